Source: an optimization exercise on an open RTL-to-GDS flow (aim: small area, a short achievable clock period and few clock cycles per item). Production flows keep margins and buffers that such runs may drop. Where RTL was checked, it was by simulation tests only, not by an equivalence proof against the original. Order is by start time. A run may have started before the one above it ended, and the first run may already hold edits. Some runs may be left out. An edit can pass the tests and still lose a function that they never use. Only the layout flow was run in runs 1, 3, 4, 6 to 10, 17 to 19, 21, 26 to 30, 33 to 37, 40, 42, 43, 45 and 47; the RTL was not checked for function there.

<file path="config.mk">
export PLATFORM = sky130hd
export DESIGN_NAME = sigmoid_unit
export DESIGN_NICKNAME = sigmoid_unit
export VERILOG_FILES = /design/flow/design.v
export SDC_FILE = /design/flow/constraint.sdc
export NUM_CORES = 4
export LEC_CHECK = 0
export CAP_MARGIN = 20
export CORE_MARGIN = 2
export CORE_UTILIZATION = 40
export SLEW_MARGIN = 20
</file>
<file path="constraint.sdc">
create_clock -name core_clock -period 62.0 [get_ports {clk}]
set_input_delay 12.4000 -clock core_clock [delete_from_list [all_inputs] [get_ports {clk}]]
set_output_delay 12.4000 -clock core_clock [all_outputs]
set_load 0.01 [all_outputs]
</file>
<file path="design.v">
module sigmoid_unit (
    input  wire               clk,
    input  wire               rst,
    input  wire               in_valid,
    input  wire signed [15:0] net_in,
    output wire               out_valid,
    output wire signed [31:0] f_net,
    output wire signed [31:0] x,
    output wire signed [31:0] y,
    output wire signed [31:0] z
);
reg [15:0] net_q;
reg        v0;
always @(posedge clk) begin
    net_q <= net_in;
    v0    <= in_valid & ~rst;
end
wire        s0 = net_q[15];
wire [15:0] d0 = (net_q ^ {16{s0}}) + {15'd0, s0} + 16'd1000;
wire [10:0] tk9 = 11'd1953;
wire        ge9 = ~|d0[15:11] & (tk9 >= d0[10:0]);
wire [10:0] df9 = tk9 - d0[10:0];
wire [10:0] tr9 = ge9 ? df9[10:0] : tk9[10:0];
wire [11:0] tk8 = {tr9, 1'b0};
wire        ge8 = ~|d0[15:12] & (tk8 >= d0[11:0]);
wire [11:0] df8 = tk8 - d0[11:0];
wire [11:0] tr8 = ge8 ? df8[11:0] : tk8[11:0];
wire [12:0] tk7 = {tr8, 1'b0};
wire        ge7 = ~|d0[15:13] & (tk7 >= d0[12:0]);
wire [12:0] df7 = tk7 - d0[12:0];
wire [12:0] tr7 = ge7 ? df7[12:0] : tk7[12:0];
wire [13:0] tk6 = {tr7, 1'b0};
wire        ge6 = ~|d0[15:14] & (tk6 >= d0[13:0]);
wire [13:0] df6 = tk6 - d0[13:0];
wire [13:0] tr6 = ge6 ? df6[13:0] : tk6[13:0];
reg [15:0] d1;
reg        s1;
reg        v1;
reg [13:0] t1;
reg        q9_1;
reg        q8_1;
reg        q7_1;
reg        q6_1;
always @(posedge clk) begin
    d1 <= d0;
    s1 <= s0;
    v1 <= v0 & ~rst;
    t1 <= tr6;
    q9_1 <= ge9;
    q8_1 <= ge8;
    q7_1 <= ge7;
    q6_1 <= ge6;
end
wire [14:0] tk5 = {t1, 1'b1};
wire        ge5 = ~|d1[15:15] & (tk5 >= d1[14:0]);
wire [14:0] df5 = tk5 - d1[14:0];
wire [14:0] tr5 = ge5 ? df5[14:0] : tk5[14:0];
wire [15:0] tk4 = {tr5, 1'b1};
wire        ge4 = ({1'd0, tk4} >= {1'b0, d1});
wire [16:0] df4 = {1'd0, tk4} - {1'b0, d1};
wire [15:0] tr4 = ge4 ? df4[15:0] : tk4[15:0];
wire [16:0] tk3 = {tr4, 1'b1};
wire        ge3 = (tk3 >= {1'b0, d1});
wire [16:0] df3 = tk3 - {1'b0, d1};
wire [15:0] tr3 = ge3 ? df3[15:0] : tk3[15:0];
wire [16:0] tk2 = {tr3, 1'b1};
wire        ge2 = (tk2 >= {1'b0, d1});
wire [16:0] df2 = tk2 - {1'b0, d1};
wire [15:0] tr2 = ge2 ? df2[15:0] : tk2[15:0];
reg [15:0] d2;
reg        s2;
reg        v2;
reg [15:0] t2;
reg        q9_2;
reg        q8_2;
reg        q7_2;
reg        q6_2;
reg        q5_2;
reg        q4_2;
reg        q3_2;
reg        q2_2;
always @(posedge clk) begin
    d2 <= d1;
    s2 <= s1;
    v2 <= v1 & ~rst;
    t2 <= tr2;
    q9_2 <= q9_1;
    q8_2 <= q8_1;
    q7_2 <= q7_1;
    q6_2 <= q6_1;
    q5_2 <= ge5;
    q4_2 <= ge4;
    q3_2 <= ge3;
    q2_2 <= ge2;
end
wire [16:0] tk1 = {t2, 1'b1};
wire        ge1 = (tk1 >= {1'b0, d2});
wire [16:0] df1 = tk1 - {1'b0, d2};
wire [15:0] tr1 = ge1 ? df1[15:0] : tk1[15:0];
wire [16:0] tk0 = {tr1, 1'b1};
wire        ge0 = (tk0 >= {1'b0, d2});
wire [16:0] df0 = tk0 - {1'b0, d2};
wire [9:0]  q  = {q9_2, q8_2, q7_2, q6_2, q5_2, q4_2, q3_2, q2_2, ge1, ge0};
wire [10:0] zz = s2 ? {1'b0, q} + 11'd1 : 11'd1999 - {1'b0, q};
wire [10:0] yy = s2 ? {1'b0, q} - 11'd999 : 11'd999 - {1'b0, q};
wire [21:0] p125 = {d2, 7'd0} - {d2, 2'd0} + d2 - 22'd125000;
wire [21:0] xx = s2 ? 22'd0 - p125 : p125;
reg        vo;
reg        xs;
reg [21:0] xr;
reg [10:0] yr;
reg [10:1] zr;
always @(posedge clk) begin
    vo <= v2 & ~rst;
    xs <= s2;
    xr <= xx;
    yr <= yy;
    zr <= zz[10:1];
end
assign out_valid = vo;
assign x     = {{7{xs}}, xr, 3'b000};
assign y     = {{21{yr[10]}}, yr};
assign z     = {21'd0, zr, yr[0]};
assign f_net = {22'd0, zr};
endmodule
</file>
<file path="run.sh">
#!/bin/bash
# synth_recipe.tcl (not shown) runs the flow's synth.tcl, then flattens the netlist and writes it again
# the make line also repeats each setting of config.mk as NAME=value (left out here)
make -C /OpenROAD-flow-scripts/flow DESIGN_CONFIG=/design/flow/config.mk WORK_HOME=/design/flow/orfs CLKGATE_MAP_FILE= SYNTH_SCRIPT=/design/flow/synth_recipe.tcl finish
</file>
==> impl_metrics.env, run 1 <==
export IMPL_outcome="timing/DRC/antenna clean"
export IMPL_post_route_cell_area_mm2=0.0151
export IMPL_post_drt_wl_per_cell_um=14.7
export IMPL_syn_area_mm2=0.0135
export IMPL_core_mm2=0.0334
export IMPL_place_hpwl_mm=26.4
export IMPL_grt_first_pass_wirelength_mm=53.5
export IMPL_reg2reg_from="d1[1]"
export IMPL_finalSetupViolCount=0
export IMPL_via_per_inst=5.25
export IMPL_n_antenna_cell=0
export IMPL_cap_violations=0
export IMPL_die_w_um=188
export IMPL_clockBufferDepth=2
export IMPL_arrival_ps=1760
export IMPL_ctsHtreeMaxLevel=4
export IMPL_place_gp_congestion=0.863
export IMPL_syn2layout_area_growth_pct=11.5
export IMPL_tightest_slew_ps=917
export IMPL_cts_root_buffer="clkbuf_16"
export IMPL_via_count=11600
export IMPL_port_buffer_count=101
export IMPL_ys_ff_latch=138
export IMPL_required_ps=49600
export IMPL_slew_headroom_pct=38.7
export IMPL_num_io_pins=148
export IMPL_ys_flop_type="dfxtp_1"
export IMPL_hp_class="flop to flop"
export IMPL_dpl_instance_area_mm2=0.0145
export IMPL_route_detailed_drc=0
export IMPL_route_final_wire_length_mm=32.5
export IMPL_worstPathCellList="clkdlybuf4s50_1"
export IMPL_min_from="s1"
export IMPL_max_freq_mhz=70.6
export IMPL_grt_use_total_pct=18.4
export IMPL_synth_warnings=1
export IMPL_crit_fanout=22
export IMPL_initial_core_util_pct=40.4
export IMPL_maxSlewViolCount=0
export IMPL_cts_repair_resize_count=0
export IMPL_numCtsBuffers=17
export IMPL_num_rows=67
export IMPL_finalNetCount=1958
export IMPL_synthCells=1707
export IMPL_fin_worst_skew_ps=13.8
export IMPL_antenna_found_initial=0
export IMPL_fillerInstances=3294
export IMPL_critical_path_slowest_cell="dfxtp_1"
export IMPL_grt_pass1_vias=10900
export IMPL_async_reset_ff_share_pct=0
export IMPL_synth_edf_count=0
export IMPL_antenna_left=0
export IMPL_cp_start_kind="flop"
export IMPL_synthTopCellsByArea="dfxtp_1 (20%), ha_1 (16%), xnor2_1 (6.0%)"
export IMPL_critPathBufInv=1
export IMPL_cts_setup_buffers=0
export IMPL_cp_end_kind="output pin"
export IMPL_ys_seq_area_share_pct=20.4
export IMPL_hold_buffers=0
export IMPL_synth_top_area_cell="dfxtp_1"
export IMPL_synth_top_area_share_pct=20.4
export IMPL_clk_pin_slew_ps=60
export IMPL_firstDrtPassIters=5
export IMPL_post_route_period_util_pct=22.8
export IMPL_critical_path_top_delay_family="flip-flops"
export IMPL_dieArea_mm2=0.0353
export IMPL_dieHeight_um=188
export IMPL_cp_startpoint="yr[10]"
export IMPL_grt_max_degree=51
export IMPL_ys_types=91
export IMPL_worstSetupPathType="flop to output pin"
export IMPL_layout_drive_gt1_share_pct=6.19
export IMPL_period_minus_slack_ps=14160
export IMPL_cts_sinks=138
export IMPL_tns_ps=0
export IMPL_grt_overflow=0
export IMPL_rsz0062_at_grt="false"
export IMPL_final_hold_viol_count=0
export IMPL_fin_util_pct=45.1
export IMPL_avgSynthCellArea_um2=7.92
export IMPL_cts_tree="done"
export IMPL_place_worst_setup_slack_ps=48250
export IMPL_timing_final_ws_setup_ps=47840
export IMPL_max_stage_delay_ps=680
export IMPL_dr_first_iter_drc_count=622
export IMPL_clock_latency_ps=430
stage by stage:
stage          std cells  hold WS, ps
2_1_floorplan       1752          310
3_3_place_gp        2177          313
3_5_place_dp        2177          314
4_1_cts             2209          329
5_1_grt             2209          332
6_report            2209          326
layout by cell type, fill, tap and decap left out, types with 19 or more instances in the layout:
| cell type | n |
|---|---|
| a21o_1 | 25 |
| a21oi_1 | 101 |
| clkdlybuf4s50_1 | 101 |
| conb_1 | 46 |
| dfxtp_1 | 138 |
| ha_1 | 176 |
| inv_1 | 162 |
| mux2_2 | 37 |
| nand2_1 | 140 |
| nand2b_1 | 19 |
| nand3_1 | 26 |
| nand4_1 | 22 |
| nor2_1 | 124 |
| nor2b_1 | 25 |
| nor3_1 | 33 |
| o21a_1 | 20 |
| o21ai_0 | 116 |
| o31ai_1 | 24 |
| xnor2_1 | 92 |
| xor2_1 | 36 |
cell type report:
type	count	area [um^2]	share of cell area, %
sequential	138	2760	18.3
clock buffer	18	439	2.91
clock inverter	14	159	1.05
multi-input combinational	1317	9460	62.8
timing repair buffer	108	1060	7.06
tap	448	561	3.72
inverter	166	623	4.13
cells in the mapped netlist, drive strengths merged, types with 8 or more instances:
cell type	count
a21boi	17
and3	13
nand2b	19
o21a	20
a21oi	102
a211oi	11
fa	15
ha	176
nor4	10
nor2b	25
or3	10
nor2	124
a21o	25
mux2	41
buf	103
xnor2	92
nand3	27
nand2	141
o31ai	26
nor3	33
clkbuf	28
o21ai	125
mux2i	12
nand4	22
a31oi	12
or2	10
dfxtp	138
xor2	36
o21bai	8
inv	164
and2	12
routing by layer:
metal | GRT usage, % | up-vias | wire length, um
met4 | 4.45 | 0 | 469
met1 | 24.1 | 5379 | 15400
met2 | 31.9 | 250 | 15200
met3 | 2.55 | 33 | 1420
li1 | - | 5940 | -
met5 | 0 | - | 0
kinds of logic after synthesis:
| group | count (synthesis) | share of synthesized area, % |
|---|---|---|
| AOI/OAI and AO/OA | 417 | 19.9 |
| xor gates and xnor gates | 129 | 8.46 |
| adders and majority gates | 193 | 18.7 |
| buffers and inverters | 297 | 10.8 |
| DFF | 138 | 20.4 |
| muxes | 53 | 4.33 |
| other | 1 | 0.0277 |
| and+or+nand+nor | 479 | 17.4 |
path summary, 6_finish.rpt:
| kind | to | slack, ps | depth (start not counted) |
|---|---|---|---|
| setup / recovery | y[24] | 47840 | 1 |
| hold / removal | s2 | 330 | 0 |
| setup reg to reg | t2[13] | 48340 | 56 |
| hold reg to reg | s2 | 330 | 0 |
sequential cells by signal, indices dropped and copies added, names as in the netlist, 9 cells and up:
name / cells
yr: 9
xr: 22
zr: 10
net_q: 16
d2: 16
t1: 14
d1: 16
t2: 16
Power of run 1 is not shown: default switching activity piles up to over one toggle a cycle in this logic, so the estimate is an artifact.
==> run 2, diff against run 1 <==
--- a/design.v
+++ b/design.v
@@ -100,26 +100,43 @@
 wire [16:0] tk0 = {tr1, 1'b1};
 wire        ge0 = (tk0 >= {1'b0, d2});
 wire [16:0] df0 = tk0 - {1'b0, d2};
-wire [9:0]  q  = {q9_2, q8_2, q7_2, q6_2, q5_2, q4_2, q3_2, q2_2, ge1, ge0};
-wire [10:0] zz = s2 ? {1'b0, q} + 11'd1 : 11'd1999 - {1'b0, q};
-wire [10:0] yy = s2 ? {1'b0, q} - 11'd999 : 11'd999 - {1'b0, q};
-wire [21:0] p125 = {d2, 7'd0} - {d2, 2'd0} + d2 - 22'd125000;
-wire [21:0] xx = s2 ? 22'd0 - p125 : p125;
+wire [8:0]  qh = {q9_2, q8_2, q7_2, q6_2, q5_2, q4_2, q3_2, q2_2, ge1};
+wire        q0 = ge0;
+wire [8:0]  v   = 9'd499 - qh;
+wire [9:0]  nv  = 10'd0 - {1'b0, v};
+wire [9:0]  zp  = 10'd999 - {1'b0, qh};
+wire [9:0]  qh1 = {1'b0, qh} + 10'd1;
+wire [9:0]  yv  = s2 ? (q0 ? {nv[8:0], 1'b0} : {~v, 1'b1}) : {v, ~q0};
+wire [9:0]  zv  = s2 ? (q0 ? qh1 : {1'b0, qh}) : zp;
+wire        yneg0 = s2 & (d2 >= 16'd1002);
+wire        yneg1 = s2 & (d2 != 16'd1001);
+wire        yneg2 = s2 & ((|d2[15:10]) | (d2[9:0] >= 10'd1002));
+wire        yneg3 = s2 & (d2[15:1] != 15'd500);
+wire [15:0] nn   = s2 ? 16'd1000 - d2 : d2 - 16'd1000;
+wire [21:0] n22  = {{6{s2}}, nn};
+wire [21:0] xx   = {n22[14:0], 7'd0} - {n22[19:0], 2'd0} + n22;
 reg        vo;
-reg        xs;
+reg [2:0] xs;
+reg [3:0] ys;
 reg [21:0] xr;
-reg [10:0] yr;
-reg [10:1] zr;
+reg [9:0]  yr;
+reg [9:0]  zr;
 always @(posedge clk) begin
     vo <= v2 & ~rst;
-    xs <= s2;
+    xs[0] <= s2;
+    xs[1] <= s2 & (d2 != 16'd1000);
+    xs[2] <= nn[15];
+    ys[0] <= yneg0;
+    ys[1] <= yneg1;
+    ys[2] <= yneg2;
+    ys[3] <= yneg3;
     xr <= xx;
-    yr <= yy;
-    zr <= zz[10:1];
+    yr <= yv;
+    zr <= zv;
 end
 assign out_valid = vo;
-assign x     = {{7{xs}}, xr, 3'b000};
-assign y     = {{21{yr[10]}}, yr};
+assign x     = {xs[0], xs[0], xs[0], xs[1], xs[1], xs[2], xs[2], xr, 3'b000};
+assign y     = {ys[0], ys[0], ys[0], ys[0], ys[0], ys[0], ys[1], ys[1], ys[1], ys[1], ys[1], ys[2], ys[2], ys[2], ys[2], ys[2], ys[2], ys[3], ys[3], ys[3], ys[3], ys[3], yr};
 assign z     = {21'd0, zr, yr[0]};
 assign f_net = {22'd0, zr};
 endmodule
==> flow/run.sh (new file) <==
#!/bin/bash
set -euo pipefail
export BUFFER_PORTS_ARGS="-buffer_cell sky130_fd_sc_hd__buf_2"
bash standard.sh > standard.log 2>&1
==> standard.sh (new file) <==
#!/bin/bash
# synth_recipe.tcl (not shown) runs the flow's synth.tcl, then flattens the netlist and writes it again
# the make line also repeats each setting of config.mk as NAME=value (left out here)
make -C /OpenROAD-flow-scripts/flow DESIGN_CONFIG=/design/flow/config.mk WORK_HOME=/design/flow/orfs CLKGATE_MAP_FILE= SYNTH_SCRIPT=/design/flow/synth_recipe.tcl "${@:-finish}"
--- a/config.mk
+++ b/config.mk
@@ -5,6 +5,7 @@
 export SDC_FILE = /design/flow/constraint.sdc
 export NUM_CORES = 4
 export LEC_CHECK = 0
+export ABC_AREA = 1
 export CAP_MARGIN = 20
 export CORE_MARGIN = 2
 export CORE_UTILIZATION = 40
removed: run.sh
==> impl_metrics.env, run 2 <==
export IMPL_worstPathCellList="buf_2"
export IMPL_crit_fanout=6
export IMPL_route_detailed_drc=0
export IMPL_cts_sinks=143
export IMPL_cp_start_kind="flop"
export IMPL_post_place_cells=2305
export IMPL_finalNetCount=2077
export IMPL_dieArea_mm2=0.0342
export IMPL_multi_input_area_mm2=0.00870
export IMPL_place_gp_congestion=0.892
export IMPL_ys_types=61
export IMPL_route_final_wire_length_mm=30.2
export IMPL_syn2layout_area_growth_pct=7.90
export IMPL_dr_first_iter_drc_count=730
export IMPL_core_mm2=0.0324
export IMPL_numCtsBuffers=17
export IMPL_final_hold_viol_count=0
export IMPL_place_hpwl_mm=25.4
export IMPL_max_freq_mhz=74.9
export IMPL_clk_pin_slew_ps=60
export IMPL_maxSlewViolCount=0
export IMPL_fin_cells=2337
export IMPL_place_worst_setup_slack_ps=49070
export IMPL_ys_flop_type="dfxtp_1"
export IMPL_grt_first_pass_wirelength_mm=50.0
export IMPL_ys_ff_latch=143
export IMPL_post_drt_wl_per_cell_um=12.9
export IMPL_fin_worst_skew_ps=7.23
export IMPL_grt_max_degree=36
export IMPL_synth_top_area_cell="dfxtp_1"
export IMPL_cap_violations=0
export IMPL_final_common_cell="nand2_1"
export IMPL_slew_headroom_pct=45.1
export IMPL_hp_class="flop to flop"
export IMPL_num_rows=66
export IMPL_synthCells=1825
export IMPL_fillerInstances=3361
export IMPL_seqCellArea_mm2=0.00286
export IMPL_cp_end_kind="output pin"
export IMPL_grt_pass1_vias=10500
export IMPL_reg2regPathDepth=68
export IMPL_critPathBufInv=1
export IMPL_rsz0062_at_grt="false"
export IMPL_synthTopCellsByArea="dfxtp_1 (22%), ha_1 (15%), nand2_1 (11%)"
export IMPL_outcome="timing/DRC/antenna clean"
export IMPL_holdPathStages=0
export IMPL_required_ps=49600
export IMPL_initial_core_util_pct=40.5
export IMPL_cts_repair_resize_count=0
export IMPL_period_minus_slack_ps=13360
export IMPL_via_per_inst=4.86
export IMPL_antenna_found_initial=0
export IMPL_cts_tree="done"
export IMPL_critical_path_slowest_cell="dfxtp_1"
export IMPL_synthTopCellsByCount="nand2_1 (384), inv_1 (237), ha_1 (160)"
export IMPL_tns_ps=0
export IMPL_layout_common_cells="nand2_1 (384), inv_1 (237), ha_1 (160), dfxtp_1 (143), o21ai_0 (133)"
export IMPL_cts_setup_buffers=0
export IMPL_tightest_slew_ps=823
export IMPL_synth_edf_count=0
export IMPL_die_w_um=185
export IMPL_ys_seq_area_share_pct=21.9
export IMPL_grt_use_total_pct=18.1
export IMPL_worstSetupPathType="flop to output pin"
export IMPL_clock_latency_ps=430
export IMPL_async_reset_ff_share_pct=0
export IMPL_critical_path_top_delay_family="flip-flops"
export IMPL_synth_warnings=1
export IMPL_arrival_ps=960
export IMPL_largest_reg_flops=22
export IMPL_via_count=11400
export IMPL_synth_most_common_cell="nand2_1"
export IMPL_port_buffer_count=101
export IMPL_avgSynthCellArea_um2=7.18
export IMPL_grt_overflow=0
export IMPL_n_antenna_cell=0
export IMPL_layout_drive_gt1_share_pct=11.6
export IMPL_hold_buffers=0
export IMPL_synth_top_area_share_pct=21.9
export IMPL_ctsHtreeMaxLevel=4
export IMPL_timing_final_ws_setup_ps=48640
export IMPL_syn_area_mm2=0.0131
export IMPL_top_register="xr"
export IMPL_num_io_pins=148
export IMPL_path_depth=1
export IMPL_firstDrtPassIters=5
export IMPL_antenna_left=0
export IMPL_cts_root_buffer="clkbuf_16"
export IMPL_post_route_period_util_pct=21.5
export IMPL_finalSetupViolCount=0
export IMPL_dieHeight_um=185
export IMPL_clockBufferDepth=2
export IMPL_max_stage_delay_ps=380
run 2: worst paths after layout:
| check | start | end | slack, ps |
|---|---|---|---|
| max | ys[2] | y[17] | 48640 |
| min reg2reg | s1 | s2 | 330 |
| min | s1 | s2 | 330 |
| max reg2reg | d1[1] | t2[1] | 49360 |
run 2: area by class of cell:
cell class,instances,area share (%)
clock buffers,21,3.19
clock inverters,11,0.823
inverters,246,6.57
multi-input cells,1371,61.6
flip-flops and latches,143,20.3
well taps,442,3.91
repair buffers,103,3.68
run 2: per-layer routing:
layer	up-vias	wire (um)	track usage, %	part of all wire, %
li1	5926	-	-	-
met3	38	1250	2.40	4.1
met2	243	14100	31.1	47
met1	5159	14200	23.1	47
met5	-	0	0	0
met4	0	741	6.48	2.5
run 2: logic make-up (layout without fill, tap and decap cells):
family | count (synthesis) | in the layout | share of synthesized area, %
fa+ha+maj | 176 | 176 | 17.7
flops | 143 | 143 | 21.9
compound gates | 315 | 315 | 13.3
other cells | 1 | 46 | 0.0286
buf+inv | 356 | 381 | 13.0
xor+xnor | 146 | 146 | 9.82
simple gates | 688 | 688 | 24.2
run 2: metrics by stage:
step                      hold WS (ps)  area, um^2  util [%]
after floorplan                    310       13300         -
after global placement             314       13600      41.9
after detailed placement           314       13600      41.9
after CTS                          327       14100      43.7
after global routing               333       14100      43.7
final                              326       14100      43.7
Testbench counts for the RTL of run 2, summed over its fixed seeds: cycles 16,032, items 16,000.
Power of run 2 is left out for the same reason.
## Run 3: large edit since run 2, in outline
design.v: 142 -> 996 lines; modules unchanged: 0
  sigmoid_unit: edited, 142 -> 593 lines, not shown
  pfx_row_h3_11_11: new, 45 lines, not shown
  pfx_row_h3_12_12: new, 51 lines, not shown
  pfx_row_h3_13_13: new, 53 lines, not shown
  pfx_row_h3_14_14: new, 57 lines, not shown
  pfx_row_h3_15_15: new, 61 lines, not shown
  pfx_row_bk_16_16: new, 67 lines, not shown
  pfx_row_bk_17_16: new, 69 lines, not shown
==> impl_metrics.env, run 3 <==
export IMPL_cts_tree="done"
export IMPL_antenna_left=0
export IMPL_top_register="xr"
export IMPL_worstSetupPathType="flop to output pin"
export IMPL_synthTopCellsByArea="dfxtp_1 (18%), ha_1 (16%), fa_1 (14%)"
export IMPL_cp_end_kind="output pin"
export IMPL_num_rows=61
export IMPL_port_buffer_count=101
export IMPL_avgSynthCellArea_um2=7.69
export IMPL_dieArea_mm2=0.0292
export IMPL_synthTopCellsByCount="nand2_1 (357), inv_1 (184), ha_1 (140)"
export IMPL_firstDrtPassIters=4
export IMPL_clock_latency_ps=360
export IMPL_via_per_inst=4.63
export IMPL_dpl_instance_area_mm2=0.0116
export IMPL_syn2layout_area_growth_pct=6.66
export IMPL_synth_edf_count=0
export IMPL_hold_buffers=0
export IMPL_fillerInstances=2830
export IMPL_antenna_found_initial=0
export IMPL_max_stage_delay_ps=370
export IMPL_layout_drive_gt1_share_pct=11.2
export IMPL_cp_startpoint="ys[0]"
export IMPL_ys_flop_type="dfxtp_1"
export IMPL_ys_seq_area_share_pct=18.5
export IMPL_tns_ps=0
export IMPL_cp_start_kind="flop"
export IMPL_reg2reg_slack_ps=49820
export IMPL_synth_top_area_share_pct=18.5
export IMPL_ctsHtreeMaxLevel=3
export IMPL_syn_area_mm2=0.0112
export IMPL_path_depth=1
export IMPL_critical_path_slowest_cell="dfxtp_1"
export IMPL_synth_warnings=1
export IMPL_clockBufferDepth=2
export IMPL_outcome="timing/DRC/antenna clean"
export IMPL_cts_sinks=103
export IMPL_clk_pin_slew_ps=80
export IMPL_reg_top3="xr: 22 flops, d1: 16 flops, net_q: 16 flops"
export IMPL_ys_ff_latch=103
export IMPL_dieHeight_um=171
export IMPL_route_final_wire_length_mm=22.2
export IMPL_ys_types=49
export IMPL_post_route_cell_area_mm2=0.0119
export IMPL_grt_first_pass_wirelength_mm=37.7
export IMPL_route_detailed_drc=0
export IMPL_place_hpwl_mm=18.7
export IMPL_via_count=8715
export IMPL_hp_class="flop to flop"
export IMPL_reg2regPathDepth=58
export IMPL_slew_headroom_pct=48.1
export IMPL_rsz0062_at_grt="false"
export IMPL_crit_fanout=6
export IMPL_final_hold_viol_count=0
export IMPL_tightest_slew_ps=773
export IMPL_post_route_period_util_pct=21.4
export IMPL_num_io_pins=148
export IMPL_cts_root_buffer="clkbuf_16"
export IMPL_cts_repair_resize_count=0
export IMPL_timing_critical_path_to="y[30]"
export IMPL_numCtsBuffers=9
export IMPL_finalSetupViolCount=0
export IMPL_post_drt_wl_per_cell_um=11.8
export IMPL_place_gp_congestion=0.862
export IMPL_maxSlewViolCount=0
export IMPL_required_ps=49600
export IMPL_reg2reg_from="d1[2]"
export IMPL_synthCells=1450
export IMPL_grt_max_degree=47
export IMPL_grt_overflow=0
export IMPL_async_reset_ff_share_pct=0
export IMPL_worstPathCellList="buf_2"
export IMPL_layout_common_cells="nand2_1 (357), inv_1 (184), ha_1 (140), dfxtp_1 (102), buf_2 (101)"
export IMPL_die_w_um=171
export IMPL_largest_reg_flops=22
export IMPL_n_antenna_cell=0
export IMPL_cts_setup_buffers=0
export IMPL_critical_path_top_delay_family="flip-flops"
export IMPL_synth_top_area_cell="dfxtp_1"
export IMPL_timing_rr_end="zr[3]"
export IMPL_critPathBufInv=1
export IMPL_cap_violations=0
export IMPL_max_freq_mhz=75.3
export IMPL_initial_core_util_pct=40.4
export IMPL_final_common_cell="nand2_1"
export IMPL_grt_use_total_pct=16.0
export IMPL_arrival_ps=880
export IMPL_synth_most_common_cell="nand2_1"
export IMPL_core_mm2=0.0276
export IMPL_fin_worst_skew_ps=14.0
export IMPL_dr_first_iter_drc_count=291
export IMPL_period_minus_slack_ps=13280
export IMPL_grt_pass1_vias=8292
export IMPL_finalNetCount=1739
run 3: changes by cell type after synthesis, moves of 16 or more:
cell | before | now
fa_1 | 16 | 80
a21oi_1 | 115 | 51
ha_1 | 160 | 140
o21ai_0 | 133 | 71
nand2_4 | 19 | 1
inv_1 | 237 | 184
o21ai_1 | 3 | 25
nand2_2 | 29 | 10
nor2_1 | 92 | 44
o21bai_1 | 18 | 2
xor2_1 | 103 | 50
nand3_1 | 94 | 70
dfxtp_1 | 143 | 103
nand2_1 | 384 | 357
run 3: kinds of logic after synthesis:
| kind of cell | after synthesis | share of synthesized area [%] |
|---|---|---|
| and+or+nand+nor | 536 | 21.0 |
| buffers and inverters | 305 | 13.4 |
| adders and majority gates | 220 | 30.1 |
| AOI/OAI and AO/OA | 189 | 9.35 |
| DFF | 103 | 18.5 |
| xor gates and xnor gates | 96 | 7.67 |
| other | 1 | 0.0336 |
run 3: stage by stage:
stage | utilization (%) | hold WS, ps | setup WS, ps | instances
CTS | 43.0 | 407 | 48710 | 1883
floorplan | - | 367 | 49030 | 1495
global placement | 41.9 | 392 | 49100 | 1867
global route | 43.1 | 444 | 48310 | 1883
finish | 43.1 | 405 | 48720 | 1883
detailed placement | 41.9 | 396 | 49090 | 1867
run 3: final cells by class:
cell class                      count  area [um^2]  area share [%]
Clock buffer                       11          253            2.12
Sequential cell                   103         2060            17.3
Tap cell                          378          473            3.97
Multi-Input combinational cell   1087         7780            65.4
Timing Repair Buffer              106          543            4.56
Clock inverter                      5         63.8           0.536
Inverter                          193          724            6.09
run 3: worst min-delay path by stage:
stage	cells past startpoint	slack, ps	end	from
finish	2	410	v1	v0
global route	2	440	v1	v0
CTS	2	410	v1	v0
detailed placement	2	400	v1	v0
global placement	2	390	v1	v0
floorplan	0	370	s1	net_q[15]
run 3: layer usage:
metal | part of all wire (%) | up-vias | global-route usage, %
met4 | 2.0 | 0 | 5.05
met5 | 0 | - | 0
met3 | 2.7 | 20 | 1.71
met1 | 47 | 3926 | 19.4
li1 | - | 4619 | -
met2 | 48 | 150 | 29.5
Power of run 3 is left out for the same reason.
## Run 4: large edit since run 3, in outline
design.v: 996 -> 864 lines; modules unchanged: 7
  sigmoid_unit: edited, 593 -> 461 lines, not shown
==> impl_metrics.env, run 4 <==
export IMPL_final_hold_viol_count=0
export IMPL_cp_end_kind="output pin"
export IMPL_ys_seq_area_share_pct=18.4
export IMPL_syn_area_mm2=0.0112
export IMPL_avgSynthCellArea_um2=7.75
export IMPL_num_rows=61
export IMPL_synthTopCellsByArea="dfxtp_1 (18%), ha_1 (16%), fa_1 (14%)"
export IMPL_tns_ps=0
export IMPL_max_stage_delay_ps=380
export IMPL_clk_pin_slew_ps=80
export IMPL_synth_warnings=1
export IMPL_grt_max_degree=38
export IMPL_cts_tree="done"
export IMPL_worstPathCellList="buf_2"
export IMPL_dr_first_iter_drc_count=349
export IMPL_grt_overflow=0
export IMPL_ys_types=53
export IMPL_finalNetCount=1737
export IMPL_rsz0062_at_grt="false"
export IMPL_cts_setup_buffers=0
export IMPL_synth_most_common_cell="nand2_1"
export IMPL_cts_sinks=103
export IMPL_via_per_inst=4.73
export IMPL_post_route_cell_area_mm2=0.0119
export IMPL_ys_flop_type="dfxtp_1"
export IMPL_initial_core_util_pct=40.5
export IMPL_place_gp_congestion=0.832
export IMPL_outcome="timing/DRC/antenna clean"
export IMPL_ctsHtreeMaxLevel=3
export IMPL_synth_edf_count=0
export IMPL_synth_top_area_cell="dfxtp_1"
export IMPL_antenna_left=0
export IMPL_numCtsBuffers=9
export IMPL_grt_use_total_pct=16.7
export IMPL_hold_buffers=0
export IMPL_critical_path_slowest_cell="dfxtp_1"
export IMPL_route_detailed_drc=0
export IMPL_place_hpwl_mm=19.9
export IMPL_slew_headroom_pct=35.0
export IMPL_critPathBufInv=1
export IMPL_route_final_wire_length_mm=23.6
export IMPL_cp_start_kind="flop"
export IMPL_port_buffer_count=101
export IMPL_syn2layout_area_growth_pct=6.09
export IMPL_synthTopCellsByCount="nand2_1 (351), inv_1 (188), ha_1 (141)"
export IMPL_hp_class="flop to flop"
export IMPL_tightest_slew_ps=976
export IMPL_maxSlewViolCount=0
export IMPL_cap_violations=0
export IMPL_top_register="xr"
export IMPL_max_freq_mhz=75.2
export IMPL_dieArea_mm2=0.0294
export IMPL_critical_path_top_delay_family="flip-flops"
export IMPL_grt_first_pass_wirelength_mm=39.8
export IMPL_final_common_cell="nand2_1"
export IMPL_grt_pass1_vias=8406
export IMPL_cts_repair_resize_count=0
export IMPL_ys_ff_latch=103
export IMPL_multi_input_area_mm2=0.00781
export IMPL_cts_root_buffer="clkbuf_16"
export IMPL_grtUsageMet2_pct=29.6
export IMPL_post_route_period_util_pct=21.5
export IMPL_gr_usage_met3_pct=2.25
export IMPL_reg_top3="xr: 22 flops, d1: 16 flops, net_q: 16 flops"
export IMPL_fin_cells=1880
export IMPL_grt_use_met1_pct=21.5
export IMPL_dieHeight_um=172
export IMPL_antenna_found_initial=0
export IMPL_layout_common_cells="nand2_1 (351), inv_1 (188), ha_1 (141), dfxtp_1 (102), buf_2 (101)"
export IMPL_fillerInstances=2910
export IMPL_fin_worst_skew_ps=13.9
export IMPL_crit_fanout=6
export IMPL_layout_drive_gt1_share_pct=11.7
export IMPL_n_antenna_cell=0
export IMPL_worstSetupPathType="flop to output pin"
export IMPL_async_reset_ff_share_pct=0
export IMPL_clock_latency_ps=360
export IMPL_finalSetupViolCount=0
export IMPL_arrival_ps=900
export IMPL_required_ps=49600
export IMPL_post_drt_wl_per_cell_um=12.6
export IMPL_num_io_pins=148
export IMPL_dpl_instance_area_mm2=0.0116
export IMPL_clockBufferDepth=2
export IMPL_largest_reg_flops=22
export IMPL_seqCellArea_mm2=0.00206
export IMPL_busiest_layer="met2"
export IMPL_synthCells=1448
export IMPL_post_place_cells=1864
export IMPL_firstDrtPassIters=5
export IMPL_die_w_um=172
export IMPL_via_count=8888
export IMPL_core_mm2=0.0277
export IMPL_period_minus_slack_ps=13300
export IMPL_synth_top_area_share_pct=18.4
run 4: metal layers:
metal | wire (um) | part of all wire (%) | vias to the layer above
met5 | 0 | 0 | -
met1 | 11000 | 46 | 4113
met3 | 749 | 3.2 | 17
met4 | 366 | 1.5 | 0
li1 | - | - | 4601
met2 | 11600 | 49 | 157
run 4: through the flow:
step	utilization [%]	hold WS, ps	setup WS [ps]
floorplan	-	367	49030
finish	43.0	411	48700
global placement	41.9	390	49100
global route	43.0	442	47960
detailed placement	41.9	399	49070
CTS	43.0	413	48670
run 4: worst paths after layout:
check / from / end / slack [ps] / cells after the start
hold / removal: v0 / v1 / 410 / 2
setup / recovery: ys[0] / y[26] / 48700 / 1
hold reg to reg: v0 / v1 / 410 / 2
setup reg to reg: net_q[15] / t1[12] / 49280 / 66
run 4: area by class of cell:
cell class	count	area share [%]
multi-input combinational	1084	65.6
sequential	103	17.3
inverter	196	6.22
timing repair buffer	103	4.37
tap	378	3.97
clock buffer	10	2.01
clock inverter	6	0.525
run 4: kinds of logic after synthesis:
kind of cell             share of synthesized area, %
flip-flops                                       18.4
adder cells (fa/ha/maj)                          30.0
AO/OA/AOI/OAI                                    10.1
AND/OR/NAND/NOR                                  20.3
other                                          0.0334
buffers and inverters                            13.6
XOR/XNOR                                         7.55
multiplexers                                   0.0892
Power of run 4 is left out for the same reason.
--- run 5: outline of the changes from run 4 ---
design.v: 864 -> 996 lines; modules unchanged: 7
  sigmoid_unit: edited, 461 -> 593 lines, not shown
--- a/config.mk
+++ b/config.mk
@@ -9,4 +9,6 @@
 export CAP_MARGIN = 20
 export CORE_MARGIN = 2
 export CORE_UTILIZATION = 40
+export CTS_CLUSTER_DIAMETER = 500
+export CTS_CLUSTER_SIZE = 100
 export SLEW_MARGIN = 20
==> impl_metrics.env, run 5 <==
export IMPL_timing_final_ws_setup_ps=48720
export IMPL_hp_class="flop to flop"
export IMPL_grt_overflow=0
export IMPL_place_gp_congestion=0.862
export IMPL_finalNetCount=1739
export IMPL_synthTopCellsByArea="dfxtp_1 (18%), ha_1 (16%), fa_1 (14%)"
export IMPL_critical_path_top_delay_family="flip-flops"
export IMPL_num_io_pins=148
export IMPL_place_worst_setup_slack_ps=49090
export IMPL_fin_cells=1883
export IMPL_finalSetupViolCount=0
export IMPL_cts_root_buffer="clkbuf_16"
export IMPL_rsz0062_at_grt="false"
export IMPL_critical_path_slowest_cell="dfxtp_1"
export IMPL_syn2layout_area_growth_pct=6.66
export IMPL_clk_pin_slew_ps=80
export IMPL_numCtsBuffers=9
export IMPL_initial_core_util_pct=40.4
export IMPL_reg_top3="xr: 22 flops, d1: 16 flops, net_q: 16 flops"
export IMPL_ys_seq_area_share_pct=18.5
export IMPL_cp_end_kind="output pin"
export IMPL_grt_use_met1_pct=19.4
export IMPL_tightest_slew_ps=773
export IMPL_grt_first_pass_wirelength_mm=37.7
export IMPL_clock_latency_ps=360
export IMPL_final_common_cell="nand2_1"
export IMPL_largest_reg_flops=22
export IMPL_cap_violations=0
export IMPL_cp_startpoint="ys[0]"
export IMPL_synth_warnings=1
export IMPL_ys_ff_latch=103
export IMPL_async_reset_ff_share_pct=0
export IMPL_period_minus_slack_ps=13280
export IMPL_hold_buffers=0
export IMPL_post_route_cell_area_mm2=0.0119
export IMPL_worstPathCellList="buf_2"
export IMPL_gr_usage_met3_pct=1.71
export IMPL_syn_area_mm2=0.0112
export IMPL_final_hold_viol_count=0
export IMPL_slew_headroom_pct=48.1
export IMPL_clockBufferDepth=2
export IMPL_layout_drive_gt1_share_pct=11.2
export IMPL_cts_tree="done"
export IMPL_ys_flop_type="dfxtp_1"
export IMPL_grtUsageMet2_pct=29.5
export IMPL_synth_most_common_cell="nand2_1"
export IMPL_synth_top_area_cell="dfxtp_1"
export IMPL_via_count=8715
export IMPL_max_freq_mhz=75.3
export IMPL_port_buffer_count=101
export IMPL_n_antenna_cell=0
export IMPL_fillerInstances=2830
export IMPL_dieArea_mm2=0.0292
export IMPL_min_from="v0"
export IMPL_post_route_period_util_pct=21.4
export IMPL_dieHeight_um=171
export IMPL_grt_use_total_pct=16.0
export IMPL_antenna_found_initial=0
export IMPL_ctsHtreeMaxLevel=3
export IMPL_antenna_left=0
export IMPL_cts_setup_buffers=0
export IMPL_cts_repair_resize_count=0
export IMPL_core_mm2=0.0276
export IMPL_busiest_layer="met2"
export IMPL_maxSlewViolCount=0
export IMPL_num_rows=61
export IMPL_die_w_um=171
export IMPL_synth_edf_count=0
export IMPL_avgSynthCellArea_um2=7.69
export IMPL_place_hpwl_mm=18.7
export IMPL_worstSetupPathType="flop to output pin"
export IMPL_arrival_ps=880
export IMPL_cts_sinks=103
export IMPL_ys_types=49
export IMPL_top_register="xr"
export IMPL_dr_first_iter_drc_count=291
export IMPL_crit_fanout=6
export IMPL_route_detailed_drc=0
export IMPL_reg2reg_from="d1[2]"
export IMPL_synth_top_area_share_pct=18.5
export IMPL_cp_start_kind="flop"
export IMPL_max_stage_delay_ps=370
export IMPL_seqCellArea_mm2=0.00206
export IMPL_route_final_wire_length_mm=22.2
export IMPL_grt_max_degree=47
export IMPL_fin_worst_skew_ps=14.0
export IMPL_outcome="timing/DRC/antenna clean"
export IMPL_synthCells=1450
export IMPL_post_place_cells=1867
export IMPL_multi_input_area_mm2=0.00778
export IMPL_via_per_inst=4.63
export IMPL_firstDrtPassIters=4
export IMPL_synthTopCellsByCount="nand2_1 (357), inv_1 (184), ha_1 (140)"
export IMPL_post_drt_wl_per_cell_um=11.8
export IMPL_required_ps=49600
export IMPL_layout_common_cells="nand2_1 (357), inv_1 (184), ha_1 (140), dfxtp_1 (102), buf_2 (101)"
export IMPL_grt_pass1_vias=8292
export IMPL_critPathBufInv=1
export IMPL_dpl_instance_area_mm2=0.0116
export IMPL_tns_ps=0
## run 5: changes by cell type in the layout (fill, tap and decap cells not counted), moves of 5 or more
cell,before,now
nor2_1,49,44
nand3_1,63,70
o21ai_2,13,0
a21oi_1,46,51
o21ai_1,20,25
xnor2_1,32,44
nand2_1,351,357
xor2_1,61,49
## run 5: final timing paths
check | end | slack, ps | depth (start not counted)
setup / recovery | y[30] | 48720 | 1
hold reg to reg | v1 | 410 | 2
hold / removal | v1 | 410 | 2
setup reg to reg | zr[3] | 49820 | 58
## run 5: cells by family (layout without fill, tap and decap cells)
group | Yosys count | in the layout | synth area share (%)
simple gates | 536 | 536 | 21.0
xor+xnor | 96 | 96 | 7.67
fa+ha+maj | 220 | 220 | 30.1
compound gates | 189 | 189 | 9.35
other cells | 1 | 46 | 0.0336
flops | 103 | 103 | 18.5
buf+inv | 305 | 315 | 13.4
## run 5: metal layers
metal  up-vias  share of wire (%)
met5         -                  0
met4         0                2.0
met3        20                2.7
met2       150                 48
met1      3926                 47
li1       4619                  -
## run 5: cell type report
cell class	count	area share [%]
flip-flops and latches	103	17.3
clock inverters	5	0.536
clock buffers	11	2.12
well taps	378	3.97
inverters	193	6.09
repair buffers	106	4.56
multi-input cells	1087	65.4
## run 5: metrics by stage
step	utilization, %	hold slack [ps]
final	43.1	405
after global routing	43.1	444
after CTS	43.0	407
after detailed placement	41.9	396
after global placement	41.9	392
after floorplan	-	367
Testbench counts for the RTL of run 5, summed over its fixed seeds: cycles 16,024, items 16,000.
Power of run 5 is left out for the same reason.
--- run 6: outline of the changes from run 5 ---
design.v: 996 -> 1021 lines; modules unchanged: 0
  sigmoid_unit: edited, 593 -> 594 lines, not shown
  pfxn_row_h3_11_11: new, 51 lines, not shown
  pfxn_row_h3_12_12: new, 53 lines, not shown
  pfxn_row_h3_13_13: new, 57 lines, not shown
  pfxn_row_h3_14_14: new, 61 lines, not shown
  pfxn_row_h3_15_15: new, 63 lines, not shown
  pfxn_row_bk_16_16: new, 69 lines, not shown
  pfxn_row_bk_17_16: new, 73 lines, not shown
  removed: pfx_row_h3_11_11, pfx_row_h3_12_12, pfx_row_h3_13_13, pfx_row_h3_14_14, pfx_row_h3_15_15, pfx_row_bk_16_16, pfx_row_bk_17_16
==> flow/run.sh (replaced) <==
#!/bin/bash
set -euo pipefail
export BUFFER_PORTS_ARGS="-buffer_cell sky130_fd_sc_hd__buf_1"
bash standard.sh > standard.log 2>&1
--- a/config.mk
+++ b/config.mk
@@ -9,6 +9,4 @@
 export CAP_MARGIN = 20
 export CORE_MARGIN = 2
 export CORE_UTILIZATION = 40
-export CTS_CLUSTER_DIAMETER = 500
-export CTS_CLUSTER_SIZE = 100
 export SLEW_MARGIN = 20
==> impl_metrics.env, run 6 <==
export IMPL_outcome="timing/DRC/antenna clean"
export IMPL_route_detailed_drc=0
export IMPL_clock_latency_ps=350
export IMPL_critPathBufInv=14
export IMPL_max_freq_mhz=60.7
export IMPL_dieArea_mm2=0.0291
export IMPL_ys_types=53
export IMPL_worstSetupPathType="flop to flop"
export IMPL_final_hold_viol_count=0
export IMPL_place_gp_congestion=0.863
export IMPL_syn_area_mm2=0.0111
export IMPL_fin_worst_skew_ps=6.95
export IMPL_grt_max_degree=43
export IMPL_ys_flop_type="dfxtp_1"
export IMPL_n_antenna_cell=0
export IMPL_critical_path_top_delay_family="compound AO/OA/AOI/OAI gates"
export IMPL_synth_top_area_cell="dfxtp_1"
export IMPL_synthTopCellsByCount="nand2_1 (320), inv_1 (198), ha_1 (146)"
export IMPL_max_stage_delay_ps=690
export IMPL_synthCells=1445
export IMPL_clockBufferDepth=2
export IMPL_grt_pass1_vias=8503
export IMPL_initial_core_util_pct=40.9
export IMPL_numCtsBuffers=9
export IMPL_dieHeight_um=170
export IMPL_tns_ps=0
export IMPL_reg_top3="xr: 22 flops, d1: 16 flops, net_q: 16 flops"
export IMPL_final_common_cell="nand2_1"
export IMPL_crit_fanout=25
export IMPL_tightest_slew_ps=1060
export IMPL_rsz0062_at_grt="false"
export IMPL_top_register="xr"
export IMPL_hold_buffers=0
export IMPL_hp_class="flop to flop"
export IMPL_grt_overflow=0
export IMPL_finalNetCount=1732
export IMPL_cts_sinks=103
export IMPL_cts_repair_resize_count=0
export IMPL_die_w_um=170
export IMPL_core_mm2=0.0271
export IMPL_num_rows=60
export IMPL_synth_edf_count=0
export IMPL_clk_pin_slew_ps=70
export IMPL_num_io_pins=148
export IMPL_syn2layout_area_growth_pct=4.94
export IMPL_cap_violations=0
export IMPL_synth_warnings=1
export IMPL_via_per_inst=4.65
export IMPL_required_ps=62240
export IMPL_largest_reg_flops=22
export IMPL_ys_seq_area_share_pct=18.6
export IMPL_antenna_left=0
export IMPL_cts_setup_buffers=0
export IMPL_via_count=8698
export IMPL_grt_first_pass_wirelength_mm=38.4
export IMPL_slew_headroom_pct=29.5
export IMPL_synthTopCellsByArea="dfxtp_1 (19%), ha_1 (16%), fa_1 (13%)"
export IMPL_port_buffer_count=101
export IMPL_synth_most_common_cell="nand2_1"
export IMPL_finalSetupViolCount=0
export IMPL_ctsHtreeMaxLevel=3
export IMPL_place_hpwl_mm=18.9
export IMPL_layout_drive_gt1_share_pct=4.73
export IMPL_firstDrtPassIters=4
export IMPL_cp_common_cell="nand2_1"
export IMPL_critical_path_slowest_cell="fa_1"
export IMPL_period_minus_slack_ps=16470
export IMPL_cp_end_kind="flop"
export IMPL_async_reset_ff_share_pct=0
export IMPL_synth_top_area_share_pct=18.6
export IMPL_cts_root_buffer="clkbuf_16"
export IMPL_ys_ff_latch=103
export IMPL_route_final_wire_length_mm=22.2
export IMPL_arrival_ps=16710
export IMPL_post_drt_wl_per_cell_um=11.9
export IMPL_dr_first_iter_drc_count=305
export IMPL_cts_tree="done"
export IMPL_maxSlewViolCount=0
export IMPL_layout_common_cells="nand2_1 (320), inv_1 (198), ha_1 (146), o21ai_0 (104), dfxtp_1 (102)"
export IMPL_avgSynthCellArea_um2=7.67
export IMPL_grt_use_total_pct=16.1
export IMPL_post_route_period_util_pct=26.6
export IMPL_cp_start_kind="flop"
export IMPL_antenna_found_initial=0
export IMPL_holdWs_ps=406
## run 6: cell types whose count changed after synthesis, moves of 8 or more
cell | before | now
o21ai_1 | 25 | 1
nand2_1 | 357 | 320
o21ai_0 | 71 | 104
a21o_1 | 15 | 7
inv_1 | 184 | 198
nand2_2 | 10 | 22
nor2_1 | 44 | 64
fa_1 | 80 | 72
nand4_1 | 17 | 8
## run 6: path summary, 6_finish.rpt
kind,endpoint,slack (ps),startpoint,cells after the start
max,yr[7],45530,d1[1],89
min,v1,410,v0,2
max reg2reg,yr[7],45530,d1[1],89
min reg2reg,v1,410,v0,2
## run 6: kinds of logic after synthesis
| group | synth area share (%) |
|---|---|
| other cells | 0.0338 |
| simple gates | 20.3 |
| xor+xnor | 7.67 |
| flops | 18.6 |
| fa+ha+maj | 29.5 |
| compound gates | 10.1 |
| buf+inv | 13.8 |
## run 6: worst reg2reg max path: cells and delay by family (launching register included)
kind                       cells  cell delay (ps)
and+or+nand+nor               39             4520
AOI/OAI and AO/OA             29             5740
xor gates and xnor gates       1              160
adders and majority gates      6             2340
DFF                            1              530
buffers and inverters         14             3070
## run 6: metrics by stage
stage	cells	util, %	instance area [um^2]	setup slack (ps)
floorplan	1490	-	11300	49030
global placement	1856	41.9	11400	45750
detailed placement	1856	41.9	11400	45350
global route	1872	42.9	11600	43040
CTS	1872	42.9	11600	45260
finish	1872	42.9	11600	45530
## run 6: area by class of cell
type	count	area (um^2)
clock buffers	11	233
fillers	2774	15500
inverters	206	776
flip-flops and latches	103	2060
repair buffers	103	394
clock inverters	5	42.5
multi-input cells	1072	7660
well taps	372	465
## run 6: layer usage
metal | GRT usage (%) | wire length, um
met5 | 0 | 0
met1 | 19.2 | 10100
met4 | 4.94 | 497
met3 | 2.04 | 583
met2 | 30.0 | 11100
Power of run 6 is left out for the same reason.
==> run 7: too many edits to list; what changed since run 6 <==
design.v: 1021 -> 984 lines; modules unchanged: 0
  sigmoid_unit: edited, 594 -> 593 lines, not shown
  pfx_row_h4_11_11: new, 45 lines, not shown
  pfx_row_h4_12_12: new, 49 lines, not shown
  pfx_row_h4_13_13: new, 51 lines, not shown
  pfx_row_h4_14_14: new, 55 lines, not shown
  pfx_row_h4_15_15: new, 59 lines, not shown
  pfx_row_h4_16_16: new, 65 lines, not shown
  pfx_row_h4_17_16: new, 67 lines, not shown
  removed: pfxn_row_h3_11_11, pfxn_row_h3_12_12, pfxn_row_h3_13_13, pfxn_row_h3_14_14, pfxn_row_h3_15_15, pfxn_row_bk_16_16, pfxn_row_bk_17_16
==> impl_metrics.env, run 7 <==
export IMPL_maxSlewViolCount=0
export IMPL_clk_pin_slew_ps=80
export IMPL_grt_use_total_pct=15.9
export IMPL_ctsHtreeMaxLevel=3
export IMPL_cts_repair_resize_count=0
export IMPL_antenna_left=0
export IMPL_place_gp_congestion=0.827
export IMPL_antenna_found_initial=0
export IMPL_synth_edf_count=0
export IMPL_async_reset_ff_share_pct=0
export IMPL_cp_end_kind="flop"
export IMPL_fillerInstances=2719
export IMPL_cap_violations=0
export IMPL_dieArea_mm2=0.0284
export IMPL_synthTopCellsByArea="dfxtp_1 (19%), ha_1 (15%), fa_1 (14%)"
export IMPL_port_buffer_count=101
export IMPL_grt_first_pass_wirelength_mm=37.0
export IMPL_num_rows=60
export IMPL_reg_top3="xr: 22 flops, d1: 16 flops, net_q: 16 flops"
export IMPL_grt_max_degree=47
export IMPL_clockBufferDepth=2
export IMPL_max_freq_mhz=67.7
export IMPL_syn2layout_area_growth_pct=5.39
export IMPL_avgSynthCellArea_um2=7.91
export IMPL_synth_top_area_share_pct=19.1
export IMPL_arrival_ps=15020
export IMPL_cp_common_cell="inv_1"
export IMPL_reg2reg_from="net_q[15]"
export IMPL_initial_core_util_pct=40.5
export IMPL_ys_flop_type="dfxtp_1"
export IMPL_worstSetupPathType="flop to flop"
export IMPL_finalNetCount=1640
export IMPL_route_final_wire_length_mm=21.5
export IMPL_post_route_cell_area_mm2=0.0114
export IMPL_n_antenna_cell=0
export IMPL_final_common_cell="nand2_1"
export IMPL_period_minus_slack_ps=14770
export IMPL_synth_top_area_cell="dfxtp_1"
export IMPL_fin_worst_skew_ps=16.1
export IMPL_top_register="xr"
export IMPL_synth_most_common_cell="nand2_1"
export IMPL_post_route_period_util_pct=23.8
export IMPL_ys_types=54
export IMPL_grt_overflow=0
export IMPL_min_from="v1"
export IMPL_finalSetupViolCount=0
export IMPL_tns_ps=0
export IMPL_ys_ff_latch=103
export IMPL_layout_common_cells="nand2_1 (280), inv_1 (181), ha_1 (128), dfxtp_1 (101), buf_1 (101)"
export IMPL_place_hpwl_mm=17.9
export IMPL_crit_fanout=25
export IMPL_critical_path_slowest_cell="dfxtp_2"
export IMPL_cts_root_buffer="clkbuf_16"
export IMPL_cp_startpoint="net_q[15]"
export IMPL_die_w_um=168
export IMPL_numCtsBuffers=9
export IMPL_core_mm2=0.0267
export IMPL_via_count=8264
export IMPL_synthTopCellsByCount="nand2_1 (280), inv_1 (181), ha_1 (128)"
export IMPL_dpl_instance_area_mm2=0.0111
export IMPL_rsz0062_at_grt="false"
export IMPL_clock_latency_ps=370
export IMPL_largest_reg_flops=22
export IMPL_tightest_slew_ps=1080
export IMPL_dieHeight_um=168
export IMPL_required_ps=62250
export IMPL_syn_area_mm2=0.0108
export IMPL_post_drt_wl_per_cell_um=12.2
export IMPL_synthCells=1369
export IMPL_outcome="timing/DRC/antenna clean"
export IMPL_grt_pass1_vias=7775
export IMPL_max_stage_delay_ps=710
export IMPL_hp_class="flop to flop"
export IMPL_dr_first_iter_drc_count=278
export IMPL_route_detailed_drc=0
export IMPL_cts_setup_buffers=0
export IMPL_fin_util_pct=42.7
export IMPL_slew_headroom_pct=27.6
export IMPL_cts_sinks=103
export IMPL_ys_seq_area_share_pct=19.1
export IMPL_firstDrtPassIters=4
export IMPL_synth_warnings=1
export IMPL_hold_buffers=0
export IMPL_cts_tree="done"
export IMPL_via_per_inst=4.68
export IMPL_final_hold_viol_count=0
export IMPL_layout_drive_gt1_share_pct=6.46
export IMPL_cp_start_kind="flop"
export IMPL_num_io_pins=148
[run 7: final timing paths]
kind / end / slack, ps / depth (start not counted)
worst max-delay path: t1[4] / 47230 / 94
worst min-delay path: vo / 410 / 2
worst max register to register: t1[4] / 47230 / 94
worst min register to register: vo / 410 / 2
[run 7: worst max-delay path: cells and delay by family, from the launching register on]
family / cells / cell delay [ps]
adder cells (fa/ha/maj): 16 / 4870
AND/OR/NAND/NOR: 32 / 3070
buffers and inverters: 24 / 2790
AO/OA/AOI/OAI: 21 / 2660
flip-flops: 1 / 710
XOR/XNOR: 1 / 490
[run 7: logic make-up (layout without fill, tap and decap cells)]
| logic type | Yosys count | in the layout | synth area share [%] |
|---|---|---|---|
| buffers and inverters | 301 | 312 | 13.7 |
| adder cells (fa/ha/maj) | 201 | 201 | 28.3 |
| other | 1 | 46 | 0.0346 |
| XOR/XNOR | 116 | 116 | 9.77 |
| multiplexers | 6 | 6 | 0.555 |
| AND/OR/NAND/NOR | 466 | 466 | 19.1 |
| AO/OA/AOI/OAI | 175 | 175 | 9.53 |
| flip-flops | 103 | 103 | 19.1 |
[run 7: through the flow]
stage          std cells  hold WS [ps]  setup WS, ps
2_1_floorplan       1414           367         48870
3_3_place_gp        1750           390         47140
3_5_place_dp        1750           399         46720
4_1_cts             1766           411         46690
5_1_grt             1766           417         45510
6_report            1766           407         47230
[run 7: layout make-up]
cell class	instances	area (um^2)	share of cell area (%)
multi-input combinational	1010	7450	65.3
tap	341	427	3.74
clock buffer	9	225	1.97
inverter	189	712	6.24
timing repair buffer	107	424	3.72
sequential	103	2060	18.1
clock inverter	7	103	0.900
[run 7: per-layer routing]
metal  vias up  GRT usage (%)  routed length [um]
met5         -              0                   0
met4         0           4.01                 257
met3        21           2.17                 614
met2       148           27.7               10100
met1      3766           20.9               10500
li1       4329              -                   -
Power of run 7 is left out for the same reason.
==> run 8: too many edits to list; what changed since run 7 <==
design.v: 984 -> 1059 lines; modules unchanged: 3
  sigmoid_unit: edited, 593 -> 593 lines, not shown
  pfx_row_h3_11_11: new, 45 lines, not shown
  pfx_row_h3_12_12: new, 51 lines, not shown
  pfx_row_h3_13_13: new, 53 lines, not shown
  pfx_row_bk_16_16: new, 67 lines, not shown
  pfx_row_bk_17_16: new, 69 lines, not shown
  removed: pfx_row_h4_11_11, pfx_row_h4_12_12, pfx_row_h4_13_13, pfx_row_h4_16_16
==> impl_metrics.env, run 8 <==
export IMPL_cap_violations=0
export IMPL_dr_first_iter_drc_count=318
export IMPL_fillerInstances=2899
export IMPL_ys_types=50
export IMPL_arrival_ps=15050
export IMPL_num_rows=61
export IMPL_via_count=8933
export IMPL_crit_fanout=23
export IMPL_seqCellArea_mm2=0.00206
export IMPL_clockBufferDepth=2
export IMPL_largest_reg_flops=22
export IMPL_fin_worst_skew_ps=11.7
export IMPL_via_per_inst=4.66
export IMPL_cp_start_kind="flop"
export IMPL_antenna_found_initial=0
export IMPL_n_antenna_cell=0
export IMPL_port_buffer_count=101
export IMPL_cts_root_buffer="clkbuf_16"
export IMPL_reg2reg_from="net_q[15]"
export IMPL_outcome="timing/DRC/antenna clean"
export IMPL_numCtsBuffers=9
export IMPL_path_depth=74
export IMPL_route_final_wire_length_mm=24.0
export IMPL_worstSetupPathType="flop to flop"
export IMPL_grt_max_degree=42
export IMPL_num_io_pins=148
export IMPL_synthCells=1490
export IMPL_die_w_um=172
export IMPL_grt_use_met1_pct=20.2
export IMPL_synth_edf_count=0
export IMPL_period_minus_slack_ps=14810
export IMPL_cp_startpoint="net_q[15]"
export IMPL_finalSetupViolCount=0
export IMPL_clk_pin_slew_ps=80
export IMPL_firstDrtPassIters=5
export IMPL_layout_common_cells="nand2_1 (353), inv_1 (208), ha_1 (135), dfxtp_1 (102), buf_1 (101)"
export IMPL_tightest_slew_ps=883
export IMPL_cp_end_kind="flop"
export IMPL_grt_overflow=0
export IMPL_critical_path_slowest_cell="dfxtp_1"
export IMPL_maxSlewViolCount=0
export IMPL_post_route_period_util_pct=23.9
export IMPL_layout_drive_gt1_share_pct=4.67
export IMPL_reg_top3="xr: 22 flops, d1: 16 flops, net_q: 16 flops"
export IMPL_multi_input_area_mm2=0.00779
export IMPL_grt_pass1_vias=8669
export IMPL_top_register="xr"
export IMPL_synthTopCellsByArea="dfxtp_1 (18%), ha_1 (15%), fa_1 (14%)"
export IMPL_place_hpwl_mm=20.2
export IMPL_synth_most_common_cell="nand2_1"
export IMPL_async_reset_ff_share_pct=0
export IMPL_initial_core_util_pct=40.6
export IMPL_grt_use_total_pct=17.1
export IMPL_dpl_instance_area_mm2=0.0115
export IMPL_dieHeight_um=172
export IMPL_gr_usage_met3_pct=2.43
export IMPL_antenna_left=0
export IMPL_synth_top_area_share_pct=18.3
export IMPL_critPathBufInv=13
export IMPL_cp_common_cell="nand2_1"
export IMPL_hold_buffers=0
export IMPL_required_ps=62240
export IMPL_post_route_cell_area_mm2=0.0119
export IMPL_core_mm2=0.0278
export IMPL_final_hold_viol_count=0
export IMPL_reg2reg_slack_ps=47190
export IMPL_max_freq_mhz=67.5
export IMPL_ctsHtreeMaxLevel=3
export IMPL_synth_top_area_cell="dfxtp_1"
export IMPL_final_common_cell="nand2_1"
export IMPL_synth_warnings=1
export IMPL_slew_headroom_pct=41.0
export IMPL_busiest_layer="met2"
export IMPL_place_gp_congestion=0.849
export IMPL_critical_path_top_delay_family="simple AND/OR/NAND/NOR gates"
export IMPL_dieArea_mm2=0.0295
export IMPL_timing_rr_end="t1[13]"
export IMPL_route_detailed_drc=0
export IMPL_syn_area_mm2=0.0113
export IMPL_holdWs_ps=409
export IMPL_synthTopCellsByCount="nand2_1 (353), inv_1 (208), ha_1 (135)"
export IMPL_hp_class="flop to flop"
export IMPL_cts_repair_resize_count=0
export IMPL_finalNetCount=1768
export IMPL_ys_ff_latch=103
export IMPL_timing_critical_path_to="t1[13]"
export IMPL_ys_seq_area_share_pct=18.3
export IMPL_cts_tree="done"
export IMPL_cts_sinks=103
export IMPL_clock_latency_ps=360
export IMPL_max_stage_delay_ps=880
export IMPL_grtUsageMet2_pct=31.6
export IMPL_avgSynthCellArea_um2=7.57
export IMPL_post_drt_wl_per_cell_um=12.5
export IMPL_rsz0062_at_grt="false"
export IMPL_ys_flop_type="dfxtp_1"
export IMPL_cts_setup_buffers=0
export IMPL_grt_first_pass_wirelength_mm=40.7
export IMPL_reg2regPathDepth=74
export IMPL_syn2layout_area_growth_pct=5.28
export IMPL_tns_ps=0
-- run 8: logic make-up (layout without fill, tap and decap cells) --
logic type               count (synthesis)  in the layout  share of synthesized area, %
other                                    1             46                        0.0333
AO/OA/AOI/OAI                          178            178                          8.89
AND/OR/NAND/NOR                        564            564                          21.9
adder cells (fa/ha/maj)                213            213                          28.8
XOR/XNOR                                99             99                          7.76
multiplexers                             2              2                         0.178
flip-flops                             103            103                          18.3
buffers and inverters                  330            336                          14.1
-- run 8: worst min-delay path by stage --
stage,startpoint,to,depth (start not counted)
3_5_place_dp,v1,vo,2
2_1_floorplan,v0,v1,2
3_3_place_gp,v0,v1,2
5_1_grt,v0,v1,2
6_report,v0,v1,2
4_1_cts,v0,v1,2
-- run 8: tightest hold or removal path, delay by kind of cell (launching register included) --
family	cells	cell delay, ps
AND/OR/NAND/NOR	1	30
flip-flops	1	300
buffers and inverters	1	40
-- run 8: final cells by class --
| cell class | count | share of cell area [%] |
|---|---|---|
| Clock buffer | 11 | 2.05 |
| Timing Repair Buffer | 104 | 3.38 |
| Inverter | 216 | 6.83 |
| Sequential cell | 103 | 17.4 |
| Tap cell | 378 | 3.98 |
| Multi-Input combinational cell | 1102 | 65.6 |
| Clock inverter | 5 | 0.738 |
-- run 8: metal layers --
metal,up-vias,wire length [um]
li1,4690,-
met1,4084,10800
met2,132,12200
met3,27,580
met4,0,514
met5,-,0
-- run 8: metrics by stage --
| step | setup WS, ps | util, % | std cells |
|---|---|---|---|
| after floorplan | 49030 | - | 1535 |
| after global placement | 47180 | 41.5 | 1903 |
| after detailed placement | 47080 | 41.5 | 1903 |
| after CTS | 47040 | 42.7 | 1919 |
| after global routing | 45770 | 42.7 | 1919 |
| final | 47190 | 42.7 | 1919 |
Power of run 8 is left out for the same reason.
## Run 9: large edit since run 8, in outline
design.v: 1059 -> 992 lines; modules unchanged: 5
  sigmoid_unit: edited, 593 -> 591 lines, not shown
  pfx_row_h3_14_14: new, 57 lines, not shown
  pfx_row_bk_15_15: new, 59 lines, not shown
  removed: pfx_row_h4_14_14, pfx_row_h4_15_15, pfx_row_h4_17_16
==> impl_metrics.env, run 9 <==
export IMPL_core_mm2=0.0271
export IMPL_min_to="v1"
export IMPL_grt_pass1_vias=8460
export IMPL_cp_start_kind="flop"
export IMPL_place_gp_congestion=0.865
export IMPL_largest_reg_flops=22
export IMPL_cap_violations=0
export IMPL_post_drt_wl_per_cell_um=12.0
export IMPL_final_common_cell="nand2_1"
export IMPL_slew_headroom_pct=48.9
export IMPL_clk_pin_slew_ps=70
export IMPL_initial_core_util_pct=40.9
export IMPL_maxSlewViolCount=0
export IMPL_synth_top_area_share_pct=18.2
export IMPL_post_route_period_util_pct=23.6
export IMPL_fin_worst_skew_ps=12.5
export IMPL_syn_area_mm2=0.0111
export IMPL_num_io_pins=148
export IMPL_dieHeight_um=171
export IMPL_synth_edf_count=0
export IMPL_layout_drive_gt1_share_pct=5.54
export IMPL_antenna_left=0
export IMPL_hold_buffers=0
export IMPL_ctsHtreeMaxLevel=3
export IMPL_reg2regPathDepth=69
export IMPL_n_antenna_cell=0
export IMPL_dieArea_mm2=0.0291
export IMPL_ys_ff_latch=101
export IMPL_tns_ps=0
export IMPL_cts_setup_buffers=0
export IMPL_num_rows=60
export IMPL_grt_first_pass_wirelength_mm=38.8
export IMPL_reg_top3="xr: 22 flops, d1: 16 flops, net_q: 16 flops"
export IMPL_holdPathStages=2
export IMPL_via_count=8616
export IMPL_rsz0062_at_grt="false"
export IMPL_clockBufferDepth=2
export IMPL_dr_first_iter_drc_count=329
export IMPL_top_register="xr"
export IMPL_max_stage_delay_ps=720
export IMPL_antenna_found_initial=0
export IMPL_via_per_inst=4.65
export IMPL_hp_class="flop to flop"
export IMPL_fillerInstances=2737
export IMPL_period_minus_slack_ps=14610
export IMPL_cp_end_kind="flop"
export IMPL_grt_overflow=0
export IMPL_synthTopCellsByCount="nand2_1 (339), inv_1 (164), ha_1 (139)"
export IMPL_cts_root_buffer="clkbuf_16"
export IMPL_place_hpwl_mm=18.9
export IMPL_grt_max_degree=48
export IMPL_crit_fanout=31
export IMPL_synth_warnings=1
export IMPL_cts_sinks=101
export IMPL_tightest_slew_ps=766
export IMPL_ys_types=44
export IMPL_route_final_wire_length_mm=22.2
export IMPL_layout_common_cells="nand2_1 (339), inv_1 (164), ha_1 (139), buf_1 (101), dfxtp_1 (100)"
export IMPL_finalSetupViolCount=0
export IMPL_syn2layout_area_growth_pct=5.02
export IMPL_reg2reg_slack_ps=47390
export IMPL_ys_seq_area_share_pct=18.2
export IMPL_outcome="timing/DRC/antenna clean"
export IMPL_reg2reg_from="d1[2]"
export IMPL_cts_tree="done"
export IMPL_avgSynthCellArea_um2=7.79
export IMPL_cts_repair_resize_count=0
export IMPL_synthCells=1425
export IMPL_ys_flop_type="dfxtp_1"
export IMPL_synth_most_common_cell="nand2_1"
export IMPL_cp_common_cell="nand2_1"
export IMPL_timing_rr_end="zr[2]"
export IMPL_critical_path_slowest_cell="dfxtp_1"
export IMPL_firstDrtPassIters=4
export IMPL_arrival_ps=14910
export IMPL_port_buffer_count=101
export IMPL_final_hold_viol_count=0
export IMPL_min_from="v0"
export IMPL_die_w_um=171
export IMPL_route_detailed_drc=0
export IMPL_synth_top_area_cell="dfxtp_1"
export IMPL_grt_use_total_pct=16.2
export IMPL_max_freq_mhz=68.5
export IMPL_numCtsBuffers=9
export IMPL_finalNetCount=1716
export IMPL_required_ps=62300
export IMPL_multi_input_area_mm2=0.00781
export IMPL_async_reset_ff_share_pct=0
export IMPL_seqCellArea_mm2=0.00202
export IMPL_clock_latency_ps=360
export IMPL_synthTopCellsByArea="dfxtp_1 (18%), ha_1 (16%), fa_1 (15%)"
export IMPL_worstSetupPathType="flop to flop"
[run 9: changes by cell type after synthesis, moves of 7 or more]
cell     previous run  this run
xnor2_1            34        52
inv_1             208       164
o21ai_0            94        59
xor2_1             64        43
nand3_1            63        78
nor3_1             11         2
nand4_1            26        16
nand2_1           353       339
o21ai_2             1         8
o21ai_1             4        17
[run 9: cell type report]
class / instances / area share [%]
repair buffers: 106 / 3.58
flip-flops and latches: 101 / 17.4
inverters: 178 / 5.75
well taps: 372 / 3.99
multi-input cells: 1079 / 67.0
clock inverters: 6 / 0.344
clock buffers: 10 / 1.96
[run 9: worst max-delay path: cells and delay by family (launching register included)]
kind,cells,cell delay [ps]
AOI/OAI and AO/OA,15,3670
adders and majority gates,7,2360
buffers and inverters,6,2200
DFF,1,720
and+or+nand+nor,41,5530
[run 9: per-stage QoR]
step	hold WS (ps)	std cells	utilization, %	instance area, um^2	setup slack (ps)
detailed placement	400	1836	42.0	11400	47200
floorplan	367	1470	-	11300	49030
global route	429	1852	43.0	11700	45240
CTS	411	1852	43.0	11700	47190
global placement	394	1836	42.0	11400	47660
finish	406	1852	43.0	11700	47390
[run 9: worst max path at each step]
stage | start | endpoint | slack (ps) | cells past startpoint
6_report | d1[2] | zr[2] | 47390 | 69
3_3_place_gp | d1[2] | zr[2] | 47660 | 69
3_5_place_dp | d1[2] | yr[3] | 47200 | 68
2_1_floorplan | ys[2] | y[16] | 49030 | 1
4_1_cts | d1[2] | zr[2] | 47190 | 69
5_1_grt | d1[2] | yr[3] | 45240 | 68
[run 9: logic make-up (layout without fill, tap and decap cells)]
kind of cell	Yosys count	after routing	share of synthesized area, %
AOI/OAI and AO/OA	168	168	8.72
xor gates and xnor gates	101	101	8.38
adders and majority gates	222	222	30.6
buffers and inverters	290	300	12.9
DFF	101	101	18.2
muxes	1	1	0.0902
other	1	46	0.0338
and+or+nand+nor	541	541	21.0
[run 9: routing by layer]
layer  GRT usage (%)  up-vias  routed length (um)
met2            30.1      122               11000
met1            20.3     3960               10400
li1                -     4521                   -
met5               0        -                   0
met3            1.85       13                 489
met4            3.12        0                 260
Power of run 9 is left out for the same reason.
--- run 10: outline of the changes from run 9 ---
design.v: 992 -> 986 lines; modules unchanged: 5
  sigmoid_unit: edited, 591 -> 593 lines, not shown
  pfx_row_rc_11_11: new, 35 lines, not shown
  pfx_row_h3_15_15: new, 61 lines, not shown
  removed: pfx_row_h3_11_11, pfx_row_bk_15_15
==> impl_metrics.env, run 10 <==
export IMPL_synth_most_common_cell="nand2_1"
export IMPL_layout_common_cells="nand2_1 (356), inv_1 (189), ha_1 (144), dfxtp_1 (102), buf_1 (101)"
export IMPL_num_rows=61
export IMPL_cap_violations=0
export IMPL_fillerInstances=2833
export IMPL_dieArea_mm2=0.0294
export IMPL_post_route_period_util_pct=21.5
export IMPL_via_count=8857
export IMPL_core_mm2=0.0277
export IMPL_ys_seq_area_share_pct=18.4
export IMPL_critPathBufInv=1
export IMPL_ys_flop_type="dfxtp_1"
export IMPL_port_buffer_count=101
export IMPL_cts_repair_resize_count=0
export IMPL_worstPathCellList="buf_1"
export IMPL_synth_xor_area_share_pct=6.32
export IMPL_reg2reg_from="net_q[15]"
export IMPL_route_detailed_drc=0
export IMPL_path_depth=1
export IMPL_critical_path_slowest_cell="dfxtp_1"
export IMPL_dieHeight_um=171
export IMPL_synthTopCellsByCount="nand2_1 (356), inv_1 (189), ha_1 (144)"
export IMPL_cts_root_buffer="clkbuf_16"
export IMPL_outcome="timing/DRC/antenna clean"
export IMPL_multi_input_area_mm2=0.00780
export IMPL_grt_use_total_pct=17.2
export IMPL_synth_warnings=1
export IMPL_place_hpwl_mm=19.7
export IMPL_synth_top_family_by_area="adder cells"
export IMPL_final_hold_viol_count=0
export IMPL_route_final_wire_length_mm=23.4
export IMPL_clockBufferDepth=2
export IMPL_cts_setup_buffers=0
export IMPL_synth_top_area_share_pct=18.4
export IMPL_antenna_found_initial=0
export IMPL_synth_edf_count=0
export IMPL_tightest_slew_ps=774
export IMPL_cp_start_kind="flop"
export IMPL_num_io_pins=148
export IMPL_numCtsBuffers=9
export IMPL_grt_first_pass_wirelength_mm=40.9
export IMPL_grt_pass1_vias=8969
export IMPL_place_worst_setup_slack_ps=48760
export IMPL_post_drt_wl_per_cell_um=12.3
export IMPL_rsz0062_at_grt="false"
export IMPL_reg2reg_slack_ps=48830
export IMPL_reg_top3="xr: 22 flops, d1: 16 flops, net_q: 16 flops"
export IMPL_largest_reg_flops=22
export IMPL_ys_types=49
export IMPL_arrival_ps=940
export IMPL_antenna_left=0
export IMPL_finalSetupViolCount=0
export IMPL_hp_class="flop to flop"
export IMPL_timing_critical_path_to="y[19]"
export IMPL_maxSlewViolCount=0
export IMPL_timing_rr_end="t1[10]"
export IMPL_clock_latency_ps=370
export IMPL_layout_drive_gt1_share_pct=5.07
export IMPL_synth_adder_area_share_pct=30.3
export IMPL_yosys_area_share_simple_pct=21.3
export IMPL_finalNetCount=1758
export IMPL_syn2layout_area_growth_pct=5.08
export IMPL_cts_sinks=103
export IMPL_dr_first_iter_drc_count=308
export IMPL_cts_tree="done"
export IMPL_tns_ps=0
export IMPL_crit_fanout=6
export IMPL_avgSynthCellArea_um2=7.64
export IMPL_clk_pin_slew_ps=70
export IMPL_critical_path_top_delay_family="flip-flops"
export IMPL_worstSetupPathType="flop to output pin"
export IMPL_firstDrtPassIters=5
export IMPL_syn_area_mm2=0.0112
export IMPL_synth_compound_area_share_pct=9.95
export IMPL_grt_max_degree=51
export IMPL_top_register="xr"
export IMPL_hold_buffers=0
export IMPL_initial_core_util_pct=40.5
export IMPL_cp_end_kind="output pin"
export IMPL_reg2regPathDepth=69
export IMPL_seqCellArea_mm2=0.00206
export IMPL_n_antenna_cell=0
export IMPL_max_freq_mhz=75.0
export IMPL_ys_ff_latch=103
export IMPL_async_reset_ff_share_pct=0
export IMPL_period_minus_slack_ps=13340
export IMPL_synthMuxAreaShare_pct=0.0892
export IMPL_synthTopCellsByArea="dfxtp_1 (18%), ha_1 (16%), fa_1 (14%)"
export IMPL_grt_overflow=0
export IMPL_slew_headroom_pct=48.1
export IMPL_via_per_inst=4.67
export IMPL_ctsHtreeMaxLevel=3
export IMPL_synthCells=1468
export IMPL_final_common_cell="nand2_1"
export IMPL_die_w_um=171
export IMPL_max_stage_delay_ps=400
export IMPL_place_gp_congestion=0.840
export IMPL_synth_top_area_cell="dfxtp_1"
export IMPL_fin_worst_skew_ps=9.25
export IMPL_timing_final_ws_setup_ps=48660
export IMPL_required_ps=49600
export IMPL_cp_startpoint="ys[2]"
==> run 10: cell count changes in the layout (fill, tap and decap cells not counted), sizes merged, moves of 6 or more <==
cell and change:
a21oi +6, inv +20, nand2 +23, nor2 -10, o21ai +25, xnor2 -23
==> run 10: cell families (layout without fill, tap and decap cells) <==
kind of cell,Yosys count,in the layout
mux,1,1
xor+xnor,81,81
simple gates,551,551
fa+ha+maj,224,224
buf+inv,311,318
other cells,1,46
flops,103,103
compound gates,196,196
==> run 10: worst min-delay path by stage <==
| stage | startpoint | to | depth (start not counted) |
|---|---|---|---|
| after global placement | v0 | v1 | 2 |
| after detailed placement | v1 | vo | 2 |
| after CTS | v1 | vo | 2 |
| after floorplan | net_q[15] | s1 | 0 |
| final | v1 | vo | 2 |
| after global routing | v1 | vo | 2 |
==> run 10: through the flow <==
stage	hold slack [ps]	instances	cell area, um^2	utilization [%]
after floorplan	367	1513	11400	-
after global placement	391	1882	11500	41.4
after detailed placement	399	1882	11500	41.4
after CTS	412	1898	11800	42.6
after global routing	424	1898	11800	42.6
final	408	1898	11800	42.6
==> run 10: layer usage <==
layer,GRT usage (%),vias to the layer above,wire length (um)
met5,0,-,0
li1,-,4667,-
met1,20.3,4012,10500
met4,6.19,0,549
met3,2.65,35,733
met2,31.4,143,11600
==> run 10: layout make-up <==
type | count | area share, %
clock buffer | 11 | 1.97
clock inverter | 5 | 0.700
inverter | 199 | 6.36
multi-input combinational | 1099 | 66.1
sequential | 103 | 17.5
tap | 378 | 4.01
timing repair buffer | 103 | 3.34
Power of run 10 is left out for the same reason.
==> run 11, diff against run 10 <==
--- a/design.v
+++ b/design.v
@@ -20,7 +20,7 @@
 wire [10:0] tk9 = 11'd1953;
 wire [10:0] df9;
 wire        ge9;
-pfx_row_rc_11_11 row9 (.t(tk9), .d(d0[10:0]), .hz(~|d0[15:11]), .ge(ge9), .r(df9));
+pfx_row_h3_11_11 row9 (.t(tk9), .d(d0[10:0]), .hz(~|d0[15:11]), .ge(ge9), .r(df9));
 wire [10:0] tr9 = df9;
 wire [11:0] tk8 = {tr9, 1'b0};
 wire [11:0] df8;
@@ -591,7 +591,7 @@
 assign z     = {21'd0, zr, yr[0]};
 assign f_net = {22'd0, zr};
 endmodule
-module pfx_row_rc_11_11 (
+module pfx_row_h3_11_11 (
     input  wire [10:0] t,
     input  wire [10:0] d,
     input  wire        hz,
@@ -603,26 +603,36 @@
 wire [10:0] g = ~t & dd;      
 wire g0_1 = g[1] | (p[1] & g[0]);
 wire p0_1 = p[1] & p[0];
+wire g0_4 = g[4] | (p[4] & g[3]);
+wire p0_4 = p[4] & p[3];
+wire g0_7 = g[7] | (p[7] & g[6]);
+wire p0_7 = p[7] & p[6];
+wire g0_10 = g[10] | (p[10] & g[9]);
+wire p0_10 = p[10] & p[9];
 wire g1_2 = g[2] | (p[2] & g0_1);
 wire p1_2 = p[2] & p0_1;
-wire g2_3 = g[3] | (p[3] & g1_2);
-wire p2_3 = p[3] & p1_2;
-wire g3_4 = g[4] | (p[4] & g2_3);
-wire p3_4 = p[4] & p2_3;
-wire g4_5 = g[5] | (p[5] & g3_4);
-wire p4_5 = p[5] & p3_4;
-wire g5_6 = g[6] | (p[6] & g4_5);
-wire p5_6 = p[6] & p4_5;
-wire g6_7 = g[7] | (p[7] & g5_6);
-wire p6_7 = p[7] & p5_6;
-wire g7_8 = g[8] | (p[8] & g6_7);
-wire p7_8 = p[8] & p6_7;
-wire g8_9 = g[9] | (p[9] & g7_8);
-wire p8_9 = p[9] & p7_8;
-wire g9_10 = g[10] | (p[10] & g8_9);
-wire p9_10 = p[10] & p8_9;
-wire [10:0] bi = {g8_9, g7_8, g6_7, g5_6, g4_5, g3_4, g2_3, g1_2, g0_1, g[0], 1'b0};
-assign ge = hz & ~g9_10;
+wire g1_5 = g[5] | (p[5] & g0_4);
+wire p1_5 = p[5] & p0_4;
+wire g1_8 = g[8] | (p[8] & g0_7);
+wire p1_8 = p[8] & p0_7;
+wire g2_5 = g1_5 | (p1_5 & g1_2);
+wire p2_5 = p1_5 & p1_2;
+wire g3_8 = g1_8 | (p1_8 & g2_5);
+wire p3_8 = p1_8 & p2_5;
+wire g4_3 = g[3] | (p[3] & g1_2);
+wire p4_3 = p[3] & p1_2;
+wire g4_4 = g0_4 | (p0_4 & g1_2);
+wire p4_4 = p0_4 & p1_2;
+wire g4_6 = g[6] | (p[6] & g2_5);
+wire p4_6 = p[6] & p2_5;
+wire g4_7 = g0_7 | (p0_7 & g2_5);
+wire p4_7 = p0_7 & p2_5;
+wire g4_9 = g[9] | (p[9] & g3_8);
+wire p4_9 = p[9] & p3_8;
+wire g4_10 = g0_10 | (p0_10 & g3_8);
+wire p4_10 = p0_10 & p3_8;
+wire [10:0] bi = {g4_9, g3_8, g4_7, g4_6, g2_5, g4_4, g4_3, g1_2, g0_1, g[0], 1'b0};
+assign ge = hz & ~g4_10;
 wire [10:0] df = t ^ dd ^ bi;
 assign r  = ge ? df[10:0] : t[10:0];
 endmodule
==> impl_metrics.env, run 11 <==
export IMPL_post_place_cells=1866
export IMPL_synthTopCellsByCount="nand2_1 (357), inv_1 (184), ha_1 (140)"
export IMPL_critical_path_slowest_cell="dfxtp_1"
export IMPL_n_antenna_cell=0
export IMPL_grt_use_met1_pct=20.2
export IMPL_firstDrtPassIters=5
export IMPL_min_from="v1"
export IMPL_arrival_ps=900
export IMPL_clock_latency_ps=350
export IMPL_syn_area_mm2=0.0112
export IMPL_avgSynthCellArea_um2=7.69
export IMPL_route_final_wire_length_mm=22.3
export IMPL_required_ps=49600
export IMPL_cp_start_kind="flop"
export IMPL_fin_cells=1882
export IMPL_synth_warnings=1
export IMPL_fin_worst_skew_ps=11.6
export IMPL_tns_ps=0
export IMPL_path_depth=1
export IMPL_finalNetCount=1738
export IMPL_ys_types=49
export IMPL_syn2layout_area_growth_pct=5.24
export IMPL_grt_overflow=0
export IMPL_cts_repair_resize_count=0
export IMPL_hold_buffers=0
export IMPL_cts_sinks=103
export IMPL_cts_setup_buffers=0
export IMPL_place_gp_congestion=0.878
export IMPL_antenna_left=0
export IMPL_layout_drive_gt1_share_pct=4.26
export IMPL_post_drt_wl_per_cell_um=11.8
export IMPL_synth_top_area_cell="dfxtp_1"
export IMPL_worstPathCellList="buf_1"
export IMPL_reg2reg_from="d1[3]"
export IMPL_dr_first_iter_drc_count=295
export IMPL_place_worst_setup_slack_ps=49060
export IMPL_slew_headroom_pct=45.0
export IMPL_rsz0062_at_grt="false"
export IMPL_synthCells=1450
export IMPL_grt_first_pass_wirelength_mm=38.6
export IMPL_grtUsageMet2_pct=29.8
export IMPL_ys_flop_type="dfxtp_1"
export IMPL_final_hold_viol_count=0
export IMPL_place_hpwl_mm=18.9
export IMPL_ctsHtreeMaxLevel=3
export IMPL_reg2regPathDepth=57
export IMPL_period_minus_slack_ps=13300
export IMPL_async_reset_ff_share_pct=0
export IMPL_top_register="xr"
export IMPL_cts_root_buffer="clkbuf_16"
export IMPL_numCtsBuffers=9
export IMPL_gr_usage_met3_pct=1.57
export IMPL_via_per_inst=4.67
export IMPL_critical_path_top_delay_family="flip-flops"
export IMPL_cts_tree="done"
export IMPL_synth_most_common_cell="nand2_1"
export IMPL_finalSetupViolCount=0
export IMPL_timing_critical_path_to="y[29]"
export IMPL_maxSlewViolCount=0
export IMPL_crit_fanout=6
export IMPL_synth_edf_count=0
export IMPL_dieArea_mm2=0.0292
export IMPL_route_detailed_drc=0
export IMPL_timing_final_ws_setup_ps=48700
export IMPL_num_io_pins=148
export IMPL_port_buffer_count=101
export IMPL_timing_rr_end="zr[3]"
export IMPL_holdWs_ps=407
export IMPL_post_route_period_util_pct=21.5
export IMPL_outcome="timing/DRC/antenna clean"
export IMPL_synth_top_area_share_pct=18.5
export IMPL_synthTopCellsByArea="dfxtp_1 (18%), ha_1 (16%), fa_1 (14%)"
export IMPL_via_count=8784
export IMPL_die_w_um=171
export IMPL_max_stage_delay_ps=390
export IMPL_cap_violations=0
export IMPL_num_rows=61
export IMPL_final_common_cell="nand2_1"
export IMPL_reg2reg_slack_ps=49420
export IMPL_cp_startpoint="ys[0]"
export IMPL_grt_use_total_pct=16.2
export IMPL_core_mm2=0.0276
export IMPL_ys_ff_latch=103
export IMPL_max_freq_mhz=75.2
export IMPL_layout_common_cells="nand2_1 (357), inv_1 (184), ha_1 (140), dfxtp_1 (102), buf_1 (101)"
export IMPL_critPathBufInv=1
export IMPL_worstSetupPathType="flop to output pin"
export IMPL_hp_class="flop to flop"
export IMPL_tightest_slew_ps=819
export IMPL_initial_core_util_pct=40.4
export IMPL_reg_top3="xr: 22 flops, d1: 16 flops, net_q: 16 flops"
export IMPL_busiest_layer="met2"
export IMPL_clockBufferDepth=2
export IMPL_ys_seq_area_share_pct=18.5
export IMPL_dieHeight_um=171
export IMPL_cp_end_kind="output pin"
export IMPL_grt_max_degree=47
export IMPL_clk_pin_slew_ps=80
export IMPL_largest_reg_flops=22
export IMPL_antenna_found_initial=0
export IMPL_grt_pass1_vias=8404
## run 11: cell count changes after synthesis, moves of 4 or more
cell / delta
o21a_1: +5
o21ai_2: -12
nand3_1: -6
ha_1: -4
nor2_1: -12
xnor2_1: +12
inv_1: -5
## run 11: worst min path at each step
stage / cells after the start / slack, ps / end
after floorplan: 0 / 370 / s1
after global placement: 2 / 390 / v1
after detailed placement: 2 / 400 / v1
after CTS: 2 / 410 / v1
after global routing: 2 / 430 / v1
final: 2 / 410 / vo
## run 11: through the flow
step | instance area (um^2) | utilization [%]
detailed placement | 11400 | 41.4
CTS | 11700 | 42.5
finish | 11700 | 42.5
floorplan | 11300 | -
global placement | 11400 | 41.4
global route | 11700 | 42.5
## run 11: cells by family after synthesis
family | count (synthesis) | synth area share [%]
adders and majority gates | 220 | 30.1
buffers and inverters | 305 | 13.4
DFF | 103 | 18.5
AOI/OAI and AO/OA | 189 | 9.35
xor gates and xnor gates | 96 | 7.67
and+or+nand+nor | 536 | 21.0
other | 1 | 0.0336
## run 11: area by class of cell
type	instances	area, um^2
Clock buffer	12	236
Clock inverter	4	55.1
Fill cell	2867	15900
Inverter	193	724
Multi-Input combinational cell	1087	7780
Sequential cell	103	2060
Tap cell	378	473
Timing Repair Buffer	105	409
## run 11: metal layers
metal / wire length (um) / vias to the layer above
met1: 10300 / 4001
met5: 0 / -
met3: 599 / 19
met4: 376 / 0
li1: - / 4613
met2: 11000 / 151
Testbench counts for the RTL of run 11, summed over its fixed seeds: cycles 16,024, items 16,000.
Power of run 11 is left out for the same reason.
==> run 12, diff against run 11 <==
==> flow/run.sh (replaced) <==
#!/bin/bash
set -euo pipefail
export BUFFER_PORTS_ARGS="-buffer_cell sky130_fd_sc_hd__buf_1"
# one tie cell drives all constant outputs
export SKIP_REPAIR_TIE_FANOUT=1
bash standard.sh > standard.log 2>&1
==> impl_metrics.env, run 12 <==
export IMPL_cp_start_kind="flop"
export IMPL_cts_setup_buffers=0
export IMPL_synthTopCellsByArea="dfxtp_1 (18%), ha_1 (16%), fa_1 (14%)"
export IMPL_n_antenna_cell=0
export IMPL_firstDrtPassIters=5
export IMPL_max_freq_mhz=75.2
export IMPL_grt_pass1_vias=8489
export IMPL_route_detailed_drc=0
export IMPL_cts_sinks=103
export IMPL_final_common_cell="nand2_1"
export IMPL_avgSynthCellArea_um2=7.69
export IMPL_top_register="xr"
export IMPL_hold_buffers=0
export IMPL_die_w_um=171
export IMPL_fin_worst_skew_ps=17.7
export IMPL_grt_max_degree=47
export IMPL_syn_area_mm2=0.0112
export IMPL_worstPathCellList="buf_1"
export IMPL_cts_repair_resize_count=0
export IMPL_synthTopCellsByCount="nand2_1 (357), inv_1 (184), ha_1 (140)"
export IMPL_seqCellArea_mm2=0.00206
export IMPL_route_final_wire_length_mm=21.8
export IMPL_grt_use_total_pct=16.0
export IMPL_synth_edf_count=0
export IMPL_core_mm2=0.0276
export IMPL_antenna_left=0
export IMPL_antenna_found_initial=0
export IMPL_final_hold_viol_count=0
export IMPL_cts_root_buffer="clkbuf_16"
export IMPL_synth_top_area_share_pct=18.5
export IMPL_reg_top3="xr: 22 flops, d1: 16 flops, net_q: 16 flops"
export IMPL_clock_latency_ps=360
export IMPL_outcome="timing/DRC/antenna clean"
export IMPL_synth_top_area_cell="dfxtp_1"
export IMPL_via_count=8616
export IMPL_ys_types=49
export IMPL_reg2reg_from="net_q[15]"
export IMPL_rsz0062_at_grt="false"
export IMPL_min_from="v0"
export IMPL_multi_input_area_mm2=0.00761
export IMPL_port_buffer_count=101
export IMPL_post_route_period_util_pct=21.5
export IMPL_fillerInstances=2847
export IMPL_arrival_ps=900
export IMPL_grt_overflow=0
export IMPL_ys_seq_area_share_pct=18.5
export IMPL_async_reset_ff_share_pct=0
export IMPL_place_gp_congestion=0.863
export IMPL_worstSetupPathType="flop to output pin"
export IMPL_maxSlewViolCount=0
export IMPL_clk_pin_slew_ps=70
export IMPL_dr_first_iter_drc_count=328
export IMPL_num_io_pins=148
export IMPL_tightest_slew_ps=1010
export IMPL_max_stage_delay_ps=390
export IMPL_cp_startpoint="ys[2]"
export IMPL_layout_common_cells="nand2_1 (357), inv_1 (184), ha_1 (140), dfxtp_1 (102), buf_1 (101)"
export IMPL_slew_headroom_pct=32.7
export IMPL_reg2reg_slack_ps=49580
export IMPL_layout_drive_gt1_share_pct=4.46
export IMPL_fin_util_pct=41.9
export IMPL_ctsHtreeMaxLevel=3
export IMPL_num_rows=61
export IMPL_initial_core_util_pct=40.4
export IMPL_largest_reg_flops=22
export IMPL_hp_class="flop to flop"
export IMPL_synth_most_common_cell="nand2_1"
export IMPL_dieArea_mm2=0.0292
export IMPL_via_per_inst=4.69
export IMPL_critPathBufInv=1
export IMPL_post_drt_wl_per_cell_um=11.8
export IMPL_numCtsBuffers=9
export IMPL_place_hpwl_mm=18.5
export IMPL_finalSetupViolCount=0
export IMPL_required_ps=49600
export IMPL_critical_path_top_delay_family="flip-flops"
export IMPL_dieHeight_um=171
export IMPL_cp_end_kind="output pin"
export IMPL_cap_violations=0
export IMPL_period_minus_slack_ps=13300
export IMPL_syn2layout_area_growth_pct=3.81
export IMPL_synthCells=1450
export IMPL_finalNetCount=1693
export IMPL_tns_ps=0
export IMPL_grt_first_pass_wirelength_mm=38.0
export IMPL_crit_fanout=6
export IMPL_critical_path_slowest_cell="dfxtp_1"
export IMPL_ys_flop_type="dfxtp_1"
export IMPL_ys_ff_latch=103
export IMPL_cts_tree="done"
export IMPL_clockBufferDepth=2
export IMPL_synth_warnings=1
-- run 12: through the flow --
stage,cell area (um^2),setup slack (ps),std cells,hold WS [ps]
CTS,11600,48670,1837,406
global route,11600,48110,1837,430
floorplan,11200,49030,1450,367
global placement,11300,49060,1821,390
detailed placement,11300,48960,1821,395
finish,11600,48700,1837,403
-- run 12: worst register-to-register path, delay by kind of cell, from the launching register on --
kind,cells,cell delay (ps)
flops,1,980
simple gates,30,3840
buf+inv,12,1520
compound gates,16,2230
fa+ha+maj,9,2980
xor+xnor,2,720
-- run 12: layout make-up --
cell class                      count  area share [%]
Timing Repair Buffer              105            3.53
Clock inverter                      4           0.475
Clock buffer                       12            2.13
Inverter                          193            6.26
Multi-Input combinational cell   1042            65.7
Tap cell                          378            4.08
Sequential cell                   103            17.8
-- run 12: per-layer routing --
metal / up-vias / track usage, % / wire (um)
met5: - / 0 / 0
met4: 0 / 4.75 / 416
met3: 21 / 2.27 / 707
met2: 144 / 29.8 / 10700
met1: 3888 / 18.9 / 9980
li1: 4563 / - / -
-- run 12: cells by family after synthesis --
logic type      Yosys count  share of synthesized area [%]
fa+ha+maj               220                           30.1
flops                   103                           18.5
compound gates          189                           9.35
buf+inv                 305                           13.4
other cells               1                         0.0336
simple gates            536                           21.0
xor+xnor                 96                           7.67
-- run 12: final timing paths --
| path | endpoint | depth (start not counted) |
|---|---|---|
| min | v1 | 2 |
| max reg2reg | t1[13] | 69 |
| min reg2reg | v1 | 2 |
| max | y[15] | 1 |
Power of run 12 is left out for the same reason.
==> run 13, diff against run 12 <==
==> flow/run.sh (replaced) <==
#!/bin/bash
set -euo pipefail
export BUFFER_PORTS_ARGS="-buffer_cell sky130_fd_sc_hd__buf_1"

bash standard.sh > standard.log 2>&1
--- a/config.mk
+++ b/config.mk
@@ -9,4 +9,5 @@
 export CAP_MARGIN = 20
 export CORE_MARGIN = 2
 export CORE_UTILIZATION = 40
+export CTS_BUF_LIST = sky130_fd_sc_hd__clkbuf_4 sky130_fd_sc_hd__clkbuf_8
 export SLEW_MARGIN = 20
==> impl_metrics.env, run 13 <==
export IMPL_post_drt_wl_per_cell_um=11.8
export IMPL_fillerInstances=2888
export IMPL_synth_warnings=1
export IMPL_layout_common_cells="nand2_1 (357), inv_1 (184), ha_1 (140), dfxtp_1 (102), buf_1 (101)"
export IMPL_critPathBufInv=1
export IMPL_cap_violations=0
export IMPL_syn_area_mm2=0.0112
export IMPL_route_final_wire_length_mm=22.3
export IMPL_fin_worst_skew_ps=19.7
export IMPL_dr_first_iter_drc_count=310
export IMPL_cts_tree="done"
export IMPL_synth_compound_area_share_pct=9.35
export IMPL_min_to="vo"
export IMPL_highest_layer="met4"
export IMPL_synthCells=1450
export IMPL_clock_latency_ps=390
export IMPL_synth_most_common_cell="nand2_1"
export IMPL_tns_ps=0
export IMPL_antenna_found_initial=0
export IMPL_cts_root_buffer="clkbuf_8"
export IMPL_slew_headroom_pct=43.3
export IMPL_firstDrtPassIters=4
export IMPL_met3WireLength_um=752
export IMPL_cts_repair_resize_count=0
export IMPL_post_route_period_util_pct=21.5
export IMPL_final_hold_viol_count=0
export IMPL_die_w_um=171
export IMPL_synth_top_area_share_pct=18.5
export IMPL_hp_class="flop to flop"
export IMPL_reg2reg_from="d1[2]"
export IMPL_syn2layout_area_growth_pct=4.43
export IMPL_synth_top_family_by_area="adder cells"
export IMPL_num_rows=61
export IMPL_synthMuxAreaShare_pct=0
export IMPL_layout_drive_gt1_share_pct=4.45
export IMPL_route_met2_wl_mm=10.9
export IMPL_ys_ff_latch=103
export IMPL_synth_adder_area_share_pct=30.1
export IMPL_place_worst_setup_slack_ps=49060
export IMPL_reg_top3="xr: 22 flops, d1: 16 flops, net_q: 16 flops"
export IMPL_cp_end_kind="output pin"
export IMPL_grt_first_pass_wirelength_mm=38.6
export IMPL_maxSlewViolCount=0
export IMPL_synth_edf_count=0
export IMPL_synthTopCellsByCount="nand2_1 (357), inv_1 (184), ha_1 (140)"
export IMPL_hold_buffers=0
export IMPL_synthTopCellsByArea="dfxtp_1 (18%), ha_1 (16%), fa_1 (14%)"
export IMPL_place_gp_congestion=0.878
export IMPL_synth_top_area_cell="dfxtp_1"
export IMPL_ys_flop_type="dfxtp_1"
export IMPL_dieArea_mm2=0.0292
export IMPL_holdPathStages=2
export IMPL_clockBufferDepth=2
export IMPL_final_common_cell="nand2_1"
export IMPL_critical_path_slowest_cell="dfxtp_1"
export IMPL_initial_core_util_pct=40.4
export IMPL_max_freq_mhz=75.0
export IMPL_reg2reg_slack_ps=49430
export IMPL_required_ps=49600
export IMPL_place_hpwl_mm=18.9
export IMPL_synth_xor_area_share_pct=7.67
export IMPL_core_mm2=0.0276
export IMPL_grt_overflow=0
export IMPL_reg2regPathDepth=57
export IMPL_clk_pin_slew_ps=110
export IMPL_min_from="v1"
export IMPL_tightest_slew_ps=845
export IMPL_largest_reg_flops=22
export IMPL_n_antenna_cell=0
export IMPL_worstPathCellList="buf_1"
export IMPL_dieHeight_um=171
export IMPL_cts_sinks=103
export IMPL_crit_fanout=6
export IMPL_arrival_ps=940
export IMPL_timing_final_ws_setup_ps=48660
export IMPL_numCtsBuffers=9
export IMPL_ys_seq_area_share_pct=18.5
export IMPL_max_stage_delay_ps=400
export IMPL_route_detailed_drc=0
export IMPL_worstSetupPathType="flop to output pin"
export IMPL_avgSynthCellArea_um2=7.69
export IMPL_timing_rr_end="zr[3]"
export IMPL_grt_max_degree=47
export IMPL_finalNetCount=1738
export IMPL_async_reset_ff_share_pct=0
export IMPL_via_per_inst=4.64
export IMPL_cp_start_kind="flop"
export IMPL_finalSetupViolCount=0
export IMPL_ctsHtreeMaxLevel=3
export IMPL_via_count=8741
export IMPL_cts_setup_buffers=0
export IMPL_grt_pass1_vias=8416
export IMPL_port_buffer_count=101
export IMPL_critical_path_top_delay_family="flip-flops"
export IMPL_period_minus_slack_ps=13340
export IMPL_num_io_pins=148
export IMPL_yosys_area_share_simple_pct=21.0
export IMPL_ys_types=49
export IMPL_grt_use_total_pct=16.2
export IMPL_wl_met1_mm=10.2
export IMPL_outcome="timing/DRC/antenna clean"
export IMPL_antenna_left=0
export IMPL_top_register="xr"
export IMPL_rsz0062_at_grt="false"
-- run 13: layout make-up --
cell class	instances	area (um^2)	area share [%]
inverter	193	724	6.22
clock inverter	4	55.1	0.473
multi-input combinational	1087	7780	66.8
sequential	103	2060	17.7
timing repair buffer	105	409	3.51
clock buffer	12	146	1.26
tap	378	473	4.06
-- run 13: kinds of logic after synthesis --
family | count (synthesis)
buf+inv | 305
fa+ha+maj | 220
other cells | 1
flops | 103
xor+xnor | 96
compound gates | 189
simple gates | 536
-- run 13: worst register-to-register path: cells and delay by family, from the launching register on --
kind	cells	cell delay [ps]
simple gates	27	4500
compound gates	16	3100
buf+inv	9	2550
fa+ha+maj	5	1570
flops	1	700
-- run 13: how the worst max path moves through the flow --
stage / end / slack [ps] / from / depth (start not counted)
floorplan: y[16] / 49030 / ys[2] / 1
global placement: y[28] / 49070 / ys[0] / 1
detailed placement: y[29] / 49060 / ys[0] / 1
CTS: y[29] / 48630 / ys[0] / 1
global route: zr[3] / 47790 / d1[2] / 58
finish: y[29] / 48660 / ys[0] / 1
-- run 13: routing by layer --
metal | track usage, % | vias up
li1 | - | 4607
met1 | 20.2 | 3977
met2 | 29.8 | 132
met3 | 1.57 | 25
met4 | 4.57 | 0
met5 | 0 | -
-- run 13: metrics by stage --
stage / hold slack, ps / cells / util (%) / area [um^2]
5_1_grt: 435 / 1882 / 42.2 / 11600
3_3_place_gp: 392 / 1866 / 41.4 / 11400
4_1_cts: 419 / 1882 / 42.1 / 11600
3_5_place_dp: 401 / 1866 / 41.4 / 11400
6_report: 412 / 1882 / 42.2 / 11600
2_1_floorplan: 367 / 1495 / - / 11300
Power of run 13 is left out for the same reason.
==> run 14, diff against run 13 <==
==> flow/run.sh (replaced) <==
#!/bin/bash
set -euo pipefail
export BUFFER_PORTS_ARGS="-buffer_cell sky130_fd_sc_hd__buf_1"
# one tie cell drives all constant outputs
export SKIP_REPAIR_TIE_FANOUT=1
bash standard.sh > standard.log 2>&1
--- a/config.mk
+++ b/config.mk
@@ -8,6 +8,6 @@
 export ABC_AREA = 1
 export CAP_MARGIN = 20
 export CORE_MARGIN = 2
-export CORE_UTILIZATION = 40
+export CORE_UTILIZATION = 60
 export CTS_BUF_LIST = sky130_fd_sc_hd__clkbuf_4 sky130_fd_sc_hd__clkbuf_8
 export SLEW_MARGIN = 20
==> impl_metrics.env, run 14 <==
export IMPL_outcome="timing/DRC/antenna clean"
export IMPL_post_place_cells=1674
export IMPL_reg_top3="xr: 22 flops, d1: 16 flops, net_q: 16 flops"
export IMPL_period_minus_slack_ps=13380
export IMPL_cts_root_buffer="clkbuf_8"
export IMPL_hold_buffers=0
export IMPL_place_gp_congestion=0.863
export IMPL_final_hold_viol_count=0
export IMPL_route_final_wire_length_mm=23.3
export IMPL_die_w_um=140
export IMPL_cts_tree="done"
export IMPL_avgSynthCellArea_um2=7.69
export IMPL_tightest_slew_ps=1100
export IMPL_max_stage_delay_ps=410
export IMPL_initial_core_util_pct=61.7
export IMPL_n_antenna_cell=0
export IMPL_antenna_found_initial=0
export IMPL_cts_setup_buffers=0
export IMPL_synth_most_common_cell="nand2_1"
export IMPL_timing_final_ws_setup_ps=48620
export IMPL_synthTopCellsByArea="dfxtp_1 (18%), ha_1 (16%), fa_1 (14%)"
export IMPL_cap_violations=0
export IMPL_grt_max_degree=47
export IMPL_ys_types=49
export IMPL_ctsHtreeMaxLevel=3
export IMPL_multi_input_area_mm2=0.00760
export IMPL_critical_path_slowest_cell="dfxtp_1"
export IMPL_place_worst_setup_slack_ps=49060
export IMPL_synth_top_area_cell="dfxtp_1"
export IMPL_seqCellArea_mm2=0.00206
export IMPL_final_common_cell="nand2_1"
export IMPL_fin_worst_skew_ps=20.6
export IMPL_critPathBufInv=1
export IMPL_dieArea_mm2=0.0197
export IMPL_post_drt_wl_per_cell_um=13.8
export IMPL_layout_common_cells="nand2_1 (357), inv_1 (184), ha_1 (140), dfxtp_1 (102), buf_1 (101)"
export IMPL_cp_start_kind="flop"
export IMPL_top_register="xr"
export IMPL_numCtsBuffers=9
export IMPL_clk_pin_slew_ps=130
export IMPL_cts_repair_resize_count=0
export IMPL_place_hpwl_mm=19.3
export IMPL_slew_headroom_pct=26.6
export IMPL_largest_reg_flops=22
export IMPL_finalSetupViolCount=0
export IMPL_ys_flop_type="dfxtp_1"
export IMPL_via_per_inst=5.20
export IMPL_worstPathCellList="buf_1"
export IMPL_met3WireLength_mm=1.07
export IMPL_core_mm2=0.0181
export IMPL_crit_fanout=6
export IMPL_tns_ps=0
export IMPL_route_detailed_drc=0
export IMPL_required_ps=49600
export IMPL_grt_first_pass_wirelength_mm=39.8
export IMPL_clockBufferDepth=2
export IMPL_maxSlewViolCount=0
export IMPL_synth_warnings=1
export IMPL_synth_top_area_share_pct=18.5
export IMPL_syn2layout_area_growth_pct=1.46
export IMPL_route_met2_wl_mm=10.8
export IMPL_cts_sinks=103
export IMPL_grt_pass1_vias=8330
export IMPL_antenna_left=0
export IMPL_layout_drive_gt1_share_pct=4.65
export IMPL_wl_met1_mm=10.9
export IMPL_grt_use_total_pct=25.1
export IMPL_fin_cells=1690
export IMPL_via_count=8785
export IMPL_critical_path_top_delay_family="flip-flops"
export IMPL_synthTopCellsByCount="nand2_1 (357), inv_1 (184), ha_1 (140)"
export IMPL_rsz0062_at_grt="false"
export IMPL_dieHeight_um=140
export IMPL_fillerInstances=1743
export IMPL_cp_end_kind="output pin"
export IMPL_finalNetCount=1695
export IMPL_arrival_ps=980
export IMPL_async_reset_ff_share_pct=0
export IMPL_syn_area_mm2=0.0112
export IMPL_hp_class="flop to flop"
export IMPL_synth_edf_count=0
export IMPL_ys_seq_area_share_pct=18.5
export IMPL_port_buffer_count=101
export IMPL_synthCells=1450
export IMPL_ys_ff_latch=103
export IMPL_firstDrtPassIters=5
export IMPL_highest_layer="met4"
export IMPL_fin_util_pct=62.6
export IMPL_dr_first_iter_drc_count=333
export IMPL_worstSetupPathType="flop to output pin"
export IMPL_grt_overflow=0
export IMPL_clock_latency_ps=410
export IMPL_num_rows=49
export IMPL_max_freq_mhz=74.7
export IMPL_num_io_pins=148
export IMPL_post_route_period_util_pct=21.6
-- run 14: area by class of cell --
type                            count  share of cell area, %
Multi-Input combinational cell   1042                   67.2
Sequential cell                   103                   18.2
Inverter                          193                   6.40
Timing Repair Buffer              107                   3.75
Tap cell                          229                   2.53
Clock buffer                        9                   1.09
Clock inverter                      7                  0.829
-- run 14: final timing paths --
| check | startpoint | end | slack [ps] | cells past startpoint |
|---|---|---|---|---|
| max | ys[0] | y[30] | 48620 | 1 |
| min | v1 | vo | 420 | 2 |
| max reg2reg | net_q[15] | t1[10] | 49570 | 68 |
| min reg2reg | v1 | vo | 420 | 2 |
-- run 14: worst min-delay path, stage by stage (launching register included) --
cell and delay (ps):
dfxtp_1 320, inv_1 40, nor2_1 30
-- run 14: kinds of logic after synthesis --
group,share of synthesized area [%]
adder cells (fa/ha/maj),30.1
AO/OA/AOI/OAI,9.35
buffers and inverters,13.4
flip-flops,18.5
XOR/XNOR,7.67
AND/OR/NAND/NOR,21.0
other,0.0336
-- run 14: through the flow --
stage          hold slack [ps]  cell area, um^2
3_3_place_gp               395            11100
2_1_floorplan              367            11200
4_1_cts                    420            11300
5_1_grt                    435            11300
6_report                   416            11300
3_5_place_dp               399            11100
-- run 14: per-layer routing --
metal / global-route usage (%) / up-vias
li1: - / 4570
met1: 33.1 / 3989
met2: 42.4 / 195
met3: 4.48 / 31
met4: 7.23 / 0
met5: 0 / -
Power of run 14 is left out for the same reason.
==> run 15, diff against run 14 <==
==> flow/run.sh (replaced) <==
#!/bin/bash
set -euo pipefail
export BUFFER_PORTS_ARGS="-buffer_cell sky130_fd_sc_hd__buf_1"
export SKIP_REPAIR_TIE_FANOUT=1
export SETUP_SLACK_MARGIN=48.9
bash standard.sh > standard.log 2>&1
--- a/config.mk
+++ b/config.mk
@@ -8,6 +8,6 @@
 export ABC_AREA = 1
 export CAP_MARGIN = 20
 export CORE_MARGIN = 2
-export CORE_UTILIZATION = 60
+export CORE_UTILIZATION = 40
 export CTS_BUF_LIST = sky130_fd_sc_hd__clkbuf_4 sky130_fd_sc_hd__clkbuf_8
 export SLEW_MARGIN = 20
==> impl_metrics.env, run 15 <==
export IMPL_cts_sinks=103
export IMPL_ys_flop_type="dfxtp_1"
export IMPL_max_stage_delay_ps=380
export IMPL_layout_drive_gt1_share_pct=12.3
export IMPL_route_detailed_drc=0
export IMPL_arrival_ps=880
export IMPL_clockBufferDepth=2
export IMPL_cts_tree="done"
export IMPL_num_rows=61
export IMPL_fin_worst_skew_ps=26.4
export IMPL_min_to="v1"
export IMPL_n_antenna_cell=0
export IMPL_initial_core_util_pct=40.4
export IMPL_port_buffer_count=101
export IMPL_avgSynthCellArea_um2=7.69
export IMPL_grt_first_pass_wirelength_mm=38.4
export IMPL_synth_top_area_cell="dfxtp_1"
export IMPL_async_reset_ff_share_pct=0
export IMPL_grt_overflow=0
export IMPL_timing_rr_end="t1[13]"
export IMPL_reg2reg_slack_ps=50310
export IMPL_place_hpwl_mm=18.5
export IMPL_synthCells=1450
export IMPL_slew_headroom_pct=42.1
export IMPL_required_ps=49600
export IMPL_outcome="timing/DRC/antenna clean"
export IMPL_rsz0062_at_grt="true"
export IMPL_critPathBufInv=1
export IMPL_holdPathStages=2
export IMPL_largest_reg_flops=22
export IMPL_tns_ps=0
export IMPL_reg2reg_from="net_q[15]"
export IMPL_ctsHtreeMaxLevel=3
export IMPL_via_count=8694
export IMPL_seqCellArea_mm2=0.00211
export IMPL_tightest_slew_ps=862
export IMPL_ys_types=49
export IMPL_grt_pass1_vias=8584
export IMPL_finalSetupViolCount=0
export IMPL_crit_fanout=6
export IMPL_cts_setup_buffers=0
export IMPL_period_minus_slack_ps=13280
export IMPL_synth_warnings=1
export IMPL_post_drt_wl_per_cell_um=12.2
export IMPL_ys_ff_latch=103
export IMPL_cap_violations=0
export IMPL_synthTopCellsByArea="dfxtp_1 (18%), ha_1 (16%), fa_1 (14%)"
export IMPL_top_register="xr"
export IMPL_cp_start_kind="flop"
export IMPL_syn_area_mm2=0.0112
export IMPL_antenna_left=0
export IMPL_clk_pin_slew_ps=110
export IMPL_ys_seq_area_share_pct=18.5
export IMPL_synth_edf_count=0
export IMPL_cp_end_kind="output pin"
export IMPL_cts_root_buffer="clkbuf_8"
export IMPL_hp_class="flop to flop"
export IMPL_grt_use_total_pct=16.2
export IMPL_maxSlewViolCount=0
export IMPL_multi_input_area_mm2=0.00763
export IMPL_synth_most_common_cell="nand2_1"
export IMPL_layout_common_cells="nand2_1 (356), inv_1 (182), ha_1 (140), fa_1 (80), dfxtp_1 (78)"
export IMPL_num_io_pins=148
export IMPL_antenna_found_initial=0
export IMPL_critical_path_slowest_cell="dfxtp_4"
export IMPL_route_final_wire_length_mm=22.4
export IMPL_syn2layout_area_growth_pct=7.00
export IMPL_numCtsBuffers=9
export IMPL_dr_first_iter_drc_count=330
export IMPL_clock_latency_ps=400
export IMPL_worstPathCellList="buf_2"
export IMPL_core_mm2=0.0276
export IMPL_max_freq_mhz=75.3
export IMPL_via_per_inst=4.73
export IMPL_firstDrtPassIters=4
export IMPL_finalNetCount=1694
export IMPL_post_route_period_util_pct=21.4
export IMPL_critical_path_top_delay_family="flip-flops"
export IMPL_worstSetupPathType="flop to output pin"
export IMPL_place_gp_congestion=0.863
export IMPL_dieArea_mm2=0.0292
export IMPL_final_common_cell="nand2_1"
export IMPL_reg2regPathDepth=69
export IMPL_synthTopCellsByCount="nand2_1 (357), inv_1 (184), ha_1 (140)"
export IMPL_die_w_um=171
export IMPL_reg_top3="xr: 22 flops, d1: 16 flops, net_q: 16 flops"
export IMPL_fillerInstances=2777
export IMPL_final_hold_viol_count=0
export IMPL_synth_top_area_share_pct=18.5
export IMPL_dieHeight_um=171
export IMPL_grt_max_degree=47
export IMPL_min_from="v0"
run 15: cell counts after synthesis:
No cell type changed its count.
run 15: final cells by class:
type | count | share of cell area (%)
Clock inverter | 4 | 0.461
Timing Repair inverter | 1 | 0.0629
Sequential cell | 103 | 17.7
Multi-Input combinational cell | 1042 | 63.9
Clock buffer | 12 | 1.28
Timing Repair Buffer | 105 | 6.50
Inverter | 193 | 6.16
Tap cell | 378 | 3.96
run 15: how the worst max path moves through the flow:
stage               startpoint  endpoint  depth (start not counted)
floorplan                ys[2]     y[16]                          1
global placement         ys[2]     y[15]                          1
detailed placement   net_q[15]    t1[13]                         69
CTS                      ys[2]     y[15]                          1
global route             ys[2]     y[16]                          1
finish                   ys[2]     y[18]                          1
run 15: what timing repair did:
item,CTS,global route
gates resized for setup,123,39
gates cloned,0,1
hold buffers,0,0
endpoints found under the setup margin,83,117
run 15: per-stage QoR:
step | setup slack, ps | hold WS, ps | area, um^2 | std cells | util [%]
floorplan | 49030 | 367 | 11200 | 1450 | -
global placement | 49060 | 390 | 11300 | 1821 | 40.8
detailed placement | 48960 | 395 | 11300 | 1821 | 40.8
CTS | 48710 | 412 | 11700 | 1837 | 42.5
global route | 48670 | 435 | 11900 | 1838 | 43.2
finish | 48720 | 407 | 11900 | 1838 | 43.2
run 15: cells by family after synthesis:
| family | after synthesis | share of synthesized area, % |
|---|---|---|
| XOR/XNOR | 96 | 7.67 |
| AND/OR/NAND/NOR | 536 | 21.0 |
| buffers and inverters | 305 | 13.4 |
| adder cells (fa/ha/maj) | 220 | 30.1 |
| flip-flops | 103 | 18.5 |
| other | 1 | 0.0336 |
| AO/OA/AOI/OAI | 189 | 9.35 |
run 15: routing by layer:
layer  wire (um)  GRT usage, %
met5           0             0
met4         432          4.50
met3         755          2.38
met2       11200          30.4
met1       10000          19.0
Power of run 15 is left out for the same reason.
==> run 16, diff against run 15 <==
==> flow/run.sh (replaced) <==
#!/bin/bash
set -euo pipefail
export BUFFER_PORTS_ARGS="-buffer_cell sky130_fd_sc_hd__buf_1"
export SKIP_REPAIR_TIE_FANOUT=1
export SETUP_SLACK_MARGIN=49.3
bash standard.sh > standard.log 2>&1
==> impl_metrics.env, run 16 <==
export IMPL_hold_buffers=0
export IMPL_worstSetupPathType="flop to output pin"
export IMPL_reg_top3="xr: 22 flops, d1: 16 flops, net_q: 16 flops"
export IMPL_period_minus_slack_ps=13320
export IMPL_route_final_wire_length_mm=23.0
export IMPL_cp_end_kind="output pin"
export IMPL_final_common_cell="nand2_1"
export IMPL_yosys_area_share_simple_pct=21.0
export IMPL_via_per_inst=4.73
export IMPL_synth_adder_area_share_pct=30.1
export IMPL_cts_sinks=103
export IMPL_required_ps=49600
export IMPL_ys_seq_area_share_pct=18.5
export IMPL_ys_ff_latch=103
export IMPL_cts_root_buffer="clkbuf_8"
export IMPL_post_route_period_util_pct=21.5
export IMPL_arrival_ps=920
export IMPL_via_count=8717
export IMPL_firstDrtPassIters=5
export IMPL_place_gp_congestion=0.832
export IMPL_min_from="v1"
export IMPL_ys_types=49
export IMPL_cts_tree="done"
export IMPL_grt_use_total_pct=16.7
export IMPL_layout_common_cells="nand2_1 (355), inv_1 (182), ha_1 (140), fa_1 (80), o21ai_0 (71)"
export IMPL_critPathBufInv=1
export IMPL_num_io_pins=148
export IMPL_synth_top_area_share_pct=18.5
export IMPL_synthTopCellsByArea="dfxtp_1 (18%), ha_1 (16%), fa_1 (14%)"
export IMPL_final_hold_viol_count=0
export IMPL_max_stage_delay_ps=370
export IMPL_clockBufferDepth=2
export IMPL_outcome="timing/DRC/antenna clean"
export IMPL_syn_area_mm2=0.0112
export IMPL_antenna_left=0
export IMPL_worstPathCellList="buf_4"
export IMPL_synth_top_family_by_area="adder cells"
export IMPL_grt_overflow=0
export IMPL_max_freq_mhz=75.1
export IMPL_ctsHtreeMaxLevel=3
export IMPL_fin_cells=1842
export IMPL_critical_path_slowest_cell="dfxtp_4"
export IMPL_layout_drive_gt1_share_pct=14.4
export IMPL_synth_top_area_cell="dfxtp_1"
export IMPL_reg2regPathDepth=55
export IMPL_post_place_cells=1820
export IMPL_reg2reg_from="d1[9]"
export IMPL_timing_critical_path_to="y[10]"
export IMPL_tns_ps=0
export IMPL_fin_worst_skew_ps=23.2
export IMPL_synth_most_common_cell="nand2_1"
export IMPL_cap_violations=0
export IMPL_grt_first_pass_wirelength_mm=39.4
export IMPL_timing_rr_end="zr[3]"
export IMPL_place_hpwl_mm=18.8
export IMPL_rsz0062_at_grt="true"
export IMPL_synth_edf_count=0
export IMPL_hp_class="flop to flop"
export IMPL_dieArea_mm2=0.0292
export IMPL_post_drt_wl_per_cell_um=12.5
export IMPL_cp_start_kind="flop"
export IMPL_antenna_found_initial=0
export IMPL_top_register="xr"
export IMPL_synthCells=1450
export IMPL_path_depth=1
export IMPL_num_rows=61
export IMPL_clock_latency_ps=410
export IMPL_holdWs_ps=405
export IMPL_slew_headroom_pct=45.2
export IMPL_clk_pin_slew_ps=110
export IMPL_reg2reg_slack_ps=50570
export IMPL_die_w_um=171
export IMPL_cp_startpoint="ys[3]"
export IMPL_dr_first_iter_drc_count=403
export IMPL_maxSlewViolCount=0
export IMPL_initial_core_util_pct=40.4
export IMPL_critical_path_top_delay_family="flip-flops"
export IMPL_core_mm2=0.0276
export IMPL_numCtsBuffers=9
export IMPL_async_reset_ff_share_pct=0
export IMPL_dieHeight_um=171
export IMPL_synthTopCellsByCount="nand2_1 (357), inv_1 (184), ha_1 (140)"
export IMPL_ys_flop_type="dfxtp_1"
export IMPL_synth_compound_area_share_pct=9.35
export IMPL_largest_reg_flops=22
export IMPL_route_detailed_drc=0
export IMPL_port_buffer_count=101
export IMPL_tightest_slew_ps=817
export IMPL_synth_warnings=1
export IMPL_finalSetupViolCount=0
export IMPL_n_antenna_cell=0
export IMPL_avgSynthCellArea_um2=7.69
export IMPL_synthMuxAreaShare_pct=0
export IMPL_finalNetCount=1698
export IMPL_syn2layout_area_growth_pct=8.98
export IMPL_synth_xor_area_share_pct=7.67
export IMPL_grt_max_degree=47
export IMPL_grt_pass1_vias=8434
export IMPL_crit_fanout=5
==> run 16: cell counts after synthesis <==
Identical to the previous run, type by type.
==> run 16: cell families (layout without fill, tap and decap cells) <==
logic type	Yosys count	count (layout)
buffers and inverters	305	319
AND/OR/NAND/NOR	536	536
adder cells (fa/ha/maj)	220	220
flip-flops	103	103
AO/OA/AOI/OAI	189	189
other	1	1
XOR/XNOR	96	96
==> run 16: layout make-up <==
cell class                 instances  area [um^2]
fill                            2771        15500
clock buffer                       9          124
timing repair inverter             2         12.5
clock inverter                     7         83.8
inverter                         193          736
sequential                       103         2150
tap                              378          473
timing repair buffer             108          947
multi-input combinational       1042         7640
==> run 16: worst min path at each step <==
stage / depth (start not counted) / slack [ps] / end
6_report: 2 / 410 / vo
5_1_grt: 2 / 420 / vo
4_1_cts: 2 / 410 / vo
3_5_place_dp: 2 / 390 / vo
3_3_place_gp: 2 / 390 / vo
2_1_floorplan: 0 / 370 / s1
==> run 16: repair_timing <==
| item | CTS | global route |
|---|---|---|
| setup buffers | 0 | 4 |
| gates resized for setup | 144 | 18 |
| endpoints found under the setup margin | 99 | 117 |
| gates cloned | 0 | 2 |
| pin swaps | 0 | 2 |
| endpoints found under the hold margin | 0 | 0 |
==> run 16: worst register-to-register path, delay by kind of cell (launching register included) <==
kind	cells	cell delay (ps)
AO/OA/AOI/OAI	20	4110
adder cells (fa/ha/maj)	5	1510
buffers and inverters	9	1630
flip-flops	1	710
AND/OR/NAND/NOR	21	3360
==> run 16: per-stage QoR <==
step / util (%) / area [um^2] / worst slack [ps]
final: 44.0 / 12200 / 48680
after global routing: 44.0 / 12200 / 48620
after CTS: 43.6 / 12000 / 48670
after global placement: 41.1 / 11300 / 49110
after detailed placement: 41.1 / 11300 / 49030
after floorplan: - / 11300 / 49120
==> run 16: layer usage <==
| layer | global-route usage (%) | up-vias | share of wire (%) |
|---|---|---|---|
| li1 | - | 4587 | - |
| met1 | 21.3 | 3973 | 47 |
| met2 | 29.8 | 138 | 48 |
| met3 | 2.22 | 19 | 3.2 |
| met4 | 4.27 | 0 | 1.7 |
| met5 | 0 | - | 0 |
Power of run 16 is left out for the same reason.
--- run 17: outline of the changes from run 16 ---
design.v: 996 -> 1097 lines; modules unchanged: 7
  sigmoid_unit: edited, 593 -> 694 lines, not shown
==> flow/run.sh (replaced) <==
#!/bin/bash
set -euo pipefail
export BUFFER_PORTS_ARGS="-buffer_cell sky130_fd_sc_hd__buf_1"
# one tie cell drives all constant outputs
export SKIP_REPAIR_TIE_FANOUT=1
bash standard.sh > standard.log 2>&1
==> impl_metrics.env, run 17 <==
export IMPL_outcome="timing/DRC/antenna clean"
export IMPL_critPathBufInv=1
export IMPL_ys_ff_latch=103
export IMPL_hp_class="flop to flop"
export IMPL_post_drt_wl_per_cell_um=11.9
export IMPL_synth_edf_count=0
export IMPL_cts_setup_buffers=0
export IMPL_maxSlewViolCount=0
export IMPL_reg2reg_slack_ps=49740
export IMPL_top_register="xr"
export IMPL_holdWs_ps=414
export IMPL_path_depth=1
export IMPL_num_rows=61
export IMPL_reg_top3="xr: 22 flops, d1: 16 flops, net_q: 16 flops"
export IMPL_critical_path_top_delay_family="flip-flops"
export IMPL_period_minus_slack_ps=13380
export IMPL_numCtsBuffers=9
export IMPL_cap_violations=0
export IMPL_synth_warnings=1
export IMPL_synthCells=1488
export IMPL_antenna_left=0
export IMPL_timing_final_ws_setup_ps=48630
export IMPL_synthTopCellsByArea="dfxtp_1 (18%), ha_1 (16%), fa_1 (14%)"
export IMPL_timing_critical_path_to="y[16]"
export IMPL_max_freq_mhz=74.8
export IMPL_largest_reg_flops=22
export IMPL_final_common_cell="nand2_1"
export IMPL_multi_input_area_mm2=0.00775
export IMPL_post_route_period_util_pct=21.6
export IMPL_async_reset_ff_share_pct=0
export IMPL_dr_first_iter_drc_count=315
export IMPL_antenna_found_initial=0
export IMPL_synthTopCellsByCount="nand2_1 (363), inv_1 (193), ha_1 (141)"
export IMPL_clockBufferDepth=2
export IMPL_firstDrtPassIters=4
export IMPL_grt_first_pass_wirelength_mm=39.8
export IMPL_ys_flop_type="dfxtp_1"
export IMPL_finalSetupViolCount=0
export IMPL_ys_types=55
export IMPL_grt_overflow=0
export IMPL_crit_fanout=6
export IMPL_route_final_wire_length_mm=22.3
export IMPL_ctsHtreeMaxLevel=3
export IMPL_place_hpwl_mm=18.8
export IMPL_reg2reg_from="net_q[15]"
export IMPL_via_count=8872
export IMPL_fin_worst_skew_ps=18.7
export IMPL_num_io_pins=148
export IMPL_synth_top_area_share_pct=18.1
export IMPL_synth_top_area_cell="dfxtp_1"
export IMPL_timing_rr_end="t1[13]"
export IMPL_route_detailed_drc=0
export IMPL_reg2regPathDepth=67
export IMPL_cts_tree="done"
export IMPL_layout_common_cells="nand2_1 (363), inv_1 (193), ha_1 (141), dfxtp_1 (102), buf_1 (101)"
export IMPL_seqCellArea_mm2=0.00206
export IMPL_n_antenna_cell=0
export IMPL_max_stage_delay_ps=410
export IMPL_synth_most_common_cell="nand2_1"
export IMPL_clk_pin_slew_ps=120
export IMPL_initial_core_util_pct=40.8
export IMPL_via_per_inst=4.73
export IMPL_core_mm2=0.0279
export IMPL_dpl_instance_area_mm2=0.0115
export IMPL_worstSetupPathType="flop to output pin"
export IMPL_dieHeight_um=173
export IMPL_worstPathCellList="buf_1"
export IMPL_place_worst_setup_slack_ps=49040
export IMPL_post_route_cell_area_mm2=0.0117
export IMPL_cp_end_kind="output pin"
export IMPL_tns_ps=0
export IMPL_tightest_slew_ps=881
export IMPL_syn2layout_area_growth_pct=2.59
export IMPL_ys_seq_area_share_pct=18.1
export IMPL_syn_area_mm2=0.0114
export IMPL_port_buffer_count=101
export IMPL_grt_pass1_vias=8822
export IMPL_rsz0062_at_grt="false"
export IMPL_place_gp_congestion=0.846
export IMPL_layout_drive_gt1_share_pct=4.95
export IMPL_holdPathStages=2
export IMPL_cp_startpoint="ys[2]"
export IMPL_cp_start_kind="flop"
export IMPL_required_ps=49600
export IMPL_fillerInstances=2914
export IMPL_cts_root_buffer="clkbuf_8"
export IMPL_die_w_um=173
export IMPL_critical_path_slowest_cell="dfxtp_1"
export IMPL_avgSynthCellArea_um2=7.64
export IMPL_grt_max_degree=51
export IMPL_slew_headroom_pct=41.2
export IMPL_clock_latency_ps=400
export IMPL_cts_repair_resize_count=0
export IMPL_grt_use_total_pct=15.8
export IMPL_finalNetCount=1732
export IMPL_hold_buffers=0
export IMPL_dieArea_mm2=0.0298
export IMPL_final_hold_viol_count=0
export IMPL_cts_sinks=103
export IMPL_arrival_ps=970
[run 17: worst min path at each step]
stage | slack [ps] | to | start
6_report | 410 | v1 | v0
2_1_floorplan | 370 | s1 | net_q[15]
4_1_cts | 420 | v1 | v0
3_5_place_dp | 400 | vo | v1
3_3_place_gp | 390 | v1 | v0
5_1_grt | 440 | v1 | v0
[run 17: stage by stage]
step | utilization (%) | instances
after floorplan | - | 1488
after global placement | 41.1 | 1859
after detailed placement | 41.1 | 1859
after CTS | 41.9 | 1874
after global routing | 41.9 | 1874
final | 41.9 | 1874
[run 17: layer usage]
layer	track usage, %	up-vias	wire, um
met5	0	-	0
met4	2.17	0	117
met3	2.09	11	624
met2	30.2	121	11200
met1	19.1	4058	10300
li1	-	4682	-
[run 17: final cells by class]
class,count,share of cell area (%)
multi-input combinational,1070,66.5
sequential,103,17.7
inverter,204,6.63
tap,378,4.06
timing repair buffer,104,3.44
clock buffer,11,1.24
clock inverter,4,0.461
[run 17: kinds of logic after synthesis]
| kind of cell | after synthesis | synth area share, % |
|---|---|---|
| simple gates | 567 | 21.9 |
| buf+inv | 315 | 13.7 |
| fa+ha+maj | 221 | 29.6 |
| compound gates | 191 | 9.66 |
| flops | 103 | 18.1 |
| xor+xnor | 89 | 6.93 |
| other cells | 1 | 0.0330 |
| mux | 1 | 0.0881 |
Power of run 17 is left out for the same reason.
--- run 18: outline of the changes from run 17 ---
design.v: 1097 -> 1000 lines; modules unchanged: 7
  sigmoid_unit: edited, 694 -> 597 lines, not shown
==> impl_metrics.env, run 18 <==
export IMPL_outcome="timing/DRC/antenna clean"
export IMPL_synth_top_area_share_pct=18.5
export IMPL_die_w_um=172
export IMPL_finalSetupViolCount=0
export IMPL_post_place_cells=1850
export IMPL_cap_violations=0
export IMPL_arrival_ps=930
export IMPL_synthCells=1477
export IMPL_num_rows=61
export IMPL_post_route_cell_area_mm2=0.0117
export IMPL_top_register="xr"
export IMPL_post_route_period_util_pct=21.5
export IMPL_place_gp_congestion=0.807
export IMPL_synthTopCellsByArea="dfxtp_1 (19%), ha_1 (15%), fa_1 (14%)"
export IMPL_period_minus_slack_ps=13330
export IMPL_rsz0062_at_grt="false"
export IMPL_fin_worst_skew_ps=17.8
export IMPL_ys_types=48
export IMPL_synth_adder_area_share_pct=29.6
export IMPL_initial_core_util_pct=40.7
export IMPL_synth_xor_area_share_pct=7.34
export IMPL_tightest_slew_ps=913
export IMPL_dr_first_iter_drc_count=394
export IMPL_place_worst_setup_slack_ps=49080
export IMPL_hp_class="flop to flop"
export IMPL_port_buffer_count=101
export IMPL_synth_top_area_cell="dfxtp_1"
export IMPL_synth_compound_area_share_pct=9.88
export IMPL_reg_top3="xr: 22 flops, d1: 16 flops, net_q: 16 flops"
export IMPL_layout_common_cells="nand2_1 (366), inv_1 (185), ha_1 (140), dfxtp_1 (104), buf_1 (101)"
export IMPL_synth_top_family_by_area="adder cells"
export IMPL_hold_buffers=0
export IMPL_maxSlewViolCount=0
export IMPL_antenna_found_initial=0
export IMPL_ctsHtreeMaxLevel=3
export IMPL_cts_sinks=105
export IMPL_required_ps=49600
export IMPL_critPathBufInv=1
export IMPL_yosys_area_share_simple_pct=21.6
export IMPL_post_drt_wl_per_cell_um=12.3
export IMPL_async_reset_ff_share_pct=0
export IMPL_synth_edf_count=0
export IMPL_ys_ff_latch=105
export IMPL_grt_max_degree=52
export IMPL_cts_repair_resize_count=0
export IMPL_cts_setup_buffers=0
export IMPL_ys_seq_area_share_pct=18.5
export IMPL_final_common_cell="nand2_1"
export IMPL_route_final_wire_length_mm=22.9
export IMPL_worstSetupPathType="flop to output pin"
export IMPL_via_count=8816
export IMPL_final_hold_viol_count=0
export IMPL_dpl_instance_area_mm2=0.0115
export IMPL_route_detailed_drc=0
export IMPL_timing_final_ws_setup_ps=48670
export IMPL_clockBufferDepth=2
export IMPL_grt_overflow=0
export IMPL_crit_fanout=4
export IMPL_grt_use_total_pct=16.6
export IMPL_largest_reg_flops=22
export IMPL_place_hpwl_mm=19.1
export IMPL_synth_most_common_cell="nand2_1"
export IMPL_clk_pin_slew_ps=100
export IMPL_antenna_left=0
export IMPL_critical_path_slowest_cell="dfxtp_1"
export IMPL_num_io_pins=148
export IMPL_cp_end_kind="output pin"
export IMPL_cts_root_buffer="clkbuf_8"
export IMPL_finalNetCount=1722
export IMPL_dieHeight_um=172
export IMPL_firstDrtPassIters=4
export IMPL_max_stage_delay_ps=370
export IMPL_via_per_inst=4.73
export IMPL_syn2layout_area_growth_pct=2.90
export IMPL_fin_cells=1865
export IMPL_max_freq_mhz=75.0
export IMPL_grt_first_pass_wirelength_mm=40.0
export IMPL_synthTopCellsByCount="nand2_1 (366), inv_1 (185), ha_1 (140)"
export IMPL_worstPathCellList="buf_1"
export IMPL_clock_latency_ps=390
export IMPL_slew_headroom_pct=38.5
export IMPL_n_antenna_cell=0
export IMPL_synthMuxAreaShare_pct=0.0883
export IMPL_synth_warnings=1
export IMPL_syn_area_mm2=0.0113
export IMPL_ys_flop_type="dfxtp_1"
export IMPL_tns_ps=0
export IMPL_dieArea_mm2=0.0297
export IMPL_cp_start_kind="flop"
export IMPL_avgSynthCellArea_um2=7.67
export IMPL_cts_tree="done"
export IMPL_numCtsBuffers=9
export IMPL_layout_drive_gt1_share_pct=4.51
export IMPL_core_mm2=0.0279
export IMPL_critical_path_top_delay_family="flip-flops"
export IMPL_grt_pass1_vias=8652
-- run 18: cell count changes in the layout (fill, tap and decap cells not counted), moves of 3 or more --
| cell | change |
|---|---|
| nand3_2 | +3 |
| nand2_1 | +3 |
| a21oi_1 | +3 |
| o21ai_1 | +7 |
| nor2_1 | -13 |
| xnor2_1 | +8 |
| inv_4 | -3 |
| inv_1 | -8 |
| a31oi_1 | +3 |
| o21ai_2 | -4 |
-- run 18: worst reg2reg max path, delay by kind of cell (launching register included) --
kind	cells	cell delay (ps)
adders and majority gates	9	2650
xor gates and xnor gates	2	760
AOI/OAI and AO/OA	16	2920
buffers and inverters	11	1900
DFF	1	330
and+or+nand+nor	31	3830
-- run 18: metal layers --
metal  vias up  GRT usage, %  share of wire, %
met5         -             0                 0
li1       4674             -                 -
met2       113          30.0                48
met1      3996          20.3                46
met3        33          2.20               2.5
met4         0          5.30               2.7
-- run 18: cell families after synthesis --
| family | after synthesis |
|---|---|
| simple gates | 555 |
| buf+inv | 301 |
| fa+ha+maj | 220 |
| compound gates | 199 |
| flops | 105 |
| xor+xnor | 95 |
| other cells | 1 |
| mux | 1 |
-- run 18: area by class of cell --
type	instances	area [um^2]
tap	378	473
inverter	192	721
clock inverter	4	51.3
fill	2863	16200
sequential	105	2100
clock buffer	11	145
timing repair buffer	104	402
multi-input combinational	1071	7770
-- run 18: metrics by stage --
stage | hold WS (ps) | util (%)
after floorplan | 388 | -
after global placement | 393 | 41.2
after detailed placement | 401 | 41.2
after CTS | 415 | 41.9
after global routing | 446 | 41.9
final | 414 | 41.9
-- run 18: final timing paths --
| path | start | end | slack, ps | depth (start not counted) |
|---|---|---|---|---|
| min | v0 | v1 | 410 | 2 |
| max | ys[0] | y[28] | 48670 | 1 |
| max reg2reg | net_q[15] | t1[13] | 49410 | 69 |
| min reg2reg | v0 | v1 | 410 | 2 |
Power of run 18 is left out for the same reason.
==> run 19: too many edits to list; what changed since run 18 <==
design.v: 1000 -> 990 lines; modules unchanged: 5
  sigmoid_unit: edited, 597 -> 593 lines, not shown
  pfx_row_h3_16_16: new, 63 lines, not shown
  pfx_row_h3_17_16: new, 67 lines, not shown
  removed: pfx_row_bk_16_16, pfx_row_bk_17_16
==> impl_metrics.env, run 19 <==
export IMPL_tightest_slew_ps=1040
export IMPL_yosys_area_share_simple_pct=19.1
export IMPL_synthTopCellsByArea="dfxtp_1 (19%), ha_1 (16%), fa_1 (14%)"
export IMPL_final_common_cell="nand2_1"
export IMPL_fillerInstances=2729
export IMPL_synthTopCellsByCount="nand2_1 (308), inv_1 (184), ha_1 (135)"
export IMPL_finalNetCount=1626
export IMPL_antenna_found_initial=0
export IMPL_grt_first_pass_wirelength_mm=36.7
export IMPL_cap_violations=0
export IMPL_max_stage_delay_ps=1020
export IMPL_die_w_um=169
export IMPL_initial_core_util_pct=40.5
export IMPL_cp_common_cell="nor2_1"
export IMPL_ctsHtreeMaxLevel=3
export IMPL_synth_xor_area_share_pct=9.29
export IMPL_cts_root_buffer="clkbuf_8"
export IMPL_multi_input_area_mm2=0.00730
export IMPL_route_detailed_drc=0
export IMPL_cp_end_kind="flop"
export IMPL_synthCells=1393
export IMPL_core_mm2=0.0268
export IMPL_layout_drive_gt1_share_pct=4.78
export IMPL_critical_path_top_delay_family="simple AND/OR/NAND/NOR gates"
export IMPL_num_rows=60
export IMPL_fin_worst_skew_ps=14.2
export IMPL_seqCellArea_mm2=0.00206
export IMPL_cts_tree="done"
export IMPL_maxSlewViolCount=0
export IMPL_clk_pin_slew_ps=100
export IMPL_arrival_ps=15550
export IMPL_synthMuxAreaShare_pct=0.462
export IMPL_hp_class="flop to flop"
export IMPL_place_worst_setup_slack_ps=46590
export IMPL_outcome="timing/DRC/antenna clean"
export IMPL_worstSetupPathType="flop to flop"
export IMPL_synth_adder_area_share_pct=29.2
export IMPL_via_per_inst=4.72
export IMPL_reg_top3="xr: 22 flops, d1: 16 flops, net_q: 16 flops"
export IMPL_route_final_wire_length_mm=20.9
export IMPL_synth_warnings=1
export IMPL_via_count=8224
export IMPL_synth_compound_area_share_pct=9.21
export IMPL_top_register="xr"
export IMPL_synth_top_family_by_area="adder cells"
export IMPL_critical_path_slowest_cell="dfxtp_1"
export IMPL_synth_top_area_share_pct=19.0
export IMPL_post_route_period_util_pct=24.6
export IMPL_dieArea_mm2=0.0284
export IMPL_ys_ff_latch=103
export IMPL_crit_fanout=27
export IMPL_max_freq_mhz=65.6
export IMPL_async_reset_ff_share_pct=0
export IMPL_grt_pass1_vias=8061
export IMPL_place_hpwl_mm=17.7
export IMPL_post_drt_wl_per_cell_um=12.0
export IMPL_antenna_left=0
export IMPL_cts_repair_resize_count=0
export IMPL_clockBufferDepth=2
export IMPL_numCtsBuffers=9
export IMPL_synth_edf_count=0
export IMPL_fin_util_pct=41.5
export IMPL_n_antenna_cell=0
export IMPL_tns_ps=0
export IMPL_rsz0062_at_grt="false"
export IMPL_slew_headroom_pct=30.4
export IMPL_timing_final_ws_setup_ps=46770
export IMPL_largest_reg_flops=22
export IMPL_cts_sinks=103
export IMPL_avgSynthCellArea_um2=7.78
export IMPL_ys_types=51
export IMPL_required_ps=62320
export IMPL_layout_common_cells="nand2_1 (308), inv_1 (184), ha_1 (135), dfxtp_1 (102), buf_1 (101)"
export IMPL_firstDrtPassIters=4
export IMPL_synth_top_area_cell="dfxtp_1"
export IMPL_ys_seq_area_share_pct=19.0
export IMPL_place_gp_congestion=0.808
export IMPL_grt_max_degree=47
export IMPL_syn_area_mm2=0.0108
export IMPL_port_buffer_count=101
export IMPL_dr_first_iter_drc_count=304
export IMPL_final_hold_viol_count=0
export IMPL_synth_most_common_cell="nand2_1"
export IMPL_finalSetupViolCount=0
export IMPL_ys_flop_type="dfxtp_1"
export IMPL_period_minus_slack_ps=15230
export IMPL_hold_buffers=0
export IMPL_grt_overflow=0
export IMPL_critPathBufInv=11
export IMPL_syn2layout_area_growth_pct=2.59
export IMPL_cp_start_kind="flop"
export IMPL_num_io_pins=148
export IMPL_dieHeight_um=169
export IMPL_clock_latency_ps=390
export IMPL_holdWs_ps=409
export IMPL_grt_use_total_pct=15.6
export IMPL_cts_setup_buffers=0
==> run 19: cell count changes after synthesis, sizes merged, moves of 9 or more <==
| cell | delta |
|---|---|
| a21oi | -13 |
| a21o | -9 |
| xor2 | +12 |
| nand2 | -68 |
| nor2 | +41 |
| nand3 | -36 |
==> run 19: worst paths after layout <==
path              from  endpoint  slack [ps]  cells past startpoint
max          net_q[15]     t1[2]       46770                     79
min reg2reg         v0        v1         410                      2
min                 v0        v1         410                      2
max reg2reg  net_q[15]     t1[2]       46770                     79
==> run 19: layer usage <==
metal / track usage, % / wire [um]
met5: 0 / 0
met4: 3.86 / 271
met3: 2.41 / 640
met2: 28.5 / 10000
met1: 19.3 / 9940
==> run 19: area by class of cell <==
type / count / area share [%]
clock inverter: 6 / 0.630
tap: 341 / 3.84
sequential: 103 / 18.5
inverter: 192 / 6.50
clock buffer: 10 / 1.18
multi-input combinational: 987 / 65.6
timing repair buffer: 105 / 3.68
==> run 19: cell families (layout without fill, tap and decap cells) <==
| group | after synthesis | count (layout) |
|---|---|---|
| buf+inv | 303 | 313 |
| fa+ha+maj | 209 | 209 |
| xor+xnor | 109 | 109 |
| flops | 103 | 103 |
| mux | 5 | 5 |
| simple gates | 490 | 490 |
| compound gates | 173 | 173 |
| other cells | 1 | 1 |
==> run 19: stage by stage <==
stage | instance area, um^2 | cells
CTS | 11100 | 1744
detailed placement | 10900 | 1728
finish | 11100 | 1744
global route | 11100 | 1744
global placement | 10900 | 1728
floorplan | 10800 | 1393
==> run 19: worst reg2reg max path: cells and delay by family (launching register included) <==
family | cells | cell delay (ps)
flip-flops | 1 | 1020
AND/OR/NAND/NOR | 36 | 4180
adder cells (fa/ha/maj) | 8 | 2690
buffers and inverters | 11 | 1950
XOR/XNOR | 1 | 690
AO/OA/AOI/OAI | 21 | 3980
multiplexers | 2 | 610
Power of run 19 is left out for the same reason.
==> run 20, diff against run 19 <==
==> design.v: back to that of run 5 <==
==> impl_metrics.env, run 20 <==
export IMPL_outcome="timing/DRC/antenna clean"
export IMPL_grt_use_total_pct=16.0
export IMPL_min_to="v1"
export IMPL_top_register="xr"
export IMPL_synth_edf_count=0
export IMPL_via_per_inst=4.69
export IMPL_cts_repair_resize_count=0
export IMPL_timing_rr_end="t1[13]"
export IMPL_finalSetupViolCount=0
export IMPL_grt_max_degree=47
export IMPL_tightest_slew_ps=1010
export IMPL_synth_top_area_cell="dfxtp_1"
export IMPL_cts_setup_buffers=0
export IMPL_avgSynthCellArea_um2=7.69
export IMPL_holdPathStages=2
export IMPL_syn2layout_area_growth_pct=2.97
export IMPL_layout_drive_gt1_share_pct=4.59
export IMPL_n_antenna_cell=0
export IMPL_final_hold_viol_count=0
export IMPL_place_worst_setup_slack_ps=48960
export IMPL_ys_flop_type="dfxtp_1"
export IMPL_core_mm2=0.0276
export IMPL_hp_class="flop to flop"
export IMPL_dieArea_mm2=0.0292
export IMPL_num_io_pins=148
export IMPL_min_from="v0"
export IMPL_reg2reg_from="net_q[15]"
export IMPL_critPathBufInv=1
export IMPL_clockBufferDepth=2
export IMPL_rsz0062_at_grt="false"
export IMPL_period_minus_slack_ps=13340
export IMPL_cap_violations=0
export IMPL_initial_core_util_pct=40.4
export IMPL_fin_worst_skew_ps=25.6
export IMPL_dieHeight_um=171
export IMPL_layout_common_cells="nand2_1 (357), inv_1 (184), ha_1 (140), dfxtp_1 (102), buf_1 (101)"
export IMPL_cp_start_kind="flop"
export IMPL_synthTopCellsByArea="dfxtp_1 (18%), ha_1 (16%), fa_1 (14%)"
export IMPL_numCtsBuffers=9
export IMPL_num_rows=61
export IMPL_critical_path_top_delay_family="flip-flops"
export IMPL_timing_final_ws_setup_ps=48660
export IMPL_port_buffer_count=101
export IMPL_cts_sinks=103
export IMPL_cp_startpoint="ys[2]"
export IMPL_final_common_cell="nand2_1"
export IMPL_post_route_period_util_pct=21.5
export IMPL_grt_overflow=0
export IMPL_route_detailed_drc=0
export IMPL_place_hpwl_mm=18.5
export IMPL_clock_latency_ps=400
export IMPL_worstPathCellList="buf_1"
export IMPL_route_final_wire_length_mm=21.8
export IMPL_hold_buffers=0
export IMPL_cp_end_kind="output pin"
export IMPL_synth_top_area_share_pct=18.5
export IMPL_place_gp_congestion=0.863
export IMPL_holdWs_ps=407
export IMPL_post_place_cells=1821
export IMPL_ys_ff_latch=103
export IMPL_reg2regPathDepth=69
export IMPL_largest_reg_flops=22
export IMPL_ys_types=49
export IMPL_reg_top3="xr: 22 flops, d1: 16 flops, net_q: 16 flops"
export IMPL_synth_most_common_cell="nand2_1"
export IMPL_reg2reg_slack_ps=49550
export IMPL_firstDrtPassIters=4
export IMPL_antenna_left=0
export IMPL_arrival_ps=940
export IMPL_synth_warnings=1
export IMPL_max_stage_delay_ps=400
export IMPL_post_drt_wl_per_cell_um=11.9
export IMPL_via_count=8616
export IMPL_grt_first_pass_wirelength_mm=38.0
export IMPL_worstSetupPathType="flop to output pin"
export IMPL_tns_ps=0
export IMPL_ys_seq_area_share_pct=18.5
export IMPL_crit_fanout=6
export IMPL_maxSlewViolCount=0
export IMPL_dr_first_iter_drc_count=306
export IMPL_max_freq_mhz=75.0
export IMPL_synthTopCellsByCount="nand2_1 (357), inv_1 (184), ha_1 (140)"
export IMPL_grt_pass1_vias=8480
export IMPL_required_ps=49600
export IMPL_async_reset_ff_share_pct=0
export IMPL_syn_area_mm2=0.0112
export IMPL_cts_tree="done"
export IMPL_finalNetCount=1693
export IMPL_die_w_um=171
export IMPL_slew_headroom_pct=32.7
export IMPL_synthCells=1450
export IMPL_clk_pin_slew_ps=110
export IMPL_ctsHtreeMaxLevel=3
export IMPL_cts_root_buffer="clkbuf_8"
export IMPL_critical_path_slowest_cell="dfxtp_1"
export IMPL_antenna_found_initial=0
export IMPL_fin_cells=1837
-- run 20: changes by cell type in the layout (fill, tap and decap cells not counted), moves of 8 or more --
cell,before,now
o21ai_0,58,71
o21ai_2,8,0
nand3_1,49,70
xor2_1,61,49
o21ai_1,33,25
a21oi_1,39,51
nor2_1,84,44
nand2_1,308,357
-- run 20: how the worst max path moves through the flow --
| stage | endpoint | slack (ps) | cells past startpoint |
|---|---|---|---|
| CTS | y[15] | 48630 | 1 |
| floorplan | y[16] | 49030 | 1 |
| finish | y[15] | 48660 | 1 |
| global placement | y[15] | 49060 | 1 |
| global route | t1[4] | 48110 | 70 |
| detailed placement | t1[13] | 48960 | 69 |
-- run 20: cell type report --
cell class | instances | area (um^2)
repair buffers | 105 | 409
fillers | 2844 | 16100
well taps | 378 | 473
clock inverters | 4 | 55.1
flip-flops and latches | 103 | 2060
multi-input cells | 1042 | 7610
inverters | 193 | 724
clock buffers | 12 | 153
-- run 20: routing by layer --
layer  part of all wire (%)  global-route usage, %  up-vias  wire length (um)
met3                    3.2                   2.38       25               691
met1                     46                   19.0     3888              9970
met2                     49                   29.8      141             10700
met5                      0                      0        -                 0
li1                       -                      -     4562                 -
met4                    2.0                   4.50        0               432
-- run 20: cells by family (layout without fill, tap and decap cells) --
group | after synthesis | after routing | synth area share [%]
compound gates | 189 | 189 | 9.35
xor+xnor | 96 | 96 | 7.67
fa+ha+maj | 220 | 220 | 30.1
buf+inv | 305 | 314 | 13.4
flops | 103 | 103 | 18.5
other cells | 1 | 1 | 0.0336
simple gates | 536 | 536 | 21.0
-- run 20: stage by stage --
stage               area [um^2]  util, %
finish                    11500     41.6
global route              11500     41.6
CTS                       11500     41.5
detailed placement        11300     40.8
global placement          11300     40.8
floorplan                 11200        -
Testbench counts for the RTL of run 20, summed over its fixed seeds: cycles 16,024, items 16,000.
Power of run 20 is left out for the same reason.
==> run 21, diff against run 20 <==
--- a/design.v
+++ b/design.v
@@ -85,7 +85,7 @@
 wire [16:0] tk0 = {tr1, 1'b1};
 wire [15:0] df0;
 wire        ge0;
-pfx_row_bk_17_16 row0 (.t(tk0), .d(d1[15:0]), .hz(1'b1), .ge(ge0), .r(df0));
+pfx_row_h3_17_16 row0 (.t(tk0), .d(d1[15:0]), .hz(1'b1), .ge(ge0), .r(df0));
 wire [8:0]  qh = {q9_1, q8_1, q7_1, q6_1, q5_1, ge4, ge3, ge2, ge1};
 wire        q0 = ge0;
 wire [8:0] v;
@@ -994,3 +994,70 @@
 wire [16:0] df = t ^ dd ^ bi;
 assign r  = ge ? df[15:0] : t[15:0];
 endmodule
+module pfx_row_h3_17_16 (
+    input  wire [16:0] t,
+    input  wire [15:0] d,
+    input  wire        hz,
+    output wire        ge,
+    output wire [15:0] r
+);
+wire [16:0] dd = {1'd0, d};
+wire [16:0] p = ~(t ^ dd);    
+wire [16:0] g = ~t & dd;      
+wire g0_1 = g[1] | (p[1] & g[0]);
+wire p0_1 = p[1] & p[0];
+wire g0_4 = g[4] | (p[4] & g[3]);
+wire p0_4 = p[4] & p[3];
+wire g0_7 = g[7] | (p[7] & g[6]);
+wire p0_7 = p[7] & p[6];
+wire g0_10 = g[10] | (p[10] & g[9]);
+wire p0_10 = p[10] & p[9];
+wire g0_13 = g[13] | (p[13] & g[12]);
+wire p0_13 = p[13] & p[12];
+wire g0_16 = g[16] | (p[16] & g[15]);
+wire p0_16 = p[16] & p[15];
+wire g1_2 = g[2] | (p[2] & g0_1);
+wire p1_2 = p[2] & p0_1;
+wire g1_5 = g[5] | (p[5] & g0_4);
+wire p1_5 = p[5] & p0_4;
+wire g1_8 = g[8] | (p[8] & g0_7);
+wire p1_8 = p[8] & p0_7;
+wire g1_11 = g[11] | (p[11] & g0_10);
+wire p1_11 = p[11] & p0_10;
+wire g1_14 = g[14] | (p[14] & g0_13);
+wire p1_14 = p[14] & p0_13;
+wire g2_5 = g1_5 | (p1_5 & g1_2);
+wire p2_5 = p1_5 & p1_2;
+wire g2_11 = g1_11 | (p1_11 & g1_8);
+wire p2_11 = p1_11 & p1_8;
+wire g3_8 = g1_8 | (p1_8 & g2_5);
+wire p3_8 = p1_8 & p2_5;
+wire g3_11 = g2_11 | (p2_11 & g2_5);
+wire p3_11 = p2_11 & p2_5;
+wire g4_14 = g1_14 | (p1_14 & g3_11);
+wire p4_14 = p1_14 & p3_11;
+wire g5_3 = g[3] | (p[3] & g1_2);
+wire p5_3 = p[3] & p1_2;
+wire g5_4 = g0_4 | (p0_4 & g1_2);
+wire p5_4 = p0_4 & p1_2;
+wire g5_6 = g[6] | (p[6] & g2_5);
+wire p5_6 = p[6] & p2_5;
+wire g5_7 = g0_7 | (p0_7 & g2_5);
+wire p5_7 = p0_7 & p2_5;
+wire g5_9 = g[9] | (p[9] & g3_8);
+wire p5_9 = p[9] & p3_8;
+wire g5_10 = g0_10 | (p0_10 & g3_8);
+wire p5_10 = p0_10 & p3_8;
+wire g5_12 = g[12] | (p[12] & g3_11);
+wire p5_12 = p[12] & p3_11;
+wire g5_13 = g0_13 | (p0_13 & g3_11);
+wire p5_13 = p0_13 & p3_11;
+wire g5_15 = g[15] | (p[15] & g4_14);
+wire p5_15 = p[15] & p4_14;
+wire g5_16 = g0_16 | (p0_16 & g4_14);
+wire p5_16 = p0_16 & p4_14;
+wire [16:0] bi = {g5_15, g4_14, g5_13, g5_12, g3_11, g5_10, g5_9, g3_8, g5_7, g5_6, g2_5, g5_4, g5_3, g1_2, g0_1, g[0], 1'b0};
+assign ge = hz & ~g5_16;
+wire [16:0] df = t ^ dd ^ bi;
+assign r  = ge ? df[15:0] : t[15:0];
+endmodule
==> impl_metrics.env, run 21 <==
export IMPL_cts_sinks=103
export IMPL_seqCellArea_mm2=0.00206
export IMPL_num_io_pins=148
export IMPL_antenna_left=0
export IMPL_place_gp_congestion=0.873
export IMPL_reg2regPathDepth=59
export IMPL_critical_path_slowest_cell="dfxtp_1"
export IMPL_finalSetupViolCount=0
export IMPL_cts_root_buffer="clkbuf_8"
export IMPL_route_final_wire_length_mm=24.5
export IMPL_synth_warnings=1
export IMPL_post_route_period_util_pct=21.6
export IMPL_largest_reg_flops=22
export IMPL_dieHeight_um=173
export IMPL_period_minus_slack_ps=13370
export IMPL_via_per_inst=4.77
export IMPL_top_register="xr"
export IMPL_ctsHtreeMaxLevel=3
export IMPL_synthTopCellsByArea="dfxtp_1 (18%), ha_1 (15%), fa_1 (14%)"
export IMPL_final_hold_viol_count=0
export IMPL_max_freq_mhz=74.8
export IMPL_ys_ff_latch=103
export IMPL_clk_pin_slew_ps=120
export IMPL_syn_area_mm2=0.0114
export IMPL_holdPathStages=2
export IMPL_num_rows=61
export IMPL_cap_violations=0
export IMPL_dr_first_iter_drc_count=513
export IMPL_synthCells=1520
export IMPL_cts_setup_buffers=0
export IMPL_cp_end_kind="output pin"
export IMPL_ys_seq_area_share_pct=18.1
export IMPL_grt_use_total_pct=17.1
export IMPL_async_reset_ff_share_pct=0
export IMPL_slew_headroom_pct=40.8
export IMPL_dieArea_mm2=0.0298
export IMPL_worstPathCellList="buf_1"
export IMPL_ys_flop_type="dfxtp_1"
export IMPL_fillerInstances=2910
export IMPL_place_worst_setup_slack_ps=49050
export IMPL_timing_final_ws_setup_ps=48630
export IMPL_ys_types=47
export IMPL_synth_most_common_cell="nand2_1"
export IMPL_grt_overflow=0
export IMPL_synthTopCellsByCount="nand2_1 (363), inv_1 (219), ha_1 (140)"
export IMPL_final_common_cell="nand2_1"
export IMPL_outcome="timing/DRC/antenna clean"
export IMPL_initial_core_util_pct=40.8
export IMPL_timing_rr_end="zr[2]"
export IMPL_clockBufferDepth=2
export IMPL_place_hpwl_mm=20.5
export IMPL_syn2layout_area_growth_pct=2.57
export IMPL_layout_drive_gt1_share_pct=4.25
export IMPL_post_place_cells=1891
export IMPL_critical_path_top_delay_family="flip-flops"
export IMPL_cts_tree="done"
export IMPL_synth_top_area_share_pct=18.1
export IMPL_crit_fanout=6
export IMPL_n_antenna_cell=0
export IMPL_multi_input_area_mm2=0.00770
export IMPL_required_ps=49600
export IMPL_maxSlewViolCount=0
export IMPL_reg2reg_slack_ps=49420
export IMPL_grt_pass1_vias=8703
export IMPL_finalNetCount=1763
export IMPL_firstDrtPassIters=5
export IMPL_cp_start_kind="flop"
export IMPL_tns_ps=0
export IMPL_max_stage_delay_ps=410
export IMPL_reg_top3="xr: 22 flops, d1: 16 flops, net_q: 16 flops"
export IMPL_fin_cells=1906
export IMPL_antenna_found_initial=0
export IMPL_numCtsBuffers=9
export IMPL_grt_max_degree=47
export IMPL_grt_first_pass_wirelength_mm=42.1
export IMPL_die_w_um=173
export IMPL_synth_edf_count=0
export IMPL_fin_worst_skew_ps=18.1
export IMPL_core_mm2=0.0279
export IMPL_min_to="vo"
export IMPL_hold_buffers=0
export IMPL_reg2reg_from="d1[9]"
export IMPL_rsz0062_at_grt="false"
export IMPL_synth_top_area_cell="dfxtp_1"
export IMPL_holdWs_ps=393
export IMPL_layout_common_cells="nand2_1 (363), inv_1 (219), ha_1 (140), dfxtp_1 (102), buf_1 (101)"
export IMPL_hp_class="flop to flop"
export IMPL_avgSynthCellArea_um2=7.50
export IMPL_critPathBufInv=1
export IMPL_port_buffer_count=101
export IMPL_post_drt_wl_per_cell_um=12.8
export IMPL_clock_latency_ps=400
export IMPL_via_count=9091
export IMPL_cts_repair_resize_count=0
export IMPL_arrival_ps=970
export IMPL_tightest_slew_ps=882
export IMPL_worstSetupPathType="flop to output pin"
export IMPL_min_from="v1"
export IMPL_route_detailed_drc=0
run 21: changes by cell type after synthesis, sizes merged, moves of 3 or more:
| cell | delta |
|---|---|
| xnor2 | -4 |
| a21oi | -6 |
| inv | +32 |
| nor3 | +3 |
| or2 | +4 |
| nand4 | -5 |
| nor2 | +16 |
| o21a | -3 |
| o21ai | +6 |
| nand2 | +11 |
| nand3 | +12 |
run 21: how the worst max path moves through the flow:
| stage | start | end | depth (start not counted) | slack (ps) |
|---|---|---|---|---|
| 5_1_grt | net_q[15] | t1[5] | 71 | 47980 |
| 2_1_floorplan | ys[2] | y[16] | 1 | 49030 |
| 4_1_cts | ys[0] | y[28] | 1 | 48590 |
| 6_report | ys[0] | y[28] | 1 | 48630 |
| 3_3_place_gp | ys[0] | y[26] | 1 | 49060 |
| 3_5_place_dp | ys[0] | y[28] | 1 | 49050 |
run 21: routing by layer:
| layer | global-route usage, % | up-vias | share of wire, % |
|---|---|---|---|
| met5 | 0 | - | 0 |
| met4 | 4.91 | 0 | 2.1 |
| met3 | 1.98 | 25 | 3.5 |
| met2 | 30.6 | 166 | 48 |
| met1 | 21.7 | 4140 | 47 |
| li1 | - | 4760 | - |
run 21: cell type report:
type	instances	area share, %
inverters	226	7.28
well taps	378	4.05
clock inverters	6	0.471
flip-flops and latches	103	17.7
clock buffers	9	1.06
multi-input cells	1078	65.9
repair buffers	106	3.57
run 21: tightest hold or removal path: cells and delay by family (launching register included):
kind,cells,cell delay (ps)
simple gates,1,30
buf+inv,1,40
flops,1,310
run 21: cells by family after synthesis:
kind of cell,share of synthesized area [%]
DFF,18.1
adders and majority gates,29.4
buffers and inverters,14.3
other,0.0329
xor gates and xnor gates,7.06
AOI/OAI and AO/OA,9.30
and+or+nand+nor,21.8
run 21: stage by stage:
stage               instance area (um^2)  utilization (%)
floorplan                          11400                -
CTS                                11700             41.8
finish                             11700             41.8
global placement                   11500             41.2
global route                       11700             41.8
detailed placement                 11500             41.2
Power of run 21 is left out for the same reason.
==> run 22, diff against run 21 <==
==> design.v: back to that of run 5 <==
--- a/config.mk
+++ b/config.mk
@@ -9,5 +9,5 @@
 export CAP_MARGIN = 20
 export CORE_MARGIN = 2
 export CORE_UTILIZATION = 40
-export CTS_BUF_LIST = sky130_fd_sc_hd__clkbuf_4 sky130_fd_sc_hd__clkbuf_8
+export CTS_BUF_LIST = sky130_fd_sc_hd__clkbuf_2 sky130_fd_sc_hd__clkbuf_4 sky130_fd_sc_hd__clkbuf_8
 export SLEW_MARGIN = 20
==> impl_metrics.env, run 22 <==
export IMPL_synth_most_common_cell="nand2_1"
export IMPL_synth_warnings=1
export IMPL_synth_xor_area_share_pct=7.67
export IMPL_die_w_um=171
export IMPL_critical_path_top_delay_family="flip-flops"
export IMPL_slew_headroom_pct=32.7
export IMPL_grt_pass1_vias=8480
export IMPL_reg2regPathDepth=69
export IMPL_reg2reg_slack_ps=49550
export IMPL_synthTopCellsByCount="nand2_1 (357), inv_1 (184), ha_1 (140)"
export IMPL_num_io_pins=148
export IMPL_cts_setup_buffers=0
export IMPL_hp_class="flop to flop"
export IMPL_maxSlewViolCount=0
export IMPL_tightest_slew_ps=1010
export IMPL_ctsHtreeMaxLevel=3
export IMPL_timing_rr_end="t1[13]"
export IMPL_grt_first_pass_wirelength_mm=38.0
export IMPL_tns_ps=0
export IMPL_dieArea_mm2=0.0292
export IMPL_worstSetupPathType="flop to output pin"
export IMPL_synth_compound_area_share_pct=9.35
export IMPL_via_count=8616
export IMPL_period_minus_slack_ps=13340
export IMPL_syn2layout_area_growth_pct=2.97
export IMPL_cts_repair_resize_count=0
export IMPL_ys_types=49
export IMPL_crit_fanout=6
export IMPL_reg_top3="xr: 22 flops, d1: 16 flops, net_q: 16 flops"
export IMPL_avgSynthCellArea_um2=7.69
export IMPL_via_per_inst=4.69
export IMPL_synthTopCellsByArea="dfxtp_1 (18%), ha_1 (16%), fa_1 (14%)"
export IMPL_critical_path_slowest_cell="dfxtp_1"
export IMPL_route_detailed_drc=0
export IMPL_grt_overflow=0
export IMPL_syn_area_mm2=0.0112
export IMPL_synth_top_area_share_pct=18.5
export IMPL_fin_worst_skew_ps=25.6
export IMPL_clock_latency_ps=400
export IMPL_layout_common_cells="nand2_1 (357), inv_1 (184), ha_1 (140), dfxtp_1 (102), buf_1 (101)"
export IMPL_cts_sinks=103
export IMPL_synth_top_family_by_area="adder cells"
export IMPL_cap_violations=0
export IMPL_port_buffer_count=101
export IMPL_post_route_period_util_pct=21.5
export IMPL_top_register="xr"
export IMPL_min_to="v1"
export IMPL_ys_seq_area_share_pct=18.5
export IMPL_dr_first_iter_drc_count=306
export IMPL_cp_end_kind="output pin"
export IMPL_final_hold_viol_count=0
export IMPL_ys_flop_type="dfxtp_1"
export IMPL_holdPathStages=2
export IMPL_cp_start_kind="flop"
export IMPL_post_place_cells=1821
export IMPL_antenna_left=0
export IMPL_dieHeight_um=171
export IMPL_synthMuxAreaShare_pct=0
export IMPL_place_gp_congestion=0.863
export IMPL_reg2reg_from="net_q[15]"
export IMPL_grt_use_total_pct=16.0
export IMPL_synth_adder_area_share_pct=30.1
export IMPL_synthCells=1450
export IMPL_required_ps=49600
export IMPL_core_mm2=0.0276
export IMPL_place_hpwl_mm=18.5
export IMPL_cts_tree="done"
export IMPL_fillerInstances=2844
export IMPL_max_stage_delay_ps=400
export IMPL_fin_cells=1837
export IMPL_rsz0062_at_grt="false"
export IMPL_numCtsBuffers=9
export IMPL_final_common_cell="nand2_1"
export IMPL_outcome="timing/DRC/antenna clean"
export IMPL_max_freq_mhz=75.0
export IMPL_async_reset_ff_share_pct=0
export IMPL_arrival_ps=940
export IMPL_ys_ff_latch=103
export IMPL_clk_pin_slew_ps=110
export IMPL_finalSetupViolCount=0
export IMPL_layout_drive_gt1_share_pct=4.59
export IMPL_clockBufferDepth=2
export IMPL_num_rows=61
export IMPL_fin_util_pct=41.6
export IMPL_finalNetCount=1693
export IMPL_synth_edf_count=0
export IMPL_cts_root_buffer="clkbuf_8"
export IMPL_initial_core_util_pct=40.4
export IMPL_firstDrtPassIters=4
export IMPL_critPathBufInv=1
export IMPL_yosys_area_share_simple_pct=21.0
export IMPL_worstPathCellList="buf_1"
export IMPL_synth_top_area_cell="dfxtp_1"
export IMPL_route_final_wire_length_mm=21.8
export IMPL_grt_max_degree=47
export IMPL_largest_reg_flops=22
export IMPL_n_antenna_cell=0
export IMPL_hold_buffers=0
export IMPL_antenna_found_initial=0
export IMPL_post_drt_wl_per_cell_um=11.9
export IMPL_min_from="v0"
run 22: worst min-delay path, cell delays in order (launching register included):
cell and delay, ps:
dfxtp_1 310, inv_1 40, nor2_1 30
run 22: layer usage:
| metal | global-route usage [%] | up-vias | routed length (um) |
|---|---|---|---|
| met5 | 0 | - | 0 |
| met4 | 4.50 | 0 | 432 |
| met3 | 2.38 | 25 | 691 |
| met2 | 29.8 | 141 | 10700 |
| met1 | 19.0 | 3888 | 9970 |
| li1 | - | 4562 | - |
run 22: logic make-up (layout without fill, tap and decap cells):
kind of cell / count (synthesis) / count (layout)
flops: 103 / 103
xor+xnor: 96 / 96
simple gates: 536 / 536
buf+inv: 305 / 314
fa+ha+maj: 220 / 220
other cells: 1 / 1
compound gates: 189 / 189
run 22: final cells by class:
type | instances | area [um^2] | share of cell area (%)
timing repair buffer | 105 | 409 | 3.56
inverter | 193 | 724 | 6.31
clock inverter | 4 | 55.1 | 0.479
clock buffer | 12 | 153 | 1.33
sequential | 103 | 2060 | 18.0
multi-input combinational | 1042 | 7610 | 66.2
tap | 378 | 473 | 4.12
run 22: metrics by stage:
stage | instance area, um^2 | hold slack, ps | worst slack, ps
after floorplan | 11200 | 367 | 49030
after global placement | 11300 | 390 | 49060
after detailed placement | 11300 | 395 | 48960
after CTS | 11500 | 412 | 48630
after global routing | 11500 | 435 | 48110
final | 11500 | 407 | 48660
run 22: worst max path at each step:
stage	from	to	slack, ps	cells after the start
final	ys[2]	y[15]	48660	1
after floorplan	ys[2]	y[16]	49030	1
after CTS	ys[2]	y[15]	48630	1
after global routing	net_q[15]	t1[4]	48110	70
after global placement	ys[2]	y[15]	49060	1
after detailed placement	net_q[15]	t1[13]	48960	69
Testbench counts for the RTL of run 22, summed over its fixed seeds: cycles 16,024, items 16,000.
Power of run 22 is left out for the same reason.
==> run 23, diff against run 22 <==
--- a/config.mk
+++ b/config.mk
@@ -9,5 +9,5 @@
 export CAP_MARGIN = 20
 export CORE_MARGIN = 2
 export CORE_UTILIZATION = 40
-export CTS_BUF_LIST = sky130_fd_sc_hd__clkbuf_2 sky130_fd_sc_hd__clkbuf_4 sky130_fd_sc_hd__clkbuf_8
+export CTS_BUF_LIST = sky130_fd_sc_hd__clkbuf_8
 export SLEW_MARGIN = 20
==> impl_metrics.env, run 23 <==
export IMPL_dieHeight_um=171
export IMPL_initial_core_util_pct=40.4
export IMPL_dr_first_iter_drc_count=338
export IMPL_cts_setup_buffers=0
export IMPL_tns_ps=0
export IMPL_finalNetCount=1693
export IMPL_worstPathCellList="buf_1"
export IMPL_num_rows=61
export IMPL_synthTopCellsByCount="nand2_1 (357), inv_1 (184), ha_1 (140)"
export IMPL_post_route_period_util_pct=21.5
export IMPL_place_hpwl_mm=18.5
export IMPL_post_drt_wl_per_cell_um=11.9
export IMPL_route_detailed_drc=0
export IMPL_cts_root_buffer="clkbuf_8"
export IMPL_grt_first_pass_wirelength_mm=38.0
export IMPL_synthCells=1450
export IMPL_synth_most_common_cell="nand2_1"
export IMPL_grt_overflow=0
export IMPL_final_hold_viol_count=0
export IMPL_ys_types=49
export IMPL_reg2regPathDepth=69
export IMPL_synthTopCellsByArea="dfxtp_1 (18%), ha_1 (16%), fa_1 (14%)"
export IMPL_synth_warnings=1
export IMPL_grt_pass1_vias=8480
export IMPL_max_stage_delay_ps=400
export IMPL_maxSlewViolCount=0
export IMPL_holdPathStages=2
export IMPL_tightest_slew_ps=1010
export IMPL_reg2reg_from="net_q[15]"
export IMPL_async_reset_ff_share_pct=0
export IMPL_synth_adder_area_share_pct=30.1
export IMPL_critical_path_top_delay_family="flip-flops"
export IMPL_route_final_wire_length_mm=21.8
export IMPL_synth_edf_count=0
export IMPL_outcome="timing/DRC/antenna clean"
export IMPL_clk_pin_slew_ps=110
export IMPL_largest_reg_flops=22
export IMPL_clock_latency_ps=400
export IMPL_arrival_ps=940
export IMPL_reg2reg_slack_ps=49530
export IMPL_port_buffer_count=101
export IMPL_ys_seq_area_share_pct=18.5
export IMPL_finalSetupViolCount=0
export IMPL_rsz0062_at_grt="false"
export IMPL_firstDrtPassIters=4
export IMPL_synth_xor_area_share_pct=7.67
export IMPL_ys_ff_latch=103
export IMPL_numCtsBuffers=9
export IMPL_cap_violations=0
export IMPL_max_freq_mhz=75.0
export IMPL_timing_rr_end="t1[13]"
export IMPL_required_ps=49600
export IMPL_hold_buffers=0
export IMPL_ys_flop_type="dfxtp_1"
export IMPL_worstSetupPathType="flop to output pin"
export IMPL_cts_sinks=103
export IMPL_place_gp_congestion=0.863
export IMPL_grt_max_degree=47
export IMPL_yosys_area_share_simple_pct=21.0
export IMPL_cp_start_kind="flop"
export IMPL_layout_common_cells="nand2_1 (357), inv_1 (186), ha_1 (140), dfxtp_1 (102), buf_1 (101)"
export IMPL_clockBufferDepth=2
export IMPL_avgSynthCellArea_um2=7.69
export IMPL_fin_worst_skew_ps=24.2
export IMPL_hp_class="flop to flop"
export IMPL_cts_repair_resize_count=0
export IMPL_critPathBufInv=1
export IMPL_die_w_um=171
export IMPL_synthMuxAreaShare_pct=0
export IMPL_via_per_inst=4.69
export IMPL_cp_end_kind="output pin"
export IMPL_antenna_found_initial=0
export IMPL_grt_use_total_pct=16.0
export IMPL_syn2layout_area_growth_pct=2.91
export IMPL_antenna_left=0
export IMPL_ctsHtreeMaxLevel=3
export IMPL_dieArea_mm2=0.0292
export IMPL_top_register="xr"
export IMPL_synth_compound_area_share_pct=9.35
export IMPL_synth_top_area_cell="dfxtp_1"
export IMPL_reg_top3="xr: 22 flops, d1: 16 flops, net_q: 16 flops"
export IMPL_num_io_pins=148
export IMPL_path_depth=1
export IMPL_slew_headroom_pct=32.8
export IMPL_period_minus_slack_ps=13340
export IMPL_critical_path_slowest_cell="dfxtp_1"
export IMPL_min_from="v0"
export IMPL_min_to="v1"
export IMPL_synth_top_area_share_pct=18.5
export IMPL_synth_top_family_by_area="adder cells"
export IMPL_n_antenna_cell=0
export IMPL_cts_tree="done"
export IMPL_crit_fanout=6
export IMPL_via_count=8610
export IMPL_final_common_cell="nand2_1"
export IMPL_layout_drive_gt1_share_pct=4.46
export IMPL_syn_area_mm2=0.0112
export IMPL_core_mm2=0.0276
run 23: layer usage:
layer	vias to the layer above	track usage (%)	part of all wire, %
li1	4565	-	-
met1	3882	19.0	46
met2	138	29.7	49
met3	25	2.38	3.3
met4	0	4.50	2.0
met5	-	0	0
run 23: through the flow:
stage                     std cells  worst slack, ps  cell area [um^2]  util (%)  hold slack, ps
after floorplan                1450            49030             11200         -             367
after global placement         1821            49060             11300      40.8             390
after detailed placement       1821            48960             11300      40.8             395
after CTS                      1837            48630             11500      41.5             412
after global routing           1837            48110             11500      41.5             435
final                          1837            48660             11500      41.5             407
run 23: cells by family (layout without fill, tap and decap cells):
family / Yosys count / after routing
compound gates: 189 / 189
other cells: 1 / 1
fa+ha+maj: 220 / 220
buf+inv: 305 / 314
xor+xnor: 96 / 96
simple gates: 536 / 536
flops: 103 / 103
run 23: how the worst max path moves through the flow:
stage                     startpoint  endpoint  slack, ps
after floorplan                ys[2]     y[16]      49030
after global placement         ys[2]     y[15]      49060
after detailed placement   net_q[15]    t1[13]      48960
after CTS                      ys[2]     y[15]      48630
after global routing       net_q[15]     t1[4]      48110
final                          ys[2]     y[15]      48660
run 23: area by class of cell:
type                       instances  area [um^2]
clock inverter                     6         62.6
clock buffer                      10          138
sequential                       103         2060
timing repair buffer             105          409
fill                            2848        16100
multi-input combinational       1042         7610
inverter                         193          724
tap                              378          473
run 23: worst register-to-register path: cells and delay by family, from the launching register on:
family | cells | cell delay (ps)
flip-flops | 1 | 990
AO/OA/AOI/OAI | 16 | 2250
adder cells (fa/ha/maj) | 9 | 2980
buffers and inverters | 12 | 1550
XOR/XNOR | 2 | 710
AND/OR/NAND/NOR | 30 | 3860
Power of run 23 is left out for the same reason.
==> run 24, diff against run 23 <==
==> flow/run.sh (replaced) <==
#!/bin/bash
set -euo pipefail
export BUFFER_PORTS_ARGS="-buffer_cell sky130_fd_sc_hd__buf_1"
# one tie cell drives all constant outputs
export SKIP_REPAIR_TIE_FANOUT=1
# stronger flip-flops where one drives several output buffers
export POST_GLOBAL_PLACE_TCL=$PWD/flow/upsize_out_ff.tcl UPSIZE_FF4_MIN=4 UPSIZE_FF2_MIN=99
bash standard.sh > standard.log 2>&1
==> flow/upsize_out_ff.tcl (new file) <==
# Give the flip-flops that drive several output-port buffers (the copies of
# the sign bits, and the z bits that also drive f_net) a stronger drive.
set block [ord::get_db_block]
set n_up 0
foreach inst [$block getInsts] {
  if {[[$inst getMaster] getName] ne "sky130_fd_sc_hd__dfxtp_1"} { continue }
  set q [$inst findITerm Q]
  set net [$q getNet]
  if {$net eq "NULL"} { continue }
  set nout 0
  foreach it [$net getITerms] {
    if {[string match "output*" [[$it getInst] getName]]} { incr nout }
  }
  if {$nout >= $::env(UPSIZE_FF4_MIN)} {
    replace_cell [$inst getName] sky130_fd_sc_hd__dfxtp_4
    incr n_up
  } elseif {$nout >= $::env(UPSIZE_FF2_MIN)} {
    replace_cell [$inst getName] sky130_fd_sc_hd__dfxtp_2
    incr n_up
  }
}
puts "upsize_out_ff: resized $n_up flip-flops"
--- a/config.mk
+++ b/config.mk
@@ -9,5 +9,5 @@
 export CAP_MARGIN = 20
 export CORE_MARGIN = 2
 export CORE_UTILIZATION = 40
-export CTS_BUF_LIST = sky130_fd_sc_hd__clkbuf_8
+export CTS_BUF_LIST = sky130_fd_sc_hd__clkbuf_4 sky130_fd_sc_hd__clkbuf_8
 export SLEW_MARGIN = 20
==> impl_metrics.env, run 24 <==
export IMPL_synthTopCellsByArea="dfxtp_1 (18%), ha_1 (16%), fa_1 (14%)"
export IMPL_dpl_instance_area_mm2=0.0113
export IMPL_max_stage_delay_ps=370
export IMPL_cp_start_kind="flop"
export IMPL_slew_headroom_pct=33.7
export IMPL_required_ps=49600
export IMPL_worstSetupPathType="flop to output pin"
export IMPL_synth_most_common_cell="nand2_1"
export IMPL_ctsHtreeMaxLevel=3
export IMPL_clk_pin_slew_ps=110
export IMPL_crit_fanout=6
export IMPL_syn_area_mm2=0.0112
export IMPL_antenna_found_initial=0
export IMPL_cts_root_buffer="clkbuf_8"
export IMPL_grt_first_pass_wirelength_mm=38.3
export IMPL_post_drt_wl_per_cell_um=11.9
export IMPL_outcome="timing/DRC/antenna clean"
export IMPL_num_rows=61
export IMPL_cts_setup_buffers=0
export IMPL_port_buffer_count=101
export IMPL_top_register="xr"
export IMPL_n_antenna_cell=0
export IMPL_via_per_inst=4.69
export IMPL_initial_core_util_pct=40.4
export IMPL_fin_worst_skew_ps=22.8
export IMPL_layout_common_cells="nand2_1 (357), inv_1 (184), ha_1 (140), buf_1 (101), dfxtp_1 (98)"
export IMPL_synth_warnings=1
export IMPL_place_worst_setup_slack_ps=48950
export IMPL_antenna_left=0
export IMPL_route_detailed_drc=0
export IMPL_hold_buffers=0
export IMPL_grt_pass1_vias=8500
export IMPL_cp_end_kind="output pin"
export IMPL_clockBufferDepth=2
export IMPL_arrival_ps=910
export IMPL_critPathBufInv=1
export IMPL_synth_edf_count=0
export IMPL_dr_first_iter_drc_count=262
export IMPL_post_route_period_util_pct=21.5
export IMPL_critical_path_top_delay_family="flip-flops"
export IMPL_synthTopCellsByCount="nand2_1 (357), inv_1 (184), ha_1 (140)"
export IMPL_cts_tree="done"
export IMPL_synthCells=1450
export IMPL_final_common_cell="nand2_1"
export IMPL_syn2layout_area_growth_pct=3.44
export IMPL_finalSetupViolCount=0
export IMPL_route_final_wire_length_mm=21.8
export IMPL_synth_top_area_cell="dfxtp_1"
export IMPL_reg2reg_slack_ps=49500
export IMPL_async_reset_ff_share_pct=0
export IMPL_period_minus_slack_ps=13310
export IMPL_firstDrtPassIters=4
export IMPL_ys_types=49
export IMPL_dieHeight_um=171
export IMPL_layout_drive_gt1_share_pct=4.87
export IMPL_core_mm2=0.0276
export IMPL_worstPathCellList="buf_1"
export IMPL_ys_ff_latch=103
export IMPL_grt_use_total_pct=16.1
export IMPL_rsz0062_at_grt="false"
export IMPL_clock_latency_ps=400
export IMPL_grt_overflow=0
export IMPL_cap_violations=0
export IMPL_grt_max_degree=47
export IMPL_post_route_cell_area_mm2=0.0115
export IMPL_ys_flop_type="dfxtp_1"
export IMPL_die_w_um=171
export IMPL_ys_seq_area_share_pct=18.5
export IMPL_fin_util_pct=41.8
export IMPL_place_hpwl_mm=18.5
export IMPL_finalNetCount=1693
export IMPL_dieArea_mm2=0.0292
export IMPL_final_hold_viol_count=0
export IMPL_hp_class="flop to flop"
export IMPL_timing_final_ws_setup_ps=48690
export IMPL_numCtsBuffers=9
export IMPL_via_count=8607
export IMPL_reg_top3="xr: 22 flops, d1: 16 flops, net_q: 16 flops"
export IMPL_tightest_slew_ps=994
export IMPL_cts_repair_resize_count=0
export IMPL_tns_ps=0
export IMPL_largest_reg_flops=22
export IMPL_avgSynthCellArea_um2=7.69
export IMPL_synth_top_area_share_pct=18.5
export IMPL_num_io_pins=148
export IMPL_critical_path_slowest_cell="dfxtp_4"
export IMPL_max_freq_mhz=75.1
export IMPL_maxSlewViolCount=0
export IMPL_cts_sinks=103
==> run 24: cells by family (layout without fill, tap and decap cells) <==
group | after synthesis | in the layout | synth area share, %
simple gates | 536 | 536 | 21.0
buf+inv | 305 | 314 | 13.4
fa+ha+maj | 220 | 220 | 30.1
compound gates | 189 | 189 | 9.35
flops | 103 | 103 | 18.5
xor+xnor | 96 | 96 | 7.67
other cells | 1 | 1 | 0.0336
==> run 24: area by class of cell <==
class	count	area [um^2]
clock buffers	11	139
clock inverters	5	106
fillers	2832	16100
inverters	193	724
multi-input cells	1042	7610
flip-flops and latches	103	2080
well taps	378	473
repair buffers	105	409
==> run 24: final timing paths <==
path             start  endpoint  cells after the start
max reg2reg  net_q[15]    t1[13]                     69
min                 v0        v1                      2
min reg2reg         v0        v1                      2
max              ys[2]     y[15]                      1
==> run 24: stage by stage <==
stage	hold WS [ps]	std cells
finish	407	1837
detailed placement	395	1821
floorplan	367	1450
CTS	411	1837
global placement	390	1821
global route	435	1837
==> run 24: routing by layer <==
metal | share of wire (%) | GRT usage (%) | routed length [um]
met2 | 49 | 30.0 | 10700
met1 | 46 | 19.2 | 9970
met4 | 1.9 | 4.31 | 409
met3 | 3.6 | 2.38 | 778
met5 | 0 | 0 | 0
Power of run 24 is left out for the same reason.
==> run 25, diff against run 24 <==
==> flow/run.sh (replaced) <==
#!/bin/bash
set -euo pipefail
export BUFFER_PORTS_ARGS="-buffer_cell sky130_fd_sc_hd__buf_1"
# one tie cell drives all constant outputs
export SKIP_REPAIR_TIE_FANOUT=1
# stronger flip-flops where one drives several output buffers
export POST_GLOBAL_PLACE_TCL=$PWD/flow/upsize_out_ff.tcl UPSIZE_FF4_MIN=4 UPSIZE_FF2_MIN=2
bash standard.sh > standard.log 2>&1
==> impl_metrics.env, run 25 <==
export IMPL_dieHeight_um=171
export IMPL_fin_worst_skew_ps=23.5
export IMPL_rsz0062_at_grt="false"
export IMPL_max_freq_mhz=75.2
export IMPL_layout_drive_gt1_share_pct=5.83
export IMPL_dr_first_iter_drc_count=323
export IMPL_port_buffer_count=101
export IMPL_synth_top_area_cell="dfxtp_1"
export IMPL_fin_cells=1837
export IMPL_layout_common_cells="nand2_1 (357), inv_1 (184), ha_1 (140), buf_1 (101), dfxtp_1 (84)"
export IMPL_async_reset_ff_share_pct=0
export IMPL_antenna_left=0
export IMPL_largest_reg_flops=22
export IMPL_grt_use_met1_pct=19.5
export IMPL_tightest_slew_ps=1010
export IMPL_grt_use_total_pct=16.2
export IMPL_ys_types=49
export IMPL_route_detailed_drc=0
export IMPL_clock_latency_ps=400
export IMPL_synth_edf_count=0
export IMPL_num_rows=61
export IMPL_cts_repair_resize_count=0
export IMPL_hp_class="flop to flop"
export IMPL_critical_path_top_delay_family="flip-flops"
export IMPL_tns_ps=0
export IMPL_finalSetupViolCount=0
export IMPL_finalNetCount=1693
export IMPL_top_register="xr"
export IMPL_grt_overflow=0
export IMPL_period_minus_slack_ps=13300
export IMPL_ctsHtreeMaxLevel=3
export IMPL_busiest_layer="met2"
export IMPL_outcome="timing/DRC/antenna clean"
export IMPL_cp_start_kind="flop"
export IMPL_num_io_pins=148
export IMPL_critical_path_slowest_cell="dfxtp_4"
export IMPL_route_final_wire_length_mm=21.8
export IMPL_ys_ff_latch=103
export IMPL_grtUsageMet2_pct=29.5
export IMPL_crit_fanout=6
export IMPL_post_route_period_util_pct=21.5
export IMPL_final_hold_viol_count=0
export IMPL_gr_usage_met3_pct=1.73
export IMPL_via_per_inst=4.72
export IMPL_avgSynthCellArea_um2=7.69
export IMPL_post_place_cells=1821
export IMPL_ys_flop_type="dfxtp_1"
export IMPL_synthCells=1450
export IMPL_grt_max_degree=47
export IMPL_cts_tree="done"
export IMPL_synth_warnings=1
export IMPL_initial_core_util_pct=40.4
export IMPL_place_hpwl_mm=18.5
export IMPL_cts_root_buffer="clkbuf_8"
export IMPL_synth_top_area_share_pct=18.5
export IMPL_synthTopCellsByArea="dfxtp_1 (18%), ha_1 (16%), fa_1 (14%)"
export IMPL_cts_setup_buffers=0
export IMPL_firstDrtPassIters=4
export IMPL_maxSlewViolCount=0
export IMPL_syn2layout_area_growth_pct=3.11
export IMPL_clk_pin_slew_ps=120
export IMPL_syn_area_mm2=0.0112
export IMPL_numCtsBuffers=9
export IMPL_die_w_um=171
export IMPL_cts_sinks=103
export IMPL_synth_most_common_cell="nand2_1"
export IMPL_grt_first_pass_wirelength_mm=38.5
export IMPL_cap_violations=0
export IMPL_dieArea_mm2=0.0292
export IMPL_antenna_found_initial=0
export IMPL_reg_top3="xr: 22 flops, d1: 16 flops, net_q: 16 flops"
export IMPL_max_stage_delay_ps=370
export IMPL_via_count=8665
export IMPL_post_drt_wl_per_cell_um=11.9
export IMPL_core_mm2=0.0276
export IMPL_n_antenna_cell=0
export IMPL_critPathBufInv=1
export IMPL_grt_pass1_vias=8540
export IMPL_final_common_cell="nand2_1"
export IMPL_slew_headroom_pct=32.7
export IMPL_arrival_ps=900
export IMPL_clockBufferDepth=2
export IMPL_ys_seq_area_share_pct=18.5
export IMPL_worstSetupPathType="flop to output pin"
export IMPL_synthTopCellsByCount="nand2_1 (357), inv_1 (184), ha_1 (140)"
export IMPL_hold_buffers=0
export IMPL_cp_end_kind="output pin"
export IMPL_required_ps=49600
export IMPL_worstPathCellList="buf_1"
==> run 25: kinds of logic (layout without fill, tap and decap cells) <==
family	Yosys count	in the layout	share of synthesized area, %
adders and majority gates	220	220	30.1
other	1	1	0.0336
buffers and inverters	305	314	13.4
AOI/OAI and AO/OA	189	189	9.35
and+or+nand+nor	536	536	21.0
xor gates and xnor gates	96	96	7.67
DFF	103	103	18.5
==> run 25: path summary, 6_finish.rpt <==
path	startpoint	to	slack [ps]	cells after the start
setup / recovery	ys[2]	y[16]	48700	1
hold reg to reg	v0	v1	410	2
setup reg to reg	net_q[15]	t1[13]	49550	69
hold / removal	v0	v1	410	2
==> run 25: per-layer routing <==
metal,part of all wire (%),wire (um)
met2,48,10600
met5,0,0
met4,2.4,529
met3,3.0,645
met1,46,10100
==> run 25: cell type report <==
class	count	area (um^2)
fillers	2844	16100
multi-input cells	1042	7610
flip-flops and latches	103	2100
inverters	193	724
well taps	378	473
repair buffers	105	409
clock buffers	10	138
clock inverters	6	52.6
==> run 25: stage by stage <==
stage	setup slack (ps)	utilization [%]	hold WS, ps	instance area [um^2]
3_5_place_dp	48940	40.9	395	11300
2_1_floorplan	49030	-	367	11200
5_1_grt	48130	41.6	434	11500
3_3_place_gp	49060	40.8	390	11300
4_1_cts	48670	41.6	413	11500
6_report	48700	41.6	410	11500
Power of run 25 is left out for the same reason.
==> run 26, diff against run 25 <==
--- a/design.v
+++ b/design.v
@@ -43,7 +43,7 @@
 pfx_row_h3_15_15 row5 (.t(tk5), .d(d0[14:0]), .hz(~|d0[15:15]), .ge(ge5), .r(df5));
 wire [14:0] tr5 = df5;
 reg [15:0] d1;
-reg        s1;
+reg [15:0] n1;
 reg        v1;
 reg [14:0] t1;
 reg        q9_1;
@@ -53,7 +53,7 @@
 reg        q5_1;
 always @(posedge clk) begin
     d1 <= d0;
-    s1 <= s0;
+    n1 <= net_q;
     v1 <= v0 & ~rst;
     t1 <= tr5;
     q9_1 <= ge9;
@@ -310,80 +310,14 @@
 assign qh1[7] = qh1_p[8] ^ qh1_g2_7;
 assign qh1[8] = qh1_p[9] ^ qh1_g3_8;
 assign qh1[9] = qh1_p[10] ^ qh1_g3_9;
-wire [9:0]  yv  = s1 ? (q0 ? {nv[8:0], 1'b0} : {~v, 1'b1}) : {v, ~q0};
-wire [9:0]  zv  = s1 ? (q0 ? qh1 : {1'b0, qh}) : zp;
-wire        yneg0 = s1 & (d1 >= 16'd1002);
-wire        yneg1 = s1 & (d1 != 16'd1001);
-wire        yneg2 = s1 & ((|d1[15:10]) | (d1[9:0] >= 10'd1002));
-wire        yneg3 = s1 & (d1[15:1] != 15'd500);
-wire [15:0] nn;
-wire [16:0] nn_p, nn_g;
-assign nn_g[0] = 1'b0; assign nn_p[0] = 1'b0;
-assign nn_p[1] = (d1[0] ^ s1) ^ (s1); assign nn_g[1] = (d1[0] ^ s1) & (s1);
-assign nn_p[2] = (d1[1] ^ s1) ^ (1'b0); assign nn_g[2] = (d1[1] ^ s1) & (1'b0);
-assign nn_p[3] = (d1[2] ^ s1) ^ (1'b0); assign nn_g[3] = (d1[2] ^ s1) & (1'b0);
-assign nn_p[4] = (d1[3] ^ s1) ^ (1'b1); assign nn_g[4] = (d1[3] ^ s1) & (1'b1);
-assign nn_p[5] = (d1[4] ^ s1) ^ (~s1); assign nn_g[5] = (d1[4] ^ s1) & (~s1);
-assign nn_p[6] = (d1[5] ^ s1) ^ (s1); assign nn_g[6] = (d1[5] ^ s1) & (s1);
-assign nn_p[7] = (d1[6] ^ s1) ^ (s1); assign nn_g[7] = (d1[6] ^ s1) & (s1);
-assign nn_p[8] = (d1[7] ^ s1) ^ (s1); assign nn_g[8] = (d1[7] ^ s1) & (s1);
-assign nn_p[9] = (d1[8] ^ s1) ^ (s1); assign nn_g[9] = (d1[8] ^ s1) & (s1);
-assign nn_p[10] = (d1[9] ^ s1) ^ (s1); assign nn_g[10] = (d1[9] ^ s1) & (s1);
-assign nn_p[11] = (d1[10] ^ s1) ^ (~s1); assign nn_g[11] = (d1[10] ^ s1) & (~s1);
-assign nn_p[12] = (d1[11] ^ s1) ^ (~s1); assign nn_g[12] = (d1[11] ^ s1) & (~s1);
-assign nn_p[13] = (d1[12] ^ s1) ^ (~s1); assign nn_g[13] = (d1[12] ^ s1) & (~s1);
-assign nn_p[14] = (d1[13] ^ s1) ^ (~s1); assign nn_g[14] = (d1[13] ^ s1) & (~s1);
-assign nn_p[15] = (d1[14] ^ s1) ^ (~s1); assign nn_g[15] = (d1[14] ^ s1) & (~s1);
-assign nn_p[16] = (d1[15] ^ s1) ^ (~s1); assign nn_g[16] = (d1[15] ^ s1) & (~s1);
-wire nn_g0_1 = nn_g[1] | (nn_p[1] & nn_g[0]);
-wire nn_p0_1 = nn_p[1] & nn_p[0];
-wire nn_g1_2 = nn_g[2] | (nn_p[2] & nn_g0_1);
-wire nn_p1_2 = nn_p[2] & nn_p0_1;
-wire nn_g2_3 = nn_g[3] | (nn_p[3] & nn_g1_2);
-wire nn_p2_3 = nn_p[3] & nn_p1_2;
-wire nn_g3_4 = nn_g[4] | (nn_p[4] & nn_g2_3);
-wire nn_p3_4 = nn_p[4] & nn_p2_3;
-wire nn_g4_5 = nn_g[5] | (nn_p[5] & nn_g3_4);
-wire nn_p4_5 = nn_p[5] & nn_p3_4;
-wire nn_g5_6 = nn_g[6] | (nn_p[6] & nn_g4_5);
-wire nn_p5_6 = nn_p[6] & nn_p4_5;
-wire nn_g6_7 = nn_g[7] | (nn_p[7] & nn_g5_6);
-wire nn_p6_7 = nn_p[7] & nn_p5_6;
-wire nn_g7_8 = nn_g[8] | (nn_p[8] & nn_g6_7);
-wire nn_p7_8 = nn_p[8] & nn_p6_7;
-wire nn_g8_9 = nn_g[9] | (nn_p[9] & nn_g7_8);
-wire nn_p8_9 = nn_p[9] & nn_p7_8;
-wire nn_g9_10 = nn_g[10] | (nn_p[10] & nn_g8_9);
-wire nn_p9_10 = nn_p[10] & nn_p8_9;
-wire nn_g10_11 = nn_g[11] | (nn_p[11] & nn_g9_10);
-wire nn_p10_11 = nn_p[11] & nn_p9_10;
-wire nn_g11_12 = nn_g[12] | (nn_p[12] & nn_g10_11);
-wire nn_p11_12 = nn_p[12] & nn_p10_11;
-wire nn_g12_13 = nn_g[13] | (nn_p[13] & nn_g11_12);
-wire nn_p12_13 = nn_p[13] & nn_p11_12;
-wire nn_g13_14 = nn_g[14] | (nn_p[14] & nn_g12_13);
-wire nn_p13_14 = nn_p[14] & nn_p12_13;
-wire nn_g14_15 = nn_g[15] | (nn_p[15] & nn_g13_14);
-wire nn_p14_15 = nn_p[15] & nn_p13_14;
-wire nn_g15_16 = nn_g[16] | (nn_p[16] & nn_g14_15);
-wire nn_p15_16 = nn_p[16] & nn_p14_15;
-assign nn[0] = nn_p[1] ^ nn_g[0];
-assign nn[1] = nn_p[2] ^ nn_g0_1;
-assign nn[2] = nn_p[3] ^ nn_g1_2;
-assign nn[3] = nn_p[4] ^ nn_g2_3;
-assign nn[4] = nn_p[5] ^ nn_g3_4;
-assign nn[5] = nn_p[6] ^ nn_g4_5;
-assign nn[6] = nn_p[7] ^ nn_g5_6;
-assign nn[7] = nn_p[8] ^ nn_g6_7;
-assign nn[8] = nn_p[9] ^ nn_g7_8;
-assign nn[9] = nn_p[10] ^ nn_g8_9;
-assign nn[10] = nn_p[11] ^ nn_g9_10;
-assign nn[11] = nn_p[12] ^ nn_g10_11;
-assign nn[12] = nn_p[13] ^ nn_g11_12;
-assign nn[13] = nn_p[14] ^ nn_g12_13;
-assign nn[14] = nn_p[15] ^ nn_g13_14;
-assign nn[15] = nn_p[16] ^ nn_g14_15;
-wire [21:0] n22  = {{6{s1}}, nn};
+wire [9:0]  yv  = n1[15] ? (q0 ? {nv[8:0], 1'b0} : {~v, 1'b1}) : {v, ~q0};
+wire [9:0]  zv  = n1[15] ? (q0 ? qh1 : {1'b0, qh}) : zp;
+wire        yneg0 = n1[15] & (d1 >= 16'd1002);
+wire        yneg1 = n1[15] & (~&n1[14:0]);
+wire        yneg2 = n1[15] & (d1 != 16'd1001);
+wire        yneg3 = n1[15] & (n1[14:0] != 15'h7FFF);
+wire [15:0] nn   = n1;
+wire [21:0] n22  = {{6{n1[15]}}, nn};
 wire [21:0] x1;
 wire [22:0] x1_p, x1_g;
 assign x1_g[0] = 1'b0; assign x1_p[0] = 1'b0;
@@ -574,9 +508,9 @@
 reg [9:0]  zr;
 always @(posedge clk) begin
     vo <= v1 & ~rst;
-    xs[0] <= s1;
-    xs[1] <= s1 & (d1 != 16'd1000);
-    xs[2] <= nn[15];
+    xs[0] <= n1[15];
+    xs[1] <= n1[15] & (d1 != 16'd1000);
+    xs[2] <= n1[15] & (d1 > 16'd1000);
     ys[0] <= yneg0;
     ys[1] <= yneg1;
     ys[2] <= yneg2;
==> impl_metrics.env, run 26 <==
export IMPL_layout_common_cells="nand2_1 (350), inv_1 (186), ha_1 (136), buf_1 (101), dfxtp_1 (100)"
export IMPL_port_buffer_count=101
export IMPL_grt_pass1_vias=8717
export IMPL_multi_input_area_mm2=0.00753
export IMPL_initial_core_util_pct=40.8
export IMPL_ys_flop_type="dfxtp_1"
export IMPL_cts_setup_buffers=0
export IMPL_critical_path_top_delay_family="flip-flops"
export IMPL_final_common_cell="nand2_1"
export IMPL_clock_latency_ps=440
export IMPL_post_drt_wl_per_cell_um=13.3
export IMPL_reg2reg_from="net_q[15]"
export IMPL_outcome="timing/DRC/antenna clean"
export IMPL_hold_buffers=0
export IMPL_rsz0062_at_grt="false"
export IMPL_tns_ps=0
export IMPL_synth_top_area_share_pct=20.6
export IMPL_reg2reg_slack_ps=49160
export IMPL_ys_seq_area_share_pct=20.6
export IMPL_fin_worst_skew_ps=16.7
export IMPL_timing_rr_end="t1[11]"
export IMPL_arrival_ps=990
export IMPL_core_mm2=0.0279
export IMPL_grt_overflow=0
export IMPL_min_from="net_q[12]"
export IMPL_max_stage_delay_ps=390
export IMPL_seqCellArea_mm2=0.00237
export IMPL_grt_use_total_pct=17.2
export IMPL_synth_warnings=1
export IMPL_max_freq_mhz=74.7
export IMPL_worstPathCellList="buf_1"
export IMPL_n_antenna_cell=0
export IMPL_ctsHtreeMaxLevel=4
export IMPL_via_per_inst=4.78
export IMPL_worstSetupPathType="flop to output pin"
export IMPL_antenna_left=0
export IMPL_dieHeight_um=173
export IMPL_met3WireLength_um=703
export IMPL_grt_max_degree=47
export IMPL_num_rows=61
export IMPL_ys_ff_latch=117
export IMPL_maxSlewViolCount=0
export IMPL_largest_reg_flops=22
export IMPL_finalNetCount=1708
export IMPL_post_route_period_util_pct=21.6
export IMPL_top_register="xr"
export IMPL_reg2regPathDepth=62
export IMPL_min_to="n1[12]"
export IMPL_holdPathStages=0
export IMPL_firstDrtPassIters=7
export IMPL_dr_first_iter_drc_count=365
export IMPL_cts_repair_resize_count=0
export IMPL_synth_top_area_cell="dfxtp_1"
export IMPL_route_met2_wl_mm=11.8
export IMPL_clockBufferDepth=2
export IMPL_route_detailed_drc=0
export IMPL_final_hold_viol_count=0
export IMPL_highest_layer="met4"
export IMPL_synthTopCellsByCount="nand2_1 (350), inv_1 (186), ha_1 (136)"
export IMPL_cts_tree="done"
export IMPL_die_w_um=173
export IMPL_synth_edf_count=0
export IMPL_antenna_found_initial=1
export IMPL_required_ps=49600
export IMPL_via_count=8909
export IMPL_cap_violations=0
export IMPL_place_hpwl_mm=20.5
export IMPL_wl_met1_mm=12.0
export IMPL_synthTopCellsByArea="dfxtp_1 (21%), ha_1 (15%), fa_1 (14%)"
export IMPL_route_final_wire_length_mm=24.8
export IMPL_ys_types=56
export IMPL_cp_start_kind="flop"
export IMPL_synth_most_common_cell="nand2_1"
export IMPL_synthCells=1460
export IMPL_async_reset_ff_share_pct=0
export IMPL_cp_startpoint="ys[3]"
export IMPL_clk_pin_slew_ps=80
export IMPL_dieArea_mm2=0.0298
export IMPL_cp_end_kind="output pin"
export IMPL_hp_class="flop to flop"
export IMPL_cts_root_buffer="clkbuf_8"
export IMPL_syn_area_mm2=0.0114
export IMPL_fillerInstances=2884
export IMPL_critPathBufInv=1
export IMPL_cts_sinks=117
export IMPL_finalSetupViolCount=0
export IMPL_syn2layout_area_growth_pct=4.60
export IMPL_num_io_pins=148
export IMPL_crit_fanout=10
export IMPL_layout_drive_gt1_share_pct=7.74
export IMPL_numCtsBuffers=17
export IMPL_slew_headroom_pct=27.1
export IMPL_grt_first_pass_wirelength_mm=42.4
export IMPL_avgSynthCellArea_um2=7.80
export IMPL_critical_path_slowest_cell="dfxtp_4"
export IMPL_tightest_slew_ps=1090
export IMPL_period_minus_slack_ps=13390
==> run 26: final cells by class <==
type                       instances  share of cell area [%]
multi-input combinational       1037                    63.2
inverter                         196                    6.22
clock buffer                      17                    1.96
clock inverter                    15                    1.34
timing repair buffer             104                    3.37
tap                              378                    3.97
sequential                       117                    19.9
==> run 26: cell families (layout without fill, tap and decap cells) <==
family | count (synthesis) | after routing | synth area share [%]
flops | 117 | 117 | 20.6
simple gates | 546 | 546 | 21.2
other cells | 1 | 1 | 0.0329
fa+ha+maj | 216 | 216 | 29.0
mux | 1 | 1 | 0.0879
xor+xnor | 78 | 78 | 6.13
compound gates | 195 | 195 | 9.72
buf+inv | 306 | 332 | 13.3
==> run 26: how the worst max path moves through the flow <==
stage / to / slack [ps] / cells past startpoint
global placement: y[23] / 48990 / 1
CTS: y[21] / 48570 / 1
detailed placement: y[21] / 49070 / 1
floorplan: y[11] / 48940 / 1
global route: t1[3] / 47900 / 62
finish: y[24] / 48610 / 1
==> run 26: layer usage <==
metal	GRT usage, %	vias up
met5	0	-
met4	4.38	0
met3	2.42	18
met2	29.8	114
met1	22.6	4152
li1	-	4625
==> run 26: through the flow <==
stage	hold slack [ps]	util [%]	std cells	worst slack, ps	instance area (um^2)
after floorplan	329	-	1460	48940	11400
final	364	42.6	1864	48610	11900
after global routing	376	42.6	1864	47900	11900
after global placement	360	41.1	1832	48990	11500
after CTS	363	42.6	1864	48570	11900
after detailed placement	362	41.2	1832	49070	11500
Power of run 26 is left out for the same reason.
==> run 27: too many edits to list; what changed since run 26 <==
design.v: 930 -> 942 lines; modules unchanged: 7
  sigmoid_unit: edited, 527 -> 539 lines, not shown
==> impl_metrics.env, run 27 <==
export IMPL_outcome="timing/DRC/antenna clean"
export IMPL_num_rows=62
export IMPL_syn_area_mm2=0.0116
export IMPL_final_common_cell="nand2_1"
export IMPL_finalNetCount=1728
export IMPL_ys_flop_type="dfxtp_1"
export IMPL_cp_end_kind="output pin"
export IMPL_numCtsBuffers=9
export IMPL_crit_fanout=2
export IMPL_ys_seq_area_share_pct=17.8
export IMPL_slew_headroom_pct=40.6
export IMPL_timing_rr_end="t1[1]"
export IMPL_finalSetupViolCount=0
export IMPL_tns_ps=0
export IMPL_synth_top_area_cell="dfxtp_1"
export IMPL_required_ps=49600
export IMPL_reg2reg_slack_ps=49560
export IMPL_grt_max_degree=57
export IMPL_core_mm2=0.0286
export IMPL_ys_types=51
export IMPL_layout_common_cells="nand2_1 (333), inv_1 (188), ha_1 (152), buf_1 (101), dfxtp_1 (84)"
export IMPL_grt_use_total_pct=16.9
export IMPL_clock_latency_ps=400
export IMPL_ys_ff_latch=103
export IMPL_synthMuxAreaShare_pct=0
export IMPL_avgSynthCellArea_um2=7.88
export IMPL_critPathBufInv=1
export IMPL_clk_pin_slew_ps=100
export IMPL_cp_start_kind="flop"
export IMPL_n_antenna_cell=0
export IMPL_synthCells=1474
export IMPL_synth_edf_count=0
export IMPL_dr_first_iter_drc_count=291
export IMPL_clockBufferDepth=2
export IMPL_seqCellArea_mm2=0.00210
export IMPL_reg2regPathDepth=75
export IMPL_num_io_pins=148
export IMPL_yosys_area_share_simple_pct=21.2
export IMPL_worstPathCellList="buf_1"
export IMPL_maxSlewViolCount=0
export IMPL_layout_drive_gt1_share_pct=10.3
export IMPL_grt_pass1_vias=9028
export IMPL_max_stage_delay_ps=350
export IMPL_critical_path_slowest_cell="dfxtp_2"
export IMPL_reg_top3="xr: 22 flops, d1: 16 flops, net_q: 16 flops"
export IMPL_holdPathStages=2
export IMPL_critical_path_top_delay_family="flip-flops"
export IMPL_via_count=8859
export IMPL_place_hpwl_mm=20.3
export IMPL_synthTopCellsByArea="dfxtp_1 (18%), ha_1 (16%), fa_1 (14%)"
export IMPL_min_from="v0"
export IMPL_port_buffer_count=101
export IMPL_fillerInstances=2924
export IMPL_cts_repair_resize_count=0
export IMPL_post_route_period_util_pct=21.5
export IMPL_largest_reg_flops=22
export IMPL_route_final_wire_length_mm=24.1
export IMPL_die_w_um=174
export IMPL_final_hold_viol_count=0
export IMPL_async_reset_ff_share_pct=0
export IMPL_ctsHtreeMaxLevel=3
export IMPL_worstSetupPathType="flop to output pin"
export IMPL_rsz0062_at_grt="false"
export IMPL_synth_warnings=1
export IMPL_initial_core_util_pct=40.6
export IMPL_fin_worst_skew_ps=15.0
export IMPL_route_detailed_drc=0
export IMPL_multi_input_area_mm2=0.00797
export IMPL_hold_buffers=0
export IMPL_synth_top_area_share_pct=17.8
export IMPL_grt_first_pass_wirelength_mm=42.1
export IMPL_tightest_slew_ps=888
export IMPL_dieArea_mm2=0.0304
export IMPL_grt_overflow=0
export IMPL_firstDrtPassIters=4
export IMPL_arrival_ps=920
export IMPL_syn2layout_area_growth_pct=2.78
export IMPL_period_minus_slack_ps=13320
export IMPL_antenna_found_initial=0
export IMPL_cts_sinks=103
export IMPL_cts_root_buffer="clkbuf_8"
export IMPL_cts_setup_buffers=0
export IMPL_synth_top_family_by_area="adder cells"
export IMPL_synthTopCellsByCount="nand2_1 (333), inv_1 (188), ha_1 (152)"
export IMPL_hp_class="flop to flop"
export IMPL_cap_violations=0
export IMPL_min_to="v1"
export IMPL_synth_xor_area_share_pct=7.07
export IMPL_post_drt_wl_per_cell_um=12.9
export IMPL_via_per_inst=4.75
export IMPL_reg2reg_from="net_q[15]"
export IMPL_synth_adder_area_share_pct=30.2
export IMPL_cts_tree="done"
export IMPL_antenna_left=0
export IMPL_dieHeight_um=174
export IMPL_max_freq_mhz=75.1
export IMPL_synth_compound_area_share_pct=10.1
export IMPL_top_register="xr"
export IMPL_synth_most_common_cell="nand2_1"
==> run 27: cell type report <==
cell class	instances	area share [%]
clock buffers	10	1.10
flip-flops and latches	103	17.6
multi-input cells	1050	66.7
repair buffers	104	3.37
inverters	209	6.61
well taps	384	4.03
clock inverters	6	0.587
==> run 27: metal layers <==
metal / wire (um) / track usage, %
met1: 10800 / 20.1
met2: 12200 / 31.4
met3: 679 / 2.36
met4: 452 / 4.45
met5: 0 / 0
==> run 27: cell families after synthesis <==
kind of cell | Yosys count
AND/OR/NAND/NOR | 537
buffers and inverters | 321
adder cells (fa/ha/maj) | 232
AO/OA/AOI/OAI | 190
flip-flops | 103
XOR/XNOR | 90
other | 1
==> run 27: how the worst max path moves through the flow <==
| stage | start | end | cells past startpoint |
|---|---|---|---|
| floorplan | ys[2] | y[16] | 1 |
| global route | net_q[15] | t1[7] | 75 |
| finish | yr[0] | z[0] | 1 |
| detailed placement | yr[0] | z[0] | 1 |
| global placement | ys[2] | y[15] | 1 |
| CTS | yr[0] | z[0] | 1 |
==> run 27: per-stage QoR <==
stage	hold slack [ps]	util [%]	area [um^2]	cells	setup WS, ps
after global placement	392	40.9	11700	1850	49060
after global routing	428	41.7	11900	1866	48110
after detailed placement	398	41.0	11700	1850	49090
final	411	41.7	11900	1866	48680
after CTS	414	41.7	11900	1866	48630
after floorplan	388	-	11600	1474	49030
Power of run 27 is left out for the same reason.
--- run 28: outline of the changes from run 27 ---
design.v: 942 -> 1083 lines; modules unchanged: 7
  sigmoid_unit: edited, 539 -> 680 lines, not shown
==> impl_metrics.env, run 28 <==
export IMPL_outcome="timing/DRC/antenna clean"
export IMPL_cap_violations=0
export IMPL_clock_latency_ps=400
export IMPL_grt_max_degree=48
export IMPL_syn2layout_area_growth_pct=2.88
export IMPL_arrival_ps=960
export IMPL_slew_headroom_pct=37.6
export IMPL_layout_common_cells="nand2_1 (322), inv_1 (190), ha_1 (146), buf_1 (101), dfxtp_1 (84)"
export IMPL_cts_repair_resize_count=0
export IMPL_async_reset_ff_share_pct=0
export IMPL_clockBufferDepth=2
export IMPL_via_count=8527
export IMPL_finalNetCount=1678
export IMPL_top_register="xr"
export IMPL_final_common_cell="nand2_1"
export IMPL_synth_top_area_cell="dfxtp_1"
export IMPL_tns_ps=0
export IMPL_cts_tree="done"
export IMPL_place_hpwl_mm=19.8
export IMPL_grt_pass1_vias=8562
export IMPL_gr_usage_met3_pct=1.96
export IMPL_ys_ff_latch=103
export IMPL_grt_use_met1_pct=20.5
export IMPL_num_io_pins=148
export IMPL_dieHeight_um=171
export IMPL_ys_types=52
export IMPL_port_buffer_count=101
export IMPL_grt_overflow=0
export IMPL_critical_path_top_delay_family="flip-flops"
export IMPL_cts_setup_buffers=0
export IMPL_critical_path_slowest_cell="dfxtp_2"
export IMPL_post_drt_wl_per_cell_um=12.9
export IMPL_dr_first_iter_drc_count=266
export IMPL_fillerInstances=2868
export IMPL_route_final_wire_length_mm=23.5
export IMPL_ys_seq_area_share_pct=18.4
export IMPL_cp_end_kind="output pin"
export IMPL_clk_pin_slew_ps=120
export IMPL_reg_top3="xr: 22 flops, d1: 16 flops, net_q: 16 flops"
export IMPL_finalSetupViolCount=0
export IMPL_ys_flop_type="dfxtp_1"
export IMPL_busiest_layer="met2"
export IMPL_antenna_left=0
export IMPL_worstPathCellList="buf_1"
export IMPL_worstSetupPathType="flop to output pin"
export IMPL_tightest_slew_ps=933
export IMPL_die_w_um=171
export IMPL_layout_drive_gt1_share_pct=7.02
export IMPL_num_rows=61
export IMPL_synthTopCellsByCount="nand2_1 (322), inv_1 (190), ha_1 (146)"
export IMPL_crit_fanout=3
export IMPL_cp_start_kind="flop"
export IMPL_synth_warnings=1
export IMPL_synthCells=1430
export IMPL_max_stage_delay_ps=400
export IMPL_synth_most_common_cell="nand2_1"
export IMPL_initial_core_util_pct=40.5
export IMPL_max_freq_mhz=74.9
export IMPL_fin_worst_skew_ps=23.6
export IMPL_core_mm2=0.0277
export IMPL_ctsHtreeMaxLevel=3
export IMPL_antenna_found_initial=0
export IMPL_firstDrtPassIters=5
export IMPL_route_detailed_drc=0
export IMPL_n_antenna_cell=0
export IMPL_rsz0062_at_grt="false"
export IMPL_critPathBufInv=1
export IMPL_grt_use_total_pct=17.1
export IMPL_required_ps=49600
export IMPL_cts_root_buffer="clkbuf_8"
export IMPL_synthTopCellsByArea="dfxtp_1 (18%), ha_1 (16%), fa_1 (14%)"
export IMPL_hold_buffers=0
export IMPL_reg2reg_slack_ps=49490
export IMPL_synth_edf_count=0
export IMPL_cts_sinks=103
export IMPL_period_minus_slack_ps=13350
export IMPL_avgSynthCellArea_um2=7.84
export IMPL_grtUsageMet2_pct=31.6
export IMPL_largest_reg_flops=22
export IMPL_numCtsBuffers=9
export IMPL_maxSlewViolCount=0
export IMPL_fin_util_pct=41.6
export IMPL_post_route_period_util_pct=21.5
export IMPL_grt_first_pass_wirelength_mm=40.1
export IMPL_final_hold_viol_count=0
export IMPL_dieArea_mm2=0.0294
export IMPL_syn_area_mm2=0.0112
export IMPL_hp_class="flop to flop"
export IMPL_via_per_inst=4.70
export IMPL_synth_top_area_share_pct=18.4
run 28: cell count changes in the layout (fill, tap and decap cells not counted), sizes merged, moves of 6 or more:
cell	previous run	this run
nand2	369	334
o21ai	96	108
xnor2	33	41
a31oi	12	6
ha	152	146
run 28: tightest hold or removal path, cell delays in order, from the launching register on:
cell and delay (ps):
dfxtp_1 310, inv_1 40, nor2_1 30
run 28: cells by family after synthesis:
group / synth area share [%]
buf+inv: 13.8
other cells: 0.0335
xor+xnor: 7.86
flops: 18.4
simple gates: 19.5
compound gates: 9.73
mux: 0.179
fa+ha+maj: 30.6
run 28: metrics by stage:
stage | worst slack, ps | hold WS, ps | area, um^2 | cells
floorplan | 49030 | 367 | 11200 | 1430
global placement | 49010 | 390 | 11300 | 1800
detailed placement | 49070 | 397 | 11300 | 1800
CTS | 48600 | 417 | 11500 | 1816
global route | 48060 | 430 | 11500 | 1816
finish | 48650 | 412 | 11500 | 1816
run 28: path summary, 6_finish.rpt:
| check | from | endpoint | cells after the start |
|---|---|---|---|
| worst max-delay path | zr[1] | f_net[1] | 1 |
| worst min-delay path | v1 | vo | 2 |
| worst max register to register | net_q[15] | t1[12] | 69 |
| worst min register to register | v1 | vo | 2 |
run 28: routing by layer:
| layer | up-vias | share of wire (%) | routed length [um] |
|---|---|---|---|
| met2 | 126 | 50 | 11600 |
| met5 | - | 0 | 0 |
| met1 | 3882 | 45 | 10600 |
| met4 | 0 | 2.6 | 599 |
| li1 | 4491 | - | - |
| met3 | 28 | 2.7 | 632 |
run 28: cell type report:
cell class / instances / area (um^2) / share of cell area (%)
multi-input cells: 1013 / 7600 / 65.9
flip-flops and latches: 103 / 2100 / 18.2
inverters: 201 / 762 / 6.61
well taps: 378 / 473 / 4.10
repair buffers: 105 / 409 / 3.55
clock buffers: 10 / 131 / 1.14
clock inverters: 6 / 57.6 / 0.499
Power of run 28 is left out for the same reason.
## Run 29: large edit since run 28, in outline
design.v: 1083 -> 845 lines; modules unchanged: 0
  sigmoid_unit: edited, 680 -> 375 lines, shown in part
  pfx_row_h3_r11_11_11: new, 45 lines, not shown
  pfx_row_h3_r12_12_12: new, 51 lines, not shown
  pfx_row_h3_r13_13_13: new, 53 lines, not shown
  pfx_row_h3_r14_14_14: new, 57 lines, not shown
  pfx_row_h3_r15_15_15: new, 61 lines, not shown
  pfx_row_bk_r15_16_16: new, 67 lines, not shown
  pfx_row_bk_r16_16_16: new, 67 lines, not shown
  pfx_row_bk_r16_17_16: new, 69 lines, not shown
  removed: pfx_row_h3_11_11, pfx_row_h3_12_12, pfx_row_h3_13_13, pfx_row_h3_14_14, pfx_row_h3_15_15, pfx_row_bk_16_16, pfx_row_bk_17_16
==> module sigmoid_unit as of run 29, first 17 of 375 lines <==
module sigmoid_unit (
    input  wire               clk,
    input  wire               rst,
    input  wire               in_valid,
    input  wire signed [15:0] net_in,
    output wire               out_valid,
    output wire signed [31:0] f_net,
    output wire signed [31:0] x,
    output wire signed [31:0] y,
    output wire signed [31:0] z
);
reg [15:0] net_q;
reg        v0;
always @(posedge clk) begin
    net_q <= net_in;
    v0    <= in_valid & ~rst;
end
==> impl_metrics.env, run 29 <==
export IMPL_port_buffer_count=101
export IMPL_synth_xor_area_share_pct=7.96
export IMPL_n_antenna_cell=0
export IMPL_async_reset_ff_share_pct=0
export IMPL_reg_top3="xr: 22 flops, d1: 16 flops, net_q: 16 flops"
export IMPL_dr_first_iter_drc_count=346
export IMPL_place_hpwl_mm=19.1
export IMPL_synth_most_common_cell="nand2_1"
export IMPL_ctsHtreeMaxLevel=3
export IMPL_worstPathCellList="buf_1"
export IMPL_synth_adder_area_share_pct=29.0
export IMPL_dieHeight_um=171
export IMPL_largest_reg_flops=22
export IMPL_yosys_area_share_simple_pct=20.4
export IMPL_grt_first_pass_wirelength_mm=39.0
export IMPL_syn_area_mm2=0.0112
export IMPL_antenna_found_initial=0
export IMPL_rsz0062_at_grt="false"
export IMPL_synth_top_area_share_pct=18.5
export IMPL_ys_types=53
export IMPL_synthTopCellsByArea="dfxtp_1 (18%), ha_1 (15%), fa_1 (14%)"
export IMPL_core_mm2=0.0276
export IMPL_clk_pin_slew_ps=120
export IMPL_num_io_pins=148
export IMPL_route_detailed_drc=0
export IMPL_grt_pass1_vias=8534
export IMPL_synthTopCellsByCount="nand2_1 (349), inv_1 (179), ha_1 (135)"
export IMPL_numCtsBuffers=9
export IMPL_synth_compound_area_share_pct=10.9
export IMPL_final_common_cell="nand2_1"
export IMPL_post_route_period_util_pct=21.5
export IMPL_worstSetupPathType="flop to output pin"
export IMPL_slew_headroom_pct=37.4
export IMPL_maxSlewViolCount=0
export IMPL_num_rows=61
export IMPL_synth_warnings=1
export IMPL_tightest_slew_ps=938
export IMPL_die_w_um=171
export IMPL_arrival_ps=930
export IMPL_finalNetCount=1701
export IMPL_top_register="xr"
export IMPL_initial_core_util_pct=40.4
export IMPL_cap_violations=0
export IMPL_max_freq_mhz=75.0
export IMPL_dieArea_mm2=0.0292
export IMPL_tns_ps=0
export IMPL_cp_end_kind="output pin"
export IMPL_fillerInstances=2902
export IMPL_ys_flop_type="dfxtp_1"
export IMPL_synthMuxAreaShare_pct=0.0897
export IMPL_grt_overflow=0
export IMPL_cts_setup_buffers=0
export IMPL_post_drt_wl_per_cell_um=12.3
export IMPL_grt_use_total_pct=16.4
export IMPL_syn2layout_area_growth_pct=3.37
export IMPL_via_per_inst=4.77
export IMPL_route_final_wire_length_mm=22.8
export IMPL_required_ps=49600
export IMPL_period_minus_slack_ps=13330
export IMPL_layout_common_cells="nand2_1 (349), inv_1 (179), ha_1 (135), buf_1 (101), dfxtp_1 (84)"
export IMPL_avgSynthCellArea_um2=7.64
export IMPL_synth_top_family_by_area="adder cells"
export IMPL_cp_start_kind="flop"
export IMPL_clockBufferDepth=2
export IMPL_cts_tree="done"
export IMPL_hp_class="flop to flop"
export IMPL_critical_path_slowest_cell="dfxtp_4"
export IMPL_critical_path_top_delay_family="flip-flops"
export IMPL_ys_ff_latch=103
export IMPL_firstDrtPassIters=5
export IMPL_synth_top_area_cell="dfxtp_1"
export IMPL_cts_sinks=103
export IMPL_crit_fanout=6
export IMPL_finalSetupViolCount=0
export IMPL_antenna_left=0
export IMPL_cts_repair_resize_count=0
export IMPL_final_hold_viol_count=0
export IMPL_hold_buffers=0
export IMPL_synthCells=1460
export IMPL_synth_edf_count=0
export IMPL_via_count=8832
export IMPL_fin_worst_skew_ps=24.3
export IMPL_cts_root_buffer="clkbuf_8"
export IMPL_grt_max_degree=47
export IMPL_max_stage_delay_ps=380
export IMPL_ys_seq_area_share_pct=18.5
export IMPL_critPathBufInv=1
export IMPL_layout_drive_gt1_share_pct=7.39
export IMPL_clock_latency_ps=400
export IMPL_outcome="timing/DRC/antenna clean"
[run 29: tightest hold or removal path, cell delays in order, from the launching register on]
cell     delay, ps
dfxtp_1        320
inv_1           40
nor2_1          30
[run 29: cell families after synthesis]
group | after synthesis
other cells | 1
flops | 103
fa+ha+maj | 212
simple gates | 527
mux | 1
xor+xnor | 99
compound gates | 214
buf+inv | 303
[run 29: through the flow]
stage	hold WS [ps]	utilization, %	area [um^2]	instances	worst slack, ps
after global routing	435	41.7	11500	1853	48280
final	410	41.7	11500	1853	48670
after CTS	413	41.7	11500	1853	48640
after floorplan	388	-	11200	1460	49030
after detailed placement	395	41.1	11300	1837	49100
after global placement	391	40.9	11300	1837	49070
[run 29: final cells by class]
class	count	area (um^2)	share of cell area, %
Clock buffer	10	131	1.14
Clock inverter	6	53.8	0.467
Multi-Input combinational cell	1054	7620	66.1
Tap cell	378	473	4.10
Timing Repair Buffer	107	424	3.68
Inverter	195	732	6.35
Sequential cell	103	2100	18.2
[run 29: layer usage]
| metal | wire (um) | track usage (%) |
|---|---|---|
| met5 | 0 | 0 |
| met4 | 473 | 4.31 |
| met3 | 690 | 2.31 |
| met2 | 11400 | 31.0 |
| met1 | 10200 | 19.2 |
[run 29: worst paths after layout]
check	start	end	slack [ps]	cells past startpoint
setup / recovery	ys[0]	y[28]	48670	1
hold / removal	v0	v1	410	2
setup reg to reg	net_q[15]	t1[13]	49560	73
hold reg to reg	v0	v1	410	2
Power of run 29 is left out for the same reason.
## Run 30: large edit since run 29, in outline
design.v: 845 -> 1126 lines; modules unchanged: 0
  sigmoid_unit: edited, 375 -> 595 lines, not shown
  pfx_row_h2_r11_11_11: new, 45 lines, not shown
  pfx_row_h2_r12_12_12: new, 51 lines, not shown
  pfx_row_h2_r13_13_13: new, 53 lines, not shown
  pfx_row_h2_r14_14_14: new, 59 lines, not shown
  pfx_row_h2_r15_15_15: new, 61 lines, not shown
  pfx_row_h2_r15_16_16: new, 69 lines, not shown
  pfx_row_h3_r15_16_16: new, 63 lines, not shown
  pfx_row_h3_r16_16_16: new, 63 lines, not shown
  pfx_row_h3_r16_17_16: new, 67 lines, not shown
  removed: pfx_row_h3_r11_11_11, pfx_row_h3_r12_12_12, pfx_row_h3_r13_13_13, pfx_row_h3_r14_14_14, pfx_row_h3_r15_15_15, pfx_row_bk_r15_16_16, pfx_row_bk_r16_16_16, pfx_row_bk_r16_17_16
==> impl_metrics.env, run 30 <==
export IMPL_reg_top3="xr: 22 flops, d1: 16 flops, net_q: 16 flops"
export IMPL_ys_seq_area_share_pct=18.2
export IMPL_syn_area_mm2=0.0114
export IMPL_cts_sinks=104
export IMPL_min_to="v1"
export IMPL_grt_use_total_pct=17.0
export IMPL_fin_worst_skew_ps=14.5
export IMPL_post_route_cell_area_mm2=0.0118
export IMPL_cap_violations=0
export IMPL_min_from="v0"
export IMPL_tns_ps=0
export IMPL_post_route_period_util_pct=25.7
export IMPL_num_rows=61
export IMPL_synthTopCellsByCount="nand2_1 (377), inv_1 (201), ha_1 (139)"
export IMPL_crit_fanout=25
export IMPL_tightest_slew_ps=974
export IMPL_syn2layout_area_growth_pct=3.15
export IMPL_dpl_instance_area_mm2=0.0116
export IMPL_clk_pin_slew_ps=100
export IMPL_numCtsBuffers=9
export IMPL_slew_headroom_pct=34.8
export IMPL_required_ps=62300
export IMPL_post_drt_wl_per_cell_um=12.9
export IMPL_ys_ff_latch=104
export IMPL_place_hpwl_mm=20.4
export IMPL_route_detailed_drc=0
export IMPL_dr_first_iter_drc_count=374
export IMPL_rsz0062_at_grt="false"
export IMPL_num_io_pins=148
export IMPL_finalSetupViolCount=0
export IMPL_final_hold_viol_count=0
export IMPL_arrival_ps=16260
export IMPL_synth_top_area_cell="dfxtp_1"
export IMPL_reg2regPathDepth=83
export IMPL_synthTopCellsByArea="dfxtp_1 (18%), ha_1 (15%), fa_1 (14%)"
export IMPL_cts_tree="done"
export IMPL_cp_start_kind="flop"
export IMPL_worstSetupPathType="flop to flop"
export IMPL_synth_most_common_cell="nand2_1"
export IMPL_synth_top_area_share_pct=18.2
export IMPL_cts_root_buffer="clkbuf_8"
export IMPL_hp_class="flop to flop"
export IMPL_holdPathStages=2
export IMPL_final_common_cell="nand2_1"
export IMPL_synthCells=1507
export IMPL_grt_pass1_vias=8684
export IMPL_port_buffer_count=101
export IMPL_antenna_left=0
export IMPL_antenna_found_initial=0
export IMPL_async_reset_ff_share_pct=0
export IMPL_timing_rr_end="t1[13]"
export IMPL_grt_overflow=0
export IMPL_place_worst_setup_slack_ps=46050
export IMPL_timing_final_ws_setup_ps=46040
export IMPL_ctsHtreeMaxLevel=3
export IMPL_reg2reg_from="net_q[15]"
export IMPL_largest_reg_flops=22
export IMPL_period_minus_slack_ps=15960
export IMPL_dieHeight_um=173
export IMPL_outcome="timing/DRC/antenna clean"
export IMPL_dieArea_mm2=0.0299
export IMPL_maxSlewViolCount=0
export IMPL_via_count=8978
export IMPL_core_mm2=0.0279
export IMPL_synth_edf_count=0
export IMPL_clockBufferDepth=2
export IMPL_reg2reg_slack_ps=46040
export IMPL_n_antenna_cell=0
export IMPL_avgSynthCellArea_um2=7.58
export IMPL_firstDrtPassIters=5
export IMPL_ys_flop_type="dfxtp_1"
export IMPL_top_register="xr"
export IMPL_hold_buffers=0
export IMPL_via_per_inst=4.74
export IMPL_max_freq_mhz=62.7
export IMPL_route_final_wire_length_mm=24.5
export IMPL_cts_repair_resize_count=0
export IMPL_grt_max_degree=47
export IMPL_cp_common_cell="nand2_1"
export IMPL_ys_types=52
export IMPL_fillerInstances=2885
export IMPL_cp_end_kind="flop"
export IMPL_layout_common_cells="nand2_1 (377), inv_1 (201), ha_1 (139), buf_1 (101), dfxtp_1 (86)"
export IMPL_grt_first_pass_wirelength_mm=41.8
export IMPL_max_stage_delay_ps=970
export IMPL_critical_path_slowest_cell="dfxtp_1"
export IMPL_initial_core_util_pct=40.9
export IMPL_cts_setup_buffers=0
export IMPL_finalNetCount=1748
export IMPL_layout_drive_gt1_share_pct=8.24
export IMPL_die_w_um=173
export IMPL_synth_warnings=1
export IMPL_clock_latency_ps=400
## run 30: cell types whose count changed after synthesis, sizes merged, moves of 7 or more
cell	delta
o21ai	-9
nor3	-7
or2	+9
and2	+7
xor2	-11
nand3	+29
a21oi	-10
inv	+18
nand2	+27
## run 30: final cells by class
type / count / area (um^2) / share of cell area (%)
tap: 378 / 473 / 4.01
timing repair buffer: 106 / 417 / 3.53
multi-input combinational: 1081 / 7780 / 66.0
inverter: 210 / 793 / 6.73
clock buffer: 12 / 159 / 1.35
clock inverter: 4 / 51.3 / 0.435
sequential: 104 / 2110 / 17.9
## run 30: critical path, delay by kind of cell (launching register included)
kind            cells  cell delay [ps]
simple gates       41             5010
buf+inv            10             1740
compound gates     20             4840
xor+xnor            2              650
fa+ha+maj          10             2600
flops               1              970
## run 30: metal layers
layer | part of all wire [%] | routed length [um] | vias up | global-route usage (%)
met2 | 49 | 12100 | 153 | 30.8
met1 | 46 | 11300 | 4115 | 21.2
li1 | - | - | 4694 | -
met3 | 2.9 | 716 | 16 | 2.09
met5 | 0 | 0 | - | 0
met4 | 1.6 | 380 | 0 | 4.41
## run 30: worst max-delay path by stage
| stage | startpoint | endpoint | slack, ps | cells after the start |
|---|---|---|---|---|
| global route | net_q[15] | t1[13] | 44210 | 83 |
| CTS | net_q[15] | t1[13] | 45980 | 83 |
| finish | net_q[15] | t1[13] | 46040 | 83 |
| floorplan | net_q[15] | t1[13] | 48290 | 89 |
| detailed placement | net_q[15] | t1[13] | 46050 | 83 |
| global placement | net_q[15] | t1[13] | 46590 | 83 |
## run 30: cells by family after synthesis
logic type                 synth area share (%)
and+or+nand+nor                            23.2
buffers and inverters                      13.7
adders and majority gates                  28.9
AOI/OAI and AO/OA                          9.11
DFF                                        18.2
xor gates and xnor gates                   6.73
muxes                                     0.175
other                                    0.0328
## run 30: stage by stage
stage / instances / hold slack, ps / utilization, %
6_report: 1895 / 407 / 42.2
3_5_place_dp: 1879 / 396 / 41.4
5_1_grt: 1895 / 445 / 42.2
3_3_place_gp: 1879 / 390 / 41.3
4_1_cts: 1895 / 410 / 42.2
2_1_floorplan: 1507 / 388 / -
Power of run 30 is left out for the same reason.
## Run 31: large edit since run 30, in outline
design.v: 1126 -> 1063 lines; modules unchanged: 0
  sigmoid_unit: edited, 595 -> 593 lines, not shown
  pfx_row_h3_r11_11_11: new, 45 lines, not shown
  pfx_row_h3_r12_12_12: new, 51 lines, not shown
  pfx_row_h3_r13_13_13: new, 53 lines, not shown
  pfx_row_h3_r14_14_14: new, 57 lines, not shown
  pfx_row_h3_r15_15_15: new, 61 lines, not shown
  pfx_row_bk_r15_16_16: new, 67 lines, not shown
  pfx_row_bk_r16_16_16: new, 67 lines, not shown
  pfx_row_bk_r16_17_16: new, 69 lines, not shown
  removed: pfx_row_h2_r11_11_11, pfx_row_h2_r12_12_12, pfx_row_h2_r13_13_13, pfx_row_h2_r14_14_14, pfx_row_h2_r15_15_15, pfx_row_h2_r15_16_16, pfx_row_h3_r15_16_16, pfx_row_h3_r16_16_16, pfx_row_h3_r16_17_16
==> impl_metrics.env, run 31 <==
export IMPL_outcome="timing/DRC/antenna clean"
export IMPL_die_w_um=171
export IMPL_clk_pin_slew_ps=110
export IMPL_grt_pass1_vias=8606
export IMPL_post_place_cells=1815
export IMPL_dieHeight_um=171
export IMPL_synthTopCellsByCount="nand2_1 (330), inv_1 (188), ha_1 (140)"
export IMPL_cts_repair_resize_count=0
export IMPL_wl_met1_mm=9.95
export IMPL_numCtsBuffers=9
export IMPL_via_per_inst=4.74
export IMPL_critPathBufInv=1
export IMPL_synth_warnings=1
export IMPL_layout_drive_gt1_share_pct=6.79
export IMPL_synth_most_common_cell="nand2_1"
export IMPL_worstPathCellList="buf_1"
export IMPL_cts_sinks=103
export IMPL_cp_end_kind="output pin"
export IMPL_hp_class="flop to flop"
export IMPL_ys_seq_area_share_pct=18.6
export IMPL_clockBufferDepth=2
export IMPL_place_worst_setup_slack_ps=49100
export IMPL_async_reset_ff_share_pct=0
export IMPL_n_antenna_cell=0
export IMPL_layout_common_cells="nand2_1 (330), inv_1 (188), ha_1 (140), buf_1 (101), dfxtp_1 (85)"
export IMPL_rsz0062_at_grt="false"
export IMPL_final_common_cell="nand2_1"
export IMPL_post_drt_wl_per_cell_um=12.3
export IMPL_final_hold_viol_count=0
export IMPL_core_mm2=0.0271
export IMPL_via_count=8670
export IMPL_reg2reg_from="net_q[15]"
export IMPL_fin_worst_skew_ps=25.1
export IMPL_firstDrtPassIters=4
export IMPL_ys_types=51
export IMPL_finalNetCount=1690
export IMPL_top_register="xr"
export IMPL_cap_violations=0
export IMPL_min_from="v1"
export IMPL_post_route_cell_area_mm2=0.0114
export IMPL_route_final_wire_length_mm=22.6
export IMPL_grt_overflow=0
export IMPL_critical_path_top_delay_family="flip-flops"
export IMPL_critical_path_slowest_cell="dfxtp_4"
export IMPL_place_hpwl_mm=19.2
export IMPL_dr_first_iter_drc_count=380
export IMPL_avgSynthCellArea_um2=7.69
export IMPL_arrival_ps=930
export IMPL_synth_top_area_share_pct=18.6
export IMPL_synth_edf_count=0
export IMPL_crit_fanout=6
export IMPL_initial_core_util_pct=40.9
export IMPL_worstSetupPathType="flop to output pin"
export IMPL_antenna_found_initial=0
export IMPL_dieArea_mm2=0.0291
export IMPL_reg_top3="xr: 22 flops, d1: 16 flops, net_q: 16 flops"
export IMPL_grt_first_pass_wirelength_mm=39.8
export IMPL_maxSlewViolCount=0
export IMPL_highest_layer="met4"
export IMPL_synthTopCellsByArea="dfxtp_1 (19%), ha_1 (16%), fa_1 (14%)"
export IMPL_num_rows=60
export IMPL_tightest_slew_ps=848
export IMPL_port_buffer_count=101
export IMPL_route_met2_wl_mm=11.8
export IMPL_reg2reg_slack_ps=49700
export IMPL_post_route_period_util_pct=21.5
export IMPL_route_detailed_drc=0
export IMPL_ys_ff_latch=103
export IMPL_period_minus_slack_ps=13330
export IMPL_syn2layout_area_growth_pct=3.20
export IMPL_tns_ps=0
export IMPL_ctsHtreeMaxLevel=3
export IMPL_synthCells=1443
export IMPL_synth_top_area_cell="dfxtp_1"
export IMPL_cp_start_kind="flop"
export IMPL_met3WireLength_um=567
export IMPL_timing_final_ws_setup_ps=48670
export IMPL_antenna_left=0
export IMPL_syn_area_mm2=0.0111
export IMPL_num_io_pins=148
export IMPL_hold_buffers=0
export IMPL_cts_setup_buffers=0
export IMPL_cp_startpoint="ys[2]"
export IMPL_grt_use_total_pct=16.9
export IMPL_max_freq_mhz=75.0
export IMPL_clock_latency_ps=400
export IMPL_finalSetupViolCount=0
export IMPL_required_ps=49600
export IMPL_ys_flop_type="dfxtp_1"
export IMPL_slew_headroom_pct=43.3
export IMPL_largest_reg_flops=22
export IMPL_cts_tree="done"
export IMPL_dpl_instance_area_mm2=0.0113
export IMPL_fin_cells=1831
export IMPL_max_stage_delay_ps=380
export IMPL_cts_root_buffer="clkbuf_8"
export IMPL_grt_max_degree=47
## run 31: cell types whose count changed in the layout (fill, tap and decap cells not counted), sizes merged, moves of 9 or more
cell and delta:
nor3 +9, o21ai +13, or2 -10, inv -10
nand2 -52, nor2 +9, nand3 -38
## run 31: layout make-up
type	instances	area [um^2]
fillers	2778	15700
multi-input cells	1032	7520
flip-flops and latches	103	2090
inverters	202	761
well taps	372	465
repair buffers	106	417
clock buffers	10	131
clock inverters	6	53.8
## run 31: metal layers
layer	vias up	track usage, %
met5	-	0
met4	0	3.98
met3	20	1.99
met2	120	32.8
met1	3972	19.5
li1	4558	-
## run 31: worst min-delay path: stages (launching register included)
cell and delay, ps:
dfxtp_1 310, inv_1 40, nor2_1 30
## run 31: final timing paths
| path | end | cells after the start |
|---|---|---|
| worst max register to register | t1[13] | 65 |
| worst max-delay path | y[15] | 1 |
| worst min register to register | vo | 2 |
| worst min-delay path | vo | 2 |
## run 31: logic make-up after synthesis
group / Yosys count / share of synthesized area (%)
compound gates: 221 / 11.3
mux: 1 / 0.0902
flops: 103 / 18.6
fa+ha+maj: 217 / 29.7
xor+xnor: 92 / 7.26
other cells: 1 / 0.0338
simple gates: 500 / 19.4
buf+inv: 308 / 13.6
## run 31: per-stage QoR
stage | utilization, % | hold slack (ps)
after floorplan | - | 388
after global placement | 41.4 | 392
after detailed placement | 41.6 | 400
after CTS | 42.2 | 418
after global routing | 42.2 | 429
final | 42.2 | 412
Testbench counts for the RTL of run 31, summed over its fixed seeds: cycles 16,024, items 16,000.
Power of run 31 is left out for the same reason.
## Run 32: large edit since run 31, in outline
design.v: 1063 -> 1063 lines; modules unchanged: 0
  sigmoid_unit: edited, 593 -> 593 lines, not shown
  pfxi_row_h3_r11_11_11: new, 45 lines, not shown
  pfxi_row_h3_r12_12_12: new, 51 lines, not shown
  pfxi_row_h3_r13_13_13: new, 53 lines, not shown
  pfxi_row_h3_r14_14_14: new, 57 lines, not shown
  pfxi_row_h3_r15_15_15: new, 61 lines, not shown
  pfxi_row_bk_r15_16_16: new, 67 lines, not shown
  pfxi_row_bk_r16_16_16: new, 67 lines, not shown
  pfxi_row_bk_r16_17_16: new, 69 lines, not shown
  removed: pfx_row_h3_r11_11_11, pfx_row_h3_r12_12_12, pfx_row_h3_r13_13_13, pfx_row_h3_r14_14_14, pfx_row_h3_r15_15_15, pfx_row_bk_r15_16_16, pfx_row_bk_r16_16_16, pfx_row_bk_r16_17_16
--- a/config.mk
+++ b/config.mk
@@ -9,5 +9,4 @@
 export CAP_MARGIN = 20
 export CORE_MARGIN = 2
 export CORE_UTILIZATION = 40
-export CTS_BUF_LIST = sky130_fd_sc_hd__clkbuf_4 sky130_fd_sc_hd__clkbuf_8
 export SLEW_MARGIN = 20
==> impl_metrics.env, run 32 <==
export IMPL_ys_flop_type="dfxtp_1"
export IMPL_async_reset_ff_share_pct=0
export IMPL_cts_root_buffer="clkbuf_16"
export IMPL_ctsHtreeMaxLevel=3
export IMPL_post_route_period_util_pct=21.4
export IMPL_max_stage_delay_ps=370
export IMPL_synth_top_area_share_pct=18.8
export IMPL_tightest_slew_ps=1060
export IMPL_cap_violations=0
export IMPL_final_common_cell="nand2_1"
export IMPL_numCtsBuffers=9
export IMPL_antenna_left=0
export IMPL_synth_top_area_cell="dfxtp_1"
export IMPL_holdPathStages=2
export IMPL_grt_first_pass_wirelength_mm=38.5
export IMPL_holdWs_ps=406
export IMPL_core_mm2=0.0269
export IMPL_hold_buffers=0
export IMPL_layout_common_cells="nand2_1 (284), inv_1 (167), ha_1 (138), o21ai_0 (104), buf_1 (101)"
export IMPL_clockBufferDepth=2
export IMPL_via_count=8247
export IMPL_tns_ps=0
export IMPL_cts_sinks=103
export IMPL_critical_path_top_delay_family="flip-flops"
export IMPL_final_hold_viol_count=0
export IMPL_synth_edf_count=0
export IMPL_top_register="xr"
export IMPL_syn_area_mm2=0.0109
export IMPL_place_hpwl_mm=18.6
export IMPL_cts_repair_resize_count=0
export IMPL_hp_class="flop to flop"
export IMPL_dieHeight_um=169
export IMPL_fin_worst_skew_ps=16.0
export IMPL_worstPathCellList="buf_1"
export IMPL_arrival_ps=880
export IMPL_num_io_pins=148
export IMPL_synth_warnings=1
export IMPL_worstSetupPathType="flop to output pin"
export IMPL_ys_seq_area_share_pct=18.8
export IMPL_avgSynthCellArea_um2=8.06
export IMPL_num_rows=60
export IMPL_outcome="timing/DRC/antenna clean"
export IMPL_cp_startpoint="ys[0]"
export IMPL_reg2reg_from="net_q[15]"
export IMPL_min_from="v0"
export IMPL_required_ps=49600
export IMPL_ys_types=55
export IMPL_maxSlewViolCount=0
export IMPL_reg_top3="xr: 22 flops, d1: 16 flops, net_q: 16 flops"
export IMPL_finalNetCount=1606
export IMPL_grt_use_total_pct=16.5
export IMPL_antenna_found_initial=0
export IMPL_cts_setup_buffers=0
export IMPL_max_freq_mhz=75.3
export IMPL_reg2reg_slack_ps=49200
export IMPL_post_drt_wl_per_cell_um=13.0
export IMPL_cp_end_kind="output pin"
export IMPL_timing_rr_end="t1[13]"
export IMPL_layout_drive_gt1_share_pct=7.78
export IMPL_crit_fanout=6
export IMPL_finalSetupViolCount=0
export IMPL_grt_max_degree=47
export IMPL_fillerInstances=2751
export IMPL_synthTopCellsByArea="dfxtp_1 (19%), ha_1 (16%), fa_1 (14%)"
export IMPL_route_final_wire_length_mm=22.3
export IMPL_firstDrtPassIters=6
export IMPL_critPathBufInv=1
export IMPL_rsz0062_at_grt="false"
export IMPL_syn2layout_area_growth_pct=4.08
export IMPL_via_per_inst=4.80
export IMPL_synth_most_common_cell="nand2_1"
export IMPL_route_detailed_drc=0
export IMPL_n_antenna_cell=0
export IMPL_synthTopCellsByCount="nand2_1 (284), inv_1 (167), ha_1 (138)"
export IMPL_slew_headroom_pct=28.8
export IMPL_cp_start_kind="flop"
export IMPL_synthCells=1357
export IMPL_port_buffer_count=101
export IMPL_grt_overflow=0
export IMPL_min_to="v1"
export IMPL_critical_path_slowest_cell="dfxtp_4"
export IMPL_dr_first_iter_drc_count=289
export IMPL_reg2regPathDepth=68
export IMPL_ys_ff_latch=103
export IMPL_initial_core_util_pct=40.7
export IMPL_largest_reg_flops=22
export IMPL_die_w_um=169
export IMPL_period_minus_slack_ps=13280
export IMPL_clock_latency_ps=360
export IMPL_dieArea_mm2=0.0287
export IMPL_clk_pin_slew_ps=90
export IMPL_cts_tree="done"
export IMPL_grt_pass1_vias=8193
-- run 32: changes by cell type after synthesis, sizes merged, moves of 4 or more --
cell   delta
nand2    -41
o21a      -4
buf       -5
xor2      -8
inv      -28
a21o      -4
a31oi     -4
xnor2    +11
nor2     -15
-- run 32: worst max-delay path by stage --
| stage | slack (ps) | to | cells after the start |
|---|---|---|---|
| 2_1_floorplan | 49030 | y[16] | 1 |
| 3_3_place_gp | 49070 | y[27] | 1 |
| 3_5_place_dp | 49040 | zr[6] | 57 |
| 4_1_cts | 48700 | y[28] | 1 |
| 5_1_grt | 47520 | yr[4] | 55 |
| 6_report | 48720 | y[28] | 1 |
-- run 32: area by class of cell --
type                            count  area [um^2]  area share [%]
Inverter                          174          659            5.79
Clock buffer                        9          225            1.98
Tap cell                          341          427            3.75
Timing Repair Buffer              107          424            3.72
Multi-Input combinational cell    976         7480            65.7
Clock inverter                      7         72.6           0.637
Sequential cell                   103         2090            18.4
-- run 32: logic make-up (layout without fill, tap and decap cells) --
kind of cell	Yosys count	in the layout	share of synthesized area, %
fa+ha+maj	216	216	30.1
other cells	1	1	0.0343
buf+inv	278	297	12.7
simple gates	453	453	18.9
xor+xnor	95	95	8.57
flops	103	103	18.8
compound gates	211	211	10.9
-- run 32: routing by layer --
| metal | wire length, um | track usage (%) | share of wire (%) | up-vias |
|---|---|---|---|---|
| met2 | 11200 | 30.7 | 50 | 114 |
| met1 | 10200 | 20.1 | 46 | 3780 |
| met5 | 0 | 0 | 0 | - |
| li1 | - | - | - | 4329 |
| met3 | 517 | 2.08 | 2.3 | 24 |
| met4 | 354 | 4.31 | 1.6 | 0 |
-- run 32: through the flow --
stage	cells	util, %	setup WS (ps)	area [um^2]
after floorplan	1357	-	49030	10900
after global placement	1701	41.1	49070	11100
after detailed placement	1701	41.3	49040	11100
after CTS	1717	42.4	48700	11400
after global routing	1717	42.4	47520	11400
final	1717	42.4	48720	11400
Testbench counts for the RTL of run 32, summed over its fixed seeds: cycles 16,024, items 16,000.
Power of run 32 is left out for the same reason.
==> run 33: too many edits to list; what changed since run 32 <==
design.v: 1063 -> 850 lines; modules unchanged: 8
  sigmoid_unit: edited, 593 -> 380 lines, not shown
==> impl_metrics.env, run 33 <==
export IMPL_hp_class="flop to flop"
export IMPL_outcome="timing/DRC/antenna clean"
export IMPL_maxSlewViolCount=0
export IMPL_required_ps=49600
export IMPL_antenna_found_initial=0
export IMPL_reg_top3="xr: 22 flops, d1: 16 flops, net_q: 16 flops"
export IMPL_post_place_cells=1727
export IMPL_cts_setup_buffers=0
export IMPL_dieArea_mm2=0.0285
export IMPL_grt_first_pass_wirelength_mm=39.7
export IMPL_rsz0062_at_grt="false"
export IMPL_cp_start_kind="flop"
export IMPL_synth_warnings=1
export IMPL_period_minus_slack_ps=13290
export IMPL_crit_fanout=6
export IMPL_firstDrtPassIters=5
export IMPL_cp_end_kind="output pin"
export IMPL_hold_buffers=0
export IMPL_top_register="xr"
export IMPL_place_hpwl_mm=19.2
export IMPL_post_drt_wl_per_cell_um=13.0
export IMPL_layout_drive_gt1_share_pct=6.78
export IMPL_synthTopCellsByCount="nand2_1 (305), inv_1 (170), ha_1 (135)"
export IMPL_dieHeight_um=169
export IMPL_cts_root_buffer="clkbuf_16"
export IMPL_via_count=8461
export IMPL_ys_flop_type="dfxtp_1"
export IMPL_cts_tree="done"
export IMPL_critPathBufInv=1
export IMPL_cts_repair_resize_count=0
export IMPL_ys_ff_latch=103
export IMPL_ys_types=54
export IMPL_layout_common_cells="nand2_1 (305), inv_1 (170), ha_1 (135), o21ai_0 (109), buf_1 (101)"
export IMPL_core_mm2=0.0268
export IMPL_dr_first_iter_drc_count=403
export IMPL_worstPathCellList="buf_1"
export IMPL_grt_use_total_pct=17.1
export IMPL_syn2layout_area_growth_pct=4.08
export IMPL_arrival_ps=890
export IMPL_cap_violations=0
export IMPL_slew_headroom_pct=40.1
export IMPL_num_io_pins=148
export IMPL_synth_top_area_cell="dfxtp_1"
export IMPL_worstSetupPathType="flop to output pin"
export IMPL_initial_core_util_pct=40.6
export IMPL_route_final_wire_length_mm=22.6
export IMPL_synthTopCellsByArea="dfxtp_1 (19%), ha_1 (16%), fa_1 (14%)"
export IMPL_final_hold_viol_count=0
export IMPL_cts_sinks=103
export IMPL_max_freq_mhz=75.2
export IMPL_route_detailed_drc=0
export IMPL_avgSynthCellArea_um2=7.85
export IMPL_post_route_period_util_pct=21.4
export IMPL_ys_seq_area_share_pct=19.0
export IMPL_die_w_um=169
export IMPL_num_rows=60
export IMPL_n_antenna_cell=0
export IMPL_synthCells=1384
export IMPL_fin_worst_skew_ps=14.8
export IMPL_synth_top_area_share_pct=19.0
export IMPL_critical_path_slowest_cell="dfxtp_4"
export IMPL_synth_most_common_cell="nand2_1"
export IMPL_grt_overflow=0
export IMPL_clockBufferDepth=2
export IMPL_largest_reg_flops=22
export IMPL_finalSetupViolCount=0
export IMPL_holdWs_ps=399
export IMPL_antenna_left=0
export IMPL_numCtsBuffers=9
export IMPL_clk_pin_slew_ps=80
export IMPL_via_per_inst=4.85
export IMPL_tightest_slew_ps=895
export IMPL_max_stage_delay_ps=370
export IMPL_critical_path_top_delay_family="flip-flops"
export IMPL_synth_edf_count=0
export IMPL_syn_area_mm2=0.0109
export IMPL_finalNetCount=1629
export IMPL_async_reset_ff_share_pct=0
export IMPL_final_common_cell="nand2_1"
export IMPL_grt_pass1_vias=8555
export IMPL_fin_cells=1743
export IMPL_tns_ps=0
export IMPL_clock_latency_ps=360
export IMPL_port_buffer_count=101
export IMPL_fillerInstances=2762
export IMPL_grt_max_degree=47
export IMPL_ctsHtreeMaxLevel=3
[run 33: area by class of cell]
cell class	instances	area, um^2	share of cell area [%]
Multi-Input combinational cell	1002	7410	65.5
Timing Repair Buffer	104	402	3.55
Sequential cell	103	2090	18.5
Tap cell	341	427	3.77
Clock inverter	5	65.1	0.575
Inverter	177	669	5.92
Clock buffer	11	243	2.15
[run 33: per-layer routing]
metal	share of wire, %	global-route usage, %	up-vias
li1	-	-	4394
met1	43	19.3	3887
met2	51	32.7	142
met3	2.6	2.03	38
met4	3.3	6.60	0
met5	0	0	-
[run 33: worst paths after layout]
| path | to | start | slack [ps] | cells after the start |
|---|---|---|---|---|
| min | vo | v1 | 400 | 2 |
| max reg2reg | yr[7] | d1[9] | 48930 | 57 |
| max | y[27] | ys[0] | 48710 | 1 |
| min reg2reg | vo | v1 | 400 | 2 |
[run 33: kinds of logic (layout without fill, tap and decap cells)]
| kind of cell | count (synthesis) | count (layout) | synth area share, % |
|---|---|---|---|
| other cells | 1 | 1 | 0.0345 |
| compound gates | 210 | 210 | 10.9 |
| buf+inv | 279 | 297 | 12.8 |
| fa+ha+maj | 213 | 213 | 29.9 |
| flops | 103 | 103 | 19.0 |
| mux | 1 | 1 | 0.0921 |
| simple gates | 487 | 487 | 19.8 |
| xor+xnor | 90 | 90 | 7.46 |
[run 33: metrics by stage]
step,instance area (um^2),util [%],setup WS [ps]
final,11300,42.2,48710
after CTS,11300,42.2,48690
after global routing,11300,42.2,47320
after detailed placement,11000,41.1,48920
after global placement,11000,40.9,49030
after floorplan,10900,-,49030
Power of run 33 is left out for the same reason.
==> run 34: too many edits to list; what changed since run 33 <==
design.v: 850 -> 844 lines; modules unchanged: 6
  sigmoid_unit: edited, 380 -> 380 lines, not shown
  pfxi_row_h3_r16_16_16: new, 63 lines, not shown
  pfxi_row_h3_r16_17_16: new, 67 lines, not shown
  removed: pfxi_row_bk_r16_16_16, pfxi_row_bk_r16_17_16
==> impl_metrics.env, run 34 <==
export IMPL_critical_path_slowest_cell="clkinv_1"
export IMPL_via_count=8591
export IMPL_outcome="timing/DRC/antenna clean"
export IMPL_fin_worst_skew_ps=13.4
export IMPL_layout_drive_gt1_share_pct=6.61
export IMPL_hold_buffers=0
export IMPL_cts_setup_buffers=0
export IMPL_max_freq_mhz=62.9
export IMPL_via_per_inst=4.83
export IMPL_tightest_slew_ps=883
export IMPL_cp_end_kind="flop"
export IMPL_place_worst_setup_slack_ps=46130
export IMPL_place_hpwl_mm=19.8
export IMPL_syn_area_mm2=0.0110
export IMPL_synth_top_area_share_pct=18.7
export IMPL_synthTopCellsByCount="nand2_1 (330), inv_1 (188), ha_1 (133)"
export IMPL_fillerInstances=2747
export IMPL_avgSynthCellArea_um2=7.72
export IMPL_fin_util_pct=42.2
export IMPL_synth_most_common_cell="nand2_1"
export IMPL_syn2layout_area_growth_pct=3.59
export IMPL_dr_first_iter_drc_count=439
export IMPL_rsz0062_at_grt="false"
export IMPL_synthCells=1427
export IMPL_arrival_ps=16170
export IMPL_period_minus_slack_ps=15910
export IMPL_synth_top_area_cell="dfxtp_1"
export IMPL_ys_flop_type="dfxtp_1"
export IMPL_firstDrtPassIters=4
export IMPL_route_detailed_drc=0
export IMPL_worstSetupPathType="flop to flop"
export IMPL_cap_violations=0
export IMPL_grt_max_degree=47
export IMPL_grt_overflow=0
export IMPL_dieHeight_um=170
export IMPL_grt_pass1_vias=8380
export IMPL_post_drt_wl_per_cell_um=13.5
export IMPL_dieArea_mm2=0.0289
export IMPL_numCtsBuffers=9
export IMPL_initial_core_util_pct=40.8
export IMPL_route_final_wire_length_mm=24.0
export IMPL_top_register="xr"
export IMPL_cts_root_buffer="clkbuf_16"
export IMPL_cts_tree="done"
export IMPL_grt_first_pass_wirelength_mm=41.0
export IMPL_die_w_um=170
export IMPL_largest_reg_flops=22
export IMPL_max_stage_delay_ps=680
export IMPL_async_reset_ff_share_pct=0
export IMPL_cp_start_kind="flop"
export IMPL_port_buffer_count=101
export IMPL_antenna_found_initial=0
export IMPL_ctsHtreeMaxLevel=3
export IMPL_critical_path_top_delay_family="compound AO/OA/AOI/OAI gates"
export IMPL_cts_sinks=103
export IMPL_antenna_left=0
export IMPL_maxSlewViolCount=0
export IMPL_synth_edf_count=0
export IMPL_finalNetCount=1662
export IMPL_timing_final_ws_setup_ps=46090
export IMPL_cts_repair_resize_count=0
export IMPL_finalSetupViolCount=0
export IMPL_hp_class="flop to flop"
export IMPL_ys_seq_area_share_pct=18.7
export IMPL_num_io_pins=148
export IMPL_dpl_instance_area_mm2=0.0111
export IMPL_required_ps=62260
export IMPL_slew_headroom_pct=41.0
export IMPL_final_hold_viol_count=0
export IMPL_reg_top3="xr: 22 flops, d1: 16 flops, net_q: 16 flops"
export IMPL_post_route_cell_area_mm2=0.0114
export IMPL_tns_ps=0
export IMPL_clk_pin_slew_ps=80
export IMPL_final_common_cell="nand2_1"
export IMPL_post_route_period_util_pct=25.7
export IMPL_layout_common_cells="nand2_1 (330), inv_1 (188), ha_1 (133), buf_1 (101), o21ai_0 (99)"
export IMPL_clock_latency_ps=360
export IMPL_grt_use_total_pct=17.6
export IMPL_synth_warnings=1
export IMPL_synthTopCellsByArea="dfxtp_1 (19%), ha_1 (15%), fa_1 (14%)"
export IMPL_ys_ff_latch=103
export IMPL_crit_fanout=26
export IMPL_critPathBufInv=10
export IMPL_cp_common_cell="nand2_1"
export IMPL_n_antenna_cell=0
export IMPL_ys_types=52
export IMPL_clockBufferDepth=2
export IMPL_num_rows=60
export IMPL_core_mm2=0.0270
==> run 34: layer usage <==
layer	global-route usage [%]	part of all wire (%)	vias up
li1	-	-	4488
met1	23.1	48	3897
met2	30.1	45	178
met3	2.65	4.3	28
met4	5.28	2.5	0
met5	0	0	-
==> run 34: final timing paths <==
| kind | start | cells after the start | end | slack [ps] |
|---|---|---|---|---|
| max | d1[3] | 74 | yr[2] | 46090 |
| min | v1 | 2 | vo | 410 |
| max reg2reg | d1[3] | 74 | yr[2] | 46090 |
| min reg2reg | v1 | 2 | vo | 410 |
==> run 34: cells by family (layout without fill, tap and decap cells) <==
group | Yosys count | in the layout | share of synthesized area, %
flip-flops | 103 | 103 | 18.7
AO/OA/AOI/OAI | 190 | 190 | 9.75
buffers and inverters | 304 | 315 | 13.5
XOR/XNOR | 98 | 98 | 8.13
AND/OR/NAND/NOR | 520 | 520 | 20.7
multiplexers | 1 | 1 | 0.0909
other | 1 | 1 | 0.0340
adder cells (fa/ha/maj) | 210 | 210 | 29.1
==> run 34: tightest hold or removal path, cell delays in order, from the launching register on <==
cell and delay [ps]:
dfxtp_1 300, inv_1 40, nor2_1 30
==> run 34: per-stage QoR <==
stage                     hold WS (ps)  cells
final                              406   1779
after global routing               441   1779
after CTS                          409   1779
after detailed placement           395   1763
after global placement             391   1763
after floorplan                    367   1427
==> run 34: area by class of cell <==
class                   count  area, um^2  share of cell area (%)
repair buffers            104         402                    3.52
inverters                 195         737                    6.46
multi-input cells        1020        7470                    65.4
well taps                 341         427                    3.74
clock inverters             6        47.5                   0.417
flip-flops and latches    103        2090                    18.4
clock buffers              10         239                    2.09
Power of run 34 is left out for the same reason.
==> run 35: too many edits to list; what changed since run 34 <==
design.v: 844 -> 1061 lines; modules unchanged: 1
  sigmoid_unit: edited, 380 -> 593 lines, not shown
  pfxi_row_bk_r11_11_11: new, 45 lines, not shown
  pfxi_row_bk_r12_12_12: new, 51 lines, not shown
  pfxi_row_bk_r13_13_13: new, 53 lines, not shown
  pfxi_row_bk_r14_14_14: new, 57 lines, not shown
  pfxi_row_bk_r15_15_15: new, 59 lines, not shown
  pfxi_row_bk_r16_16_16: new, 67 lines, not shown
  pfxi_row_bk_r16_17_16: new, 69 lines, not shown
  removed: pfxi_row_h3_r11_11_11, pfxi_row_h3_r12_12_12, pfxi_row_h3_r13_13_13, pfxi_row_h3_r14_14_14, pfxi_row_h3_r15_15_15, pfxi_row_h3_r16_16_16, pfxi_row_h3_r16_17_16
==> impl_metrics.env, run 35 <==
export IMPL_outcome="timing/DRC/antenna clean"
export IMPL_grt_first_pass_wirelength_mm=43.4
export IMPL_min_from="v1"
export IMPL_min_to="vo"
export IMPL_ys_types=59
export IMPL_firstDrtPassIters=4
export IMPL_place_hpwl_mm=21.2
export IMPL_dieArea_mm2=0.0299
export IMPL_worstPathCellList="buf_1"
export IMPL_avgSynthCellArea_um2=7.92
export IMPL_synth_top_area_share_pct=18.0
export IMPL_grt_pass1_vias=8887
export IMPL_rsz0062_at_grt="false"
export IMPL_grt_use_total_pct=17.7
export IMPL_tns_ps=0
export IMPL_n_antenna_cell=0
export IMPL_max_stage_delay_ps=370
export IMPL_clock_latency_ps=370
export IMPL_clk_pin_slew_ps=80
export IMPL_critPathBufInv=1
export IMPL_largest_reg_flops=22
export IMPL_finalNetCount=1697
export IMPL_fin_worst_skew_ps=19.6
export IMPL_post_route_period_util_pct=21.4
export IMPL_antenna_left=0
export IMPL_cp_end_kind="output pin"
export IMPL_antenna_found_initial=0
export IMPL_reg2regPathDepth=61
export IMPL_syn_area_mm2=0.0114
export IMPL_reg_top3="xr: 22 flops, d1: 16 flops, net_q: 16 flops"
export IMPL_synthTopCellsByArea="dfxtp_1 (18%), ha_1 (16%), fa_1 (14%)"
export IMPL_reg2reg_slack_ps=49140
export IMPL_via_count=8911
export IMPL_cts_repair_resize_count=0
export IMPL_crit_fanout=6
export IMPL_cts_setup_buffers=0
export IMPL_synth_edf_count=0
export IMPL_hold_buffers=0
export IMPL_max_freq_mhz=75.2
export IMPL_dr_first_iter_drc_count=413
export IMPL_ys_ff_latch=103
export IMPL_synth_most_common_cell="nand2_1"
export IMPL_final_hold_viol_count=0
export IMPL_route_detailed_drc=0
export IMPL_holdPathStages=2
export IMPL_grt_overflow=0
export IMPL_worstSetupPathType="flop to output pin"
export IMPL_initial_core_util_pct=40.9
export IMPL_top_register="xr"
export IMPL_route_final_wire_length_mm=25.1
export IMPL_ys_flop_type="dfxtp_1"
export IMPL_via_per_inst=4.86
export IMPL_critical_path_slowest_cell="dfxtp_4"
export IMPL_die_w_um=173
export IMPL_async_reset_ff_share_pct=0
export IMPL_ys_seq_area_share_pct=18.0
export IMPL_critical_path_top_delay_family="flip-flops"
export IMPL_timing_rr_end="t1[3]"
export IMPL_required_ps=49600
export IMPL_cts_sinks=103
export IMPL_num_rows=61
export IMPL_period_minus_slack_ps=13290
export IMPL_core_mm2=0.0279
export IMPL_cts_tree="done"
export IMPL_numCtsBuffers=9
export IMPL_clockBufferDepth=2
export IMPL_cts_root_buffer="clkbuf_16"
export IMPL_grt_max_degree=47
export IMPL_finalSetupViolCount=0
export IMPL_slew_headroom_pct=47.5
export IMPL_dieHeight_um=173
export IMPL_fillerInstances=2848
export IMPL_synthCells=1443
export IMPL_arrival_ps=890
export IMPL_maxSlewViolCount=0
export IMPL_ctsHtreeMaxLevel=3
export IMPL_fin_util_pct=42.5
export IMPL_post_drt_wl_per_cell_um=13.7
export IMPL_syn2layout_area_growth_pct=3.84
export IMPL_reg2reg_from="net_q[15]"
export IMPL_hp_class="flop to flop"
export IMPL_port_buffer_count=101
export IMPL_synth_warnings=1
export IMPL_final_common_cell="nand2_1"
export IMPL_synthTopCellsByCount="nand2_1 (334), inv_1 (153), ha_1 (144)"
export IMPL_layout_drive_gt1_share_pct=10.0
export IMPL_tightest_slew_ps=785
export IMPL_num_io_pins=148
export IMPL_cap_violations=0
export IMPL_cp_start_kind="flop"
export IMPL_layout_common_cells="nand2_1 (334), inv_1 (153), ha_1 (144), buf_1 (101), dfxtp_1 (84)"
export IMPL_synth_top_area_cell="dfxtp_1"
run 35: cell count changes after synthesis, moves of 14 or more:
cell	change
a21oi_1	+14
clkbuf_1	-14
inv_1	-35
o21ai_0	-37
o21ai_1	+22
o21ai_2	+16
run 35: cell families after synthesis:
| kind of cell | share of synthesized area [%] |
|---|---|
| other | 0.0328 |
| buffers and inverters | 12.8 |
| DFF | 18.0 |
| muxes | 0.197 |
| xor gates and xnor gates | 6.96 |
| adders and majority gates | 30.1 |
| and+or+nand+nor | 20.4 |
| AOI/OAI and AO/OA | 11.5 |
run 35: area by class of cell:
class                   count  area, um^2  share of cell area (%)
inverters                 174         668                    5.63
multi-input cells        1056        7910                    66.7
flip-flops and latches    103        2100                    17.7
well taps                 378         473                    3.99
clock inverters             6        57.6                   0.485
repair buffers            108         432                    3.64
clock buffers              10         229                    1.93
run 35: layer usage:
layer / track usage (%) / wire [um]
met5: 0 / 0
met4: 5.47 / 610
met1: 21.4 / 11000
met2: 32.6 / 12700
met3: 2.09 / 777
run 35: how the worst max path moves through the flow:
stage | end | from | slack [ps] | depth (start not counted)
after global placement | y[20] | ys[2] | 49050 | 1
after CTS | y[16] | ys[2] | 48690 | 1
after detailed placement | y[31] | ys[0] | 49100 | 1
after global routing | t1[4] | net_q[15] | 47630 | 62
after floorplan | y[16] | ys[2] | 49030 | 1
final | y[29] | ys[0] | 48710 | 1
run 35: metrics by stage:
step / instance area [um^2] / instances / hold WS [ps] / worst slack (ps)
finish: 11900 / 1835 / 399 / 48710
global route: 11900 / 1835 / 412 / 47630
floorplan: 11400 / 1443 / 367 / 49030
detailed placement: 11600 / 1819 / 393 / 49100
global placement: 11500 / 1819 / 392 / 49050
CTS: 11900 / 1835 / 400 / 48690
Power of run 35 is left out for the same reason.
==> run 36, diff against run 35 <==
==> design.v: back to that of run 33 <==
--- a/config.mk
+++ b/config.mk
@@ -9,4 +9,5 @@
 export CAP_MARGIN = 20
 export CORE_MARGIN = 2
 export CORE_UTILIZATION = 40
+export CTS_BUF_LIST = sky130_fd_sc_hd__clkbuf_8 sky130_fd_sc_hd__clkbuf_16
 export SLEW_MARGIN = 20
==> impl_metrics.env, run 36 <==
export IMPL_outcome="timing/DRC/antenna clean"
export IMPL_synth_edf_count=0
export IMPL_place_hpwl_mm=19.2
export IMPL_seqCellArea_mm2=0.00209
export IMPL_maxSlewViolCount=0
export IMPL_antenna_found_initial=0
export IMPL_dieArea_mm2=0.0285
export IMPL_synth_most_common_cell="nand2_1"
export IMPL_place_worst_setup_slack_ps=48920
export IMPL_holdPathStages=2
export IMPL_grt_overflow=0
export IMPL_cts_repair_resize_count=0
export IMPL_initial_core_util_pct=40.6
export IMPL_fin_cells=1743
export IMPL_finalNetCount=1629
export IMPL_ctsHtreeMaxLevel=3
export IMPL_finalSetupViolCount=0
export IMPL_worstSetupPathType="flop to output pin"
export IMPL_grt_pass1_vias=8555
export IMPL_cts_root_buffer="clkbuf_16"
export IMPL_synthTopCellsByCount="nand2_1 (305), inv_1 (170), ha_1 (135)"
export IMPL_slew_headroom_pct=40.1
export IMPL_antenna_left=0
export IMPL_post_route_period_util_pct=21.4
export IMPL_syn2layout_area_growth_pct=4.08
export IMPL_synthCells=1384
export IMPL_via_count=8469
export IMPL_rsz0062_at_grt="false"
export IMPL_post_route_cell_area_mm2=0.0113
export IMPL_reg2reg_slack_ps=48930
export IMPL_port_buffer_count=101
export IMPL_multi_input_area_mm2=0.00741
export IMPL_async_reset_ff_share_pct=0
export IMPL_num_rows=60
export IMPL_reg_top3="xr: 22 flops, d1: 16 flops, net_q: 16 flops"
export IMPL_grt_max_degree=47
export IMPL_top_register="xr"
export IMPL_firstDrtPassIters=5
export IMPL_cp_start_kind="flop"
export IMPL_cts_tree="done"
export IMPL_path_depth=1
export IMPL_timing_rr_end="yr[7]"
export IMPL_dieHeight_um=169
export IMPL_period_minus_slack_ps=13290
export IMPL_numCtsBuffers=9
export IMPL_layout_drive_gt1_share_pct=6.78
export IMPL_ys_types=54
export IMPL_dpl_instance_area_mm2=0.0110
export IMPL_tns_ps=0
export IMPL_synth_warnings=1
export IMPL_largest_reg_flops=22
export IMPL_max_freq_mhz=75.2
export IMPL_clk_pin_slew_ps=80
export IMPL_clockBufferDepth=2
export IMPL_ys_ff_latch=103
export IMPL_cts_sinks=103
export IMPL_post_drt_wl_per_cell_um=13.0
export IMPL_timing_final_ws_setup_ps=48710
export IMPL_critPathBufInv=1
export IMPL_arrival_ps=890
export IMPL_tightest_slew_ps=895
export IMPL_route_detailed_drc=0
export IMPL_grt_use_total_pct=17.1
export IMPL_final_common_cell="nand2_1"
export IMPL_ys_seq_area_share_pct=19.0
export IMPL_critical_path_slowest_cell="dfxtp_4"
export IMPL_required_ps=49600
export IMPL_worstPathCellList="buf_1"
export IMPL_ys_flop_type="dfxtp_1"
export IMPL_fin_worst_skew_ps=14.8
export IMPL_synth_top_area_cell="dfxtp_1"
export IMPL_hp_class="flop to flop"
export IMPL_reg2reg_from="d1[9]"
export IMPL_synth_top_area_share_pct=19.0
export IMPL_via_per_inst=4.86
export IMPL_cts_setup_buffers=0
export IMPL_synthTopCellsByArea="dfxtp_1 (19%), ha_1 (16%), fa_1 (14%)"
export IMPL_cp_end_kind="output pin"
export IMPL_max_stage_delay_ps=370
export IMPL_min_from="v1"
export IMPL_cap_violations=0
export IMPL_fillerInstances=2762
export IMPL_critical_path_top_delay_family="flip-flops"
export IMPL_n_antenna_cell=0
export IMPL_syn_area_mm2=0.0109
export IMPL_grt_first_pass_wirelength_mm=39.7
export IMPL_num_io_pins=148
export IMPL_clock_latency_ps=360
export IMPL_core_mm2=0.0268
export IMPL_post_place_cells=1727
export IMPL_avgSynthCellArea_um2=7.85
export IMPL_crit_fanout=6
export IMPL_die_w_um=169
export IMPL_dr_first_iter_drc_count=403
export IMPL_reg2regPathDepth=57
export IMPL_route_final_wire_length_mm=22.6
export IMPL_min_to="vo"
export IMPL_hold_buffers=0
export IMPL_final_hold_viol_count=0
export IMPL_layout_common_cells="nand2_1 (305), inv_1 (171), ha_1 (135), o21ai_0 (109), buf_1 (101)"
-- run 36: worst max-delay path by stage --
stage | from | to | slack (ps)
4_1_cts | ys[0] | y[30] | 48690
3_3_place_gp | ys[0] | y[30] | 49030
3_5_place_dp | d1[9] | yr[8] | 48920
6_report | ys[0] | y[27] | 48710
5_1_grt | d1[9] | yr[7] | 47320
2_1_floorplan | ys[2] | y[16] | 49030
-- run 36: final cells by class --
cell class	count	area share [%]
Multi-Input combinational cell	1002	65.5
Inverter	177	5.92
Sequential cell	103	18.5
Clock buffer	10	2.11
Timing Repair Buffer	104	3.55
Clock inverter	6	0.608
Tap cell	341	3.77
-- run 36: routing by layer --
metal  up-vias  GRT usage, %  wire (um)
li1       4394             -          -
met1      3891          19.3       9680
met2       146          32.7      11600
met3        38          2.03        583
met4         0          6.60        736
met5         -             0          0
-- run 36: worst min-delay path, delay by kind of cell, from the launching register on --
family	cells	cell delay, ps
flops	1	300
buf+inv	1	40
simple gates	1	30
-- run 36: cell families (layout without fill, tap and decap cells) --
logic type,after synthesis,after routing,synth area share (%)
AOI/OAI and AO/OA,210,210,10.9
xor gates and xnor gates,90,90,7.46
adders and majority gates,213,213,29.9
buffers and inverters,279,297,12.8
DFF,103,103,19.0
muxes,1,1,0.0921
other,1,1,0.0345
and+or+nand+nor,487,487,19.8
-- run 36: per-stage QoR --
stage	util, %	hold WS, ps
finish	42.2	399
CTS	42.2	402
global placement	40.9	391
global route	42.2	416
floorplan	-	367
detailed placement	41.1	392
Power of run 36 is left out for the same reason.
--- run 37: outline of the changes from run 36 ---
design.v: 850 -> 1061 lines; modules unchanged: 8
  sigmoid_unit: edited, 380 -> 591 lines, not shown
--- a/config.mk
+++ b/config.mk
@@ -9,5 +9,4 @@
 export CAP_MARGIN = 20
 export CORE_MARGIN = 2
 export CORE_UTILIZATION = 40
-export CTS_BUF_LIST = sky130_fd_sc_hd__clkbuf_8 sky130_fd_sc_hd__clkbuf_16
 export SLEW_MARGIN = 20
==> impl_metrics.env, run 37 <==
export IMPL_hold_buffers=0
export IMPL_core_mm2=0.0279
export IMPL_synthTopCellsByArea="dfxtp_1 (18%), ha_1 (15%), fa_1 (14%)"
export IMPL_path_depth=78
export IMPL_dieArea_mm2=0.0298
export IMPL_grt_pass1_vias=8979
export IMPL_cts_sinks=102
export IMPL_route_detailed_drc=0
export IMPL_synth_most_common_cell="nand2_1"
export IMPL_synth_top_area_cell="dfxtp_1"
export IMPL_initial_core_util_pct=40.8
export IMPL_max_stage_delay_ps=820
export IMPL_antenna_left=0
export IMPL_ys_ff_latch=102
export IMPL_avgSynthCellArea_um2=7.57
export IMPL_synth_warnings=1
export IMPL_async_reset_ff_share_pct=0
export IMPL_final_hold_viol_count=0
export IMPL_outcome="timing/DRC/antenna clean"
export IMPL_period_minus_slack_ps=15540
export IMPL_die_w_um=172
export IMPL_reg_top3="xr: 22 flops, d1: 16 flops, net_q: 16 flops"
export IMPL_reg2reg_from="net_q[15]"
export IMPL_syn2layout_area_growth_pct=3.97
export IMPL_cp_end_kind="flop"
export IMPL_cap_violations=0
export IMPL_ys_types=53
export IMPL_critical_path_top_delay_family="simple AND/OR/NAND/NOR gates"
export IMPL_reg2regPathDepth=78
export IMPL_ys_flop_type="dfxtp_1"
export IMPL_grt_first_pass_wirelength_mm=41.9
export IMPL_seqCellArea_mm2=0.00207
export IMPL_dr_first_iter_drc_count=360
export IMPL_post_route_period_util_pct=25.1
export IMPL_clk_pin_slew_ps=80
export IMPL_post_drt_wl_per_cell_um=13.0
export IMPL_tns_ps=0
export IMPL_min_to="v1"
export IMPL_fin_cells=1887
export IMPL_worstSetupPathType="flop to flop"
export IMPL_arrival_ps=15840
export IMPL_critical_path_slowest_cell="dfxtp_1"
export IMPL_num_io_pins=148
export IMPL_via_per_inst=4.81
export IMPL_cts_setup_buffers=0
export IMPL_synthCells=1500
export IMPL_cp_common_cell="nand2_1"
export IMPL_fin_worst_skew_ps=12.7
export IMPL_slew_headroom_pct=36.2
export IMPL_crit_fanout=22
export IMPL_layout_drive_gt1_share_pct=7.49
export IMPL_antenna_found_initial=0
export IMPL_num_rows=61
export IMPL_grt_max_degree=47
export IMPL_hp_class="flop to flop"
export IMPL_grt_use_total_pct=17.6
export IMPL_firstDrtPassIters=5
export IMPL_grt_overflow=0
export IMPL_tightest_slew_ps=950
export IMPL_syn_area_mm2=0.0114
export IMPL_clock_latency_ps=360
export IMPL_place_hpwl_mm=20.6
export IMPL_timing_rr_end="t1[9]"
export IMPL_maxSlewViolCount=0
export IMPL_synth_edf_count=0
export IMPL_synthTopCellsByCount="nand2_1 (378), inv_1 (172), ha_1 (139)"
export IMPL_layout_common_cells="nand2_1 (378), inv_1 (172), ha_1 (139), buf_1 (101), nand3_1 (88)"
export IMPL_cts_root_buffer="clkbuf_16"
export IMPL_port_buffer_count=101
export IMPL_finalNetCount=1740
export IMPL_finalSetupViolCount=0
export IMPL_multi_input_area_mm2=0.00786
export IMPL_n_antenna_cell=0
export IMPL_max_freq_mhz=64.4
export IMPL_synth_top_area_share_pct=18.0
export IMPL_holdPathStages=2
export IMPL_route_final_wire_length_mm=24.5
export IMPL_fillerInstances=2907
export IMPL_cp_start_kind="flop"
export IMPL_post_place_cells=1871
export IMPL_cts_tree="done"
export IMPL_numCtsBuffers=9
export IMPL_final_common_cell="nand2_1"
export IMPL_largest_reg_flops=22
export IMPL_dieHeight_um=172
export IMPL_reg2reg_slack_ps=46460
export IMPL_ctsHtreeMaxLevel=3
export IMPL_clockBufferDepth=2
export IMPL_cts_repair_resize_count=0
export IMPL_required_ps=62300
export IMPL_rsz0062_at_grt="false"
export IMPL_fin_util_pct=42.4
export IMPL_top_register="xr"
export IMPL_critPathBufInv=11
export IMPL_ys_seq_area_share_pct=18.0
export IMPL_via_count=9083
export IMPL_min_from="v0"
run 37: cell types whose count changed after synthesis, moves of 5 or more:
cell / before / now
a21oi_1: 48 / 40
o21ai_0: 109 / 62
xnor2_1: 43 / 34
and2_1: 2 / 15
or2_2: 1 / 13
inv_2: 1 / 7
nand4_1: 7 / 12
nand2_1: 305 / 378
o21ai_1: 3 / 14
buf_2: 0 / 8
nand3_1: 43 / 88
run 37: per-layer routing:
metal	GRT usage, %	vias up	share of wire, %	wire length [um]
met2	32.6	123	50	12300
met1	20.9	4182	45	11000
met4	5.52	0	2.5	618
met3	2.36	31	2.3	574
met5	0	-	0	0
li1	-	4747	-	-
run 37: layout make-up:
| class | instances | share of cell area (%) |
|---|---|---|
| sequential | 102 | 17.5 |
| clock buffer | 10 | 2.12 |
| timing repair buffer | 104 | 3.40 |
| inverter | 183 | 5.82 |
| clock inverter | 6 | 0.572 |
| tap | 378 | 4.01 |
| multi-input combinational | 1104 | 66.5 |
run 37: kinds of logic (layout without fill, tap and decap cells):
kind of cell	count (synthesis)	count (layout)	synth area share, %
xor+xnor	80	80	6.24
fa+ha+maj	217	217	29.1
flops	102	102	18.0
compound gates	170	170	8.81
buf+inv	294	303	12.8
mux	1	1	0.0881
other cells	1	1	0.0330
simple gates	635	635	24.9
run 37: per-stage QoR:
| stage | cell area, um^2 | hold WS [ps] | setup WS [ps] |
|---|---|---|---|
| detailed placement | 11500 | 396 | 46380 |
| finish | 11800 | 405 | 46460 |
| global placement | 11500 | 390 | 46850 |
| floorplan | 11400 | 388 | 48980 |
| global route | 11800 | 423 | 44550 |
| CTS | 11800 | 409 | 46330 |
run 37: how the worst max path moves through the flow:
stage / endpoint / from / slack [ps]
floorplan: y[25] / ys[0] / 48980
global placement: t1[9] / net_q[15] / 46850
detailed placement: t1[9] / net_q[15] / 46380
CTS: t1[9] / net_q[15] / 46330
global route: t1[9] / net_q[15] / 44550
finish: t1[9] / net_q[15] / 46460
run 37: worst register-to-register path, delay by kind of cell (launching register included):
kind / cells / cell delay, ps
flops: 1 / 820
xor+xnor: 1 / 550
buf+inv: 11 / 2520
compound gates: 12 / 1960
simple gates: 44 / 6120
fa+ha+maj: 10 / 3540
Power of run 37 is left out for the same reason.
==> run 38, diff against run 37 <==
--- a/design.v
+++ b/design.v
@@ -315,6 +315,7 @@
 wire        yneg0 = s1 & (d1 >= 16'd1002);
 wire        yneg1 = s1 & (d1 != 16'd1001);
 wire        yneg2 = s1 & ((|d1[15:10]) | (d1[9:0] >= 10'd1002));
+wire        yneg3 = s1 & (d1[15:1] != 15'd500);
 wire [15:0] nn;
 wire [16:0] nn_p, nn_g;
 assign nn_g[0] = 1'b0; assign nn_p[0] = 1'b0;
@@ -566,8 +567,8 @@
 assign xx[20] = xx_p[21] ^ xx_g19_20;
 assign xx[21] = xx_p[22] ^ xx_g20_21;
 reg        vo;
-reg [2:0] xs;
-reg [2:0] ys;
+reg [1:0] xs;
+reg [3:0] ys;
 reg [21:0] xr;
 reg [9:0]  yr;
 reg [9:0]  zr;
@@ -575,17 +576,17 @@
     vo <= v1 & ~rst;
     xs[0] <= s1;
     xs[1] <= s1 & (d1 != 16'd1000);
-    xs[2] <= nn[15];
     ys[0] <= yneg0;
     ys[1] <= yneg1;
     ys[2] <= yneg2;
+    ys[3] <= yneg3;
     xr <= xx;
     yr <= yv;
     zr <= zv;
 end
 assign out_valid = vo;
-assign x     = {xs[0], xs[0], xs[0], xs[1], xs[1], xs[2], xs[2], xr, 3'b000};
-assign y     = {ys[0], ys[0], ys[0], ys[0], ys[0], ys[0], ys[0], ys[0], ys[1], ys[1], ys[1], ys[1], ys[1], ys[1], ys[1], ys[2], ys[2], ys[2], ys[2], ys[2], ys[2], ys[2], yr};
+assign x     = {xs[0], xs[0], xs[0], xs[0], xs[1], xs[1], xs[1], xr, 3'b000};
+assign y     = {ys[0], ys[0], ys[0], ys[0], ys[0], ys[0], ys[1], ys[1], ys[1], ys[1], ys[1], ys[2], ys[2], ys[2], ys[2], ys[2], ys[2], ys[3], ys[3], ys[3], ys[3], ys[3], yr};
 assign z     = {21'd0, zr, yr[0]};
 assign f_net = {22'd0, zr};
 endmodule
==> impl_metrics.env, run 38 <==
export IMPL_final_hold_viol_count=0
export IMPL_critPathBufInv=1
export IMPL_required_ps=49600
export IMPL_cp_end_kind="output pin"
export IMPL_cts_setup_buffers=0
export IMPL_route_final_wire_length_mm=21.8
export IMPL_max_stage_delay_ps=370
export IMPL_dieHeight_um=169
export IMPL_synthTopCellsByArea="dfxtp_1 (19%), ha_1 (16%), fa_1 (14%)"
export IMPL_slew_headroom_pct=42.6
export IMPL_ys_flop_type="dfxtp_1"
export IMPL_cts_sinks=102
export IMPL_cp_start_kind="flop"
export IMPL_syn_area_mm2=0.0110
export IMPL_final_common_cell="nand2_1"
export IMPL_synth_top_area_share_pct=18.6
export IMPL_finalSetupViolCount=0
export IMPL_async_reset_ff_share_pct=0
export IMPL_ctsHtreeMaxLevel=3
export IMPL_num_rows=60
export IMPL_crit_fanout=6
export IMPL_num_io_pins=148
export IMPL_place_hpwl_mm=18.5
export IMPL_die_w_um=169
export IMPL_port_buffer_count=101
export IMPL_cts_root_buffer="clkbuf_16"
export IMPL_tightest_slew_ps=858
export IMPL_hp_class="flop to flop"
export IMPL_post_drt_wl_per_cell_um=12.4
export IMPL_via_per_inst=4.79
export IMPL_max_freq_mhz=75.3
export IMPL_critical_path_top_delay_family="flip-flops"
export IMPL_largest_reg_flops=22
export IMPL_cap_violations=0
export IMPL_worstPathCellList="buf_1"
export IMPL_reg_top3="xr: 22 flops, d1: 16 flops, net_q: 16 flops"
export IMPL_grt_pass1_vias=8245
export IMPL_clockBufferDepth=2
export IMPL_top_register="xr"
export IMPL_worstSetupPathType="flop to output pin"
export IMPL_layout_common_cells="nand2_1 (302), inv_1 (171), ha_1 (138), o21ai_0 (109), buf_1 (101)"
export IMPL_syn2layout_area_growth_pct=3.87
export IMPL_multi_input_area_mm2=0.00749
export IMPL_via_count=8382
export IMPL_ys_ff_latch=102
export IMPL_fin_worst_skew_ps=16.7
export IMPL_fillerInstances=2748
export IMPL_route_detailed_drc=0
export IMPL_antenna_left=0
export IMPL_critical_path_slowest_cell="dfxtp_4"
export IMPL_initial_core_util_pct=40.6
export IMPL_grt_overflow=0
export IMPL_numCtsBuffers=9
export IMPL_n_antenna_cell=0
export IMPL_ys_types=52
export IMPL_synth_top_area_cell="dfxtp_1"
export IMPL_dieArea_mm2=0.0287
export IMPL_avgSynthCellArea_um2=7.87
export IMPL_layout_drive_gt1_share_pct=6.46
export IMPL_synth_warnings=1
export IMPL_grt_max_degree=47
export IMPL_arrival_ps=880
export IMPL_ys_seq_area_share_pct=18.6
export IMPL_grt_first_pass_wirelength_mm=37.7
export IMPL_firstDrtPassIters=6
export IMPL_synth_most_common_cell="nand2_1"
export IMPL_grt_use_total_pct=16.0
export IMPL_rsz0062_at_grt="false"
export IMPL_post_route_period_util_pct=21.4
export IMPL_cts_tree="done"
export IMPL_hold_buffers=0
export IMPL_core_mm2=0.0270
export IMPL_tns_ps=0
export IMPL_synth_edf_count=0
export IMPL_clock_latency_ps=360
export IMPL_clk_pin_slew_ps=80
export IMPL_maxSlewViolCount=0
export IMPL_cts_repair_resize_count=0
export IMPL_dr_first_iter_drc_count=316
export IMPL_synthCells=1392
export IMPL_outcome="timing/DRC/antenna clean"
export IMPL_synthTopCellsByCount="nand2_1 (302), inv_1 (171), ha_1 (138)"
export IMPL_antenna_found_initial=0
export IMPL_period_minus_slack_ps=13280
export IMPL_seqCellArea_mm2=0.00208
export IMPL_finalNetCount=1639
-- run 38: cell type report --
type | instances | share of cell area, %
Clock buffer | 9 | 1.98
Clock inverter | 7 | 0.506
Inverter | 178 | 5.89
Multi-Input combinational cell | 1005 | 65.8
Sequential cell | 102 | 18.2
Tap cell | 341 | 3.75
Timing Repair Buffer | 108 | 3.79
-- run 38: per-layer routing --
layer	global-route usage, %	share of wire, %
met4	5.65	2.6
met3	1.77	2.4
met2	30.2	51
met5	0	0
met1	18.6	44
-- run 38: path summary, 6_finish.rpt --
| path | depth (start not counted) | from | end | slack (ps) |
|---|---|---|---|---|
| hold / removal | 2 | v0 | v1 | 400 |
| hold reg to reg | 2 | v0 | v1 | 400 |
| setup reg to reg | 69 | net_q[15] | t1[13] | 49340 |
| setup / recovery | 1 | ys[2] | y[18] | 48720 |
-- run 38: through the flow --
step | utilization [%] | area, um^2 | setup slack [ps] | instances | hold WS [ps]
CTS | 42.2 | 11400 | 48700 | 1750 | 405
floorplan | - | 11000 | 49030 | 1392 | 386
global route | 42.2 | 11400 | 47970 | 1750 | 435
detailed placement | 41.2 | 11100 | 49100 | 1734 | 395
finish | 42.2 | 11400 | 48720 | 1750 | 401
global placement | 41.0 | 11100 | 49070 | 1734 | 392
-- run 38: kinds of logic after synthesis --
kind of cell	after synthesis	synth area share [%]
and+or+nand+nor	473	19.0
buffers and inverters	285	13.0
AOI/OAI and AO/OA	219	11.2
other	1	0.0342
DFF	102	18.6
xor gates and xnor gates	96	8.12
adders and majority gates	216	30.0
Testbench counts for the RTL of run 38, summed over its fixed seeds: cycles 16,024, items 16,000.
Power of run 38 is left out for the same reason.
==> run 39, diff against run 38 <==
--- a/config.mk
+++ b/config.mk
@@ -8,5 +8,5 @@
 export ABC_AREA = 1
 export CAP_MARGIN = 20
 export CORE_MARGIN = 2
-export CORE_UTILIZATION = 40
+export CORE_UTILIZATION = 50
 export SLEW_MARGIN = 20
==> impl_metrics.env, run 39 <==
export IMPL_firstDrtPassIters=5
export IMPL_slew_headroom_pct=39.1
export IMPL_via_per_inst=5.01
export IMPL_reg_top3="xr: 22 flops, d1: 16 flops, net_q: 16 flops"
export IMPL_required_ps=49600
export IMPL_cts_sinks=102
export IMPL_max_stage_delay_ps=370
export IMPL_cts_root_buffer="clkbuf_16"
export IMPL_synth_warnings=1
export IMPL_grt_max_degree=47
export IMPL_post_route_period_util_pct=21.4
export IMPL_worstPathCellList="buf_1"
export IMPL_reg2reg_slack_ps=49280
export IMPL_synth_top_area_cell="dfxtp_1"
export IMPL_initial_core_util_pct=50.5
export IMPL_core_mm2=0.0217
export IMPL_ctsHtreeMaxLevel=3
export IMPL_num_rows=54
export IMPL_synthTopCellsByArea="dfxtp_1 (19%), ha_1 (16%), fa_1 (14%)"
export IMPL_layout_drive_gt1_share_pct=6.33
export IMPL_die_w_um=152
export IMPL_cts_setup_buffers=0
export IMPL_syn_area_mm2=0.0110
export IMPL_gr_usage_met3_pct=2.68
export IMPL_min_from="v1"
export IMPL_busiest_layer="met2"
export IMPL_period_minus_slack_ps=13290
export IMPL_post_route_cell_area_mm2=0.0113
export IMPL_critical_path_slowest_cell="dfxtp_4"
export IMPL_worstSetupPathType="flop to output pin"
export IMPL_layout_common_cells="nand2_1 (302), inv_1 (171), ha_1 (138), o21ai_0 (109), buf_1 (101)"
export IMPL_synth_top_area_share_pct=18.6
export IMPL_ys_types=52
export IMPL_holdPathStages=2
export IMPL_synth_edf_count=0
export IMPL_ys_seq_area_share_pct=18.6
export IMPL_min_to="vo"
export IMPL_place_hpwl_mm=18.5
export IMPL_antenna_left=0
export IMPL_n_antenna_cell=0
export IMPL_tightest_slew_ps=911
export IMPL_tns_ps=0
export IMPL_antenna_found_initial=0
export IMPL_ys_flop_type="dfxtp_1"
export IMPL_post_drt_wl_per_cell_um=13.4
export IMPL_cap_violations=0
export IMPL_clock_latency_ps=370
export IMPL_final_hold_viol_count=0
export IMPL_outcome="timing/DRC/antenna clean"
export IMPL_via_count=8453
export IMPL_port_buffer_count=101
export IMPL_finalSetupViolCount=0
export IMPL_hold_buffers=0
export IMPL_cp_start_kind="flop"
export IMPL_dr_first_iter_drc_count=306
export IMPL_maxSlewViolCount=0
export IMPL_grt_use_met1_pct=27.2
export IMPL_fin_worst_skew_ps=10.3
export IMPL_synth_most_common_cell="nand2_1"
export IMPL_grt_overflow=0
export IMPL_holdWs_ps=409
export IMPL_grt_first_pass_wirelength_mm=38.1
export IMPL_cts_repair_resize_count=0
export IMPL_async_reset_ff_share_pct=0
export IMPL_timing_rr_end="zr[8]"
export IMPL_ys_ff_latch=102
export IMPL_route_final_wire_length_mm=22.5
export IMPL_dieHeight_um=152
export IMPL_critical_path_top_delay_family="flip-flops"
export IMPL_synthTopCellsByCount="nand2_1 (302), inv_1 (171), ha_1 (138)"
export IMPL_grtUsageMet2_pct=33.4
export IMPL_reg2regPathDepth=54
export IMPL_clockBufferDepth=2
export IMPL_num_io_pins=148
export IMPL_critPathBufInv=1
export IMPL_hp_class="flop to flop"
export IMPL_reg2reg_from="d1[3]"
export IMPL_cp_end_kind="output pin"
export IMPL_arrival_ps=890
export IMPL_grt_use_total_pct=20.1
export IMPL_dieArea_mm2=0.0231
export IMPL_final_common_cell="nand2_1"
export IMPL_syn2layout_area_growth_pct=3.30
export IMPL_rsz0062_at_grt="false"
export IMPL_fin_cells=1687
export IMPL_dpl_instance_area_mm2=0.0110
export IMPL_crit_fanout=6
export IMPL_cts_tree="done"
export IMPL_numCtsBuffers=9
export IMPL_top_register="xr"
export IMPL_largest_reg_flops=22
export IMPL_avgSynthCellArea_um2=7.87
export IMPL_route_detailed_drc=0
export IMPL_grt_pass1_vias=7844
export IMPL_max_freq_mhz=75.3
export IMPL_clk_pin_slew_ps=80
export IMPL_post_place_cells=1671
export IMPL_finalNetCount=1637
export IMPL_synthCells=1392
-- run 39: kinds of logic after synthesis --
logic type	after synthesis	synth area share (%)
compound gates	219	11.2
other cells	1	0.0342
fa+ha+maj	216	30.0
flops	102	18.6
simple gates	473	19.0
xor+xnor	96	8.12
buf+inv	285	13.0
-- run 39: worst max path at each step --
| stage | cells after the start | startpoint | end | slack [ps] |
|---|---|---|---|---|
| after CTS | 1 | ys[0] | y[29] | 48690 |
| after detailed placement | 1 | ys[0] | y[29] | 49100 |
| final | 1 | ys[0] | y[29] | 48710 |
| after global placement | 1 | ys[0] | y[29] | 49060 |
| after global routing | 54 | d1[3] | zr[8] | 47650 |
| after floorplan | 1 | ys[2] | y[16] | 49030 |
-- run 39: per-layer routing --
metal | part of all wire (%) | routed length, um
met5 | 0 | 0
met4 | 2.3 | 526
met3 | 2.9 | 663
met2 | 46 | 10400
met1 | 48 | 10900
-- run 39: through the flow --
step | util (%) | setup slack [ps]
CTS | 52.2 | 48690
global route | 52.2 | 47650
global placement | 50.6 | 49060
floorplan | - | 49030
detailed placement | 50.7 | 49100
finish | 52.2 | 48710
-- run 39: layout make-up --
class / instances / area, um^2
Timing Repair Buffer: 106 / 417
Fill cell: 2166 / 10400
Multi-Input combinational cell: 1005 / 7490
Sequential cell: 102 / 2080
Inverter: 178 / 671
Clock buffer: 9 / 225
Tap cell: 280 / 350
Clock inverter: 7 / 86.3
Power of run 39 is left out for the same reason.
--- run 40: outline of the changes from run 39 ---
design.v: 1062 -> 852 lines; modules unchanged: 8
  sigmoid_unit: edited, 592 -> 382 lines, shown in part
==> module sigmoid_unit, changes in run 40, first 22 of 264 lines <==
@@ -9,14 +9,17 @@
     output wire signed [31:0] y,
     output wire signed [31:0] z
 );
-reg [15:0] net_q;
+reg [14:0] nx_q;
+reg        s_q;
 reg        v0;
 always @(posedge clk) begin
-    net_q <= net_in;
+    nx_q  <= net_in[14:0] ^ {15{net_in[15]}};
+    s_q   <= net_in[15];
     v0    <= in_valid & ~rst;
 end
-wire        s0 = net_q[15];
-wire [15:0] d0 = ((net_q ^ {16{s0}}) + {15'd0, s0} + 16'd1000);
+wire        s0 = s_q;
+wire [15:0] nx0 = {1'b0, nx_q};
+wire [15:0] d0 = (nx0 + {15'd0, s0} + 16'd1000);
 wire [10:0] tk9 = ~11'd1953;    
 wire [10:0] df9;
 wire        ge9;
--- a/config.mk
+++ b/config.mk
@@ -8,5 +8,5 @@
 export ABC_AREA = 1
 export CAP_MARGIN = 20
 export CORE_MARGIN = 2
-export CORE_UTILIZATION = 50
+export CORE_UTILIZATION = 40
 export SLEW_MARGIN = 20
==> impl_metrics.env, run 40 <==
export IMPL_outcome="timing/DRC/antenna clean"
export IMPL_post_route_period_util_pct=21.4
export IMPL_largest_reg_flops=22
export IMPL_fin_util_pct=42.4
export IMPL_min_from="s_q"
export IMPL_timing_rr_end="zr[2]"
export IMPL_ys_seq_area_share_pct=18.5
export IMPL_route_detailed_drc=0
export IMPL_antenna_left=0
export IMPL_critical_path_slowest_cell="dfxtp_4"
export IMPL_die_w_um=170
export IMPL_max_freq_mhz=75.3
export IMPL_finalSetupViolCount=0
export IMPL_post_drt_wl_per_cell_um=12.5
export IMPL_layout_drive_gt1_share_pct=7.38
export IMPL_maxSlewViolCount=0
export IMPL_via_per_inst=4.79
export IMPL_syn_area_mm2=0.0110
export IMPL_cp_start_kind="flop"
export IMPL_worstPathCellList="buf_1"
export IMPL_reg2reg_from="d1[6]"
export IMPL_clockBufferDepth=2
export IMPL_clk_pin_slew_ps=80
export IMPL_rsz0062_at_grt="false"
export IMPL_synth_adder_area_share_pct=29.6
export IMPL_synth_top_area_cell="dfxtp_1"
export IMPL_required_ps=49600
export IMPL_synthMuxAreaShare_pct=0
export IMPL_fillerInstances=2803
export IMPL_hp_class="flop to flop"
export IMPL_num_io_pins=148
export IMPL_slew_headroom_pct=32.9
export IMPL_grt_first_pass_wirelength_mm=38.5
export IMPL_cts_root_buffer="clkbuf_16"
export IMPL_worstSetupPathType="flop to output pin"
export IMPL_port_buffer_count=101
export IMPL_ys_flop_type="dfxtp_1"
export IMPL_grt_pass1_vias=8327
export IMPL_num_rows=60
export IMPL_cts_setup_buffers=0
export IMPL_reg2reg_slack_ps=49380
export IMPL_synth_xor_area_share_pct=8.44
export IMPL_holdPathStages=0
export IMPL_multi_input_area_mm2=0.00756
export IMPL_dieHeight_um=170
export IMPL_cts_sinks=102
export IMPL_final_common_cell="nand2_1"
export IMPL_critPathBufInv=1
export IMPL_antenna_found_initial=0
export IMPL_via_count=8445
export IMPL_hold_buffers=0
export IMPL_ys_types=54
export IMPL_avgSynthCellArea_um2=7.82
export IMPL_synth_top_area_share_pct=18.5
export IMPL_synth_most_common_cell="nand2_1"
export IMPL_synth_warnings=1
export IMPL_firstDrtPassIters=4
export IMPL_ctsHtreeMaxLevel=3
export IMPL_max_stage_delay_ps=370
export IMPL_synth_top_family_by_area="adder cells"
export IMPL_cp_startpoint="ys[0]"
export IMPL_min_to="s1"
export IMPL_synthCells=1412
export IMPL_grt_max_degree=47
export IMPL_cts_repair_resize_count=0
export IMPL_tns_ps=0
export IMPL_cp_end_kind="output pin"
export IMPL_dieArea_mm2=0.0289
export IMPL_final_hold_viol_count=0
export IMPL_synthTopCellsByCount="nand2_1 (309), inv_1 (174), ha_1 (136)"
export IMPL_reg_top3="xr: 22 flops, d1: 16 flops"
export IMPL_clock_latency_ps=360
export IMPL_cap_violations=0
export IMPL_crit_fanout=6
export IMPL_grt_use_total_pct=16.2
export IMPL_finalNetCount=1651
export IMPL_top_register="xr"
export IMPL_async_reset_ff_share_pct=0
export IMPL_critical_path_top_delay_family="flip-flops"
export IMPL_core_mm2=0.0270
export IMPL_synth_compound_area_share_pct=11.1
export IMPL_synth_edf_count=0
export IMPL_dr_first_iter_drc_count=327
export IMPL_initial_core_util_pct=40.8
export IMPL_arrival_ps=880
export IMPL_cts_tree="done"
export IMPL_layout_common_cells="nand2_1 (309), inv_1 (174), ha_1 (136), buf_1 (101), dfxtp_1 (84)"
export IMPL_route_final_wire_length_mm=22.0
export IMPL_syn2layout_area_growth_pct=3.71
export IMPL_tightest_slew_ps=1010
export IMPL_grt_overflow=0
export IMPL_numCtsBuffers=9
export IMPL_seqCellArea_mm2=0.00208
export IMPL_n_antenna_cell=0
export IMPL_synthTopCellsByArea="dfxtp_1 (18%), ha_1 (15%), fa_1 (14%)"
export IMPL_ys_ff_latch=102
export IMPL_reg2regPathDepth=55
export IMPL_fin_worst_skew_ps=17.3
export IMPL_yosys_area_share_simple_pct=19.4
export IMPL_place_hpwl_mm=18.6
export IMPL_period_minus_slack_ps=13280
## run 40: cell count changes in the layout (fill, tap and decap cells not counted), sizes merged, moves of 5 or more
| cell | before | now |
|---|---|---|
| nand3 | 51 | 58 |
| xnor2 | 50 | 35 |
| nand2 | 320 | 332 |
| nor2 | 68 | 62 |
| inv | 176 | 187 |
| xor2 | 46 | 68 |
| o21ai | 119 | 114 |
| a21oi | 55 | 49 |
## run 40: kinds of logic (layout without fill, tap and decap cells)
family | count (synthesis) | count (layout)
compound gates | 210 | 210
xor+xnor | 104 | 104
fa+ha+maj | 214 | 214
buf+inv | 294 | 305
flops | 102 | 102
other cells | 1 | 1
simple gates | 487 | 487
## run 40: stage by stage
stage / hold slack (ps) / std cells / worst slack (ps) / instance area (um^2)
floorplan: 337 / 1412 / 48640 / 11000
global placement: 338 / 1748 / 48570 / 11100
detailed placement: 339 / 1748 / 48520 / 11200
CTS: 349 / 1764 / 48690 / 11400
global route: 361 / 1764 / 47690 / 11400
finish: 348 / 1764 / 48720 / 11400
## run 40: area by class of cell
type,instances,area share [%]
Timing Repair Buffer,103,3.44
Tap cell,341,3.73
Multi-Input combinational cell,1016,66.1
Clock buffer,10,2.09
Sequential cell,102,18.1
Inverter,186,6.10
Clock inverter,6,0.426
## run 40: worst register-to-register path, delay by kind of cell, from the launching register on
kind                       cells  cell delay (ps)
and+or+nand+nor               24             4140
AOI/OAI and AO/OA             15             3960
buffers and inverters         10             2060
adders and majority gates      5             1440
DFF                            1              720
xor gates and xnor gates       1              200
## run 40: worst max-delay path by stage
stage	end	slack [ps]	depth (start not counted)
floorplan	nx_q[10]	48640	3
global placement	nx_q[5]	48570	2
detailed placement	nx_q[9]	48520	2
CTS	x[28]	48690	1
global route	zr[2]	47690	55
finish	y[29]	48720	1
## run 40: per-layer routing
metal,vias up,global-route usage [%],share of wire [%]
li1,4459,-,-
met1,3861,19.4,45
met2,106,30.5,50
met3,19,1.95,2.7
met4,0,4.24,1.8
met5,-,0,0
Power of run 40 is left out for the same reason.
==> run 41: too many edits to list; what changed since run 40 <==
design.v: 852 -> 1065 lines; modules unchanged: 8
  sigmoid_unit: edited, 382 -> 595 lines, not shown
==> impl_metrics.env, run 41 <==
export IMPL_initial_core_util_pct=40.7
export IMPL_layout_common_cells="nand2_1 (320), inv_1 (164), ha_1 (139), buf_1 (101), dfxtp_1 (85)"
export IMPL_async_reset_ff_share_pct=0
export IMPL_synth_warnings=1
export IMPL_ys_flop_type="dfxtp_1"
export IMPL_cts_setup_buffers=0
export IMPL_ys_types=52
export IMPL_reg_top3="xr: 22 flops, d1: 16 flops"
export IMPL_synth_edf_count=0
export IMPL_holdPathStages=0
export IMPL_cts_root_buffer="clkbuf_16"
export IMPL_worstSetupPathType="flop to output pin"
export IMPL_fillerInstances=2762
export IMPL_slew_headroom_pct=31.1
export IMPL_cap_violations=0
export IMPL_outcome="timing/DRC/antenna clean"
export IMPL_hold_buffers=0
export IMPL_num_rows=60
export IMPL_ys_ff_latch=102
export IMPL_n_antenna_cell=0
export IMPL_tightest_slew_ps=1030
export IMPL_finalNetCount=1646
export IMPL_ys_seq_area_share_pct=18.7
export IMPL_syn2layout_area_growth_pct=3.63
export IMPL_cts_sinks=102
export IMPL_cts_tree="done"
export IMPL_period_minus_slack_ps=13280
export IMPL_dieArea_mm2=0.0287
export IMPL_place_hpwl_mm=18.4
export IMPL_synth_top_area_share_pct=18.7
export IMPL_synthTopCellsByCount="nand2_1 (320), inv_1 (164), ha_1 (139)"
export IMPL_critical_path_slowest_cell="dfxtp_2"
export IMPL_dr_first_iter_drc_count=308
export IMPL_route_detailed_drc=0
export IMPL_antenna_left=0
export IMPL_via_count=8472
export IMPL_top_register="xr"
export IMPL_num_io_pins=148
export IMPL_grt_pass1_vias=8485
export IMPL_synth_top_area_cell="dfxtp_1"
export IMPL_die_w_um=169
export IMPL_cp_start_kind="flop"
export IMPL_synth_most_common_cell="nand2_1"
export IMPL_worstPathCellList="buf_1"
export IMPL_final_common_cell="nand2_1"
export IMPL_clock_latency_ps=360
export IMPL_cts_repair_resize_count=0
export IMPL_maxSlewViolCount=0
export IMPL_path_depth=1
export IMPL_grt_first_pass_wirelength_mm=38.4
export IMPL_tns_ps=0
export IMPL_clk_pin_slew_ps=70
export IMPL_layout_drive_gt1_share_pct=6.57
export IMPL_multi_input_area_mm2=0.00748
export IMPL_post_route_period_util_pct=21.4
export IMPL_post_drt_wl_per_cell_um=12.4
export IMPL_ctsHtreeMaxLevel=3
export IMPL_grt_use_total_pct=16.3
export IMPL_fin_worst_skew_ps=17.5
export IMPL_finalSetupViolCount=0
export IMPL_critPathBufInv=1
export IMPL_via_per_inst=4.82
export IMPL_required_ps=49600
export IMPL_grt_max_degree=47
export IMPL_antenna_found_initial=0
export IMPL_crit_fanout=3
export IMPL_seqCellArea_mm2=0.00208
export IMPL_critical_path_top_delay_family="flip-flops"
export IMPL_route_final_wire_length_mm=21.8
export IMPL_max_freq_mhz=75.3
export IMPL_numCtsBuffers=9
export IMPL_grt_overflow=0
export IMPL_cp_end_kind="output pin"
export IMPL_clockBufferDepth=2
export IMPL_synthCells=1403
export IMPL_rsz0062_at_grt="false"
export IMPL_port_buffer_count=101
export IMPL_max_stage_delay_ps=360
export IMPL_arrival_ps=880
export IMPL_reg2regPathDepth=54
export IMPL_avgSynthCellArea_um2=7.79
export IMPL_dieHeight_um=169
export IMPL_hp_class="flop to flop"
export IMPL_largest_reg_flops=22
export IMPL_syn_area_mm2=0.0109
export IMPL_final_hold_viol_count=0
export IMPL_synthTopCellsByArea="dfxtp_1 (19%), ha_1 (16%), fa_1 (14%)"
export IMPL_core_mm2=0.0269
export IMPL_firstDrtPassIters=4
-- run 41: metrics by stage --
stage / hold WS, ps / std cells / worst slack (ps) / area (um^2) / utilization (%)
after global routing: 380 / 1756 / 47620 / 11300 / 42.1
after floorplan: 337 / 1403 / 48640 / 10900 / -
after CTS: 372 / 1756 / 48690 / 11300 / 42.1
after detailed placement: 354 / 1740 / 48510 / 11000 / 41.1
after global placement: 341 / 1740 / 48540 / 11000 / 40.9
final: 367 / 1756 / 48720 / 11300 / 42.1
-- run 41: final cells by class --
type | count | area share, %
clock buffers | 11 | 2.14
clock inverters | 5 | 0.365
inverters | 172 | 5.70
multi-input cells | 1020 | 66.1
flip-flops and latches | 102 | 18.3
well taps | 341 | 3.77
repair buffers | 105 | 3.61
-- run 41: cell families (layout without fill, tap and decap cells) --
family / Yosys count / in the layout / share of synthesized area (%)
mux: 1 / 1 / 0.0916
fa+ha+maj: 217 / 217 / 30.2
other cells: 1 / 1 / 0.0343
xor+xnor: 94 / 94 / 7.66
compound gates: 211 / 211 / 11.0
simple gates: 496 / 496 / 19.5
flops: 102 / 102 / 18.7
buf+inv: 281 / 293 / 12.8
-- run 41: worst paths after layout --
check        start       end  slack, ps
max          zr[1]  f_net[1]      48720
min            s_q        s1        370
max reg2reg  d1[2]     yr[7]      49250
min reg2reg    s_q        s1        370
-- run 41: layer usage --
layer	vias up	part of all wire (%)	wire length (um)	global-route usage (%)
li1	4445	-	-	-
met1	3901	45	9860	19.0
met2	104	51	11000	30.9
met4	0	1.7	367	4.46
met5	-	0	0	0
met3	22	2.4	520	2.05
Testbench counts for the RTL of run 41, summed over its fixed seeds: cycles 16,024, items 16,000.
Power of run 41 is left out for the same reason.
==> run 42, diff against run 41 <==
--- a/design.v
+++ b/design.v
@@ -23,7 +23,7 @@
 wire [10:0] tk9 = ~11'd1953;    
 wire [10:0] df9;
 wire        ge9;
-pfxi_row_h3_r11_11_11 row9 (.t(tk9), .d(d0[10:0]), .hz(~|d0[15:11]), .ge(ge9), .r(df9));
+pfxi_row_rc_r11_11_11 row9 (.t(tk9), .d(d0[10:0]), .hz(~|d0[15:11]), .ge(ge9), .r(df9));
 wire [10:0] tr9 = df9;
 wire [11:0] tk8 = {tr9, 1'b1};
 wire [11:0] df8;
@@ -593,7 +593,7 @@
 assign z     = {21'd0, zr, yr[0]};
 assign f_net = {22'd0, zr};
 endmodule
-module pfxi_row_h3_r11_11_11 (
+module pfxi_row_rc_r11_11_11 (
     input  wire [10:0] t,
     input  wire [10:0] d,
     input  wire        hz,
@@ -605,36 +605,26 @@
 wire [10:0] g = t & dd;    
 wire g0_1 = g[1] | (p[1] & g[0]);
 wire p0_1 = p[1] & p[0];
-wire g0_4 = g[4] | (p[4] & g[3]);
-wire p0_4 = p[4] & p[3];
-wire g0_7 = g[7] | (p[7] & g[6]);
-wire p0_7 = p[7] & p[6];
-wire g0_10 = g[10] | (p[10] & g[9]);
-wire p0_10 = p[10] & p[9];
 wire g1_2 = g[2] | (p[2] & g0_1);
 wire p1_2 = p[2] & p0_1;
-wire g1_5 = g[5] | (p[5] & g0_4);
-wire p1_5 = p[5] & p0_4;
-wire g1_8 = g[8] | (p[8] & g0_7);
-wire p1_8 = p[8] & p0_7;
-wire g2_5 = g1_5 | (p1_5 & g1_2);
-wire p2_5 = p1_5 & p1_2;
-wire g3_8 = g1_8 | (p1_8 & g2_5);
-wire p3_8 = p1_8 & p2_5;
-wire g4_3 = g[3] | (p[3] & g1_2);
-wire p4_3 = p[3] & p1_2;
-wire g4_4 = g0_4 | (p0_4 & g1_2);
-wire p4_4 = p0_4 & p1_2;
-wire g4_6 = g[6] | (p[6] & g2_5);
-wire p4_6 = p[6] & p2_5;
-wire g4_7 = g0_7 | (p0_7 & g2_5);
-wire p4_7 = p0_7 & p2_5;
-wire g4_9 = g[9] | (p[9] & g3_8);
-wire p4_9 = p[9] & p3_8;
-wire g4_10 = g0_10 | (p0_10 & g3_8);
-wire p4_10 = p0_10 & p3_8;
-wire [10:0] bi = {g4_9, g3_8, g4_7, g4_6, g2_5, g4_4, g4_3, g1_2, g0_1, g[0], 1'b0};
-assign ge = hz & ~g4_10;
+wire g2_3 = g[3] | (p[3] & g1_2);
+wire p2_3 = p[3] & p1_2;
+wire g3_4 = g[4] | (p[4] & g2_3);
+wire p3_4 = p[4] & p2_3;
+wire g4_5 = g[5] | (p[5] & g3_4);
+wire p4_5 = p[5] & p3_4;
+wire g5_6 = g[6] | (p[6] & g4_5);
+wire p5_6 = p[6] & p4_5;
+wire g6_7 = g[7] | (p[7] & g5_6);
+wire p6_7 = p[7] & p5_6;
+wire g7_8 = g[8] | (p[8] & g6_7);
+wire p7_8 = p[8] & p6_7;
+wire g8_9 = g[9] | (p[9] & g7_8);
+wire p8_9 = p[9] & p7_8;
+wire g9_10 = g[10] | (p[10] & g8_9);
+wire p9_10 = p[10] & p8_9;
+wire [10:0] bi = {g8_9, g7_8, g6_7, g5_6, g4_5, g3_4, g2_3, g1_2, g0_1, g[0], 1'b0};
+assign ge = hz & ~g9_10;
 wire [10:0] dn = p ^ bi;    
 assign r  = ge ? dn[10:0] : t[10:0];
 endmodule
==> impl_metrics.env, run 42 <==
export IMPL_cp_start_kind="flop"
export IMPL_cap_violations=0
export IMPL_critPathBufInv=1
export IMPL_synthTopCellsByArea="dfxtp_1 (18%), ha_1 (16%), fa_1 (14%)"
export IMPL_dr_first_iter_drc_count=302
export IMPL_antenna_left=0
export IMPL_cts_tree="done"
export IMPL_holdWs_ps=375
export IMPL_synth_edf_count=0
export IMPL_via_count=8699
export IMPL_ys_flop_type="dfxtp_1"
export IMPL_synth_top_area_share_pct=18.3
export IMPL_grt_use_total_pct=16.5
export IMPL_outcome="timing/DRC/antenna clean"
export IMPL_clock_latency_ps=360
export IMPL_numCtsBuffers=9
export IMPL_dieArea_mm2=0.0293
export IMPL_layout_common_cells="nand2_1 (335), inv_1 (180), ha_1 (146), nand3_1 (101), buf_1 (101)"
export IMPL_port_buffer_count=101
export IMPL_slew_headroom_pct=36.5
export IMPL_fin_worst_skew_ps=10.6
export IMPL_post_route_cell_area_mm2=0.0116
export IMPL_post_drt_wl_per_cell_um=12.3
export IMPL_ys_ff_latch=102
export IMPL_fillerInstances=2839
export IMPL_synth_top_area_cell="dfxtp_1"
export IMPL_critical_path_top_delay_family="flip-flops"
export IMPL_hp_class="flop to flop"
export IMPL_top_register="xr"
export IMPL_async_reset_ff_share_pct=0
export IMPL_multi_input_area_mm2=0.00764
export IMPL_rsz0062_at_grt="false"
export IMPL_place_hpwl_mm=19.2
export IMPL_cts_setup_buffers=0
export IMPL_clockBufferDepth=2
export IMPL_clk_pin_slew_ps=80
export IMPL_cts_sinks=102
export IMPL_crit_fanout=6
export IMPL_required_ps=49600
export IMPL_initial_core_util_pct=40.4
export IMPL_syn_area_mm2=0.0112
export IMPL_grt_overflow=0
export IMPL_avgSynthCellArea_um2=7.71
export IMPL_worstSetupPathType="flop to output pin"
export IMPL_max_freq_mhz=75.3
export IMPL_maxSlewViolCount=0
export IMPL_via_per_inst=4.73
export IMPL_arrival_ps=890
export IMPL_grt_first_pass_wirelength_mm=39.4
export IMPL_dieHeight_um=171
export IMPL_ctsHtreeMaxLevel=3
export IMPL_tightest_slew_ps=952
export IMPL_grt_pass1_vias=8550
export IMPL_final_hold_viol_count=0
export IMPL_tns_ps=0
export IMPL_die_w_um=171
export IMPL_fin_util_pct=42.1
export IMPL_grt_max_degree=47
export IMPL_route_detailed_drc=0
export IMPL_num_rows=61
export IMPL_layout_drive_gt1_share_pct=7.53
export IMPL_num_io_pins=148
export IMPL_synth_most_common_cell="nand2_1"
export IMPL_cts_root_buffer="clkbuf_16"
export IMPL_cts_repair_resize_count=0
export IMPL_finalNetCount=1699
export IMPL_finalSetupViolCount=0
export IMPL_post_route_period_util_pct=21.4
export IMPL_synthTopCellsByCount="nand2_1 (335), inv_1 (180), ha_1 (146)"
export IMPL_period_minus_slack_ps=13290
export IMPL_syn2layout_area_growth_pct=4.19
export IMPL_ys_types=54
export IMPL_hold_buffers=0
export IMPL_synthCells=1449
export IMPL_largest_reg_flops=22
export IMPL_route_final_wire_length_mm=22.7
export IMPL_critical_path_slowest_cell="dfxtp_4"
export IMPL_cp_end_kind="output pin"
export IMPL_ys_seq_area_share_pct=18.3
export IMPL_firstDrtPassIters=5
export IMPL_dpl_instance_area_mm2=0.0113
export IMPL_final_common_cell="nand2_1"
export IMPL_n_antenna_cell=0
export IMPL_antenna_found_initial=0
export IMPL_synth_warnings=1
export IMPL_seqCellArea_mm2=0.00208
export IMPL_worstPathCellList="buf_1"
export IMPL_max_stage_delay_ps=370
export IMPL_reg_top3="xr: 22 flops, d1: 16 flops"
export IMPL_core_mm2=0.0276
## run 42: metrics by stage
step / instances / setup WS, ps
final: 1839 / 48710
after global routing: 1839 / 47450
after CTS: 1839 / 48700
after detailed placement: 1823 / 48530
after global placement: 1823 / 48610
after floorplan: 1449 / 48640
## run 42: layout make-up
class | instances | area share (%)
inverter | 190 | 6.18
timing repair buffer | 106 | 3.58
clock buffer | 10 | 2.05
tap | 378 | 4.06
sequential | 102 | 17.8
clock inverter | 6 | 0.634
multi-input combinational | 1047 | 65.6
## run 42: logic make-up after synthesis
kind of cell               count (synthesis)  share of synthesized area, %
adders and majority gates                224                          30.3
DFF                                      102                          18.3
AOI/OAI and AO/OA                        154                          7.73
and+or+nand+nor                          585                          23.6
other                                      1                        0.0336
xor gates and xnor gates                  83                          6.64
buffers and inverters                    300                          13.3
## run 42: worst paths after layout
path / start / end / slack, ps / depth (start not counted)
worst max register to register: s_q / t1[8] / 49250 / 84
worst min register to register: s_q / s1 / 380 / 0
worst max-delay path: ys[0] / y[28] / 48710 / 1
worst min-delay path: s_q / s1 / 380 / 0
## run 42: per-layer routing
metal,vias to the layer above,GRT usage (%),part of all wire (%)
met1,3955,19.7,45
li1,4574,-,-
met4,0,5.78,2.6
met2,140,30.2,49
met3,30,2.36,3.0
met5,-,0,0
Power of run 42 is left out for the same reason.
--- run 43: outline of the changes from run 42 ---
design.v: 1055 -> 1152 lines; modules unchanged: 7
  sigmoid_unit: edited, 595 -> 682 lines, not shown
  pfxi_row_h3_r11_11_11: new, 45 lines, not shown
  removed: pfxi_row_rc_r11_11_11
==> impl_metrics.env, run 43 <==
export IMPL_post_place_cells=1759
export IMPL_cts_tree="done"
export IMPL_grt_first_pass_wirelength_mm=36.4
export IMPL_clock_latency_ps=360
export IMPL_antenna_found_initial=0
export IMPL_avgSynthCellArea_um2=7.95
export IMPL_place_hpwl_mm=17.9
export IMPL_numCtsBuffers=9
export IMPL_firstDrtPassIters=4
export IMPL_fin_cells=1775
export IMPL_ys_flop_type="dfxtp_1"
export IMPL_route_detailed_drc=0
export IMPL_synth_adder_area_share_pct=30.5
export IMPL_holdWs_ps=385
export IMPL_clockBufferDepth=2
export IMPL_n_antenna_cell=0
export IMPL_synth_warnings=1
export IMPL_synthMuxAreaShare_pct=0.0904
export IMPL_critical_path_slowest_cell="dfxtp_4"
export IMPL_synthTopCellsByCount="nand2_1 (303), inv_1 (167), ha_1 (145)"
export IMPL_tns_ps=0
export IMPL_clk_pin_slew_ps=80
export IMPL_final_common_cell="nand2_1"
export IMPL_tightest_slew_ps=1010
export IMPL_grt_max_degree=47
export IMPL_core_mm2=0.0271
export IMPL_reg_top3="xr: 22 flops, d1: 16 flops"
export IMPL_fillerInstances=2779
export IMPL_ctsHtreeMaxLevel=3
export IMPL_dieHeight_um=170
export IMPL_grt_use_total_pct=15.2
export IMPL_rsz0062_at_grt="false"
export IMPL_synth_most_common_cell="nand2_1"
export IMPL_max_stage_delay_ps=360
export IMPL_critPathBufInv=1
export IMPL_synth_xor_area_share_pct=7.52
export IMPL_crit_fanout=5
export IMPL_post_drt_wl_per_cell_um=11.8
export IMPL_cts_setup_buffers=0
export IMPL_syn2layout_area_growth_pct=3.96
export IMPL_synthTopCellsByArea="dfxtp_1 (18%), ha_1 (16%), fa_1 (14%)"
export IMPL_cap_violations=0
export IMPL_finalSetupViolCount=0
export IMPL_cp_end_kind="output pin"
export IMPL_layout_drive_gt1_share_pct=8.48
export IMPL_cp_start_kind="flop"
export IMPL_required_ps=49600
export IMPL_initial_core_util_pct=40.8
export IMPL_cts_sinks=102
export IMPL_synth_top_area_share_pct=18.4
export IMPL_slew_headroom_pct=32.6
export IMPL_via_per_inst=4.72
export IMPL_maxSlewViolCount=0
export IMPL_antenna_left=0
export IMPL_hold_buffers=0
export IMPL_synth_compound_area_share_pct=11.2
export IMPL_post_route_cell_area_mm2=0.0115
export IMPL_async_reset_ff_share_pct=0
export IMPL_cts_root_buffer="clkbuf_16"
export IMPL_worstSetupPathType="flop to output pin"
export IMPL_ys_seq_area_share_pct=18.4
export IMPL_post_route_period_util_pct=21.4
export IMPL_num_rows=60
export IMPL_largest_reg_flops=22
export IMPL_fin_worst_skew_ps=9.88
export IMPL_max_freq_mhz=75.4
export IMPL_critical_path_top_delay_family="flip-flops"
export IMPL_layout_common_cells="nand2_1 (303), inv_1 (167), ha_1 (145), buf_1 (101), dfxtp_1 (84)"
export IMPL_route_final_wire_length_mm=20.9
export IMPL_top_register="xr"
export IMPL_grt_pass1_vias=8010
export IMPL_ys_ff_latch=102
export IMPL_dieArea_mm2=0.0290
export IMPL_hp_class="flop to flop"
export IMPL_dr_first_iter_drc_count=297
export IMPL_arrival_ps=870
export IMPL_via_count=8379
export IMPL_worstPathCellList="buf_1"
export IMPL_die_w_um=170
export IMPL_dpl_instance_area_mm2=0.0112
export IMPL_yosys_area_share_simple_pct=19.2
export IMPL_synth_edf_count=0
export IMPL_synth_top_family_by_area="adder cells"
export IMPL_syn_area_mm2=0.0111
export IMPL_ys_types=54
export IMPL_port_buffer_count=101
export IMPL_final_hold_viol_count=0
export IMPL_synthCells=1392
export IMPL_grt_overflow=0
export IMPL_synth_top_area_cell="dfxtp_1"
export IMPL_finalNetCount=1640
export IMPL_period_minus_slack_ps=13270
export IMPL_reg2reg_slack_ps=50300
export IMPL_cts_repair_resize_count=0
export IMPL_outcome="timing/DRC/antenna clean"
export IMPL_num_io_pins=148
[run 43: cell types whose count changed in the layout (fill, tap and decap cells not counted), moves of 5 or more]
cell	change
o21ai_1	+5
nor2_1	+16
xnor2_1	+10
o21ai_2	+14
nand3_1	-56
nand2_1	-32
or2_2	-12
a21oi_1	-12
o21ai_0	+18
inv_1	-13
a21o_1	+8
nand2_4	+6
and2_1	-17
nand3_2	-7
[run 43: layout make-up]
type                            count  area [um^2]  area share, %
Sequential cell                   102         2080           18.0
Timing Repair Buffer              105          409           3.56
Clock buffer                       10          239           2.08
Multi-Input combinational cell   1001         7590           65.9
Tap cell                          372          465           4.04
Clock inverter                      6         51.3          0.446
Inverter                          179          677           5.88
[run 43: logic make-up after synthesis]
family | after synthesis
AOI/OAI and AO/OA | 198
xor gates and xnor gates | 95
adders and majority gates | 223
buffers and inverters | 289
DFF | 102
muxes | 1
other | 1
and+or+nand+nor | 483
[run 43: final timing paths]
path	start	endpoint	cells past startpoint
worst max register to register	s_q	t1[13]	69
worst min register to register	s_q	s1	0
worst min-delay path	s_q	s1	0
worst max-delay path	ys[1]	y[22]	1
[run 43: per-layer routing]
layer,GRT usage [%],wire length [um],vias to the layer above
met1,18.5,9590,3835
met5,0,0,-
met3,1.98,682,12
met2,28.8,10500,134
li1,-,-,4398
met4,2.12,124,0
[run 43: stage by stage]
stage | setup WS [ps] | util (%)
global placement | 48590 | 41.3
floorplan | 48640 | -
global route | 48670 | 42.5
CTS | 48710 | 42.5
finish | 48730 | 42.5
detailed placement | 48550 | 41.4
Power of run 43 is left out for the same reason.
--- run 44: outline of the changes from run 43 ---
design.v: 1152 -> 1154 lines; modules unchanged: 8
  sigmoid_unit: edited, 682 -> 684 lines, not shown
==> impl_metrics.env, run 44 <==
export IMPL_outcome="timing/DRC/antenna clean"
export IMPL_num_rows=60
export IMPL_core_mm2=0.0268
export IMPL_seqCellArea_mm2=0.00208
export IMPL_syn2layout_area_growth_pct=3.97
export IMPL_ctsHtreeMaxLevel=3
export IMPL_tns_ps=0
export IMPL_ys_types=55
export IMPL_layout_common_cells="nand2_1 (268), inv_1 (179), ha_1 (144), buf_1 (101), o21ai_0 (89)"
export IMPL_holdPathStages=0
export IMPL_required_ps=49600
export IMPL_synthCells=1358
export IMPL_ys_ff_latch=102
export IMPL_holdWs_ps=385
export IMPL_grt_overflow=0
export IMPL_fin_cells=1715
export IMPL_largest_reg_flops=22
export IMPL_synth_warnings=1
export IMPL_max_stage_delay_ps=370
export IMPL_final_hold_viol_count=0
export IMPL_fillerInstances=2726
export IMPL_final_common_cell="nand2_1"
export IMPL_cts_setup_buffers=0
export IMPL_critical_path_slowest_cell="dfxtp_4"
export IMPL_max_freq_mhz=75.3
export IMPL_via_count=8344
export IMPL_worstSetupPathType="flop to output pin"
export IMPL_place_hpwl_mm=18.6
export IMPL_num_io_pins=148
export IMPL_synth_top_area_share_pct=18.8
export IMPL_slew_headroom_pct=34.5
export IMPL_synth_most_common_cell="nand2_1"
export IMPL_wl_met1_mm=9.53
export IMPL_layout_drive_gt1_share_pct=7.42
export IMPL_grt_first_pass_wirelength_mm=38.0
export IMPL_firstDrtPassIters=4
export IMPL_crit_fanout=6
export IMPL_multi_input_area_mm2=0.00737
export IMPL_cts_repair_resize_count=0
export IMPL_synthTopCellsByCount="nand2_1 (268), inv_1 (179), ha_1 (144)"
export IMPL_fin_worst_skew_ps=15.2
export IMPL_grt_max_degree=47
export IMPL_clockBufferDepth=2
export IMPL_reg_top3="xr: 22 flops, d1: 16 flops"
export IMPL_fin_util_pct=42.1
export IMPL_grt_pass1_vias=8361
export IMPL_antenna_left=0
export IMPL_synth_edf_count=0
export IMPL_dieArea_mm2=0.0284
export IMPL_ys_seq_area_share_pct=18.8
export IMPL_rsz0062_at_grt="false"
export IMPL_cts_root_buffer="clkbuf_16"
export IMPL_post_drt_wl_per_cell_um=12.8
export IMPL_async_reset_ff_share_pct=0
export IMPL_route_met2_wl_mm=11.1
export IMPL_critical_path_top_delay_family="flip-flops"
export IMPL_port_buffer_count=101
export IMPL_worstPathCellList="buf_1"
export IMPL_clk_pin_slew_ps=80
export IMPL_ys_flop_type="dfxtp_1"
export IMPL_critPathBufInv=1
export IMPL_cp_end_kind="output pin"
export IMPL_dr_first_iter_drc_count=324
export IMPL_period_minus_slack_ps=13280
export IMPL_route_final_wire_length_mm=21.9
export IMPL_met3WireLength_um=631
export IMPL_top_register="xr"
export IMPL_grt_use_total_pct=16.3
export IMPL_synth_top_area_cell="dfxtp_1"
export IMPL_hp_class="flop to flop"
export IMPL_highest_layer="met4"
export IMPL_finalSetupViolCount=0
export IMPL_numCtsBuffers=9
export IMPL_clock_latency_ps=360
export IMPL_finalNetCount=1608
export IMPL_initial_core_util_pct=40.5
export IMPL_post_route_period_util_pct=21.4
export IMPL_cap_violations=0
export IMPL_die_w_um=169
export IMPL_post_place_cells=1699
export IMPL_via_per_inst=4.87
export IMPL_arrival_ps=880
export IMPL_dieHeight_um=169
export IMPL_path_depth=1
export IMPL_tightest_slew_ps=958
export IMPL_syn_area_mm2=0.0108
export IMPL_cts_sinks=102
export IMPL_antenna_found_initial=0
export IMPL_n_antenna_cell=0
export IMPL_reg2regPathDepth=73
export IMPL_maxSlewViolCount=0
export IMPL_cp_start_kind="flop"
export IMPL_cts_tree="done"
export IMPL_route_detailed_drc=0
export IMPL_avgSynthCellArea_um2=7.98
export IMPL_synthTopCellsByArea="dfxtp_1 (19%), ha_1 (17%), fa_1 (14%)"
export IMPL_hold_buffers=0
==> run 44: cell count changes in the layout (fill, tap and decap cells not counted), sizes merged, moves of 4 or more <==
cell     previous run  this run
nand2             324       293
o22ai               0         5
a2111oi             0         4
o21a                6         2
nand3              53        43
inv               179       188
xor2               58        63
a21oi              46        53
a21o               11         7
==> run 44: layout make-up <==
type                       count  area share, %
multi-input combinational    964           65.4
timing repair buffer         105           3.63
sequential                   102           18.4
clock buffer                  10           2.03
clock inverter                 6          0.555
tap                          341           3.78
inverter                     187           6.23
==> run 44: cell families after synthesis <==
family,count (synthesis),synth area share [%]
multiplexers,1,0.0923
AO/OA/AOI/OAI,207,11.0
other,1,0.0346
adder cells (fa/ha/maj),220,30.6
AND/OR/NAND/NOR,437,18.2
flip-flops,102,18.8
XOR/XNOR,98,7.99
buffers and inverters,292,13.2
==> run 44: worst paths after layout <==
check	from	to	slack, ps
hold reg to reg	s_q	s1	390
setup reg to reg	s_q	t1[13]	49290
hold / removal	s_q	s1	390
setup / recovery	ys[0]	y[27]	48720
==> run 44: metal layers <==
metal / vias to the layer above / GRT usage [%]
li1: 4298 / -
met1: 3876 / 18.0
met2: 130 / 31.3
met3: 40 / 2.29
met4: 0 / 6.18
met5: - / 0
==> run 44: metrics by stage <==
| step | instance area, um^2 | setup slack (ps) |
|---|---|---|
| floorplan | 10800 | 48640 |
| global placement | 10900 | 48580 |
| detailed placement | 11000 | 48560 |
| CTS | 11300 | 48700 |
| global route | 11300 | 47950 |
| finish | 11300 | 48720 |
Testbench counts for the RTL of run 44, summed over its fixed seeds: cycles 16,024, items 16,000.
Power of run 44 is left out for the same reason.
==> run 45, diff against run 44 <==
--- a/design.v
+++ b/design.v
@@ -54,59 +54,71 @@
 wire dp0_p0_13 = dp0_p[13] & dp0_p[12];
 wire dp0_g0_15 = dp0_g[15] | (dp0_p[15] & dp0_g[14]);
 wire dp0_p0_15 = dp0_p[15] & dp0_p[14];
+wire dp0_g1_2 = dp0_g[2] | (dp0_p[2] & dp0_g0_1);
+wire dp0_p1_2 = dp0_p[2] & dp0_p0_1;
 wire dp0_g1_3 = dp0_g0_3 | (dp0_p0_3 & dp0_g0_1);
 wire dp0_p1_3 = dp0_p0_3 & dp0_p0_1;
+wire dp0_g1_6 = dp0_g[6] | (dp0_p[6] & dp0_g0_5);
+wire dp0_p1_6 = dp0_p[6] & dp0_p0_5;
 wire dp0_g1_7 = dp0_g0_7 | (dp0_p0_7 & dp0_g0_5);
 wire dp0_p1_7 = dp0_p0_7 & dp0_p0_5;
+wire dp0_g1_10 = dp0_g[10] | (dp0_p[10] & dp0_g0_9);
+wire dp0_p1_10 = dp0_p[10] & dp0_p0_9;
 wire dp0_g1_11 = dp0_g0_11 | (dp0_p0_11 & dp0_g0_9);
 wire dp0_p1_11 = dp0_p0_11 & dp0_p0_9;
+wire dp0_g1_14 = dp0_g[14] | (dp0_p[14] & dp0_g0_13);
+wire dp0_p1_14 = dp0_p[14] & dp0_p0_13;
 wire dp0_g1_15 = dp0_g0_15 | (dp0_p0_15 & dp0_g0_13);
 wire dp0_p1_15 = dp0_p0_15 & dp0_p0_13;
+wire dp0_g2_4 = dp0_g[4] | (dp0_p[4] & dp0_g1_3);
+wire dp0_p2_4 = dp0_p[4] & dp0_p1_3;
+wire dp0_g2_5 = dp0_g0_5 | (dp0_p0_5 & dp0_g1_3);
+wire dp0_p2_5 = dp0_p0_5 & dp0_p1_3;
+wire dp0_g2_6 = dp0_g1_6 | (dp0_p1_6 & dp0_g1_3);
+wire dp0_p2_6 = dp0_p1_6 & dp0_p1_3;
 wire dp0_g2_7 = dp0_g1_7 | (dp0_p1_7 & dp0_g1_3);
 wire dp0_p2_7 = dp0_p1_7 & dp0_p1_3;
+wire dp0_g2_12 = dp0_g[12] | (dp0_p[12] & dp0_g1_11);
+wire dp0_p2_12 = dp0_p[12] & dp0_p1_11;
+wire dp0_g2_13 = dp0_g0_13 | (dp0_p0_13 & dp0_g1_11);
+wire dp0_p2_13 = dp0_p0_13 & dp0_p1_11;
+wire dp0_g2_14 = dp0_g1_14 | (dp0_p1_14 & dp0_g1_11);
+wire dp0_p2_14 = dp0_p1_14 & dp0_p1_11;
 wire dp0_g2_15 = dp0_g1_15 | (dp0_p1_15 & dp0_g1_11);
 wire dp0_p2_15 = dp0_p1_15 & dp0_p1_11;
+wire dp0_g3_8 = dp0_g[8] | (dp0_p[8] & dp0_g2_7);
+wire dp0_p3_8 = dp0_p[8] & dp0_p2_7;
+wire dp0_g3_9 = dp0_g0_9 | (dp0_p0_9 & dp0_g2_7);
+wire dp0_p3_9 = dp0_p0_9 & dp0_p2_7;
+wire dp0_g3_10 = dp0_g1_10 | (dp0_p1_10 & dp0_g2_7);
+wire dp0_p3_10 = dp0_p1_10 & dp0_p2_7;
+wire dp0_g3_11 = dp0_g1_11 | (dp0_p1_11 & dp0_g2_7);
+wire dp0_p3_11 = dp0_p1_11 & dp0_p2_7;
+wire dp0_g3_12 = dp0_g2_12 | (dp0_p2_12 & dp0_g2_7);
+wire dp0_p3_12 = dp0_p2_12 & dp0_p2_7;
+wire dp0_g3_13 = dp0_g2_13 | (dp0_p2_13 & dp0_g2_7);
+wire dp0_p3_13 = dp0_p2_13 & dp0_p2_7;
+wire dp0_g3_14 = dp0_g2_14 | (dp0_p2_14 & dp0_g2_7);
+wire dp0_p3_14 = dp0_p2_14 & dp0_p2_7;
 wire dp0_g3_15 = dp0_g2_15 | (dp0_p2_15 & dp0_g2_7);
 wire dp0_p3_15 = dp0_p2_15 & dp0_p2_7;
-wire dp0_g4_11 = dp0_g1_11 | (dp0_p1_11 & dp0_g2_7);
-wire dp0_p4_11 = dp0_p1_11 & dp0_p2_7;
-wire dp0_g5_5 = dp0_g0_5 | (dp0_p0_5 & dp0_g1_3);
-wire dp0_p5_5 = dp0_p0_5 & dp0_p1_3;
-wire dp0_g5_9 = dp0_g0_9 | (dp0_p0_9 & dp0_g2_7);
-wire dp0_p5_9 = dp0_p0_9 & dp0_p2_7;
-wire dp0_g5_13 = dp0_g0_13 | (dp0_p0_13 & dp0_g4_11);
-wire dp0_p5_13 = dp0_p0_13 & dp0_p4_11;
-wire dp0_g6_2 = dp0_g[2] | (dp0_p[2] & dp0_g0_1);
-wire dp0_p6_2 = dp0_p[2] & dp0_p0_1;
-wire dp0_g6_4 = dp0_g[4] | (dp0_p[4] & dp0_g1_3);
-wire dp0_p6_4 = dp0_p[4] & dp0_p1_3;
-wire dp0_g6_6 = dp0_g[6] | (dp0_p[6] & dp0_g5_5);
-wire dp0_p6_6 = dp0_p[6] & dp0_p5_5;
-wire dp0_g6_8 = dp0_g[8] | (dp0_p[8] & dp0_g2_7);
-wire dp0_p6_8 = dp0_p[8] & dp0_p2_7;
-wire dp0_g6_10 = dp0_g[10] | (dp0_p[10] & dp0_g5_9);
-wire dp0_p6_10 = dp0_p[10] & dp0_p5_9;
-wire dp0_g6_12 = dp0_g[12] | (dp0_p[12] & dp0_g4_11);
-wire dp0_p6_12 = dp0_p[12] & dp0_p4_11;
-wire dp0_g6_14 = dp0_g[14] | (dp0_p[14] & dp0_g5_13);
-wire dp0_p6_14 = dp0_p[14] & dp0_p5_13;
-wire dp0_g6_16 = dp0_g[16] | (dp0_p[16] & dp0_g3_15);
-wire dp0_p6_16 = dp0_p[16] & dp0_p3_15;
+wire dp0_g4_16 = dp0_g[16] | (dp0_p[16] & dp0_g3_15);
+wire dp0_p4_16 = dp0_p[16] & dp0_p3_15;
 assign dp0[0] = dp0_p[1] ^ dp0_g[0];
 assign dp0[1] = dp0_p[2] ^ dp0_g0_1;
-assign dp0[2] = dp0_p[3] ^ dp0_g6_2;
+assign dp0[2] = dp0_p[3] ^ dp0_g1_2;
 assign dp0[3] = dp0_p[4] ^ dp0_g1_3;
-assign dp0[4] = dp0_p[5] ^ dp0_g6_4;
-assign dp0[5] = dp0_p[6] ^ dp0_g5_5;
-assign dp0[6] = dp0_p[7] ^ dp0_g6_6;
+assign dp0[4] = dp0_p[5] ^ dp0_g2_4;
+assign dp0[5] = dp0_p[6] ^ dp0_g2_5;
+assign dp0[6] = dp0_p[7] ^ dp0_g2_6;
 assign dp0[7] = dp0_p[8] ^ dp0_g2_7;
-assign dp0[8] = dp0_p[9] ^ dp0_g6_8;
-assign dp0[9] = dp0_p[10] ^ dp0_g5_9;
-assign dp0[10] = dp0_p[11] ^ dp0_g6_10;
-assign dp0[11] = dp0_p[12] ^ dp0_g4_11;
-assign dp0[12] = dp0_p[13] ^ dp0_g6_12;
-assign dp0[13] = dp0_p[14] ^ dp0_g5_13;
-assign dp0[14] = dp0_p[15] ^ dp0_g6_14;
+assign dp0[8] = dp0_p[9] ^ dp0_g3_8;
+assign dp0[9] = dp0_p[10] ^ dp0_g3_9;
+assign dp0[10] = dp0_p[11] ^ dp0_g3_10;
+assign dp0[11] = dp0_p[12] ^ dp0_g3_11;
+assign dp0[12] = dp0_p[13] ^ dp0_g3_12;
+assign dp0[13] = dp0_p[14] ^ dp0_g3_13;
+assign dp0[14] = dp0_p[15] ^ dp0_g3_14;
 assign dp0[15] = dp0_p[16] ^ dp0_g3_15;
 wire [15:0] d0 = dp0;
 wire [10:0] tk9 = ~11'd1953;    
==> impl_metrics.env, run 45 <==
export IMPL_outcome="timing/DRC/antenna clean"
export IMPL_fillerInstances=2740
export IMPL_synthTopCellsByArea="dfxtp_1 (19%), ha_1 (16%), fa_1 (14%)"
export IMPL_num_rows=60
export IMPL_min_to="s1"
export IMPL_via_per_inst=4.79
export IMPL_layout_common_cells="nand2_1 (267), inv_1 (175), ha_1 (139), buf_1 (100), o21ai_0 (89)"
export IMPL_cts_tree="done"
export IMPL_layout_drive_gt1_share_pct=6.97
export IMPL_syn_area_mm2=0.0108
export IMPL_cap_violations=0
export IMPL_via_count=8155
export IMPL_cts_sinks=102
export IMPL_slew_headroom_pct=37.7
export IMPL_min_from="s_q"
export IMPL_busiest_layer="met2"
export IMPL_period_minus_slack_ps=13270
export IMPL_synthCells=1345
export IMPL_final_hold_viol_count=0
export IMPL_ys_flop_type="dfxtp_1"
export IMPL_grt_use_total_pct=16.2
export IMPL_critical_path_slowest_cell="dfxtp_4"
export IMPL_antenna_left=0
export IMPL_antenna_found_initial=0
export IMPL_synth_top_area_share_pct=18.9
export IMPL_rsz0062_at_grt="false"
export IMPL_hp_class="flop to flop"
export IMPL_firstDrtPassIters=4
export IMPL_dieArea_mm2=0.0283
export IMPL_finalNetCount=1594
export IMPL_numCtsBuffers=9
export IMPL_dieHeight_um=168
export IMPL_worstPathCellList="buf_1"
export IMPL_place_hpwl_mm=18.4
export IMPL_final_common_cell="nand2_1"
export IMPL_cp_end_kind="output pin"
export IMPL_cts_root_buffer="clkbuf_16"
export IMPL_crit_fanout=6
export IMPL_finalSetupViolCount=0
export IMPL_dr_first_iter_drc_count=375
export IMPL_hold_buffers=0
export IMPL_syn2layout_area_growth_pct=4.57
export IMPL_cts_repair_resize_count=0
export IMPL_reg2reg_slack_ps=49480
export IMPL_arrival_ps=870
export IMPL_ys_types=57
export IMPL_cp_start_kind="flop"
export IMPL_maxSlewViolCount=0
export IMPL_largest_reg_flops=22
export IMPL_cts_setup_buffers=0
export IMPL_clockBufferDepth=2
export IMPL_ys_ff_latch=102
export IMPL_n_antenna_cell=0
export IMPL_port_buffer_count=101
export IMPL_path_depth=1
export IMPL_worstSetupPathType="flop to output pin"
export IMPL_synth_edf_count=0
export IMPL_ys_seq_area_share_pct=18.9
export IMPL_grt_first_pass_wirelength_mm=37.5
export IMPL_route_detailed_drc=0
export IMPL_grt_overflow=0
export IMPL_route_final_wire_length_mm=21.7
export IMPL_required_ps=49600
export IMPL_critical_path_top_delay_family="flip-flops"
export IMPL_grt_max_degree=47
export IMPL_holdPathStages=0
export IMPL_timing_rr_end="zr[8]"
export IMPL_die_w_um=168
export IMPL_fin_worst_skew_ps=14.8
export IMPL_max_stage_delay_ps=370
export IMPL_synth_top_area_cell="dfxtp_1"
export IMPL_max_freq_mhz=75.3
export IMPL_core_mm2=0.0267
export IMPL_clk_pin_slew_ps=80
export IMPL_reg2reg_from="d1[1]"
export IMPL_grt_pass1_vias=8029
export IMPL_tightest_slew_ps=910
export IMPL_avgSynthCellArea_um2=8.02
export IMPL_grtUsageMet2_pct=28.6
export IMPL_critPathBufInv=1
export IMPL_num_io_pins=148
export IMPL_ctsHtreeMaxLevel=3
export IMPL_gr_usage_met3_pct=2.66
export IMPL_synthTopCellsByCount="nand2_1 (267), inv_1 (175), ha_1 (139)"
export IMPL_post_drt_wl_per_cell_um=12.7
export IMPL_reg2regPathDepth=56
export IMPL_grt_use_met1_pct=20.5
export IMPL_reg_top3="xr: 22 flops, d1: 16 flops"
export IMPL_synth_warnings=1
export IMPL_post_route_period_util_pct=21.4
export IMPL_initial_core_util_pct=40.4
export IMPL_clock_latency_ps=360
export IMPL_async_reset_ff_share_pct=0
export IMPL_tns_ps=0
export IMPL_top_register="xr"
export IMPL_synth_most_common_cell="nand2_1"
-- run 45: cell types whose count changed in the layout (fill, tap and decap cells not counted), moves of 4 or more --
cell      change
inv_1         -4
ha_1          -5
nand3_1       +7
xnor2_1       +7
xor2_1        -8
nor2_1       -10
a211oi_1      -4
a21o_1        +4
or2_2         -4
a21oi_1       +8
-- run 45: how the worst max path moves through the flow --
| stage | startpoint | to | slack (ps) |
|---|---|---|---|
| floorplan | net_in[15] | nx_q[10] | 48640 |
| global placement | net_in[15] | nx_q[12] | 48490 |
| detailed placement | net_in[15] | nx_q[11] | 48450 |
| CTS | ys[0] | y[29] | 48700 |
| global route | d1[1] | zr[8] | 48020 |
| finish | ys[0] | y[29] | 48730 |
-- run 45: cell families (layout without fill, tap and decap cells) --
logic type | Yosys count | after routing | synth area share, %
and+or+nand+nor | 425 | 425 | 17.8
buffers and inverters | 285 | 303 | 12.9
adders and majority gates | 217 | 217 | 30.6
other | 1 | 1 | 0.0348
DFF | 102 | 102 | 18.9
AOI/OAI and AO/OA | 217 | 217 | 11.6
xor gates and xnor gates | 97 | 97 | 7.94
muxes | 1 | 1 | 0.0928
-- run 45: layout make-up --
cell class / count / area [um^2] / share of cell area [%]
Clock buffer: 10 / 250 / 2.22
Sequential cell: 102 / 2080 / 18.4
Clock inverter: 6 / 78.8 / 0.699
Timing Repair Buffer: 106 / 418 / 3.70
Multi-Input combinational cell: 958 / 7350 / 65.2
Inverter: 181 / 682 / 6.04
Tap cell: 341 / 427 / 3.78
-- run 45: routing by layer --
| metal | part of all wire, % | up-vias |
|---|---|---|
| met4 | 2.1 | 0 |
| li1 | - | 4280 |
| met2 | 49 | 120 |
| met3 | 2.9 | 22 |
| met1 | 46 | 3733 |
| met5 | 0 | - |
-- run 45: stage by stage --
stage	area (um^2)	hold slack [ps]	util (%)	cells	worst slack (ps)
final	11300	381	42.2	1704	48730
after global routing	11300	396	42.2	1704	48020
after CTS	11300	383	42.2	1704	48700
after detailed placement	11000	372	41.0	1688	48450
after global placement	10900	366	40.8	1688	48490
after floorplan	10800	359	-	1345	48640
Power of run 45 is left out for the same reason.
--- run 46: outline of the changes from run 45 ---
design.v: 1166 -> 1155 lines; modules unchanged: 8
  sigmoid_unit: edited, 696 -> 685 lines, not shown
==> impl_metrics.env, run 46 <==
export IMPL_outcome="timing/DRC/antenna clean"
export IMPL_crit_fanout=6
export IMPL_layout_drive_gt1_share_pct=6.64
export IMPL_num_io_pins=148
export IMPL_post_route_period_util_pct=21.4
export IMPL_finalNetCount=1604
export IMPL_clockBufferDepth=2
export IMPL_via_count=8206
export IMPL_num_rows=60
export IMPL_finalSetupViolCount=0
export IMPL_arrival_ps=860
export IMPL_fin_worst_skew_ps=12.9
export IMPL_port_buffer_count=101
export IMPL_cts_repair_resize_count=0
export IMPL_top_register="xr"
export IMPL_path_depth=1
export IMPL_ys_seq_area_share_pct=19.0
export IMPL_dr_first_iter_drc_count=311
export IMPL_critical_path_top_delay_family="flip-flops"
export IMPL_critical_path_slowest_cell="dfxtp_4"
export IMPL_place_hpwl_mm=18.4
export IMPL_syn2layout_area_growth_pct=4.09
export IMPL_tns_ps=0
export IMPL_clock_latency_ps=360
export IMPL_synth_top_area_share_pct=19.0
export IMPL_synth_edf_count=0
export IMPL_cts_setup_buffers=0
export IMPL_hold_buffers=0
export IMPL_synthTopCellsByCount="nand2_1 (259), inv_1 (191), ha_1 (144)"
export IMPL_synth_most_common_cell="nand2_1"
export IMPL_grt_use_total_pct=16.3
export IMPL_synthCells=1356
export IMPL_dieHeight_um=169
export IMPL_antenna_found_initial=0
export IMPL_cts_tree="done"
export IMPL_reg2reg_from="d1[3]"
export IMPL_initial_core_util_pct=40.4
export IMPL_max_stage_delay_ps=360
export IMPL_reg2regPathDepth=55
export IMPL_worstPathCellList="buf_1"
export IMPL_numCtsBuffers=9
export IMPL_critPathBufInv=1
export IMPL_final_hold_viol_count=0
export IMPL_ctsHtreeMaxLevel=3
export IMPL_timing_rr_end="yr[4]"
export IMPL_ys_ff_latch=103
export IMPL_clk_pin_slew_ps=70
export IMPL_post_drt_wl_per_cell_um=12.7
export IMPL_cp_end_kind="output pin"
export IMPL_async_reset_ff_share_pct=0
export IMPL_reg_top3="xr: 22 flops, d1: 16 flops"
export IMPL_route_final_wire_length_mm=21.6
export IMPL_synth_warnings=1
export IMPL_grt_first_pass_wirelength_mm=37.8
export IMPL_slew_headroom_pct=34.7
export IMPL_avgSynthCellArea_um2=7.99
export IMPL_max_freq_mhz=75.4
export IMPL_largest_reg_flops=22
export IMPL_cp_startpoint="ys[0]"
export IMPL_ys_flop_type="dfxtp_1"
export IMPL_reg2reg_slack_ps=49200
export IMPL_dieArea_mm2=0.0284
export IMPL_layout_common_cells="nand2_1 (259), inv_1 (191), ha_1 (144), buf_1 (101), o21ai_0 (86)"
export IMPL_via_per_inst=4.80
export IMPL_antenna_left=0
export IMPL_maxSlewViolCount=0
export IMPL_synthTopCellsByArea="dfxtp_1 (19%), ha_1 (17%), fa_1 (14%)"
export IMPL_worstSetupPathType="flop to output pin"
export IMPL_ys_types=54
export IMPL_cts_sinks=103
export IMPL_cp_start_kind="flop"
export IMPL_route_detailed_drc=0
export IMPL_grt_overflow=0
export IMPL_required_ps=49600
export IMPL_period_minus_slack_ps=13260
export IMPL_cts_root_buffer="clkbuf_16"
export IMPL_synth_top_area_cell="dfxtp_1"
export IMPL_core_mm2=0.0268
export IMPL_firstDrtPassIters=4
export IMPL_grt_max_degree=47
export IMPL_grt_pass1_vias=8185
export IMPL_syn_area_mm2=0.0108
export IMPL_cap_violations=0
export IMPL_rsz0062_at_grt="false"
export IMPL_die_w_um=169
export IMPL_tightest_slew_ps=955
export IMPL_n_antenna_cell=0
export IMPL_timing_critical_path_to="y[26]"
export IMPL_hp_class="flop to flop"
export IMPL_final_common_cell="nand2_1"
==> run 46: routing by layer <==
layer | routed length [um] | part of all wire [%] | vias up | GRT usage (%)
met2 | 10400 | 48 | 129 | 29.6
li1 | - | - | 4290 | -
met5 | 0 | 0 | - | 0
met3 | 647 | 3.0 | 21 | 2.41
met1 | 10200 | 47 | 3766 | 20.0
met4 | 386 | 1.8 | 0 | 4.54
==> run 46: final cells by class <==
class / count / area, um^2
clock buffer: 10 / 229
clock inverter: 6 / 85.1
fill: 2746 / 15500
inverter: 197 / 739
multi-input combinational: 951 / 7300
sequential: 103 / 2090
tap: 341 / 427
timing repair buffer: 103 / 394
==> run 46: cell families (layout without fill, tap and decap cells) <==
logic type      Yosys count  count (layout)  share of synthesized area, %
simple gates            418             418                          17.4
compound gates          213             213                          11.2
other cells               1               1                        0.0346
buf+inv                 302             316                          13.5
flops                   103             103                          19.0
xor+xnor                 98              98                          8.00
fa+ha+maj               220             220                          30.7
mux                       1               1                        0.0924
==> run 46: worst min-delay path by stage <==
stage / endpoint / start / cells past startpoint / slack (ps)
finish: s1 / s_q / 0 / 380
global route: s1 / s_q / 0 / 400
CTS: s1 / s_q / 0 / 390
detailed placement: s1 / s_q / 0 / 370
global placement: s1 / s_q / 0 / 370
floorplan: s1 / s_q / 0 / 360
==> run 46: metrics by stage <==
step / area, um^2 / setup slack (ps) / hold WS, ps / std cells / util (%)
after floorplan: 10800 / 48640 / 359 / 1356 / -
after global placement: 10900 / 48620 / 372 / 1695 / 40.8
after detailed placement: 11000 / 48560 / 375 / 1695 / 40.9
after CTS: 11300 / 48720 / 385 / 1711 / 42.1
after global routing: 11300 / 47250 / 401 / 1711 / 42.1
final: 11300 / 48740 / 383 / 1711 / 42.1
Testbench counts for the RTL of run 46, summed over its fixed seeds: cycles 16,024, items 16,000.
Power of run 46 is left out for the same reason.
==> run 47, diff against run 46 <==
--- a/design.v
+++ b/design.v
@@ -408,6 +408,7 @@
 wire        yneg1 = s1 & (d1 != 16'd1001);
 wire        yneg2 = s1 & ((|d1[15:10]) | (d1[9:0] >= 10'd1002));
 wire        yneg3 = s1 & (d1[15:1] != 15'd500);
+wire        yneg4 = s1 & (d1 > 16'd1001);
 wire [15:0] nn;
 wire [16:0] nn_p, nn_g;
 assign nn_g[0] = 1'b0; assign nn_p[0] = 1'b0;
@@ -660,7 +661,7 @@
 assign xx[21] = xx_p[22] ^ xx_g20_21;
 reg        vo;
 reg [2:0] xs;
-reg [3:0] ys;
+reg [4:0] ys;
 reg [21:0] xr;
 reg [9:0]  yr;
 reg [9:0]  zr;
@@ -673,13 +674,14 @@
     ys[1] <= yneg1;
     ys[2] <= yneg2;
     ys[3] <= yneg3;
+    ys[4] <= yneg4;
     xr <= xx;
     yr <= yv;
     zr <= zv;
 end
 assign out_valid = vo;
 assign x     = {xs[0], xs[0], xs[0], xs[1], xs[1], xs[2], xs[2], xr, 3'b000};
-assign y     = {ys[0], ys[0], ys[0], ys[0], ys[0], ys[0], ys[1], ys[1], ys[1], ys[1], ys[1], ys[2], ys[2], ys[2], ys[2], ys[2], ys[2], ys[3], ys[3], ys[3], ys[3], ys[3], yr};
+assign y     = {ys[0], ys[0], ys[0], ys[0], ys[0], ys[1], ys[1], ys[1], ys[1], ys[2], ys[2], ys[2], ys[2], ys[2], ys[3], ys[3], ys[3], ys[3], ys[4], ys[4], ys[4], ys[4], yr};
 assign z     = {21'd0, zr, yr[0]};
 assign f_net = {22'd0, zr};
 endmodule
==> impl_metrics.env, run 47 <==
export IMPL_hp_class="flop to flop"
export IMPL_cts_setup_buffers=0
export IMPL_synthTopCellsByArea="dfxtp_1 (19%), ha_1 (16%), fa_1 (14%)"
export IMPL_num_rows=60
export IMPL_grt_max_degree=47
export IMPL_clk_pin_slew_ps=80
export IMPL_grt_use_total_pct=16.3
export IMPL_numCtsBuffers=9
export IMPL_tightest_slew_ps=991
export IMPL_maxSlewViolCount=0
export IMPL_ys_ff_latch=104
export IMPL_largest_reg_flops=22
export IMPL_finalNetCount=1625
export IMPL_ctsHtreeMaxLevel=3
export IMPL_core_mm2=0.0270
export IMPL_cap_violations=0
export IMPL_fin_worst_skew_ps=20.4
export IMPL_tns_ps=0
export IMPL_crit_fanout=5
export IMPL_dieArea_mm2=0.0287
export IMPL_grt_first_pass_wirelength_mm=38.4
export IMPL_via_per_inst=4.80
export IMPL_hold_buffers=0
export IMPL_finalSetupViolCount=0
export IMPL_busiest_layer="met2"
export IMPL_port_buffer_count=101
export IMPL_reg_top3="xr: 22 flops, d1: 16 flops"
export IMPL_synth_top_area_share_pct=19.0
export IMPL_syn2layout_area_growth_pct=4.33
export IMPL_ys_types=55
export IMPL_synth_warnings=1
export IMPL_final_common_cell="nand2_1"
export IMPL_num_io_pins=148
export IMPL_post_drt_wl_per_cell_um=12.6
export IMPL_initial_core_util_pct=40.6
export IMPL_arrival_ps=870
export IMPL_critical_path_top_delay_family="flip-flops"
export IMPL_required_ps=49600
export IMPL_antenna_found_initial=0
export IMPL_fillerInstances=2726
export IMPL_ys_seq_area_share_pct=19.0
export IMPL_clock_latency_ps=360
export IMPL_dr_first_iter_drc_count=376
export IMPL_cp_end_kind="output pin"
export IMPL_synth_top_area_cell="dfxtp_1"
export IMPL_cts_root_buffer="clkbuf_16"
export IMPL_grt_overflow=0
export IMPL_route_detailed_drc=0
export IMPL_clockBufferDepth=2
export IMPL_worstPathCellList="buf_1"
export IMPL_top_register="xr"
export IMPL_rsz0062_at_grt="false"
export IMPL_critical_path_slowest_cell="dfxtp_4"
export IMPL_async_reset_ff_share_pct=0
export IMPL_grt_pass1_vias=8207
export IMPL_n_antenna_cell=0
export IMPL_layout_drive_gt1_share_pct=8.05
export IMPL_synthTopCellsByCount="nand2_1 (268), inv_1 (184), ha_1 (144)"
export IMPL_via_count=8307
export IMPL_firstDrtPassIters=6
export IMPL_grtUsageMet2_pct=30.1
export IMPL_slew_headroom_pct=33.9
export IMPL_synthCells=1373
export IMPL_synth_most_common_cell="nand2_1"
export IMPL_cts_tree="done"
export IMPL_max_freq_mhz=75.4
export IMPL_synth_edf_count=0
export IMPL_outcome="timing/DRC/antenna clean"
export IMPL_grt_use_met1_pct=20.2
export IMPL_cp_start_kind="flop"
export IMPL_final_hold_viol_count=0
export IMPL_post_route_period_util_pct=21.4
export IMPL_max_stage_delay_ps=360
export IMPL_worstSetupPathType="flop to output pin"
export IMPL_dieHeight_um=169
export IMPL_avgSynthCellArea_um2=7.98
export IMPL_syn_area_mm2=0.0110
export IMPL_route_final_wire_length_mm=21.8
export IMPL_cts_sinks=104
export IMPL_die_w_um=169
export IMPL_cts_repair_resize_count=0
export IMPL_layout_common_cells="nand2_1 (268), inv_1 (184), ha_1 (144), buf_1 (101), o21ai_0 (86)"
export IMPL_place_hpwl_mm=18.6
export IMPL_gr_usage_met3_pct=2.01
export IMPL_antenna_left=0
export IMPL_period_minus_slack_ps=13270
export IMPL_critPathBufInv=1
export IMPL_ys_flop_type="dfxtp_1"
==> run 47: worst register-to-register path: cells and delay by family (launching register included) <==
kind | cells | cell delay (ps)
XOR/XNOR | 2 | 440
AND/OR/NAND/NOR | 42 | 5330
AO/OA/AOI/OAI | 9 | 1180
flip-flops | 1 | 360
buffers and inverters | 9 | 1380
adder cells (fa/ha/maj) | 11 | 3700
==> run 47: path summary, 6_finish.rpt <==
check,endpoint,from,slack (ps),cells past startpoint
worst max register to register,t1[13],s_q,49470,73
worst min-delay path,s1,s_q,380,0
worst max-delay path,y[27],ys[0],48730,1
worst min register to register,s1,s_q,380,0
==> run 47: final cells by class <==
cell class,instances,area (um^2),share of cell area (%)
multi-input cells,972,7430,65.0
flip-flops and latches,104,2120,18.5
well taps,341,427,3.73
inverters,195,733,6.42
clock buffers,10,229,2.00
clock inverters,6,86.3,0.756
repair buffers,104,402,3.52
==> run 47: through the flow <==
| step | setup WS (ps) | hold WS, ps | util (%) | cell area [um^2] | instances |
|---|---|---|---|---|---|
| 2_1_floorplan | 48640 | 359 | - | 11000 | 1373 |
| 3_3_place_gp | 48520 | 366 | 41.1 | 11100 | 1716 |
| 3_5_place_dp | 48490 | 371 | 41.2 | 11100 | 1716 |
| 4_1_cts | 48710 | 375 | 42.4 | 11400 | 1732 |
| 5_1_grt | 47880 | 386 | 42.4 | 11400 | 1732 |
| 6_report | 48730 | 381 | 42.4 | 11400 | 1732 |
==> run 47: per-layer routing <==
layer / up-vias / wire [um]
li1: 4352 / -
met1: 3810 / 9940
met2: 120 / 10900
met3: 25 / 579
met4: 0 / 388
met5: - / 0
==> run 47: cell families (layout without fill, tap and decap cells) <==
group	count (synthesis)	in the layout	synth area share [%]
simple gates	444	444	18.5
buf+inv	297	315	13.1
fa+ha+maj	220	220	30.3
compound gates	208	208	11.0
flops	104	104	19.0
xor+xnor	98	98	7.91
other cells	1	1	0.0342
mux	1	1	0.0914
Power of run 47 is left out for the same reason.
==> run 48, diff against run 47 <==
--- a/design.v
+++ b/design.v
@@ -408,7 +408,6 @@
 wire        yneg1 = s1 & (d1 != 16'd1001);
 wire        yneg2 = s1 & ((|d1[15:10]) | (d1[9:0] >= 10'd1002));
 wire        yneg3 = s1 & (d1[15:1] != 15'd500);
-wire        yneg4 = s1 & (d1 > 16'd1001);
 wire [15:0] nn;
 wire [16:0] nn_p, nn_g;
 assign nn_g[0] = 1'b0; assign nn_p[0] = 1'b0;
@@ -661,7 +660,7 @@
 assign xx[21] = xx_p[22] ^ xx_g20_21;
 reg        vo;
 reg [2:0] xs;
-reg [4:0] ys;
+reg [3:0] ys;
 reg [21:0] xr;
 reg [9:0]  yr;
 reg [9:0]  zr;
@@ -674,14 +673,13 @@
     ys[1] <= yneg1;
     ys[2] <= yneg2;
     ys[3] <= yneg3;
-    ys[4] <= yneg4;
     xr <= xx;
     yr <= yv;
     zr <= zv;
 end
 assign out_valid = vo;
 assign x     = {xs[0], xs[0], xs[0], xs[1], xs[1], xs[2], xs[2], xr, 3'b000};
-assign y     = {ys[0], ys[0], ys[0], ys[0], ys[0], ys[1], ys[1], ys[1], ys[1], ys[2], ys[2], ys[2], ys[2], ys[2], ys[3], ys[3], ys[3], ys[3], ys[4], ys[4], ys[4], ys[4], yr};
+assign y     = {ys[0], ys[0], ys[0], ys[0], ys[0], ys[0], ys[1], ys[1], ys[1], ys[1], ys[1], ys[2], ys[2], ys[2], ys[2], ys[2], ys[2], ys[3], ys[3], ys[3], ys[3], ys[3], yr};
 assign z     = {21'd0, zr, yr[0]};
 assign f_net = {22'd0, zr};
 endmodule
--- a/config.mk
+++ b/config.mk
@@ -8,5 +8,5 @@
 export ABC_AREA = 1
 export CAP_MARGIN = 20
 export CORE_MARGIN = 2
-export CORE_UTILIZATION = 40
+export CORE_UTILIZATION = 45
 export SLEW_MARGIN = 20
==> impl_metrics.env, run 48 <==
export IMPL_syn2layout_area_growth_pct=3.85
export IMPL_clock_latency_ps=350
export IMPL_synth_top_area_share_pct=19.0
export IMPL_synth_most_common_cell="nand2_1"
export IMPL_slew_headroom_pct=34.4
export IMPL_via_count=8156
export IMPL_dieHeight_um=159
export IMPL_ys_ff_latch=103
export IMPL_clockBufferDepth=2
export IMPL_hp_class="flop to flop"
export IMPL_synth_warnings=1
export IMPL_dr_first_iter_drc_count=373
export IMPL_synthTopCellsByCount="nand2_1 (259), inv_1 (191), ha_1 (144)"
export IMPL_grt_pass1_vias=8183
export IMPL_via_per_inst=4.83
export IMPL_avgSynthCellArea_um2=7.99
export IMPL_firstDrtPassIters=5
export IMPL_clk_pin_slew_ps=80
export IMPL_syn_area_mm2=0.0108
export IMPL_synthTopCellsByArea="dfxtp_1 (19%), ha_1 (17%), fa_1 (14%)"
export IMPL_antenna_found_initial=0
export IMPL_antenna_left=0
export IMPL_numCtsBuffers=9
export IMPL_largest_reg_flops=22
export IMPL_num_rows=56
export IMPL_crit_fanout=6
export IMPL_multi_input_area_mm2=0.00730
export IMPL_ys_flop_type="dfxtp_1"
export IMPL_max_freq_mhz=75.4
export IMPL_tightest_slew_ps=984
export IMPL_route_detailed_drc=0
export IMPL_cts_root_buffer="clkbuf_16"
export IMPL_port_buffer_count=101
export IMPL_worstPathCellList="buf_1"
export IMPL_async_reset_ff_share_pct=0
export IMPL_dieArea_mm2=0.0253
export IMPL_synth_edf_count=0
export IMPL_required_ps=49600
export IMPL_post_route_period_util_pct=21.4
export IMPL_critical_path_slowest_cell="dfxtp_4"
export IMPL_cts_setup_buffers=0
export IMPL_period_minus_slack_ps=13270
export IMPL_route_final_wire_length_mm=22.2
export IMPL_num_io_pins=148
export IMPL_worstSetupPathType="flop to output pin"
export IMPL_maxSlewViolCount=0
export IMPL_synth_top_area_cell="dfxtp_1"
export IMPL_fin_worst_skew_ps=12.5
export IMPL_final_common_cell="nand2_1"
export IMPL_seqCellArea_mm2=0.00209
export IMPL_grt_use_total_pct=18.6
export IMPL_hold_buffers=0
export IMPL_cap_violations=0
export IMPL_max_stage_delay_ps=370
export IMPL_holdWs_ps=383
export IMPL_ys_types=54
export IMPL_grt_overflow=0
export IMPL_cp_end_kind="output pin"
export IMPL_synthCells=1356
export IMPL_dpl_instance_area_mm2=0.0109
export IMPL_ys_seq_area_share_pct=19.0
export IMPL_final_hold_viol_count=0
export IMPL_core_mm2=0.0235
export IMPL_cts_tree="done"
export IMPL_initial_core_util_pct=46.0
export IMPL_finalSetupViolCount=0
export IMPL_layout_drive_gt1_share_pct=6.72
export IMPL_critPathBufInv=1
export IMPL_cts_sinks=103
export IMPL_rsz0062_at_grt="false"
export IMPL_post_drt_wl_per_cell_um=13.2
export IMPL_top_register="xr"
export IMPL_cts_repair_resize_count=0
export IMPL_ctsHtreeMaxLevel=3
export IMPL_grt_max_degree=47
export IMPL_place_hpwl_mm=18.6
export IMPL_tns_ps=0
export IMPL_die_w_um=159
export IMPL_arrival_ps=870
export IMPL_reg_top3="xr: 22 flops, d1: 16 flops"
export IMPL_n_antenna_cell=0
export IMPL_outcome="timing/DRC/antenna clean"
export IMPL_finalNetCount=1604
export IMPL_layout_common_cells="nand2_1 (259), inv_1 (191), ha_1 (144), buf_1 (101), o21ai_0 (86)"
export IMPL_critical_path_top_delay_family="flip-flops"
export IMPL_cp_start_kind="flop"
export IMPL_post_route_cell_area_mm2=0.0112
export IMPL_fillerInstances=2353
export IMPL_grt_first_pass_wirelength_mm=39.0
run 48: cell types whose count changed in the layout (fill, tap and decap cells not counted), sizes merged, moves of 5 or more:
| cell | previous run | this run |
|---|---|---|
| nor2 | 69 | 63 |
| inv | 192 | 197 |
| clkinv | 8 | 2 |
| a21oi | 55 | 60 |
| nor3 | 11 | 6 |
| nand2 | 297 | 278 |
run 48: per-stage QoR:
step | worst slack [ps] | cells | util (%)
global placement | 48540 | 1673 | 46.3
global route | 47290 | 1689 | 47.8
finish | 48730 | 1689 | 47.8
floorplan | 48640 | 1356 | -
detailed placement | 48520 | 1673 | 46.4
CTS | 48710 | 1689 | 47.8
run 48: kinds of logic (layout without fill, tap and decap cells):
logic type | count (synthesis) | after routing | synth area share (%)
buf+inv | 302 | 316 | 13.5
mux | 1 | 1 | 0.0924
fa+ha+maj | 220 | 220 | 30.7
flops | 103 | 103 | 19.0
compound gates | 213 | 213 | 11.2
simple gates | 418 | 418 | 17.4
xor+xnor | 98 | 98 | 8.00
other cells | 1 | 1 | 0.0346
run 48: layout make-up:
| type | instances | area share [%] |
|---|---|---|
| tap | 319 | 3.55 |
| clock inverter | 4 | 0.512 |
| timing repair buffer | 103 | 3.50 |
| multi-input combinational | 951 | 64.9 |
| inverter | 197 | 6.58 |
| sequential | 103 | 18.6 |
| clock buffer | 12 | 2.29 |
run 48: metal layers:
layer  vias up  track usage, %  wire length (um)
li1       4288               -                 -
met1      3703            23.3             10200
met2       141            33.6             10800
met3        24            2.42               740
met4         0            5.21               404
met5         -               0                 0
run 48: path summary, 6_finish.rpt:
check                           slack (ps)  startpoint     to  cells past startpoint
worst max register to register       48930       d1[3]  yr[7]                     56
worst max-delay path                 48730       ys[2]  y[19]                      1
worst min register to register         380         s_q     s1                      0
worst min-delay path                   380         s_q     s1                      0
Testbench counts for the RTL of run 48, summed over its fixed seeds: cycles 16,024, items 16,000.
Power of run 48 is left out for the same reason.

what the ideal ports hide:
Ports are ideal in the flow. The routed layouts listed here were re-timed in OpenROAD.
Step 1 sets driving cells, clkbuf_16 on the clock port and buf_2 on the other inputs (assumed; they add their load-dependent delay and slew).
Step 2 moves the port delays by t, midway between the first and last clock arrival at a register: inputs arrive t later, outputs are due t later. That takes back most of the time a late clock gives input paths.
a / b / c = ideal ports / drivers / drivers and shift; a / b = the first two.
run | t, ns | slack for setup (ns) | worst setup path after step 2 | latest minus earliest clock arrival (ns)
run 1 | 0.477 | 47.842 / 47.792 / 48.269 | register to output | 0.014 / 0.014
run 2 | 0.473 | 48.642 / 48.592 / 49.065 | register to output | 0.008 / 0.008
run 3 | 0.403 | 48.725 / 48.677 / 49.080 | register to output | 0.015 / 0.015
run 4 | 0.398 | 48.699 / 48.655 / 49.053 | register to output | 0.014 / 0.014
run 5 | 0.403 | 48.725 / 48.677 / 49.080 | register to output | 0.015 / 0.015
run 6 | 0.396 | 45.531 / 45.531 / 45.531 | register to register | 0.008 / 0.008
run 7 | 0.402 | 47.234 / 47.234 / 47.234 | register to register | 0.018 / 0.018
run 8 | 0.403 | 47.194 / 47.194 / 47.194 | register to register | 0.011 / 0.012
run 9 | 0.396 | 47.392 / 47.392 / 47.392 | register to register | 0.013 / 0.012
run 10 | 0.410 | 48.663 / 48.614 / 48.835 | register to register | 0.010 / 0.009
run 11 | 0.390 | 48.695 / 48.654 / 49.043 | register to output | 0.013 / 0.013
run 12 | 0.396 | 48.697 / 48.651 / 49.047 | register to output | 0.017 / 0.018
run 13 | 0.416 | 48.658 / 48.621 / 49.037 | register to output | 0.020 / 0.020
run 14 | 0.434 | 48.616 / 48.581 / 49.015 | register to output | 0.021 / 0.021
run 15 | 0.424 | 48.717 / 48.677 / 49.101 | register to output | 0.026 / 0.026
run 16 | 0.442 | 48.681 / 48.640 / 49.082 | register to output | 0.024 / 0.024
run 17 | 0.425 | 48.625 / 48.590 / 49.015 | register to output | 0.020 / 0.019
run 18 | 0.418 | 48.675 / 48.640 / 49.058 | register to output | 0.018 / 0.018
run 19 | 0.426 | 46.767 / 46.767 / 46.767 | register to register | 0.014 / 0.014
run 20 | 0.424 | 48.659 / 48.619 / 49.043 | register to output | 0.026 / 0.026
run 21 | 0.431 | 48.630 / 48.589 / 49.020 | register to output | 0.018 / 0.018
run 22 | 0.424 | 48.659 / 48.619 / 49.043 | register to output | 0.026 / 0.026
run 23 | 0.423 | 48.658 / 48.618 / 49.042 | register to output | 0.025 / 0.025
run 24 | 0.424 | 48.690 / 48.650 / 49.075 | register to output | 0.023 / 0.023
run 25 | 0.432 | 48.696 / 48.653 / 49.085 | register to output | 0.023 / 0.024
run 26 | 0.473 | 48.608 / 48.571 / 49.043 | register to output | 0.016 / 0.017
run 27 | 0.430 | 48.679 / 48.643 / 49.073 | register to output | 0.015 / 0.015
run 28 | 0.432 | 48.645 / 48.604 / 49.036 | register to output | 0.023 / 0.024
run 29 | 0.424 | 48.668 / 48.628 / 49.053 | register to output | 0.024 / 0.025
run 30 | 0.434 | 46.043 / 46.043 / 46.043 | register to register | 0.015 / 0.015
run 31 | 0.427 | 48.666 / 48.626 / 49.053 | register to output | 0.025 / 0.025
run 32 | 0.404 | 48.716 / 48.669 / 49.073 | register to output | 0.018 / 0.018
run 33 | 0.405 | 48.709 / 48.661 / 48.929 | register to register | 0.015 / 0.015
run 34 | 0.396 | 46.089 / 46.089 / 46.089 | register to register | 0.014 / 0.014
run 35 | 0.403 | 48.709 / 48.665 / 49.068 | register to output | 0.019 / 0.020
run 36 | 0.405 | 48.709 / 48.661 / 48.934 | register to register | 0.015 / 0.015
run 37 | 0.400 | 46.463 / 46.463 / 46.463 | register to register | 0.013 / 0.013
run 38 | 0.394 | 48.719 / 48.678 / 49.071 | register to output | 0.017 / 0.017
run 39 | 0.407 | 48.711 / 48.665 / 49.072 | register to output | 0.011 / 0.012
run 40 | 0.386 | 48.715 / 48.678 / 48.553 | input to register | 0.017 / 0.018
run 41 | 0.398 | 48.723 / 48.678 / 48.531 | input to register | 0.018 / 0.017
run 42 | 0.402 | 48.713 / 48.669 / 48.584 | input to register | 0.010 / 0.010
run 43 | 0.393 | 48.731 / 48.695 / 48.581 | input to register | 0.010 / 0.010
run 44 | 0.399 | 48.721 / 48.678 / 48.587 | input to register | 0.015 / 0.015
run 45 | 0.399 | 48.726 / 48.680 / 48.876 | input to register | 0.015 / 0.015
run 46 | 0.400 | 48.738 / 48.691 / 48.607 | input to register | 0.014 / 0.013
run 47 | 0.392 | 48.731 / 48.689 / 48.553 | input to register | 0.020 / 0.020
run 48 | 0.392 | 48.731 / 48.686 / 48.557 | input to register | 0.013 / 0.013
After both steps setup and hold are still met in every run listed. For run 41, which loses most, drivers alone change the setup slack by -0.045 ns; drivers and shift together by -0.192 ns.
